This design comes from an exercise in tuning for small area on the open sky130 flow, not from production work. At most, simulation tests tie the RTL to the original design; equivalence was not proved. Runs are listed by start time; runs that overlapped did not see each other's results, and the first one shown may already differ from the original design. Some runs may be left out. An edit can pass the tests and still lose a function that they never use. Only the layout flow was run in runs 3 to 6; the RTL was not checked for function there. No activity file was given, so power comes from the tool's default toggle rates.

### run.sh
#!/bin/bash
# synth_recipe.tcl (not shown) runs the flow's synth.tcl, then flattens the netlist and writes it again
# the make line also repeats each setting of config.mk as NAME=value (left out here)
make -C /OpenROAD-flow-scripts/flow DESIGN_CONFIG=/design/flow/config.mk WORK_HOME=/design/flow/orfs CLKGATE_MAP_FILE= SYNTH_SCRIPT=/design/flow/synth_recipe.tcl finish
### config.mk
export PLATFORM = sky130hd
export DESIGN_NAME = main
export DESIGN_NICKNAME = main
export VERILOG_FILES = /design/flow/design.v
export SDC_FILE = /design/flow/constraint.sdc
export NUM_CORES = 4
export LEC_CHECK = 0
export CAP_MARGIN = 20
export CORE_MARGIN = 2
export CORE_UTILIZATION = 40
export SLEW_MARGIN = 20
### constraint.sdc
create_clock -name core_clock -period 10.0 [get_ports {clk}]
set_input_delay 2.0000 -clock core_clock [delete_from_list [all_inputs] [get_ports {clk}]]
set_output_delay 2.0000 -clock core_clock [all_outputs]
set_load 0.01 [all_outputs]
### design.v
`timescale 1ns / 1ps
module debounce(input clk, input reset_n, input btn_input, output btn_output);
parameter DEBOUNCE_PERIOD = 488;    
reg [$clog2(DEBOUNCE_PERIOD):0] counter;
assign btn_output = (counter == DEBOUNCE_PERIOD);
always@(posedge clk) begin
  if (~reset_n || btn_input == 0)
    counter <= 0;
  else
    counter <= counter + (counter != DEBOUNCE_PERIOD);
end
endmodule
`timescale 1ns / 1ps
module player(
    input  clk,
    input  reset_n,
    input  [3:0] usr_btn,
    input  [1:0] game_state,
    output [11:0] x,
    output [11:0] y
);
reg  [31:0] player_clock;
reg  [31:0] player_vclock;
wire [9:0]  pos;
wire [9:0]  posv;
reg [26:0] speed;
reg [26:0] speed_clk;
wire btn_level, btn_pressed;
reg  prev_btn_level;
localparam VBUF_W = 320;  
localparam VBUF_H = 240;  
localparam PLAYER_W      = 41;  
localparam PLAYER_H      = 42;  
parameter gravity = 27'd1;  
parameter init_speed = 27'd4; 
localparam TS = 12;
wire [31:0] vstep = {speed, 5'd0} << (TS - 5);  
debounce btn_db(
  .clk(clk),
  .reset_n(reset_n),
  .btn_input(usr_btn[1]),
  .btn_output(btn_level)
);
assign x = player_clock[31:20];  
assign y = {2'b00,player_vclock[31:22]};  
reg face;
reg facev;
always @(posedge clk) begin
  if (~reset_n || game_state == 1) begin
    player_clock <= {12'd278, 20'd0};  
    face <= 1;
  end else if(face==1 && ~(player_clock[31:20]+ PLAYER_W > VBUF_W) && usr_btn[0]==1)
    player_clock <= player_clock + (32'd1 << TS);
  else if(face==0 && ~(player_clock[31:20] <= 160) && usr_btn[2]==1)
    player_clock <= player_clock - (32'd1 << TS);
  if (usr_btn[0]==1) begin
     face<=1 ;
  end else if(usr_btn[2]==1) begin
     face<=0;
  end
end
always @(posedge clk) begin
  if (~reset_n || game_state == 1) begin
     player_vclock <= {10'd177, 22'd0};  
  end else if (facev == 1 && player_vclock[31:22] > 0) begin
     player_vclock <= player_vclock - vstep;
  end else if (facev == 0 && player_vclock[31:22] + PLAYER_H < VBUF_H -20) begin
     player_vclock <= player_vclock + vstep;
  end
end
always @(posedge clk) begin
  if (~reset_n)
    prev_btn_level <= 0;
  else
    prev_btn_level <= btn_level;
end
assign btn_pressed = (btn_level == 1 && prev_btn_level == 0)? 1 : 0;
always @(posedge clk) begin
  if (~reset_n) begin
    speed <= 0;
    facev <= 1;
    speed_clk <=0;
  end else if (btn_pressed && player_vclock[31:22] == (VBUF_H - PLAYER_H - 20)) begin
    speed <= 20;
    facev <= 1;
  end else if (facev == 1 && speed_clk > 27'd2048) begin
    if (speed == 0 ) facev <= 0;
    else     speed <= speed - 4;
    speed_clk <= 0;
  end else if (facev == 0 && player_vclock[31:22] + PLAYER_H < VBUF_H -20 && speed_clk > 27'd2048) begin
    speed <= speed + 2;
    speed_clk <= 0;
  end else
    speed_clk = speed_clk +1;
end
endmodule
`timescale 1ns / 1ps
module npc(
    input clk,
    input reset_n,
    input  [11:0] ball_pos_x,
    input  [11:0] ball_pos_y,
    input game_mode,  
    input [1:0] game_state,  
    output [11:0] npc_pos_x,
    output [11:0] npc_pos_y
);
reg [31:0] npc_clock;
reg [31:0] npc_vclock;
reg [20:0] doziness_clock;  
wire [9:0] pos;
wire [9:0] pos_v;
reg [26:0] speed;
reg [26:0] speed_clk;
localparam VBUF_W = 320;
localparam VBUF_H = 240;
localparam NPC_W = 41;
localparam NPC_H = 42;
localparam BALL_DIST = 18;
parameter gravity = 27'd1;
parameter init_speed = 27'd4;
localparam TS = 12;
wire [31:0] vstep = {speed, 5'd0} << (TS - 5);  
assign npc_pos_x = npc_clock[31:20];
assign npc_pos_y = {2'b00, npc_vclock[31:22]};
reg face_v;
always @(posedge clk) begin
    if (~reset_n || game_state == 1) npc_clock <= {12'd1, 20'd0};
    else if (~(npc_clock[31:20] + NPC_W > 160) && ball_pos_x > npc_pos_x + BALL_DIST + npc_clock[TS+1:TS]
            && (game_mode == 0 || doziness_clock < 21'd170))
        npc_clock <= npc_clock + (32'd1 << TS);
    else if (~(npc_clock[31:20] <= 0) && ball_pos_x < npc_pos_x + BALL_DIST + npc_clock[TS+1:TS]
            && (game_mode == 0 || doziness_clock < 21'd170))
        npc_clock <= npc_clock - (32'd1 << TS);
end
always @(posedge clk) begin
    if (~reset_n || game_state == 1 ) npc_vclock <= {10'd177, 22'd0};  
    else if (face_v && npc_vclock[31:22] > 0)
        npc_vclock <= npc_vclock - vstep;
    else if (~face_v && npc_vclock[31:22] + NPC_H < VBUF_H - 20)
        npc_vclock <= npc_vclock + vstep;
end
always @(posedge clk) begin
    if (~reset_n) begin
        speed <= 0;
        face_v <= 1;
        speed_clk <= 0;
    end else if (ball_pos_y <= 80 && npc_vclock[31:22] == (VBUF_H - NPC_H - 20)) begin
        speed <= 20;
        face_v <= 1;
    end else if (face_v && speed_clk > 27'd2048) begin
        if (speed == 0) face_v <= 0;
        else speed <= speed - 4;
        speed_clk <= 0;
    end else if (~face_v && npc_vclock[31:22] + NPC_H < VBUF_H - 20 && speed_clk > 27'd2048) begin
        speed <= speed + 2;
        speed_clk <= 0;
    end else speed_clk <= speed_clk + 1;
end
always @(posedge clk) begin
    if (~reset_n) doziness_clock <= 0;
    else if (game_mode == 1 && doziness_clock < 21'd244) doziness_clock <= doziness_clock + 1;
    else doziness_clock <= 0;
end
endmodule
`timescale 1ns / 1ps
module Ball(
    input clk,
    input reset_n,
    input [11:0] Player_X,
    input [11:0] Player_Y,
    input [11:0] NPC_X,
    input [11:0] NPC_Y,
    input [1:0] game_state,  
    input who_win,  
    input smash,  
    input smash1,
    output [11:0] Ball_X,
    output [11:0] Ball_Y
);
localparam [11:0] Ball_W = 30,
                  Ball_H = 30,
                  Pika_W = 41,
                  Pika_H = 42,
                  VBUF_H = 240,
                  VBUF_W = 320,
                  NET_W = 6,
                  NET_H = 90,
                  NET_POS_X = 160,
                  NET_POS_Y = 150,
                  START_POS_PLAYER_X = 180,
                  START_POS_PLAYER_Y = 30,
                  START_POS_NPC_X = 100,
                  START_POS_NPC_Y = 30,
                  START_V_X = 0,
                  START_V_Y = 2,
                  g = 2, 
                  range = 23,
                  smash_speed = 8,
                  ground_y = 220;
localparam [31:0] smash_cnt_max = 5000;
localparam TS = 12;
localparam [31:0] max_number_0 = 1,
                  max_number_1 = 3,
                  max_number_2 = 5;
reg [31:0] pos_x , pos_y;
reg [31:0] v_x , v_y;
reg check_x_dir , check_y_dir;
reg [2:0] smash_times;
reg [31:0] clk_cnt;
reg [31:0] smash_cnt;
wire check_cnt_max;
wire check_smash_cnt_max;
wire player_collison;
wire player_left_side , player_right_side , player_top;
wire player_left_e , player_right_e , player_top_e , player_center_e;
wire NPC_left_side , NPC_right_side , NPC_top_side;
wire NPC_left_e , NPC_right_e , NPC_top_e , NPC_center_e;
wire NPC_collison;
wire player_on_ground , NPC_on_ground;
wire net_collison;
wire net_collison_top;
wire net_collison_side;
reg start;   
localparam [31:0] clk_cnt_max = max_number_0;
reg x_dir , y_dir;
assign player_left_side = (pos_x[31:20] + Ball_W >= Player_X  );
assign player_right_side = ( pos_x[31:20] <= Player_X + Pika_W - 2);
assign player_top = (pos_y[31:20] + Ball_H >= Player_Y);
assign player_left_e = (pos_x[31:20] + Ball_W >= Player_X) && (pos_x[31:20] + Ball_W <= Player_X + range);
assign player_right_e = (pos_x[31:20] >= Player_X + Pika_W - range) && (pos_x[31:20] <= Player_X + Pika_W );
assign player_center_e = (pos_x[31:20] + Ball_W >= Player_X + range) && (pos_x[31:20] <= Player_X + Pika_W - range);
assign player_top_e = (pos_y[31:20] + Ball_H >= Player_Y) && ( pos_y[31:20] + Ball_H <= Player_Y + 21);
assign player_collison = (player_right_side && player_left_side &&player_top 
                         && ( pos_y[31:20] <= Player_Y + Pika_H));
assign NPC_left_side = (pos_x[31:20] + Ball_W >= NPC_X +5);
assign NPC_right_side = ( pos_x[31:20] <= NPC_X + Pika_W -7);
assign NPC_top_side = (pos_y[31:20] + Ball_H  >= NPC_Y);
assign NPC_left_e = (pos_x[31:20] + Ball_W >= NPC_X ) && (pos_x[31:20] + Ball_W <= NPC_X + range);
assign NPC_right_e = (pos_x[31:20] >= NPC_X + Pika_W - range) && (pos_x[31:20] <= NPC_X + Pika_W );
assign NPC_center_e = (pos_x[31:20] + Ball_W >= NPC_X + range) && (pos_x[31:20] <= NPC_X + Pika_W - range);
assign NPC_top_e = (pos_y[31:20] + Ball_H  >= NPC_Y) && ( pos_y[31:20] + Ball_H <= NPC_Y + 21);
assign NPC_collison = (NPC_left_side && (NPC_right_side) && (NPC_top_side) && 
                      ( pos_y[31:20] <= NPC_Y + Pika_H));
assign net_collison = (pos_y[31:20] + Ball_H >= NET_POS_Y) && (pos_x[31:20] + Ball_W >= NET_POS_X) && ( pos_x[31:20] <= NET_POS_X + NET_W);
assign net_collison_top  =(pos_y[31:20] + Ball_H == NET_POS_Y) && (pos_x[31:20] + Ball_W >= NET_POS_X) && (pos_x[31:20] <= NET_POS_X + NET_W);
assign player_on_ground =  Player_Y + Pika_H < ground_y;
assign NPC_on_ground = NPC_Y + Pika_H < ground_y;
wire [31:0] step_y = {12'd0, v_y[31:24], 12'd0};  
localparam [31:0] g_step = {20'd0, g} << TS;
assign Ball_X = pos_x[31:20];
assign Ball_Y = pos_y[31:20];
assign check_cnt_max = (clk_cnt == clk_cnt_max);
assign check_smash_cnt_max = (smash_cnt == smash_cnt_max);
always @(posedge clk)begin
    if(~reset_n) clk_cnt <= 0;
    else clk_cnt <= (clk_cnt == clk_cnt_max)?0:(clk_cnt + 1);
end 
always @(posedge clk)begin
    if(~reset_n) begin 
        smash_cnt <= 0;
        start <= 0;
    end else if(start)begin
        smash_cnt <= (smash_cnt == smash_cnt_max)?smash_cnt_max:(smash_cnt+1);
        start <= (check_smash_cnt_max)?0:1;
    end else begin
        start <= ( (player_collison && smash) || (NPC_collison && smash1) );
        smash_cnt <= 0;
    end
end
always @(posedge clk)begin
    if(~reset_n || game_state != 2'b10)begin
        pos_x <= {((who_win)?NPC_X:Player_X), 20'd0};
        x_dir <= 1;
        v_x <= START_V_X;
    end else begin
        if(check_cnt_max) pos_x <= (x_dir) ? (pos_x + (v_x << TS)):(pos_x - (v_x << TS));
        if(pos_x[31:20] == 12'b0) x_dir <= 1;
        else if(pos_x[31:20] + Ball_W == VBUF_W) x_dir <= 0;
        else if(net_collison && pos_x[31:20] + Ball_W == NET_POS_X) x_dir <= 0;
        else if(net_collison && pos_x[31:20] == NET_POS_X + NET_W ) x_dir <= 1;
        else if(player_collison && smash)begin
            x_dir <= 0;
            v_x <= smash_speed;
        end else if(NPC_collison && smash1)begin
            x_dir <= 1;
            v_x <= smash_speed;
        end else if(player_collison && player_left_e && ~check_smash_cnt_max)begin 
            x_dir <= 0;
            v_x <= 2; 
        end else if(player_collison && player_right_e && ~check_smash_cnt_max)begin 
            x_dir <= 1;
            v_x <= 2; 
        end else if(NPC_collison && NPC_left_e && ~check_smash_cnt_max)begin 
            x_dir <= 0;
            v_x <= 2;
        end else if(NPC_collison && NPC_right_e && ~check_smash_cnt_max)begin 
            x_dir <= 1;
            v_x <= 2;
        end else if(NPC_collison && NPC_center_e && ~check_smash_cnt_max)begin
            v_x <= 0;
        end else if(player_collison && player_center_e && ~check_smash_cnt_max)begin    
            v_x <= 0;
        end else x_dir <= x_dir;
    end
end
always @(posedge clk)begin
    if(~reset_n || game_state != 2'b10)begin
        if(who_win) pos_y <= {START_POS_NPC_Y, 20'd0};
        else pos_y <= {START_POS_PLAYER_Y, 20'd0};
        y_dir <= 1;
    end else begin
        if(check_cnt_max) pos_y <= (y_dir) ? (pos_y + step_y) : ( (pos_y < step_y)?0:(pos_y - step_y));
        if(pos_y[31:20] == 0 || v_y[31:24] == 0)y_dir <= 1;
        else if(( (player_collison && player_on_ground) || (NPC_collison && NPC_on_ground) ) && smash) y_dir <= 1;
        else if(pos_y[31:20] + Ball_H == VBUF_H - 20) y_dir <= 0;
        else if( (player_collison && player_top_e) || (NPC_collison && NPC_top_e    ) || net_collison_top) y_dir <= 0;
        else y_dir <= y_dir; 
    end
end
always @(posedge clk)begin
    if(~reset_n || game_state != 2'b10)begin
        v_y <= {START_V_Y[8:0], 23'd0};
    end else begin
        v_y <= ( y_dir )? (v_y + g_step) : ( (v_y < g_step)?0: (v_y - g_step) );
    end
end
endmodule
`timescale 1ns / 1ps
module main(
    input  clk,
    input  reset_n,
    input  [3:0] usr_btn,
    input [3:0] usr_sw,
    output [11:0] player_x,
    output [11:0] player_y,
    output [11:0] computer_x,
    output [11:0] computer_y,
    output [11:0] ball_x,
    output [11:0] ball_y,
    output reg [2:0] player_score,
    output reg [2:0] computer_score,
    output reg [1:0] state
    );
localparam [3:0] S_MAIN_INIT = 0 , S_MAIN_IDLE = 1,
                 S_MAIN_START = 2 ,  S_MAIN_WAIT1 =3, S_MAIN_PLAY = 4,
                 S_MAIN_CAL = 5 ,  S_MAIN_WAIT2 =6,
                 S_MAIN_END =7;
localparam VBUF_W = 320;
localparam VBUF_H = 240;
localparam BALL_W = 30;
localparam BALL_H = 30;
wire touched;  
reg  [2:0] P, P_next;
reg [31:0] cnt1;  
reg [31:0] cnt2;  
reg win;  
reg [9:0] sm_clk;  
wire sm;  
assign sm = usr_sw[1]== 1'b1 ? sm_clk[3] : 1'b1;
assign touched = (ball_y + BALL_H >= VBUF_H - 20)? 1:0;
Ball ball(
    .clk(clk),
    .reset_n(reset_n),
    .Player_X(player_x),
    .Player_Y(player_y),
    .NPC_X(computer_x),
    .NPC_Y(computer_y),
    .game_state(state),  
    .who_win(win),  
    .smash(usr_btn[3]),  
    .smash1(sm),
    .Ball_X(ball_x),
    .Ball_Y(ball_y)
);
player players(
    .clk(clk),
    .reset_n(reset_n),
    .usr_btn(usr_btn),
    .game_state(state),
    .x(player_x),
    .y(player_y)
);
npc npcs(
    .clk(clk),
    .reset_n(reset_n),
    .ball_pos_x(ball_x),
    .ball_pos_y(ball_y),
    .game_mode(usr_sw[1]),
    .game_state(state),
    .npc_pos_x(computer_x),
    .npc_pos_y(computer_y)
);
always @(posedge clk) begin
  if (~reset_n || P==S_MAIN_INIT) begin
    state <= 0;
  end else  if(P == S_MAIN_START)begin
    state <= 0;
  end else  if(P == S_MAIN_WAIT1)begin
    state <= 1;
  end else  if(P == S_MAIN_PLAY)begin
    state <= 2;
  end else  if(P == S_MAIN_END)begin
    state <= 3;
  end
end
always @(posedge clk) begin
  if (~reset_n) begin
    P <= S_MAIN_INIT;
  end else begin
    P <= P_next;
  end
end
always @(posedge clk) begin
  if (~reset_n || P==S_MAIN_INIT) begin
    sm_clk <= 0;
  end else if(sm_clk > 1000) begin
    sm_clk <= 0;
  end else begin
    sm_clk <= sm_clk+1;
  end
end
always @(posedge clk) begin
  if (~reset_n || P==S_MAIN_INIT) begin
    cnt1 <= 0;
    cnt2 <= 0;
  end else if(P == S_MAIN_START) begin
    cnt1 <= cnt1 + 1;
  end else if(P == S_MAIN_WAIT1) begin
    cnt2 <= cnt2 + 1;
  end else begin
    cnt1 <= 0;
    cnt2 <= 0;
  end
end
always @(*) begin  
  case (P)
    S_MAIN_INIT: 
      P_next = S_MAIN_IDLE;
    S_MAIN_IDLE:  
      if (usr_sw[0] == 0) P_next = S_MAIN_START;
      else P_next = S_MAIN_IDLE;
    S_MAIN_START:  
        if(cnt1>24414) P_next = S_MAIN_WAIT1;
        else P_next = S_MAIN_START;
    S_MAIN_WAIT1:
        if(cnt2>12207) P_next = S_MAIN_PLAY;
        else P_next = S_MAIN_WAIT1;
    S_MAIN_PLAY:  
      if (touched) P_next = S_MAIN_WAIT2;
      else P_next = S_MAIN_PLAY;
    S_MAIN_WAIT2:
        P_next = S_MAIN_CAL ;
    S_MAIN_CAL:  
      if(player_score >= 7) P_next = S_MAIN_END;
      else if (computer_score >= 7) P_next = S_MAIN_END;
      else P_next = S_MAIN_WAIT1;
    S_MAIN_END:  
        if (usr_sw[0] == 1) P_next = S_MAIN_INIT;
        else P_next = S_MAIN_END;
    default:
      P_next = S_MAIN_INIT;
  endcase
end
always @(posedge clk) begin
    if(~reset_n || P==S_MAIN_INIT) begin
        player_score <= 0;
        computer_score <= 0;
        win <= 0;
    end else if(P_next == S_MAIN_WAIT2) begin
        if(ball_x >=160)begin
            computer_score <= computer_score + 1;
            win <= 1;
        end else if(ball_x <160) begin
            player_score <= player_score + 1;
            win <= 0;
        end
    end  
end
endmodule
==> results of run 1 <==
final cells by class:
cell class,count,area (sq um),area share
Multi-Input combinational cell,3577,23960,0.6348
Sequential cell,432,8770,0.2324
Clock buffer,77,1548,0.04101
Tap cell,1144,1431,0.03793
Timing Repair Buffer,125,1166,0.03090
Inverter,165,619.3,0.01641
Clock inverter,19,245.2,0.006499
where the power goes:
group / total (W) / leakage, nW / switching, W / internal, W
logic: 0.00452 / 10.1 / 0.00256 / 0.00195
registers: 0.00212 / 3.53 / 0.000271 / 0.00185
clock network: 0.00197 / 0.879 / 0.000810 / 0.00116
stage by stage:
stage	util	total power, W	std cells	setup slack (ps)	hold WS [ps]
2_1_floorplan	-	0.005541	4416	4249	426.1
3_3_place_gp	0.4209	0.006569	5442	2758	443.4
3_5_place_dp	0.4209	0.006612	5442	2770	451.1
4_1_cts	0.4420	0.008641	5538	2734	468.6
5_1_grt	0.4425	0.009300	5539	2151	487.1
6_report	0.4425	0.008610	5539	2771	464.9
cells by family after synthesis:
kind of cell	share of synthesized area
simple gates	0.2466
compound gates	0.1629
xor+xnor	0.1261
flops	0.2544
buf+inv	0.05397
fa+ha+maj	0.1384
mux	0.01753
other cells	0.0001088
worst max-delay path: stages (launching register included):
cell and delay (ps):
dfxtp_1 800, inv_1 310, ha_1 450, nor3b_1 350, nand2_1 150, o31ai_1 390, nand3_1 150, xnor2_1 180
ha_1 270, nand4_1 100, nor2_1 80, nand2_1 70, nand3_1 100, nor4_1 370, or4b_1 470, buf_4 240
fa_1 430, a21oi_1 200, o21ai_0 140, a2111oi_0 700, o31ai_1 260, nor4_1 200, nor3_1 140, a211oi_1 260
xnor2_1 150, mux2i_1 80, nor2_1 110
synthesized netlist by cell type, types with 29 or more instances:
cell	n	share of area
buf_4	78	0.017
and2_1	30	0.0054
o211ai_1	30	0.0065
a211oi_1	31	0.0068
nor4_1	74	0.013
a21oi_1	313	0.045
dfxtp_1	420	0.24
or3_1	77	0.014
and3_1	70	0.013
nand4_1	99	0.018
xor2_1	203	0.052
and4_1	34	0.0086
o21ai_0	187	0.027
inv_1	152	0.017
ha_1	371	0.13
nor2b_1	40	0.0073
nand3_1	166	0.024
nand2b_1	33	0.0060
nor3_1	123	0.018
o21a_1	29	0.0063
a21o_1	67	0.015
xnor2_1	289	0.073
nand2_1	326	0.035
a31oi_1	35	0.0064
clkbuf_1	139	0.015
mux2i_1	57	0.017
nor2_1	557	0.061
registers in the layout, summed over array words and instances, names as in the netlist, 20 cells and up:
signal                count
ball.clk_cnt             32
ball.smash_cnt           32
cnt1                     32
cnt2                     32
npcs.speed_clk           27
players.speed_clk        27
npcs.speed               26
players.speed            26
npcs.doziness_clock      21
ball.pos_y               20
npcs.npc_clock           20
players.player_clock     20
path summary, 6_finish.rpt:
check / end / slack [ps] / cells after the start
worst max-delay path: npcs.npc_clock[30] / 2770 / 26
worst min-delay path: sm_clk[0] / 460 / 1
worst max register to register: npcs.npc_clock[30] / 2770 / 26
worst min register to register: sm_clk[0] / 460 / 1
layer usage:
| metal | global-route usage | up-vias | share of wire |
|---|---|---|---|
| li1 | - | 15560 | - |
| met5 | 0 | - | 0.00014 |
| met4 | 0.06349 | 2 | 0.029 |
| met3 | 0.03681 | 142 | 0.057 |
| met1 | 0.2758 | 14210 | 0.47 |
| met2 | 0.3277 | 611 | 0.44 |
==> run_results.csv, run 1 <==
group,metric,value,unit
finish,finish.instance_area,37740,sq um
finish,final_common_cell,"nor2_1",
finish,nFillCells,8631,
detailed_routing,drt_first_iter_violations,1956,
floorplanning,die_area,88540,sq um
clock_tree,htreeDepth,2,
sta,rsz0062_at_grt,"false",
synth,yosysSeqAreaShare,0.2544,
detailed_routing,vias_per_cell,5.510,
floorplanning,io_pins,90,
sta,fin_setup_tns,0,ps
sta,slew_headroom,0.2899,
setup_path,worstPathArrival,7790,ps
sta,fmax,138.3,MHz
detailed_routing,wire_per_inst,16.81,um
clock_tree,cts_resized,0,
clock_tree,clk_pin_slew_worst_paths,60,ps
worst_hold_path,hold_start,"sm_clk[0]",
setup_path,critPathKind,"flop to flop",
clock_tree,root_buffer,"clkbuf_16",
sta,fin_skew,25.98,ps
grt,grt_pass1_vias,28470,
finish,syn2layout_area_growth,9.470,%
clock_tree,cts.sinks,432,
worst_hold_path,hold_path.class,"flop to flop",
clock_tree,cts_hold_buffers,0,
outcome,status,"complete, no violations",
grt,grt_max_degree,65,
detailed_routing,dr.pass1.iters,5,
grt,grt_overflow,0,
detailed_routing,drc,0,
sta,hold_viol,0,
grt,antenna_found_initial,1,
synth,async_reset_ff_frac,0,
floorplanning,core_region_area,85280,sq um
detailed_routing,finalWirelength,93.09,mm
floorplanning,rows,107,
grt,grt_pass1_wl,151.0,mm
synth,synth_edf_count,12,
floorplanning,initial_core_util,0.4042,
finish,final_cell_mix,"556 x nor2_1, 419 x dfxtp_1, 371 x ha_1",
setup_path,critPathLaunch,"npcs.npc_clock[21]",
sta,period_share,0.7229,
synth,synth-main-ff-cell,"dfxtp_1",
setup_path,r2r-start,"npcs.npc_clock[21]",
sta,period_minus_slack,7229,ps
setup_path,crit_required,10560,ps
synth,netlist_area,34470,sq um
floorplanning,fp.dieH,297.6,um
finish,fin_nets,4740,
clock_tree,numCtsBuffers,52,
detailed_routing,vias,30520,
place,routabilityCongestion,0.9242,
place,numPortBuffers,83,
place,place_area,35900,sq um
clock_tree,insertion_delay,620,ps
sta,setup_violations,0,
pwr,ir_worst_vdd,0.1853,mV
setup_path,cp_max_fo,24,
pwr,p_per_area,228.1,nW/um^2
floorplanning,die_w,297.6,um
setup_path,critPathCaptureType,"flop",
grt,track_usage,0.2038,
detailed_routing,drtAntennaViolNets,0,
clock_tree,cts_setup_buffers,0,
synth,avgSynthCellArea,7.835,sq um
synth,yosys_warnings,5,
synth,synth-seq-cells,432,
sta,slew_violations,0,
clock_tree,ctsLongestPathBuffers,3,
pwr,p_leak,14.47,nW
place,dp_hpwl,68.30,mm
job,maxCapViolations,0,
synth,synth_cells,4400,
sta,worstMarginPinSlew,1064,ps
clock_tree,cts_tree,"yes",
setup_path,critPathLaunchType,"flop",
synth,yosysUniqueCellTypes,95,
finish,antennaDiodeCount,0,
finish,drive_above_1_share,0.04369,
==> run 2: changes to the inputs <==
==> design.v (replaced) <==
`timescale 1ns / 1ps
module debounce(input clk, input reset_n, input btn_input, output btn_output);
reg [8:0] counter;
assign btn_output = counter[8] & counter[7] & counter[6] & counter[5] & counter[3];
always @(posedge clk) begin
  if (~reset_n || btn_input == 0)
    counter <= 0;
  else if (!btn_output)
    counter <= counter + 1'b1;
end
endmodule
`timescale 1ns / 1ps
module player(
    input  clk,
    input  reset_n,
    input  [3:0] usr_btn,
    input  [1:0] game_state,
    output [11:0] x,
    output [11:0] y
);
localparam VBUF_W = 320;
localparam VBUF_H = 240;
localparam PLAYER_W = 41;
localparam PLAYER_H = 42;
reg  [16:0] hpos;
reg  [19:0] vpos;
reg  [19:1] speed;
reg  [26:0] speed_clk;
reg  face, facev;
reg  prev_btn_level;
wire btn_level, btn_pressed;
debounce btn_db(
  .clk(clk),
  .reset_n(reset_n),
  .btn_input(usr_btn[1]),
  .btn_output(btn_level)
);
wire [11:0] xi = {3'b000, hpos[16:8]};
wire [9:0]  yi = vpos[19:10];
assign x = xi;
assign y = {2'b00, yi};
always @(posedge clk) begin
  if (~reset_n || game_state == 1) begin
    hpos <= {9'd278, 8'd0};
    face <= 1;
  end else if (face == 1 && ~(xi + PLAYER_W > VBUF_W) && usr_btn[0] == 1)
    hpos <= hpos + 1'b1;
  else if (face == 0 && ~(xi <= 160) && usr_btn[2] == 1)
    hpos <= hpos - 1'b1;
  if (usr_btn[0] == 1)
    face <= 1;
  else if (usr_btn[2] == 1)
    face <= 0;
end
wire on_floor_above = (yi + PLAYER_H < VBUF_H - 20);
always @(posedge clk) begin
  if (~reset_n || game_state == 1)
    vpos <= {10'd177, 10'd0};
  else if (facev == 1 && yi > 0)
    vpos <= vpos - {speed, 1'b0};
  else if (facev == 0 && on_floor_above)
    vpos <= vpos + {speed, 1'b0};
end
always @(posedge clk) begin
  if (~reset_n)
    prev_btn_level <= 0;
  else
    prev_btn_level <= btn_level;
end
assign btn_pressed = btn_level & ~prev_btn_level;
wire clk_due = |speed_clk[26:12] | (speed_clk[11] & |speed_clk[10:0]);  
always @(posedge clk) begin
  if (~reset_n) begin
    speed <= 0;
    facev <= 1;
    speed_clk <= 0;
  end else if (btn_pressed && yi == (VBUF_H - PLAYER_H - 20)) begin
    speed <= 10;
    facev <= 1;
  end else if (facev == 1 && clk_due) begin
    if (speed[4:2] == 0) facev <= 0;
    else speed <= speed - 2'd2;
    speed_clk <= 0;
  end else if (facev == 0 && on_floor_above && clk_due) begin
    speed <= speed + 1'b1;
    speed_clk <= 0;
  end else
    speed_clk <= speed_clk + 1'b1;
end
endmodule
`timescale 1ns / 1ps
module npc(
    input clk,
    input reset_n,
    input  [11:0] ball_pos_x,
    input  [11:0] ball_pos_y,
    input game_mode,  
    input [1:0] game_state,  
    output [11:0] npc_pos_x,
    output [11:0] npc_pos_y
);
localparam VBUF_W = 320;
localparam VBUF_H = 240;
localparam NPC_W = 41;
localparam NPC_H = 42;
localparam BALL_DIST = 18;
reg  [14:0] hpos;
reg  [19:0] vpos;
reg  [19:1] speed;
reg  [26:0] speed_clk;
reg  [7:0]  doziness_clock;  
reg  face_v;
wire [11:0] xi = {5'd0, hpos[14:8]};
wire [9:0]  yi = vpos[19:10];
assign npc_pos_x = xi;
assign npc_pos_y = {2'b00, yi};
wire awake = (game_mode == 0 || doziness_clock < 8'd170);
always @(posedge clk) begin
    if (~reset_n || game_state == 1) hpos <= {7'd1, 8'd0};
    else if (~(xi + NPC_W > 160) && ball_pos_x > xi + BALL_DIST + hpos[1:0] && awake)
        hpos <= hpos + 1'b1;
    else if (~(xi <= 0) && ball_pos_x < xi + BALL_DIST + hpos[1:0] && awake)
        hpos <= hpos - 1'b1;
end
wire above_floor = (yi + NPC_H < VBUF_H - 20);
always @(posedge clk) begin
    if (~reset_n || game_state == 1) vpos <= {10'd177, 10'd0};
    else if (face_v && yi > 0)
        vpos <= vpos - {speed, 1'b0};
    else if (~face_v && above_floor)
        vpos <= vpos + {speed, 1'b0};
end
wire clk_due = |speed_clk[26:12] | (speed_clk[11] & |speed_clk[10:0]);  
always @(posedge clk) begin
    if (~reset_n) begin
        speed <= 0;
        face_v <= 1;
        speed_clk <= 0;
    end else if (ball_pos_y <= 80 && yi == (VBUF_H - NPC_H - 20)) begin
        speed <= 10;
        face_v <= 1;
    end else if (face_v && clk_due) begin
        if (speed[4:2] == 0) face_v <= 0;
        else speed <= speed - 2'd2;
        speed_clk <= 0;
    end else if (~face_v && above_floor && clk_due) begin
        speed <= speed + 1'b1;
        speed_clk <= 0;
    end else speed_clk <= speed_clk + 1'b1;
end
always @(posedge clk) begin
    if (~reset_n) doziness_clock <= 0;
    else if (game_mode == 1 && doziness_clock < 8'd244) doziness_clock <= doziness_clock + 1'b1;
    else doziness_clock <= 0;
end
endmodule
`timescale 1ns / 1ps
module Ball(
    input clk,
    input reset_n,
    input [11:0] Player_X,
    input [11:0] Player_Y,
    input [11:0] NPC_X,
    input [11:0] NPC_Y,
    input [1:0] game_state,  
    input who_win,  
    input smash,  
    input smash1,
    output [11:0] Ball_X,
    output [11:0] Ball_Y
);
localparam [11:0] Ball_W = 30,
                  Ball_H = 30,
                  Pika_W = 41,
                  Pika_H = 42,
                  VBUF_H = 240,
                  VBUF_W = 320,
                  NET_W = 6,
                  NET_H = 90,
                  NET_POS_X = 160,
                  NET_POS_Y = 150,
                  START_POS_Y = 30,
                  range = 23,
                  ground_y = 220;
reg [18:0] px;
reg [19:0] py;
reg [18:0] vy;
reg vx1, vx4;           
reg x_dir, y_dir;
reg clk_cnt;            
reg [12:0] smash_cnt;   
reg start;              
wire [11:0] X = px[18:7];
wire [11:0] Y = py[19:8];
assign Ball_X = X;
assign Ball_Y = Y;
wire check_cnt_max = clk_cnt;
wire check_smash_cnt_max = smash_cnt[12] & smash_cnt[9] & smash_cnt[8] & smash_cnt[7] & smash_cnt[3];
wire player_left_side  = (X + Ball_W >= Player_X);
wire player_right_side = (X <= Player_X + Pika_W - 2);
wire player_top        = (Y + Ball_H >= Player_Y);
wire player_left_e   = (X + Ball_W >= Player_X) && (X + Ball_W <= Player_X + range);
wire player_right_e  = (X >= Player_X + Pika_W - range) && (X <= Player_X + Pika_W);
wire player_center_e = (X + Ball_W >= Player_X + range) && (X <= Player_X + Pika_W - range);
wire player_top_e    = (Y + Ball_H >= Player_Y) && (Y + Ball_H <= Player_Y + 21);
wire player_collison = (player_right_side && player_left_side && player_top
                        && (Y <= Player_Y + Pika_H));
wire NPC_left_side  = (X + Ball_W >= NPC_X + 5);
wire NPC_right_side = (X <= NPC_X + Pika_W - 7);
wire NPC_top_side   = (Y + Ball_H >= NPC_Y);
wire NPC_left_e   = (X + Ball_W >= NPC_X) && (X + Ball_W <= NPC_X + range);
wire NPC_right_e  = (X >= NPC_X + Pika_W - range) && (X <= NPC_X + Pika_W);
wire NPC_center_e = (X + Ball_W >= NPC_X + range) && (X <= NPC_X + Pika_W - range);
wire NPC_top_e    = (Y + Ball_H >= NPC_Y) && (Y + Ball_H <= NPC_Y + 21);
wire NPC_collison = (NPC_left_side && NPC_right_side && NPC_top_side &&
                     (Y <= NPC_Y + Pika_H));
wire net_collison     = (Y + Ball_H >= NET_POS_Y) && (X + Ball_W >= NET_POS_X) && (X <= NET_POS_X + NET_W);
wire net_collison_top = (Y + Ball_H == NET_POS_Y) && (X + Ball_W >= NET_POS_X) && (X <= NET_POS_X + NET_W);
wire player_on_ground = Player_Y + Pika_H < ground_y;
wire NPC_on_ground    = NPC_Y + Pika_H < ground_y;
wire [7:0] step_y = vy[18:11];
wire play = reset_n && game_state == 2'b10;
always @(posedge clk) begin
    if (~reset_n) clk_cnt <= 0;
    else clk_cnt <= ~clk_cnt;
end
always @(posedge clk) begin
    if (~reset_n) begin
        smash_cnt <= 0;
        start <= 0;
    end else if (start) begin
        if (!check_smash_cnt_max) smash_cnt <= smash_cnt + 1'b1;
        start <= ~check_smash_cnt_max;
    end else begin
        start <= ((player_collison && smash) || (NPC_collison && smash1));
        smash_cnt <= 0;
    end
end
always @(posedge clk) begin
    if (!play) begin
        px <= {(who_win ? NPC_X : Player_X), 7'd0};
        x_dir <= 1;
        vx1 <= 0;
        vx4 <= 0;
    end else begin
        if (check_cnt_max) px <= x_dir ? (px + {vx4, 1'b0, vx1}) : (px - {vx4, 1'b0, vx1});
        if (X == 12'b0) x_dir <= 1;
        else if (X + Ball_W == VBUF_W) x_dir <= 0;
        else if (net_collison && X + Ball_W == NET_POS_X) x_dir <= 0;
        else if (net_collison && X == NET_POS_X + NET_W) x_dir <= 1;
        else if (player_collison && smash) begin
            x_dir <= 0; vx1 <= 0; vx4 <= 1;
        end else if (NPC_collison && smash1) begin
            x_dir <= 1; vx1 <= 0; vx4 <= 1;
        end else if (player_collison && player_left_e && ~check_smash_cnt_max) begin
            x_dir <= 0; vx1 <= 1; vx4 <= 0;
        end else if (player_collison && player_right_e && ~check_smash_cnt_max) begin
            x_dir <= 1; vx1 <= 1; vx4 <= 0;
        end else if (NPC_collison && NPC_left_e && ~check_smash_cnt_max) begin
            x_dir <= 0; vx1 <= 1; vx4 <= 0;
        end else if (NPC_collison && NPC_right_e && ~check_smash_cnt_max) begin
            x_dir <= 1; vx1 <= 1; vx4 <= 0;
        end else if (NPC_collison && NPC_center_e && ~check_smash_cnt_max) begin
            vx1 <= 0; vx4 <= 0;
        end else if (player_collison && player_center_e && ~check_smash_cnt_max) begin
            vx1 <= 0; vx4 <= 0;
        end
    end
end
always @(posedge clk) begin
    if (!play) begin
        py <= {START_POS_Y, 8'd0};
        y_dir <= 1;
    end else begin
        if (check_cnt_max) py <= y_dir ? (py + step_y) : ((py < step_y) ? 20'd0 : (py - step_y));
        if (Y == 0 || step_y == 0) y_dir <= 1;
        else if (((player_collison && player_on_ground) || (NPC_collison && NPC_on_ground)) && smash) y_dir <= 1;
        else if (Y + Ball_H == VBUF_H - 20) y_dir <= 0;
        else if ((player_collison && player_top_e) || (NPC_collison && NPC_top_e) || net_collison_top) y_dir <= 0;
    end
end
always @(posedge clk) begin
    if (!play)
        vy <= 19'd1 << 11;
    else if (y_dir)
        vy <= vy + 1'b1;
    else if (vy != 0)
        vy <= vy - 1'b1;
end
endmodule
`timescale 1ns / 1ps
module main(
    input  clk,
    input  reset_n,
    input  [3:0] usr_btn,
    input [3:0] usr_sw,
    output [11:0] player_x,
    output [11:0] player_y,
    output [11:0] computer_x,
    output [11:0] computer_y,
    output [11:0] ball_x,
    output [11:0] ball_y,
    output reg [2:0] player_score,
    output reg [2:0] computer_score,
    output reg [1:0] state
    );
localparam [2:0] S_MAIN_INIT = 0 , S_MAIN_IDLE = 1,
                 S_MAIN_START = 2 ,  S_MAIN_WAIT1 =3, S_MAIN_PLAY = 4,
                 S_MAIN_CAL = 5 ,  S_MAIN_WAIT2 =6,
                 S_MAIN_END =7;
reg  [2:0] P, P_next;
reg [14:0] cnt;
reg win;  
reg [9:0] sm_clk;  
wire sm = usr_sw[1] == 1'b1 ? sm_clk[3] : 1'b1;
wire touched = (ball_y >= 190);
wire start_done = cnt[14] & cnt[12] & cnt[11] & cnt[10] & cnt[9] & cnt[8] & cnt[6] & cnt[4] & cnt[3] & cnt[2] & cnt[1] & cnt[0];
wire wait_done  = cnt[13] & cnt[11] & cnt[10] & cnt[9] & cnt[8] & cnt[7] & cnt[5] & cnt[4];
wire sm_wrap = sm_clk[9] & sm_clk[8] & sm_clk[7] & sm_clk[6] & sm_clk[5] & sm_clk[3] & sm_clk[0];
Ball ball(
    .clk(clk),
    .reset_n(reset_n),
    .Player_X(player_x),
    .Player_Y(player_y),
    .NPC_X(computer_x),
    .NPC_Y(computer_y),
    .game_state(state),
    .who_win(win),
    .smash(usr_btn[3]),
    .smash1(sm),
    .Ball_X(ball_x),
    .Ball_Y(ball_y)
);
player players(
    .clk(clk),
    .reset_n(reset_n),
    .usr_btn(usr_btn),
    .game_state(state),
    .x(player_x),
    .y(player_y)
);
npc npcs(
    .clk(clk),
    .reset_n(reset_n),
    .ball_pos_x(ball_x),
    .ball_pos_y(ball_y),
    .game_mode(usr_sw[1]),
    .game_state(state),
    .npc_pos_x(computer_x),
    .npc_pos_y(computer_y)
);
always @(posedge clk) begin
  if (~reset_n || P == S_MAIN_INIT || P == S_MAIN_START)
    state <= 0;
  else if (P == S_MAIN_WAIT1)
    state <= 1;
  else if (P == S_MAIN_PLAY)
    state <= 2;
  else if (P == S_MAIN_END)
    state <= 3;
end
always @(posedge clk) begin
  if (~reset_n) P <= S_MAIN_INIT;
  else P <= P_next;
end
always @(posedge clk) begin
  if (~reset_n || P == S_MAIN_INIT || sm_wrap) sm_clk <= 0;
  else sm_clk <= sm_clk + 1'b1;
end
always @(posedge clk) begin
  if (~reset_n || !(P == S_MAIN_START || P == S_MAIN_WAIT1) || (P == S_MAIN_START && start_done))
    cnt <= 0;
  else
    cnt <= cnt + 1'b1;
end
always @(*) begin
  case (P)
    S_MAIN_INIT:  P_next = S_MAIN_IDLE;
    S_MAIN_IDLE:  P_next = (usr_sw[0] == 0) ? S_MAIN_START : S_MAIN_IDLE;
    S_MAIN_START: P_next = start_done ? S_MAIN_WAIT1 : S_MAIN_START;
    S_MAIN_WAIT1: P_next = wait_done ? S_MAIN_PLAY : S_MAIN_WAIT1;
    S_MAIN_PLAY:  P_next = touched ? S_MAIN_WAIT2 : S_MAIN_PLAY;
    S_MAIN_WAIT2: P_next = S_MAIN_CAL;
    S_MAIN_CAL:   P_next = (player_score == 7 || computer_score == 7) ? S_MAIN_END : S_MAIN_WAIT1;
    default:      P_next = usr_sw[0] ? S_MAIN_INIT : S_MAIN_END;  
  endcase
end
always @(posedge clk) begin
  if (~reset_n || P == S_MAIN_INIT) begin
    player_score <= 0;
    computer_score <= 0;
    win <= 0;
  end else if (P == S_MAIN_PLAY && touched) begin
    if (ball_x >= 160) begin
      computer_score <= computer_score + 1;
      win <= 1;
    end else begin
      player_score <= player_score + 1;
      win <= 0;
    end
  end
end
endmodule
==> run 2 against run 1 <==
Effect of this change:
- die area shrank 22%
- clock skew is 13 ps higher
- setup slack improved by 190 ps
- register-to-register slack better by 190 ps
- flip-flop and latch count shrank 135
- core utilization is essentially flat
- clock-buffer cell count decreased by 21
- via count decreased by 23%
- still clean on timing, DRC and antenna
- sequential share of layout area fell by 2.4 points
==> run_results.csv, run 2 <==
group,metric,value,unit
synth,synth_cells,3425,
clock_tree,htreeDepth,2,
pwr,p_leak,11.91,nW
detailed_routing,vias,23640,
detailed_routing,finalWirelength,71.18,mm
setup_path,r2r-start,"npcs.hpos[9]",
setup_path,cpMaxStageDelayCell,"a2111oi_0",
pwr,ir_worst_vdd,0.1230,mV
setup_path,rr_worst_depth,24,
worst_hold_path,hold_path.class,"flop to flop",
synth,yosysMostFrequentCell,"nor2_1",
sta,fin_skew,38.66,ps
job,maxCapViolations,0,
detailed_routing,wl_met2,32.75,mm
floorplanning,core_region_area,65860,sq um
grt,grt_pass1_vias,22160,
synth,async_reset_ff_frac,0,
worst_hold_path,hold_start,"npcs.doziness_clock[0]",
floorplanning,rows,94,
clock_tree,cts_resized,0,
detailed_routing,drc,0,
place,numPortBuffers,75,
setup_path,cp_max_fo,17,
detailed_routing,drt_first_iter_violations,1581,
synth,yosysSeqAreaShare,0.2274,
outcome,status,"complete, no violations",
finish,finish.utilization,0.4427,
grt,track_usage,0.2010,
synth,synth_edf_count,12,
finish,final_cell_mix,"403 x nor2_1, 347 x ha_1, 285 x dfxtp_1",
sta,slew_headroom,0.1865,
detailed_routing,dr.pass1.iters,5,
sta,rsz0062_at_grt,"false",
place,place_ws,2978,ps
synth,synth-seq-cells,297,
finish,final_common_cell,"nor2_1",
detailed_routing,top_layer,"met4",
sta,setup_violations,0,
clock_tree,cts_hold_buffers,0,
synth,synth-main-ff-cell,"dfxtp_1",
finish,reg_top3,"npcs.speed_clk x27, players.speed_clk x27, ball.py x20",
synth,yosys.area.top_type_share,0.2139,
setup_path,worstSetupPathDepth,24,
clock_tree,insertion_delay,580,ps
floorplanning,initial_core_util,0.4050,
worst_hold_path,hold_path_depth,1,
grt,grt_overflow,0,
clock_tree,cts.sinks,297,
setup_path,crit_required,10490,ps
clock_tree,cts_tree,"yes",
clock_tree,root_buffer,"clkbuf_16",
setup_path,r2r_end,"npcs.hpos[14]",
setup_path,crit_family,"compound AO/OA/AOI/OAI gates",
sta,fmax,142.0,MHz
place,routabilityCongestion,0.9110,
finish,syn2layout_area_growth,9.310,%
clock_tree,numCtsBuffers,39,
clock_tree,cts_setup_buffers,0,
synth,ys_top_cells_by_area,"dfxtp_1 21%, ha_1 16%, xnor2_1 6.3%",
floorplanning,io_pins,90,
synth,netlist_area,26680,sq um
synth,avgSynthCellArea,7.788,sq um
grt,grt_max_degree,61,
synth,yosysUniqueCellTypes,93,
detailed_routing,routedLengthMet1,33.72,mm
pwr,power,0.005912,W
clock_tree,ctsLongestPathBuffers,3,
sta,period_minus_slack,7043,ps
setup_path,critPathLaunch,"npcs.hpos[9]",
grt,antenna_found_initial,1,
detailed_routing,wl_met3,2.947,mm
finish,fin_nets,3759,
floorplanning,die_area,68770,sq um
floorplanning,fp.dieH,262.2,um
worst_hold_path,worstHoldEndpoint,"npcs.doziness_clock[0]",
sta,hold_slack,446.9,ps
floorplanning,die_w,262.2,um
clock_tree,clk_pin_slew_worst_paths,60,ps
setup_path,rrSetupSlack,2960,ps
sta,setup_slack,2957,ps
synth,yosysTopAreaCell,"dfxtp_1",
sta,slew_violations,0,
sta,hold_viol,0,
detailed_routing,drtAntennaViolNets,0,
grt,grt_pass1_wl,115.8,mm
setup_path,path_cells,"inv_1, ha_1, inv_1, ha_1, inv_1, fa_1, nor2_1, and3_1, o21ai_0, ha_1, nand4_1, nor3_1, a2111oi_0, nand2_1, fa_1, a21oi_1, o21bai_1, a2111oi_0, nor3_1, o31ai_1, o21bai_1, a21oi_1, mux2i_1, mux2i_1",
sta,fin_setup_tns,0,ps
setup_path,critPathLaunchType,"flop",
sta,worstMarginPinSlew,1189,ps
setup_path,critPathBufInv,3,
setup_path,critPathKind,"flop to flop",
sta,period_share,0.7043,
place,dp_hpwl,53.39,mm
setup_path,crit_path_max_incr_delay,670,ps
pwr,p_per_area,202.8,nW/um^2
synth,yosys_warnings,5,
detailed_routing,vias_per_cell,5.513,
finish,drive_above_1_share,0.04530,
setup_path,worstPathArrival,7530,ps
synth,synth_commonest_cells,"403 x nor2_1, 347 x ha_1, 285 x dfxtp_1",
setup_path,critPathCaptureType,"flop",
detailed_routing,wire_per_inst,16.60,um
==> run 2: cell families (layout without fill, tap and decap cells) <==
family | after synthesis | in the layout | synth area share
adders and majority gates | 357 | 357 | 0.1699
muxes | 54 | 54 | 0.02036
buffers and inverters | 364 | 349 | 0.06220
DFF | 297 | 297 | 0.2274
other | 2 | 15 | 0.0002815
AOI/OAI and AO/OA | 794 | 794 | 0.1876
xor gates and xnor gates | 326 | 326 | 0.1070
and+or+nand+nor | 1231 | 1231 | 0.2253
==> run 2: worst max path at each step <==
stage | end | slack [ps]
global placement | npcs.hpos[14] | 3170
CTS | npcs.hpos[14] | 2930
floorplan | npcs.hpos[14] | 4330
finish | npcs.hpos[14] | 2960
global route | npcs.hpos[14] | 2310
detailed placement | npcs.hpos[14] | 2980
==> run 2: stage by stage <==
stage	area, sq um	instances
floorplan	26720	3437
global placement	27840	4216
detailed placement	27840	4216
CTS	29150	4286
global route	29160	4286
finish	29160	4287
==> run 2: worst reg2reg max path, stage by stage (launching register included) <==
cell and delay [ps]:
dfxtp_1 640, inv_1 250, ha_1 340, inv_1 60
ha_1 150, inv_1 50, fa_1 390, nor2_1 140
and3_1 170, o21ai_0 80, ha_1 320, nand4_1 120
nor3_1 60, a2111oi_0 670, nand2_1 620, fa_1 610
a21oi_1 170, o21bai_1 130, a2111oi_0 620, nor3_1 170
o31ai_1 420, o21bai_1 100, a21oi_1 200, mux2i_1 260
mux2i_1 210
==> run 2: final cells by class <==
class,instances,area (sq um)
clock buffers,56,1120
inverters,170,638.1
repair buffers,109,1006
diodes,1,2.502
fillers,6751,36700
clock inverters,14,197.7
multi-input cells,2776,19050
flip-flops and latches,297,6066
well taps,864,1081
==> run 2: per-layer routing <==
metal,up-vias,global-route usage
met5,-,0
met4,0,0.05713
met3,93,0.03116
met2,400,0.3383
met1,11000,0.2652
li1,12140,-
==> run 2: power by group <==
part	internal (W)	switching, W	total (W)
logic	0.00127	0.00172	0.00299
registers	0.00129	0.000205	0.00149
clock network	0.000863	0.000569	0.00143
==> run 3: changes to the inputs <==
==> design.v (replaced) <==
`timescale 1ns / 1ps
module debounce(input clk, input reset_n, input btn_input, output btn_output);
reg [8:0] counter;
assign btn_output = counter[8] & counter[7] & counter[6] & counter[5] & counter[3];
wire [9:0] carry;
wire [8:0] inc;
assign carry[0] = 1'b1;
genvar i;
generate for (i = 0; i < 9; i = i + 1) begin : g_inc
  assign inc[i] = counter[i] ^ carry[i];
  assign carry[i + 1] = counter[i] & carry[i];
end endgenerate
always @(posedge clk) begin
  if (~reset_n || btn_input == 0)
    counter <= 0;
  else if (!btn_output)
    counter <= inc;
end
endmodule
`timescale 1ns / 1ps
module player(
    input  clk,
    input  reset_n,
    input  [3:0] usr_btn,
    input  [1:0] game_state,
    output [11:0] x,
    output [11:0] y
);
function [32:0] add;  
    input [31:0] a, b;
    input cin;
    reg c;
    integer i;
    begin
        c = cin;
        for (i = 0; i < 32; i = i + 1) begin
            add[i] = a[i] ^ b[i] ^ c;
            c = (a[i] & b[i]) | (c & (a[i] ^ b[i]));
        end
        add[32] = c;
    end
endfunction
function ult;  
    input [31:0] a, b;
    integer i;
    begin
        ult = 1'b0;
        for (i = 0; i < 32; i = i + 1)
            ult = (~a[i] & b[i]) | (~(a[i] ^ b[i]) & ult);
    end
endfunction
reg  [16:0] hpos;
reg  [19:0] vpos;
reg  [19:1] speed;
reg  [26:0] speed_clk;
reg  face, facev;
reg  prev_btn_level;
wire btn_level, btn_pressed;
debounce btn_db(
  .clk(clk),
  .reset_n(reset_n),
  .btn_input(usr_btn[1]),
  .btn_output(btn_level)
);
wire [8:0] xi = hpos[16:8];
wire [9:0] yi = vpos[19:10];
assign x = {3'b000, xi};
assign y = {2'b00, yi};
wire move_r = face == 1 && ult(xi, 280) && usr_btn[0] == 1;    
wire move_l = face == 0 && ~ult(xi, 161) && usr_btn[2] == 1;   
wire [32:0] hsum = add({15'd0, hpos}, {32{move_l}}, move_r);
always @(posedge clk) begin
  if (~reset_n || game_state == 1) begin
    hpos <= {9'd278, 8'd0};
    face <= 1;
  end else
    hpos <= hsum[16:0];
  if (usr_btn[0] == 1)
    face <= 1;
  else if (usr_btn[2] == 1)
    face <= 0;
end
wire above_floor = ult(yi, 178);      
wire at_floor    = (yi == 10'd178);
wire v_move = facev ? (yi != 0) : above_floor;
wire [19:0] vstep = {speed[19:5] | {15{facev}}, {speed[4:1], 1'b0} ^ {5{facev}}};
wire [32:0] vsum = add({12'd0, vpos}, {12'd0, vstep}, facev);
always @(posedge clk) begin
  if (~reset_n || game_state == 1)
    vpos <= {10'd177, 10'd0};
  else if (v_move)
    vpos <= vsum[19:0];
end
always @(posedge clk) begin
  if (~reset_n)
    prev_btn_level <= 0;
  else
    prev_btn_level <= btn_level;
end
assign btn_pressed = btn_level & ~prev_btn_level;
wire clk_due = |speed_clk[26:12] | (speed_clk[11] & |speed_clk[10:0]);  
wire [32:0] clk_inc = add({5'd0, speed_clk}, 32'd0, 1'b1);
wire [32:0] speed_inc = add({13'd0, speed}, 32'd0, 1'b1);
wire [32:0] speed_dec = add({29'd0, speed[4:2]}, 32'hffffffff, 1'b0);
always @(posedge clk) begin
  if (~reset_n) begin
    speed <= 0;
    facev <= 1;
    speed_clk <= 0;
  end else if (btn_pressed && at_floor) begin
    speed <= 10;  
    facev <= 1;
  end else if (facev == 1 && clk_due) begin
    if (speed[4:2] == 0) facev <= 0;
    else speed[4:2] <= speed_dec[2:0];
    speed_clk <= 0;
  end else if (facev == 0 && above_floor && clk_due) begin
    speed <= speed_inc[18:0];
    speed_clk <= 0;
  end else
    speed_clk <= clk_inc[26:0];
end
endmodule
`timescale 1ns / 1ps
module npc(
    input clk,
    input reset_n,
    input  [11:0] ball_pos_x,
    input  [11:0] ball_pos_y,
    input game_mode,  
    input [1:0] game_state,  
    output [11:0] npc_pos_x,
    output [11:0] npc_pos_y
);
function [32:0] add;  
    input [31:0] a, b;
    input cin;
    reg c;
    integer i;
    begin
        c = cin;
        for (i = 0; i < 32; i = i + 1) begin
            add[i] = a[i] ^ b[i] ^ c;
            c = (a[i] & b[i]) | (c & (a[i] ^ b[i]));
        end
        add[32] = c;
    end
endfunction
function ult;  
    input [31:0] a, b;
    integer i;
    begin
        ult = 1'b0;
        for (i = 0; i < 32; i = i + 1)
            ult = (~a[i] & b[i]) | (~(a[i] ^ b[i]) & ult);
    end
endfunction
reg  [14:0] hpos;
reg  [19:0] vpos;
reg  [19:1] speed;
reg  [26:0] speed_clk;
reg  [7:0]  doziness_clock;  
reg  face_v;
wire [6:0] xi = hpos[14:8];
wire [9:0] yi = vpos[19:10];
assign npc_pos_x = {5'd0, xi};
assign npc_pos_y = {2'b00, yi};
wire awake = (game_mode == 0 || ult(doziness_clock, 170));
wire [32:0] t1 = add({25'd0, xi}, {30'd0, hpos[1:0]}, 1'b0);
wire [32:0] target = add(t1[31:0], 32'd18, 1'b0);
wire move_r = ult(xi, 120) && ult(target[31:0], {20'd0, ball_pos_x}) && awake;   
wire move_l = (xi != 0) && ult({20'd0, ball_pos_x}, target[31:0]) && awake;
wire [32:0] hsum = add({17'd0, hpos}, {32{move_l}}, move_r);
always @(posedge clk) begin
    if (~reset_n || game_state == 1) hpos <= {7'd1, 8'd0};
    else hpos <= hsum[14:0];
end
wire above_floor = ult(yi, 178);
wire at_floor    = (yi == 10'd178);
wire v_move = face_v ? (yi != 0) : above_floor;
wire [19:0] vstep = {speed[19:5] | {15{face_v}}, {speed[4:1], 1'b0} ^ {5{face_v}}};
wire [32:0] vsum = add({12'd0, vpos}, {12'd0, vstep}, face_v);
always @(posedge clk) begin
    if (~reset_n || game_state == 1) vpos <= {10'd177, 10'd0};
    else if (v_move) vpos <= vsum[19:0];
end
wire clk_due = |speed_clk[26:12] | (speed_clk[11] & |speed_clk[10:0]);  
wire [32:0] clk_inc = add({5'd0, speed_clk}, 32'd0, 1'b1);
wire [32:0] speed_inc = add({13'd0, speed}, 32'd0, 1'b1);
wire [32:0] speed_dec = add({29'd0, speed[4:2]}, 32'hffffffff, 1'b0);
always @(posedge clk) begin
    if (~reset_n) begin
        speed <= 0;
        face_v <= 1;
        speed_clk <= 0;
    end else if (ult(ball_pos_y, 81) && at_floor) begin
        speed <= 10;  
        face_v <= 1;
    end else if (face_v && clk_due) begin
        if (speed[4:2] == 0) face_v <= 0;
        else speed[4:2] <= speed_dec[2:0];
        speed_clk <= 0;
    end else if (~face_v && above_floor && clk_due) begin
        speed <= speed_inc[18:0];
        speed_clk <= 0;
    end else speed_clk <= clk_inc[26:0];
end
wire [32:0] doz_inc = add({24'd0, doziness_clock}, 32'd0, 1'b1);
always @(posedge clk) begin
    if (~reset_n) doziness_clock <= 0;
    else if (game_mode == 1 && ult(doziness_clock, 244)) doziness_clock <= doz_inc[7:0];
    else doziness_clock <= 0;
end
endmodule
`timescale 1ns / 1ps
module Ball(
    input clk,
    input reset_n,
    input [11:0] Player_X,
    input [11:0] Player_Y,
    input [11:0] NPC_X,
    input [11:0] NPC_Y,
    input [1:0] game_state,  
    input who_win,  
    input smash,  
    input smash1,
    output [11:0] Ball_X,
    output [11:0] Ball_Y
);
function [32:0] add;  
    input [31:0] a, b;
    input cin;
    reg c;
    integer i;
    begin
        c = cin;
        for (i = 0; i < 32; i = i + 1) begin
            add[i] = a[i] ^ b[i] ^ c;
            c = (a[i] & b[i]) | (c & (a[i] ^ b[i]));
        end
        add[32] = c;
    end
endfunction
function ult;  
    input [31:0] a, b;
    integer i;
    begin
        ult = 1'b0;
        for (i = 0; i < 32; i = i + 1)
            ult = (~a[i] & b[i]) | (~(a[i] ^ b[i]) & ult);
    end
endfunction
reg [18:0] px;
reg [19:0] py;
reg [18:0] vy;
reg vx1, vx4;           
reg x_dir, y_dir;
reg clk_cnt;            
reg [12:0] smash_cnt;   
reg start;              
wire [11:0] X = px[18:7];
wire [11:0] Y = py[19:8];
assign Ball_X = X;
assign Ball_Y = Y;
wire check_cnt_max = clk_cnt;
wire check_smash_cnt_max = smash_cnt[12] & smash_cnt[9] & smash_cnt[8] & smash_cnt[7] & smash_cnt[3];
wire [32:0] spx = add({22'd0, X[8:0]}, ~{23'd0, Player_X[8:0]}, 1'b1);
wire [32:0] snx = add({24'd0, X[7:0]}, ~{25'd0, NPC_X[6:0]}, 1'b1);
wire [32:0] spy = add({21'd0, Y[10:0]}, ~{22'd0, Player_Y[9:0]}, 1'b1);
wire [32:0] sny = add({21'd0, Y[10:0]}, ~{22'd0, NPC_Y[9:0]}, 1'b1);
wire [9:0]  opx = {~spx[9], spx[8:0]};    
wire [8:0]  onx = {~snx[8], snx[7:0]};    
wire [11:0] opy = {~spy[11], spy[10:0]};  
wire [11:0] ony = {~sny[11], sny[10:0]};
wire px_ok = (X[11:9] == 0);
wire nx_ok = (X[11:8] == 0);
wire y_ok  = ~Y[11];
wire player_collison = px_ok && y_ok &&
                       ~ult(opx, 512 - 30) && ult(opx, 512 + 40) &&
                       ~ult(opy, 2048 - 30) && ult(opy, 2048 + 43);
wire player_left_e   = ult(opx, 512 - 6);
wire player_center_e = ~ult(opx, 512 - 7) && ult(opx, 512 + 19);
wire player_right_e  = ~ult(opx, 512 + 18);
wire player_top_e    = ult(opy, 2048 - 8);
wire NPC_collison = nx_ok && y_ok &&
                    ~ult(onx, 256 - 25) && ult(onx, 256 + 35) &&
                    ~ult(ony, 2048 - 30) && ult(ony, 2048 + 43);
wire NPC_left_e   = ult(onx, 256 - 6);
wire NPC_center_e = ~ult(onx, 256 - 7) && ult(onx, 256 + 19);
wire NPC_right_e  = ~ult(onx, 256 + 18);
wire NPC_top_e    = ult(ony, 2048 - 8);
wire net_x            = ~ult(X, 130) && ult(X, 167);
wire net_collison     = net_x && ~ult(Y, 120) && ult(Y, 4066);
wire net_collison_top = net_x && (Y == 12'd120);
wire player_on_ground = ult(Player_Y, 178);
wire NPC_on_ground    = ult(NPC_Y, 178);
wire [7:0] step_y = vy[18:11];
wire play = reset_n && game_state == 2'b10;
wire [32:0] ysum = add({12'd0, py}, y_dir ? {24'd0, step_y} : ~{24'd0, step_y}, ~y_dir);
wire [32:0] xsum = add({13'd0, px}, {{29{~x_dir}}, vx4 ^ ~x_dir, ~x_dir, vx1 ^ ~x_dir}, ~x_dir);
wire vy_nz = |vy;
wire [32:0] vsum = add({13'd0, vy}, {32{~y_dir & vy_nz}}, y_dir);
always @(posedge clk) begin
    if (~reset_n) clk_cnt <= 0;
    else clk_cnt <= ~clk_cnt;
end
wire [32:0] smash_inc = add({19'd0, smash_cnt}, 32'd0, 1'b1);
always @(posedge clk) begin
    if (~reset_n) begin
        smash_cnt <= 0;
        start <= 0;
    end else if (start) begin
        if (!check_smash_cnt_max) smash_cnt <= smash_inc[12:0];
        start <= ~check_smash_cnt_max;
    end else begin
        start <= ((player_collison && smash) || (NPC_collison && smash1));
        smash_cnt <= 0;
    end
end
always @(posedge clk) begin
    if (!play) begin
        px <= {(who_win ? NPC_X : Player_X), 7'd0};
        x_dir <= 1;
        vx1 <= 0;
        vx4 <= 0;
    end else begin
        if (check_cnt_max) px <= xsum[18:0];
        if (X == 12'b0) x_dir <= 1;
        else if (X == 12'd290) x_dir <= 0;
        else if (net_collison && X == 12'd130) x_dir <= 0;
        else if (net_collison && X == 12'd166) x_dir <= 1;
        else if (player_collison && smash) begin
            x_dir <= 0; vx1 <= 0; vx4 <= 1;
        end else if (NPC_collison && smash1) begin
            x_dir <= 1; vx1 <= 0; vx4 <= 1;
        end else if (player_collison && player_left_e && ~check_smash_cnt_max) begin
            x_dir <= 0; vx1 <= 1; vx4 <= 0;
        end else if (player_collison && player_right_e && ~check_smash_cnt_max) begin
            x_dir <= 1; vx1 <= 1; vx4 <= 0;
        end else if (NPC_collison && NPC_left_e && ~check_smash_cnt_max) begin
            x_dir <= 0; vx1 <= 1; vx4 <= 0;
        end else if (NPC_collison && NPC_right_e && ~check_smash_cnt_max) begin
            x_dir <= 1; vx1 <= 1; vx4 <= 0;
        end else if (NPC_collison && NPC_center_e && ~check_smash_cnt_max) begin
            vx1 <= 0; vx4 <= 0;
        end else if (player_collison && player_center_e && ~check_smash_cnt_max) begin
            vx1 <= 0; vx4 <= 0;
        end
    end
end
always @(posedge clk) begin
    if (!play) begin
        py <= {12'd30, 8'd0};
        y_dir <= 1;
    end else begin
        if (check_cnt_max) py <= (!y_dir && !ysum[32]) ? 20'd0 : ysum[19:0];
        if (Y == 0 || step_y == 0) y_dir <= 1;
        else if (((player_collison && player_on_ground) || (NPC_collison && NPC_on_ground)) && smash) y_dir <= 1;
        else if (Y == 12'd190) y_dir <= 0;
        else if ((player_collison && player_top_e) || (NPC_collison && NPC_top_e) || net_collison_top) y_dir <= 0;
    end
end
always @(posedge clk) begin
    if (!play)
        vy <= 19'd1 << 11;
    else
        vy <= vsum[18:0];
end
endmodule
`timescale 1ns / 1ps
module main(
    input  clk,
    input  reset_n,
    input  [3:0] usr_btn,
    input [3:0] usr_sw,
    output [11:0] player_x,
    output [11:0] player_y,
    output [11:0] computer_x,
    output [11:0] computer_y,
    output [11:0] ball_x,
    output [11:0] ball_y,
    output reg [2:0] player_score,
    output reg [2:0] computer_score,
    output reg [1:0] state
    );
localparam [2:0] S_MAIN_INIT = 0 , S_MAIN_IDLE = 1,
                 S_MAIN_START = 2 ,  S_MAIN_WAIT1 =3, S_MAIN_PLAY = 4,
                 S_MAIN_CAL = 5 ,  S_MAIN_WAIT2 =6,
                 S_MAIN_END =7;
function [32:0] add;  
    input [31:0] a, b;
    input cin;
    reg c;
    integer i;
    begin
        c = cin;
        for (i = 0; i < 32; i = i + 1) begin
            add[i] = a[i] ^ b[i] ^ c;
            c = (a[i] & b[i]) | (c & (a[i] ^ b[i]));
        end
        add[32] = c;
    end
endfunction
function ult;  
    input [31:0] a, b;
    integer i;
    begin
        ult = 1'b0;
        for (i = 0; i < 32; i = i + 1)
            ult = (~a[i] & b[i]) | (~(a[i] ^ b[i]) & ult);
    end
endfunction
reg  [2:0] P, P_next;
reg [14:0] cnt;
reg win;  
reg [9:0] sm_clk;  
wire sm = usr_sw[1] == 1'b1 ? sm_clk[3] : 1'b1;
wire touched = ~ult(ball_y, 190);
wire start_done = cnt[14] & cnt[12] & cnt[11] & cnt[10] & cnt[9] & cnt[8] & cnt[6] & cnt[4] & cnt[3] & cnt[2] & cnt[1] & cnt[0];
wire wait_done  = cnt[13] & cnt[11] & cnt[10] & cnt[9] & cnt[8] & cnt[7] & cnt[5] & cnt[4];
wire sm_wrap = sm_clk[9] & sm_clk[8] & sm_clk[7] & sm_clk[6] & sm_clk[5] & sm_clk[3] & sm_clk[0];
Ball ball(
    .clk(clk),
    .reset_n(reset_n),
    .Player_X(player_x),
    .Player_Y(player_y),
    .NPC_X(computer_x),
    .NPC_Y(computer_y),
    .game_state(state),
    .who_win(win),
    .smash(usr_btn[3]),
    .smash1(sm),
    .Ball_X(ball_x),
    .Ball_Y(ball_y)
);
player players(
    .clk(clk),
    .reset_n(reset_n),
    .usr_btn(usr_btn),
    .game_state(state),
    .x(player_x),
    .y(player_y)
);
npc npcs(
    .clk(clk),
    .reset_n(reset_n),
    .ball_pos_x(ball_x),
    .ball_pos_y(ball_y),
    .game_mode(usr_sw[1]),
    .game_state(state),
    .npc_pos_x(computer_x),
    .npc_pos_y(computer_y)
);
always @(posedge clk) begin
  if (~reset_n || P == S_MAIN_INIT || P == S_MAIN_START)
    state <= 0;
  else if (P == S_MAIN_WAIT1)
    state <= 1;
  else if (P == S_MAIN_PLAY)
    state <= 2;
  else if (P == S_MAIN_END)
    state <= 3;
end
always @(posedge clk) begin
  if (~reset_n) P <= S_MAIN_INIT;
  else P <= P_next;
end
wire [32:0] sm_inc = add({22'd0, sm_clk}, 32'd0, 1'b1);
wire [32:0] cnt_inc = add({17'd0, cnt}, 32'd0, 1'b1);
wire [32:0] ps_inc = add({29'd0, player_score}, 32'd0, 1'b1);
wire [32:0] cs_inc = add({29'd0, computer_score}, 32'd0, 1'b1);
always @(posedge clk) begin
  if (~reset_n || P == S_MAIN_INIT || sm_wrap) sm_clk <= 0;
  else sm_clk <= sm_inc[9:0];
end
always @(posedge clk) begin
  if (~reset_n || !(P == S_MAIN_START || P == S_MAIN_WAIT1) || (P == S_MAIN_START && start_done))
    cnt <= 0;
  else
    cnt <= cnt_inc[14:0];
end
always @(*) begin
  case (P)
    S_MAIN_INIT:  P_next = S_MAIN_IDLE;
    S_MAIN_IDLE:  P_next = (usr_sw[0] == 0) ? S_MAIN_START : S_MAIN_IDLE;
    S_MAIN_START: P_next = start_done ? S_MAIN_WAIT1 : S_MAIN_START;
    S_MAIN_WAIT1: P_next = wait_done ? S_MAIN_PLAY : S_MAIN_WAIT1;
    S_MAIN_PLAY:  P_next = touched ? S_MAIN_WAIT2 : S_MAIN_PLAY;
    S_MAIN_WAIT2: P_next = S_MAIN_CAL;
    S_MAIN_CAL:   P_next = (player_score == 7 || computer_score == 7) ? S_MAIN_END : S_MAIN_WAIT1;
    default:      P_next = usr_sw[0] ? S_MAIN_INIT : S_MAIN_END;  
  endcase
end
always @(posedge clk) begin
  if (~reset_n || P == S_MAIN_INIT) begin
    player_score <= 0;
    computer_score <= 0;
    win <= 0;
  end else if (P == S_MAIN_PLAY && touched) begin
    if (~ult(ball_x, 160)) begin
      computer_score <= cs_inc[2:0];
      win <= 1;
    end else begin
      player_score <= ps_inc[2:0];
      win <= 0;
    end
  end
end
endmodule
--- a/config.mk
+++ b/config.mk
@@ -8,4 +8,5 @@
 export CAP_MARGIN = 20
 export CORE_MARGIN = 2
 export CORE_UTILIZATION = 40
+export CTS_BUF_LIST = sky130_fd_sc_hd__clkbuf_4
 export SLEW_MARGIN = 20
==> run 3 against run 2 <==
Effect of this change:
- worst hold slack lost 15 ps
- fmax is 26% lower
- sequential power shrank 11%
- die area decreased by 32%
- flip-flop and latch count up 2
- largest power group is now registers
==> run_results.csv, run 3 <==
group,metric,value,unit
synth,yosysUniqueCellTypes,76,
finish,drive_above_1_share,0.09397,
sta,slew_violations,0,
grt,track_usage,0.1679,
pwr,ir_worst_vdd,0.06806,mV
clock_tree,ctsLongestPathBuffers,3,
floorplanning,die_area,46960,sq um
sta,fin_setup_tns,0,ps
grt,grt_max_degree,53,
setup_path,critPathKind,"flop to flop",
finish,stdcell_count,2551,
pwr,p_leak,8.842,nW
synth,synth-seq-cells,299,
finish,syn2layout_area_growth,11.55,%
outcome,status,"complete, no violations",
finish,final_common_cell,"dfxtp_1",
place,numPortBuffers,75,
synth,yosysSeqAreaShare,0.3374,
job,maxCapViolations,0,
synth,yosysMostFrequentCell,"dfxtp_1",
setup_path,path_common_cell,"fa_1",
sta,slew_headroom,0.3926,
detailed_routing,wire_per_inst,14.95,um
setup_path,cp_max_fo,3,
setup_path,cpMaxStageDelayCell,"fa_1",
setup_path,critPathCaptureType,"flop",
grt,grt_pass1_vias,13040,
floorplanning,io_pins,90,
synth,synth_edf_count,12,
worst_hold_path,hold_path.class,"flop to flop",
synth,synth_commonest_cells,"287 x dfxtp_1, 189 x nor2_1, 179 x ha_1",
place,place_area,19050,sq um
detailed_routing,drtAntennaViolNets,0,
detailed_routing,vias_per_cell,5.016,
clock_tree,insertion_delay,810,ps
detailed_routing,vias,12800,
floorplanning,core_region_area,44410,sq um
synth,ys_top_cells_by_area,"dfxtp_1 32%, fa_1 17%, ha_1 12%",
sta,period_minus_slack,9568,ps
synth,netlist_area,18100,sq um
floorplanning,fp.dieH,216.7,um
setup_path,crit_required,10680,ps
place,placed_cells,2407,
sta,period_share,0.9568,
detailed_routing,drt_first_iter_violations,695,
finish,finish.instance_area,20190,sq um
grt,antenna_found_initial,2,
pwr,power,0.003128,W
floorplanning,initial_core_util,0.4075,
place,dp_hpwl,27.97,mm
finish,reg_top3,"npcs.speed_clk x27, players.speed_clk x27",
grt,grt_pass1_wl,64.05,mm
sta,hold_viol,0,
sta,fmax,104.5,MHz
synth,async_reset_ff_frac,0,
clock_tree,numCtsBuffers,85,
synth,yosys.area.top_type_share,0.3175,
detailed_routing,dr.pass1.iters,7,
clock_tree,root_buffer,"clkbuf_4",
clock_tree,cts.sinks,299,
detailed_routing,drc,0,
setup_path,critPathLaunchType,"flop",
grt,grt_overflow,0,
pwr,p_per_area,154.9,nW/um^2
finish,final_cell_mix,"287 x dfxtp_1, 189 x nor2_1, 178 x ha_1",
synth,synth_cells,1845,
setup_path,crit_path_max_incr_delay,550,ps
setup_path,worstPathArrival,10250,ps
detailed_routing,finalWirelength,38.14,mm
sta,fin_skew,69.21,ps
sta,worstMarginPinSlew,909.0,ps
clock_tree,clk_pin_slew_worst_paths,60,ps
clock_tree,cts_tree,"yes",
floorplanning,rows,77,
synth,synth-main-ff-cell,"dfxtp_1",
setup_path,critPathBufInv,2,
synth,yosysTopAreaCell,"dfxtp_1",
place,routabilityCongestion,0.8259,
clock_tree,htreeDepth,3,
sta,rsz0062_at_grt,"false",
setup_path,crit_family,"adder cells",
synth,avgSynthCellArea,9.810,sq um
sta,setup_violations,0,
floorplanning,die_w,216.7,um
synth,yosys_warnings,5,
finish,fin_nets,2244,
[run 3: changes by cell type after synthesis, moves of 67 or more]
cell and change:
nor3_1 -67, ha_1 -168, nand2_1 -105, o21ai_0 -134, nand3_1 -83, fa_1 +144, xor2_1 -121, nor2_1 -214
a21oi_1 -178, xnor2_1 -159
[run 3: repair_timing]
| action | 4_1_cts | 5_1_grt |
|---|---|---|
| hold buffers | 0 | 0 |
| resized for setup | 0 | 7 |
| buffers inserted | 0 | 0 |
| endpoints found under the setup margin | 0 | 2 |
[run 3: area by class of cell]
| cell class | count | area [sq um] |
|---|---|---|
| diodes | 1 | 2.502 |
| clock buffers | 126 | 945.9 |
| clock inverters | 17 | 161.4 |
| flip-flops and latches | 299 | 6106 |
| multi-input cells | 1296 | 10850 |
| repair buffers | 100 | 933.4 |
| fillers | 4298 | 24220 |
| well taps | 592 | 740.7 |
| inverters | 120 | 450.4 |
[run 3: worst reg2reg max path: cells and delay by family (launching register included)]
family	cells	cell delay, ps
AO/OA/AOI/OAI	4	710
XOR/XNOR	2	290
adder cells (fa/ha/maj)	23	7940
buffers and inverters	2	90
flip-flops	1	310
AND/OR/NAND/NOR	1	150
[run 3: worst paths after layout]
path | start | endpoint | slack (ps) | cells past startpoint
max | npcs.hpos[8] | npcs.hpos[14] | 430 | 32
min | npcs.doziness_clock[0] | npcs.doziness_clock[0] | 430 | 1
max reg2reg | npcs.hpos[8] | npcs.hpos[14] | 430 | 32
min reg2reg | npcs.doziness_clock[0] | npcs.doziness_clock[0] | 430 | 1
[run 3: power by group]
part	leakage [nW]	total, W	internal [W]	switching [W]
registers	2.45	0.00132	0.00125	0.0000704
logic	5.73	0.000637	0.000284	0.000353
clock network	0.662	0.00117	0.000650	0.000523
total	8.84	0.00313	0.00218	0.000947
[run 3: cell families (layout without fill, tap and decap cells)]
group / Yosys count / after routing / share of synthesized area
flip-flops: 299 / 299 / 0.3374
multiplexers: 28 / 28 / 0.01549
AND/OR/NAND/NOR: 598 / 598 / 0.1614
XOR/XNOR: 46 / 46 / 0.02226
other: 1 / 13 / 0.0002072
buffers and inverters: 261 / 363 / 0.06955
AO/OA/AOI/OAI: 280 / 280 / 0.1008
adder cells (fa/ha/maj): 332 / 332 / 0.2930
[run 3: layer usage]
metal | part of all wire | vias up | track usage
met5 | 0 | - | 0
met4 | 0.030 | 0 | 0.07580
met3 | 0.055 | 79 | 0.04126
met2 | 0.46 | 244 | 0.2671
met1 | 0.46 | 6147 | 0.2161
li1 | - | 6327 | -
[run 3: through the flow]
stage / worst slack, ps / hold WS (ps) / util
3_5_place_dp: 70.85 / 411.2 / 0.4290
5_1_grt: 24.78 / 442.0 / 0.4546
2_1_floorplan: -11.44 / 398.4 / -
6_report: 432.2 / 431.8 / 0.4546
3_3_place_gp: 196.3 / 411.3 / 0.4290
4_1_cts: 58.27 / 424.8 / 0.4540
==> run 4: changes to the inputs <==
--- a/config.mk
+++ b/config.mk
@@ -8,5 +8,4 @@
 export CAP_MARGIN = 20
 export CORE_MARGIN = 2
 export CORE_UTILIZATION = 40
-export CTS_BUF_LIST = sky130_fd_sc_hd__clkbuf_4
 export SLEW_MARGIN = 20
==> run 4 against run 3 <==
Effect of this change:
- still clean on timing, DRC and antenna
- clock-buffer cell count down 75
- synthesized area is the same
- register-to-register slack about the same
- flip-flop and latch count unchanged
- sequential share of layout area barely moved
- routed wire length shrank 1.3%
- sequential power hardly changed
- non-clock buffer count stayed put
- clock skew decreased by 50 ps
- highest routed layer unchanged
==> run_results.csv, run 4 <==
group,metric,value,unit
setup_path,critPathLaunchType,"flop",
grt,grt_use_met2,0.2675,
synth,yosys.area.top_type_share,0.3175,
worst_hold_path,hold_start,"npcs.doziness_clock[0]",
place,numPortBuffers,75,
place,place_ws,70.85,ps
detailed_routing,wire_per_inst,15.28,um
finish,final_cell_mix,"287 x dfxtp_1, 189 x nor2_1, 178 x ha_1",
clock_tree,cts.sinks,299,
clock_tree,numCtsBuffers,36,
clock_tree,cts_tree,"yes",
finish,reg_top3,"npcs.speed_clk x27, players.speed_clk x27",
synth,synth_edf_count,12,
synth,synth-seq-cells,299,
finish,syn2layout_area_growth,11.52,%
floorplanning,io_pins,90,
place,routabilityCongestion,0.8259,
grt,grt_overflow,0,
sta,period_share,0.9567,
pwr,p_leak,8.717,nW
grt,antenna_found_initial,1,
floorplanning,initial_core_util,0.4075,
finish,drive_above_1_share,0.05125,
clock_tree,cts_setup_buffers,0,
grt,track_usage,0.1651,
finish,finish.utilization,0.4545,
clock_tree,htreeDepth,2,
outcome,status,"complete, no violations",
clock_tree,root_buffer,"clkbuf_16",
synth,yosysUniqueCellTypes,76,
sta,slew_violations,0,
synth,async_reset_ff_frac,0,
setup_path,worstPathArrival,10020,ps
synth,synth-main-ff-cell,"dfxtp_1",
setup_path,crit_required,10450,ps
floorplanning,rows,77,
clock_tree,insertion_delay,560,ps
finish,final_common_cell,"dfxtp_1",
synth,netlist_area,18100,sq um
setup_path,path_common_cell,"fa_1",
setup_path,crit_path_max_incr_delay,550,ps
grt,grt_pass1_vias,12590,
floorplanning,core_region_area,44410,sq um
detailed_routing,drtAntennaViolNets,0,
synth,ys_top_cells_by_area,"dfxtp_1 32%, fa_1 17%, ha_1 12%",
synth,yosysMostFrequentCell,"dfxtp_1",
setup_path,critPathLaunch,"npcs.hpos[8]",
clock_tree,ctsLongestPathBuffers,3,
grt,grt_max_degree,53,
grt,use_met1,0.2195,
synth,yosysSeqAreaShare,0.3374,
clock_tree,clk_pin_slew_worst_paths,50,ps
sta,fin_setup_tns,0,ps
sta,rsz0062_at_grt,"false",
detailed_routing,drt_first_iter_violations,676,
synth,synth_commonest_cells,"287 x dfxtp_1, 189 x nor2_1, 179 x ha_1",
floorplanning,fp.dieH,216.7,um
pwr,power,0.003192,W
grt,met3_usage,0.03818,
grt,grt.busiest_layer,"met2",
sta,setup_slack,432.8,ps
job,maxCapViolations,0,
setup_path,r2r-start,"npcs.hpos[8]",
sta,hold_viol,0,
floorplanning,die_area,46960,sq um
detailed_routing,finalWirelength,37.66,mm
pwr,ir_worst_vdd,0.08945,mV
pwr,p_per_area,158.2,nW/um^2
synth,synth_cells,1845,
detailed_routing,vias_per_cell,5.073,
sta,period_minus_slack,9567,ps
detailed_routing,vias,12510,
synth,yosysTopAreaCell,"dfxtp_1",
synth,yosys_warnings,5,
synth,avgSynthCellArea,9.810,sq um
sta,hold_slack,425.3,ps
setup_path,cpMaxStageDelayCell,"fa_1",
setup_path,cp_max_fo,3,
worst_hold_path,hold_path.class,"flop to flop",
setup_path,critPathCaptureType,"flop",
sta,worstMarginPinSlew,903.3,ps
sta,setup_violations,0,
floorplanning,die_w,216.7,um
sta,slew_headroom,0.3964,
setup_path,rrSetupSlack,430,ps
finish,fin_nets,2195,
sta,fmax,104.5,MHz
finish,antennaDiodeCount,0,
detailed_routing,dr.pass1.iters,5,
grt,grt_pass1_wl,63.40,mm
detailed_routing,drc,0,
setup_path,critPathKind,"flop to flop",
sta,fin_skew,19.41,ps
place,dp_hpwl,27.97,mm
==> run 4: what timing repair did <==
action,4_1_cts,5_1_grt
resized for setup,0,7
hold buffers,0,0
setup endpoints to repair,0,2
==> run 4: worst paths after layout <==
check	cells past startpoint	endpoint
setup / recovery	32	npcs.hpos[14]
hold / removal	1	npcs.doziness_clock[0]
setup reg to reg	32	npcs.hpos[14]
hold reg to reg	1	npcs.doziness_clock[0]
==> run 4: layout make-up <==
class,instances,area (sq um)
Clock buffer,51,1007
Clock inverter,7,97.59
Fill cell,4241,24230
Inverter,120,450.4
Multi-Input combinational cell,1296,10850
Sequential cell,299,6106
Tap cell,592,740.7
Timing Repair Buffer,100,933.4
==> run 4: logic make-up after synthesis <==
family / Yosys count / synth area share
AO/OA/AOI/OAI: 280 / 0.1008
flip-flops: 299 / 0.3374
XOR/XNOR: 46 / 0.02226
buffers and inverters: 261 / 0.06955
adder cells (fa/ha/maj): 332 / 0.2930
other: 1 / 0.0002072
AND/OR/NAND/NOR: 598 / 0.1614
multiplexers: 28 / 0.01549
==> run 4: power breakdown <==
part	switching, W	leakage [nW]	internal [W]
sequential	0.0000712	2.45	0.00125
clock	0.000508	0.538	0.000727
combinational	0.000355	5.73	0.000284
total	0.000933	8.72	0.00226
==> run 4: worst max-delay path: cells and delay by family (launching register included) <==
family,cells,cell delay (ps)
DFF,1,310
buffers and inverters,2,100
AOI/OAI and AO/OA,4,710
and+or+nand+nor,1,150
xor gates and xnor gates,2,290
adders and majority gates,23,7920
==> run 4: metrics by stage <==
stage,instances,area (sq um)
CTS,2465,20160
detailed placement,2407,19050
global route,2465,20180
floorplan,1856,18150
finish,2465,20180
global placement,2407,19050
==> run 4: routing by layer <==
metal / routed length (um) / vias up
met5: 0 / -
met3: 2060 / 63
met4: 841 / 0
met2: 17410 / 220
li1: - / 6185
met1: 17350 / 6037
==> run 5: changes to the inputs <==
--- a/config.mk
+++ b/config.mk
@@ -8,4 +8,7 @@
 export CAP_MARGIN = 20
 export CORE_MARGIN = 2
 export CORE_UTILIZATION = 40
+export CTS_BUF_LIST = sky130_fd_sc_hd__clkbuf_16
+export CTS_CLUSTER_DIAMETER = 80
+export CTS_CLUSTER_SIZE = 40
 export SLEW_MARGIN = 20
==> run 5 against run 4 <==
Effect of this change:
- sequential share of layout area increased by 0.073 points
- combinational power up 0.8%
- non-clock buffer count unchanged
- clock skew rose by 34 ps
- highest routed layer unchanged
- power is 1.0% lower
- worst hold slack better by 6.4 ps
- clock power down 3%
- still clean on timing, DRC and antenna
- via count is 0.36% lower
==> run_results.csv, run 5 <==
group,metric,value,unit
synth,yosys.area.top_type_share,0.3175,
finish,antennaDiodeCount,0,
clock_tree,insertion_delay,590,ps
detailed_routing,finalWirelength,37.65,mm
clock_tree,cts_tree,"yes",
finish,final_cell_mix,"287 x dfxtp_1, 189 x nor2_1, 178 x ha_1",
setup_path,crit_required,10500,ps
clock_tree,cts_setup_buffers,0,
synth,yosys_warnings,5,
synth,synth-seq-cells,299,
sta,worstMarginPinSlew,891.9,ps
place,numPortBuffers,75,
detailed_routing,drtAntennaViolNets,0,
floorplanning,rows,77,
finish,reg_top3,"npcs.speed_clk x27, players.speed_clk x27",
pwr,p_per_area,156.9,nW/um^2
place,routabilityCongestion,0.8259,
setup_path,r2r-start,"npcs.hpos[0]",
pwr,ir_worst_vdd,0.1421,mV
grt,antenna_found_initial,1,
floorplanning,fp.dieH,216.7,um
sta,hold_viol,0,
synth,netlist_area,18100,sq um
grt,grt_max_degree,53,
place,place_area,19050,sq um
finish,fin_nets,2184,
setup_path,cpMaxStageDelayCell,"fa_1",
worst_hold_path,hold_start,"npcs.doziness_clock[0]",
setup_path,critPathCaptureType,"flop",
synth,synth_edf_count,12,
worst_hold_path,worstHoldEndpoint,"npcs.doziness_clock[0]",
grt,track_usage,0.1642,
setup_path,rr_worst_depth,32,
clock_tree,root_buffer,"clkbuf_16",
setup_path,cp_max_fo,3,
sta,rsz0062_at_grt,"false",
detailed_routing,vias,12460,
sta,hold_slack,431.7,ps
synth,ys_top_cells_by_area,"dfxtp_1 32%, fa_1 17%, ha_1 12%",
outcome,status,"complete, no violations",
setup_path,crit_path_max_incr_delay,550,ps
grt,grt_pass1_wl,63.49,mm
synth,synth_commonest_cells,"287 x dfxtp_1, 189 x nor2_1, 179 x ha_1",
sta,fin_skew,53.63,ps
finish,syn2layout_area_growth,11.25,%
setup_path,rrSetupSlack,420,ps
setup_path,critPathLaunchType,"flop",
clock_tree,htreeDepth,1,
pwr,p_leak,8.676,nW
worst_hold_path,hold_path_depth,1,
worst_hold_path,hold_path.class,"flop to flop",
detailed_routing,dr.pass1.iters,5,
sta,slew_violations,0,
clock_tree,ctsLongestPathBuffers,3,
finish,drive_above_1_share,0.05000,
place,dp_hpwl,27.97,mm
detailed_routing,vias_per_cell,5.082,
synth,yosysSeqAreaShare,0.3374,
synth,avgSynthCellArea,9.810,sq um
setup_path,critPathKind,"flop to flop",
job,maxCapViolations,0,
detailed_routing,drt_first_iter_violations,787,
synth,async_reset_ff_frac,0,
synth,synth-main-ff-cell,"dfxtp_1",
floorplanning,io_pins,90,
clock_tree,numCtsBuffers,25,
detailed_routing,wire_per_inst,15.36,um
sta,fmax,104.4,MHz
clock_tree,cts.sinks,299,
finish,finish.instance_area,20140,sq um
grt,grt_pass1_vias,12540,
setup_path,r2r_end,"npcs.hpos[14]",
synth,yosysTopAreaCell,"dfxtp_1",
clock_tree,clk_pin_slew_worst_paths,120,ps
setup_path,worstPathArrival,10080,ps
synth,yosysUniqueCellTypes,76,
finish,final_common_cell,"dfxtp_1",
floorplanning,die_w,216.7,um
synth,yosysMostFrequentCell,"dfxtp_1",
sta,slew_headroom,0.4040,
setup_path,path_common_cell,"fa_1",
detailed_routing,drc,0,
sta,period_minus_slack,9582,ps
sta,period_share,0.9582,
floorplanning,initial_core_util,0.4075,
synth,synth_cells,1845,
sta,setup_violations,0,
floorplanning,core_region_area,44410,sq um
grt,grt_overflow,0,
floorplanning,die_area,46960,sq um
## run 5: cell count changes in the layout (fill, tap and decap cells not counted), sizes merged
cell	change
inv	+12
clkinv	+1
clkbuf	-26
## run 5: cells by family (layout without fill, tap and decap cells)
| logic type | after synthesis | count (layout) | share of synthesized area |
|---|---|---|---|
| buffers and inverters | 261 | 265 | 0.06955 |
| other | 1 | 12 | 0.0002072 |
| xor gates and xnor gates | 46 | 46 | 0.02226 |
| DFF | 299 | 299 | 0.3374 |
| AOI/OAI and AO/OA | 280 | 280 | 0.1008 |
| adders and majority gates | 332 | 332 | 0.2930 |
| and+or+nand+nor | 598 | 598 | 0.1614 |
| muxes | 28 | 28 | 0.01549 |
## run 5: worst max path at each step
stage | startpoint | endpoint | slack (ps)
after floorplan | ball.vy[12] | ball.vy[18] | -10
after global placement | npcs.hpos[0] | npcs.hpos[14] | 200
after detailed placement | npcs.hpos[8] | npcs.hpos[14] | 70
after CTS | npcs.hpos[0] | npcs.hpos[14] | 50
after global routing | npcs.hpos[0] | npcs.hpos[14] | 30
final | npcs.hpos[0] | npcs.hpos[14] | 420
## run 5: layer usage
metal | track usage | routed length, um | vias up
met3 | 0.02751 | 1905 | 47
met5 | 0 | 0 | -
met2 | 0.2700 | 17340 | 207
met4 | 0.04817 | 835 | 0
li1 | - | - | 6162
met1 | 0.2223 | 17570 | 6044
## run 5: worst max-delay path, delay by kind of cell, from the launching register on
kind                     cells  cell delay (ps)
AO/OA/AOI/OAI                4              710
adder cells (fa/ha/maj)     23             7920
XOR/XNOR                     2              290
buffers and inverters        2              100
AND/OR/NAND/NOR              1              150
flip-flops                   1              350
## run 5: power by group
| part | leakage [nW] | switching, W | internal, W |
|---|---|---|---|
| Clock | 0.495 | 0.000629 | 0.000570 |
| Sequential | 2.45 | 0.0000714 | 0.00125 |
| Combinational | 5.73 | 0.000359 | 0.000285 |
| Total | 8.68 | 0.00106 | 0.00210 |
## run 5: through the flow
step | std cells | utilization | setup WS [ps] | power (W) | setup TNS [ps]
6_report | 2452 | 0.4534 | 418.0 | 0.003160 | 0
3_5_place_dp | 2407 | 0.4290 | 70.85 | 0.001971 | 0
3_3_place_gp | 2407 | 0.4290 | 196.3 | 0.001955 | 0
4_1_cts | 2452 | 0.4528 | 51.76 | 0.003190 | 0
2_1_floorplan | 1856 | - | -11.44 | 0.001787 | -11.44
5_1_grt | 2452 | 0.4534 | 29.83 | 0.003335 | 0
## run 5: repair_timing
| item | CTS | global route |
|---|---|---|
| gates resized for setup | 0 | 7 |
| hold endpoints to repair | 0 | 0 |
| setup endpoints to repair | 0 | 2 |
| hold buffers | 0 | 0 |
## run 5: cell type report
cell class	count	area, sq um
Fill cell	4194	24280
Sequential cell	299	6106
Inverter	120	450.4
Clock inverter	20	430.4
Timing Repair Buffer	100	933.4
Clock buffer	25	625.6
Tap cell	592	740.7
Multi-Input combinational cell	1296	10850
==> run 6: changes to the inputs <==
--- a/config.mk
+++ b/config.mk
@@ -8,7 +8,7 @@
 export CAP_MARGIN = 20
 export CORE_MARGIN = 2
 export CORE_UTILIZATION = 40
-export CTS_BUF_LIST = sky130_fd_sc_hd__clkbuf_16
-export CTS_CLUSTER_DIAMETER = 80
-export CTS_CLUSTER_SIZE = 40
+export CTS_BUF_LIST = sky130_fd_sc_hd__clkbuf_8
+export CTS_CLUSTER_DIAMETER = 60
+export CTS_CLUSTER_SIZE = 30
 export SLEW_MARGIN = 20
==> run 6 against run 5 <==
Effect of this change:
- synthesized cell count is the same
- still clean
- clock-buffer cell count grew 7
- critical path depth is the same
- critical path type unchanged
- fmax grew 0.36%
- final cell count grew 0.29%
- combinational power shrank 0.8%
- global-route usage shrank 0.25 points
- die area is the same
- clock skew shrank 24 ps
- flip-flop and latch count is the same
- largest power group unchanged
- non-clock buffer count is the same
- via count shrank 0.16%
==> run_results.csv, run 6 <==
group,metric,value,unit
pwr,intPower,0.001875,W
clock_tree,clk_pin_slew_worst_paths,110,ps
synth,yosysTopAreaCell,"dfxtp_1",
outcome,status,"complete, no violations",
place,numPortBuffers,75,
pwr,seqPwrFrac,0.473,
detailed_routing,drc,0,
synth,netlist_area,18100,sq um
pwr,switching_share,0.3259,
synth,ys_top_cells_by_area,"dfxtp_1 32%, fa_1 17%, ha_1 12%",
finish,drive_above_1_share,0.05196,
place,dp_hpwl,27.97,mm
clock_tree,numCtsBuffers,29,
sta,slew_violations,0,
detailed_routing,top_layer,"met4",
finish,antennaDiodeCount,0,
setup_path,crit_path_max_incr_delay,550,ps
finish,fin_nets,2188,
clock_tree,root_buffer,"clkbuf_8",
synth,yosys.area.top_type_share,0.3175,
finish,final_cell_mix,"287 x dfxtp_1, 189 x nor2_1, 178 x ha_1",
detailed_routing,vias_per_cell,5.059,
finish,final_common_cell,"dfxtp_1",
pwr,p_leak,8.504,nW
synth,yosysSeqAreaShare,0.3374,
clock_tree,cts.sinks,299,
floorplanning,fp.dieH,216.7,um
detailed_routing,vias,12440,
synth,synth-seq-cells,299,
sta,period_share,0.9547,
job,maxCapViolations,0,
synth,avgSynthCellArea,9.810,sq um
grt,grt_pass1_wl,62.71,mm
setup_path,critPathKind,"flop to flop",
detailed_routing,wire_per_inst,15.18,um
setup_path,path_common_cell,"fa_1",
floorplanning,initial_core_util,0.4075,
place,routabilityCongestion,0.8259,
clock_tree,insertion_delay,640,ps
detailed_routing,dr.pass1.iters,5,
pwr,p_per_area,141.1,nW/um^2
detailed_routing,wl_met3,1.811,mm
setup_path,worstPathArrival,10080,ps
synth,synth-main-ff-cell,"dfxtp_1",
sta,fin_setup_tns,0,ps
sta,fin_skew,29.69,ps
grt,antenna_found_initial,1,
synth,yosysMostFrequentCell,"dfxtp_1",
floorplanning,die_w,216.7,um
pwr,comb_power_share,0.230,
synth,synth_edf_count,12,
grt,grt_overflow,0,
grt,track_usage,0.1617,
setup_path,critPathCaptureType,"flop",
clock_tree,htreeDepth,1,
sta,setup_violations,0,
setup_path,cp_max_fo,3,
finish,reg_top3,"npcs.speed_clk x27, players.speed_clk x27",
detailed_routing,routedLengthMet1,17.44,mm
grt,grt_max_degree,53,
sta,fmax,104.7,MHz
setup_path,critPathLaunchType,"flop",
floorplanning,core_region_area,44410,sq um
setup_path,crit_required,10530,ps
pwr,ir_worst_vdd,0.08106,mV
floorplanning,die_area,46960,sq um
synth,yosys_warnings,5,
floorplanning,rows,77,
detailed_routing,drt_first_iter_violations,723,
pwr,switching_power,0.0009062,W
clock_tree,ctsLongestPathBuffers,3,
finish,syn2layout_area_growth,8.932,%
pwr,clock_power_share,0.297,
sta,slew_headroom,0.4056,
detailed_routing,drtAntennaViolNets,0,
sta,rsz0062_at_grt,"false",
detailed_routing,finalWirelength,37.32,mm
setup_path,cpMaxStageDelayCell,"fa_1",
sta,hold_viol,0,
grt,grt_pass1_vias,12470,
floorplanning,io_pins,90,
pwr,power,0.002781,W
clock_tree,cts_setup_buffers,0,
worst_hold_path,hold_path.class,"flop to flop",
synth,async_reset_ff_frac,0,
sta,period_minus_slack,9547,ps
sta,worstMarginPinSlew,889.5,ps
clock_tree,cts_tree,"yes",
detailed_routing,wl_met2,17.18,mm
synth,synth_cells,1845,
synth,yosysUniqueCellTypes,76,
synth,synth_commonest_cells,"287 x dfxtp_1, 189 x nor2_1, 179 x ha_1",
-- run 6: cell counts after synthesis --
No cell type changed its count.
-- run 6: metal layers --
layer,track usage,up-vias
met4,0.04977,0
met2,0.2634,208
li1,-,6161
met3,0.02470,53
met1,0.2215,6018
met5,0,-
-- run 6: logic make-up after synthesis --
family                   share of synthesized area
other                                    0.0002072
AND/OR/NAND/NOR                             0.1614
flip-flops                                  0.3374
buffers and inverters                      0.06955
multiplexers                               0.01549
adder cells (fa/ha/maj)                     0.2930
XOR/XNOR                                   0.02226
AO/OA/AOI/OAI                               0.1008
-- run 6: timing repair --
action                                  CTS  global route
hold buffers                              0             0
endpoints found under the setup margin    0             2
gates resized for setup                   0             8
-- run 6: critical path, delay by kind of cell (launching register included) --
| kind | cells | cell delay, ps |
|---|---|---|
| compound gates | 4 | 710 |
| simple gates | 1 | 150 |
| fa+ha+maj | 23 | 7880 |
| xor+xnor | 2 | 290 |
| buf+inv | 2 | 100 |
| flops | 1 | 330 |
-- run 6: per-stage QoR --
| stage | cells | hold WS (ps) | area [sq um] | setup WS (ps) | util |
|---|---|---|---|---|---|
| 4_1_cts | 2459 | 431.0 | 19690 | 30.10 | 0.4433 |
| 3_3_place_gp | 2407 | 411.3 | 19050 | 196.3 | 0.4290 |
| 3_5_place_dp | 2407 | 411.2 | 19050 | 70.85 | 0.4290 |
| 5_1_grt | 2459 | 448.0 | 19720 | 35.34 | 0.4439 |
| 6_report | 2459 | 430.2 | 19720 | 452.6 | 0.4439 |
| 2_1_floorplan | 1856 | 398.4 | 18150 | -11.44 | - |
-- run 6: final timing paths --
path	startpoint	endpoint	cells past startpoint	slack [ps]
max	npcs.hpos[8]	npcs.hpos[14]	32	450
min	npcs.doziness_clock[0]	npcs.doziness_clock[0]	1	430
max reg2reg	npcs.hpos[8]	npcs.hpos[14]	32	450
min reg2reg	npcs.doziness_clock[0]	npcs.doziness_clock[0]	1	430
-- run 6: power by group through the flow --
| stage | Combinational [W] | Clock [W] | Sequential, W |
|---|---|---|---|
| 2_1_floorplan | 0.000465 | 0 | 0.00132 |
| 3_3_place_gp | 0.000612 | 0 | 0.00134 |
| 3_5_place_dp | 0.000626 | 0 | 0.00134 |
| 4_1_cts | 0.000631 | 0.000864 | 0.00132 |
| 5_1_grt | 0.000724 | 0.000907 | 0.00133 |
| 6_report | 0.000639 | 0.000826 | 0.00132 |
-- run 6: area by class of cell --
cell class | instances | area (sq um)
clock buffer | 32 | 440.4
clock inverter | 20 | 192.7
fill | 4294 | 24700
inverter | 120 | 450.4
multi-input combinational | 1296 | 10850
sequential | 299 | 6106
tap | 592 | 740.7
timing repair buffer | 100 | 933.4
==> run 7: changes to the inputs <==
--- a/design.v
+++ b/design.v
@@ -49,8 +49,8 @@
             ult = (~a[i] & b[i]) | (~(a[i] ^ b[i]) & ult);
     end
 endfunction
-reg  [16:0] hpos;
-reg  [19:0] vpos;
+reg  [14:0] hpos;
+reg  [19:1] vpos;
 reg  [19:1] speed;
 reg  [26:0] speed_clk;
 reg  face, facev;
@@ -62,19 +62,20 @@
   .btn_input(usr_btn[1]),
   .btn_output(btn_level)
 );
-wire [8:0] xi = hpos[16:8];
+wire [6:0] xo = hpos[14:8];
+wire [8:0] xi = {xo[6] & xo[5], ~(xo[6] & xo[5]), xo[6] ^ xo[5], ~xo[5], xo[4:0]};
 wire [9:0] yi = vpos[19:10];
 assign x = {3'b000, xi};
 assign y = {2'b00, yi};
-wire move_r = face == 1 && ult(xi, 280) && usr_btn[0] == 1;    
-wire move_l = face == 0 && ~ult(xi, 161) && usr_btn[2] == 1;   
-wire [32:0] hsum = add({15'd0, hpos}, {32{move_l}}, move_r);
+wire move_r = face == 1 && ult(xo, 120) && usr_btn[0] == 1;    
+wire move_l = face == 0 && (xo != 0) && usr_btn[2] == 1;       
+wire [32:0] hsum = add({17'd0, hpos}, {32{move_l}}, move_r);
 always @(posedge clk) begin
   if (~reset_n || game_state == 1) begin
-    hpos <= {9'd278, 8'd0};
+    hpos <= {7'd118, 8'd0};  
     face <= 1;
   end else
-    hpos <= hsum[16:0];
+    hpos <= hsum[14:0];
   if (usr_btn[0] == 1)
     face <= 1;
   else if (usr_btn[2] == 1)
@@ -83,13 +84,13 @@
 wire above_floor = ult(yi, 178);      
 wire at_floor    = (yi == 10'd178);
 wire v_move = facev ? (yi != 0) : above_floor;
-wire [19:0] vstep = {speed[19:5] | {15{facev}}, {speed[4:1], 1'b0} ^ {5{facev}}};
-wire [32:0] vsum = add({12'd0, vpos}, {12'd0, vstep}, facev);
+wire [19:1] vstep = {speed[19:5] | {15{facev}}, speed[4:1] ^ {4{facev}}};
+wire [32:0] vsum = add({13'd0, vpos}, {13'd0, vstep}, facev);
 always @(posedge clk) begin
   if (~reset_n || game_state == 1)
-    vpos <= {10'd177, 10'd0};
+    vpos <= {10'd177, 9'd0};
   else if (v_move)
-    vpos <= vsum[19:0];
+    vpos <= vsum[18:0];
 end
 always @(posedge clk) begin
   if (~reset_n)
@@ -156,7 +157,7 @@
     end
 endfunction
 reg  [14:0] hpos;
-reg  [19:0] vpos;
+reg  [19:1] vpos;
 reg  [19:1] speed;
 reg  [26:0] speed_clk;
 reg  [7:0]  doziness_clock;  
@@ -166,8 +167,7 @@
 assign npc_pos_x = {5'd0, xi};
 assign npc_pos_y = {2'b00, yi};
 wire awake = (game_mode == 0 || ult(doziness_clock, 170));
-wire [32:0] t1 = add({25'd0, xi}, {30'd0, hpos[1:0]}, 1'b0);
-wire [32:0] target = add(t1[31:0], 32'd18, 1'b0);
+wire [32:0] target = add({25'd0, xi}, {27'd0, 1'b1, 1'b0, hpos[1], ~hpos[1], hpos[0]}, 1'b0);
 wire move_r = ult(xi, 120) && ult(target[31:0], {20'd0, ball_pos_x}) && awake;   
 wire move_l = (xi != 0) && ult({20'd0, ball_pos_x}, target[31:0]) && awake;
 wire [32:0] hsum = add({17'd0, hpos}, {32{move_l}}, move_r);
@@ -178,11 +178,11 @@
 wire above_floor = ult(yi, 178);
 wire at_floor    = (yi == 10'd178);
 wire v_move = face_v ? (yi != 0) : above_floor;
-wire [19:0] vstep = {speed[19:5] | {15{face_v}}, {speed[4:1], 1'b0} ^ {5{face_v}}};
-wire [32:0] vsum = add({12'd0, vpos}, {12'd0, vstep}, face_v);
+wire [19:1] vstep = {speed[19:5] | {15{face_v}}, speed[4:1] ^ {4{face_v}}};
+wire [32:0] vsum = add({13'd0, vpos}, {13'd0, vstep}, face_v);
 always @(posedge clk) begin
-    if (~reset_n || game_state == 1) vpos <= {10'd177, 10'd0};
-    else if (v_move) vpos <= vsum[19:0];
+    if (~reset_n || game_state == 1) vpos <= {10'd177, 9'd0};
+    else if (v_move) vpos <= vsum[18:0];
 end
 wire clk_due = |speed_clk[26:12] | (speed_clk[11] & |speed_clk[10:0]);  
 wire [32:0] clk_inc = add({5'd0, speed_clk}, 32'd0, 1'b1);
--- a/config.mk
+++ b/config.mk
@@ -7,8 +7,8 @@
 export LEC_CHECK = 0
 export CAP_MARGIN = 20
 export CORE_MARGIN = 2
-export CORE_UTILIZATION = 40
+export CORE_UTILIZATION = 65
 export CTS_BUF_LIST = sky130_fd_sc_hd__clkbuf_8
 export CTS_CLUSTER_DIAMETER = 60
-export CTS_CLUSTER_SIZE = 30
+export CTS_CLUSTER_SIZE = 20
 export SLEW_MARGIN = 20
==> run 7 against run 6 <==
Effect of this change:
- worst hold slack improved by 9.9 ps
- power increased by 6.7%
- core utilization grew 27 points
- combinational power grew 21%
- fmax grew 0.35%
- register-to-register slack gained 30 ps
- via count down 1.8%
- routed wire length shrank 5.5%
- non-clock buffer count down 1
- critical endpoint is now ball.vy[18]
- largest power group unchanged
==> run_results.csv, run 7 <==
group,metric,value,unit
outcome,status,"complete, no violations",
synth,yosysTopAreaCell,"dfxtp_1",
setup_path,critPathCaptureType,"flop",
floorplanning,initial_core_util,0.6586,
grt,grt_max_degree,61,
finish,reg_top3,"npcs.speed_clk x27, players.speed_clk x27, ball.py x20",
floorplanning,core_region_area,26800,sq um
clock_tree,insertion_delay,610,ps
finish,final_cell_mix,"283 x dfxtp_1, 235 x nor2_1, 167 x ha_1",
grt,antenna_found_initial,0,
sta,slew_headroom,0.3738,
floorplanning,die_area,28490,sq um
finish,antennaDiodeCount,0,
detailed_routing,drtAntennaViolNets,0,
synth,netlist_area,17650,sq um
detailed_routing,vias,12220,
synth,yosysMostFrequentCell,"dfxtp_1",
grt,grt_overflow,0,
setup_path,cp_max_fo,5,
sta,fin_skew,24.48,ps
finish,multiInputGateArea,10530,sq um
sta,fmax,105.1,MHz
grt,track_usage,0.2552,
synth,yosysUniqueCellTypes,77,
sta,worstMarginPinSlew,939.3,ps
synth,synth_edf_count,12,
clock_tree,htreeDepth,1,
finish,syn2layout_area_growth,7.826,%
finish,final_common_cell,"dfxtp_1",
place,place_ws,284.9,ps
synth,yosys.area.top_type_share,0.3210,
synth,yosysSeqAreaShare,0.3414,
synth,synth-seq-cells,295,
setup_path,critPathKind,"flop to flop",
finish,fin_nets,2080,
sta,fin_setup_tns,0,ps
setup_path,worstPathArrival,10000,ps
clock_tree,root_buffer,"clkbuf_8",
setup_path,rrSetupSlack,490,ps
synth,synth-main-ff-cell,"dfxtp_1",
detailed_routing,vias_per_cell,5.778,
detailed_routing,drc,0,
floorplanning,io_pins,90,
setup_path,crit_required,10490,ps
sta,setup_violations,0,
place,dp_hpwl,25.85,mm
grt,grt_pass1_vias,12400,
setup_path,critPathLaunchType,"flop",
clock_tree,cts.sinks,295,
clock_tree,cts_tree,"yes",
synth,synth_commonest_cells,"283 x dfxtp_1, 236 x nor2_1, 167 x ha_1",
place,placed_cells,2067,
finish,stdcell_count,2115,
synth,avgSynthCellArea,10.09,sq um
sta,period_share,0.9514,
sta,hold_viol,0,
grt,grt_pass1_wl,60.05,mm
pwr,ir_worst_vdd,0.1082,mV
detailed_routing,wire_per_inst,16.68,um
job,maxCapViolations,0,
synth,async_reset_ff_frac,0,
detailed_routing,dr.pass1.iters,5,
sta,period_minus_slack,9514,ps
synth,yosys_warnings,5,
finish,finish.utilization,0.7101,
floorplanning,die_w,168.8,um
clock_tree,clk_pin_slew_worst_paths,110,ps
floorplanning,rows,60,
clock_tree,numCtsBuffers,26,
clock_tree,cts_setup_buffers,0,
pwr,p_per_area,155.9,nW/um^2
finish,seq_area,6026,sq um
floorplanning,fp.dieH,168.8,um
detailed_routing,finalWirelength,35.28,mm
finish,nFillCells,2037,
finish,drive_above_1_share,0.05468,
sta,slew_violations,0,
worst_hold_path,hold_path.class,"flop to flop",
sta,setup_slack,486.3,ps
sta,rsz0062_at_grt,"false",
synth,synth_cells,1749,
pwr,p_leak,8.641,nW
synth,ys_top_cells_by_area,"dfxtp_1 32%, fa_1 17%, ha_1 12%",
clock_tree,ctsLongestPathBuffers,3,
sta,hold_slack,440.1,ps
place,numPortBuffers,75,
detailed_routing,drt_first_iter_violations,896,
place,routabilityCongestion,0.8507,
-- run 7: cell type report --
cell class | instances | share of cell area
multi-input combinational | 1216 | 0.5534
clock inverter | 18 | 0.01407
timing repair buffer | 99 | 0.04891
clock buffer | 30 | 0.02169
inverter | 116 | 0.02288
sequential | 295 | 0.3166
tap | 341 | 0.02242
-- run 7: final timing paths --
| kind | start | to | cells after the start |
|---|---|---|---|
| worst min-delay path | npcs.doziness_clock[0] | npcs.doziness_clock[0] | 1 |
| worst min register to register | npcs.doziness_clock[0] | npcs.doziness_clock[0] | 1 |
| worst max-delay path | ball.vy[11] | ball.vy[18] | 25 |
| worst max register to register | ball.vy[11] | ball.vy[18] | 25 |
-- run 7: through the flow --
stage | area (sq um) | total power (W)
floorplan | 17710 | 0.001895
global placement | 18350 | 0.002086
detailed placement | 18350 | 0.002120
CTS | 19030 | 0.002992
global route | 19030 | 0.003144
finish | 19030 | 0.002967
-- run 7: power breakdown --
part,switching (W),leakage (nW),internal [W]
clock,0.000448,0.342,0.000422
sequential,0.0000863,2.42,0.00124
combinational,0.000424,5.88,0.000349
-- run 7: per-layer routing --
layer / share of wire / vias up / wire (um) / global-route usage
met3: 0.038 / 64 / 1353 / 0.03180
met1: 0.44 / 5971 / 15500 / 0.3288
met4: 0.025 / 0 / 894 / 0.06859
met5: 0 / - / 0 / 0
met2: 0.50 / 238 / 17540 / 0.4551
li1: - / 5947 / - / -
-- run 7: worst max-delay path, stage by stage, from the launching register on --
cell	delay [ps]
dfxtp_1	380
or4_1	560
nor2_2	260
a41oi_4	150
ha_1	220
a21o_1	170
fa_1	420
fa_1	450
fa_1	430
fa_1	440
fa_1	430
fa_1	430
fa_1	420
fa_1	420
fa_1	420
fa_1	420
fa_1	440
fa_1	440
fa_1	430
fa_1	440
fa_1	440
fa_1	430
fa_1	410
xor2_1	180
xnor2_1	130
nor2_1	50
-- run 7: cells by family (layout without fill, tap and decap cells) --
kind of cell / Yosys count / count (layout) / share of synthesized area
AOI/OAI and AO/OA: 261 / 261 / 0.1041
xor gates and xnor gates: 43 / 43 / 0.02134
adders and majority gates: 316 / 316 / 0.2874
buffers and inverters: 249 / 263 / 0.06777
DFF: 295 / 295 / 0.3414
muxes: 44 / 44 / 0.02502
other: 1 / 12 / 0.0002125
and+or+nand+nor: 540 / 540 / 0.1528
-- run 7: what timing repair did --
| item | in CTS | in global routing |
|---|---|---|
| hold buffers | 0 | 0 |
| endpoints found under the setup margin | 0 | 1 |
| gates resized for setup | 0 | 1 |
==> run 8: changes to the inputs <==
==> config.mk (replaced) <==
export PLATFORM = sky130hd
export DESIGN_NAME = main
export DESIGN_NICKNAME = main
export VERILOG_FILES = /design/flow/design.v
export SDC_FILE = /design/flow/constraint.sdc
export NUM_CORES = 4
export LEC_CHECK = 0
export CAP_MARGIN = 20
export CORE_MARGIN = 2
export CORE_UTILIZATION = 40
export CTS_BUF_LIST = sky130_fd_sc_hd__clkbuf_4
export CTS_CLUSTER_DIAMETER = 40
export CTS_CLUSTER_SIZE = 12
export SLEW_MARGIN = 20
==> run 8 against run 7 <==
Effect of this change:
- register-to-register slack improved by 40 ps
- fmax increased by 0.44%
- sequential share of layout area decreased by 0.78 points
- clock power increased by 16%
- final cell count increased by 14%
- critical path depth unchanged
- via count increased by 0.57%
- power increased by 4.9%
- first-iteration DRC count decreased by 18%
- routed wire length increased by 5.2%
- sequential power about the same
- critical endpoint unchanged
- largest cell class unchanged
- largest power group unchanged
- highest routed layer unchanged
==> run_results.csv, run 8 <==
group,metric,value,unit
finish,reg_top3,"npcs.speed_clk x27, players.speed_clk x27, ball.py x20",
pwr,p_per_area,159.5,nW/um^2
synth,synth-seq-cells,295,
grt,grt_max_degree,61,
floorplanning,initial_core_util,0.4071,
grt,grt_pass1_wl,62.56,mm
grt,grt.busiest_layer,"met2",
floorplanning,die_w,214.1,um
setup_path,cp_max_fo,5,
synth,ys_top_cells_by_area,"dfxtp_1 32%, fa_1 17%, ha_1 12%",
detailed_routing,vias,12290,
outcome,status,"complete, no violations",
sta,rsz0062_at_grt,"false",
setup_path,crit_required,10660,ps
synth,yosysUniqueCellTypes,77,
grt,track_usage,0.1651,
synth,synth-main-ff-cell,"dfxtp_1",
place,dp_hpwl,27.10,mm
sta,hold_slack,429.9,ps
place,place_area,18670,sq um
finish,final_cell_mix,"283 x dfxtp_1, 235 x nor2_1, 167 x ha_1",
grt,met3_usage,0.03376,
clock_tree,cts_hold_buffers,0,
synth,async_reset_ff_frac,0,
detailed_routing,drtAntennaViolNets,0,
synth,netlist_area,17650,sq um
grt,grt_overflow,0,
job,maxCapViolations,0,
finish,drive_above_1_share,0.07629,
grt,grt_pass1_vias,12460,
place,numPortBuffers,75,
detailed_routing,vias_per_cell,5.104,
finish,final_common_cell,"dfxtp_1",
sta,hold_viol,0,
sta,period_share,0.9472,
synth,synth_cells,1749,
floorplanning,die_area,45820,sq um
sta,slew_headroom,0.3417,
clock_tree,numCtsBuffers,51,
clock_tree,cts_tree,"yes",
detailed_routing,finalWirelength,37.14,mm
floorplanning,core_region_area,43360,sq um
sta,period_minus_slack,9472,ps
detailed_routing,drt_first_iter_violations,734,
synth,yosys_warnings,5,
grt,antenna_found_initial,1,
clock_tree,root_buffer,"clkbuf_4",
pwr,ir_worst_vdd,0.08613,mV
floorplanning,fp.dieH,214.1,um
sta,worstMarginPinSlew,977.1,ps
setup_path,critPathLaunchType,"flop",
synth,yosys.area.top_type_share,0.3210,
sta,fmax,105.6,MHz
finish,finish.utilization,0.4501,
synth,synth_edf_count,12,
clock_tree,cts_setup_buffers,0,
sta,fin_skew,44.12,ps
grt,grt_use_met2,0.2777,
clock_tree,ctsLongestPathBuffers,3,
finish,finish.instance_area,19520,sq um
finish,fin_nets,2106,
finish,syn2layout_area_growth,10.56,%
sta,fin_setup_tns,0,ps
grt,use_met1,0.2114,
synth,synth_commonest_cells,"283 x dfxtp_1, 236 x nor2_1, 167 x ha_1",
detailed_routing,dr.pass1.iters,7,
setup_path,critPathCaptureType,"flop",
sta,slew_violations,0,
synth,yosysMostFrequentCell,"dfxtp_1",
clock_tree,cts_resized,0,
detailed_routing,wire_per_inst,15.42,um
clock_tree,htreeDepth,2,
synth,avgSynthCellArea,10.09,sq um
synth,yosysSeqAreaShare,0.3414,
clock_tree,clk_pin_slew_worst_paths,110,ps
worst_hold_path,hold_path.class,"flop to flop",
finish,nFillCells,4180,
detailed_routing,drc,0,
sta,setup_violations,0,
clock_tree,insertion_delay,770,ps
setup_path,critPathKind,"flop to flop",
floorplanning,rows,76,
floorplanning,io_pins,90,
clock_tree,cts.sinks,295,
place,routabilityCongestion,0.8834,
synth,yosysTopAreaCell,"dfxtp_1",
pwr,p_leak,8.751,nW
setup_path,worstPathArrival,10130,ps
run 8: cells by family (layout without fill, tap and decap cells):
kind of cell               after synthesis  in the layout  share of synthesized area
buffers and inverters                  249            311                    0.06777
adders and majority gates              316            316                     0.2874
and+or+nand+nor                        540            540                     0.1528
other                                    1             13                  0.0002125
DFF                                    295            295                     0.3414
AOI/OAI and AO/OA                      261            261                     0.1041
muxes                                   44             44                    0.02502
xor gates and xnor gates                43             43                    0.02134
run 8: report_power, final:
group | internal (W) | switching, W
registers | 0.00124 | 0.0000833
clock network | 0.000502 | 0.000511
logic | 0.000352 | 0.000426
total | 0.00209 | 0.00102
run 8: worst max-delay path, stage by stage (launching register included):
cell and delay (ps):
dfxtp_1 370, or4_1 560, nor2_2 260, a41oi_4 160
ha_1 220, a21o_1 170, fa_1 410, fa_1 430
fa_1 440, fa_1 440, fa_1 430, fa_1 430
fa_1 420, fa_1 420, fa_1 420, fa_1 440
fa_1 440, fa_1 420, fa_1 440, fa_1 430
fa_1 430, fa_1 420, fa_1 410, xor2_1 190
xnor2_1 130, nor2_1 50
run 8: per-stage QoR:
step / power (W) / setup WS [ps] / cells
floorplan: 0.001895 / 325.9 / 1760
global placement: 0.002106 / 410.5 / 2312
detailed placement: 0.002123 / 338.9 / 2312
CTS: 0.003155 / 325.0 / 2407
global route: 0.003325 / 33.67 / 2408
finish: 0.003112 / 527.8 / 2408
run 8: layout make-up:
cell class,count,area [sq um],share of cell area
inverter,116,435.4,0.02231
timing repair buffer,100,938.4,0.04809
sequential,295,6026,0.3088
tap,585,732.0,0.03751
antenna,1,2.502,0.0001282
clock inverter,38,415.4,0.02129
clock buffer,57,427.9,0.02193
multi-input combinational,1216,10540,0.5400
run 8: final timing paths:
path / startpoint / endpoint / slack, ps / cells past startpoint
worst max-delay path: ball.vy[11] / ball.vy[18] / 530 / 25
worst min-delay path: npcs.doziness_clock[0] / npcs.doziness_clock[0] / 430 / 1
worst max register to register: ball.vy[11] / ball.vy[18] / 530 / 25
worst min register to register: npcs.doziness_clock[0] / npcs.doziness_clock[0] / 430 / 1
run 8: layer usage:
metal | part of all wire | routed length [um]
met5 | 0 | 0
met4 | 0.027 | 1000
met3 | 0.048 | 1765
met2 | 0.48 | 17660
met1 | 0.45 | 16700
==> run 9: changes to the inputs <==
==> config.mk (replaced) <==
export PLATFORM = sky130hd
export DESIGN_NAME = main
export DESIGN_NICKNAME = main
export VERILOG_FILES = /design/flow/design.v
export SDC_FILE = /design/flow/constraint.sdc
export NUM_CORES = 4
export LEC_CHECK = 0
export CAP_MARGIN = 20
export CORE_MARGIN = 2
export CORE_UTILIZATION = 75
export CTS_BUF_LIST = sky130_fd_sc_hd__clkbuf_8
export CTS_CLUSTER_DIAMETER = 50
export CTS_CLUSTER_SIZE = 25
export SLEW_MARGIN = 20
==> run 9 against run 8 <==
Effect of this change:
- setup slack got worse by 66 ps
- worst hold slack improved by 22 ps
- still clean on timing, DRC and antenna
- non-clock buffer count shrank 3
- flip-flop and latch count unchanged
- die area decreased by 46%
- final cell count decreased by 13%
- core utilization grew 37 points
- combinational power decreased by 0.8%
- clock skew down 7.4 ps
- power decreased by 6.4%
- largest cell class unchanged
- critical path type unchanged
- via count increased by 1.8%
- sequential share of layout area increased by 0.90 points
==> run_results.csv, run 9 <==
group,metric,value,unit
setup_path,critPathKind,"flop to flop",
worst_hold_path,worstHoldEndpoint,"sm_clk[0]",
grt,met3_usage,0.04488,
setup_path,cp_max_fo,3,
pwr,intPower,0.001928,W
clock_tree,cts_tree,"yes",
pwr,p_per_area,153.5,nW/um^2
detailed_routing,dr.pass1.iters,6,
synth,ys_top_cells_by_area,"dfxtp_1 32%, fa_1 17%, ha_1 12%",
finish,final_common_cell,"dfxtp_1",
place,numPortBuffers,75,
sta,slew_headroom,0.2167,
finish,drive_above_1_share,0.05674,
floorplanning,die_area,24780,sq um
pwr,ir_worst_vdd,0.1418,mV
grt,track_usage,0.3015,
finish,syn2layout_area_growth,7.443,%
floorplanning,initial_core_util,0.7588,
pwr,switching_share,0.3378,
synth,synth_cells,1749,
grt,grt_max_degree,61,
clock_tree,cts_resized,0,
setup_path,rrSetupSlack,460,ps
synth,synth_edf_count,12,
detailed_routing,drtAntennaViolNets,0,
synth,yosys_warnings,5,
job,maxCapViolations,0,
grt,grt_overflow,0,
setup_path,critPathCaptureType,"flop",
floorplanning,rows,56,
setup_path,critPathLaunchType,"flop",
outcome,status,"complete, no violations",
sta,worstMarginPinSlew,1164,ps
worst_hold_path,hold_path_depth,1,
sta,fmax,104.8,MHz
synth,avgSynthCellArea,10.09,sq um
pwr,p_leak,8.623,nW
place,dp_hpwl,26.81,mm
floorplanning,core_region_area,23260,sq um
sta,fin_skew,36.76,ps
synth,yosys.area.top_type_share,0.3210,
setup_path,crit_required,10490,ps
sta,slew_violations,0,
detailed_routing,vias_per_cell,5.961,
synth,synth-seq-cells,295,
sta,period_share,0.9538,
detailed_routing,drt_first_iter_violations,724,
clock_tree,insertion_delay,620,ps
finish,final_cell_mix,"283 x dfxtp_1, 235 x nor2_1, 167 x ha_1",
synth,yosysSeqAreaShare,0.3414,
detailed_routing,wire_per_inst,17.14,um
grt,grt_pass1_vias,12980,
floorplanning,fp.dieH,157.4,um
detailed_routing,finalWirelength,35.97,mm
sta,fin_setup_tns,0,ps
sta,hold_viol,0,
place,routabilityCongestion,0.8657,
pwr,seqPwrFrac,0.454,
sta,setup_violations,0,
grt,grt.busiest_layer,"met2",
detailed_routing,drc,0,
synth,yosysMostFrequentCell,"dfxtp_1",
floorplanning,io_pins,90,
setup_path,worstPathArrival,10030,ps
setup_path,r2r-start,"ball.vy[15]",
finish,reg_top3,"npcs.speed_clk x27, players.speed_clk x27, ball.py x20",
detailed_routing,vias,12510,
clock_tree,ctsLongestPathBuffers,3,
place,place_area,18310,sq um
worst_hold_path,hold_start,"sm_clk[0]",
worst_hold_path,hold_path.class,"flop to flop",
setup_path,r2r_end,"ball.vy[18]",
synth,yosysUniqueCellTypes,77,
finish,fin_nets,2082,
clock_tree,numCtsBuffers,30,
clock_tree,cts_hold_buffers,0,
pwr,comb_power_share,0.265,
grt,grt_pass1_wl,60.71,mm
synth,yosysTopAreaCell,"dfxtp_1",
grt,antenna_found_initial,0,
synth,netlist_area,17650,sq um
sta,period_minus_slack,9538,ps
clock_tree,root_buffer,"clkbuf_8",
clock_tree,cts_setup_buffers,0,
finish,finish.instance_area,18960,sq um
finish,antennaDiodeCount,0,
synth,synth-main-ff-cell,"dfxtp_1",
clock_tree,clk_pin_slew_worst_paths,90,ps
pwr,switching_power,0.0009837,W
sta,rsz0062_at_grt,"false",
synth,synth_commonest_cells,"283 x dfxtp_1, 236 x nor2_1, 167 x ha_1",
clock_tree,cts.sinks,295,
synth,async_reset_ff_frac,0,
grt,use_met1,0.3659,
setup_path,rr_worst_depth,25,
grt,grt_use_met2,0.5469,
floorplanning,die_w,157.4,um
clock_tree,htreeDepth,1,
pwr,clock_power_share,0.280,
==> run 9: changes by cell type in the layout (fill, tap and decap cells not counted), sizes merged, moves of 3 or more <==
cell / previous run / this run
clkinvlp: 8 / 3
clkinv: 17 / 11
bufinv: 8 / 1
inv: 121 / 126
clkbuf: 57 / 31
buf: 25 / 22
==> run 9: area by class of cell <==
cell class,instances,area [sq um]
Clock buffer,31,426.7
Clock inverter,25,227.7
Fill cell,1486,4298
Inverter,116,435.4
Multi-Input combinational cell,1216,10530
Sequential cell,295,6026
Tap cell,319,399.1
Timing Repair Buffer,97,915.9
==> run 9: power groups by stage <==
stage	registers, W	logic [W]	clock network, W
final	0.00132	0.000772	0.000816
after global placement	0.00135	0.000725	0
after detailed placement	0.00135	0.000763	0
after global routing	0.00133	0.000877	0.000882
after CTS	0.00132	0.000770	0.000832
after floorplan	0.00132	0.000573	0
==> run 9: critical path, stage by stage (launching register included) <==
cell,delay (ps)
dfxtp_1,350
or4_1,550
nor2_2,270
a41oi_4,160
ha_1,220
a21o_1,180
fa_1,420
fa_1,420
fa_1,420
fa_1,440
fa_1,430
fa_1,430
fa_1,450
fa_1,450
fa_1,430
fa_1,420
fa_1,430
fa_1,420
fa_1,420
fa_1,450
fa_1,440
fa_1,430
fa_1,410
xor2_1,190
xnor2_1,140
nor2_1,60
==> run 9: per-stage QoR <==
stage | setup slack (ps) | hold slack, ps | util | cells | total power, W
after floorplan | 325.9 | 398.4 | - | 1760 | 0.001895
after global placement | 522.2 | 411.9 | 0.7870 | 2043 | 0.002074
after detailed placement | 296.6 | 442.5 | 0.7870 | 2043 | 0.002114
after CTS | 281.2 | 458.1 | 0.8151 | 2099 | 0.002926
after global routing | 69.05 | 472.9 | 0.8152 | 2099 | 0.003093
final | 462.0 | 451.4 | 0.8152 | 2099 | 0.002912
==> run 9: logic make-up (layout without fill, tap and decap cells) <==
logic type               count (synthesis)  count (layout)  synth area share
buffers and inverters                  249             269           0.06777
multiplexers                            44              44           0.02502
XOR/XNOR                                43              43           0.02134
AO/OA/AOI/OAI                          261             261            0.1041
other                                    1              12         0.0002125
adder cells (fa/ha/maj)                316             316            0.2874
AND/OR/NAND/NOR                        540             540            0.1528
flip-flops                             295             295            0.3414
==> run 9: worst max-delay path by stage <==
stage | cells past startpoint | slack, ps | end | startpoint
after floorplan | 25 | 330 | ball.vy[18] | ball.vy[15]
after CTS | 25 | 280 | ball.vy[18] | ball.vy[11]
final | 25 | 460 | ball.vy[18] | ball.vy[15]
after global routing | 25 | 70 | ball.vy[18] | ball.vy[15]
after global placement | 25 | 520 | ball.vy[18] | ball.vy[11]
after detailed placement | 25 | 300 | ball.vy[18] | ball.vy[11]
==> run 9: metal layers <==
metal	part of all wire	routed length, um
met1	0.41	14700
met2	0.51	18410
met3	0.047	1686
met4	0.032	1167
met5	0	0
==> run 10: changes to the inputs <==
==> flow/run.sh (new file) <==
#!/bin/bash
# Layout flow: the standard ORFS flow (standard.sh) with two changes:
#  - synthesis maps the logic with an area-oriented ABC script (flow/abc_area.script);
#    everything before ABC, and so every register, is as in the standard synthesis
#  - the port buffers that placement adds are the smallest buffer, buf_1
set -euo pipefail
here=$(pwd)
rm -rf "$here/scripts"
cp -r "$FLOW_HOME/scripts" "$here/scripts"
cp "$here/flow/abc_area.script" "$here/scripts/abc_area.script"
export SCRIPTS_DIR="$here/scripts"
export ABC_AREA=1
export BUFFER_PORTS_ARGS="-buffer_cell sky130_fd_sc_hd__buf_1"
bash standard.sh > "$here/standard.log" 2>&1
==> flow/abc_area.script (new file) <==
strash
dc2
dch -f
amap
topo
stime -c
==> standard.sh (new file) <==
#!/bin/bash
# synth_recipe.tcl (not shown) runs the flow's synth.tcl, then flattens the netlist and writes it again
# the make line also repeats each setting of config.mk as NAME=value (left out here)
make -C /OpenROAD-flow-scripts/flow DESIGN_CONFIG=/design/flow/config.mk WORK_HOME=/design/flow/orfs CLKGATE_MAP_FILE= SYNTH_SCRIPT=/design/flow/synth_recipe.tcl "${@:-finish}"
removed: run.sh
==> run 10 against run 9 <==
Effect of this change:
- sequential share of layout area increased by 1.5 points
- via count down 0.17%
- routed wire length down 1.9%
- clock-buffer cell count decreased by 2
- first-iteration DRC count increased by 11%
- worst hold slack lost 17 ps
==> run_results.csv, run 10 <==
group,metric,value,unit
place,routabilityCongestion,0.9523,
sta,hold_viol,0,
clock_tree,clk_pin_slew_worst_paths,110,ps
pwr,p_leak,7.635,nW
synth,synth_commonest_cells,"283 x dfxtp_1, 232 x nor2_1, 204 x clkinv_1",
sta,period_minus_slack,9528,ps
outcome,status,"complete, no violations",
sta,fin_skew,19.57,ps
floorplanning,die_area,23890,sq um
detailed_routing,drt_first_iter_violations,803,
finish,drive_above_1_share,0.04848,
floorplanning,fp.dieH,154.6,um
clock_tree,cts_tree,"yes",
setup_path,r2r-start,"ball.vy[14]",
detailed_routing,finalWirelength,35.28,mm
grt,grt_pass1_wl,59.01,mm
floorplanning,initial_core_util,0.7578,
job,maxCapViolations,0,
finish,final_cell_mix,"283 x dfxtp_1, 232 x nor2_1, 203 x clkinv_1",
clock_tree,root_buffer,"clkbuf_8",
synth,avgSynthCellArea,10.12,sq um
worst_hold_path,hold_start,"npcs.doziness_clock[0]",
sta,fmax,105.0,MHz
detailed_routing,drtAntennaViolNets,0,
place,dp_hpwl,25.81,mm
pwr,power,0.002818,W
worst_hold_path,hold_path_depth,1,
clock_tree,cts_hold_buffers,0,
clock_tree,cts_resized,0,
setup_path,crit_required,10520,ps
synth,synth-seq-cells,295,
floorplanning,rows,55,
detailed_routing,drc,0,
clock_tree,insertion_delay,600,ps
sta,slew_violations,0,
finish,syn2layout_area_growth,6.579,%
detailed_routing,wire_per_inst,17.14,um
clock_tree,htreeDepth,1,
setup_path,critPathCaptureType,"flop",
floorplanning,die_w,154.6,um
finish,stdcell_count,2059,
synth,yosysSeqAreaShare,0.3544,
synth,synth-main-ff-cell,"dfxtp_1",
synth,async_reset_ff_frac,0,
detailed_routing,vias,12490,
synth,ys_top_cells_by_area,"dfxtp_1 33%, fa_1 18%, ha_1 12%",
sta,fin_setup_tns,0,ps
floorplanning,core_region_area,22430,sq um
setup_path,rr_worst_depth,27,
clock_tree,cts_setup_buffers,0,
clock_tree,numCtsBuffers,29,
worst_hold_path,hold_path.class,"flop to flop",
detailed_routing,dr.pass1.iters,6,
finish,fin_nets,2077,
setup_path,critPathKind,"flop to flop",
pwr,ir_worst_vdd,0.1732,mV
place,numPortBuffers,75,
setup_path,critPathLaunchType,"flop",
detailed_routing,vias_per_cell,6.067,
finish,reg_top3,"npcs.speed_clk x27, players.speed_clk x27, ball.py x20",
setup_path,worstPathArrival,10040,ps
finish,final_common_cell,"dfxtp_1",
synth,yosys.area.top_type_share,0.3332,
synth,yosysTopAreaCell,"dfxtp_1",
sta,period_share,0.9528,
clock_tree,ctsLongestPathBuffers,3,
floorplanning,io_pins,90,
grt,grt_pass1_vias,12290,
grt,antenna_found_initial,1,
synth,yosysUniqueCellTypes,48,
finish,finish.instance_area,18120,sq um
place,placed_cells,2005,
synth,synth_edf_count,12,
setup_path,critPathLaunch,"ball.vy[14]",
grt,track_usage,0.3003,
clock_tree,cts.sinks,295,
grt,grt_overflow,0,
synth,synth_cells,1680,
synth,yosys_warnings,5,
sta,worstMarginPinSlew,999.1,ps
finish,antennaDiodeCount,0,
sta,rsz0062_at_grt,"false",
pwr,p_per_area,155.5,nW/um^2
synth,yosysMostFrequentCell,"dfxtp_1",
sta,slew_headroom,0.3314,
setup_path,cp_max_fo,3,
place,place_area,17400,sq um
grt,grt_max_degree,67,
synth,netlist_area,17000,sq um
sta,setup_violations,0,
-- run 10: changes by cell type after synthesis, moves of 27 or more --
cell and delta:
a221oi_1 +27, and2_1 -73, clkbuf_1 -54, clkinv_1 +203, inv_1 -115, mux2i_1 -43
nor2b_1 +64, o221a_1 +37
-- run 10: kinds of logic after synthesis --
logic type,after synthesis,synth area share
flip-flops,295,0.3544
AND/OR/NAND/NOR,480,0.1334
adder cells (fa/ha/maj),316,0.2984
other,1,0.0002206
buffers and inverters,272,0.07507
AO/OA/AOI/OAI,316,0.1385
-- run 10: worst paths after layout --
| kind | slack, ps | endpoint |
|---|---|---|
| worst max register to register | 470 | ball.vy[18] |
| worst min-delay path | 430 | npcs.doziness_clock[0] |
| worst min register to register | 430 | npcs.doziness_clock[0] |
| worst max-delay path | 470 | ball.vy[18] |
-- run 10: final cells by class --
| class | instances | area [sq um] |
|---|---|---|
| Multi-Input combinational cell | 1124 | 9802 |
| Sequential cell | 295 | 6026 |
| Fill cell | 1462 | 4314 |
| Inverter | 204 | 765.7 |
| Timing Repair Buffer | 97 | 446.7 |
| Clock buffer | 29 | 399.1 |
| Tap cell | 285 | 356.6 |
| Clock inverter | 25 | 324.1 |
-- run 10: per-stage QoR --
step	hold WS, ps	setup slack, ps	util
3_5_place_dp	421.5	470.3	0.7755
5_1_grt	459.4	32.78	0.8077
2_1_floorplan	399.2	135.4	-
3_3_place_gp	410.9	592.7	0.7751
4_1_cts	437.5	360.5	0.8077
6_report	434.2	472.1	0.8077
-- run 10: per-layer routing --
metal  up-vias  track usage  wire length, um
li1       6012            -                -
met4         2      0.07848              882
met5         -            0               13
met3        75      0.06024             2284
met1      6038       0.3884            14770
met2       365       0.5204            17330
-- run 10: critical path, stage by stage, from the launching register on --
cell	delay [ps]
dfxtp_1	360
clkinv_1	70
nand3_1	70
nor4_1	500
buf_4	220
a41oi_4	110
ha_1	230
a21o_1	180
fa_1	430
fa_1	430
fa_1	420
fa_1	440
fa_1	440
fa_1	430
fa_1	440
fa_1	440
fa_1	430
fa_1	430
fa_1	430
fa_1	430
fa_1	420
fa_1	420
fa_1	420
fa_1	420
fa_1	410
a21oi_1	180
nor2_1	60
a211oi_1	170
-- run 10: power breakdown --
| part | switching [W] | internal, W | total [W] |
|---|---|---|---|
| registers | 0.0000688 | 0.00123 | 0.00130 |
| logic | 0.000376 | 0.000256 | 0.000633 |
| clock network | 0.000508 | 0.000375 | 0.000883 |
==> run 11: changes to the inputs <==
==> flow/abc_area.script (replaced) <==
strash
&get -n
&deepsyn -T 60
&put
dch -f
amap
topo
stime -c
==> run 11 against run 10 <==
Effect of this change:
- clock skew rose by 9.3 ps
- clock-buffer cell count is 2 higher
- die area down 1.9%
- first-iteration DRC count decreased by 1.5%
- non-clock buffer count decreased by 5
- routed wire length fell by 3.5%
- via count decreased by 4.5%
- cell area decreased by 1.8%
- combinational power about the same
==> run_results.csv, run 11 <==
group,metric,value,unit
finish,syn2layout_area_growth,6.727,%
synth,synth_top_family_by_area,"adder cells",
floorplanning,rows,54,
sta,period_share,0.9609,
floorplanning,io_pins,90,
grt,grt_max_degree,34,
place,place_area,17010,sq um
synth,yosys.area.top_type_share,0.3400,
setup_path,crit_path_max_incr_delay,570,ps
pwr,p_per_area,160.8,nW/um^2
setup_path,r2r-start,"ball.vy[1]",
setup_path,crit_required,10500,ps
pwr,ir_worst_vdd,0.1480,mV
finish,finish.utilization,0.8150,
detailed_routing,drt_first_iter_violations,791,
synth,yosysUniqueCellTypes,53,
synth,yosysMostFrequentCell,"dfxtp_1",
sta,period_minus_slack,9609,ps
worst_hold_path,hold_path.class,"flop to flop",
sta,fin_skew,28.89,ps
clock_tree,ctsLongestPathBuffers,3,
finish,reg_top3,"npcs.speed_clk x27, players.speed_clk x27, ball.py x20",
finish,antennaDiodeCount,0,
grt,grt_overflow,0,
outcome,status,"complete, no violations",
clock_tree,cts_hold_buffers,0,
floorplanning,core_region_area,21820,sq um
finish,drive_above_1_share,0.04853,
clock_tree,cts_tree,"yes",
clock_tree,insertion_delay,620,ps
finish,fin_nets,2034,
detailed_routing,drc,0,
setup_path,critPathBufInv,1,
job,maxCapViolations,0,
synth,synth_edf_count,12,
finish,final_cell_mix,"282 x dfxtp_1, 222 x clkinv_1, 184 x nor2_1",
finish,finish.instance_area,17790,sq um
floorplanning,die_area,23430,sq um
synth,yosys.area_share.simple,0.1208,
setup_path,worstPathArrival,10110,ps
synth,synth_fa_ha_area_frac,0.3044,
setup_path,critPathCaptureType,"flop",
setup_path,critPathLaunch,"ball.vy[1]",
worst_hold_path,hold_start,"npcs.doziness_clock[0]",
setup_path,crit_family,"adder cells",
clock_tree,root_buffer,"clkbuf_8",
detailed_routing,drtAntennaViolNets,0,
synth,yosysTopAreaCell,"dfxtp_1",
synth,yosysSeqAreaShare,0.3616,
setup_path,cpMaxStageDelayCell,"or4_1",
detailed_routing,wire_per_inst,16.94,um
floorplanning,fp.dieH,153.1,um
synth,async_reset_ff_frac,0,
sta,slew_violations,0,
sta,fmax,104.1,MHz
grt,antenna_found_initial,0,
sta,slew_headroom,0.2803,
synth,netlist_area,16660,sq um
synth,synth-seq-cells,295,
clock_tree,htreeDepth,1,
sta,hold_slack,432.4,ps
detailed_routing,vias,11930,
detailed_routing,dr.pass1.iters,5,
synth,ys_top_cells_by_area,"dfxtp_1 34%, fa_1 18%, ha_1 13%",
floorplanning,die_w,153.1,um
clock_tree,cts.sinks,295,
clock_tree,clk_pin_slew_worst_paths,90,ps
synth,yosys_warnings,5,
sta,worstMarginPinSlew,1076,ps
synth,synth_compound_area_frac,0.1319,
synth,synth_commonest_cells,"283 x dfxtp_1, 224 x clkinv_1, 185 x nor2_1",
setup_path,cp_max_fo,2,
finish,final_common_cell,"dfxtp_1",
synth,synth-xor-area-share,0,
setup_path,critPathKind,"flop to flop",
floorplanning,initial_core_util,0.7636,
synth,synthMuxAreaShare,0,
sta,hold_viol,0,
setup_path,path_common_cell,"fa_1",
synth,avgSynthCellArea,10.16,sq um
detailed_routing,finalWirelength,34.06,mm
grt,track_usage,0.2997,
place,dp_hpwl,25.35,mm
pwr,p_leak,7.608,nW
synth,synth_cells,1640,
grt,grt_pass1_wl,58.44,mm
place,numPortBuffers,75,
setup_path,critPathLaunchType,"flop",
place,routabilityCongestion,0.9034,
synth,synth-main-ff-cell,"dfxtp_1",
grt,grt_pass1_vias,12220,
detailed_routing,vias_per_cell,5.933,
sta,setup_violations,0,
clock_tree,numCtsBuffers,31,
## run 11: cell count changes after synthesis, moves of 11 or more
cell      previous run  this run
nor3_1              32        21
a22oi_1             61         5
a22o_1               0        49
nor2_1             232       185
o221a_1             37         0
nand2_1             43        61
a221oi_1            27         4
o21ai_0             35        60
a32o_1               1        17
clkinv_1           204       224
o22ai_1             33        60
## run 11: path summary, 6_finish.rpt
| path | endpoint | slack, ps | cells past startpoint |
|---|---|---|---|
| worst max register to register | ball.vy[18] | 390 | 25 |
| worst min-delay path | npcs.doziness_clock[0] | 430 | 1 |
| worst min register to register | npcs.doziness_clock[0] | 430 | 1 |
| worst max-delay path | ball.vy[18] | 390 | 25 |
## run 11: through the flow
stage          setup TNS, ps  worst slack, ps  cells  total power, W
5_1_grt               -12.11           -12.11   2011        0.003032
6_report                   0            391.2   2011        0.002861
2_1_floorplan              0            107.3   1651        0.001816
3_3_place_gp               0            359.9   1954        0.001928
3_5_place_dp               0            198.0   1954        0.001974
4_1_cts                    0            142.6   2010        0.002871
## run 11: final cells by class
class / instances / area [sq um]
multi-input cells: 1064 / 9418
clock inverters: 25 / 311.5
well taps: 280 / 350.3
fillers: 1410 / 4038
inverters: 224 / 843.3
flip-flops and latches: 295 / 6027
clock buffers: 31 / 426.7
repair buffers: 92 / 409.1
## run 11: worst register-to-register path, delay by kind of cell, from the launching register on
| kind | cells | cell delay, ps |
|---|---|---|
| compound gates | 4 | 950 |
| fa+ha+maj | 18 | 7460 |
| buf+inv | 1 | 120 |
| flops | 1 | 330 |
| simple gates | 2 | 650 |
## run 11: repair_timing
action | 4_1_cts | 5_1_grt
buffers inserted | 0 | 1
setup endpoints to repair | 0 | 2
resized for setup | 0 | 4
## run 11: logic make-up after synthesis
kind of cell	Yosys count
AO/OA/AOI/OAI	313
adder cells (fa/ha/maj)	316
buffers and inverters	292
flip-flops	295
other	1
AND/OR/NAND/NOR	423
## run 11: metal layers
layer  global-route usage  wire length, um
met5                    0                0
met4              0.08201              807
met3              0.05075             1987
met2               0.4974            16270
met1               0.4115            15000
## run 11: power breakdown
group	internal, W	total, W	switching (W)
combinational	0.000257	0.000634	0.000377
clock	0.000389	0.000905	0.000516
sequential	0.00124	0.00132	0.0000820
total	0.00189	0.00286	0.000975
==> run 12: changes to the inputs <==
--- a/design.v
+++ b/design.v
@@ -4,7 +4,7 @@
 assign btn_output = counter[8] & counter[7] & counter[6] & counter[5] & counter[3];
 wire [9:0] carry;
 wire [8:0] inc;
-assign carry[0] = 1'b1;
+assign carry[0] = ~btn_output;  
 genvar i;
 generate for (i = 0; i < 9; i = i + 1) begin : g_inc
   assign inc[i] = counter[i] ^ carry[i];
@@ -13,7 +13,7 @@
 always @(posedge clk) begin
   if (~reset_n || btn_input == 0)
     counter <= 0;
-  else if (!btn_output)
+  else
     counter <= inc;
 end
 endmodule
@@ -84,12 +84,12 @@
 wire above_floor = ult(yi, 178);      
 wire at_floor    = (yi == 10'd178);
 wire v_move = facev ? (yi != 0) : above_floor;
-wire [19:1] vstep = {speed[19:5] | {15{facev}}, speed[4:1] ^ {4{facev}}};
-wire [32:0] vsum = add({13'd0, vpos}, {13'd0, vstep}, facev);
+wire [19:1] vstep = {speed[19:5] | {15{facev}}, speed[4:1] ^ {4{facev}}} & {19{v_move}};
+wire [32:0] vsum = add({13'd0, vpos}, {13'd0, vstep}, facev & v_move);
 always @(posedge clk) begin
   if (~reset_n || game_state == 1)
     vpos <= {10'd177, 9'd0};
-  else if (v_move)
+  else
     vpos <= vsum[18:0];
 end
 always @(posedge clk) begin
@@ -100,26 +100,29 @@
 end
 assign btn_pressed = btn_level & ~prev_btn_level;
 wire clk_due = |speed_clk[26:12] | (speed_clk[11] & |speed_clk[10:0]);  
-wire [32:0] clk_inc = add({5'd0, speed_clk}, 32'd0, 1'b1);
-wire [32:0] speed_inc = add({13'd0, speed}, 32'd0, 1'b1);
-wire [32:0] speed_dec = add({29'd0, speed[4:2]}, 32'hffffffff, 1'b0);
+wire jump = btn_pressed && at_floor;
+wire slow_down = ~jump & facev & clk_due;                  
+wire speed_up  = ~jump & ~facev & above_floor & clk_due;   
+wire sc_clear  = ~reset_n | slow_down | speed_up;
+wire [32:0] clk_inc = add({5'd0, speed_clk}, 32'd0, ~jump);
+wire dec = slow_down & (speed[4:2] != 0);
+wire [32:0] sp_lo = add({28'd0, speed[4:1]}, {28'd0, dec, dec, dec, 1'b0}, speed_up);
+wire [32:0] sp_hi = add({17'd0, speed[19:5]}, 32'd0, sp_lo[4] & ~dec);
+always @(posedge clk) begin
+  if (sc_clear) speed_clk <= 0;
+  else speed_clk <= clk_inc[26:0];
+end
 always @(posedge clk) begin
   if (~reset_n) begin
     speed <= 0;
     facev <= 1;
-    speed_clk <= 0;
-  end else if (btn_pressed && at_floor) begin
+  end else if (jump) begin
     speed <= 10;  
     facev <= 1;
-  end else if (facev == 1 && clk_due) begin
-    if (speed[4:2] == 0) facev <= 0;
-    else speed[4:2] <= speed_dec[2:0];
-    speed_clk <= 0;
-  end else if (facev == 0 && above_floor && clk_due) begin
-    speed <= speed_inc[18:0];
-    speed_clk <= 0;
-  end else
-    speed_clk <= clk_inc[26:0];
+  end else begin
+    speed <= {sp_hi[14:0], sp_lo[3:0]};
+    if (slow_down && speed[4:2] == 0) facev <= 0;
+  end
 end
 endmodule
 `timescale 1ns / 1ps
@@ -178,32 +181,36 @@
 wire above_floor = ult(yi, 178);
 wire at_floor    = (yi == 10'd178);
 wire v_move = face_v ? (yi != 0) : above_floor;
-wire [19:1] vstep = {speed[19:5] | {15{face_v}}, speed[4:1] ^ {4{face_v}}};
-wire [32:0] vsum = add({13'd0, vpos}, {13'd0, vstep}, face_v);
+wire [19:1] vstep = {speed[19:5] | {15{face_v}}, speed[4:1] ^ {4{face_v}}} & {19{v_move}};
+wire [32:0] vsum = add({13'd0, vpos}, {13'd0, vstep}, face_v & v_move);
 always @(posedge clk) begin
     if (~reset_n || game_state == 1) vpos <= {10'd177, 9'd0};
-    else if (v_move) vpos <= vsum[18:0];
+    else vpos <= vsum[18:0];
 end
 wire clk_due = |speed_clk[26:12] | (speed_clk[11] & |speed_clk[10:0]);  
-wire [32:0] clk_inc = add({5'd0, speed_clk}, 32'd0, 1'b1);
-wire [32:0] speed_inc = add({13'd0, speed}, 32'd0, 1'b1);
-wire [32:0] speed_dec = add({29'd0, speed[4:2]}, 32'hffffffff, 1'b0);
+wire jump = ult(ball_pos_y, 81) && at_floor;
+wire slow_down = ~jump & face_v & clk_due;                  
+wire speed_up  = ~jump & ~face_v & above_floor & clk_due;   
+wire sc_clear  = ~reset_n | slow_down | speed_up;
+wire [32:0] clk_inc = add({5'd0, speed_clk}, 32'd0, ~jump);
+wire dec = slow_down & (speed[4:2] != 0);
+wire [32:0] sp_lo = add({28'd0, speed[4:1]}, {28'd0, dec, dec, dec, 1'b0}, speed_up);
+wire [32:0] sp_hi = add({17'd0, speed[19:5]}, 32'd0, sp_lo[4] & ~dec);
 always @(posedge clk) begin
-    if (~reset_n) begin
-        speed <= 0;
-        face_v <= 1;
-        speed_clk <= 0;
-    end else if (ult(ball_pos_y, 81) && at_floor) begin
-        speed <= 10;  
-        face_v <= 1;
-    end else if (face_v && clk_due) begin
-        if (speed[4:2] == 0) face_v <= 0;
-        else speed[4:2] <= speed_dec[2:0];
-        speed_clk <= 0;
-    end else if (~face_v && above_floor && clk_due) begin
-        speed <= speed_inc[18:0];
-        speed_clk <= 0;
-    end else speed_clk <= clk_inc[26:0];
+  if (sc_clear) speed_clk <= 0;
+  else speed_clk <= clk_inc[26:0];
+end
+always @(posedge clk) begin
+  if (~reset_n) begin
+    speed <= 0;
+    face_v <= 1;
+  end else if (jump) begin
+    speed <= 10;  
+    face_v <= 1;
+  end else begin
+    speed <= {sp_hi[14:0], sp_lo[3:0]};
+    if (slow_down && speed[4:2] == 0) face_v <= 0;
+  end
 end
 wire [32:0] doz_inc = add({24'd0, doziness_clock}, 32'd0, 1'b1);
 always @(posedge clk) begin
@@ -296,21 +303,22 @@
 wire NPC_on_ground    = ult(NPC_Y, 178);
 wire [7:0] step_y = vy[18:11];
 wire play = reset_n && game_state == 2'b10;
-wire [32:0] ysum = add({12'd0, py}, y_dir ? {24'd0, step_y} : ~{24'd0, step_y}, ~y_dir);
-wire [32:0] xsum = add({13'd0, px}, {{29{~x_dir}}, vx4 ^ ~x_dir, ~x_dir, vx1 ^ ~x_dir}, ~x_dir);
+wire [32:0] ysum = add({12'd0, py}, (y_dir ? {24'd0, step_y} : ~{24'd0, step_y}) & {32{check_cnt_max}}, ~y_dir & check_cnt_max);
+wire y_floor = check_cnt_max & ~y_dir & ~ysum[32];  
+wire [32:0] xsum = add({13'd0, px}, {{29{~x_dir}}, vx4 ^ ~x_dir, ~x_dir, vx1 ^ ~x_dir} & {32{check_cnt_max}}, ~x_dir & check_cnt_max);
 wire vy_nz = |vy;
 wire [32:0] vsum = add({13'd0, vy}, {32{~y_dir & vy_nz}}, y_dir);
 always @(posedge clk) begin
     if (~reset_n) clk_cnt <= 0;
     else clk_cnt <= ~clk_cnt;
 end
-wire [32:0] smash_inc = add({19'd0, smash_cnt}, 32'd0, 1'b1);
+wire [32:0] smash_inc = add({19'd0, smash_cnt}, 32'd0, ~check_smash_cnt_max);  
 always @(posedge clk) begin
     if (~reset_n) begin
         smash_cnt <= 0;
         start <= 0;
     end else if (start) begin
-        if (!check_smash_cnt_max) smash_cnt <= smash_inc[12:0];
+        smash_cnt <= smash_inc[12:0];
         start <= ~check_smash_cnt_max;
     end else begin
         start <= ((player_collison && smash) || (NPC_collison && smash1));
@@ -324,7 +332,7 @@
         vx1 <= 0;
         vx4 <= 0;
     end else begin
-        if (check_cnt_max) px <= xsum[18:0];
+        px <= xsum[18:0];
         if (X == 12'b0) x_dir <= 1;
         else if (X == 12'd290) x_dir <= 0;
         else if (net_collison && X == 12'd130) x_dir <= 0;
@@ -353,7 +361,7 @@
         py <= {12'd30, 8'd0};
         y_dir <= 1;
     end else begin
-        if (check_cnt_max) py <= (!y_dir && !ysum[32]) ? 20'd0 : ysum[19:0];
+        py <= y_floor ? 20'd0 : ysum[19:0];
         if (Y == 0 || step_y == 0) y_dir <= 1;
         else if (((player_collison && player_on_ground) || (NPC_collison && NPC_on_ground)) && smash) y_dir <= 1;
         else if (Y == 12'd190) y_dir <= 0;
@@ -467,8 +475,10 @@
 end
 wire [32:0] sm_inc = add({22'd0, sm_clk}, 32'd0, 1'b1);
 wire [32:0] cnt_inc = add({17'd0, cnt}, 32'd0, 1'b1);
-wire [32:0] ps_inc = add({29'd0, player_score}, 32'd0, 1'b1);
-wire [32:0] cs_inc = add({29'd0, computer_score}, 32'd0, 1'b1);
+wire point = (P == S_MAIN_PLAY) && touched;
+wire npc_point = ~ult(ball_x, 160);
+wire [32:0] ps_inc = add({29'd0, player_score}, 32'd0, point & ~npc_point);
+wire [32:0] cs_inc = add({29'd0, computer_score}, 32'd0, point & npc_point);
 always @(posedge clk) begin
   if (~reset_n || P == S_MAIN_INIT || sm_wrap) sm_clk <= 0;
   else sm_clk <= sm_inc[9:0];
@@ -496,14 +506,10 @@
     player_score <= 0;
     computer_score <= 0;
     win <= 0;
-  end else if (P == S_MAIN_PLAY && touched) begin
-    if (~ult(ball_x, 160)) begin
-      computer_score <= cs_inc[2:0];
-      win <= 1;
-    end else begin
-      player_score <= ps_inc[2:0];
-      win <= 0;
-    end
+  end else begin
+    player_score <= ps_inc[2:0];
+    computer_score <= cs_inc[2:0];
+    if (point) win <= npc_point;
   end
 end
 endmodule
==> run.sh (new file) <==
#!/bin/bash
# synth_recipe.tcl (not shown) runs the flow's synth.tcl, then flattens the netlist and writes it again
# the make line also repeats each setting of config.mk as NAME=value (left out here)
make -C /OpenROAD-flow-scripts/flow DESIGN_CONFIG=/design/flow/config.mk WORK_HOME=/design/flow/orfs CLKGATE_MAP_FILE= SYNTH_SCRIPT=/design/flow/synth_recipe.tcl finish
removed: flow/run.sh
removed: flow/abc_area.script
removed: standard.sh
==> run 12 against run 11 <==
Effect of this change:
- final cell count shrank 5.2%
- power rose by 1.3%
- core utilization rose by 1.2 points
- synthesized cell count down 3.7%
- routed wire length down 5.8%
- sequential share of layout area shrank 1.2 points
- largest cell class unchanged
- cell area increased by 1.5%
- clock power down 3.8%
- global-route usage shrank 1.6 points
- via count fell by 9.3%
- synthesized area about the same
- highest routed layer unchanged
- critical path depth up 6
==> run_results.csv, run 12 <==
group,metric,value,unit
outcome,status,"complete, no violations",
floorplanning,die_w,153.1,um
synth,netlist_area,16680,sq um
sta,fmax,104.3,MHz
pwr,comb_power_share,0.252,
setup_path,worstPathArrival,10150,ps
sta,rsz0062_at_grt,"false",
sta,slew_violations,0,
setup_path,crit_required,10560,ps
detailed_routing,vias,10830,
synth,avgSynthCellArea,10.56,sq um
finish,final_cell_mix,"295 x dfxtp_1, 165 x and2_1, 161 x ha_1",
synth,synth_cells,1579,
setup_path,rrSetupSlack,410,ps
grt,track_usage,0.2839,
sta,setup_violations,0,
synth,synth_fa_ha_area_frac,0.3117,
place,place_area,17310,sq um
detailed_routing,vias_per_cell,5.680,
pwr,switching_share,0.3329,
grt,grt_max_degree,66,
clock_tree,cts.sinks,295,
place,numPortBuffers,75,
worst_hold_path,hold_path.class,"flop to flop",
synth,yosys.area.top_type_share,0.3541,
job,maxCapViolations,0,
sta,fin_setup_tns,0,ps
setup_path,r2r-start,"npcs.hpos[0]",
synth,yosysMostFrequentCell,"dfxtp_1",
synth,synth_top_family_by_area,"adder cells",
finish,reg_top3,"npcs.speed_clk x27, players.speed_clk x27, ball.py x20",
place,routabilityCongestion,0.8553,
floorplanning,fp.dieH,153.1,um
synth,ys_top_cells_by_area,"dfxtp_1 35%, fa_1 19%, ha_1 12%",
floorplanning,die_area,23450,sq um
pwr,p_per_area,160.5,nW/um^2
pwr,switching_power,0.0009645,W
floorplanning,core_region_area,21820,sq um
synth,yosysTopAreaCell,"dfxtp_1",
grt,antenna_found_initial,0,
pwr,intPower,0.001933,W
synth,synth-main-ff-cell,"dfxtp_1",
detailed_routing,wire_per_inst,16.83,um
sta,fin_skew,26.81,ps
pwr,ir_worst_vdd,0.1274,mV
finish,antennaDiodeCount,0,
clock_tree,root_buffer,"clkbuf_8",
synth,yosys_warnings,5,
finish,drive_above_1_share,0.07134,
detailed_routing,drtAntennaViolNets,0,
clock_tree,insertion_delay,630,ps
sta,worstMarginPinSlew,786.4,ps
clock_tree,numCtsBuffers,30,
synth,synth-seq-cells,295,
setup_path,critPathKind,"flop to flop",
synth,synthMuxAreaShare,0.004201,
clock_tree,ctsLongestPathBuffers,3,
finish,syn2layout_area_growth,8.268,%
pwr,clock_power_share,0.301,
pwr,seqPwrFrac,0.447,
finish,finish.instance_area,18060,sq um
synth,yosys.area_share.simple,0.1887,
sta,slew_headroom,0.4714,
detailed_routing,drc,0,
finish,final_common_cell,"dfxtp_1",
worst_hold_path,hold_start,"npcs.doziness_clock[0]",
detailed_routing,dr.pass1.iters,5,
synth,yosysUniqueCellTypes,87,
detailed_routing,finalWirelength,32.08,mm
setup_path,cp_max_fo,3,
setup_path,critPathLaunchType,"flop",
sta,hold_viol,0,
setup_path,crit_path_max_incr_delay,450,ps
sta,hold_slack,425.9,ps
synth,synth-xor-area-share,0.02048,
synth,async_reset_ff_frac,0,
sta,period_share,0.9588,
grt,grt_pass1_vias,11150,
detailed_routing,drt_first_iter_violations,611,
grt,grt_pass1_wl,54.73,mm
place,dp_hpwl,23.47,mm
setup_path,critPathCaptureType,"flop",
clock_tree,clk_pin_slew_worst_paths,100,ps
floorplanning,initial_core_util,0.7642,
synth,synth_compound_area_frac,0.05507,
grt,grt_overflow,0,
setup_path,critPathLaunch,"npcs.hpos[0]",
clock_tree,htreeDepth,1,
finish,fin_nets,1932,
setup_path,path_common_cell,"fa_1",
clock_tree,cts_tree,"yes",
synth,yosysSeqAreaShare,0.3541,
floorplanning,io_pins,90,
pwr,p_leak,8.475,nW
setup_path,cpMaxStageDelayCell,"or4_1",
synth,synth_commonest_cells,"295 x dfxtp_1, 165 x and2_1, 161 x ha_1",
floorplanning,rows,54,
sta,period_minus_slack,9588,ps
synth,synth_edf_count,0,
## run 12: changes by cell type after synthesis, sizes merged, moves of 16 or more
cell / delta
clkinv: -223
and2: +166
inv: +108
and3: +65
nor2: -64
nor2b: -62
o22ai: -58
a22o: -49
clkbuf: +38
o21ai: -25
xnor2: +23
a32o: -17
nand2b: +17
xor2: +16
## run 12: critical path: cells and delay by family, from the launching register on
kind            cells  cell delay [ps]
compound gates      2              360
xor+xnor            1              160
fa+ha+maj          22             7570
buf+inv             2               90
flops               1              340
simple gates        4             1000
## run 12: logic make-up (layout without fill, tap and decap cells)
| kind of cell | count (synthesis) | in the layout |
|---|---|---|
| buffers and inverters | 222 | 258 |
| AOI/OAI and AO/OA | 131 | 131 |
| xor gates and xnor gates | 39 | 39 |
| DFF | 295 | 295 |
| and+or+nand+nor | 564 | 564 |
| adders and majority gates | 320 | 320 |
| other | 1 | 12 |
| muxes | 7 | 7 |
## run 12: through the flow
stage | utilization | cells | worst slack, ps | power (W)
floorplan | - | 1590 | 5.906 | 0.001836
global placement | 0.7933 | 1850 | 258.7 | 0.002000
detailed placement | 0.7933 | 1850 | 136.0 | 0.002030
CTS | 0.8267 | 1906 | 46.47 | 0.002902
global route | 0.8274 | 1906 | 24.42 | 0.003049
finish | 0.8274 | 1906 | 412.0 | 0.002898
## run 12: area by class of cell
cell class / count / area, sq um
timing repair buffer: 93 / 885.9
fill: 1308 / 3767
sequential: 295 / 5906
clock buffer: 32 / 440.4
clock inverter: 24 / 287.8
multi-input combinational: 1073 / 9777
inverter: 109 / 409.1
tap: 280 / 350.3
## run 12: power by group through the flow
stage	logic (W)	clock network (W)	registers (W)
finish	0.000730	0.000871	0.00130
detailed placement	0.000707	0	0.00132
global route	0.000810	0.000934	0.00130
global placement	0.000677	0	0.00132
CTS	0.000715	0.000892	0.00130
floorplan	0.000537	0	0.00130
## run 12: repair_timing
item | CTS | global route
hold endpoints to repair | 0 | 0
setup endpoints to repair | 0 | 1
buffers inserted | 0 | 0
resized for setup | 0 | 6
hold buffers | 0 | 0
## run 12: routing by layer
| layer | wire, um | up-vias | GRT usage |
|---|---|---|---|
| li1 | - | 5237 | - |
| met5 | 0 | - | 0 |
| met2 | 15820 | 244 | 0.4881 |
| met4 | 870 | 0 | 0.08377 |
| met3 | 1269 | 69 | 0.03714 |
| met1 | 14120 | 5277 | 0.3795 |
## run 12: worst paths after layout
kind / depth (start not counted) / end
min: 1 / npcs.doziness_clock[0]
max reg2reg: 31 / npcs.hpos[14]
min reg2reg: 1 / npcs.doziness_clock[0]
max: 31 / npcs.hpos[14]
==> run 13: changes to the inputs <==
==> flow/run.sh (new file) <==
#!/bin/bash
# Layout flow: the standard ORFS flow (standard.sh) with two changes:
#  - synthesis maps the logic with an area-oriented ABC script (flow/abc_area.script);
#    everything before ABC, and so every register, is as in the standard synthesis
#  - the port buffers that placement adds are the smallest buffer, buf_1
set -euo pipefail
here=$(pwd)
rm -rf "$here/scripts"
cp -r "$FLOW_HOME/scripts" "$here/scripts"
cp "$here/flow/abc_area.script" "$here/scripts/abc_area.script"
export SCRIPTS_DIR="$here/scripts"
export ABC_AREA=1
export BUFFER_PORTS_ARGS="-buffer_cell sky130_fd_sc_hd__buf_1"
bash standard.sh > "$here/standard.log" 2>&1
==> flow/abc_area.script (new file) <==
strash
&get -n
&deepsyn -T 60
&put
dch -f
amap
topo
stime -c
==> standard.sh (new file) <==
#!/bin/bash
# synth_recipe.tcl (not shown) runs the flow's synth.tcl, then flattens the netlist and writes it again
# the make line also repeats each setting of config.mk as NAME=value (left out here)
make -C /OpenROAD-flow-scripts/flow DESIGN_CONFIG=/design/flow/config.mk WORK_HOME=/design/flow/orfs CLKGATE_MAP_FILE= SYNTH_SCRIPT=/design/flow/synth_recipe.tcl "${@:-finish}"
removed: run.sh
==> run 13 against run 12 <==
Effect of this change:
- still clean
- synthesized cell count shrank 6.3%
- register-to-register slack gained 130 ps
- clock-buffer cell count fell by 1
- power is 6.3% lower
- final cell count fell by 3.4%
- core utilization fell by 1.8 points
- flip-flop and latch count did not move
- clock power rose by 2%
- die area down 4.4%
- setup slack improved by 130 ps
- synthesized area fell by 4.5%
- clock skew decreased by 0.59 ps
- critical path type unchanged
- critical endpoint unchanged
- largest cell class unchanged
- largest power group unchanged
==> run_results.csv, run 13 <==
group,metric,value,unit
setup_path,r2r-start,"npcs.hpos[8]",
place,dp_hpwl,21.77,mm
sta,rsz0062_at_grt,"false",
sta,hold_viol,0,
detailed_routing,drc,0,
synth,yosysTopAreaCell,"dfxtp_1",
synth,async_reset_ff_frac,0,
clock_tree,htreeDepth,1,
detailed_routing,finalWirelength,29.53,mm
detailed_routing,vias,10380,
detailed_routing,drt_first_iter_violations,493,
clock_tree,cts_tree,"yes",
pwr,p_leak,7.544,nW
finish,antennaDiodeCount,0,
setup_path,crit_path_max_incr_delay,460,ps
clock_tree,cts_resized,0,
grt,antenna_found_initial,0,
synth,netlist_area,15930,sq um
synth,synth_cells,1479,
finish,reg_top3,"npcs.speed_clk x27, players.speed_clk x27, ball.py x20",
grt,grt_pass1_wl,50.54,mm
setup_path,r2r_end,"npcs.hpos[14]",
detailed_routing,drtAntennaViolNets,0,
sta,slew_violations,0,
clock_tree,root_buffer,"clkbuf_8",
setup_path,cp_max_fo,5,
synth,avgSynthCellArea,10.77,sq um
synth,yosysMostFrequentCell,"dfxtp_1",
detailed_routing,dr.pass1.iters,5,
finish,fin_nets,1872,
worst_hold_path,hold_path.class,"flop to flop",
clock_tree,cts_setup_buffers,0,
setup_path,rr_worst_depth,30,
synth,synth_edf_count,0,
synth,ys_top_cells_by_area,"dfxtp_1 37%, fa_1 20%, ha_1 13%",
sta,fin_skew,26.22,ps
floorplanning,die_w,149.7,um
sta,worstMarginPinSlew,991.5,ps
setup_path,critPathCaptureType,"flop",
sta,setup_violations,0,
sta,setup_slack,542.0,ps
setup_path,rrSetupSlack,540,ps
worst_hold_path,worstHoldEndpoint,"npcs.doziness_clock[0]",
grt,grt_overflow,0,
synth,yosys.area.top_type_share,0.3708,
setup_path,cpMaxStageDelayCell,"fa_1",
finish,final_cell_mix,"295 x dfxtp_1, 168 x nor2b_1, 161 x ha_1",
job,maxCapViolations,0,
pwr,p_per_area,160.1,nW/um^2
clock_tree,insertion_delay,610,ps
pwr,ir_worst_vdd,0.1586,mV
synth,synth-seq-cells,295,
finish,drive_above_1_share,0.04789,
sta,period_minus_slack,9458,ps
setup_path,worstPathArrival,9980,ps
clock_tree,numCtsBuffers,30,
sta,fmax,105.7,MHz
sta,fin_setup_tns,0,ps
setup_path,critPathLaunchType,"flop",
sta,period_share,0.9458,
floorplanning,die_area,22420,sq um
detailed_routing,wire_per_inst,16.04,um
floorplanning,io_pins,90,
floorplanning,fp.dieH,149.7,um
setup_path,crit_required,10520,ps
grt,track_usage,0.2801,
worst_hold_path,hold_path_depth,1,
finish,stdcell_count,1841,
outcome,status,"complete, no violations",
floorplanning,initial_core_util,0.7601,
synth,synth_commonest_cells,"295 x dfxtp_1, 168 x nor2b_1, 161 x ha_1",
place,place_ws,565.4,ps
worst_hold_path,hold_start,"npcs.doziness_clock[0]",
clock_tree,cts.sinks,295,
finish,final_common_cell,"dfxtp_1",
grt,grt_max_degree,60,
synth,yosysUniqueCellTypes,47,
floorplanning,core_region_area,20960,sq um
clock_tree,clk_pin_slew_worst_paths,90,ps
sta,slew_headroom,0.3219,
finish,finish.utilization,0.8092,
grt,grt_pass1_vias,10530,
setup_path,path_common_cell,"fa_1",
synth,yosysSeqAreaShare,0.3708,
place,routabilityCongestion,0.9115,
place,numPortBuffers,75,
place,placed_cells,1785,
synth,synth-main-ff-cell,"dfxtp_1",
clock_tree,cts_hold_buffers,0,
detailed_routing,vias_per_cell,5.638,
finish,syn2layout_area_growth,6.465,%
floorplanning,rows,53,
clock_tree,ctsLongestPathBuffers,3,
synth,yosys_warnings,5,
setup_path,critPathKind,"flop to flop",
run 13: metrics by stage:
| stage | hold WS (ps) | cell area, sq um | power [W] |
|---|---|---|---|
| 6_report | 430.2 | 16960 | 0.002715 |
| 5_1_grt | 451.0 | 16960 | 0.002867 |
| 4_1_cts | 429.7 | 16960 | 0.002734 |
| 3_5_place_dp | 416.4 | 16220 | 0.001853 |
| 3_3_place_gp | 409.7 | 16220 | 0.001812 |
| 2_1_floorplan | 399.2 | 15970 | 0.001716 |
run 13: how the worst max path moves through the flow:
stage / startpoint / to
final: npcs.hpos[8] / npcs.hpos[14]
after global routing: ball.vy[5] / ball.vy[18]
after CTS: ball.vy[5] / ball.vy[17]
after detailed placement: ball.vy[5] / ball.vy[18]
after global placement: npcs.hpos[8] / npcs.hpos[14]
after floorplan: ball.vy[5] / ball.vy[18]
run 13: kinds of logic after synthesis:
group | after synthesis | synth area share
simple gates | 486 | 0.1661
fa+ha+maj | 320 | 0.3263
flops | 295 | 0.3708
buf+inv | 209 | 0.06528
compound gates | 168 | 0.07133
other cells | 1 | 0.0002354
run 13: worst max-delay path, delay by kind of cell (launching register included):
kind | cells | cell delay [ps]
AOI/OAI and AO/OA | 4 | 720
adders and majority gates | 22 | 8030
buffers and inverters | 2 | 110
DFF | 1 | 400
and+or+nand+nor | 2 | 140
run 13: area by class of cell:
cell class,count,area [sq um]
well taps,275,344.1
repair buffers,88,380.4
clock inverters,25,307.8
fillers,1322,3998
multi-input cells,986,9064
flip-flops and latches,295,5906
inverters,141,529.3
clock buffers,31,426.7
run 13: routing by layer:
layer  routed length [um]  global-route usage  part of all wire
met1                12590              0.3655              0.43
met2                14550              0.4791              0.49
met3                 1425             0.04573             0.048
met4                  964             0.09387             0.033
met5                    0                   0                 0
run 13: where the power goes:
group | internal, W | switching, W
registers | 0.00122 | 0.0000635
clock network | 0.000402 | 0.000485
logic | 0.000237 | 0.000312
total | 0.00185 | 0.000861
==> run 14: changes to the inputs <==
--- a/config.mk
+++ b/config.mk
@@ -5,10 +5,10 @@
 export SDC_FILE = /design/flow/constraint.sdc
 export NUM_CORES = 4
 export LEC_CHECK = 0
-export CAP_MARGIN = 20
+export CAP_MARGIN = 0
 export CORE_MARGIN = 2
 export CORE_UTILIZATION = 75
 export CTS_BUF_LIST = sky130_fd_sc_hd__clkbuf_8
 export CTS_CLUSTER_DIAMETER = 50
 export CTS_CLUSTER_SIZE = 25
-export SLEW_MARGIN = 20
+export SLEW_MARGIN = 0
==> run 14 against run 13 <==
Effect of this change:
- still clean
- routed wire length stayed put
- non-clock buffer count stayed put
- first-iteration DRC count stayed put
- synthesized area stayed put
- flip-flop and latch count stayed put
- clock skew stayed put
- clock-buffer cell count stayed put
- register-to-register slack hardly changed
- cell area stayed put
- highest routed layer unchanged
==> run_results.csv, run 14 <==
group,metric,value,unit
outcome,status,"complete, no violations",
floorplanning,io_pins,90,
finish,nFillCells,1322,
sta,slew_headroom,0.3219,
setup_path,critPathLaunchType,"flop",
sta,setup_slack,542.0,ps
synth,yosysSeqAreaShare,0.3708,
clock_tree,clk_pin_slew_worst_paths,90,ps
synth,yosysTopAreaCell,"dfxtp_1",
floorplanning,die_w,149.7,um
worst_hold_path,hold_path.class,"flop to flop",
detailed_routing,dr.pass1.iters,5,
finish,drive_above_1_share,0.04789,
floorplanning,die_area,22420,sq um
finish,final_cell_mix,"295 x dfxtp_1, 168 x nor2b_1, 161 x ha_1",
clock_tree,cts_tree,"yes",
clock_tree,insertion_delay,610,ps
synth,synth_edf_count,0,
finish,fin_nets,1872,
worst_hold_path,hold_path_depth,1,
setup_path,critPathCaptureType,"flop",
clock_tree,root_buffer,"clkbuf_8",
clock_tree,cts_resized,0,
synth,synth-seq-cells,295,
place,numPortBuffers,75,
place,routabilityCongestion,0.9115,
synth,yosys_warnings,5,
setup_path,critPathKind,"flop to flop",
setup_path,critPathLaunch,"npcs.hpos[8]",
setup_path,cpMaxStageDelayCell,"fa_1",
floorplanning,fp.dieH,149.7,um
pwr,p_leak,7.544,nW
finish,antennaDiodeCount,0,
detailed_routing,finalWirelength,29.53,mm
sta,hold_viol,0,
detailed_routing,vias_per_cell,5.638,
sta,worstMarginPinSlew,991.5,ps
floorplanning,core_region_area,20960,sq um
grt,grt_pass1_wl,50.54,mm
setup_path,crit_required,10520,ps
setup_path,rrSetupSlack,540,ps
setup_path,rr_worst_depth,30,
synth,yosysUniqueCellTypes,47,
setup_path,worstPathArrival,9980,ps
floorplanning,rows,53,
sta,period_share,0.9458,
setup_path,critPathBufInv,2,
clock_tree,ctsLongestPathBuffers,3,
synth,yosysMostFrequentCell,"dfxtp_1",
worst_hold_path,hold_start,"npcs.doziness_clock[0]",
place,place_ws,565.4,ps
setup_path,crit_path_max_incr_delay,460,ps
synth,async_reset_ff_frac,0,
clock_tree,numCtsBuffers,30,
sta,rsz0062_at_grt,"false",
grt,grt_overflow,0,
clock_tree,htreeDepth,1,
detailed_routing,drt_first_iter_violations,493,
worst_hold_path,worstHoldEndpoint,"npcs.doziness_clock[0]",
finish,finish.instance_area,16960,sq um
pwr,seqPwrFrac,0.471,
finish,syn2layout_area_growth,6.465,%
floorplanning,initial_core_util,0.7601,
grt,grt_max_degree,60,
setup_path,r2r-start,"npcs.hpos[8]",
sta,fin_setup_tns,0,ps
setup_path,crit_family,"adder cells",
pwr,comb_power_share,0.202,
synth,synth_cells,1479,
detailed_routing,vias,10380,
sta,setup_violations,0,
grt,track_usage,0.2801,
pwr,p_per_area,160.1,nW/um^2
place,place_area,16220,sq um
sta,fin_skew,26.22,ps
setup_path,cp_max_fo,5,
pwr,clock_power_share,0.326,
detailed_routing,wire_per_inst,16.04,um
job,maxCapViolations,0,
detailed_routing,drtAntennaViolNets,0,
synth,avgSynthCellArea,10.77,sq um
finish,final_common_cell,"dfxtp_1",
place,dp_hpwl,21.77,mm
synth,netlist_area,15930,sq um
pwr,switching_share,0.3170,
clock_tree,cts_hold_buffers,0,
sta,slew_violations,0,
pwr,intPower,0.001854,W
clock_tree,cts.sinks,295,
detailed_routing,drc,0,
setup_path,r2r_end,"npcs.hpos[14]",
clock_tree,cts_setup_buffers,0,
setup_path,path_common_cell,"fa_1",
synth,synth-main-ff-cell,"dfxtp_1",
synth,synth_commonest_cells,"295 x dfxtp_1, 168 x nor2b_1, 161 x ha_1",
sta,period_minus_slack,9458,ps
finish,reg_top3,"npcs.speed_clk x27, players.speed_clk x27, ball.py x20",
synth,ys_top_cells_by_area,"dfxtp_1 37%, fa_1 20%, ha_1 13%",
sta,fmax,105.7,MHz
pwr,switching_power,0.0008606,W
grt,grt_pass1_vias,10530,
pwr,ir_worst_vdd,0.1586,mV
synth,yosys.area.top_type_share,0.3708,
grt,antenna_found_initial,0,
-- run 14: how the worst max path moves through the flow --
stage | to | slack, ps | depth (start not counted)
2_1_floorplan | ball.vy[18] | 410 | 24
3_3_place_gp | npcs.hpos[14] | 680 | 30
3_5_place_dp | ball.vy[18] | 570 | 24
4_1_cts | ball.vy[17] | 450 | 23
5_1_grt | ball.vy[18] | 20 | 24
6_report | npcs.hpos[14] | 540 | 30
-- run 14: logic make-up (layout without fill, tap and decap cells) --
logic type / Yosys count / after routing / share of synthesized area
AO/OA/AOI/OAI: 168 / 168 / 0.07133
adder cells (fa/ha/maj): 320 / 320 / 0.3263
buffers and inverters: 209 / 285 / 0.06528
flip-flops: 295 / 295 / 0.3708
other: 1 / 12 / 0.0002354
AND/OR/NAND/NOR: 486 / 486 / 0.1661
-- run 14: layer usage --
metal / wire length [um] / GRT usage / part of all wire / up-vias
met5: 0 / 0 / 0 / -
met4: 964 / 0.09387 / 0.033 / 0
met3: 1425 / 0.04573 / 0.048 / 74
met2: 14550 / 0.4791 / 0.49 / 227
met1: 12590 / 0.3655 / 0.43 / 5038
li1: - / - / - / 5040
-- run 14: layout make-up --
| cell class | instances | area, sq um | area share |
|---|---|---|---|
| clock buffer | 31 | 426.7 | 0.02516 |
| clock inverter | 25 | 307.8 | 0.01815 |
| inverter | 141 | 529.3 | 0.03121 |
| multi-input combinational | 986 | 9064 | 0.5345 |
| sequential | 295 | 5906 | 0.3483 |
| tap | 275 | 344.1 | 0.02029 |
| timing repair buffer | 88 | 380.4 | 0.02243 |
-- run 14: stage by stage --
step	utilization	instances	hold slack (ps)	total power, W
final	0.8092	1841	430.2	0.002715
after global placement	0.7742	1785	409.7	0.001812
after global routing	0.8092	1841	451.0	0.002867
after detailed placement	0.7742	1785	416.4	0.001853
after CTS	0.8092	1841	429.7	0.002734
after floorplan	-	1490	399.2	0.001716
-- run 14: power groups by stage --
stage / Clock, W / Sequential [W] / Combinational (W)
2_1_floorplan: 0 / 0.00129 / 0.000429
3_3_place_gp: 0 / 0.00131 / 0.000507
3_5_place_dp: 0 / 0.00131 / 0.000546
4_1_cts: 0.000903 / 0.00128 / 0.000551
5_1_grt: 0.000949 / 0.00129 / 0.000630
6_report: 0.000886 / 0.00128 / 0.000549
==> run 15: changes to the inputs <==
==> flow/run.sh (replaced) <==
#!/bin/bash
# Layout flow: the standard ORFS flow (standard.sh) with these changes:
#  - synthesis maps the logic with an area-oriented ABC script (flow/abc_area.script);
#    everything before ABC, and so every register, is as in the standard synthesis
#  - the port buffers that placement adds are the smallest buffer, buf_1
#  - clock tree synthesis inserts no dummy loads (clock buffers, clustering as in config.mk)
set -euo pipefail
here=$(pwd)
rm -rf "$here/scripts"
cp -r "$FLOW_HOME/scripts" "$here/scripts"
cp "$here/flow/abc_area.script" "$here/scripts/abc_area.script"
export SCRIPTS_DIR="$here/scripts"
export ABC_AREA=1
export BUFFER_PORTS_ARGS="-buffer_cell sky130_fd_sc_hd__buf_1"
export CTS_ARGS="-sink_clustering_enable -repair_clock_nets -dont_use_dummy_load -sink_clustering_size 25 -sink_clustering_max_diameter 50 -buf_list sky130_fd_sc_hd__clkbuf_8"
bash standard.sh > "$here/standard.log" 2>&1
--- a/config.mk
+++ b/config.mk
@@ -5,10 +5,10 @@
 export SDC_FILE = /design/flow/constraint.sdc
 export NUM_CORES = 4
 export LEC_CHECK = 0
-export CAP_MARGIN = 0
+export CAP_MARGIN = 20
 export CORE_MARGIN = 2
 export CORE_UTILIZATION = 75
 export CTS_BUF_LIST = sky130_fd_sc_hd__clkbuf_8
 export CTS_CLUSTER_DIAMETER = 50
 export CTS_CLUSTER_SIZE = 25
-export SLEW_MARGIN = 0
+export SLEW_MARGIN = 20
==> run 15 against run 14 <==
Effect of this change:
- still clean on timing, DRC and antenna
- via count fell by 1.3%
- first-iteration DRC count decreased by 25%
- sequential share of layout area up 0.67 points
- largest power group unchanged
- global-route usage fell by 0.74 points
- cell area decreased by 1.9%
- fmax rose by 0.17%
==> run_results.csv, run 15 <==
group,metric,value,unit
sta,slew_violations,0,
detailed_routing,drc,0,
worst_hold_path,hold_path.class,"flop to flop",
grt,antenna_found_initial,0,
detailed_routing,vias,10240,
clock_tree,cts_setup_buffers,0,
place,routabilityCongestion,0.9115,
setup_path,critPathCaptureType,"flop",
pwr,switching_power,0.0007453,W
synth,synth-main-ff-cell,"dfxtp_1",
synth,synth_edf_count,0,
setup_path,rrSetupSlack,560,ps
clock_tree,cts_hold_buffers,0,
finish,syn2layout_area_growth,4.446,%
sta,period_share,0.9442,
setup_path,cpMaxStageDelayCell,"fa_1",
pwr,seqPwrFrac,0.519,
synth,yosysMostFrequentCell,"dfxtp_1",
finish,final_common_cell,"dfxtp_1",
detailed_routing,vias_per_cell,5.642,
setup_path,worstPathArrival,9930,ps
pwr,p_leak,7.397,nW
sta,fmax,105.9,MHz
clock_tree,htreeDepth,1,
clock_tree,cts_tree,"yes",
place,numPortBuffers,75,
synth,async_reset_ff_frac,0,
synth,ys_top_cells_by_area,"dfxtp_1 37%, fa_1 20%, ha_1 13%",
setup_path,cp_max_fo,5,
synth,yosys.area.top_type_share,0.3708,
finish,drive_above_1_share,0.03182,
sta,rsz0062_at_grt,"false",
pwr,clock_power_share,0.259,
clock_tree,root_buffer,"clkbuf_8",
synth,synth_commonest_cells,"295 x dfxtp_1, 168 x nor2b_1, 161 x ha_1",
job,maxCapViolations,0,
synth,yosysSeqAreaShare,0.3708,
grt,grt_pass1_wl,49.27,mm
setup_path,crit_path_max_incr_delay,460,ps
sta,fin_skew,58.76,ps
detailed_routing,drt_first_iter_violations,372,
grt,grt_pass1_vias,10370,
floorplanning,die_w,149.7,um
sta,hold_viol,0,
pwr,intPower,0.001718,W
detailed_routing,drtAntennaViolNets,0,
clock_tree,cts.sinks,295,
synth,yosysTopAreaCell,"dfxtp_1",
clock_tree,cts_resized,0,
synth,yosys_warnings,5,
synth,yosysUniqueCellTypes,47,
detailed_routing,finalWirelength,28.65,mm
setup_path,critPathLaunchType,"flop",
finish,stdcell_count,1815,
setup_path,crit_required,10490,ps
floorplanning,die_area,22420,sq um
place,placed_cells,1785,
place,dp_hpwl,21.77,mm
grt,grt_max_degree,60,
grt,grt_overflow,0,
finish,reg_top3,"npcs.speed_clk x27, players.speed_clk x27, ball.py x20",
synth,avgSynthCellArea,10.77,sq um
outcome,status,"complete, no violations",
synth,netlist_area,15930,sq um
grt,track_usage,0.2727,
synth,synth-seq-cells,295,
sta,worstMarginPinSlew,984.5,ps
sta,fin_setup_tns,0,ps
detailed_routing,dr.pass1.iters,5,
clock_tree,numCtsBuffers,30,
pwr,ir_worst_vdd,0.1220,mV
sta,setup_violations,0,
detailed_routing,wire_per_inst,15.78,um
sta,slew_headroom,0.3267,
floorplanning,rows,53,
setup_path,path_common_cell,"fa_1",
floorplanning,core_region_area,20960,sq um
finish,fin_nets,1872,
clock_tree,clk_pin_slew_worst_paths,80,ps
floorplanning,fp.dieH,149.7,um
floorplanning,initial_core_util,0.7601,
clock_tree,ctsLongestPathBuffers,3,
floorplanning,io_pins,90,
setup_path,critPathKind,"flop to flop",
clock_tree,insertion_delay,610,ps
finish,antennaDiodeCount,0,
pwr,switching_share,0.3026,
pwr,comb_power_share,0.222,
pwr,p_per_area,148.1,nW/um^2
finish,final_cell_mix,"295 x dfxtp_1, 168 x nor2b_1, 161 x ha_1",
sta,period_minus_slack,9442,ps
synth,synth_cells,1479,
run 15: routing by layer:
metal | vias up | wire length, um | global-route usage
met3 | 66 | 1258 | 0.04665
met1 | 4952 | 12530 | 0.3545
met2 | 209 | 14010 | 0.4663
met5 | - | 0 | 0
li1 | 5014 | - | -
met4 | 0 | 849 | 0.09151
run 15: critical path: cells and delay by family (launching register included):
| family | cells | cell delay [ps] |
|---|---|---|
| AO/OA/AOI/OAI | 4 | 720 |
| adder cells (fa/ha/maj) | 22 | 8030 |
| buffers and inverters | 2 | 110 |
| flip-flops | 1 | 390 |
| AND/OR/NAND/NOR | 2 | 140 |
run 15: power by group through the flow:
stage / clock [W] / combinational (W) / sequential (W)
4_1_cts: 0.000653 / 0.000549 / 0.00128
5_1_grt: 0.000697 / 0.000628 / 0.00129
3_5_place_dp: 0 / 0.000546 / 0.00131
6_report: 0.000638 / 0.000546 / 0.00128
2_1_floorplan: 0 / 0.000429 / 0.00129
3_3_place_gp: 0 / 0.000507 / 0.00131
run 15: kinds of logic after synthesis:
family	Yosys count	share of synthesized area
buffers and inverters	209	0.06528
AO/OA/AOI/OAI	168	0.07133
other	1	0.0002354
adder cells (fa/ha/maj)	320	0.3263
flip-flops	295	0.3708
AND/OR/NAND/NOR	486	0.1661
run 15: layout make-up:
class | instances | area [sq um]
multi-input cells | 986 | 9064
well taps | 275 | 344.1
inverters | 141 | 529.3
repair buffers | 88 | 380.4
fillers | 1377 | 4319
flip-flops and latches | 295 | 5906
clock buffers | 30 | 412.9
run 15: stage by stage:
step	worst slack, ps	cell area, sq um	total power (W)	utilization	hold WS [ps]
detailed placement	565.4	16220	0.001853	0.7742	416.4
global placement	680.5	16220	0.001812	0.7742	409.7
floorplan	410.7	15970	0.001716	-	399.2
CTS	518.7	16640	0.002482	0.7939	427.7
finish	558.2	16640	0.002463	0.7939	424.9
global route	80.08	16640	0.002612	0.7939	448.9
run 15: final timing paths:
| path | startpoint | to | cells past startpoint |
|---|---|---|---|
| setup / recovery | npcs.hpos[8] | npcs.hpos[14] | 30 |
| hold reg to reg | npcs.doziness_clock[0] | npcs.doziness_clock[0] | 1 |
| setup reg to reg | npcs.hpos[8] | npcs.hpos[14] | 30 |
| hold / removal | npcs.doziness_clock[0] | npcs.doziness_clock[0] | 1 |
==> run 16: changes to the inputs <==
--- a/design.v
+++ b/design.v
@@ -257,55 +257,52 @@
             ult = (~a[i] & b[i]) | (~(a[i] ^ b[i]) & ult);
     end
 endfunction
-reg [18:0] px;
-reg [19:0] py;
+reg [15:0] px;
+reg [15:0] py;
 reg [18:0] vy;
 reg vx1, vx4;           
 reg x_dir, y_dir;
 reg clk_cnt;            
 reg [12:0] smash_cnt;   
 reg start;              
-wire [11:0] X = px[18:7];
-wire [11:0] Y = py[19:8];
+wire [11:0] X = {3'd0, px[15:7]};
+wire [11:0] Y = {4'd0, py[15:8]};
 assign Ball_X = X;
 assign Ball_Y = Y;
 wire check_cnt_max = clk_cnt;
 wire check_smash_cnt_max = smash_cnt[12] & smash_cnt[9] & smash_cnt[8] & smash_cnt[7] & smash_cnt[3];
 wire [32:0] spx = add({22'd0, X[8:0]}, ~{23'd0, Player_X[8:0]}, 1'b1);
 wire [32:0] snx = add({24'd0, X[7:0]}, ~{25'd0, NPC_X[6:0]}, 1'b1);
-wire [32:0] spy = add({21'd0, Y[10:0]}, ~{22'd0, Player_Y[9:0]}, 1'b1);
-wire [32:0] sny = add({21'd0, Y[10:0]}, ~{22'd0, NPC_Y[9:0]}, 1'b1);
+wire [32:0] spy = add({24'd0, Y[7:0]}, ~{22'd0, Player_Y[9:0]}, 1'b1);
+wire [32:0] sny = add({24'd0, Y[7:0]}, ~{22'd0, NPC_Y[9:0]}, 1'b1);
 wire [9:0]  opx = {~spx[9], spx[8:0]};    
 wire [8:0]  onx = {~snx[8], snx[7:0]};    
-wire [11:0] opy = {~spy[11], spy[10:0]};  
-wire [11:0] ony = {~sny[11], sny[10:0]};
-wire px_ok = (X[11:9] == 0);
-wire nx_ok = (X[11:8] == 0);
-wire y_ok  = ~Y[11];
-wire player_collison = px_ok && y_ok &&
-                       ~ult(opx, 512 - 30) && ult(opx, 512 + 40) &&
-                       ~ult(opy, 2048 - 30) && ult(opy, 2048 + 43);
+wire [10:0] opy = {~spy[10], spy[9:0]};  
+wire [10:0] ony = {~sny[10], sny[9:0]};
+wire nx_ok = ~X[8];
+wire player_collison = ~ult(opx, 512 - 30) && ult(opx, 512 + 40) &&
+                       ~ult(opy, 1024 - 30) && ult(opy, 1024 + 43);
 wire player_left_e   = ult(opx, 512 - 6);
 wire player_center_e = ~ult(opx, 512 - 7) && ult(opx, 512 + 19);
 wire player_right_e  = ~ult(opx, 512 + 18);
-wire player_top_e    = ult(opy, 2048 - 8);
-wire NPC_collison = nx_ok && y_ok &&
+wire player_top_e    = ult(opy, 1024 - 8);
+wire NPC_collison = nx_ok &&
                     ~ult(onx, 256 - 25) && ult(onx, 256 + 35) &&
-                    ~ult(ony, 2048 - 30) && ult(ony, 2048 + 43);
+                    ~ult(ony, 1024 - 30) && ult(ony, 1024 + 43);
 wire NPC_left_e   = ult(onx, 256 - 6);
 wire NPC_center_e = ~ult(onx, 256 - 7) && ult(onx, 256 + 19);
 wire NPC_right_e  = ~ult(onx, 256 + 18);
-wire NPC_top_e    = ult(ony, 2048 - 8);
+wire NPC_top_e    = ult(ony, 1024 - 8);
 wire net_x            = ~ult(X, 130) && ult(X, 167);
-wire net_collison     = net_x && ~ult(Y, 120) && ult(Y, 4066);
+wire net_collison     = net_x && ~ult(Y, 120);
 wire net_collison_top = net_x && (Y == 12'd120);
 wire player_on_ground = ult(Player_Y, 178);
 wire NPC_on_ground    = ult(NPC_Y, 178);
 wire [7:0] step_y = vy[18:11];
 wire play = reset_n && game_state == 2'b10;
-wire [32:0] ysum = add({12'd0, py}, (y_dir ? {24'd0, step_y} : ~{24'd0, step_y}) & {32{check_cnt_max}}, ~y_dir & check_cnt_max);
+wire [32:0] ysum = add({16'd0, py}, (y_dir ? {24'd0, step_y} : ~{24'd0, step_y}) & {32{check_cnt_max}}, ~y_dir & check_cnt_max);
 wire y_floor = check_cnt_max & ~y_dir & ~ysum[32];  
-wire [32:0] xsum = add({13'd0, px}, {{29{~x_dir}}, vx4 ^ ~x_dir, ~x_dir, vx1 ^ ~x_dir} & {32{check_cnt_max}}, ~x_dir & check_cnt_max);
+wire [32:0] xsum = add({16'd0, px}, {{29{~x_dir}}, vx4 ^ ~x_dir, ~x_dir, vx1 ^ ~x_dir} & {32{check_cnt_max}}, ~x_dir & check_cnt_max);
 wire vy_nz = |vy;
 wire [32:0] vsum = add({13'd0, vy}, {32{~y_dir & vy_nz}}, y_dir);
 always @(posedge clk) begin
@@ -327,12 +324,12 @@
 end
 always @(posedge clk) begin
     if (!play) begin
-        px <= {(who_win ? NPC_X : Player_X), 7'd0};
+        px <= {(who_win ? NPC_X[8:0] : Player_X[8:0]), 7'd0};
         x_dir <= 1;
         vx1 <= 0;
         vx4 <= 0;
     end else begin
-        px <= xsum[18:0];
+        px <= xsum[15:0];
         if (X == 12'b0) x_dir <= 1;
         else if (X == 12'd290) x_dir <= 0;
         else if (net_collison && X == 12'd130) x_dir <= 0;
@@ -358,10 +355,10 @@
 end
 always @(posedge clk) begin
     if (!play) begin
-        py <= {12'd30, 8'd0};
+        py <= {8'd30, 8'd0};
         y_dir <= 1;
     end else begin
-        py <= y_floor ? 20'd0 : ysum[19:0];
+        py <= y_floor ? 16'd0 : ysum[15:0];
         if (Y == 0 || step_y == 0) y_dir <= 1;
         else if (((player_collison && player_on_ground) || (NPC_collison && NPC_on_ground)) && smash) y_dir <= 1;
         else if (Y == 12'd190) y_dir <= 0;
--- a/flow/run.sh
+++ b/flow/run.sh
@@ -12,5 +12,5 @@
 export SCRIPTS_DIR="$here/scripts"
 export ABC_AREA=1
 export BUFFER_PORTS_ARGS="-buffer_cell sky130_fd_sc_hd__buf_1"
-export CTS_ARGS="-sink_clustering_enable -repair_clock_nets -dont_use_dummy_load -sink_clustering_size 25 -sink_clustering_max_diameter 50 -buf_list sky130_fd_sc_hd__clkbuf_8"
+export CTS_ARGS="-sink_clustering_enable -repair_clock_nets -dont_use_dummy_load -sink_clustering_size 16 -sink_clustering_max_diameter 50 -buf_list sky130_fd_sc_hd__clkbuf_8"
 bash standard.sh > "$here/standard.log" 2>&1
==> run 16 against run 15 <==
Effect of this change:
- still clean on timing, DRC and antenna
- sequential power about the same
- setup slack lost 70 ps
- clock skew shrank 25 ps
- clock power shrank 4.9%
- via count shrank 3.3%
- final cell count is 2.3% lower
- critical path type unchanged
- largest power group unchanged
- highest routed layer unchanged
==> run_results.csv, run 16 <==
group,metric,value,unit
outcome,status,"complete, no violations",
grt,antenna_found_initial,0,
synth,synth_commonest_cells,"288 x dfxtp_1, 164 x nor2b_1, 163 x ha_1",
synth,synth-seq-cells,288,
floorplanning,initial_core_util,0.7663,
synth,netlist_area,15500,sq um
sta,rsz0062_at_grt,"false",
place,dp_hpwl,21.19,mm
sta,hold_slack,441.0,ps
grt,grt_pass1_wl,47.98,mm
detailed_routing,wl_met3,1.356,mm
finish,reg_top3,"npcs.speed_clk x27, players.speed_clk x27",
pwr,p_per_area,152.4,nW/um^2
clock_tree,numCtsBuffers,28,
sta,period_share,0.9512,
clock_tree,cts_setup_buffers,0,
finish,finish.utilization,0.8005,
sta,fin_skew,33.83,ps
detailed_routing,dr.pass1.iters,5,
worst_hold_path,hold_path_depth,1,
place,numPortBuffers,68,
setup_path,rrSetupSlack,490,ps
finish,antennaDiodeCount,0,
sta,slew_violations,0,
clock_tree,ctsLongestPathBuffers,3,
synth,yosysTopAreaCell,"dfxtp_1",
floorplanning,fp.dieH,147.8,um
clock_tree,root_buffer,"clkbuf_8",
detailed_routing,top_layer,"met4",
sta,worstMarginPinSlew,992.2,ps
setup_path,path_common_cell,"fa_1",
grt,grt_pass1_vias,10270,
setup_path,crit_required,10430,ps
detailed_routing,finalWirelength,27.83,mm
setup_path,cp_max_fo,2,
grt,grt_overflow,0,
synth,ys_top_cells_by_area,"dfxtp_1 37%, fa_1 19%, ha_1 13%",
worst_hold_path,worstHoldEndpoint,"npcs.doziness_clock[0]",
synth,async_reset_ff_frac,0,
floorplanning,rows,52,
clock_tree,cts_resized,0,
finish,fin_nets,1827,
grt,track_usage,0.2698,
detailed_routing,drt_first_iter_violations,514,
finish,syn2layout_area_growth,4.463,%
setup_path,critPathBufInv,2,
pwr,p_leak,7.198,nW
detailed_routing,vias_per_cell,5.582,
synth,yosysMostFrequentCell,"dfxtp_1",
setup_path,worstPathArrival,9950,ps
finish,final_cell_mix,"288 x dfxtp_1, 164 x nor2b_1, 163 x ha_1",
synth,yosysSeqAreaShare,0.3719,
finish,final_common_cell,"dfxtp_1",
clock_tree,cts_tree,"yes",
synth,synth-main-ff-cell,"dfxtp_1",
setup_path,crit_family,"adder cells",
synth,avgSynthCellArea,10.74,sq um
sta,fin_setup_tns,0,ps
synth,synth_cells,1443,
synth,synth_edf_count,0,
synth,yosys.area.top_type_share,0.3719,
worst_hold_path,hold_start,"npcs.doziness_clock[0]",
detailed_routing,vias,9903,
setup_path,critPathCaptureType,"flop",
detailed_routing,routedLengthMet1,12.27,mm
floorplanning,die_area,21840,sq um
sta,hold_viol,0,
detailed_routing,drtAntennaViolNets,0,
sta,fmax,105.1,MHz
floorplanning,die_w,147.8,um
setup_path,worstSetupPathDepth,31,
worst_hold_path,hold_path.class,"flop to flop",
clock_tree,cts_hold_buffers,0,
setup_path,r2r_end,"npcs.hpos[14]",
clock_tree,clk_pin_slew_worst_paths,90,ps
setup_path,cpMaxStageDelayCell,"fa_1",
detailed_routing,wire_per_inst,15.69,um
job,maxCapViolations,0,
sta,setup_violations,0,
setup_path,critPathLaunchType,"flop",
place,routabilityCongestion,0.8447,
finish,drive_above_1_share,0.03324,
synth,yosys_warnings,5,
sta,period_minus_slack,9512,ps
floorplanning,core_region_area,20230,sq um
clock_tree,htreeDepth,1,
setup_path,rr_worst_depth,31,
clock_tree,cts.sinks,288,
pwr,ir_worst_vdd,0.1168,mV
clock_tree,insertion_delay,570,ps
setup_path,r2r-start,"npcs.hpos[8]",
detailed_routing,drc,0,
setup_path,crit_path_max_incr_delay,460,ps
sta,slew_headroom,0.3215,
setup_path,critPathKind,"flop to flop",
floorplanning,io_pins,90,
synth,yosysUniqueCellTypes,47,
detailed_routing,wl_met2,13.39,mm
grt,grt_max_degree,70,
-- run 16: cell types whose count changed in the layout (fill, tap and decap cells not counted), moves of 4 or more --
cell,change
dfxtp_1,-7
o22ai_1,-6
a21oi_1,-6
nand2_1,-6
a211oi_1,-5
clkinv_1,-6
nor3_1,+10
fa_1,-11
a222oi_1,+5
nor2b_1,-4
conb_1,+7
buf_1,-7
-- run 16: worst max-delay path by stage --
| stage | endpoint | start | slack (ps) |
|---|---|---|---|
| after floorplan | npcs.hpos[14] | npcs.hpos[8] | 310 |
| after global placement | npcs.hpos[14] | npcs.hpos[8] | 610 |
| after detailed placement | npcs.hpos[14] | npcs.hpos[8] | 520 |
| after CTS | npcs.hpos[14] | npcs.hpos[8] | 460 |
| after global routing | npcs.hpos[14] | npcs.hpos[8] | 90 |
| final | npcs.hpos[14] | npcs.hpos[8] | 490 |
-- run 16: area by class of cell --
| class | instances | area [sq um] |
|---|---|---|
| well taps | 270 | 337.8 |
| inverters | 135 | 506.7 |
| multi-input cells | 970 | 8832 |
| flip-flops and latches | 288 | 5766 |
| repair buffers | 83 | 369.1 |
| clock buffers | 28 | 385.4 |
| fillers | 1325 | 4038 |
-- run 16: routing by layer --
layer | global-route usage | up-vias
met5 | 0 | -
met4 | 0.09135 | 0
met3 | 0.04259 | 60
met2 | 0.4586 | 224
met1 | 0.3561 | 4729
li1 | - | 4890
-- run 16: worst reg2reg max path, delay by kind of cell (launching register included) --
family | cells | cell delay, ps
buffers and inverters | 2 | 120
DFF | 1 | 330
and+or+nand+nor | 3 | 200
adders and majority gates | 22 | 8000
AOI/OAI and AO/OA | 4 | 710
-- run 16: stage by stage --
stage	power (W)	instance area, sq um	cells	setup slack (ps)
2_1_floorplan	0.001744	15570	1461	311.5
3_3_place_gp	0.001853	15810	1746	612.2
3_5_place_dp	0.001881	15810	1746	522.5
4_1_cts	0.002485	16190	1774	460.8
5_1_grt	0.002620	16200	1774	85.18
6_report	0.002468	16200	1774	488.5
-- run 16: logic make-up after synthesis --
logic type	after synthesis	share of synthesized area
adders and majority gates	311	0.3226
and+or+nand+nor	483	0.1693
other	1	0.0002419
AOI/OAI and AO/OA	157	0.07037
buffers and inverters	203	0.06561
DFF	288	0.3719
-- run 16: where the power goes --
group | switching (W) | internal [W]
Clock | 0.000359 | 0.000248
Combinational | 0.000333 | 0.000258
Sequential | 0.0000731 | 0.00120
Total | 0.000765 | 0.00170
==> run 17: changes to the inputs <==
--- a/flow/run.sh
+++ b/flow/run.sh
@@ -12,5 +12,5 @@
 export SCRIPTS_DIR="$here/scripts"
 export ABC_AREA=1
 export BUFFER_PORTS_ARGS="-buffer_cell sky130_fd_sc_hd__buf_1"
-export CTS_ARGS="-sink_clustering_enable -repair_clock_nets -dont_use_dummy_load -sink_clustering_size 16 -sink_clustering_max_diameter 50 -buf_list sky130_fd_sc_hd__clkbuf_8"
+export CTS_ARGS="-sink_clustering_enable -repair_clock_nets -dont_use_dummy_load -sink_clustering_size 20 -sink_clustering_max_diameter 40 -buf_list sky130_fd_sc_hd__clkbuf_8"
 bash standard.sh > "$here/standard.log" 2>&1
==> run 17 against run 16 <==
Effect of this change:
- cell area is 0.77% higher
- first-iteration DRC count down 1.8%
- global-route usage up 0.62 points
- die area did not move
- sequential share of layout area is 0.27 points lower
- final cell count grew 0.51%
- routed wire length up 1.5%
- sequential power hardly changed
- critical path depth stayed put
==> run_results.csv, run 17 <==
group,metric,value,unit
sta,slew_headroom,0.3462,
place,routabilityCongestion,0.8447,
outcome,status,"complete, no violations",
detailed_routing,drtAntennaViolNets,0,
floorplanning,die_area,21840,sq um
clock_tree,cts.sinks,288,
worst_hold_path,worstHoldEndpoint,"npcs.doziness_clock[0]",
synth,yosysUniqueCellTypes,47,
detailed_routing,drt_first_iter_violations,505,
sta,fmax,104.7,MHz
setup_path,worstPathArrival,9910,ps
finish,syn2layout_area_growth,5.270,%
synth,yosys_warnings,5,
worst_hold_path,hold_start,"npcs.doziness_clock[0]",
setup_path,critPathKind,"flop to flop",
grt,grt_pass1_vias,10380,
synth,synth_edf_count,0,
clock_tree,cts_hold_buffers,0,
grt,grt_pass1_wl,48.73,mm
pwr,power,0.002569,W
setup_path,critPathCaptureType,"flop",
clock_tree,cts_tree,"yes",
clock_tree,cts_resized,0,
sta,period_minus_slack,9553,ps
finish,reg_top3,"npcs.speed_clk x27, players.speed_clk x27",
synth,synth_cells,1443,
sta,hold_viol,0,
synth,ys_top_cells_by_area,"dfxtp_1 37%, fa_1 19%, ha_1 13%",
clock_tree,cts_setup_buffers,0,
sta,period_share,0.9553,
synth,yosys.area.top_type_share,0.3719,
grt,antenna_found_initial,0,
setup_path,critPathLaunchType,"flop",
detailed_routing,vias_per_cell,5.607,
worst_hold_path,hold_path.class,"flop to flop",
detailed_routing,vias,9997,
setup_path,r2r-start,"npcs.hpos[8]",
setup_path,crit_required,10350,ps
detailed_routing,drc,0,
pwr,p_leak,7.262,nW
synth,synth-seq-cells,288,
synth,yosysMostFrequentCell,"dfxtp_1",
pwr,ir_worst_vdd,0.1104,mV
synth,synth_fa_ha_area_frac,0.3226,
setup_path,r2r_end,"npcs.hpos[14]",
finish,finish.utilization,0.8066,
worst_hold_path,hold_path_depth,1,
sta,slew_violations,0,
finish,antennaDiodeCount,0,
setup_path,path_common_cell,"fa_1",
synth,synth-main-ff-cell,"dfxtp_1",
detailed_routing,dr.pass1.iters,5,
finish,final_cell_mix,"288 x dfxtp_1, 164 x nor2b_1, 163 x ha_1",
grt,grt_overflow,0,
clock_tree,insertion_delay,540,ps
floorplanning,core_region_area,20230,sq um
synth,synth_compound_area_frac,0.07037,
synth,avgSynthCellArea,10.74,sq um
floorplanning,io_pins,90,
synth,yosysTopAreaCell,"dfxtp_1",
detailed_routing,wire_per_inst,15.85,um
synth,synth_commonest_cells,"288 x dfxtp_1, 164 x nor2b_1, 163 x ha_1",
sta,fin_skew,46.18,ps
job,maxCapViolations,0,
synth,synthMuxAreaShare,0,
floorplanning,rows,52,
sta,rsz0062_at_grt,"false",
setup_path,crit_path_max_incr_delay,460,ps
floorplanning,fp.dieH,147.8,um
synth,yosys.area_share.simple,0.1693,
synth,netlist_area,15500,sq um
pwr,p_per_area,157.4,nW/um^2
finish,final_common_cell,"dfxtp_1",
finish,stdcell_count,1783,
clock_tree,clk_pin_slew_worst_paths,90,ps
place,placed_cells,1746,
sta,fin_setup_tns,0,ps
floorplanning,initial_core_util,0.7663,
detailed_routing,finalWirelength,28.26,mm
synth,async_reset_ff_frac,0,
clock_tree,numCtsBuffers,37,
finish,fin_nets,1836,
clock_tree,htreeDepth,2,
setup_path,rr_worst_depth,31,
grt,track_usage,0.2760,
sta,worstMarginPinSlew,956.0,ps
finish,nFillCells,1313,
clock_tree,root_buffer,"clkbuf_8",
sta,hold_slack,440.9,ps
synth,synth-xor-area-share,0,
grt,grt_max_degree,70,
synth,synth_top_family_by_area,"adder cells",
synth,yosysSeqAreaShare,0.3719,
setup_path,cpMaxStageDelayCell,"fa_1",
floorplanning,die_w,147.8,um
sta,setup_violations,0,
place,dp_hpwl,21.19,mm
setup_path,cp_max_fo,2,
setup_path,rrSetupSlack,450,ps
place,numPortBuffers,68,
clock_tree,ctsLongestPathBuffers,3,
finish,drive_above_1_share,0.03900,
==> run 17: changes by cell type in the layout (fill, tap and decap cells not counted) <==
cell       previous run  this run
a2111oi_0             7         6
a2111oi_1             0         1
clkbuf_8             28        37
==> run 17: kinds of logic after synthesis <==
kind of cell | after synthesis
flip-flops | 288
other | 1
buffers and inverters | 203
AND/OR/NAND/NOR | 483
AO/OA/AOI/OAI | 157
adder cells (fa/ha/maj) | 311
==> run 17: cell type report <==
| type | instances | area (sq um) | share of cell area |
|---|---|---|---|
| well taps | 270 | 337.8 | 0.02070 |
| flip-flops and latches | 288 | 5766 | 0.3532 |
| clock buffers | 37 | 509.2 | 0.03120 |
| repair buffers | 83 | 369.1 | 0.02261 |
| multi-input cells | 970 | 8833 | 0.5412 |
| inverters | 135 | 506.7 | 0.03105 |
==> run 17: worst max-delay path by stage <==
| stage | startpoint | slack (ps) | to |
|---|---|---|---|
| after floorplan | npcs.hpos[8] | 310 | npcs.hpos[14] |
| after global placement | npcs.hpos[8] | 610 | npcs.hpos[14] |
| after CTS | npcs.hpos[8] | 420 | npcs.hpos[14] |
| final | npcs.hpos[8] | 450 | npcs.hpos[14] |
| after global routing | npcs.hpos[8] | 50 | npcs.hpos[14] |
| after detailed placement | npcs.hpos[8] | 520 | npcs.hpos[14] |
==> run 17: report_power, final <==
part | total [W] | internal [W] | switching [W]
Sequential | 0.00127 | 0.00120 | 0.0000736
Combinational | 0.000595 | 0.000260 | 0.000336
Clock | 0.000703 | 0.000328 | 0.000374
Total | 0.00257 | 0.00179 | 0.000784
==> run 17: per-stage QoR <==
stage	setup WS (ps)	cell area [sq um]
after floorplan	311.5	15570
after global placement	612.2	15810
after detailed placement	522.5	15810
after CTS	424.8	16320
after global routing	53.27	16320
final	446.5	16320
==> run 17: metal layers <==
layer,global-route usage,share of wire,vias to the layer above
met2,0.4735,0.49,199
met5,0,0,-
li1,-,-,4913
met1,0.3593,0.44,4830
met4,0.09038,0.022,0
met3,0.04691,0.047,55
==> run 17: critical path, delay by kind of cell, from the launching register on <==
kind	cells	cell delay, ps
AND/OR/NAND/NOR	3	200
AO/OA/AOI/OAI	4	710
adder cells (fa/ha/maj)	22	8030
flip-flops	1	330
buffers and inverters	2	120
==> run 18: changes to the inputs <==
--- a/flow/run.sh
+++ b/flow/run.sh
@@ -12,5 +12,5 @@
 export SCRIPTS_DIR="$here/scripts"
 export ABC_AREA=1
 export BUFFER_PORTS_ARGS="-buffer_cell sky130_fd_sc_hd__buf_1"
-export CTS_ARGS="-sink_clustering_enable -repair_clock_nets -dont_use_dummy_load -sink_clustering_size 20 -sink_clustering_max_diameter 40 -buf_list sky130_fd_sc_hd__clkbuf_8"
+export CTS_ARGS="-sink_clustering_enable -repair_clock_nets -dont_use_dummy_load -sink_clustering_size 16 -sink_clustering_max_diameter 50 -buf_list sky130_fd_sc_hd__clkbuf_8"
 bash standard.sh > "$here/standard.log" 2>&1
--- a/config.mk
+++ b/config.mk
@@ -10,5 +10,5 @@
 export CORE_UTILIZATION = 75
 export CTS_BUF_LIST = sky130_fd_sc_hd__clkbuf_8
 export CTS_CLUSTER_DIAMETER = 50
-export CTS_CLUSTER_SIZE = 25
+export CTS_CLUSTER_SIZE = 16
 export SLEW_MARGIN = 20
==> run 18 against run 17 <==
Effect of this change:
- clock-buffer cell count fell by 9
- clock skew shrank 12 ps
- power fell by 3.9%
- sequential power is essentially flat
- fmax is 0.44% higher
- register-to-register slack improved by 40 ps
- largest power group unchanged
- highest routed layer unchanged
==> run_results.csv, run 18 <==
group,metric,value,unit
clock_tree,cts_hold_buffers,0,
grt,grt_pass1_wl,47.98,mm
grt,antenna_found_initial,0,
floorplanning,die_area,21840,sq um
setup_path,critPathKind,"flop to flop",
synth,yosysSeqAreaShare,0.3719,
clock_tree,clk_pin_slew_worst_paths,90,ps
job,maxCapViolations,0,
setup_path,critPathBufInv,2,
pwr,clock_power_share,0.246,
outcome,status,"complete, no violations",
synth,synth-seq-cells,288,
clock_tree,root_buffer,"clkbuf_8",
setup_path,cp_max_fo,2,
setup_path,rrSetupSlack,490,ps
detailed_routing,wire_per_inst,15.69,um
sta,slew_violations,0,
finish,drive_above_1_share,0.03324,
pwr,ir_worst_vdd,0.1168,mV
sta,slew_headroom,0.3215,
pwr,intPower,0.001703,W
grt,grt_pass1_vias,10270,
clock_tree,htreeDepth,1,
setup_path,critPathLaunchType,"flop",
floorplanning,core_region_area,20230,sq um
place,routabilityCongestion,0.8447,
synth,yosys.area.top_type_share,0.3719,
setup_path,path_common_cell,"fa_1",
setup_path,crit_family,"adder cells",
pwr,p_per_area,152.4,nW/um^2
pwr,switching_share,0.3101,
place,numPortBuffers,68,
sta,period_minus_slack,9512,ps
sta,period_share,0.9512,
detailed_routing,drt_first_iter_violations,514,
sta,hold_slack,441.0,ps
sta,setup_slack,488.5,ps
grt,track_usage,0.2698,
clock_tree,numCtsBuffers,28,
synth,netlist_area,15500,sq um
clock_tree,cts_resized,0,
clock_tree,cts.sinks,288,
place,dp_hpwl,21.19,mm
sta,hold_viol,0,
finish,antennaDiodeCount,0,
synth,ys_top_cells_by_area,"dfxtp_1 37%, fa_1 19%, ha_1 13%",
sta,fin_skew,33.83,ps
detailed_routing,drtAntennaViolNets,0,
floorplanning,io_pins,90,
sta,worstMarginPinSlew,992.2,ps
finish,fin_nets,1827,
synth,yosysUniqueCellTypes,47,
sta,setup_violations,0,
sta,fin_setup_tns,0,ps
setup_path,crit_required,10430,ps
grt,grt_max_degree,70,
clock_tree,cts_setup_buffers,0,
detailed_routing,finalWirelength,27.83,mm
sta,fmax,105.1,MHz
synth,synth_cells,1443,
worst_hold_path,hold_path.class,"flop to flop",
setup_path,critPathCaptureType,"flop",
clock_tree,insertion_delay,570,ps
synth,async_reset_ff_frac,0,
synth,yosysMostFrequentCell,"dfxtp_1",
floorplanning,fp.dieH,147.8,um
finish,nFillCells,1325,
pwr,p_leak,7.198,nW
sta,rsz0062_at_grt,"false",
pwr,comb_power_share,0.240,
synth,avgSynthCellArea,10.74,sq um
floorplanning,rows,52,
detailed_routing,vias,9903,
finish,final_cell_mix,"288 x dfxtp_1, 164 x nor2b_1, 163 x ha_1",
synth,synth-main-ff-cell,"dfxtp_1",
clock_tree,cts_tree,"yes",
detailed_routing,vias_per_cell,5.582,
synth,yosys_warnings,5,
detailed_routing,drc,0,
pwr,switching_power,0.0007654,W
floorplanning,die_w,147.8,um
synth,synth_commonest_cells,"288 x dfxtp_1, 164 x nor2b_1, 163 x ha_1",
setup_path,worstPathArrival,9950,ps
pwr,seqPwrFrac,0.514,
finish,reg_top3,"npcs.speed_clk x27, players.speed_clk x27",
setup_path,crit_path_max_incr_delay,460,ps
finish,final_common_cell,"dfxtp_1",
place,place_ws,522.5,ps
detailed_routing,dr.pass1.iters,5,
grt,grt_overflow,0,
clock_tree,ctsLongestPathBuffers,3,
finish,syn2layout_area_growth,4.463,%
synth,synth_edf_count,0,
floorplanning,initial_core_util,0.7663,
synth,yosysTopAreaCell,"dfxtp_1",
setup_path,cpMaxStageDelayCell,"fa_1",
run 18: cell families (layout without fill, tap and decap cells):
group | after synthesis | in the layout | synth area share
simple gates | 483 | 483 | 0.1693
fa+ha+maj | 311 | 311 | 0.3226
flops | 288 | 288 | 0.3719
buf+inv | 203 | 246 | 0.06561
compound gates | 157 | 157 | 0.07037
other cells | 1 | 19 | 0.0002419
run 18: path summary, 6_finish.rpt:
kind | cells after the start | startpoint | endpoint
setup reg to reg | 31 | npcs.hpos[8] | npcs.hpos[14]
setup / recovery | 31 | npcs.hpos[8] | npcs.hpos[14]
hold reg to reg | 1 | npcs.doziness_clock[0] | npcs.doziness_clock[0]
hold / removal | 1 | npcs.doziness_clock[0] | npcs.doziness_clock[0]
run 18: final cells by class:
cell class,instances,area [sq um],share of cell area
Sequential cell,288,5766,0.3560
Multi-Input combinational cell,970,8832,0.5453
Timing Repair Buffer,83,369.1,0.02279
Inverter,135,506.7,0.03129
Tap cell,270,337.8,0.02086
Clock buffer,28,385.4,0.02379
run 18: through the flow:
step	instances	total power [W]	utilization	cell area, sq um
finish	1774	0.002468	0.8005	16200
global route	1774	0.002620	0.8005	16200
CTS	1774	0.002485	0.8003	16190
detailed placement	1746	0.001881	0.7813	15810
global placement	1746	0.001853	0.7813	15810
floorplan	1461	0.001744	-	15570
run 18: power groups by stage:
stage,Clock (W),Combinational (W),Sequential [W]
floorplan,0,0.000470,0.00127
global placement,0,0.000559,0.00129
detailed placement,0,0.000586,0.00130
CTS,0.000621,0.000595,0.00127
global route,0.000664,0.000678,0.00128
finish,0.000607,0.000592,0.00127
run 18: layer usage:
layer	GRT usage	share of wire
met1	0.3561	0.44
met2	0.4586	0.48
met3	0.04259	0.049
met4	0.09135	0.029
met5	0	0
==> run 19: changes to the inputs <==
--- a/config.mk
+++ b/config.mk
@@ -7,7 +7,7 @@
 export LEC_CHECK = 0
 export CAP_MARGIN = 20
 export CORE_MARGIN = 2
-export CORE_UTILIZATION = 75
+export CORE_UTILIZATION = 85
 export CTS_BUF_LIST = sky130_fd_sc_hd__clkbuf_8
 export CTS_CLUSTER_DIAMETER = 50
 export CTS_CLUSTER_SIZE = 16
==> run 19 against run 18 <==
Effect of this change:
- clock-buffer cell count fell by 2
- fmax down 0.84%
- register-to-register slack worse by 80 ps
- global-route usage rose by 6.1 points
- combinational power increased by 4.2%
- clock skew is 12 ps higher
- critical path type unchanged
- synthesized cell count stayed put
- final cell count down 2.6%
- die area shrank 11%
- cell area down 0.58%
- routed wire length increased by 10%
- largest power group unchanged
==> run_results.csv, run 19 <==
group,metric,value,unit
outcome,status,"complete, no violations",
detailed_routing,drc,0,
setup_path,rr_worst_depth,31,
sta,hold_slack,433.3,ps
detailed_routing,vias,10440,
detailed_routing,finalWirelength,30.67,mm
synth,yosysUniqueCellTypes,47,
floorplanning,fp.dieH,139.1,um
finish,final_cell_mix,"288 x dfxtp_1, 164 x nor2b_1, 163 x ha_1",
clock_tree,cts_tree,"yes",
clock_tree,cts.sinks,288,
synth,synth-seq-cells,288,
worst_hold_path,hold_path_depth,1,
setup_path,critPathCaptureType,"flop",
synth,yosys_warnings,5,
sta,slew_headroom,0.3085,
sta,period_minus_slack,9592,ps
sta,fin_setup_tns,0,ps
sta,fmax,104.3,MHz
setup_path,worstSetupPathDepth,31,
synth,avgSynthCellArea,10.74,sq um
setup_path,worstPathArrival,10030,ps
floorplanning,io_pins,90,
clock_tree,root_buffer,"clkbuf_8",
grt,grt_overflow,0,
place,place_ws,438.4,ps
sta,slew_violations,0,
place,dp_hpwl,22.73,mm
floorplanning,rows,49,
setup_path,cpMaxStageDelayCell,"fa_1",
sta,worstMarginPinSlew,1028,ps
finish,seq_area,5766,sq um
clock_tree,htreeDepth,1,
sta,rsz0062_at_grt,"false",
setup_path,critPathLaunchType,"flop",
sta,setup_slack,407.7,ps
clock_tree,cts_hold_buffers,0,
worst_hold_path,hold_path.class,"flop to flop",
sta,fin_skew,45.43,ps
clock_tree,numCtsBuffers,26,
grt,grt_pass1_vias,11140,
finish,multiInputGateArea,8840,sq um
clock_tree,insertion_delay,580,ps
floorplanning,initial_core_util,0.8661,
sta,period_share,0.9592,
synth,synth_cells,1443,
synth,async_reset_ff_frac,0,
setup_path,path_common_cell,"fa_1",
synth,yosysTopAreaCell,"dfxtp_1",
detailed_routing,dr.pass1.iters,5,
detailed_routing,wire_per_inst,17.75,um
place,routabilityCongestion,0.8677,
finish,drive_above_1_share,0.03069,
clock_tree,clk_pin_slew_worst_paths,100,ps
grt,grt_max_degree,70,
setup_path,r2r_end,"npcs.hpos[14]",
setup_path,crit_family,"adder cells",
synth,synth_edf_count,0,
detailed_routing,drt_first_iter_violations,694,
floorplanning,die_w,139.1,um
synth,yosysMostFrequentCell,"dfxtp_1",
setup_path,rrSetupSlack,410,ps
synth,synth-main-ff-cell,"dfxtp_1",
floorplanning,core_region_area,17900,sq um
clock_tree,cts_resized,0,
synth,synth_commonest_cells,"288 x dfxtp_1, 164 x nor2b_1, 163 x ha_1",
synth,yosysSeqAreaShare,0.3719,
job,maxCapViolations,0,
finish,syn2layout_area_growth,3.857,%
pwr,p_leak,7.169,nW
synth,netlist_area,15500,sq um
place,numPortBuffers,68,
finish,final_common_cell,"dfxtp_1",
finish,antennaDiodeCount,0,
setup_path,crit_required,10440,ps
setup_path,critPathKind,"flop to flop",
worst_hold_path,worstHoldEndpoint,"npcs.doziness_clock[0]",
finish,nFillCells,794,
finish,fin_nets,1822,
detailed_routing,drtAntennaViolNets,0,
detailed_routing,vias_per_cell,6.040,
grt,track_usage,0.3308,
floorplanning,die_area,19340,sq um
finish,reg_top3,"npcs.speed_clk x27, players.speed_clk x27",
worst_hold_path,hold_start,"npcs.doziness_clock[0]",
pwr,ir_worst_vdd,0.2133,mV
sta,setup_violations,0,
sta,hold_viol,0,
setup_path,r2r-start,"npcs.hpos[0]",
synth,yosys.area.top_type_share,0.3719,
clock_tree,ctsLongestPathBuffers,3,
grt,antenna_found_initial,0,
setup_path,crit_path_max_incr_delay,480,ps
setup_path,cp_max_fo,2,
clock_tree,cts_setup_buffers,0,
pwr,p_per_area,154.1,nW/um^2
grt,grt_pass1_wl,52.37,mm
setup_path,critPathBufInv,2,
synth,ys_top_cells_by_area,"dfxtp_1 37%, fa_1 19%, ha_1 13%",
==> run 19: cell types whose count changed in the layout (fill, tap and decap cells not counted) <==
| cell | delta |
|---|---|
| buf_4 | -3 |
| a2111oi_1 | +1 |
| a2111oi_0 | -1 |
| nor4_2 | +1 |
| clkbuf_8 | -2 |
| nor4_1 | -1 |
==> run 19: logic make-up after synthesis <==
kind of cell,after synthesis,synth area share
simple gates,483,0.1693
fa+ha+maj,311,0.3226
flops,288,0.3719
buf+inv,203,0.06561
compound gates,157,0.07037
other cells,1,0.0002419
==> run 19: final cells by class <==
class                      instances  share of cell area
multi-input combinational        970              0.5490
sequential                       288              0.3580
inverter                         135             0.03147
clock buffer                      26             0.02222
timing repair buffer              80             0.02152
tap                              229             0.01779
==> run 19: how the worst max path moves through the flow <==
stage	startpoint	to	slack (ps)
after floorplan	npcs.hpos[8]	npcs.hpos[14]	310
after global placement	npcs.hpos[0]	npcs.hpos[14]	740
after detailed placement	npcs.hpos[8]	npcs.hpos[14]	440
after CTS	npcs.hpos[0]	npcs.hpos[14]	370
after global routing	npcs.vpos[13]	npcs.vpos[19]	80
final	npcs.hpos[0]	npcs.hpos[14]	410
==> run 19: metrics by stage <==
stage / instance area [sq um] / utilization / cells / total power, W
6_report: 16100 / 0.8995 / 1728 / 0.002481
5_1_grt: 16100 / 0.8995 / 1728 / 0.002604
4_1_cts: 16090 / 0.8989 / 1728 / 0.002480
3_5_place_dp: 15740 / 0.8789 / 1702 / 0.001903
3_3_place_gp: 15740 / 0.8789 / 1702 / 0.001843
2_1_floorplan: 15570 / - / 1461 / 0.001744
==> run 19: power by group <==
group / internal (W) / switching, W
clock: 0.000231 / 0.000360
combinational: 0.000266 / 0.000351
sequential: 0.00120 / 0.0000760
total: 0.00169 / 0.000787
==> run 19: routing by layer <==
layer | global-route usage | up-vias | routed length [um]
met1 | 0.4188 | 5068 | 12320
met5 | 0 | - | 0
met3 | 0.04213 | 114 | 1758
li1 | - | 4883 | -
met2 | 0.5745 | 372 | 15150
met4 | 0.1483 | 0 | 1449
==> run 20: changes to the inputs <==
--- a/flow/run.sh
+++ b/flow/run.sh
@@ -12,5 +12,5 @@
 export SCRIPTS_DIR="$here/scripts"
 export ABC_AREA=1
 export BUFFER_PORTS_ARGS="-buffer_cell sky130_fd_sc_hd__buf_1"
-export CTS_ARGS="-sink_clustering_enable -repair_clock_nets -dont_use_dummy_load -sink_clustering_size 16 -sink_clustering_max_diameter 50 -buf_list sky130_fd_sc_hd__clkbuf_8"
+export CTS_ARGS="-sink_clustering_enable -repair_clock_nets -dont_use_dummy_load -sink_clustering_size 18 -sink_clustering_max_diameter 50 -buf_list sky130_fd_sc_hd__clkbuf_8"
 bash standard.sh > "$here/standard.log" 2>&1
--- a/config.mk
+++ b/config.mk
@@ -7,7 +7,7 @@
 export LEC_CHECK = 0
 export CAP_MARGIN = 20
 export CORE_MARGIN = 2
-export CORE_UTILIZATION = 85
+export CORE_UTILIZATION = 80
 export CTS_BUF_LIST = sky130_fd_sc_hd__clkbuf_8
 export CTS_CLUSTER_DIAMETER = 50
 export CTS_CLUSTER_SIZE = 16
==> run 20 against run 19 <==
Effect of this change:
- still clean
- register-to-register slack improved by 70 ps
- die area rose by 6.1%
- final cell count rose by 2.1%
- non-clock buffer count rose by 2
- worst hold slack improved by 14 ps
- via count fell by 0.58%
- global-route usage fell by 1.2 points
- sequential power barely moved
- largest power group unchanged
==> run_results.csv, run 20 <==
group,metric,value,unit
pwr,ir_worst_vdd,0.1154,mV
clock_tree,cts.sinks,288,
synth,synth-main-ff-cell,"dfxtp_1",
grt,grt_max_degree,70,
synth,yosys.area_share.simple,0.1693,
finish,final_common_cell,"dfxtp_1",
clock_tree,ctsLongestPathBuffers,3,
detailed_routing,dr.pass1.iters,5,
sta,fin_setup_tns,0,ps
pwr,clock_power_share,0.251,
sta,fmax,105.0,MHz
pwr,switching_power,0.0007916,W
sta,slew_violations,0,
place,routabilityCongestion,0.8870,
synth,yosysSeqAreaShare,0.3719,
setup_path,worstPathArrival,9920,ps
synth,synth_fa_ha_area_frac,0.3226,
worst_hold_path,hold_path.class,"flop to flop",
synth,yosys_warnings,5,
floorplanning,die_area,20510,sq um
setup_path,path_common_cell,"fa_1",
setup_path,critPathCaptureType,"flop",
clock_tree,cts_tree,"yes",
clock_tree,insertion_delay,610,ps
synth,synth_top_family_by_area,"adder cells",
floorplanning,die_w,143.2,um
clock_tree,numCtsBuffers,29,
sta,worstMarginPinSlew,1072,ps
pwr,switching_share,0.3158,
detailed_routing,finalWirelength,30.56,mm
detailed_routing,vias_per_cell,5.882,
sta,rsz0062_at_grt,"false",
sta,fin_skew,69.76,ps
grt,track_usage,0.3190,
floorplanning,rows,50,
synth,yosysUniqueCellTypes,47,
detailed_routing,wire_per_inst,17.32,um
sta,period_minus_slack,9524,ps
clock_tree,clk_pin_slew_worst_paths,70,ps
setup_path,critPathKind,"flop to flop",
setup_path,cpMaxStageDelayCell,"fa_1",
sta,setup_violations,0,
place,numPortBuffers,68,
pwr,p_per_area,154.7,nW/um^2
sta,hold_viol,0,
synth,synth-xor-area-share,0,
floorplanning,initial_core_util,0.8234,
grt,grt_overflow,0,
floorplanning,fp.dieH,143.2,um
synth,synth-seq-cells,288,
detailed_routing,drc,0,
synth,yosysMostFrequentCell,"dfxtp_1",
clock_tree,htreeDepth,1,
pwr,comb_power_share,0.241,
sta,period_share,0.9524,
finish,antennaDiodeCount,0,
synth,synth_cells,1443,
clock_tree,cts_setup_buffers,0,
synth,avgSynthCellArea,10.74,sq um
finish,reg_top3,"npcs.speed_clk x27, players.speed_clk x27",
synth,ys_top_cells_by_area,"dfxtp_1 37%, fa_1 19%, ha_1 13%",
job,maxCapViolations,0,
detailed_routing,vias,10380,
grt,antenna_found_initial,0,
finish,drive_above_1_share,0.03524,
pwr,p_leak,7.202,nW
place,dp_hpwl,22.21,mm
synth,yosys.area.top_type_share,0.3719,
setup_path,crit_required,10400,ps
setup_path,critPathLaunchType,"flop",
synth,async_reset_ff_frac,0,
clock_tree,root_buffer,"clkbuf_8",
floorplanning,io_pins,90,
synth,netlist_area,15500,sq um
finish,final_cell_mix,"287 x dfxtp_1, 164 x nor2b_1, 163 x ha_1",
setup_path,cp_max_fo,6,
synth,synth_commonest_cells,"288 x dfxtp_1, 164 x nor2b_1, 163 x ha_1",
sta,slew_headroom,0.2666,
grt,grt_pass1_vias,10950,
detailed_routing,drt_first_iter_violations,571,
detailed_routing,drtAntennaViolNets,0,
setup_path,crit_path_max_incr_delay,470,ps
finish,fin_nets,1827,
grt,grt_pass1_wl,52.10,mm
outcome,status,"complete, no violations",
finish,finish.utilization,0.8605,
synth,synth_edf_count,0,
pwr,seqPwrFrac,0.509,
synth,yosysTopAreaCell,"dfxtp_1",
floorplanning,core_region_area,18830,sq um
synth,synth_compound_area_frac,0.07037,
pwr,intPower,0.001715,W
synth,synthMuxAreaShare,0,
finish,syn2layout_area_growth,4.503,%
==> run 20: repair_timing <==
action / CTS / global route
hold buffers: 0 / 0
endpoints found under the setup margin: 0 / 2
resized for setup: 0 / 4
==> run 20: worst max-delay path, delay by kind of cell (launching register included) <==
kind	cells	cell delay (ps)
AO/OA/AOI/OAI	4	650
adder cells (fa/ha/maj)	22	8060
buffers and inverters	2	110
flip-flops	1	390
AND/OR/NAND/NOR	3	180
==> run 20: power by group through the flow <==
stage / combinational, W / sequential, W / clock, W
final: 0.000603 / 0.00127 / 0.000628
after global placement: 0.000546 / 0.00130 / 0
after floorplan: 0.000470 / 0.00127 / 0
after detailed placement: 0.000592 / 0.00130 / 0
after global routing: 0.000683 / 0.00128 / 0.000684
after CTS: 0.000601 / 0.00127 / 0.000638
==> run 20: cell type report <==
type / instances / area, sq um
clock buffers: 29 / 399.1
fillers: 1032 / 2628
inverters: 135 / 506.7
multi-input cells: 970 / 8843
flip-flops and latches: 288 / 5767
well taps: 260 / 325.3
repair buffers: 82 / 361.6
==> run 20: kinds of logic (layout without fill, tap and decap cells) <==
kind of cell	count (synthesis)	count (layout)
AOI/OAI and AO/OA	157	157
adders and majority gates	311	311
buffers and inverters	203	246
DFF	288	288
other	1	19
and+or+nand+nor	483	483
==> run 20: worst paths after layout <==
path	start	endpoint	slack [ps]	cells after the start
setup / recovery	npcs.hpos[8]	npcs.hpos[14]	480	31
hold / removal	npcs.doziness_clock[0]	npcs.doziness_clock[0]	450	1
setup reg to reg	npcs.hpos[8]	npcs.hpos[14]	480	31
hold reg to reg	npcs.doziness_clock[0]	npcs.doziness_clock[0]	450	1
==> run 20: routing by layer <==
| layer | vias up | global-route usage | wire length (um) |
|---|---|---|---|
| met5 | - | 0 | 0 |
| met3 | 93 | 0.04863 | 1449 |
| met4 | 0 | 0.1295 | 1199 |
| met1 | 5089 | 0.4068 | 12830 |
| met2 | 306 | 0.5487 | 15080 |
| li1 | 4888 | - | - |
==> run 20: through the flow <==
stage | cells | cell area (sq um) | hold WS (ps) | setup WS, ps | power (W)
after floorplan | 1461 | 15570 | 399.2 | 311.5 | 0.001744
after global placement | 1735 | 15790 | 409.0 | 613.7 | 0.001844
after detailed placement | 1735 | 15790 | 418.5 | 491.0 | 0.001892
after CTS | 1764 | 16190 | 443.8 | 370.7 | 0.002513
after global routing | 1764 | 16200 | 470.4 | 22.58 | 0.002650
final | 1764 | 16200 | 447.7 | 476.3 | 0.002506
==> run 21: changes to the inputs <==
--- a/flow/run.sh
+++ b/flow/run.sh
@@ -12,5 +12,5 @@
 export SCRIPTS_DIR="$here/scripts"
 export ABC_AREA=1
 export BUFFER_PORTS_ARGS="-buffer_cell sky130_fd_sc_hd__buf_1"
-export CTS_ARGS="-sink_clustering_enable -repair_clock_nets -dont_use_dummy_load -sink_clustering_size 18 -sink_clustering_max_diameter 50 -buf_list sky130_fd_sc_hd__clkbuf_8"
+export CTS_ARGS="-sink_clustering_enable -repair_clock_nets -dont_use_dummy_load -sink_clustering_size 10 -sink_clustering_max_diameter 35 -buf_list sky130_fd_sc_hd__clkbuf_4"
 bash standard.sh > "$here/standard.log" 2>&1
--- a/config.mk
+++ b/config.mk
@@ -7,7 +7,7 @@
 export LEC_CHECK = 0
 export CAP_MARGIN = 20
 export CORE_MARGIN = 2
-export CORE_UTILIZATION = 80
+export CORE_UTILIZATION = 85
 export CTS_BUF_LIST = sky130_fd_sc_hd__clkbuf_8
 export CTS_CLUSTER_DIAMETER = 50
 export CTS_CLUSTER_SIZE = 16
==> run 21 against run 20 <==
Effect of this change:
- synthesized cell count unchanged
- setup slack worse by 140 ps
- core utilization up 3.7 points
- power down 1.8%
- cell area decreased by 0.83%
- non-clock buffer count down 2
- sequential power hardly changed
- critical path type unchanged
- highest routed layer unchanged
==> run_results.csv, run 21 <==
group,metric,value,unit
sta,slew_violations,0,
finish,syn2layout_area_growth,3.640,%
pwr,power,0.002460,W
floorplanning,fp.dieH,139.1,um
setup_path,cp_max_fo,2,
sta,worstMarginPinSlew,949.1,ps
setup_path,critPathLaunchType,"flop",
grt,track_usage,0.3356,
detailed_routing,top_layer,"met4",
pwr,p_per_area,153.1,nW/um^2
synth,yosysUniqueCellTypes,47,
sta,slew_headroom,0.3615,
detailed_routing,drtAntennaViolNets,0,
finish,final_cell_mix,"288 x dfxtp_1, 164 x nor2b_1, 163 x ha_1",
synth,yosysTopAreaCell,"dfxtp_1",
synth,synth_commonest_cells,"288 x dfxtp_1, 164 x nor2b_1, 163 x ha_1",
setup_path,critPathLaunch,"npcs.hpos[0]",
sta,hold_viol,0,
synth,synth_cells,1443,
finish,fin_nets,1838,
clock_tree,ctsLongestPathBuffers,3,
synth,ys_top_cells_by_area,"dfxtp_1 37%, fa_1 19%, ha_1 13%",
pwr,comb_power_share,0.254,
worst_hold_path,hold_start,"npcs.doziness_clock[0]",
floorplanning,die_w,139.1,um
clock_tree,root_buffer,"clkbuf_4",
sta,period_share,0.9661,
sta,setup_violations,0,
place,numPortBuffers,68,
worst_hold_path,hold_path.class,"flop to flop",
synth,netlist_area,15500,sq um
detailed_routing,drc,0,
detailed_routing,routedLengthMet1,12.51,mm
setup_path,crit_path_max_incr_delay,480,ps
synth,yosysSeqAreaShare,0.3719,
setup_path,critPathBufInv,2,
outcome,status,"complete, no violations",
finish,stdcell_count,1745,
grt,grt_pass1_vias,11080,
floorplanning,rows,49,
synth,synth-seq-cells,288,
detailed_routing,vias_per_cell,6.001,
detailed_routing,vias,10470,
setup_path,path_common_cell,"fa_1",
job,maxCapViolations,0,
synth,yosysMostFrequentCell,"dfxtp_1",
pwr,switching_power,0.0008041,W
sta,period_minus_slack,9661,ps
clock_tree,insertion_delay,680,ps
grt,antenna_found_initial,1,
place,dp_hpwl,22.73,mm
synth,synth_edf_count,0,
sta,fin_setup_tns,0,ps
floorplanning,initial_core_util,0.8661,
synth,avgSynthCellArea,10.74,sq um
clock_tree,cts_tree,"yes",
finish,finish.utilization,0.8976,
setup_path,crit_family,"adder cells",
pwr,seqPwrFrac,0.517,
detailed_routing,wl_met3,1.886,mm
grt,grt_max_degree,70,
detailed_routing,wl_met2,15.45,mm
detailed_routing,dr.pass1.iters,5,
setup_path,cpMaxStageDelayCell,"fa_1",
synth,async_reset_ff_frac,0,
detailed_routing,drt_first_iter_violations,618,
pwr,clock_power_share,0.229,
pwr,intPower,0.001656,W
synth,yosys_warnings,5,
grt,grt_overflow,0,
floorplanning,core_region_area,17900,sq um
clock_tree,cts.sinks,288,
setup_path,r2r-start,"npcs.hpos[0]",
setup_path,critPathKind,"flop to flop",
finish,final_common_cell,"dfxtp_1",
finish,drive_above_1_share,0.04224,
sta,fmax,103.5,MHz
finish,reg_top3,"npcs.speed_clk x27, players.speed_clk x27",
sta,rsz0062_at_grt,"false",
detailed_routing,wire_per_inst,17.93,um
clock_tree,htreeDepth,2,
synth,yosys.area.top_type_share,0.3719,
place,placed_cells,1702,
setup_path,worstPathArrival,10130,ps
pwr,ir_worst_vdd,0.2303,mV
setup_path,critPathCaptureType,"flop",
pwr,p_leak,7.175,nW
floorplanning,die_area,19340,sq um
clock_tree,cts_setup_buffers,0,
pwr,switching_share,0.3268,
grt,grt_pass1_wl,52.63,mm
clock_tree,numCtsBuffers,42,
floorplanning,io_pins,90,
detailed_routing,finalWirelength,31.29,mm
synth,synth-main-ff-cell,"dfxtp_1",
place,place_area,15740,sq um
finish,finish.instance_area,16070,sq um
place,routabilityCongestion,0.8677,
clock_tree,clk_pin_slew_worst_paths,90,ps
setup_path,crit_required,10470,ps
sta,fin_skew,76.29,ps
## run 21: cell families after synthesis
logic type | count (synthesis) | share of synthesized area
fa+ha+maj | 311 | 0.3226
flops | 288 | 0.3719
simple gates | 483 | 0.1693
compound gates | 157 | 0.07037
other cells | 1 | 0.0002419
buf+inv | 203 | 0.06561
## run 21: worst paths after layout
path,endpoint,depth (start not counted),slack (ps)
max,npcs.hpos[14],31,340
min,npcs.doziness_clock[0],1,430
max reg2reg,npcs.hpos[14],31,340
min reg2reg,npcs.doziness_clock[0],1,430
## run 21: routing by layer
layer,up-vias,GRT usage
met5,-,0
met4,0,0.1531
met3,106,0.05214
met2,365,0.5782
met1,5081,0.4215
li1,4920,-
## run 21: area by class of cell
type / count / area, sq um
multi-input combinational: 970 / 8846
sequential: 288 / 5766
fill: 806 / 1833
inverter: 135 / 506.7
timing repair buffer: 80 / 346.6
clock buffer: 42 / 315.3
tap: 229 / 286.5
antenna: 1 / 2.502
## run 21: stage by stage
stage / hold WS, ps / worst slack [ps]
after detailed placement: 418.7 / 438.4
after global placement: 408.2 / 737.6
after CTS: 430.8 / 306.1
after floorplan: 399.2 / 311.5
after global routing: 456.1 / 5.747
final: 431.3 / 338.8
## run 21: power groups by stage
stage / Combinational, W / Sequential, W / Clock [W]
after detailed placement: 0.000606 / 0.00130 / 0
after global routing: 0.000696 / 0.00128 / 0.000615
final: 0.000624 / 0.00127 / 0.000563
after CTS: 0.000617 / 0.00127 / 0.000566
after global placement: 0.000547 / 0.00130 / 0
after floorplan: 0.000470 / 0.00127 / 0
## run 21: timing repair
action                                  CTS  global route
hold buffers                              0             0
resized for setup                         0             3
endpoints found under the setup margin    0             2
==> run 22: changes to the inputs <==
--- a/flow/run.sh
+++ b/flow/run.sh
@@ -12,5 +12,5 @@
 export SCRIPTS_DIR="$here/scripts"
 export ABC_AREA=1
 export BUFFER_PORTS_ARGS="-buffer_cell sky130_fd_sc_hd__buf_1"
-export CTS_ARGS="-sink_clustering_enable -repair_clock_nets -dont_use_dummy_load -sink_clustering_size 10 -sink_clustering_max_diameter 35 -buf_list sky130_fd_sc_hd__clkbuf_4"
+export CTS_ARGS="-sink_clustering_enable -repair_clock_nets -dont_use_dummy_load -sink_clustering_size 30 -sink_clustering_max_diameter 60 -buf_list sky130_fd_sc_hd__clkbuf_16"
 bash standard.sh > "$here/standard.log" 2>&1
==> run 22 against run 21 <==
Effect of this change:
- first-iteration DRC count grew 8.9%
- worst hold slack lost 1.2 ps
- flip-flop and latch count stayed put
- highest routed layer unchanged
==> run_results.csv, run 22 <==
group,metric,value,unit
clock_tree,numCtsBuffers,17,
setup_path,critPathBufInv,2,
sta,hold_slack,430.1,ps
outcome,status,"complete, no violations",
setup_path,critPathCaptureType,"flop",
setup_path,r2r-start,"npcs.hpos[0]",
floorplanning,core_region_area,17900,sq um
clock_tree,insertion_delay,520,ps
detailed_routing,dr.pass1.iters,7,
place,dp_hpwl,22.73,mm
synth,async_reset_ff_frac,0,
synth,yosysMostFrequentCell,"dfxtp_1",
synth,avgSynthCellArea,10.74,sq um
setup_path,worstPathArrival,9980,ps
detailed_routing,vias_per_cell,6.080,
job,maxCapViolations,0,
floorplanning,fp.dieH,139.1,um
setup_path,cp_max_fo,2,
sta,fmax,103.9,MHz
clock_tree,cts_tree,"yes",
detailed_routing,drtAntennaViolNets,0,
setup_path,critPathKind,"flop to flop",
detailed_routing,wire_per_inst,18.20,um
floorplanning,die_area,19340,sq um
pwr,ir_worst_vdd,0.2273,mV
setup_path,crit_family,"adder cells",
worst_hold_path,hold_path.class,"flop to flop",
place,place_area,15740,sq um
sta,fin_skew,49.61,ps
grt,antenna_found_initial,0,
floorplanning,io_pins,90,
synth,synth_cells,1443,
finish,syn2layout_area_growth,4.285,%
setup_path,cpMaxStageDelayCell,"fa_1",
floorplanning,rows,49,
synth,yosys.area.top_type_share,0.3719,
sta,worstMarginPinSlew,1054,ps
synth,yosys_warnings,5,
synth,yosysUniqueCellTypes,47,
sta,rsz0062_at_grt,"false",
sta,fin_setup_tns,0,ps
synth,yosysSeqAreaShare,0.3719,
synth,synth_commonest_cells,"288 x dfxtp_1, 164 x nor2b_1, 163 x ha_1",
synth,yosysTopAreaCell,"dfxtp_1",
place,routabilityCongestion,0.8677,
setup_path,crit_path_max_incr_delay,480,ps
sta,hold_viol,0,
floorplanning,initial_core_util,0.8661,
detailed_routing,drc,0,
synth,ys_top_cells_by_area,"dfxtp_1 37%, fa_1 19%, ha_1 13%",
pwr,p_leak,7.192,nW
floorplanning,die_w,139.1,um
finish,final_cell_mix,"288 x dfxtp_1, 164 x nor2b_1, 163 x ha_1",
clock_tree,cts.sinks,288,
grt,grt_pass1_wl,52.97,mm
synth,synth_edf_count,0,
setup_path,critPathLaunch,"npcs.hpos[0]",
clock_tree,ctsLongestPathBuffers,3,
sta,slew_headroom,0.2793,
clock_tree,htreeDepth,1,
setup_path,critPathLaunchType,"flop",
sta,period_share,0.9624,
finish,reg_top3,"npcs.speed_clk x27, players.speed_clk x27",
finish,seq_area,5766,sq um
grt,grt_max_degree,70,
grt,grt_overflow,0,
finish,final_common_cell,"dfxtp_1",
setup_path,crit_required,10360,ps
pwr,p_per_area,158.5,nW/um^2
setup_path,path_common_cell,"fa_1",
finish,nFillCells,751,
finish,finish.instance_area,16170,sq um
detailed_routing,finalWirelength,31.28,mm
finish,multiInputGateArea,8838,sq um
worst_hold_path,hold_start,"npcs.doziness_clock[0]",
detailed_routing,vias,10450,
clock_tree,root_buffer,"clkbuf_16",
sta,setup_violations,0,
place,numPortBuffers,68,
synth,netlist_area,15500,sq um
finish,antennaDiodeCount,0,
finish,drive_above_1_share,0.02483,
grt,track_usage,0.3344,
finish,fin_nets,1813,
sta,period_minus_slack,9624,ps
sta,slew_violations,0,
clock_tree,cts_setup_buffers,0,
synth,synth-seq-cells,288,
grt,grt_pass1_vias,11140,
detailed_routing,drt_first_iter_violations,673,
synth,synth-main-ff-cell,"dfxtp_1",
clock_tree,clk_pin_slew_worst_paths,90,ps
-- run 22: cell counts after synthesis --
No cell type changed its count.
-- run 22: path summary, 6_finish.rpt --
check,endpoint,slack (ps),depth (start not counted)
max,npcs.hpos[14],380,31
min,npcs.doziness_clock[0],430,1
max reg2reg,npcs.hpos[14],380,31
min reg2reg,npcs.doziness_clock[0],430,1
-- run 22: logic make-up (layout without fill, tap and decap cells) --
family	after synthesis	count (layout)	share of synthesized area
adder cells (fa/ha/maj)	311	311	0.3226
flip-flops	288	288	0.3719
AO/OA/AOI/OAI	157	157	0.07037
AND/OR/NAND/NOR	483	483	0.1693
buffers and inverters	203	232	0.06561
other	1	19	0.0002419
-- run 22: timing repair --
item,CTS,global route
resized for setup,0,1
hold buffers,0,0
setup endpoints to repair,0,1
-- run 22: layout make-up --
type	count	share of cell area
clock buffer	17	0.02631
inverter	135	0.03134
multi-input combinational	970	0.5466
sequential	288	0.3566
tap	229	0.01772
timing repair buffer	80	0.02143
-- run 22: power breakdown --
part / internal [W] / leakage, nW / switching (W) / total (W)
clock: 0.000304 / 0.209 / 0.000360 / 0.000665
combinational: 0.000267 / 4.65 / 0.000359 / 0.000626
sequential: 0.00120 / 2.33 / 0.0000759 / 0.00127
-- run 22: metrics by stage --
stage / std cells / util / worst slack, ps / power [W]
after floorplan: 1461 / - / 311.5 / 0.001744
after global placement: 1702 / 0.8789 / 737.6 / 0.001843
after detailed placement: 1702 / 0.8789 / 438.4 / 0.001903
after CTS: 1719 / 0.9027 / 326.7 / 0.002560
after global routing: 1719 / 0.9032 / 28.13 / 0.002687
final: 1719 / 0.9032 / 375.6 / 0.002563
-- run 22: per-layer routing --
layer,track usage,part of all wire,up-vias
met3,0.04765,0.057,114
met4,0.1414,0.044,0
met5,0,0,-
met1,0.4219,0.40,5090
met2,0.5828,0.50,383
li1,-,-,4864
==> run 23: changes to the inputs <==
--- a/design.v
+++ b/design.v
@@ -1,10 +1,12 @@
 `timescale 1ns / 1ps
-module debounce(input clk, input reset_n, input btn_input, output btn_output);
-reg [8:0] counter;
-assign btn_output = counter[8] & counter[7] & counter[6] & counter[5] & counter[3];
+module debounce(input clk, input reset_n, input btn_input, output btn_pressed);
+reg [8:0] counter;  
+wire at_period = counter[8] & counter[7] & counter[6] & counter[5] & counter[3];
+assign btn_pressed = at_period & ~counter[0];
+wire done = at_period & counter[0];
 wire [9:0] carry;
 wire [8:0] inc;
-assign carry[0] = ~btn_output;  
+assign carry[0] = ~done;
 genvar i;
 generate for (i = 0; i < 9; i = i + 1) begin : g_inc
   assign inc[i] = counter[i] ^ carry[i];
@@ -54,13 +56,12 @@
 reg  [19:1] speed;
 reg  [26:0] speed_clk;
 reg  face, facev;
-reg  prev_btn_level;
-wire btn_level, btn_pressed;
+wire btn_pressed;  
 debounce btn_db(
   .clk(clk),
   .reset_n(reset_n),
   .btn_input(usr_btn[1]),
-  .btn_output(btn_level)
+  .btn_pressed(btn_pressed)
 );
 wire [6:0] xo = hpos[14:8];
 wire [8:0] xi = {xo[6] & xo[5], ~(xo[6] & xo[5]), xo[6] ^ xo[5], ~xo[5], xo[4:0]};
@@ -92,13 +93,6 @@
   else
     vpos <= vsum[18:0];
 end
-always @(posedge clk) begin
-  if (~reset_n)
-    prev_btn_level <= 0;
-  else
-    prev_btn_level <= btn_level;
-end
-assign btn_pressed = btn_level & ~prev_btn_level;
 wire clk_due = |speed_clk[26:12] | (speed_clk[11] & |speed_clk[10:0]);  
 wire jump = btn_pressed && at_floor;
 wire slow_down = ~jump & facev & clk_due;                  
--- a/flow/run.sh
+++ b/flow/run.sh
@@ -12,5 +12,6 @@
 export SCRIPTS_DIR="$here/scripts"
 export ABC_AREA=1
 export BUFFER_PORTS_ARGS="-buffer_cell sky130_fd_sc_hd__buf_1"
-export CTS_ARGS="-sink_clustering_enable -repair_clock_nets -dont_use_dummy_load -sink_clustering_size 30 -sink_clustering_max_diameter 60 -buf_list sky130_fd_sc_hd__clkbuf_16"
+export SKIP_REPAIR_TIE_FANOUT=1
+export CTS_ARGS="-sink_clustering_enable -repair_clock_nets -dont_use_dummy_load -sink_clustering_size 10 -sink_clustering_max_diameter 35 -buf_list sky130_fd_sc_hd__clkbuf_4"
 bash standard.sh > "$here/standard.log" 2>&1
==> flow/abc_area.script (replaced) <==
strash
&get -n
&deepsyn -T 60
&put
dch -f
amap
strash
dch -f
amap
topo
stime -c
==> run 23 against run 22 <==
Effect of this change:
- synthesized area down 0.42%
- cell area is 1.2% lower
- highest routed layer unchanged
- register-to-register slack got worse by 99 ps
- setup slack worse by 99 ps
- largest cell class unchanged
- global-route usage grew 0.82 points
- flip-flop and latch count fell by 1
- clock-buffer cell count is 27 higher
- non-clock buffer count up 3
==> run_results.csv, run 23 <==
group,metric,value,unit
setup_path,crit_required,10570,ps
floorplanning,fp.dieH,138.8,um
clock_tree,cts.sinks,287,
grt,grt_max_degree,60,
setup_path,rr_worst_depth,33,
floorplanning,io_pins,90,
grt,grt_pass1_vias,11600,
job,maxCapViolations,0,
floorplanning,die_w,138.8,um
setup_path,critPathCaptureType,"flop",
sta,fin_setup_tns,0,ps
finish,drive_above_1_share,0.04633,
floorplanning,initial_core_util,0.8625,
finish,reg_top3,"npcs.speed_clk x27, players.speed_clk x27",
clock_tree,root_buffer,"clkbuf_4",
synth,synth-seq-cells,287,
detailed_routing,finalWirelength,31.73,mm
synth,ys_top_cells_by_area,"dfxtp_1 37%, fa_1 19%, ha_1 13%",
finish,nFillCells,838,
detailed_routing,drtAntennaViolNets,0,
setup_path,critPathBufInv,3,
finish,syn2layout_area_growth,3.444,%
finish,fin_nets,1833,
pwr,power,0.002421,W
sta,period_minus_slack,9724,ps
synth,yosysMostFrequentCell,"dfxtp_1",
worst_hold_path,worstHoldEndpoint,"npcs.doziness_clock[0]",
pwr,ir_worst_vdd,0.1593,mV
grt,antenna_found_initial,1,
sta,fin_skew,65.54,ps
setup_path,cpMaxStageDelayCell,"fa_1",
sta,slew_violations,0,
sta,fmax,102.8,MHz
synth,yosysSeqAreaShare,0.3721,
grt,grt_overflow,0,
worst_hold_path,hold_path.class,"flop to flop",
detailed_routing,vias_per_cell,6.126,
setup_path,critPathKind,"flop to flop",
place,placed_cells,1696,
sta,setup_violations,0,
setup_path,r2r_end,"npcs.hpos[14]",
setup_path,cp_max_fo,2,
sta,period_share,0.9724,
synth,async_reset_ff_frac,0,
finish,finish.instance_area,15970,sq um
synth,yosysUniqueCellTypes,48,
synth,yosys_warnings,5,
finish,final_common_cell,"dfxtp_1",
sta,hold_viol,0,
clock_tree,htreeDepth,2,
worst_hold_path,hold_path_depth,1,
synth,avgSynthCellArea,10.63,sq um
place,dp_hpwl,22.11,mm
place,place_area,15610,sq um
synth,synth-main-ff-cell,"dfxtp_1",
place,numPortBuffers,68,
sta,worstMarginPinSlew,868.7,ps
setup_path,crit_path_max_incr_delay,480,ps
sta,hold_slack,429.4,ps
finish,stdcell_count,1741,
synth,netlist_area,15440,sq um
synth,synth_cells,1452,
sta,slew_headroom,0.4208,
synth,yosysTopAreaCell,"dfxtp_1",
outcome,status,"complete, no violations",
pwr,p_per_area,151.6,nW/um^2
setup_path,crit_family,"adder cells",
pwr,p_leak,7.143,nW
clock_tree,clk_pin_slew_worst_paths,110,ps
detailed_routing,drc,0,
detailed_routing,dr.pass1.iters,18,
clock_tree,numCtsBuffers,44,
clock_tree,insertion_delay,690,ps
setup_path,path_common_cell,"fa_1",
grt,grt_pass1_wl,53.82,mm
synth,synth_commonest_cells,"287 x dfxtp_1, 162 x ha_1, 162 x nor2b_1",
finish,final_cell_mix,"287 x dfxtp_1, 162 x nor2b_1, 162 x ha_1",
setup_path,worstPathArrival,10290,ps
clock_tree,cts_hold_buffers,0,
floorplanning,core_region_area,17900,sq um
synth,yosys.area.top_type_share,0.3721,
setup_path,r2r-start,"npcs.hpos[0]",
place,routabilityCongestion,0.8794,
clock_tree,cts_setup_buffers,0,
synth,synth_edf_count,0,
detailed_routing,drt_first_iter_violations,798,
clock_tree,cts_tree,"yes",
setup_path,critPathLaunchType,"flop",
grt,track_usage,0.3426,
clock_tree,ctsLongestPathBuffers,3,
detailed_routing,vias,10670,
worst_hold_path,hold_start,"npcs.doziness_clock[0]",
floorplanning,die_area,19260,sq um
setup_path,rrSetupSlack,280,ps
floorplanning,rows,49,
detailed_routing,wire_per_inst,18.22,um
run 23: cell count changes after synthesis, sizes merged, moves of 3 or more:
cell | previous run | this run
a21o | 6 | 1
o21ai | 31 | 34
or4 | 13 | 3
o22ai | 6 | 11
a211oi | 11 | 14
clkinv | 135 | 140
nor2 | 109 | 120
a311oi | 5 | 0
nor3 | 27 | 36
a31oi | 2 | 6
o21a | 39 | 31
a21oi | 22 | 27
run 23: metrics by stage:
stage / utilization / setup WS (ps)
after global routing: 0.8922 / -29.77
final: 0.8922 / 276.5
after CTS: 0.8903 / 196.9
after floorplan: - / 444.7
after detailed placement: 0.8718 / 322.1
after global placement: 0.8718 / 570.2
run 23: worst register-to-register path: cells and delay by family (launching register included):
kind	cells	cell delay, ps
buffers and inverters	3	200
AOI/OAI and AO/OA	2	380
and+or+nand+nor	6	590
adders and majority gates	22	8100
DFF	1	350
run 23: power breakdown:
group / switching [W] / internal (W)
sequential: 0.0000654 / 0.00119
combinational: 0.000363 / 0.000226
clock: 0.000379 / 0.000202
total: 0.000807 / 0.00161
run 23: logic make-up after synthesis:
kind of cell,after synthesis,share of synthesized area
other cells,1,0.0002429
buf+inv,208,0.06710
fa+ha+maj,310,0.3232
compound gates,155,0.06743
simple gates,491,0.1699
flops,287,0.3721
run 23: area by class of cell:
class                           count  area, sq um  area share
Sequential cell                   287         5746      0.3597
Multi-Input combinational cell    957         8712      0.5455
Inverter                          140        525.5     0.03290
Timing Repair Buffer               83        369.1     0.02311
Antenna cell                        1        2.502   0.0001567
Tap cell                          229        286.5     0.01794
Clock buffer                       44        330.3     0.02068
run 23: layer usage:
| layer | up-vias | part of all wire | GRT usage |
|---|---|---|---|
| met4 | 0 | 0.056 | 0.1770 |
| li1 | 4926 | - | - |
| met3 | 182 | 0.067 | 0.06595 |
| met2 | 437 | 0.50 | 0.5966 |
| met5 | - | 0 | 0 |
| met1 | 5120 | 0.38 | 0.4069 |
run 23: worst max path at each step:
stage                             endpoint  depth (start not counted)        startpoint  slack [ps]
after CTS                    npcs.hpos[14]                         33      npcs.hpos[0]         200
final                        npcs.hpos[14]                         33      npcs.hpos[0]         280
after global placement    players.vpos[19]                         27  players.vpos[18]         570
after floorplan              npcs.hpos[14]                         33      npcs.hpos[8]         440
after global routing         npcs.hpos[14]                         33      npcs.hpos[0]         -30
after detailed placement  players.vpos[19]                         27  players.vpos[18]         320
run 23: what timing repair did:
| item | CTS | global route |
|---|---|---|
| endpoints found under the hold margin | 0 | 0 |
| endpoints found under the setup margin | 0 | 3 |
| resized for setup | 0 | 7 |
==> run 24: changes to the inputs <==
--- a/flow/run.sh
+++ b/flow/run.sh
@@ -12,6 +12,5 @@
 export SCRIPTS_DIR="$here/scripts"
 export ABC_AREA=1
 export BUFFER_PORTS_ARGS="-buffer_cell sky130_fd_sc_hd__buf_1"
-export SKIP_REPAIR_TIE_FANOUT=1
 export CTS_ARGS="-sink_clustering_enable -repair_clock_nets -dont_use_dummy_load -sink_clustering_size 10 -sink_clustering_max_diameter 35 -buf_list sky130_fd_sc_hd__clkbuf_4"
 bash standard.sh > "$here/standard.log" 2>&1
--- a/config.mk
+++ b/config.mk
@@ -8,7 +8,7 @@
 export CAP_MARGIN = 20
 export CORE_MARGIN = 2
 export CORE_UTILIZATION = 85
-export CTS_BUF_LIST = sky130_fd_sc_hd__clkbuf_8
-export CTS_CLUSTER_DIAMETER = 50
-export CTS_CLUSTER_SIZE = 16
+export CTS_BUF_LIST = sky130_fd_sc_hd__clkbuf_4
+export CTS_CLUSTER_DIAMETER = 35
+export CTS_CLUSTER_SIZE = 10
 export SLEW_MARGIN = 20
==> run 24 against run 23 <==
Effect of this change:
- sequential share of layout area decreased by 0.13 points
- cell area grew 0.38%
- register-to-register slack better by 70 ps
- synthesized area did not move
- setup slack improved by 67 ps
- worst hold slack got worse by 3.0 ps
- via count is 0.87% lower
- first-iteration DRC count fell by 26%
- critical path type unchanged
- critical endpoint is now players.vpos[19]
- largest cell class unchanged
==> run_results.csv, run 24 <==
group,metric,value,unit
detailed_routing,drtAntennaViolNets,0,
clock_tree,cts.sinks,287,
synth,synth_cells,1452,
sta,period_share,0.9656,
grt,track_usage,0.3302,
grt,grt_pass1_vias,11200,
clock_tree,htreeDepth,2,
sta,period_minus_slack,9656,ps
clock_tree,clk_pin_slew_worst_paths,100,ps
grt,grt_use_met2,0.5784,
grt,grt_pass1_wl,51.98,mm
sta,slew_violations,0,
floorplanning,initial_core_util,0.8625,
place,routabilityCongestion,0.9110,
setup_path,critPathLaunchType,"flop",
finish,stdcell_count,1758,
synth,synth_edf_count,0,
clock_tree,cts_tree,"yes",
clock_tree,root_buffer,"clkbuf_4",
pwr,p_leak,7.198,nW
setup_path,r2r-start,"players.vpos[18]",
finish,syn2layout_area_growth,3.833,%
sta,fmax,103.6,MHz
floorplanning,core_region_area,17900,sq um
grt,use_met1,0.4005,
floorplanning,io_pins,90,
floorplanning,fp.dieH,138.8,um
pwr,p_per_area,148.2,nW/um^2
detailed_routing,vias_per_cell,6.014,
sta,setup_violations,0,
sta,slew_headroom,0.4315,
setup_path,cp_max_fo,6,
finish,drive_above_1_share,0.04581,
synth,async_reset_ff_frac,0,
synth,avgSynthCellArea,10.63,sq um
floorplanning,die_area,19260,sq um
detailed_routing,finalWirelength,30.63,mm
grt,grt_overflow,0,
clock_tree,insertion_delay,670,ps
worst_hold_path,hold_path.class,"flop to flop",
sta,worstMarginPinSlew,852.7,ps
clock_tree,cts_hold_buffers,0,
setup_path,critPathCaptureType,"flop",
synth,yosysTopAreaCell,"dfxtp_1",
setup_path,crit_required,10560,ps
floorplanning,rows,49,
outcome,status,"complete, no violations",
sta,hold_viol,0,
synth,yosysUniqueCellTypes,48,
finish,nFillCells,811,
place,dp_hpwl,22.41,mm
synth,yosysMostFrequentCell,"dfxtp_1",
sta,fin_skew,62.04,ps
finish,final_common_cell,"dfxtp_1",
detailed_routing,vias,10570,
detailed_routing,drc,0,
grt,met3_usage,0.05628,
setup_path,worstPathArrival,10220,ps
setup_path,critPathKind,"flop to flop",
synth,yosys_warnings,5,
place,placed_cells,1712,
clock_tree,numCtsBuffers,43,
floorplanning,die_w,138.8,um
clock_tree,ctsLongestPathBuffers,3,
synth,yosys.area.top_type_share,0.3721,
finish,final_cell_mix,"286 x dfxtp_1, 162 x nor2b_1, 162 x ha_1",
finish,fin_nets,1850,
synth,yosysSeqAreaShare,0.3721,
detailed_routing,wire_per_inst,17.42,um
sta,fin_setup_tns,0,ps
detailed_routing,dr.pass1.iters,16,
synth,netlist_area,15440,sq um
detailed_routing,drt_first_iter_violations,593,
worst_hold_path,hold_start,"npcs.doziness_clock[0]",
sta,rsz0062_at_grt,"true",
job,maxCapViolations,0,
synth,ys_top_cells_by_area,"dfxtp_1 37%, fa_1 19%, ha_1 13%",
place,numPortBuffers,68,
grt,grt.busiest_layer,"met2",
synth,synth_commonest_cells,"287 x dfxtp_1, 162 x ha_1, 162 x nor2b_1",
grt,antenna_found_initial,1,
synth,synth-seq-cells,287,
grt,grt_max_degree,60,
finish,reg_top3,"npcs.speed_clk x27, players.speed_clk x27",
pwr,ir_worst_vdd,0.1477,mV
synth,synth-main-ff-cell,"dfxtp_1",
setup_path,critPathLaunch,"players.vpos[18]",
[run 24: cells by family (layout without fill, tap and decap cells)]
family / count (synthesis) / after routing / synth area share
flops: 287 / 287 / 0.3721
fa+ha+maj: 310 / 310 / 0.3232
other cells: 1 / 20 / 0.0002429
compound gates: 155 / 155 / 0.06743
buf+inv: 208 / 266 / 0.06710
simple gates: 491 / 491 / 0.1699
[run 24: what timing repair did]
| action | in CTS | in global routing |
|---|---|---|
| setup endpoints to repair | 0 | 3 |
| resized for setup | 0 | 8 |
| buffers inserted | 0 | 2 |
[run 24: layout make-up]
cell class                      instances  area (sq um)  area share
Antenna cell                            1         2.502   0.0001561
Clock buffer                           43         322.8     0.02014
Inverter                              140         525.5     0.03278
Multi-Input combinational cell        975          8778      0.5476
Sequential cell                       287          5747      0.3585
Tap cell                              229         286.5     0.01787
Timing Repair Buffer                   83         369.1     0.02302
[run 24: worst max-delay path, cell delays in order, from the launching register on]
cell      delay, ps
dfxtp_1         400
or4_1           570
o41ai_2         270
buf_4           210
nor2_1           50
a21oi_2         150
fa_1            200
clkinv_1         80
fa_1            430
fa_1            430
fa_1            440
fa_1            430
fa_1            430
fa_1            430
fa_1            420
fa_1            470
fa_1            430
fa_1            400
fa_1            390
fa_1            380
fa_1            400
fa_1            400
fa_1            390
fa_1            400
fa_1            430
a21oi_2         190
nor2_1           60
a211oi_1        230
[run 24: per-layer routing]
layer | vias up | wire length, um
li1 | 4930 | -
met1 | 5138 | 12070
met4 | 0 | 1358
met5 | - | 0
met2 | 385 | 15500
met3 | 119 | 1694
[run 24: final timing paths]
kind / slack (ps) / endpoint / depth (start not counted)
worst max register to register: 340 / players.vpos[19] / 27
worst min register to register: 430 / npcs.doziness_clock[0] / 1
worst min-delay path: 430 / npcs.doziness_clock[0] / 1
worst max-delay path: 340 / players.vpos[19] / 27
[run 24: power breakdown]
| group | leakage (nW) | internal [W] | switching, W |
|---|---|---|---|
| registers | 2.32 | 0.00119 | 0.0000657 |
| clock network | 0.198 | 0.000198 | 0.000369 |
| logic | 4.68 | 0.000221 | 0.000336 |
| total | 7.20 | 0.00160 | 0.000771 |
[run 24: metrics by stage]
stage	utilization	cell area, sq um	worst slack, ps	hold WS [ps]	total power, W
2_1_floorplan	-	15510	444.7	399.2	0.001684
3_3_place_gp	0.8748	15660	551.8	413.6	0.001778
3_5_place_dp	0.8748	15660	272.3	417.9	0.001820
4_1_cts	0.8928	15980	198.5	431.9	0.002378
5_1_grt	0.8955	16030	-21.14	456.9	0.002503
6_report	0.8955	16030	343.7	426.4	0.002376
==> run 25: changes to the inputs <==
--- a/flow/run.sh
+++ b/flow/run.sh
@@ -4,6 +4,7 @@
 #    everything before ABC, and so every register, is as in the standard synthesis
 #  - the port buffers that placement adds are the smallest buffer, buf_1
 #  - clock tree synthesis inserts no dummy loads (clock buffers, clustering as in config.mk)
+#  - the constant outputs share one tie cell instead of one tie cell each
 set -euo pipefail
 here=$(pwd)
 rm -rf "$here/scripts"
@@ -12,5 +13,6 @@
 export SCRIPTS_DIR="$here/scripts"
 export ABC_AREA=1
 export BUFFER_PORTS_ARGS="-buffer_cell sky130_fd_sc_hd__buf_1"
+export SKIP_REPAIR_TIE_FANOUT=1
 export CTS_ARGS="-sink_clustering_enable -repair_clock_nets -dont_use_dummy_load -sink_clustering_size 10 -sink_clustering_max_diameter 35 -buf_list sky130_fd_sc_hd__clkbuf_4"
 bash standard.sh > "$here/standard.log" 2>&1
==> run 25 against run 24 <==
Effect of this change:
- core utilization fell by 0.34 points
- first-iteration DRC count up 35%
- clock power rose by 2%
- cell area decreased by 0.37%
- power rose by 1.9%
- routed wire length up 3.6%
- synthesized area stayed put
- die area is the same
- synthesized cell count is the same
- combinational power grew 5.7%
- clock skew is 3.5 ps higher
- critical path depth is 6 higher
- critical path type unchanged
==> run_results.csv, run 25 <==
group,metric,value,unit
outcome,status,"complete, no violations",
finish,syn2layout_area_growth,3.444,%
finish,final_common_cell,"dfxtp_1",
sta,period_minus_slack,9724,ps
pwr,p_leak,7.143,nW
place,dp_hpwl,22.11,mm
finish,multiInputGateArea,8712,sq um
setup_path,crit_path_max_incr_delay,480,ps
setup_path,cp_max_fo,2,
setup_path,critPathKind,"flop to flop",
synth,ys_top_cells_by_area,"dfxtp_1 37%, fa_1 19%, ha_1 13%",
detailed_routing,vias_per_cell,6.126,
synth,synth_cells,1452,
detailed_routing,drtAntennaViolNets,0,
synth,yosys_warnings,5,
sta,period_share,0.9724,
sta,setup_violations,0,
synth,yosys.area.top_type_share,0.3721,
floorplanning,die_w,138.8,um
floorplanning,fp.dieH,138.8,um
synth,yosysUniqueCellTypes,48,
clock_tree,insertion_delay,690,ps
clock_tree,htreeDepth,2,
grt,grt_pass1_vias,11600,
finish,fin_nets,1833,
sta,slew_headroom,0.4208,
place,routabilityCongestion,0.8794,
synth,synth_edf_count,0,
setup_path,worstPathArrival,10290,ps
detailed_routing,drt_first_iter_violations,798,
floorplanning,die_area,19260,sq um
setup_path,path_common_cell,"fa_1",
floorplanning,core_region_area,17900,sq um
clock_tree,cts_tree,"yes",
setup_path,critPathCaptureType,"flop",
detailed_routing,finalWirelength,31.73,mm
setup_path,crit_family,"adder cells",
setup_path,r2r-start,"npcs.hpos[0]",
synth,netlist_area,15440,sq um
detailed_routing,drc,0,
setup_path,critPathBufInv,3,
setup_path,crit_required,10570,ps
finish,final_cell_mix,"287 x dfxtp_1, 162 x nor2b_1, 162 x ha_1",
sta,hold_viol,0,
pwr,p_per_area,151.6,nW/um^2
setup_path,cpMaxStageDelayCell,"fa_1",
pwr,ir_worst_vdd,0.1593,mV
clock_tree,clk_pin_slew_worst_paths,110,ps
grt,grt_overflow,0,
place,place_ws,322.1,ps
pwr,power,0.002421,W
finish,reg_top3,"npcs.speed_clk x27, players.speed_clk x27",
clock_tree,cts_hold_buffers,0,
finish,nFillCells,838,
synth,synth-seq-cells,287,
grt,track_usage,0.3426,
sta,worstMarginPinSlew,868.7,ps
detailed_routing,vias,10670,
floorplanning,initial_core_util,0.8625,
detailed_routing,wire_per_inst,18.22,um
sta,setup_slack,276.5,ps
sta,slew_violations,0,
finish,seq_area,5746,sq um
sta,fin_skew,65.54,ps
synth,synth-main-ff-cell,"dfxtp_1",
clock_tree,ctsLongestPathBuffers,3,
place,numPortBuffers,68,
setup_path,critPathLaunch,"npcs.hpos[0]",
floorplanning,rows,49,
synth,synth_commonest_cells,"287 x dfxtp_1, 162 x ha_1, 162 x nor2b_1",
clock_tree,numCtsBuffers,44,
floorplanning,io_pins,90,
synth,async_reset_ff_frac,0,
grt,grt_max_degree,60,
synth,yosysSeqAreaShare,0.3721,
setup_path,critPathLaunchType,"flop",
clock_tree,root_buffer,"clkbuf_4",
worst_hold_path,hold_path.class,"flop to flop",
sta,fmax,102.8,MHz
finish,finish.utilization,0.8922,
synth,yosysMostFrequentCell,"dfxtp_1",
sta,hold_slack,429.4,ps
clock_tree,cts.sinks,287,
synth,avgSynthCellArea,10.63,sq um
job,maxCapViolations,0,
synth,yosysTopAreaCell,"dfxtp_1",
detailed_routing,dr.pass1.iters,18,
grt,grt_pass1_wl,53.82,mm
worst_hold_path,hold_start,"npcs.doziness_clock[0]",
grt,antenna_found_initial,1,
finish,drive_above_1_share,0.04633,
-- run 25: power by group --
group          switching (W)  leakage [nW]  internal, W
registers          0.0000654          2.32      0.00119
logic               0.000363          4.62     0.000226
clock network       0.000379         0.202     0.000202
total               0.000807          7.14      0.00161
-- run 25: cell type report --
| class | instances | share of cell area |
|---|---|---|
| multi-input cells | 957 | 0.5455 |
| flip-flops and latches | 287 | 0.3597 |
| inverters | 140 | 0.03290 |
| repair buffers | 83 | 0.02311 |
| clock buffers | 44 | 0.02068 |
| well taps | 229 | 0.01794 |
| diodes | 1 | 0.0001567 |
-- run 25: path summary, 6_finish.rpt --
path / cells past startpoint / slack [ps] / end
max: 33 / 280 / npcs.hpos[14]
min: 1 / 430 / npcs.doziness_clock[0]
min reg2reg: 1 / 430 / npcs.doziness_clock[0]
max reg2reg: 33 / 280 / npcs.hpos[14]
-- run 25: cells by family (layout without fill, tap and decap cells) --
family	after synthesis	count (layout)	share of synthesized area
flip-flops	287	287	0.3721
AO/OA/AOI/OAI	155	155	0.06743
AND/OR/NAND/NOR	491	491	0.1699
other	1	2	0.0002429
adder cells (fa/ha/maj)	310	310	0.3232
buffers and inverters	208	267	0.06710
-- run 25: repair_timing --
| action | 4_1_cts | 5_1_grt |
|---|---|---|
| endpoints found under the hold margin | 0 | 0 |
| gates resized for setup | 0 | 7 |
| setup endpoints to repair | 0 | 3 |
| buffers inserted | 0 | 0 |
-- run 25: through the flow --
step           setup TNS, ps  cells  instance area (sq um)
6_report                   0   1741                  15970
5_1_grt               -49.47   1741                  15970
4_1_cts                    0   1740                  15940
3_5_place_dp               0   1696                  15610
3_3_place_gp               0   1696                  15610
2_1_floorplan              0   1452                  15440
-- run 25: worst register-to-register path: cells and delay by family (launching register included) --
kind,cells,cell delay (ps)
compound gates,2,380
fa+ha+maj,22,8100
buf+inv,3,200
flops,1,350
simple gates,6,590
-- run 25: layer usage --
metal,GRT usage,vias up,share of wire
li1,-,4926,-
met1,0.4069,5120,0.38
met2,0.5966,437,0.50
met3,0.06595,182,0.067
met4,0.1770,0,0.056
met5,0,-,0
==> run 26: changes to the inputs <==
==> flow/run.sh (replaced) <==
#!/bin/bash
# Layout flow: the standard ORFS flow (standard.sh) with these changes:
#  - synthesis leaves the adders to ABC (no separate full/half-adder cell mapping) and
#    maps the logic with an area-oriented ABC script (flow/abc_area.script); only the
#    combinational mapping differs from the standard synthesis, so every register is as there
#  - the port buffers that placement adds are the smallest buffer, buf_1
#  - clock tree synthesis inserts no dummy loads (clock buffers, clustering as in config.mk)
#  - the constant outputs share one tie cell instead of one tie cell each
set -euo pipefail
here=$(pwd)
rm -rf "$here/scripts"
cp -r "$FLOW_HOME/scripts" "$here/scripts"
cp "$here/flow/abc_area.script" "$here/scripts/abc_area.script"
export SCRIPTS_DIR="$here/scripts"
export ABC_AREA=1
export ADDER_MAP_FILE=
export BUFFER_PORTS_ARGS="-buffer_cell sky130_fd_sc_hd__buf_1"
export SKIP_REPAIR_TIE_FANOUT=1
export CTS_ARGS="-sink_clustering_enable -repair_clock_nets -dont_use_dummy_load -sink_clustering_size 10 -sink_clustering_max_diameter 35 -buf_list sky130_fd_sc_hd__clkbuf_4"
bash standard.sh > "$here/standard.log" 2>&1
==> run 26 against run 25 <==
Effect of this change:
- synthesized area is 5.1% lower
- synthesized cell count grew 42%
- the run now fails in 3_1_place_gp_skip_io
==> run_results.csv, run 26 <==
group,metric,value,unit
floorplanning,fp.dieH,135.3,um
synth,synth_top_family_by_area,"simple AND/OR/NAND/NOR gates",
floorplanning,initial_core_util,0.8592,
synth,yosysTopAreaCell,"dfxtp_1",
synth,yosysMostFrequentCell,"nor2_1",
synth,synth_commonest_cells,"485 x nor2_1, 287 x dfxtp_1, 211 x clkinv_1",
outcome,firstError,"[ERROR GPL-0301] Utilization 101.532 % exceeds 100%.",
synth,synth_cells,2061,
synth,synth_edf_count,0,
floorplanning,die_w,135.3,um
synth,synthMuxAreaShare,0,
synth,yosys.area.top_type_share,0.3920,
synth,yosys_warnings,5,
synth,yosysUniqueCellTypes,49,
synth,async_reset_ff_frac,0,
synth,synth-xor-area-share,0.0005976,
synth,synth-seq-cells,287,
synth,ys_top_cells_by_area,"dfxtp_1 39%, nor2_1 12%, nor3_1 5.9%",
synth,avgSynthCellArea,7.111,sq um
synth,yosys.area_share.simple,0.3009,
synth,netlist_area,14660,sq um
synth,yosysSeqAreaShare,0.3920,
synth,synth-main-ff-cell,"dfxtp_1",
outcome,status,"did not finish",
outcome,failing_step,"3_1_place_gp_skip_io",
synth,synth_compound_area_frac,0.2174,
floorplanning,rows,48,
synth,synth_fa_ha_area_frac,0,
[run 26: cell types whose count changed after synthesis, moves of 121 or more]
cell / before / now
ha_1: 162 / 0
nor2b_1: 162 / 15
nor3_1: 36 / 173
o21ai_0: 34 / 155
fa_1: 148 / 0
nor2_1: 120 / 485
[run 26: logic make-up after synthesis]
family	Yosys count
AND/OR/NAND/NOR	986
AO/OA/AOI/OAI	507
flip-flops	287
buffers and inverters	279
XOR/XNOR	1
other	1
==> run 27: changes to the inputs <==
--- a/config.mk
+++ b/config.mk
@@ -7,7 +7,7 @@
 export LEC_CHECK = 0
 export CAP_MARGIN = 20
 export CORE_MARGIN = 2
-export CORE_UTILIZATION = 85
+export CORE_UTILIZATION = 70
 export CTS_BUF_LIST = sky130_fd_sc_hd__clkbuf_4
 export CTS_CLUSTER_DIAMETER = 35
 export CTS_CLUSTER_SIZE = 10
==> run 27 against run 26 <==
Effect of this change:
- now clean on timing, DRC and antenna
- synthesized cell count stayed put
- synthesized area did not move
==> run_results.csv, run 27 <==
group,metric,value,unit
outcome,status,"complete, no violations",
setup_path,critPathBufInv,2,
clock_tree,cts_setup_buffers,0,
detailed_routing,vias_per_cell,5.991,
setup_path,crit_family,"simple AND/OR/NAND/NOR gates",
pwr,switching_share,0.3032,
clock_tree,cts.sinks,287,
synth,yosysUniqueCellTypes,49,
sta,fin_setup_tns,0,ps
synth,async_reset_ff_frac,0,
finish,final_common_cell,"nor2_1",
finish,reg_top3,"npcs.speed_clk x27, players.speed_clk x27",
detailed_routing,drc,0,
synth,yosys_warnings,5,
finish,fin_nets,2125,
setup_path,crit_required,10580,ps
grt,grt_overflow,0,
worst_hold_path,hold_path.class,"flop to flop",
pwr,intPower,0.001519,W
place,dp_hpwl,25.40,mm
synth,yosysSeqAreaShare,0.3920,
synth,ys_top_cells_by_area,"dfxtp_1 39%, nor2_1 12%, nor3_1 5.9%",
job,maxCapViolations,0,
setup_path,cpMaxStageDelayCell,"clkinv_1",
pwr,seqPwrFrac,0.564,
setup_path,cp_max_fo,15,
finish,finish.instance_area,15140,sq um
synth,avgSynthCellArea,7.111,sq um
finish,drive_above_1_share,0.02508,
setup_path,critPathLaunchType,"flop",
detailed_routing,wire_per_inst,14.26,um
pwr,power,0.002180,W
detailed_routing,drt_first_iter_violations,947,
sta,setup_violations,0,
sta,period_minus_slack,7196,ps
clock_tree,cts_tree,"yes",
floorplanning,core_region_area,20360,sq um
pwr,switching_power,0.0006611,W
place,numPortBuffers,68,
pwr,p_leak,5.225,nW
finish,syn2layout_area_growth,3.279,%
detailed_routing,finalWirelength,33.99,mm
synth,yosysTopAreaCell,"dfxtp_1",
clock_tree,htreeDepth,2,
clock_tree,root_buffer,"clkbuf_4",
clock_tree,cts_hold_buffers,0,
clock_tree,clk_pin_slew_worst_paths,80,ps
floorplanning,rows,52,
sta,rsz0062_at_grt,"false",
pwr,comb_power_share,0.168,
setup_path,critPathCaptureType,"flop",
setup_path,critPathKind,"flop to flop",
sta,worstMarginPinSlew,841.0,ps
grt,antenna_found_initial,1,
setup_path,worstPathArrival,7780,ps
synth,yosys.area.top_type_share,0.3920,
floorplanning,io_pins,90,
pwr,p_per_area,144.0,nW/um^2
detailed_routing,drtAntennaViolNets,0,
synth,yosysMostFrequentCell,"nor2_1",
clock_tree,cts_resized,0,
synth,netlist_area,14660,sq um
place,place_area,14780,sq um
synth,synth_cells,2061,
floorplanning,fp.dieH,148.7,um
sta,slew_violations,0,
sta,fmax,139.0,MHz
pwr,ir_worst_vdd,0.1112,mV
setup_path,path_common_cell,"nor2_1",
grt,track_usage,0.3050,
clock_tree,ctsLongestPathBuffers,3,
finish,final_cell_mix,"485 x nor2_1, 287 x dfxtp_1, 211 x clkinv_1",
clock_tree,insertion_delay,690,ps
sta,period_share,0.7196,
grt,grt_pass1_vias,12810,
sta,fin_skew,90.02,ps
floorplanning,die_w,148.7,um
grt,grt_max_degree,35,
floorplanning,initial_core_util,0.7196,
sta,slew_headroom,0.4373,
sta,hold_viol,0,
setup_path,rrSetupSlack,2800,ps
place,routabilityCongestion,0.9471,
detailed_routing,vias,14280,
setup_path,crit_path_max_incr_delay,430,ps
synth,synth_commonest_cells,"485 x nor2_1, 287 x dfxtp_1, 211 x clkinv_1",
synth,synth_edf_count,0,
floorplanning,die_area,22110,sq um
pwr,clock_power_share,0.267,
clock_tree,numCtsBuffers,46,
detailed_routing,dr.pass1.iters,8,
synth,synth-main-ff-cell,"dfxtp_1",
grt,grt_pass1_wl,56.75,mm
synth,synth-seq-cells,287,
## run 27: cell counts after synthesis
Identical to the previous run, type by type.
## run 27: metal layers
metal / global-route usage / vias to the layer above / wire length (um)
met2: 0.5181 / 493 / 15480
met1: 0.3860 / 6364 / 14790
met5: 0 / - / 0
met4: 0.1162 / 0 / 1098
li1: - / 7325 / -
met3: 0.05828 / 100 / 2624
## run 27: worst paths after layout
| kind | from | depth (start not counted) | end |
|---|---|---|---|
| setup / recovery | npcs.vpos[15] | 38 | npcs.vpos[19] |
| hold / removal | ball.vy[0] | 1 | ball.vy[0] |
| setup reg to reg | npcs.vpos[15] | 38 | npcs.vpos[19] |
| hold reg to reg | ball.vy[0] | 1 | ball.vy[0] |
## run 27: cell type report
| cell class | instances | area, sq um |
|---|---|---|
| Inverter | 211 | 792.0 |
| Fill cell | 1656 | 5229 |
| Sequential cell | 287 | 5746 |
| Antenna cell | 1 | 2.502 |
| Timing Repair Buffer | 74 | 300.3 |
| Multi-Input combinational cell | 1495 | 7612 |
| Clock buffer | 46 | 345.3 |
| Tap cell | 270 | 337.8 |
## run 27: cells by family after synthesis
family	count (synthesis)	synth area share
AND/OR/NAND/NOR	986	0.3009
buffers and inverters	279	0.08888
flip-flops	287	0.3920
XOR/XNOR	1	0.0005977
other	1	0.0002559
AO/OA/AOI/OAI	507	0.2174
## run 27: per-stage QoR
stage / worst slack [ps] / hold WS (ps) / utilization / instances
CTS: 2876 / 429.0 / 0.7429 / 2383
global placement: 3220 / 415.1 / 0.7259 / 2337
detailed placement: 2893 / 421.0 / 0.7259 / 2337
finish: 2804 / 423.9 / 0.7432 / 2384
floorplan: 3910 / 405.9 / - / 2061
global route: 1810 / 454.3 / 0.7432 / 2384
## run 27: power groups by stage
stage | clock, W | sequential [W] | combinational, W
4_1_cts | 0.000598 | 0.00123 | 0.000364
3_3_place_gp | 0 | 0.00125 | 0.000348
5_1_grt | 0.000643 | 0.00124 | 0.000418
6_report | 0.000583 | 0.00123 | 0.000367
2_1_floorplan | 0 | 0.00124 | 0.000306
3_5_place_dp | 0 | 0.00125 | 0.000362
==> run 28: changes to the inputs <==
--- a/design.v
+++ b/design.v
@@ -258,13 +258,14 @@
 reg x_dir, y_dir;
 reg clk_cnt;            
 reg [12:0] smash_cnt;   
-reg start;              
 wire [11:0] X = {3'd0, px[15:7]};
 wire [11:0] Y = {4'd0, py[15:8]};
 assign Ball_X = X;
 assign Ball_Y = Y;
 wire check_cnt_max = clk_cnt;
-wire check_smash_cnt_max = smash_cnt[12] & smash_cnt[9] & smash_cnt[8] & smash_cnt[7] & smash_cnt[3];
+wire smash_top = smash_cnt[12] & smash_cnt[9] & smash_cnt[8] & smash_cnt[7] & smash_cnt[3];
+wire check_smash_cnt_max = smash_top & (smash_cnt[1] | smash_cnt[0]);  
+wire smash_idle = (smash_cnt == 0) | (smash_top & smash_cnt[1]);        
 wire [32:0] spx = add({22'd0, X[8:0]}, ~{23'd0, Player_X[8:0]}, 1'b1);
 wire [32:0] snx = add({24'd0, X[7:0]}, ~{25'd0, NPC_X[6:0]}, 1'b1);
 wire [32:0] spy = add({24'd0, Y[7:0]}, ~{22'd0, Player_Y[9:0]}, 1'b1);
@@ -303,17 +304,15 @@
     if (~reset_n) clk_cnt <= 0;
     else clk_cnt <= ~clk_cnt;
 end
-wire [32:0] smash_inc = add({19'd0, smash_cnt}, 32'd0, ~check_smash_cnt_max);  
+wire [32:0] smash_inc = add({19'd0, smash_cnt}, 32'd0, 1'b1);
+wire smash_hit = (player_collison && smash) || (NPC_collison && smash1);
 always @(posedge clk) begin
     if (~reset_n) begin
         smash_cnt <= 0;
-        start <= 0;
-    end else if (start) begin
-        smash_cnt <= smash_inc[12:0];
-        start <= ~check_smash_cnt_max;
+    end else if (smash_idle) begin
+        smash_cnt <= {12'd0, smash_hit};
     end else begin
-        start <= ((player_collison && smash) || (NPC_collison && smash1));
-        smash_cnt <= 0;
+        smash_cnt <= smash_inc[12:0];
     end
 end
 always @(posedge clk) begin
==> flow/abc_area.script (replaced) <==
strash
&get -n
&deepsyn -T 180
&put
dch -f
amap
topo
stime -c
==> run 28 against run 27 <==
Effect of this change:
- power shrank 0.88%
- highest routed layer unchanged
- via count shrank 2.1%
- combinational power shrank 2%
==> run_results.csv, run 28 <==
group,metric,value,unit
clock_tree,clk_pin_slew_worst_paths,110,ps
setup_path,critPathCaptureType,"flop",
floorplanning,rows,52,
place,numPortBuffers,68,
clock_tree,insertion_delay,650,ps
sta,period_share,0.7273,
synth,yosysUniqueCellTypes,50,
detailed_routing,wire_per_inst,14.42,um
finish,finish.instance_area,14970,sq um
place,dp_hpwl,24.66,mm
detailed_routing,vias,13980,
grt,track_usage,0.3037,
place,placed_cells,2283,
place,place_area,14610,sq um
pwr,ir_worst_vdd,0.1024,mV
floorplanning,initial_core_util,0.7152,
finish,nFillCells,1636,
synth,yosys_warnings,5,
setup_path,cp_max_fo,15,
synth,synth_cells,2007,
sta,rsz0062_at_grt,"false",
sta,worstMarginPinSlew,994.0,ps
setup_path,crit_path_max_incr_delay,440,ps
setup_path,critPathKind,"flop to flop",
worst_hold_path,hold_path.class,"flop to flop",
synth,yosysMostFrequentCell,"nor2_1",
clock_tree,numCtsBuffers,46,
pwr,p_leak,5.067,nW
floorplanning,core_region_area,20230,sq um
synth,yosys.area.top_type_share,0.3956,
sta,fmax,137.5,MHz
detailed_routing,finalWirelength,33.63,mm
outcome,status,"complete, no violations",
detailed_routing,drc,0,
pwr,power,0.002161,W
detailed_routing,vias_per_cell,5.994,
clock_tree,htreeDepth,2,
detailed_routing,dr.pass1.iters,6,
clock_tree,ctsLongestPathBuffers,3,
synth,avgSynthCellArea,7.210,sq um
sta,setup_slack,2727,ps
detailed_routing,drtAntennaViolNets,0,
sta,fin_skew,48.10,ps
setup_path,worstPathArrival,7810,ps
setup_path,critPathLaunch,"players.vpos[12]",
clock_tree,cts_setup_buffers,0,
setup_path,crit_required,10530,ps
setup_path,critPathLaunchType,"flop",
clock_tree,cts.sinks,286,
sta,slew_headroom,0.3354,
clock_tree,cts_tree,"yes",
grt,grt_max_degree,62,
place,routabilityCongestion,0.9585,
grt,grt_pass1_wl,56.09,mm
sta,fin_setup_tns,0,ps
finish,reg_top3,"npcs.speed_clk x27, players.speed_clk x27",
finish,drive_above_1_share,0.02623,
sta,slew_violations,0,
floorplanning,die_area,21840,sq um
floorplanning,die_w,147.8,um
grt,grt_overflow,0,
floorplanning,io_pins,90,
synth,yosysSeqAreaShare,0.3956,
clock_tree,root_buffer,"clkbuf_4",
synth,synth_commonest_cells,"436 x nor2_1, 286 x dfxtp_1, 217 x clkinv_1",
finish,syn2layout_area_growth,3.450,%
clock_tree,cts_hold_buffers,0,
floorplanning,fp.dieH,147.8,um
sta,setup_violations,0,
synth,synth_edf_count,0,
job,maxCapViolations,0,
synth,netlist_area,14470,sq um
synth,synth-seq-cells,286,
sta,hold_viol,0,
synth,async_reset_ff_frac,0,
clock_tree,cts_resized,0,
grt,antenna_found_initial,1,
setup_path,cpMaxStageDelayCell,"clkinv_1",
setup_path,r2r-start,"players.vpos[12]",
synth,yosysTopAreaCell,"dfxtp_1",
place,place_ws,2814,ps
synth,synth-main-ff-cell,"dfxtp_1",
grt,grt_pass1_vias,12650,
synth,ys_top_cells_by_area,"dfxtp_1 40%, nor2_1 11%, nor3_1 6.2%",
pwr,p_per_area,144.3,nW/um^2
finish,stdcell_count,2333,
finish,final_cell_mix,"436 x nor2_1, 286 x dfxtp_1, 217 x clkinv_1",
worst_hold_path,hold_start,"npcs.doziness_clock[0]",
sta,period_minus_slack,7273,ps
detailed_routing,drt_first_iter_violations,928,
finish,fin_nets,2071,
finish,final_common_cell,"nor2_1",
[run 28: cell types whose count changed after synthesis, moves of 5 or more]
| cell | before | now |
|---|---|---|
| a21oi_1 | 105 | 88 |
| a31oi_1 | 18 | 9 |
| and3_1 | 61 | 73 |
| clkinv_1 | 211 | 217 |
| nand2_1 | 127 | 115 |
| nand3_1 | 24 | 13 |
| nor2_1 | 485 | 436 |
| nor3_1 | 173 | 179 |
| o21a_1 | 22 | 15 |
| o21ai_0 | 155 | 167 |
| o22ai_1 | 38 | 45 |
| o32a_1 | 1 | 7 |
| o32ai_1 | 4 | 9 |
| or3_1 | 13 | 4 |
[run 28: final cells by class]
class	count	area (sq um)	share of cell area
Multi-Input combinational cell	1436	7437	0.4968
Sequential cell	286	5725	0.3824
Inverter	217	814.5	0.05441
Timing Repair Buffer	74	300.3	0.02006
Clock buffer	46	345.3	0.02307
Tap cell	270	337.8	0.02257
Antenna cell	4	10.01	0.0006686
[run 28: cell families after synthesis]
group | after synthesis | synth area share
AND/OR/NAND/NOR | 932 | 0.2923
AO/OA/AOI/OAI | 502 | 0.2196
flip-flops | 286 | 0.3956
buffers and inverters | 285 | 0.09156
XOR/XNOR | 1 | 0.0006053
other | 1 | 0.0002591
[run 28: where the power goes]
group          internal, W  leakage [nW]  total (W)  switching [W]
clock             0.000211         0.212   0.000578       0.000367
combinational     0.000127          2.54   0.000361       0.000234
sequential         0.00118          2.31    0.00122      0.0000411
[run 28: final timing paths]
| path | to | slack [ps] | depth (start not counted) |
|---|---|---|---|
| worst max register to register | players.vpos[19] | 2730 | 35 |
| worst min register to register | npcs.doziness_clock[0] | 440 | 1 |
| worst min-delay path | npcs.doziness_clock[0] | 440 | 1 |
| worst max-delay path | players.vpos[19] | 2730 | 35 |
[run 28: critical path, delay by kind of cell (launching register included)]
family                 cells  cell delay, ps
buffers and inverters      2             810
AND/OR/NAND/NOR           22            3780
AO/OA/AOI/OAI             11            2220
flip-flops                 1             360
[run 28: per-layer routing]
metal	share of wire	track usage
met5	0	0
met4	0.034	0.1221
met3	0.069	0.05617
met2	0.46	0.5165
met1	0.44	0.3819
[run 28: stage by stage]
step                utilization  hold slack, ps
floorplan                     -           408.6
global route             0.7399           470.0
global placement         0.7221           417.6
finish                   0.7399           442.7
detailed placement       0.7221           425.6
CTS                      0.7391           441.0
==> run 29: changes to the inputs <==
--- a/config.mk
+++ b/config.mk
@@ -7,7 +7,7 @@
 export LEC_CHECK = 0
 export CAP_MARGIN = 20
 export CORE_MARGIN = 2
-export CORE_UTILIZATION = 70
+export CORE_UTILIZATION = 78
 export CTS_BUF_LIST = sky130_fd_sc_hd__clkbuf_4
 export CTS_CLUSTER_DIAMETER = 35
 export CTS_CLUSTER_SIZE = 10
==> run 29 against run 28 <==
Effect of this change:
- still clean
- global-route usage grew 4.2 points
- critical path depth did not move
- via count rose by 2.4%
- die area shrank 10%
- clock-buffer cell count shrank 4
- non-clock buffer count fell by 1
- clock power down 4.5%
- fmax fell by 0.92%
- critical endpoint unchanged
==> run_results.csv, run 29 <==
group,metric,value,unit
pwr,clock_power_share,0.258,
sta,hold_viol,0,
setup_path,critPathBufInv,2,
sta,fmax,136.2,MHz
grt,grt_overflow,0,
place,place_ws,2841,ps
detailed_routing,vias_per_cell,6.266,
detailed_routing,finalWirelength,34.34,mm
synth,synth-main-ff-cell,"dfxtp_1",
grt,grt_max_degree,62,
clock_tree,numCtsBuffers,42,
floorplanning,io_pins,90,
sta,fin_skew,69.77,ps
clock_tree,clk_pin_slew_worst_paths,100,ps
pwr,ir_worst_vdd,0.1214,mV
pwr,p_leak,5.041,nW
pwr,intPower,0.001500,W
setup_path,critPathCaptureType,"flop",
setup_path,critPathKind,"flop to flop",
synth,async_reset_ff_frac,0,
clock_tree,cts_resized,0,
floorplanning,fp.dieH,140.2,um
detailed_routing,vias,14320,
sta,period_share,0.7340,
clock_tree,htreeDepth,2,
floorplanning,die_w,140.2,um
pwr,switching_power,0.0006373,W
pwr,seqPwrFrac,0.572,
grt,antenna_found_initial,1,
finish,drive_above_1_share,0.02337,
grt,met3_usage,0.06701,
grt,grt_use_met2,0.6011,
pwr,comb_power_share,0.169,
detailed_routing,drt_first_iter_violations,1175,
place,numPortBuffers,68,
place,routabilityCongestion,0.9553,
sta,slew_violations,0,
finish,nFillCells,1294,
floorplanning,core_region_area,18090,sq um
setup_path,worstPathArrival,7840,ps
outcome,status,"complete, no violations",
synth,yosysSeqAreaShare,0.3956,
finish,reg_top3,"npcs.speed_clk x27, players.speed_clk x27",
synth,avgSynthCellArea,7.210,sq um
finish,final_common_cell,"nor2_1",
sta,rsz0062_at_grt,"false",
clock_tree,ctsLongestPathBuffers,3,
finish,fin_nets,2066,
clock_tree,insertion_delay,670,ps
sta,setup_slack,2660,ps
grt,grt_pass1_wl,57.84,mm
sta,setup_violations,0,
grt,track_usage,0.3453,
grt,grt.busiest_layer,"met2",
job,maxCapViolations,0,
synth,yosys_warnings,5,
finish,final_cell_mix,"436 x nor2_1, 286 x dfxtp_1, 217 x clkinv_1",
detailed_routing,drc,0,
setup_path,cpMaxStageDelayCell,"clkinv_1",
clock_tree,cts_hold_buffers,0,
synth,synth-seq-cells,286,
pwr,switching_share,0.2982,
setup_path,critPathLaunchType,"flop",
setup_path,crit_family,"simple AND/OR/NAND/NOR gates",
sta,worstMarginPinSlew,1007,ps
floorplanning,initial_core_util,0.8001,
detailed_routing,drtAntennaViolNets,0,
synth,ys_top_cells_by_area,"dfxtp_1 40%, nor2_1 11%, nor3_1 6.2%",
synth,yosys.area.top_type_share,0.3956,
clock_tree,cts_setup_buffers,0,
synth,yosysMostFrequentCell,"nor2_1",
grt,use_met1,0.4173,
finish,finish.instance_area,14870,sq um
setup_path,crit_path_max_incr_delay,390,ps
grt,grt_pass1_vias,13250,
synth,synth_commonest_cells,"436 x nor2_1, 286 x dfxtp_1, 217 x clkinv_1",
pwr,p_per_area,143.7,nW/um^2
synth,netlist_area,14470,sq um
detailed_routing,dr.pass1.iters,8,
synth,yosysUniqueCellTypes,50,
floorplanning,die_area,19660,sq um
clock_tree,cts_tree,"yes",
detailed_routing,wire_per_inst,15.03,um
setup_path,crit_required,10500,ps
floorplanning,rows,49,
sta,period_minus_slack,7340,ps
synth,synth_cells,2007,
worst_hold_path,hold_path.class,"flop to flop",
place,place_area,14550,sq um
sta,fin_setup_tns,0,ps
synth,yosysTopAreaCell,"dfxtp_1",
setup_path,cp_max_fo,15,
place,dp_hpwl,25.14,mm
synth,synth_edf_count,0,
sta,slew_headroom,0.3270,
clock_tree,cts.sinks,286,
finish,syn2layout_area_growth,2.767,%
clock_tree,root_buffer,"clkbuf_4",
## run 29: cell count changes in the layout (fill, tap and decap cells not counted), sizes merged
| cell | delta |
|---|---|
| clkbuf | -4 |
| diode | -2 |
| buf | -1 |
## run 29: kinds of logic after synthesis
| logic type | after synthesis | synth area share |
|---|---|---|
| AO/OA/AOI/OAI | 502 | 0.2196 |
| flip-flops | 286 | 0.3956 |
| AND/OR/NAND/NOR | 932 | 0.2923 |
| buffers and inverters | 285 | 0.09156 |
| other | 1 | 0.0002591 |
| XOR/XNOR | 1 | 0.0006053 |
## run 29: worst paths after layout
check / slack, ps / cells after the start / to / from
worst min register to register: 450 / 1 / npcs.doziness_clock[0] / npcs.doziness_clock[0]
worst max-delay path: 2660 / 35 / players.vpos[19] / players.vpos[12]
worst min-delay path: 450 / 1 / npcs.doziness_clock[0] / npcs.doziness_clock[0]
worst max register to register: 2660 / 35 / players.vpos[19] / players.vpos[12]
## run 29: layer usage
layer  wire, um  share of wire
met1      14350           0.42
met2      16410           0.48
met3       2496          0.073
met4       1083          0.032
met5          0              0
## run 29: power by group through the flow
| stage | sequential [W] | clock (W) | combinational [W] |
|---|---|---|---|
| floorplan | 0.00124 | 0 | 0.000293 |
| detailed placement | 0.00125 | 0 | 0.000352 |
| CTS | 0.00122 | 0.000562 | 0.000354 |
| finish | 0.00122 | 0.000552 | 0.000362 |
| global route | 0.00123 | 0.000606 | 0.000406 |
| global placement | 0.00124 | 0 | 0.000337 |
## run 29: cell type report
class,count,area [sq um],area share
Tap cell,229,286.5,0.01927
Clock buffer,42,315.3,0.02120
Antenna cell,2,5.005,0.0003365
Sequential cell,286,5725,0.3850
Inverter,217,814.5,0.05477
Timing Repair Buffer,73,292.8,0.01969
Multi-Input combinational cell,1436,7432,0.4997
## run 29: metrics by stage
step | hold slack [ps] | total power [W] | util | instances
floorplan | 408.6 | 0.001530 | - | 2007
global placement | 417.0 | 0.001581 | 0.8046 | 2241
detailed placement | 440.6 | 0.001599 | 0.8046 | 2241
CTS | 451.9 | 0.002137 | 0.8220 | 2283
global route | 459.5 | 0.002240 | 0.8221 | 2284
finish | 449.6 | 0.002137 | 0.8223 | 2285
==> run 30: changes to the inputs <==
==> flow/abc_area.script (replaced) <==
strash
&get -n
&deepsyn -T 400
&put
dch -f
amap
topo
stime -c
==> run 30 against run 29 <==
Effect of this change:
- still clean on timing, DRC and antenna
- largest power group unchanged
- setup slack improved by 1000 ps
- combinational power shrank 67%
- synthesized cell count fell by 0.20%
- cell area fell by 0.34%
- critical path type unchanged
==> run_results.csv, run 30 <==
group,metric,value,unit
outcome,status,"complete, no violations",
sta,fin_setup_tns,0,ps
place,numPortBuffers,68,
grt,grt_pass1_wl,56.57,mm
clock_tree,ctsLongestPathBuffers,3,
detailed_routing,drtAntennaViolNets,0,
synth,yosysUniqueCellTypes,47,
grt,grt_pass1_vias,12900,
floorplanning,rows,49,
detailed_routing,drt_first_iter_violations,1069,
sta,setup_violations,0,
setup_path,crit_path_max_incr_delay,490,ps
place,place_area,14510,sq um
detailed_routing,vias,14040,
synth,synth-main-ff-cell,"dfxtp_1",
setup_path,worstPathArrival,6840,ps
finish,reg_top3,"npcs.speed_clk x27, players.speed_clk x27",
clock_tree,numCtsBuffers,41,
clock_tree,insertion_delay,660,ps
detailed_routing,drc,0,
finish,final_cell_mix,"440 x nor2_1, 286 x dfxtp_1, 225 x clkinv_1",
floorplanning,core_region_area,18090,sq um
floorplanning,die_w,140.0,um
sta,fin_skew,56.50,ps
setup_path,critPathCaptureType,"flop",
detailed_routing,wl_met2,15.82,mm
grt,grt_overflow,0,
setup_path,crit_required,10520,ps
clock_tree,cts_setup_buffers,0,
clock_tree,htreeDepth,2,
pwr,p_leak,5.182,nW
synth,yosysTopAreaCell,"dfxtp_1",
synth,yosys.area.top_type_share,0.3968,
detailed_routing,routedLengthMet1,13.86,mm
synth,async_reset_ff_frac,0,
pwr,ir_worst_vdd,0.1179,mV
clock_tree,cts_resized,0,
place,dp_hpwl,24.76,mm
setup_path,path_common_cell,"nand2_1",
finish,multiInputGateArea,7355,sq um
job,maxCapViolations,0,
finish,nFillCells,1243,
synth,yosysSeqAreaShare,0.3968,
place,placed_cells,2238,
sta,slew_headroom,0.3439,
setup_path,cpMaxStageDelayCell,"or4_1",
pwr,p_per_area,124.5,nW/um^2
detailed_routing,wire_per_inst,14.62,um
finish,final_common_cell,"nor2_1",
finish,seq_area,5725,sq um
synth,yosysMostFrequentCell,"nor2_1",
grt,grt_max_degree,30,
synth,netlist_area,14430,sq um
worst_hold_path,hold_start,"cnt[14]",
synth,avgSynthCellArea,7.204,sq um
detailed_routing,top_layer,"met4",
sta,worstMarginPinSlew,981.5,ps
sta,slew_violations,0,
sta,fmax,158.3,MHz
grt,track_usage,0.3366,
detailed_routing,finalWirelength,33.33,mm
detailed_routing,vias_per_cell,6.158,
sta,period_minus_slack,6319,ps
finish,stdcell_count,2280,
synth,ys_top_cells_by_area,"dfxtp_1 40%, nor2_1 11%, clkinv_1 5.9%",
place,routabilityCongestion,0.9631,
setup_path,critPathLaunchType,"flop",
grt,antenna_found_initial,1,
clock_tree,root_buffer,"clkbuf_4",
finish,syn2layout_area_growth,2.714,%
clock_tree,clk_pin_slew_worst_paths,100,ps
sta,period_share,0.6319,
synth,synth_edf_count,0,
floorplanning,fp.dieH,140.0,um
finish,fin_nets,2062,
setup_path,r2r-start,"npcs.vpos[18]",
synth,synth_cells,2003,
finish,drive_above_1_share,0.02341,
sta,hold_viol,0,
floorplanning,initial_core_util,0.7979,
clock_tree,cts_hold_buffers,0,
finish,finish.instance_area,14820,sq um
floorplanning,io_pins,90,
clock_tree,cts_tree,"yes",
setup_path,cp_max_fo,16,
worst_hold_path,hold_path.class,"flop to flop",
detailed_routing,dr.pass1.iters,21,
synth,synth-seq-cells,286,
detailed_routing,wl_met3,2.429,mm
synth,synth_commonest_cells,"440 x nor2_1, 286 x dfxtp_1, 225 x clkinv_1",
floorplanning,die_area,19600,sq um
synth,yosys_warnings,5,
setup_path,critPathLaunch,"npcs.vpos[18]",
sta,rsz0062_at_grt,"false",
setup_path,critPathKind,"flop to flop",
clock_tree,cts.sinks,286,
-- run 30: changes by cell type after synthesis, sizes merged, moves of 12 or more --
cell / before / now
nor3: 179 / 155
a211oi: 72 / 60
o22ai: 45 / 28
o21a: 15 / 29
or2: 20 / 8
a22oi: 15 / 32
-- run 30: routing by layer --
layer,track usage,vias up
met5,0,-
met4,0.1377,0
met3,0.06291,108
met2,0.5857,506
met1,0.4128,6293
li1,-,7133
-- run 30: worst max-delay path, delay by kind of cell, from the launching register on --
kind            cells  cell delay (ps)
compound gates     17             2060
buf+inv             3              710
flops               1              370
simple gates       21             2990
-- run 30: cell families (layout without fill, tap and decap cells) --
| group | count (synthesis) | after routing | share of synthesized area |
|---|---|---|---|
| AOI/OAI and AO/OA | 522 | 522 | 0.2299 |
| buffers and inverters | 293 | 340 | 0.09390 |
| DFF | 286 | 286 | 0.3968 |
| other | 1 | 2 | 0.0002599 |
| and+or+nand+nor | 901 | 901 | 0.2792 |
-- run 30: layout make-up --
cell class / count / area share
diodes: 1 / 0.0001688
clock buffers: 41 / 0.02077
inverters: 225 / 0.05698
multi-input cells: 1424 / 0.4962
flip-flops and latches: 286 / 0.3863
well taps: 229 / 0.01933
repair buffers: 74 / 0.02026
-- run 30: through the flow --
stage	utilization	power, W	setup WS [ps]	hold WS [ps]
CTS	0.8194	0.001851	3714	453.1
floorplan	-	0.001293	4745	408.6
global route	0.8195	0.001913	2692	477.4
global placement	0.8024	0.001316	4026	423.1
finish	0.8195	0.001845	3681	452.1
detailed placement	0.8024	0.001320	3712	438.7
-- run 30: worst paths after layout --
kind	endpoint	slack [ps]	cells after the start
worst max register to register	npcs.vpos[19]	3680	41
worst max-delay path	npcs.vpos[19]	3680	41
worst min register to register	cnt[14]	450	1
worst min-delay path	cnt[14]	450	1
-- run 30: power breakdown --
group          switching, W  total, W  internal [W]
clock              0.000360  0.000549      0.000189
sequential        0.0000208   0.00118       0.00115
combinational     0.0000853  0.000121     0.0000359

static timing again, ports no longer ideal:
In the flow no input, the clock included, has a driving cell. The finished layouts below were timed again as built, in two steps. Step 1 sets driving cells, clkbuf_16 on the clock port and buf_2 on the other inputs (assumed; they add their load-dependent delay and slew). Step 2, shift: input delay + t, output delay - t, t = (earliest + latest rising clock arrival at the registers) / 2. This alone moves slack from input paths to output paths. a / b / c = ideal / step 1 / step 2; a / b = the first two.
run	t (ns)	slack for setup (ns)	worst setup path after step 2
run 1	0.672	2.771 / 2.771 / 2.771	register to register
run 2	0.627	2.957 / 2.957 / 2.957	register to register
run 3	0.825	0.432 / 0.432 / 0.256	input to register
run 4	0.595	0.433 / 0.433 / 0.273	input to register
run 5	0.617	0.418 / 0.418 / 0.309	input to register
run 6	0.669	0.453 / 0.453 / 0.282	input to register
run 7	0.641	0.486 / 0.486 / 0.452	input to register
run 8	0.798	0.528 / 0.528 / 0.472	input to register
run 9	0.645	0.462 / 0.462 / 0.462	register to register
run 10	0.635	0.472 / 0.472 / 0.472	register to register
run 11	0.647	0.391 / 0.391 / 0.391	register to register
run 12	0.663	0.412 / 0.412 / 0.383	input to register
run 13	0.647	0.542 / 0.542 / 0.542	register to register
run 14	0.647	0.542 / 0.542 / 0.542	register to register
run 15	0.627	0.558 / 0.558 / 0.558	register to register
run 16	0.599	0.488 / 0.488 / 0.488	register to register
run 17	0.553	0.447 / 0.447 / 0.447	register to register
run 18	0.599	0.488 / 0.488 / 0.488	register to register
run 19	0.602	0.408 / 0.408 / 0.408	register to register
run 20	0.614	0.476 / 0.476 / 0.476	register to register
run 21	0.681	0.339 / 0.339 / 0.339	register to register
run 22	0.538	0.376 / 0.376 / 0.376	register to register
run 23	0.695	0.276 / 0.276 / 0.276	register to register
run 24	0.684	0.344 / 0.344 / 0.344	register to register
run 25	0.695	0.276 / 0.276 / 0.276	register to register
run 27	0.686	2.804 / 2.804 / 2.804	register to register
run 28	0.679	2.727 / 2.727 / 2.727	register to register
run 29	0.681	2.660 / 2.660 / 2.660	register to register
run 30	0.673	3.681 / 3.681 / 3.681	register to register
After both steps every run listed still meets setup and hold. The setup slack of run 3, which loses most, moves by 0.000 ns with the drivers and by -0.176 ns with both steps.
